Source: an optimization exercise on an open RTL-to-GDS flow (aim: small area, a short achievable clock period and few clock cycles). Production flows keep margins and buffers that such runs may drop. Where RTL was checked, it was by simulation tests only, not by an equivalence proof against the original. Runs are listed by start time; runs that overlapped did not see each other's results, and the first one shown may already differ from the original design. Some runs may be left out. An edit can pass the tests and still lose a function that they never use. No functional check of the RTL was part of runs 20, 21, 23 to 26, 32, 34, 41, 43, 44 and 49. Power and IR drop assume default switching activity.

===== flow/run.sh =====
#!/bin/bash
# synth_recipe.tcl (not shown) runs the flow's synth.tcl, then flattens the netlist and writes it again
# the make line also repeats each setting of config.mk as NAME=value (left out here)
make -C /OpenROAD-flow-scripts/flow DESIGN_CONFIG=/design/flow/config.mk WORK_HOME=/design/flow/orfs CLKGATE_MAP_FILE= SYNTH_SCRIPT=/design/flow/synth_recipe.tcl finish

===== flow/config.mk =====
export PLATFORM = sky130hd
export DESIGN_NAME = proc
export DESIGN_NICKNAME = proc
export VERILOG_FILES = /design/flow/design.v
export SDC_FILE = /design/flow/constraint.sdc
export NUM_CORES = 4
export LEC_CHECK = 0
export CAP_MARGIN = 20
export CORE_MARGIN = 2
export CORE_UTILIZATION = 40
export PLACE_DENSITY = 0.6
export SLEW_MARGIN = 20

===== flow/constraint.sdc =====
create_clock -name core_clock -period 12.0 [get_ports {clk}]
set_input_delay 2.4000 -clock core_clock [delete_from_list [all_inputs] [get_ports {clk}]]
set_output_delay 2.4000 -clock core_clock [all_outputs]
set_load 0.01 [all_outputs]

===== flow/design.v =====
module nand2 (in1,in2,out);
    input in1,in2;
    output out;
    assign out = ~(in1 & in2);
endmodule
module nand3 (in1,in2,in3,out);
    input in1,in2,in3;
    output out;
    assign out = ~(in1 & in2 & in3);
endmodule
module nor2 (in1,in2,out);
    input in1,in2;
    output out;
    assign out = ~(in1 | in2);
endmodule
module nor3 (in1,in2,in3,out);
    input  in1,in2,in3;
    output out;
    assign out = ~(in1 | in2 | in3);
endmodule
module not1 (in1,out);
    input in1;
    output out;
    assign out = ~in1;
endmodule
module xor2 (in1,in2,out);
    input in1,in2;
    output out;
    assign out = in1 ^ in2;
endmodule
module xor3 (in1,in2,in3,out);
   input in1,in2,in3;
   output out;
   assign out = in1 ^ in2 ^ in3;
endmodule
module fullAdder_1b(A, B, C_in, p, g, S, C_out);
    input  A, B;
    input  C_in;
    output p;
    output g;
    output S;
    output C_out;
    wire g_bar, p_bar, nand2_1_out, nand2_2_out, nand2_3_out;
    nand2 nand2_0(.in1(A), .in2(B), .out(g_bar));
    not1 not1_0(.in1(g_bar), .out(g));
    nor2 nor2_0(.in1(A), .in2(B), .out(p_bar));
    not1 not1_1(.in1(p_bar), .out(p));
    nand2 nand2_1(.in1(A), .in2(B), .out(nand2_1_out));
    nand2 nand2_2(.in1(A), .in2(C_in), .out(nand2_2_out));
    nand2 nand2_3(.in1(B), .in2(C_in), .out(nand2_3_out));
    nand3 nand3_0(.in1(nand2_1_out), .in2(nand2_2_out), 
    	.in3(nand2_3_out), .out(C_out));
    xor3 xor3_0(.in1(A), .in2(B), .in3(C_in), .out(S));
endmodule
module cla_4b(A, B, C_in, P, G, S, C_out);
    parameter   N = 4;
    input [N-1: 0] A, B;
    input          C_in;
    output [N-1:0] S;
    output         P, G, C_out;
    wire c0, c1, c2;
    wire p0, g0, p1, g1, p2, g2, p3, g3;
    wire g0_bar, g1_bar, g2_bar, g3_bar;
    wire nand2_c0_0_out, nand2_c1_0_out, nand2_c2_0_out, nand2_c3_0_out;
    wire nand2_p3_p2, nand2_p1_p0;
    wire nand2_p3g2_out, nand2_p3p2g1_out, nand3_G_0_out, nand2_p1g0_out, nor2_G_0_out;
    wire G_bar;
    not1 not1_c0_0(.in1(g0), .out(g0_bar));
    nand2 nand2_c0_0(.in1(p0), .in2(C_in), .out(nand2_c0_0_out));
    nand2 nand2_c0_1(.in1(g0_bar), .in2(nand2_c0_0_out), .out(c0));
    not1 not1_c1_0(.in1(g1), .out(g1_bar));
    nand2 nand2_c1_0(.in1(p1), .in2(c0), .out(nand2_c1_0_out));
    nand2 nand2_c1_1(.in1(g1_bar), .in2(nand2_c1_0_out), .out(c1));
    not1 not1_c2_0(.in1(g2), .out(g2_bar));
    nand2 nand2_c2_0(.in1(p2), .in2(c1), .out(nand2_c2_0_out));
    nand2 nand2_c2_1(.in1(g2_bar), .in2(nand2_c2_0_out), .out(c2));
    not1 not1_c3_0(.in1(g3), .out(g3_bar));
    nand2 nand2_c3_0(.in1(p3), .in2(c2), .out(nand2_c3_0_out));
    nand2 nand2_c3_1(.in1(g3_bar), .in2(nand2_c3_0_out), .out(C_out));
    nand2 nand2_p32(.in1(p3), .in2(p2), .out(nand2_p3_p2));
    nand2 nand2_p10(.in1(p1), .in2(p0), .out(nand2_p1_p0));
    nor2 nor2_P(.in1(nand2_p3_p2), .in2(nand2_p1_p0), .out(P));
    nand2 nand2_p3g2(.in1(p3), .in2(g2), .out(nand2_p3g2_out));
    nand3 nand2_p3p2g1(.in1(p3), .in2(p2), .in3(g1), .out(nand2_p3p2g1_out));
    nand3 nand3_G_0(.in1(g3_bar), .in2(nand2_p3g2_out), .in3(nand2_p3p2g1_out), .out(nand3_G_0_out));
    nand2 nand2_p1g0(.in1(p1), .in2(g0), .out(nand2_p1g0_out));
    nor2 nor2_G_0(.in1(nand2_p3_p2), .in2(nand2_p1g0_out), .out(nor2_G_0_out));
    nor2 nor2_G(.in1(nand3_G_0_out), .in2(nor2_G_0_out), .out(G_bar));
    not1 not1_G(.in1(G_bar), .out(G)); 
    fullAdder_1b fulladder_0(.A(A[0]), .B(B[0]), .C_in(C_in), .p(p0), .g(g0),
     .S(S[0]), .C_out());
    fullAdder_1b fulladder_1(.A(A[1]), .B(B[1]), .C_in(c0), .p(p1), .g(g1),
     .S(S[1]), .C_out());
    fullAdder_1b fulladder_2(.A(A[2]), .B(B[2]), .C_in(c1), .p(p2), .g(g2),
     .S(S[2]), .C_out());
    fullAdder_1b fulladder_3(.A(A[3]), .B(B[3]), .C_in(c2), .p(p3), .g(g3),
     .S(S[3]), .C_out());
endmodule
module cla_16b(A, B, C_in, S, C_out);
    parameter   N = 16;
    input [N-1: 0] A, B;
    input          C_in;
    output [N-1:0] S;
    output         C_out;
    wire C0, C1, C2;
    wire P0, P0_bar, P1, P1_bar, P2, P2_bar, P3, P3_bar;
    wire G0, G0_bar, G1, G1_bar, G2, G2_bar, G3, G3_bar;
    wire nand2_c0_0_out, nand2_c1_0_out, nand2_c2_0_out, nand2_c3_0_out;
    cla_4b cla4_0(.A(A[3:0]), .B(B[3:0]), .C_in(C_in), 
        .S(S[3:0]), .P(P0), .G(G0), .C_out());
    cla_4b cla4_1(.A(A[7:4]), .B(B[7:4]), .C_in(C0), 
        .S(S[7:4]), .P(P1), .G(G1), .C_out());
    cla_4b cla4_2(.A(A[11:8]), .B(B[11:8]), .C_in(C1), 
        .S(S[11:8]), .P(P2), .G(G2), .C_out());
    cla_4b cla4_3(.A(A[15:12]), .B(B[15:12]), .C_in(C2), 
        .S(S[15:12]), .P(P3), .G(G3), .C_out());
    not1 not1_c0_0(.in1(G0), .out(G0_bar));
    nand2 nand2_c0_0(.in1(P0), .in2(C_in), .out(nand2_c0_0_out));
    nand2 nand2_c0_1(.in1(G0_bar), .in2(nand2_c0_0_out), .out(C0));
    not1 not1_c1_0(.in1(G1), .out(G1_bar));
    nand2 nand2_c1_0(.in1(P1), .in2(C0), .out(nand2_c1_0_out));
    nand2 nand2_c1_1(.in1(G1_bar), .in2(nand2_c1_0_out), .out(C1));
    not1 not1_c2_0(.in1(G2), .out(G2_bar));
    nand2 nand2_c2_0(.in1(P2), .in2(C1), .out(nand2_c2_0_out));
    nand2 nand2_c2_1(.in1(G2_bar), .in2(nand2_c2_0_out), .out(C2));
    not1 not1_c3_0(.in1(G3), .out(G3_bar));
    nand2 nand2_c3_0(.in1(P3), .in2(C2), .out(nand2_c3_0_out));
    nand2 nand2_c3_1(.in1(G3_bar), .in2(nand2_c3_0_out), .out(C_out));
endmodule
module dff (q, d, clk, rst);
    output         q;
    input          d;
    input          clk;
    input          rst;
    reg            state;
    assign q = state;
    always @(posedge clk) begin
      state <= rst? 1'b0 : d;
    end
endmodule
module reg16 (D, clk, rst, en, Q);	
	input	clk, rst, en;	
	input	[15:0]	D;	
	output	[15:0]	Q;	
	wire 	[15:0]	in, out;	
	assign in = (en)? D[15:0] : out[15:0];	
	assign Q = out[15:0];	
	dff dff_0(.d(in[0]), .clk(clk), .rst(rst), .q(out[0]));	
	dff dff_1(.d(in[1]), .clk(clk), .rst(rst), .q(out[1]));	
	dff dff_2(.d(in[2]), .clk(clk), .rst(rst), .q(out[2]));	
	dff dff_3(.d(in[3]), .clk(clk), .rst(rst), .q(out[3]));	
	dff dff_4(.d(in[4]), .clk(clk), .rst(rst), .q(out[4]));	
	dff dff_5(.d(in[5]), .clk(clk), .rst(rst), .q(out[5]));	
	dff dff_6(.d(in[6]), .clk(clk), .rst(rst), .q(out[6]));	
	dff dff_7(.d(in[7]), .clk(clk), .rst(rst), .q(out[7]));	
	dff dff_8(.d(in[8]), .clk(clk), .rst(rst), .q(out[8]));	
	dff dff_9(.d(in[9]), .clk(clk), .rst(rst), .q(out[9]));	
	dff dff_10(.d(in[10]), .clk(clk), .rst(rst), .q(out[10]));	
	dff dff_11(.d(in[11]), .clk(clk), .rst(rst), .q(out[11]));	
	dff dff_12(.d(in[12]), .clk(clk), .rst(rst), .q(out[12]));	
	dff dff_13(.d(in[13]), .clk(clk), .rst(rst), .q(out[13]));	
	dff dff_14(.d(in[14]), .clk(clk), .rst(rst), .q(out[14]));	
	dff dff_15(.d(in[15]), .clk(clk), .rst(rst), .q(out[15]));	
endmodule
module dec3to8 (in, out);
	input	[2:0]	in;
	output	[7:0]	out;
	assign out[0] = ~in[0]&~in[1]&~in[2];
	assign out[1] = in[0]&~in[1]&~in[2];
	assign out[2] = ~in[0]&in[1]&~in[2];
	assign out[3] = in[0]&in[1]&~in[2];
	assign out[4] = ~in[0]&~in[1]&in[2];
	assign out[5] = in[0]&~in[1]&in[2];
	assign out[6] = ~in[0]&in[1]&in[2];
	assign out[7] = in[0]&in[1]&in[2];
endmodule
module mux8_16 (sel, in0, in1, in2, in3, in4, in5, in6, in7, out);
	input	[2:0]	sel;
	input 	[15:0]	in0, in1, in2, in3, in4, in5, in6, in7;
	output	reg [15:0]	out;
	always @(*) begin 
		case (sel)
			3'b000: out <= in0;
			3'b001: out <= in1;
			3'b010: out <= in2;
			3'b011: out <= in3;
			3'b100: out <= in4;
			3'b101: out <= in5;
			3'b110: out <= in6;
			3'b111: out <= in7;
		endcase  
	end
endmodule
module regFile (
                read1Data, read2Data, err,
                clk, rst, read1RegSel, read2RegSel, writeRegSel, writeData, writeEn
                );
  input        clk, rst;
  input [2:0]  read1RegSel;
  input [2:0]  read2RegSel;
  input [2:0]  writeRegSel;
  input [15:0] writeData;
  input        writeEn;
  output [15:0] read1Data;
  output [15:0] read2Data;
  output        err;
  assign err = 1'b0;
  parameter N = 16;
  wire [7:0] writedec_out, writeRegSel_dec;
  wire [N-1:0] R0_out, R1_out, R2_out, R3_out, R4_out, R5_out, R6_out, R7_out;
  wire en0, en1, en2, en3, en4, en5, en6, en7;
  assign en0 = writeRegSel_dec[0] & writeEn;
  assign en1 = writeRegSel_dec[1] & writeEn;
  assign en2 = writeRegSel_dec[2] & writeEn;
  assign en3 = writeRegSel_dec[3] & writeEn;
  assign en4 = writeRegSel_dec[4] & writeEn;
  assign en5 = writeRegSel_dec[5] & writeEn;
  assign en6 = writeRegSel_dec[6] & writeEn;
  assign en7 = writeRegSel_dec[7] & writeEn;
  reg16 R0(.D(writeData), .clk(clk), .rst(rst), .en(en0), .Q(R0_out));
  reg16 R1(.D(writeData), .clk(clk), .rst(rst), .en(en1), .Q(R1_out));
  reg16 R2(.D(writeData), .clk(clk), .rst(rst), .en(en2), .Q(R2_out));
  reg16 R3(.D(writeData), .clk(clk), .rst(rst), .en(en3), .Q(R3_out));
  reg16 R4(.D(writeData), .clk(clk), .rst(rst), .en(en4), .Q(R4_out));
  reg16 R5(.D(writeData), .clk(clk), .rst(rst), .en(en5), .Q(R5_out));
  reg16 R6(.D(writeData), .clk(clk), .rst(rst), .en(en6), .Q(R6_out));
  reg16 R7(.D(writeData), .clk(clk), .rst(rst), .en(en7), .Q(R7_out));
  dec3to8 decoder_write(.in(writeRegSel), .out(writeRegSel_dec));
  mux8_16 read1mux(.sel(read1RegSel), .in0(R0_out), .in1(R1_out), .in2(R2_out),
    .in3(R3_out), .in4(R4_out), .in5(R5_out), .in6(R6_out), .in7(R7_out), .out(read1Data));
  mux8_16 read2mux(.sel(read2RegSel), .in0(R0_out), .in1(R1_out), .in2(R2_out),
    .in3(R3_out), .in4(R4_out), .in5(R5_out), .in6(R6_out), .in7(R7_out), .out(read2Data));
endmodule
module shifter (In, Cnt, Op, Out);
   parameter   N = 16;
   parameter   C = 4;
   parameter   O = 2;
   input [N-1:0]   In;
   input [C-1:0]   Cnt;
   input [O-1:0]   Op;
   output [N-1:0]  Out;
    wire [N-1:0] out_stage1, out_stage2, out_stage3;
    assign out_stage1 = (Cnt[0] == 1)? (Op[1] == 0)? {In[N-2:0], (Op[0] == 0)? In[N-1]:1'b0}:
                                                     {(Op[0] == 0)? In[N-1]:1'b0, In[N-1:1]}:In;
    assign out_stage2 = (Cnt[1] == 1)? (Op[1] == 0)? {out_stage1[N-3:0], (Op[0] == 0)? out_stage1[N-1:N-2]:2'b0}: 
                                                     {(Op[0] == 0)? {out_stage1[N-1], out_stage1[N-1]}:2'b00, out_stage1[N-1:2]}:out_stage1;
    assign out_stage3 = (Cnt[2] == 1)? (Op[1] == 0)? {out_stage2[N-5:0], (Op[0] == 0)? out_stage2[N-1:N-4]:4'b0}: 
                                                     {(Op[0] == 0)? {out_stage2[N-1], out_stage2[N-1], out_stage2[N-1], out_stage2[N-1]}:4'b0000, out_stage2[N-1:4]}:out_stage2;
    assign Out = (Cnt[3] == 1)? (Op[1] == 0)? {out_stage3[7:0], (Op[0] == 0)? out_stage3[N-1:N-8]:8'b0}: 
                                              {(Op[0] == 0)? {out_stage3[N-1], out_stage3[N-1], out_stage3[N-1], out_stage3[N-1],out_stage3[N-1], out_stage3[N-1], out_stage3[N-1], out_stage3[N-1]}:
                                                             8'b0, out_stage3[N-1:8]}:out_stage3;
endmodule
module shifter32 (In, Cnt, shft_left, log_right);
   parameter   N = 32;
   parameter   C = 5;
   parameter   O = 2;
   input [N-1:0]   In;
   input [C-1:0]   Cnt;
   output reg [N-1:0] shft_left, log_right;
   wire [N-1:0] rot_left;
   wire [N-1:0] int_arith_right, arith_right;
always @ (*)
 begin
   case (Cnt[C-1:0])
	   5'b00000: begin shft_left[31:0] <= In; log_right[31:0] <= In; end
	   5'b00001: begin shft_left[31:0]  <= {In[30:0], 1'b0}; log_right[31:0] <= {1'b0, In[31:1]}; end
	5'b00010: begin shft_left[31:0]  <= {In[29:0], {2{1'b0}}}; log_right[31:0] <= {{2{1'b0}}, In[31:2]}; end
	5'b00011: begin shft_left[31:0]  <= {In[28:0], {3{1'b0}}}; log_right[31:0] <= {{3{1'b0}}, In[31:3]}; end
	5'b00100: begin shft_left[31:0] <= {In[27:0], {4{1'b0}}}; log_right[31:0] <= {{4{1'b0}}, In[31:4]}; end
	5'b00101: begin shft_left[31:0] <= {In[26:0], {5{1'b0}}}; log_right[31:0] <= {{5{1'b0}}, In[31:5]}; end
	5'b00110: begin shft_left[31:0] <= {In[25:0], {6{1'b0}}}; log_right[31:0] <= {{6{1'b0}}, In[31:6]}; end
	5'b00111: begin shft_left[31:0] <= {In[24:0], {7{1'b0}}}; log_right[31:0] <= {{7{1'b0}}, In[31:7]}; end
	5'b01000: begin shft_left[31:0] <= {In[23:0], {8{1'b0}}}; log_right[31:0] <= {{8{1'b0}}, In[31:8]}; end
	5'b01001: begin shft_left[31:0] <= {In[22:0], {9{1'b0}}}; log_right[31:0] <= {{9{1'b0}}, In[31:9]}; end
	5'b01010: begin shft_left[31:0] <= {In[21:0], {10{1'b0}}}; log_right[31:0] <= {{10{1'b0}}, In[31:10]}; end
	5'b01011: begin shft_left[31:0] <= {In[20:0], {11{1'b0}}}; log_right[31:0] <= {{11{1'b0}}, In[31:11]}; end
	5'b01100: begin shft_left[31:0] <= {In[19:0], {12{1'b0}}}; log_right[31:0] <= {{12{1'b0}}, In[31:12]}; end
	5'b01101: begin shft_left[31:0] <= {In[18:0], {13{1'b0}}}; log_right[31:0] <= {{13{1'b0}}, In[31:13]}; end
	5'b01110: begin shft_left[31:0] <= {In[17:0], {14{1'b0}}}; log_right[31:0] <= {{14{1'b0}}, In[31:14]}; end
	5'b01111: begin shft_left[31:0] <= {In[16:0], {15{1'b0}}}; log_right[31:0] <= {{15{1'b0}}, In[31:15]}; end
        5'b10000: begin shft_left[31:0] <= {In[15:0], {16{1'b0}}}; log_right[31:0] <= {{16{1'b0}}, In[31:16]}; end
	default: begin shft_left[31:0] <= 4'hF; log_right[31:0] <= 4'hF; end
  endcase
end
endmodule
module alu (slbi, InA, InB, Cin, Op, invA, invB, sign, Out, Zero, Ofl, cout);
   parameter    N = 16;
   parameter    O = 3;
   input [N-1:0] InA;  
   input [N-1:0] InB;  
   input         Cin;  
   input [O-1:0] Op;   
   input         invA; 
   input         invB; 
   input         sign; 
   input	 slbi;
   output [N-1:0] Out;
   output         Ofl; 
   output         Zero; 
   output 	  cout;
  wire [15:0] rotate;
  wire [31:0] tmp, tmp2, tmp3;
  wire [N-1:0] shifter_out, ror_check;
  wire [N-1:0] AND_RESULT, OR_RESULT, XOR_RESULT, ADD_RESULT, LOGIC_RESULT, SUB_RESULT;
  wire [N-1:0] A, B;
  wire Overflow;
  assign A = (invA==1'b1)? ~InA : InA;
  assign B = (invB==1'b1)? ~InB : InB;
  shifter shift(.In(A), .Cnt(B[3:0]), .Op(Op[1:0]), .Out(shifter_out));
  cla_16b adder(.A(A), .B(B), .C_in(Cin), .S(ADD_RESULT), .C_out(Overflow));
  assign cout = Overflow;
  assign Ofl = (sign==1'b1)? (~A[15]&~B[15]&ADD_RESULT[15])|(A[15]&B[15]&~ADD_RESULT[15]):Overflow;
  cla_16b BminusA(.A(B), .B(~A), .C_in(1'b1), .S(SUB_RESULT), .C_out());
  assign AND_RESULT = A & ~B;
  assign OR_RESULT = A | B;
  assign XOR_RESULT = A ^ B;
  assign LOGIC_RESULT = slbi ? OR_RESULT:
			(Op == 3'b100)? ADD_RESULT: 
                        (Op == 3'b101)? SUB_RESULT: 
                        (Op == 3'b110)? XOR_RESULT:
                        AND_RESULT;
  assign Zero = (LOGIC_RESULT == 16'b0)?1:(shifter_out == 16'b00)?1:0;
  assign ror_check = (Op[1:0] == 2'b10) ? rotate : shifter_out;
  assign Out = (Op[2] == 1)? LOGIC_RESULT:ror_check;
  wire [4:0] leftShiftAmount;
  assign leftShiftAmount = 5'b10000;
  shifter32 left_shift(.In({{16{A[15]}}, A[15:0]}), .Cnt(leftShiftAmount), .shft_left(tmp), .log_right() );
  shifter32 right_shift(.In({tmp[31:16], A[15:0]}), .Cnt({1'b0, B[3:0]}), .shft_left(), .log_right(tmp3));
  assign rotate = tmp3[15:0];
endmodule
module control(instr, clk, rst, ldOrSt, sl, sco, seq, regWrite, aluSrc, aluCtl, memWrite, memRead, memToReg, branchCtl, jumpCtl, invA, invB, halt, noOp, immCtl, stu, slbi, immPres, lbi, btr);
   input clk, rst;
   input [15:0] instr;
   output reg regWrite, aluSrc, btr, memWrite, memRead, memToReg, branchCtl, jumpCtl, invA, invB, halt, noOp, immCtl, stu, slbi, immPres, lbi;
   output reg seq, sl, sco, ldOrSt;
   output reg [1:0] aluCtl;
always @ (*)
begin
	regWrite <= 0; aluSrc <= 0; memWrite <= 0; memRead <= 0; memToReg <= 0; branchCtl <= 0; jumpCtl <= 0;
	invA <= 0; invB <= 0; immCtl <= 0; slbi <= 0; immPres <= 0; lbi <= 0; aluCtl <= 0;
	stu <= 0;
	halt <= 0;
	noOp <= 0;
	ldOrSt <= 0;
	btr <= 0;
	sco <= 0;
	sl <= 0;
	seq <= 0;
	case (instr[15:11])
        5'b00000: begin
        	regWrite <= 0; aluSrc <= 0; memWrite <= 0; memRead <= 0; memToReg <= 0; branchCtl <= 0; jumpCtl <= 0;
            invA <= 0; invB <= 0; halt <= 1; noOp <= 0; immCtl <= 0; stu <= 0; slbi <= 0; immPres <= 0; lbi <= 0;	  
            aluCtl <= 0;
        end
        5'b00001: begin noOp <= 1; 
			regWrite <= 0; aluSrc <= 0; memWrite <= 0; memRead <= 0; memToReg <= 0; branchCtl <= 0; jumpCtl <= 0;
            invA <= 0; invB <= 0; halt <= 0; noOp <= 0; immCtl <= 0; stu <= 0; slbi <= 0; immPres <= 0; lbi <= 0;	  
            aluCtl <= 0;
		  end
		5'b01000: begin
			regWrite <= 1; aluSrc <= 1; memWrite <= 0; memRead <= 0; memToReg <= 0; branchCtl <= 0; jumpCtl <= 0;
            invA <= 0; invB <= 0; halt <= 0; noOp <= 0; immCtl <= 0; stu <= 0; slbi <= 0; immPres <= 1; lbi <= 0;	  
            aluCtl <= 0;
	  	end
		5'b01001: begin
			regWrite <= 1; aluSrc <= 1; memWrite <= 0; memRead <= 0; memToReg <= 0; branchCtl <= 0; jumpCtl <= 0;
            invA <= 0; invB <= 0; halt <= 0; noOp <= 0; immCtl <= 0; stu <= 0; slbi <= 0; immPres <= 1; lbi <= 0;
            aluCtl <= 1;
	  end
	5'b01010: begin
		  	regWrite <= 1; aluSrc <= 1; memWrite <= 0; memRead <= 0; memToReg <= 0; branchCtl <= 0; jumpCtl <= 0;
                  invA <= 0; invB <= 0; halt <= 0; noOp <= 0; immCtl <= 0; stu <= 0; slbi <= 0; immPres <= 1; lbi <= 0;
                  aluCtl <= 2;
	  end
	5'b01011: begin
		  regWrite <= 1; aluSrc <= 1; memWrite <= 0; memRead <= 0; memToReg <= 0; branchCtl <= 0; jumpCtl <= 0;
                  invA <= 0; invB <= 0; halt <= 0; noOp <= 0; immCtl <= 0; stu <= 0; slbi <= 0; immPres <= 1; lbi <= 0;
                  aluCtl <= 0;
	  end
	5'b10100: begin
		  regWrite <= 1; aluSrc <= 1; memWrite <= 0; memRead <= 0; memToReg <= 0; branchCtl <= 0; jumpCtl <= 0;
                  invA <= 0; invB <= 0; halt <= 0; noOp <= 0; immCtl <= 0; stu <= 0; slbi <= 0; immPres <= 1; lbi <= 0;
                  aluCtl <= 0;
	  end
	5'b10101: begin
		  regWrite <= 1; aluSrc <= 1; memWrite <= 0; memRead <= 0; memToReg <= 0; branchCtl <= 0; jumpCtl <= 0;
                  invA <= 0; invB <= 0; halt <= 0; noOp <= 0; immCtl <= 0; stu <= 0; slbi <= 0; immPres <= 1; lbi <= 0;
                  aluCtl <= 0;
	  end
	5'b10110: begin
		  regWrite <= 1; aluSrc <= 1; memWrite <= 0; memRead <= 0; memToReg <= 0; branchCtl <= 0; jumpCtl <= 0;
                  invA <= 0; invB <= 0; halt <= 0; noOp <= 0; immCtl <= 0; stu <= 0; slbi <= 0; immPres <= 1; lbi <= 0;
                  aluCtl <= 0;
	  end
	5'b10111: begin
		  regWrite <= 1; aluSrc <= 1; memWrite <= 0; memRead <= 0; memToReg <= 0; branchCtl <= 0; jumpCtl <= 0;
                  invA <= 0; invB <= 0; halt <= 0; noOp <= 0; immCtl <= 0; stu <= 0; slbi <= 0; immPres <= 1; lbi <= 0;
                  aluCtl <= 0;
	  end
	5'b10000: begin
		  regWrite <= 0; aluSrc <= 1; memWrite <= 1; memRead <= 0; memToReg <= 1; branchCtl <= 0; jumpCtl <= 0;
                  invA <= 0; invB <= 0; halt <= 0; noOp <= 0; immCtl <= 0; stu <= 0; slbi <= 0; immPres <= 1; lbi <= 0;
                  aluCtl <= 0; ldOrSt <= 1;
	  end
	5'b10001: begin
		  regWrite <= 1; aluSrc <= 1; memWrite <= 0; memRead <= 1; memToReg <= 1; branchCtl <= 0; jumpCtl <= 0;
                  invA <= 0; invB <= 0; halt <= 0; noOp <= 0; immCtl <= 0; stu <= 0; slbi <= 0; immPres <= 1; lbi <= 0;
                  aluCtl <= 0; ldOrSt <= 1;
	  end
	5'b10011: begin
		  regWrite <= 1; aluSrc <= 1; memWrite <= 1; memRead <= 0; memToReg <= 1; branchCtl <= 0; jumpCtl <= 0;
                  invA <= 0; invB <= 0; halt <= 0; noOp <= 0; immCtl <= 0; stu <= 1; slbi <= 0; immPres <= 1; lbi <= 0;
                  aluCtl <= 0; ldOrSt <= 1;
	  end
	5'b11001: begin 
	          regWrite <= 1; aluSrc <= 0; memWrite <= 0; memRead <= 0; memToReg <= 0; branchCtl <= 0; jumpCtl <= 0;
                  invA <= 0; invB <= 0; halt <= 0; noOp <= 0; immCtl <= 0; stu <= 0; slbi <= 0; immPres <= 0; lbi <= 0;
                  aluCtl <= 0;
		  btr <= 1;
	  end
	5'b11011: begin 
	          regWrite <= 1; aluSrc <= 0; memWrite <= 0; memRead <= 0; memToReg <= 0; branchCtl <= 0; jumpCtl <= 0;
                  invA <= 0; invB <= 0; halt <= 0; noOp <= 0; immCtl <= 0; stu <= 0; slbi <= 0; immPres <= 0; lbi <= 0;
                  aluCtl <= 0;
	  end
	5'b11010: begin
		  regWrite <= 1; aluSrc <= 0; memWrite <= 0; memRead <= 0; memToReg <= 0; branchCtl <= 0; jumpCtl <= 0;
                  invA <= 0; invB <= 0; halt <= 0; noOp <= 0; immCtl <= 0; stu <= 0; slbi <= 0; immPres <= 0; lbi <= 0;
                  aluCtl <= 0;
	  end
	5'b11100: begin 
		  regWrite <= 1; aluSrc <= 0; memWrite <= 0; memRead <= 0; memToReg <= 0; branchCtl <= 0; jumpCtl <= 0;
                  invA <= 0; invB <= 0; halt <= 0; noOp <= 0; immCtl <= 0; stu <= 0; slbi <= 0; immPres <= 0; lbi <= 0;
                  aluCtl <= 0;
		  seq <= 1;
	  end
	5'b11101: begin
		  regWrite <= 1; aluSrc <= 0; memWrite <= 0; memRead <= 0; memToReg <= 0; branchCtl <= 0; jumpCtl <= 0;
                  invA <= 0; invB <= 0; halt <= 0; noOp <= 0; immCtl <= 0; stu <= 0; slbi <= 0; immPres <= 0; lbi <= 0;
                  aluCtl <= 0;
		  sl <= 1;
	  end
	5'b11110: begin
		  regWrite <= 1; aluSrc <= 0; memWrite <= 0; memRead <= 0; memToReg <= 0; branchCtl <= 0; jumpCtl <= 0;
                  invA <= 0; invB <= 0; halt <= 0; noOp <= 0; immCtl <= 0; stu <= 0; slbi <= 0; immPres <= 0; lbi <= 0;
                  aluCtl <= 0;
		  sl <= 1;
	  end
	5'b11111: begin
		  regWrite <= 1; aluSrc <= 0; memWrite <= 0; memRead <= 0; memToReg <= 0; branchCtl <= 0; jumpCtl <= 0;
                  invA <= 0; invB <= 0; halt <= 0; noOp <= 0; immCtl <= 0; stu <= 0; slbi <= 0; immPres <= 0; lbi <= 0;
                  aluCtl <= 0;
		  sco <= 1;
	  end
	5'b01100: begin
		  regWrite <= 0; aluSrc <= 1; memWrite <= 0; memRead <= 0; memToReg <= 0; branchCtl <= 1; jumpCtl <= 0;
                  invA <= 0; invB <= 0; halt <= 0; noOp <= 0; immCtl <= 1; stu <= 0; slbi <= 0; immPres <= 0; lbi <= 0;
                  aluCtl <= 0;
	  end
	5'b01101: begin
		  regWrite <= 0; aluSrc <= 1; memWrite <= 0; memRead <= 0; memToReg <= 0; branchCtl <= 1; jumpCtl <= 0;
                  invA <= 0; invB <= 0; halt <= 0; noOp <= 0; immCtl <= 1; stu <= 0; slbi <= 0; immPres <= 0; lbi <= 0;
                  aluCtl <= 0;
	  end
	5'b01110: begin
		  regWrite <= 0; aluSrc <= 1; memWrite <= 0; memRead <= 0; memToReg <= 0; branchCtl <= 1; jumpCtl <= 0;
                  invA <= 0; invB <= 0; halt <= 0; noOp <= 0; immCtl <= 1; stu <= 0; slbi <= 0; immPres <= 0; lbi <= 0;
                  aluCtl <= 0;
	  end
	5'b01111: begin
		  regWrite <= 0; aluSrc <= 1; memWrite <= 0; memRead <= 0; memToReg <= 0; branchCtl <= 1; jumpCtl <= 0;
                  invA <= 0; invB <= 0; halt <= 0; noOp <= 0; immCtl <= 1; stu <= 0; slbi <= 0; immPres <= 0; lbi <= 0;
                  aluCtl <= 0;
	  end
	5'b11000: begin
		  regWrite <= 1; aluSrc <= 1; memWrite <= 0; memRead <= 0; memToReg <= 0; branchCtl <= 0; jumpCtl <= 0;
                  invA <= 0; invB <= 0; halt <= 0; noOp <= 0; immCtl <= 1; stu <= 0; slbi <= 0; immPres <= 1; lbi <= 1;
                  aluCtl <= 0;
	  end
	5'b10010: begin
		  regWrite <= 1; aluSrc <= 1; memWrite <= 0; memRead <= 0; memToReg <= 0; branchCtl <= 0; jumpCtl <= 0;
                  invA <= 0; invB <= 0; halt <= 0; noOp <= 0; immCtl <= 1; stu <= 0; slbi <= 1; immPres <= 1; lbi <= 0;
                  aluCtl <= 0;
	  end
	5'b00100: begin
		  regWrite <= 0; aluSrc <= 1; memWrite <= 0; memRead <= 0; memToReg <= 0; branchCtl <= 0; jumpCtl <= 1;
                  invA <= 0; invB <= 0; halt <= 0; noOp <= 0; immCtl <= 0; stu <= 0; slbi <= 0; immPres <= 0; lbi <= 0;
                  aluCtl <= 0;
	  end
	5'b00101: begin
		  regWrite <= 0; aluSrc <= 1; memWrite <= 0; memRead <= 0; memToReg <= 0; branchCtl <= 0; jumpCtl <= 1;
                  invA <= 0; invB <= 0; halt <= 0; noOp <= 0; immCtl <= 1; stu <= 0; slbi <= 0; immPres <= 0; lbi <= 0;
                  aluCtl <= 0;
	  end
	5'b00110: begin
		  regWrite <= 1; aluSrc <= 1; memWrite <= 0; memRead <= 0; memToReg <= 0; branchCtl <= 0; jumpCtl <= 1;
                  invA <= 0; invB <= 0; halt <= 0; noOp <= 0; immCtl <= 0; stu <= 0; slbi <= 0; immPres <= 0; lbi <= 0;
                  aluCtl <= 0;
	  end
	5'b00111: begin
		  regWrite <= 1; aluSrc <= 1; memWrite <= 0; memRead <= 0; memToReg <= 0; branchCtl <= 0; jumpCtl <= 1;
                  invA <= 0; invB <= 0; halt <= 0; noOp <= 0; immCtl <= 1; stu <= 0; slbi <= 0; immPres <= 0; lbi <= 0;
                  aluCtl <= 0;
	  end
	  5'b00010:begin end  
	  5'b00011: begin end  
	  default: begin end  
   endcase
end
endmodule
module fetch (imem_data, jumpCtl, pc, wr, enable, clk, rst, lbi, halt, noOp, immPres,  immCtl, readReg1, readReg2, writeReg1, immVal, branch, jump, new_pc, instr);
   input wr, enable, clk, rst, halt, noOp, immPres, immCtl, lbi, jumpCtl;
   input [15:0] pc;
   input [15:0] imem_data;
   output [2:0] readReg1, readReg2, writeReg1;
   output [15:0] immVal, branch, jump, new_pc, instr;
   wire   [15:0]  pc_inc, noOp_or_inc;
   assign instr = imem_data;
  cla_16b incPC(.A(pc), .B(16'h0002), .C_in(0), .S(pc_inc), .C_out());
  assign readReg1 = instr[10:8];
  assign readReg2 = instr[7:5];
  assign writeReg1 = jumpCtl ? 3'b111 : (immPres ? immCtl ? instr[10:8] : instr[7:5] : instr[4:2]);
  assign immVal = immCtl ? instr[7:0] : instr[4:0];
  assign noOp_or_inc = noOp ? pc : pc_inc;
  assign branch = instr[7:0];
  assign jump = instr[11] ? instr[7:0] : instr[10:0];
  assign new_pc = halt ? pc : noOp_or_inc;
endmodule
module decode (slbi, stu, aluOut, writeEn, writeData, writeRegSel, read2RegSel, read1RegSel, immCtl, immVal, rst, clk, jump, regRs, read1Data, read2Data, signedImmVal, err);
    input writeEn, jump, immCtl, clk, rst, slbi, stu;
    input [2:0] writeRegSel, read1RegSel, read2RegSel;
    input [15:0] writeData, aluOut;
    input [15:0] immVal;
    output err;
    output [15:0]  read1Data, read2Data;
    output [2:0] regRs;
    output [15:0] signedImmVal;
    wire [15:0] read1Out, read2Out;
    regFile decodeRegisters(
                .read1Data(read1Out), .read2Data(read2Out), .err(err),
                .clk(clk), .rst(rst), .read1RegSel(read1RegSel), .read2RegSel(read2RegSel), .writeRegSel(writeRegSel), .writeData(writeData), .writeEn(writeEn)
                );
    assign regRs = read1RegSel;
    assign signedImmVal = slbi ? immVal : immCtl ? { {8{immVal[7]}}, immVal[7:0]} : { {11{immVal[4]}} , immVal[4:0]};
    assign read1Data = read1Out;
    assign read2Data = read2Out;
endmodule
module execute (ldOrSt, sl, sco, seq, immPres, slbi, btr, aluSrc, regData1, regData2, immVal, immCtl, jump, branch, jumpVal, branchVal, pc, instr, invA, invB, next_pc, Out, wrData, Zero, Ofl, pc_modified);
   input sl, sco, seq, ldOrSt;
   input slbi, jump, branch, immCtl, invA, invB, aluSrc, immPres, btr;
   input [15:0] regData1, regData2, immVal, branchVal, jumpVal, instr, pc;
   wire [15:0] almost_newPc, newPc, InA, InB, immValShifted, jumpValSigned, branchValSigned, pc_or_rs, aluOut;
   wire [2:0] opCode;
   wire sign, setOutput, cout, doWeBranch;
   output [15:0] next_pc, Out, wrData;
   output Zero, Ofl, pc_modified;
   wire [15:0] InAminusInB, InAminusInBsgned, InB_positive;
   wire InAlessInB;
   cla_16b Twos_complementB(.A(~InB), .B(1), .C_in(0), .S(InB_positive), .C_out());
   cla_16b InA_minus_InB_Signed(.A(InA), .B(InB_positive), .C_in(0), .S(InAminusInBsgned), .C_out());
	cla_16b InA_minus_InB(.A(InA), .B(InB_positive), .C_in(0), .S(InAminusInB), .C_out());
   assign InAlessInB = (InA[15] == 1'b1 & InB[15] == 1'b0) ? 1'b1 : 
	   (InA[15] == 1'b0 & InB[15] == 1'b1) ? 1'b0 :
	   (InA[15] == 1'b1 & InB[15] == 1'b1) ? InAminusInBsgned[15] : InAminusInB[15];
   assign setOutput = sco ? cout : seq ? (InA == InB) : (sl & instr[11]) ? InAlessInB : (InAlessInB | (InA == InB));
   assign InA = slbi ? (regData1 << 8) : regData1;
   assign InB = aluSrc ? immVal : regData2;
   assign wrData = regData2;
   assign opCode = ldOrSt ? instr[15:13] : (immPres ? {~instr[13], instr[12:11]} : {instr[11],instr[1:0]});
   assign sign = (regData1[15] | regData2[15]);
   alu executeALU(.slbi(slbi), .InA(InA), .InB(InB), .Cin(1'b0), .Op(opCode), .invA(invA), .invB(invB), .sign(sign), .Out(aluOut), .Zero(Zero), .Ofl(Ofl), .cout(cout));  
   assign Out = (sl | seq | sco) ? setOutput : btr ? {InA[0],InA[1],InA[2],InA[3],InA[4],InA[5],InA[6],InA[7],InA[8],InA[9],InA[10],InA[11],InA[12],InA[13],InA[14],InA[15]} : aluOut;
   assign immValShifted = immVal << 1;
   assign jumpValSigned = instr[11] ? {{8{jumpVal[10]}}, jumpVal[7:0]} : {{5{jumpVal[10]}}, jumpVal[10:0]};
   assign branchValSigned = { {8{branchVal[7]}}, branchVal[7:0]};
   assign pc_or_rs = (jump & immCtl) ? regData1 : pc;
   assign almost_newPc = jump ? jumpValSigned : branch ? branchValSigned : immVal;
   cla_16b incPC(.A(almost_newPc), .B(pc_or_rs), .C_in(0), .S(newPc), .C_out());
   assign doWeBranch = (instr[12:11] == 2'b00 & branch) ? (regData1[15:0] == 0) :
	   (instr[12:11] == 2'b01 & branch) ? (regData1[15:0] != 0):
	   (instr[12:11] == 2'b10 & branch) ? (regData1[15]) :
	   (instr[12:11] == 2'b11 & branch) ? (~regData1[15]): 1'b0;
   assign next_pc = (jump | doWeBranch) ? newPc : pc;
   assign pc_modified = (jump | doWeBranch);
endmodule
module wb (currInstr, writeReg1, readReg1, stu, pc, jumpCtl, memToReg, memData, aluOut, lbi, immVal, writeData, writeRegSel);
   input memToReg, lbi, jumpCtl, stu;
   input [15:0] memData, aluOut, immVal, pc, currInstr;
   input [2:0] writeReg1, readReg1;
   output [15:0] writeData; 
   output [2:0] writeRegSel;
   wire [15:0] inter_writeData;
   assign inter_writeData = memToReg ? memData : aluOut;  
   assign writeData = jumpCtl ? pc : (lbi ? immVal : (stu ? aluOut : inter_writeData));
   assign writeRegSel = (currInstr[15:11] == 5'b10011) ? readReg1 : writeReg1;
endmodule
module proc (
   imem_addr, dmem_addr, dmem_wdata, dmem_we, halted,
   clk, rst, imem_data, dmem_rdata
   );
   input clk;
   input rst;
   input [15:0] imem_data;
   input [15:0] dmem_rdata;
   output [15:0] imem_addr;
   output [15:0] dmem_addr;
   output [15:0] dmem_wdata;
   output dmem_we;
   output halted;
   wire regWrite, btr, aluSrc, memWrite, memRead, memToReg, branchCtl, jumpCtl, invA, invB, halt, noOp, immCtl, stu, slbi, immPres, lbi;
   wire decode_err, sl, sco, seq, ldOrSt;
   wire [1:0] aluCtl;
   wire Zero, Ofl, pc_modified;
   wire [2:0] regRs, readReg1, readReg2, writeReg1, writeRegSel;
   wire [15:0] immVal;
   wire [15:0] currInstr, next_pc, signedImmVal, branch, jump, new_pc, Out, wrData;
   wire [15:0] read1Data, read2Data, writeData, memoryOut;
   wire [15:0] nextpc, pc;
   assign nextpc = rst ? 16'h0000 : next_pc;
   reg16 pcreg(.clk(clk), .rst(rst), .en(1'b1), .D(nextpc), .Q(pc));
   control ctlSignals(.instr(currInstr), .clk(clk), .rst(rst), .regWrite(regWrite), .aluSrc(aluSrc), .aluCtl(aluCtl), .memWrite(memWrite), .memRead(memRead), .memToReg(memToReg), .branchCtl(branchCtl),
	   .ldOrSt(ldOrSt), .jumpCtl(jumpCtl), .invA(invA), .invB(invB), .halt(halt), .noOp(noOp), .immCtl(immCtl), .stu(stu), .slbi(slbi), .immPres(immPres), .lbi(lbi), .btr(btr), .sl(sl), .sco(sco), .seq(seq));
   fetch fetchStage(.imem_data(imem_data), .jumpCtl(jumpCtl), .pc(pc), .wr(1'b0), .enable(1'b1), .clk(clk), .rst(rst), .lbi(lbi), .halt(halt), .noOp(noOp), .immPres(immPres), .immCtl(immCtl), .readReg1(readReg1), .readReg2(readReg2), .writeReg1(writeReg1), .immVal(immVal), .branch(branch), .jump(jump), .new_pc(new_pc), .instr(currInstr));
   decode decodeStage(.slbi(slbi), .writeEn(regWrite), .writeData(writeData), .writeRegSel(writeRegSel), .read2RegSel(readReg2), .read1RegSel(readReg1), .stu(stu), .aluOut(Out), .immCtl(immCtl), .immVal(immVal), .rst(rst), .clk(clk), .jump(jumpCtl), .regRs(regRs), .read1Data(read1Data), .read2Data(read2Data), .signedImmVal(signedImmVal), .err(decode_err));
   execute executeStage(.ldOrSt(ldOrSt), .sl(sl), .sco(sco), .seq(seq), .immPres(immPres), .btr(btr), .slbi(slbi), .aluSrc(aluSrc), .regData1(read1Data), .regData2(read2Data), .immVal(signedImmVal), .immCtl(immCtl), .jump(jumpCtl), .branch(branchCtl), .jumpVal(jump), .branchVal(branch), .pc(new_pc), .instr(currInstr), .invA(invA), .invB(invB), .next_pc(next_pc), .Out(Out), .wrData(wrData), .Zero(Zero), .Ofl(Ofl), .pc_modified(pc_modified));
   assign dmem_addr = Out;
   assign dmem_wdata = wrData;
   assign dmem_we = memWrite;
   assign memoryOut = dmem_rdata;
   wb wbStage(.currInstr(currInstr), .writeReg1(writeReg1), .readReg1(readReg1), .stu(stu), .pc(new_pc), .jumpCtl(jumpCtl), .memToReg(memToReg), .memData(memoryOut), .aluOut(Out), .lbi(lbi), .immVal(signedImmVal), .writeData(writeData), .writeRegSel(writeRegSel));
   assign imem_addr = pc;
   assign halted = halt;
endmodule  

==> results_dict.tcl, run 1 <==
set metrics [dict create \
    syn_nets 2507 \
    rrSetupSlack_ns 5.18 \
    path_clk_slew_ns 0.07 \
    ctsRootBufferMaster "clkbuf_16" \
    reg2regPathDepth 25 \
    grt_usage 0.430 \
    relSlewSlack 0.176 \
    busiest_layer "met2" \
    ys_warn_count 10 \
    die_area_sq_um 45400 \
    syn-cell-area_sq_um 17500 \
    critical_path_class "in -> out" \
    synth_most_common_cell "nand2_1" \
    worstHoldPathType "reg -> reg" \
    grt_max_degree 76 \
    die_h_microns 213 \
    min_period_over_period 0.977 \
    ys_types 113 \
    fmax_mhz 85.3 \
    final_max_slew_viol_count 0 \
    min_to "decodeStage.decodeRegisters.R3.dff_13.state" \
    drt-wirelength-per-cell_microns 33.3 \
    tightest_slew_ns 1.24 \
    synth_seq_cells 144 \
    dpl_cell_area_sq_um 18900 \
    final_nets 2517 \
    grt_pass1_wl_microns 140000 \
    ys_top_cells_by_count "230 x nand2_1, 224 x nor2_1, 144 x dfxtp_1" \
    ys_seq_area_frac 0.165 \
    crit_fanout 11 \
    reg2reg_from "decodeStage.decodeRegisters.R6.dff_0.state" \
    synth_top_area_cell "dfxtp_1" \
    ios 84 \
    endpoint_kind "output pin" \
    start_util 0.406 \
    clockBufferDepth 2 \
    ys.flop_type "dfxtp_1" \
    stdcell_area_sq_um 19500 \
    cts_tree "done" \
    syn_area_per_cell_sq_um 7.49 \
    p_per_area_nw_per_um2 118 \
    arrival_ns 9.33 \
    via_count 20500 \
    post_cts_resized 0 \
    run_status "complete, no violations" \
    met1_usage 0.538 \
    min_period_ns 11.73 \
    peakVddDrop_mv 0.116 \
    drive_above_1_share 0.119 \
    syn_inst 2332 \
    clock_sinks 144 \
    netlist_top_cells_area "dfxtp_1 16%, ha_1 7.7%, mux2i_1 5.4%" \
    reg2reg_to "decodeStage.decodeRegisters.R7.dff_10.state" \
    row_count 76 \
    setup_viol 0 \
    hold_path.startpoint "decodeStage.decodeRegisters.R3.dff_13.state" \
    overflow 0 \
    clock_latency_ns 0.45 \
    place.gp.congestion 1.06 \
    leakagePower_nw 7.40 \
    hold_depth 2 \
    finalPower_mw 2.31 \
    antenna_found_initial 3 \
    h-tree-depth 4 \
    numCtsBuffers 17 \
    grt_util_met3 0.0788 \
    drc 0 \
    tns_ns 0 \
    fp.dieW_microns 213 \
    synth_edf_count 0 \
    area_growth_pct 11.7 \
    postCtsSetupBuffers 0 \
    hold_viol_final 0 \
    dr.first_iter.drc_count 2512 \
    core_area_sq_um 43100 \
    hpwl_microns 73100 \
    rsz0062_at_grt "false" \
    fin_skew_ns 0.0121 \
    via_per_inst 6.97 \
    use_met2 0.664 \
    netlist.area_leader.share 0.165 \
    ys_async_sr_fraction 0 \
    worstSetupStartpointType "input pin" \
    drt_pass1_iterations 6 \
    grt_pass1_vias 19200 \
    postRouteAntennaNets 0 \
    port_buffers 83 \
    maxCapViolations 0 \
    wirelength_microns 97800 \
    hold_buffers 0 \
    diodes 0 \
    critPathRequiredTime_ns 9.60 \
]
==> power by group <==
part / internal (mW) / switching [mW] / leakage (nW)
registers: 0.510 / 0.0324 / 1.17
clock network: 0.359 / 0.224 / 0.310
logic: 0.379 / 0.805 / 5.92
==> cell families after synthesis <==
kind of cell             Yosys count  synth area share
AO/OA/AOI/OAI                    813             0.338
adder cells (fa/ha/maj)          144             0.117
flip-flops                       144             0.165
XOR/XNOR                          16           0.00802
multiplexers                     124            0.0810
AND/OR/NAND/NOR                  757             0.202
buffers and inverters            334            0.0888
==> worst max path at each step <==
stage	start	slack, ns	to
finish	imem_data[15]	0.27	dmem_addr[9]
global route	imem_data[15]	0.02	dmem_addr[14]
CTS	imem_data[15]	0.51	dmem_addr[14]
detailed placement	imem_data[15]	0.54	dmem_addr[9]
global placement	imem_data[15]	0.43	dmem_addr[9]
floorplan	imem_data[13]	2.16	dmem_addr[14]
==> metal layers <==
layer / part of all wire / wire length [microns] / vias to the layer above
met1: 0.38 / 37400 / 9970
met2: 0.44 / 43000 / 1402
met5: 0.00043 / 42 / -
li1: - / - / 8737
met3: 0.095 / 9310 / 382
met4: 0.083 / 8090 / 6
==> per-stage QoR <==
stage	instances	setup slack [ns]	hold WS, ns	utilization
2_1_floorplan	2332	2.16	0.446	-
3_5_place_dp	2906	0.536	0.469	0.438
5_1_grt	2939	0.0220	0.507	0.453
6_report	2939	0.273	0.479	0.453
3_3_place_gp	2905	0.433	0.462	0.438
4_1_cts	2937	0.514	0.476	0.453
==> final cells by class <==
cell class	instances	area (sq um)
multi-input combinational	1854	13100
inverter	118	445
sequential	144	2880
clock buffer	19	453
tap	585	732
clock inverter	12	181
timing repair buffer	207	1740
fill	4412	23600
==> placed cells by master (no fill, tap or decap), types with 17 or more instances in the layout <==
cell / instances
buf_4: 122
nand2b_1: 22
nand3_1: 68
clkbuf_16: 17
a22oi_1: 17
o22ai_1: 74
nor3_1: 64
fa_1: 33
mux2i_1: 94
nand4_1: 23
nand2_1: 230
o32ai_1: 24
a221oi_1: 31
a211oi_1: 87
dfxtp_1: 144
ha_1: 108
o21ai_0: 119
clkdlybuf4s50_1: 78
o211ai_1: 26
nor2b_1: 22
inv_1: 106
a31oi_1: 27
nor2_1: 223
o221ai_1: 28
a21oi_1: 140
==> critical path, stage by stage <==
cell and delay (ns):
clkdlybuf4s50_1 0.67, buf_4 0.26, nor3b_1 0.31, a22o_1 0.44, a21oi_1 0.29, mux2i_1 0.56
inv_1 0.37, ha_1 0.32, or3_1 0.34, o221a_2 0.23, o21bai_1 0.21, fa_1 0.21
inv_1 0.05, fa_1 0.43, nand2_1 0.07, o21ai_0 0.08, a21oi_1 0.21, o211ai_1 0.11
o21ai_0 0.34, o32ai_2 0.26, mux2_2 0.34, nor2_1 0.21, clkdlybuf4s50_1 0.58
Testbench counts, summed over its fixed seeds: cycles 36,021.
==> run 2: changes to the inputs <==
==> flow/design.v (replaced) <==
module proc (
   imem_addr, dmem_addr, dmem_wdata, dmem_we, halted,
   clk, rst, imem_data, dmem_rdata
   );
   input clk;
   input rst;
   input [15:0] imem_data;
   input [15:0] dmem_rdata;
   output [15:0] imem_addr;
   output [15:0] dmem_addr;
   output [15:0] dmem_wdata;
   output dmem_we;
   output halted;
   reg [15:0] ir;       
   reg        v;        
   reg [15:0] pcn;      
   reg [15:0] r0, r1, r2, r3, r4, r5, r6, r7;
   wire [4:0] op = ir[15:11];
   wire [2:0] rs = ir[10:8];
   wire [2:0] rt = ir[7:5];
   wire [2:0] rd = ir[4:2];
   wire is_halt  = (op == 5'b00000);
   wire is_jr    = (op == 5'b00101) | (op == 5'b00111);    
   wire is_jd    = (op == 5'b00100) | (op == 5'b00110);    
   wire is_link  = (op[4:1] == 4'b0011);                   
   wire is_br    = (op[4:2] == 3'b011);
   wire is_alui  = (op[4:2] == 3'b010);                    
   wire is_shi   = (op[4:2] == 3'b101);                    
   wire is_st    = (op == 5'b10000);
   wire is_ld    = (op == 5'b10001);
   wire is_slbi  = (op == 5'b10010);
   wire is_stu   = (op == 5'b10011);
   wire is_lbi   = (op == 5'b11000);
   wire is_btr   = (op == 5'b11001);
   wire is_shr   = (op == 5'b11010);
   wire is_arr   = (op == 5'b11011);
   wire is_set   = (op[4:2] == 3'b111);
   reg [15:0] a, b;
   always @(*) begin
      case (rs)
        3'd0: a = r0; 3'd1: a = r1; 3'd2: a = r2; 3'd3: a = r3;
        3'd4: a = r4; 3'd5: a = r5; 3'd6: a = r6; default: a = r7;
      endcase
      case (rt)
        3'd0: b = r0; 3'd1: b = r1; 3'd2: b = r2; 3'd3: b = r3;
        3'd4: b = r4; 3'd5: b = r5; 3'd6: b = r6; default: b = r7;
      endcase
   end
   wire [15:0] sext5 = {{11{ir[4]}}, ir[4:0]};
   wire [15:0] sext8 = {{8{ir[7]}}, ir[7:0]};
   wire [15:0] zext8 = {8'h00, ir[7:0]};
   wire use_imm5 = is_alui | is_st | is_ld | is_stu;
   wire sub = (is_alui & (op[1:0] == 2'b01)) | (is_arr & (ir[1:0] == 2'b01)) | (is_set & (op[1:0] != 2'b11));
   wire [15:0] y = use_imm5 ? sext5 : (is_jr ? zext8 : b);
   wire [15:0] x = sub ? ~a : a;
   wire [16:0] sum17 = {1'b0, x} + {1'b0, y} + {16'h0000, sub};
   wire [15:0] sum = sum17[15:0];
   wire cout = sum17[16];
   wire [15:0] lop = is_alui ? sext5 : b;
   wire lxor = is_alui ? (op[1:0] == 2'b10) : (ir[1:0] == 2'b10);
   wire [15:0] logic_r = lxor ? (a ^ lop) : (a & ~lop);
   wire eq  = (a == b);
   wire ovf = (a[15] ^ b[15]) & (sum[15] ^ b[15]);      
   wire le  = ~(sum[15] ^ ovf);                          
   reg set_r;
   always @(*) begin
      case (op[1:0])
        2'b00: set_r = eq;
        2'b01: set_r = le & ~eq;
        2'b10: set_r = le;
        default: set_r = cout;
      endcase
   end
   wire [1:0] shop = is_shi ? op[1:0] : ir[1:0];        
   wire [3:0] amt  = is_shi ? ir[3:0] : b[3:0];
   wire left = ~shop[1];
   wire [15:0] arev;
   genvar gi;
   generate for (gi = 0; gi < 16; gi = gi + 1) begin : g_rev
      assign arev[gi] = a[15 - gi];
   end endgenerate
   wire [15:0] sx = left ? arev : a;
   wire [15:0] s1 = amt[0] ? {sx[0], sx[15:1]} : sx;
   wire [15:0] s2 = amt[1] ? {s1[1:0], s1[15:2]} : s1;
   wire [15:0] s3 = amt[2] ? {s2[3:0], s2[15:4]} : s2;
   wire [15:0] s4 = amt[3] ? {s3[7:0], s3[15:8]} : s3;
   wire [15:0] mask = 16'hFFFF >> amt;
   wire [15:0] sm = shop[0] ? (s4 & mask) : s4;
   wire [15:0] smrev;
   generate for (gi = 0; gi < 16; gi = gi + 1) begin : g_rev2
      assign smrev[gi] = sm[15 - gi];
   end endgenerate
   wire [15:0] shift_r = left ? smrev : sm;
   wire sel_sum = (is_alui & ~op[1]) | is_stu | (is_arr & ~ir[1]);
   wire sel_log = (is_alui & op[1]) | (is_arr & ir[1]);
   wire sel_sh  = is_shi | is_shr;
   reg [15:0] wdata;
   always @(*) begin
      wdata = 16'h0000;
      if (sel_sum) wdata = sum;
      if (sel_log) wdata = logic_r;
      if (sel_sh)  wdata = shift_r;
      if (is_set)  wdata = {15'h0000, set_r};
      if (is_btr)  wdata = arev;
      if (is_slbi) wdata = {a[7:0], ir[7:0]};
      if (is_lbi)  wdata = sext8;
      if (is_ld)   wdata = dmem_rdata;
      if (is_link) wdata = pcn;
   end
   wire wen = v & (is_alui | is_shi | is_ld | is_slbi | is_stu | op[4:3] == 2'b11 | is_link);
   reg [2:0] wsel;
   always @(*) begin
      if (is_link) wsel = 3'd7;
      else if (is_alui | is_shi | is_ld) wsel = rt;
      else if (is_stu | is_slbi | is_lbi) wsel = rs;
      else wsel = rd;
   end
   wire [15:0] wd = rst ? 16'h0000 : wdata;
   wire [7:0] wdec = 8'b1 << wsel;
   wire [7:0] we = {8{rst}} | ({8{wen}} & wdec);
   always @(posedge clk) begin
      if (we[0]) r0 <= wd;
      if (we[1]) r1 <= wd;
      if (we[2]) r2 <= wd;
      if (we[3]) r3 <= wd;
      if (we[4]) r4 <= wd;
      if (we[5]) r5 <= wd;
      if (we[6]) r6 <= wd;
      if (we[7]) r7 <= wd;
   end
   assign dmem_addr  = sum;
   assign dmem_wdata = b;
   assign dmem_we    = v & (is_st | is_stu);
   wire [15:0] joff = is_br ? sext8 : {{5{ir[10]}}, ir[10:0]};
   wire [15:0] jtgt = pcn + joff;
   reg bcond;
   always @(*) begin
      case (op[1:0])
        2'b00: bcond = (a == 16'h0000);
        2'b01: bcond = (a != 16'h0000);
        2'b10: bcond = a[15];
        default: bcond = ~a[15];
      endcase
   end
   wire take_j  = v & (is_jd | (is_br & bcond));
   wire take_jr = v & is_jr;
   assign imem_addr = take_jr ? sum : (take_j ? jtgt : pcn);
   wire hold = v & is_halt;
   always @(posedge clk) begin
      if (rst) begin
         v   <= 1'b0;
         pcn <= 16'h0000;
      end else if (!hold) begin
         v   <= 1'b1;
         pcn <= imem_addr + 16'd2;
      end
   end
   always @(posedge clk) begin
      if (!hold) ir <= imem_data;
   end
   assign halted = hold;
endmodule
==> run 2 against run 1 <==
Net effect: die area is 25% lower; power down 3.8%; highest routed layer is now met4; global-route usage down 14 points; via count decreased by 41%; worst hold slack improved by 0.054 ns; sequential share of layout area rose by 17 points; design area is 24% lower; still clean; critical path type is now reg -> out; non-clock buffer count is 94 lower; combinational power fell by 19%; core utilization increased by 0.56 points.
==> results_dict.tcl, run 2 <==
set metrics [dict create \
    ys_top_cells_by_count "144 x edfxtp_1, 144 x nand2_1, 127 x nor2_1" \
    buffers 113 \
    tightest_slew_ns 1.21 \
    fillers 3169 \
    h-tree-depth 4 \
    postRouteAntennaNets 0 \
    nFlopsAndLatches 161 \
    rsz0062_at_grt "false" \
    hold_buffers 0 \
    die_area_sq_um 34100 \
    p_per_area_nw_per_um2 150 \
    drc 0 \
    inv_count 37 \
    peakVddDrop_mv 0.105 \
    die_h_microns 185 \
    clockBufferDepth 2 \
    ys.flop_type "edfxtp_1" \
    multi_input_area_sq_um 7860 \
    syn_nets 1481 \
    multi_input_area_share 0.529 \
    synth_top_area_cell "edfxtp_1" \
    min_to "pcn[14]" \
    clk_share 0.0383 \
    area_growth_pct 13.7 \
    final_max_slew_viol_count 0 \
    dr.first_iter.drc_count 1681 \
    layout_common_cells "144 x nand2_1, 144 x edfxtp_1, 127 x nor2_1" \
    final_util 0.459 \
    postCtsSetupBuffers 0 \
    critical_path_class "reg -> out" \
    clkbuf_count 19 \
    cts_tree "done" \
    multi_input_cells 1113 \
    fin_skew_ns 0.0141 \
    well_tap_count 442 \
    drt-wirelength-per-cell_microns 26.2 \
    seq_share 0.314 \
    wirelength_microns 49800 \
    fp.dieW_microns 185 \
    path_clk_slew_ns 0.07 \
    via_count 12000 \
    syn_inst 1398 \
    hold_depth 2 \
    start_util 0.403 \
    grt_max_degree 53 \
    hpwl_microns 36300 \
    final_nets 1526 \
    critPathRequiredTime_ns 9.60 \
    grt_pass1_vias 11500 \
    worstHoldPathType "reg -> reg" \
    reg2reg_from "ir[7]" \
    ys_warn_count 1 \
    overflow 0 \
    relSlewSlack 0.186 \
    ios 84 \
    setup_viol 0 \
    drive_above_1_share 0.103 \
    buf_share 0.0716 \
    maxCapViolations 0 \
    rrSetupSlack_ns 5.98 \
    tns_ns 0 \
    seq_area_sq_um 4660 \
    post_cts_resized 0 \
    core_area_sq_um 32400 \
    hold_viol_final 0 \
    clock_sinks 161 \
    largestClassByArea "multi-input gates" \
    netlist.area_leader.share 0.331 \
    synth_edf_count 144 \
    arrival_ns 5.90 \
    grt_usage 0.295 \
    reg2regPathDepth 19 \
    worstSetupStartpointType "register" \
    ys_types 110 \
    drt_pass1_iterations 6 \
    place.gp.congestion 0.978 \
    ys_seq_area_frac 0.357 \
    syn-cell-area_sq_um 13100 \
    netlist_top_cells_area "edfxtp_1 33%, mux2i_1 8.0%, ha_1 4.5%" \
    hold_path.startpoint "pcn[14]" \
    crit_fanout 40 \
    clock_latency_ns 0.46 \
    row_count 66 \
    min_period_over_period 0.691 \
    ys_async_sr_fraction 0 \
    port_buffers 83 \
    min_period_ns 8.30 \
    antenna_found_initial 0 \
    via_per_inst 6.34 \
    diodes 0 \
    endpoint_kind "output pin" \
    ctsRootBufferMaster "clkbuf_16" \
    leakagePower_nw 5.67 \
    run_status "complete, no violations" \
    reg2reg_to "r1[13]" \
    synth_seq_cells 161 \
    syn_area_per_cell_sq_um 9.34 \
    grt_pass1_wl_microns 73600 \
    fmax_mhz 121 \
    numCtsBuffers 17 \
]
## run 2: cell types whose count changed after synthesis, moves of 57 or more
cell      change
inv_1        -72
a211oi_1     -61
edfxtp_1    +144
o21ai_0      -57
ha_1         -61
nor2_1       -97
dfxtp_1     -127
nand2_1      -86
## run 2: how the worst max path moves through the flow
stage	slack, ns	depth (start not counted)	endpoint	from
finish	3.70	20	imem_addr[15]	ir[7]
floorplan	4.98	21	imem_addr[15]	ir[6]
CTS	3.80	17	imem_addr[15]	ir[9]
detailed placement	4.29	17	imem_addr[15]	ir[9]
global placement	4.34	19	imem_addr[14]	ir[6]
global route	3.15	19	imem_addr[14]	ir[14]
## run 2: stage by stage
stage                     std cells  instance area, sq um  total power, mW  worst slack (ns)  hold WS, ns
after floorplan                1398                 13100             1.31              4.98        0.461
after CTS                      1897                 14800             2.20              3.80        0.534
final                          1898                 14800             2.22              3.70        0.533
after global routing           1898                 14800             2.32              3.15        0.586
after global placement         1865                 14300             1.67              4.34        0.524
after detailed placement       1865                 14300             1.67              4.29        0.521
## run 2: power by group
part           internal [mW]  switching, mW  total, mW
clock                  0.305          0.227      0.532
sequential             0.685         0.0463      0.731
combinational          0.375          0.584      0.959
## run 2: critical path, cell delays in order, from the launching register on
cell	delay, ns
edfxtp_1	0.32
buf_4	0.43
nor2b_1	0.87
a221oi_1	0.18
nor2_1	0.16
o22a_1	0.25
o21ai_0	0.15
a21oi_1	0.21
ha_1	0.30
nand2_1	0.10
and3b_1	0.18
nor2b_1	0.25
nand2_1	0.09
a21o_1	0.19
a311oi_1	0.35
o21bai_1	0.12
a21oi_1	0.18
xnor2_1	0.23
nand2_1	0.09
o21ai_0	0.17
clkdlybuf4s50_1	0.61
## run 2: cell families after synthesis
family | Yosys count | share of synthesized area
compound gates | 427 | 0.234
fa+ha+maj | 50 | 0.0489
buf+inv | 124 | 0.0434
flops | 161 | 0.357
xor+xnor | 65 | 0.0436
mux | 138 | 0.112
simple gates | 433 | 0.161
## run 2: routing by layer
layer / GRT usage / routed length [microns]
met1: 0.407 / 21300
met2: 0.445 / 21400
met3: 0.0524 / 4690
met4: 0.145 / 2430
met5: 0 / 0
Testbench counts for the RTL of run 2, summed over its fixed seeds: cycles 36,069.
==> run 3: changes to the inputs <==
==> flow/design.v (replaced) <==
module proc (
   imem_addr, dmem_addr, dmem_wdata, dmem_we, halted,
   clk, rst, imem_data, dmem_rdata
   );
   input clk;
   input rst;
   input [15:0] imem_data;
   input [15:0] dmem_rdata;
   output [15:0] imem_addr;
   output [15:0] dmem_addr;
   output [15:0] dmem_wdata;
   output dmem_we;
   output halted;
   reg [15:0] ir;       
   reg [7:0]  sa, sb;   
   reg        v;        
   reg        hf;       
   reg        sub;      
   reg        use_b;    
   reg [15:0] pcn;      
   reg [15:0] r0, r1, r2, r3, r4, r5, r6, r7;
   wire [4:0] op = ir[15:11];
   wire [2:0] rs = ir[10:8];
   wire [2:0] rt = ir[7:5];
   wire [2:0] rd = ir[4:2];
   wire is_halt  = (op == 5'b00000);
   wire is_jr    = (op[4:2] == 3'b001) & op[0];            
   wire is_jd    = (op[4:2] == 3'b001) & ~op[0];           
   wire is_link  = (op[4:1] == 4'b0011);                   
   wire is_br    = (op[4:2] == 3'b011);
   wire is_alui  = (op[4:2] == 3'b010);                    
   wire is_shi   = (op[4:2] == 3'b101);                    
   wire is_st    = (op == 5'b10000);
   wire is_ld    = (op == 5'b10001);
   wire is_slbi  = (op == 5'b10010);
   wire is_stu   = (op == 5'b10011);
   wire is_lbi   = (op == 5'b11000);
   wire is_btr   = (op == 5'b11001);
   wire is_shr   = (op == 5'b11010);
   wire is_arr   = (op == 5'b11011);
   wire is_set   = (op[4:2] == 3'b111);
   wire [15:0] a = ({16{sa[0]}} & r0) | ({16{sa[1]}} & r1) | ({16{sa[2]}} & r2) | ({16{sa[3]}} & r3)
                 | ({16{sa[4]}} & r4) | ({16{sa[5]}} & r5) | ({16{sa[6]}} & r6) | ({16{sa[7]}} & r7);
   wire [15:0] b = ({16{sb[0]}} & r0) | ({16{sb[1]}} & r1) | ({16{sb[2]}} & r2) | ({16{sb[3]}} & r3)
                 | ({16{sb[4]}} & r4) | ({16{sb[5]}} & r5) | ({16{sb[6]}} & r6) | ({16{sb[7]}} & r7);
   wire [15:0] sext5 = {{11{ir[4]}}, ir[4:0]};
   wire [15:0] sext8 = {{8{ir[7]}}, ir[7:0]};
   wire [15:0] imm = (op[4:2] == 3'b001) ? {8'h00, ir[7:0]} : sext5;
   wire [15:0] y = use_b ? b : imm;
   wire [15:0] x = a ^ {16{sub}};
   wire [15:0] p = x ^ y;
   wire [15:0] g = x & y;
   wire [15:0] g0 = {g[15:1], g[0] | (p[0] & sub)};
   wire [15:0] p0 = p;
   wire [15:0] g1, p1, g2, p2, g3, p3, g4, p4;
   genvar gi;
   generate for (gi = 0; gi < 16; gi = gi + 1) begin : g_pfx
      if (gi % 2 == 1) begin : l1a
         assign g1[gi] = g0[gi] | (p0[gi] & g0[gi - 1]);
         assign p1[gi] = p0[gi] & p0[gi - 1];
      end else begin : l1b
         assign g1[gi] = g0[gi]; assign p1[gi] = p0[gi];
      end
      if (gi % 4 >= 2) begin : l2a
         assign g2[gi] = g1[gi] | (p1[gi] & g1[gi - (gi % 4) + 1]);
         assign p2[gi] = p1[gi] & p1[gi - (gi % 4) + 1];
      end else begin : l2b
         assign g2[gi] = g1[gi]; assign p2[gi] = p1[gi];
      end
      if (gi % 8 >= 4) begin : l3a
         assign g3[gi] = g2[gi] | (p2[gi] & g2[gi - (gi % 8) + 3]);
         assign p3[gi] = p2[gi] & p2[gi - (gi % 8) + 3];
      end else begin : l3b
         assign g3[gi] = g2[gi]; assign p3[gi] = p2[gi];
      end
      if (gi >= 8) begin : l4a
         assign g4[gi] = g3[gi] | (p3[gi] & g3[7]);
         assign p4[gi] = p3[gi] & p3[7];
      end else begin : l4b
         assign g4[gi] = g3[gi]; assign p4[gi] = p3[gi];
      end
   end endgenerate
   wire [15:0] carry = {g4[14:0], sub};                    
   wire [15:0] sum = p ^ carry;
   wire cout = g4[15];
   wire eq  = &p;                                          
   wire ovf = (a[15] ^ b[15]) & (sum[15] ^ b[15]);         
   wire le  = ~(sum[15] ^ ovf);                            
   reg set_r;
   always @(*) begin
      case (op[1:0])
        2'b00: set_r = eq;
        2'b01: set_r = le & ~eq;
        2'b10: set_r = le;
        default: set_r = cout;
      endcase
   end
   wire [1:0] shop = is_shi ? op[1:0] : ir[1:0];          
   wire [3:0] amt  = is_shi ? ir[3:0] : b[3:0];
   wire left = ~shop[1];
   wire [3:0] ramt = left ? (4'd0 - amt) : amt;
   wire [15:0] s1 = ramt[0] ? {a[0], a[15:1]} : a;
   wire [15:0] s2 = ramt[1] ? {s1[1:0], s1[15:2]} : s1;
   wire [15:0] s3 = ramt[2] ? {s2[3:0], s2[15:4]} : s2;
   wire [15:0] s4 = ramt[3] ? {s3[7:0], s3[15:8]} : s3;
   wire [15:0] mask_r = 16'hFFFF >> amt;
   wire [15:0] mask_l = 16'hFFFF << amt;
   wire [15:0] mask = ~shop[0] ? 16'hFFFF : (left ? mask_l : mask_r);
   wire [15:0] shift_r = s4 & mask;
   wire [15:0] arev;
   generate for (gi = 0; gi < 16; gi = gi + 1) begin : g_rev
      assign arev[gi] = a[15 - gi];
   end endgenerate
   wire lxor = is_alui ? ~op[0] : ~ir[0];
   wire [15:0] logic_r = lxor ? p : (p & a);
   wire sel_sum = (is_alui & ~op[1]) | is_stu | (is_arr & ~ir[1]);
   wire sel_log = (is_alui & op[1]) | (is_arr & ir[1]);
   wire sel_sh  = is_shi | is_shr;
   wire [15:0] wdata = ({16{sel_sum}} & sum)
                     | ({16{sel_log}} & logic_r)
                     | ({16{sel_sh}}  & shift_r)
                     | {15'h0000, is_set & set_r}
                     | ({16{is_btr}}  & arev)
                     | ({16{is_slbi}} & {a[7:0], ir[7:0]})
                     | ({16{is_lbi}}  & sext8)
                     | ({16{is_ld}}   & dmem_rdata)
                     | ({16{is_link}} & pcn);
   wire act = v & ~hf;
   wire wen = act & (is_alui | is_shi | is_ld | is_slbi | is_stu | op[4:3] == 2'b11 | is_link);
   reg [2:0] wsel;
   always @(*) begin
      if (is_link) wsel = 3'd7;
      else if (is_alui | is_shi | is_ld) wsel = rt;
      else if (is_stu | is_slbi | is_lbi) wsel = rs;
      else wsel = rd;
   end
   wire [15:0] wd = rst ? 16'h0000 : wdata;
   wire [7:0] wdec = 8'b1 << wsel;
   wire [7:0] we = {8{rst}} | ({8{wen}} & wdec);
   always @(posedge clk) begin
      if (we[0]) r0 <= wd;
      if (we[1]) r1 <= wd;
      if (we[2]) r2 <= wd;
      if (we[3]) r3 <= wd;
      if (we[4]) r4 <= wd;
      if (we[5]) r5 <= wd;
      if (we[6]) r6 <= wd;
      if (we[7]) r7 <= wd;
   end
   assign dmem_addr  = sum;
   assign dmem_wdata = b;
   assign dmem_we    = act & (is_st | is_stu);
   wire [15:0] joff = is_br ? sext8 : {{5{ir[10]}}, ir[10:0]};
   wire [15:0] jtgt = pcn + joff;
   wire az = ~|a;
   reg bcond;
   always @(*) begin
      case (op[1:0])
        2'b00: bcond = az;
        2'b01: bcond = ~az;
        2'b10: bcond = a[15];
        default: bcond = ~a[15];
      endcase
   end
   wire take_j  = v & (is_jd | (is_br & bcond));
   wire take_jr = v & is_jr;
   assign imem_addr = take_jr ? sum : (take_j ? jtgt : pcn);
   always @(posedge clk) begin
      if (rst) begin
         v   <= 1'b0;
         hf  <= 1'b0;
         pcn <= 16'h0000;
      end else begin
         v   <= 1'b1;
         hf  <= hf | (v & is_halt);
         pcn <= imem_addr + 16'd2;
      end
   end
   always @(posedge clk) begin
      ir <= imem_data;
      sa <= 8'b1 << imem_data[10:8];
      sb <= 8'b1 << imem_data[7:5];
      sub <= (imem_data[15:11] == 5'b01001) | (imem_data[15:11] == 5'b11011 && imem_data[1:0] == 2'b01)
           | (imem_data[15:13] == 3'b111 && imem_data[12:11] != 2'b11);
      use_b <= imem_data[15] & imem_data[14];
   end
   assign halted = hf | (v & is_halt);
endmodule
==> run 3 against run 2 <==
Net effect: still clean on timing, DRC and antenna; via count fell by 14%; core utilization decreased by 0.095 points; critical endpoint is now imem_addr[14]; register-to-register slack better by 0.60 ns; largest cell class unchanged; combinational power shrank about 20%; clock-buffer cell count decreased by 2; worst hold slack gained 0.097 ns; global-route usage down 3.0 points; sequential share of layout area rose by 4.7 points; synthesized area decreased by 8.4%; highest routed layer unchanged; fmax rose by 9.7%; sequential power is 11% higher; clock power increased by 9.2%.
==> results_dict.tcl, run 3 <==
set metrics [dict create \
    area_growth_pct 13.1 \
    netlist.area_leader.share 0.321 \
    grt_pass1_vias 9716 \
    hpwl_microns 30800 \
    fmax_mhz 132 \
    clockPowerShare 0.269 \
    worstHoldPathType "reg -> reg" \
    grt_pass1_wl_microns 61400 \
    grt_max_degree 33 \
    place_inst 1587 \
    setup_viol 0 \
    die_h_microns 177 \
    seq_area_sq_um 4880 \
    multi_input_area_sq_um 6500 \
    ys.flop_type "edfxtp_1" \
    synth_seq_cells 180 \
    ys_async_sr_fraction 0 \
    fin_cells 1619 \
    port_buffers 83 \
    seq_power_share 0.376 \
    clock_sinks 180 \
    drt_pass1_iterations 6 \
    finalPower_mw 2.16 \
    combPwrFrac 0.355 \
    leakagePower_nw 5.05 \
    path_cells "a22oi_1, nand4_4, xor2_1, inv_1, fa_1, nor2b_1, o21ai_0, a31oi_1, o21bai_1, a31o_2, nor2b_1, nor2_1, xnor2_1, a2bb2oi_1, clkdlybuf4s50_1" \
    overflow 0 \
    fillers 2796 \
    cpMaxStageDelayCell "dfxtp_1" \
    grt_usage 0.265 \
    tightest_slew_ns 1.09 \
    worstSetupStartpointType "register" \
    p_sw_frac 0.374 \
    post-place-ws_ns 4.97 \
    drc 0 \
    rsz0062_at_grt "false" \
    die_area_sq_um 31300 \
    ys_types 97 \
    ys_top_cells_by_count "129 x a22oi_1, 128 x edfxtp_1, 122 x nor2_1" \
    drive_above_1_share 0.106 \
    path_clk_slew_ns 0.07 \
    fin_skew_ns 0.0220 \
    ys_seq_area_frac 0.408 \
    hold_viol_final 0 \
    final_util 0.458 \
    place.gp.congestion 0.988 \
    p_per_area_nw_per_um2 160 \
    syn-cell-area_sq_um 12000 \
    layout_common_cells "129 x a22oi_1, 128 x edfxtp_1, 122 x nor2_1" \
    ios 84 \
    layout_commonest_cell "a22oi_1" \
    row_count 63 \
    synth_most_common_cell "a22oi_1" \
    wirelength_microns 41900 \
    netlist_top_cells_area "edfxtp_1 32%, dfxtp_1 8.7%, a22oi_1 8.1%" \
    crit_fanout 16 \
    post_cts_resized 0 \
    clock_latency_ns 0.46 \
    synth_edf_count 128 \
    ys_warn_count 1 \
    start_util 0.405 \
    critical_path_class "reg -> out" \
    peakVddDrop_mv 0.0976 \
    synth_top_area_cell "edfxtp_1" \
    final_nets 1290 \
    ctsRootBufferMaster "clkbuf_16" \
    run_status "complete, no violations" \
    h-tree-depth 4 \
    postCtsSetupBuffers 0 \
    arrival_ns 5.16 \
    cp_common_cell "nor2b_1" \
    max_stage_delay_ns 0.90 \
    relSlewSlack 0.270 \
    diodes 0 \
    via_count 10300 \
    final_max_slew_viol_count 0 \
    syn_inst 1174 \
    tns_ns 0 \
    worst-path-buf-inv 2 \
    dr.first_iter.drc_count 1422 \
    drt-wirelength-per-cell_microns 25.9 \
    critPathRequiredTime_ns 9.60 \
    p_sw_mw 0.809 \
    min_period_ns 7.56 \
    postRouteAntennaNets 0 \
    cp_top_family "compound AO/OA/AOI/OAI gates" \
    fp.dieW_microns 177 \
    numCtsBuffers 17 \
    setup_ws_ns 4.44 \
    min_period_over_period 0.630 \
    endpoint_kind "output pin" \
    syn_nets 1248 \
    clockBufferDepth 2 \
    internal-power_mw 1.35 \
    maxCapViolations 0 \
    syn_area_per_cell_sq_um 10.2 \
    core_area_sq_um 29600 \
    via_per_inst 6.38 \
    cts_tree "done" \
    hold_buffers 0 \
    antenna_found_initial 1 \
]
[run 3: cell types whose count changed in the layout (fill, tap and decap cells not counted), moves of 17 or more]
| cell | delta |
|---|---|
| a22oi_1 | +117 |
| nand2_1 | -66 |
| mux2i_1 | -53 |
| dfxtp_1 | +35 |
| a21oi_1 | -32 |
| o21ai_0 | -32 |
| a211oi_1 | -23 |
| o22ai_1 | -19 |
| buf_4 | -17 |
| xnor2_1 | -17 |
[run 3: path summary, 6_finish.rpt]
check | from | end | slack [ns] | cells after the start
setup / recovery | sa[0] | imem_addr[14] | 4.44 | 15
hold / removal | hf | hf | 0.63 | 2
setup reg to reg | ir[14] | r2[0] | 6.58 | 12
hold reg to reg | hf | hf | 0.63 | 2
[run 3: per-stage QoR]
step | instance area [sq um] | hold slack, ns
2_1_floorplan | 12000 | 0.617
6_report | 13500 | 0.629
3_5_place_dp | 12900 | 0.609
3_3_place_gp | 12900 | 0.618
4_1_cts | 13500 | 0.629
5_1_grt | 13500 | 0.647
[run 3: final cells by class]
class	count	area share
multi-input combinational	888	0.480
timing repair buffer	95	0.0681
sequential	180	0.361
tap	390	0.0361
clock inverter	15	0.0135
inverter	34	0.00943
clock buffer	17	0.0314
[run 3: power groups by stage]
stage          logic (mW)  registers [mW]  clock network (mW)
2_1_floorplan       0.494           0.782                   0
3_3_place_gp        0.746           0.826                   0
3_5_place_dp        0.753           0.824                   0
4_1_cts             0.756           0.811               0.589
5_1_grt             0.825           0.818               0.614
6_report            0.768           0.814               0.581
[run 3: cells by family (layout without fill, tap and decap cells)]
family                   count (synthesis)  after routing  share of synthesized area
adder cells (fa/ha/maj)                 41             41                     0.0458
multiplexers                            68             68                     0.0589
XOR/XNOR                                50             50                     0.0366
buffers and inverters                  106            161                     0.0513
AND/OR/NAND/NOR                        360            360                      0.169
AO/OA/AOI/OAI                          369            369                      0.230
flip-flops                             180            180                      0.408
[run 3: per-layer routing]
metal,track usage,up-vias,wire length [microns]
met4,0.0902,0,1400
met5,0,-,0
met1,0.352,4994,17100
li1,-,4622,-
met3,0.0520,105,3770
met2,0.431,615,19600
Testbench counts for the RTL of run 3, summed over its fixed seeds: cycles 36,069.
==> run 4: changes to the inputs <==
--- a/flow/config.mk
+++ b/flow/config.mk
@@ -10,3 +10,4 @@
 export CORE_UTILIZATION = 40
 export PLACE_DENSITY = 0.6
+export SETUP_SLACK_MARGIN = 5
 export SLEW_MARGIN = 20
==> run 4 against run 3 <==
Net effect: combinational power rose by 1%; non-clock buffer count grew 5; wire length increased by 0.17%; largest cell class unchanged; sequential cell count unchanged; sequential share of layout area about the same; synthesized area stayed put; die area unchanged; final cell count grew 0.31%; power rose by 0.46%.
==> results_dict.tcl, run 4 <==
set metrics [dict create \
    hpwl_microns 30800 \
    drive_above_1_share 0.141 \
    max_stage_delay_ns 0.52 \
    drt_pass1_iterations 8 \
    ys_top_cells_by_count "129 x a22oi_1, 128 x edfxtp_1, 122 x nor2_1" \
    ys_warn_count 1 \
    netlist_top_cells_area "edfxtp_1 32%, dfxtp_1 8.7%, a22oi_1 8.1%" \
    final_max_slew_viol_count 0 \
    syn_inst 1174 \
    area_growth_pct 14.7 \
    clock_sinks 180 \
    cts_tree "done" \
    grt_max_degree 33 \
    overflow 0 \
    tns_ns 0 \
    postRouteAntennaNets 0 \
    hold_depth 2 \
    finalPower_mw 2.17 \
    antenna_found_initial 1 \
    cp_top_family "adder cells" \
    core_area_sq_um 29600 \
    syn_area_per_cell_sq_um 10.2 \
    path_clk_slew_ns 0.08 \
    dpl_cell_area_sq_um 12900 \
    min_period_ns 6.80 \
    setup_viol 0 \
    hold-worst-slack_ns 0.614 \
    dr.first_iter.drc_count 1329 \
    leakagePower_nw 5.10 \
    ctsRootBufferMaster "clkbuf_16" \
    layout_commonest_cell "edfxtp_1" \
    arrival_ns 4.40 \
    run_status "complete, no violations" \
    place.gp.congestion 0.988 \
    worst-path-buf-inv 2 \
    grt_pass1_wl_microns 61600 \
    numCtsBuffers 17 \
    drc 0 \
    tightest_slew_ns 1.10 \
    synth_edf_count 128 \
    path_cells "a22oi_1, nand4_1, mux2i_2, inv_1, mux2i_1, fa_1, nor2b_1, o21ai_1, a31oi_2, nor2_1, fa_1, xor2_1, nor2_1, a221o_2, clkdlybuf4s50_1" \
    m1WireLength_microns 17400 \
    cpMaxStageDelayCell "fa_1" \
    wirelength_microns 42000 \
    layout_common_cells "128 x edfxtp_1, 121 x a22oi_1, 121 x nor2_1" \
    min_period_over_period 0.567 \
    netlist.area_leader.share 0.321 \
    fmax_mhz 147 \
    maxCapViolations 0 \
    clockBufferDepth 2 \
    ys_types 97 \
    syn-cell-area_sq_um 12000 \
    hold_viol_final 0 \
    place_inst 1587 \
    wl_met2_microns 19800 \
    synth_most_common_cell "a22oi_1" \
    combPwrFrac 0.358 \
    via_count 10400 \
    wl_met3_microns 3540 \
    setup_ws_ns 5.20 \
    syn_nets 1248 \
    die_h_microns 177 \
    row_count 63 \
    clock_latency_ns 0.46 \
    seq_power_share 0.374 \
    post-place-ws_ns 4.97 \
    drt-wirelength-per-cell_microns 25.8 \
    hold_path.startpoint "hf" \
    internal-power_mw 1.36 \
    p_sw_frac 0.374 \
    critPathRequiredTime_ns 9.60 \
    diodes 0 \
    fin_cells 1624 \
    h-tree-depth 4 \
    via_per_inst 6.38 \
    synth_seq_cells 180 \
    final_nets 1295 \
    crit_fanout 16 \
    p_sw_mw 0.814 \
    grt_pass1_vias 9698 \
    endpoint_kind "output pin" \
    fin_skew_ns 0.0188 \
    critical_path_class "reg -> out" \
    ys.flop_type "edfxtp_1" \
    rsz0062_at_grt "true" \
    ios 84 \
    p_per_area_nw_per_um2 158 \
    ys_seq_area_frac 0.408 \
    clockPowerShare 0.267 \
    worstHoldPathType "reg -> reg" \
    die_area_sq_um 31300 \
    synth_top_area_cell "edfxtp_1" \
    peakVddDrop_mv 0.0980 \
    highest_layer "met4" \
    min_to "hf" \
    worstSetupStartpointType "register" \
    stdcell_area_sq_um 13700 \
    rrSetupSlack_ns 6.75 \
    reg2reg_to "r2[0]" \
    final_util 0.464 \
    port_buffers 83 \
    reg2reg_from "ir[14]" \
    grt_usage 0.266 \
    ys_async_sr_fraction 0 \
    reg2regPathDepth 12 \
    fp.dieW_microns 177 \
    relSlewSlack 0.269 \
    start_util 0.405 \
]
[run 4: layout make-up]
cell class	instances	area (sq um)
fill	2778	15800
clock inverter	15	183
tap	390	488
timing repair buffer	100	958
multi-input combinational	888	6590
inverter	34	129
sequential	180	4950
clock buffer	17	425
[run 4: power groups by stage]
stage	logic (mW)	registers, mW	clock network (mW)
6_report	0.779	0.814	0.581
3_5_place_dp	0.753	0.824	0
4_1_cts	0.758	0.812	0.589
3_3_place_gp	0.746	0.826	0
5_1_grt	0.835	0.818	0.614
2_1_floorplan	0.494	0.782	0
[run 4: metal layers]
layer | vias up | GRT usage
li1 | 4632 | -
met1 | 5022 | 0.354
met2 | 607 | 0.438
met3 | 97 | 0.0485
met4 | 0 | 0.0826
met5 | - | 0
[run 4: how the worst max path moves through the flow]
| stage | from | endpoint | slack [ns] | cells after the start |
|---|---|---|---|---|
| detailed placement | sa[0] | imem_addr[14] | 4.97 | 15 |
| global route | r4[1] | imem_addr[9] | 4.93 | 14 |
| global placement | sa[0] | imem_addr[14] | 5.11 | 15 |
| floorplan | sub | imem_addr[14] | 6.09 | 13 |
| CTS | sa[4] | imem_addr[9] | 5.00 | 14 |
| finish | sb[2] | imem_addr[9] | 5.20 | 15 |
[run 4: worst reg2reg max path: stages, from the launching register on]
cell and delay [ns]:
dfxtp_2 0.53, and2b_1 0.25, nand2_1 0.37, mux2_2 0.56, inv_2 0.34, ha_1 0.25
inv_1 0.05, ha_1 0.29, a21oi_2 0.86, mux2i_1 0.35, a21oi_1 0.10, a311o_1 0.40
a31oi_1 0.61
[run 4: cells by family (layout without fill, tap and decap cells)]
kind of cell,count (synthesis),count (layout),share of synthesized area
XOR/XNOR,50,50,0.0366
buffers and inverters,106,166,0.0513
AO/OA/AOI/OAI,369,369,0.230
AND/OR/NAND/NOR,360,360,0.169
multiplexers,68,68,0.0589
flip-flops,180,180,0.408
adder cells (fa/ha/maj),41,41,0.0458
[run 4: timing repair]
item,CTS,global route
gates cloned,0,0
pin swaps,1,3
buffers inserted,0,5
hold buffers,0,0
endpoints found under the hold margin,0,0
gates resized for setup,36,22
setup endpoints to repair,12,9
==> run 5: changes to the inputs <==
==> flow/flow/run.sh (new file) <==
#!/bin/bash
set -euo pipefail
bash standard.sh SETUP_SLACK_MARGIN=8 finish > flow_make.log 2>&1
==> flow/standard.sh (new file) <==
#!/bin/bash
# synth_recipe.tcl (not shown) runs the flow's synth.tcl, then flattens the netlist and writes it again
# the make line also repeats each setting of config.mk as NAME=value (left out here)
make -C /OpenROAD-flow-scripts/flow DESIGN_CONFIG=/design/flow/config.mk WORK_HOME=/design/flow/orfs CLKGATE_MAP_FILE= SYNTH_SCRIPT=/design/flow/synth_recipe.tcl "${@:-finish}"
--- a/flow/config.mk
+++ b/flow/config.mk
@@ -10,4 +10,3 @@
 export CORE_UTILIZATION = 40
 export PLACE_DENSITY = 0.6
-export SETUP_SLACK_MARGIN = 5
 export SLEW_MARGIN = 20
removed: flow/run.sh
==> run 5 against run 4 <==
Net effect: sequential power up 0.5%; register-to-register slack better by 0.98 ns; critical path type unchanged; via count up 12%; wire length up 13%; first-iteration DRC count up 16%; die area unchanged; core utilization up 11 points; non-clock buffer count up 210; largest power group is now combinational logic; largest cell class unchanged; combinational power up 55%; still clean.
==> results_dict.tcl, run 5 <==
set metrics [dict create \
    cp_top_family "adder cells" \
    grt_usage 0.294 \
    finalPower_mw 2.59 \
    port_buffers 83 \
    drc 0 \
    cp_common_cell "fa_2" \
    hold_viol_final 0 \
    cts_tree "done" \
    ys_top_cells_by_count "129 x a22oi_1, 128 x edfxtp_1, 122 x nor2_1" \
    via_count 11600 \
    overflow 0 \
    ios 84 \
    synth_most_common_cell "a22oi_1" \
    core_area_sq_um 29600 \
    fin_skew_ns 0.0209 \
    post-place-ws_ns 5.38 \
    min_period_ns 6.05 \
    start_util 0.405 \
    diodes 0 \
    synth_seq_cells 180 \
    peakVddDrop_mv 0.113 \
    row_count 63 \
    p_per_area_nw_per_um2 154 \
    worst-path-buf-inv 2 \
    synth_edf_count 128 \
    setup_ws_ns 5.95 \
    max_stage_delay_ns 0.56 \
    fmax_mhz 165 \
    tns_ns 0 \
    synth_top_area_cell "edfxtp_1" \
    ctsRootBufferMaster "clkbuf_16" \
    dr.first_iter.drc_count 1547 \
    arrival_ns 3.65 \
    final_util 0.570 \
    clockBufferDepth 2 \
    path_cells "a22oi_2, nand4_4, xor2_2, inv_2, fa_2, nor2b_4, o21ai_4, a31oi_4, nor2_2, fa_2, nor2_1, a221o_2, buf_2" \
    die_h_microns 177 \
    worstHoldPathType "reg -> reg" \
    place.gp.congestion 0.982 \
    hold-worst-slack_ns 0.700 \
    via_per_inst 6.34 \
    syn_inst 1174 \
    drt-wirelength-per-cell_microns 25.8 \
    hold_buffers 0 \
    run_status "complete, no violations" \
    numCtsBuffers 17 \
    leakagePower_nw 6.58 \
    netlist_top_cells_area "edfxtp_1 32%, dfxtp_1 8.7%, a22oi_1 8.1%" \
    area_growth_pct 40.9 \
    relSlewSlack 0.522 \
    syn-cell-area_sq_um 12000 \
    clock_sinks 180 \
    grt_pass1_vias 11000 \
    grt_max_degree 33 \
    syn_nets 1248 \
    drive_above_1_share 0.420 \
    h-tree-depth 4 \
    netlist.area_leader.share 0.321 \
    critical_path_class "reg -> out" \
    ys_async_sr_fraction 0 \
    wirelength_microns 47200 \
    clock_latency_ns 0.45 \
    min_period_over_period 0.504 \
    ys_warn_count 1 \
    ys.flop_type "edfxtp_1" \
    path_clk_slew_ns 0.07 \
    ys_types 97 \
    setup_viol 0 \
    hpwl_microns 31200 \
    crit_fanout 3 \
    rsz0062_at_grt "true" \
    final_nets 1505 \
    layout_common_cells "161 x buf_4, 128 x edfxtp_1, 105 x nor2_1" \
    maxCapViolations 0 \
    final_max_slew_viol_count 0 \
    postRouteAntennaNets 0 \
    worstSetupStartpointType "register" \
    syn_area_per_cell_sq_um 10.2 \
    fillers 2443 \
    die_area_sq_um 31300 \
    antenna_found_initial 0 \
    grt_pass1_wl_microns 68200 \
    ys_seq_area_frac 0.408 \
    critPathRequiredTime_ns 9.60 \
    cpMaxStageDelayCell "fa_2" \
    layout_commonest_cell "buf_4" \
    endpoint_kind "output pin" \
    drt_pass1_iterations 6 \
    tightest_slew_ns 0.718 \
    fp.dieW_microns 177 \
]
run 5: changes by cell type in the layout (fill, tap and decap cells not counted), sizes merged:
cell	change
buf	+249
bufinv	-1
clkbuf	+10
clkdlybuf4s15	+1
clkdlybuf4s50	-50
clkinvlp	+2
inv	-1
run 5: worst paths after layout:
kind	endpoint	cells past startpoint	startpoint	slack (ns)
worst max-delay path	imem_addr[8]	13	r0[1]	5.95
worst min register to register	hf	2	hf	0.70
worst min-delay path	hf	2	hf	0.70
worst max register to register	pcn[15]	21	sa[0]	7.73
run 5: worst min-delay path, stage by stage (launching register included):
cell and delay (ns):
dfxtp_1 0.40, a41o_1 0.14, and2_1 0.13
run 5: cell families after synthesis:
kind of cell	Yosys count	share of synthesized area
DFF	180	0.408
buffers and inverters	106	0.0513
and+or+nand+nor	360	0.169
muxes	68	0.0589
adders and majority gates	41	0.0458
xor gates and xnor gates	50	0.0366
AOI/OAI and AO/OA	369	0.230
run 5: final cells by class:
type,count,area (sq um),share of cell area
multi-input cells,888,7790,0.462
inverters,34,145,0.00861
repair buffers,310,2860,0.170
clock buffers,17,425,0.0252
clock inverters,15,178,0.0105
flip-flops and latches,180,4970,0.295
well taps,390,488,0.0289
run 5: routing by layer:
layer	GRT usage	vias up	routed length (microns)
met5	0	-	0
met3	0.0619	169	4730
met1	0.379	5659	18100
li1	-	5057	-
met4	0.120	0	2240
met2	0.481	739	22100
run 5: what timing repair did:
item                                    4_1_cts  5_1_grt
endpoints found under the setup margin      317      203
pin swaps                                   103       74
cloned                                        0        1
setup buffers                               167       45
resized for setup                           419      149
run 5: stage by stage:
step                cells  instance area (sq um)
global placement     1589                  13100
floorplan            1174                  12200
finish               1834                  16900
global route         1834                  16900
CTS                  1788                  16000
detailed placement   1589                  13100
run 5: report_power, final:
part           switching (mW)  leakage (nW)  internal [mW]  total, mW
Clock                   0.281         0.296          0.284      0.565
Sequential             0.0757          1.77          0.742      0.818
Combinational           0.619          4.51          0.590       1.21
Total                   0.976          6.58           1.62       2.59
==> run 6: changes to the inputs <==
--- a/flow/design.v
+++ b/flow/design.v
@@ -14,4 +14,5 @@
    reg [15:0] ir;       
    reg [7:0]  sa, sb;   
+   reg        spc;      
    reg        v;        
    reg        hf;       
@@ -25,6 +26,4 @@
    wire [2:0] rd = ir[4:2];
    wire is_halt  = (op == 5'b00000);
-   wire is_jr    = (op[4:2] == 3'b001) & op[0];            
-   wire is_jd    = (op[4:2] == 3'b001) & ~op[0];           
    wire is_link  = (op[4:1] == 4'b0011);                   
    wire is_br    = (op[4:2] == 3'b011);
@@ -40,5 +39,5 @@
    wire is_arr   = (op == 5'b11011);
    wire is_set   = (op[4:2] == 3'b111);
-   wire [15:0] a = ({16{sa[0]}} & r0) | ({16{sa[1]}} & r1) | ({16{sa[2]}} & r2) | ({16{sa[3]}} & r3)
+   wire [15:0] a = ({16{spc}} & pcn) | ({16{sa[0]}} & r0) | ({16{sa[1]}} & r1) | ({16{sa[2]}} & r2) | ({16{sa[3]}} & r3)
                  | ({16{sa[4]}} & r4) | ({16{sa[5]}} & r5) | ({16{sa[6]}} & r6) | ({16{sa[7]}} & r7);
    wire [15:0] b = ({16{sb[0]}} & r0) | ({16{sb[1]}} & r1) | ({16{sb[2]}} & r2) | ({16{sb[3]}} & r3)
@@ -46,5 +45,6 @@
    wire [15:0] sext5 = {{11{ir[4]}}, ir[4:0]};
    wire [15:0] sext8 = {{8{ir[7]}}, ir[7:0]};
-   wire [15:0] imm = (op[4:2] == 3'b001) ? {8'h00, ir[7:0]} : sext5;
+   wire [15:0] imm = (op[4:2] == 3'b001) ? (op[0] ? {8'h00, ir[7:0]} : {{5{ir[10]}}, ir[10:0]})
+                   : (op[4:2] == 3'b011) ? sext8 : sext5;
    wire [15:0] y = use_b ? b : imm;
    wire [15:0] x = a ^ {16{sub}};
@@ -151,19 +151,16 @@
    assign dmem_wdata = b;
    assign dmem_we    = act & (is_st | is_stu);
-   wire [15:0] joff = is_br ? sext8 : {{5{ir[10]}}, ir[10:0]};
-   wire [15:0] jtgt = pcn + joff;
-   wire az = ~|a;
+   wire bz = ~|b;
    reg bcond;
    always @(*) begin
       case (op[1:0])
-        2'b00: bcond = az;
-        2'b01: bcond = ~az;
-        2'b10: bcond = a[15];
-        default: bcond = ~a[15];
+        2'b00: bcond = bz;
+        2'b01: bcond = ~bz;
+        2'b10: bcond = b[15];
+        default: bcond = ~b[15];
       endcase
    end
-   wire take_j  = v & (is_jd | (is_br & bcond));
-   wire take_jr = v & is_jr;
-   assign imem_addr = take_jr ? sum : (take_j ? jtgt : pcn);
+   wire take = v & ((op[4:2] == 3'b001) | (is_br & bcond));
+   assign imem_addr = take ? sum : pcn;
    always @(posedge clk) begin
       if (rst) begin
@@ -179,6 +176,7 @@
    always @(posedge clk) begin
       ir <= imem_data;
-      sa <= 8'b1 << imem_data[10:8];
-      sb <= 8'b1 << imem_data[7:5];
+      spc <= (imem_data[15:13] == 3'b011) | (imem_data[15:13] == 3'b001 && !imem_data[11]);
+      sa <= ((imem_data[15:13] == 3'b011) | (imem_data[15:13] == 3'b001 && !imem_data[11])) ? 8'h00 : 8'b1 << imem_data[10:8];
+      sb <= 8'b1 << ((imem_data[15:13] == 3'b011) ? imem_data[10:8] : imem_data[7:5]);
       sub <= (imem_data[15:11] == 5'b01001) | (imem_data[15:11] == 5'b11011 && imem_data[1:0] == 2'b01)
            | (imem_data[15:13] == 3'b111 && imem_data[12:11] != 2'b11);
==> flow/run.sh (new file) <==
#!/bin/bash
# synth_recipe.tcl (not shown) runs the flow's synth.tcl, then flattens the netlist and writes it again
# the make line also repeats each setting of config.mk as NAME=value (left out here)
make -C /OpenROAD-flow-scripts/flow DESIGN_CONFIG=/design/flow/config.mk WORK_HOME=/design/flow/orfs CLKGATE_MAP_FILE= SYNTH_SCRIPT=/design/flow/synth_recipe.tcl finish
--- a/flow/config.mk
+++ b/flow/config.mk
@@ -10,3 +10,4 @@
 export CORE_UTILIZATION = 40
 export PLACE_DENSITY = 0.6
+export SETUP_SLACK_MARGIN = 5
 export SLEW_MARGIN = 20
removed: flow/flow/run.sh
removed: flow/standard.sh
==> run 6 against run 5 <==
Net effect: still clean on timing, DRC and antenna; worst setup slack got worse by 0.81 ns; register-to-register slack got worse by 1.2 ns; first-iteration DRC count rose by 4.0%; critical path depth fell by 1; synthesized area fell by 7.6%; sequential power rose by 0.5%; die area fell by 7.4%; clock-buffer cell count did not move.
==> results_dict.tcl, run 6 <==
set metrics [dict create \
    run_status "complete, no violations" \
    highest_layer "met4" \
    path_cells "a22o_1, or4_4, mux2i_2, nor2_1, a21oi_1, fa_1, nand3b_1, a21oi_2, nor2_1, a21boi_1, mux2_2, clkdlybuf4s50_1" \
    grt_pass1_wl_microns 63500 \
    seq_power_share 0.356 \
    syn_area_per_cell_sq_um 10.1 \
    hold_buffers 0 \
    final_max_slew_viol_count 0 \
    tightest_slew_ns 1.06 \
    critical_path_class "reg -> out" \
    clock_sinks 181 \
    min_to "hf" \
    arrival_ns 4.46 \
    grt_pass1_vias 9603 \
    leakagePower_nw 4.80 \
    clockPowerShare 0.272 \
    combPwrFrac 0.371 \
    min_period_ns 6.86 \
    synth_seq_cells 181 \
    tns_ns 0 \
    setup_viol 0 \
    final_nets 1216 \
    reg2reg_to "r1[11]" \
    final_util 0.486 \
    hold_viol_final 0 \
    clock_latency_ns 0.45 \
    pg_clk_mw 0.628 \
    path_clk_slew_ns 0.08 \
    rsz0062_at_grt "false" \
    ys_types 71 \
    port_buffers 83 \
    drc 0 \
    place.gp.congestion 0.987 \
    comb-power_mw 0.855 \
    busiest_layer "met2" \
    min_period_over_period 0.572 \
    via_per_inst 6.80 \
    worstHoldPathType "reg -> reg" \
    syn-cell-area_sq_um 11100 \
    cts_tree "done" \
    ios 84 \
    overflow 0 \
    rrSetupSlack_ns 6.57 \
    synth_most_common_cell "edfxtp_1" \
    endpoint_kind "output pin" \
    drt_pass1_iterations 9 \
    layout_common_cells "128 x edfxtp_1, 90 x a22oi_1, 83 x clkdlybuf4s50_1" \
    area_growth_pct 18.8 \
    postRouteAntennaNets 0 \
    drt-wirelength-per-cell_microns 29.2 \
    wirelength_microns 44200 \
    hold_depth 2 \
    row_count 60 \
    reg2regPathDepth 12 \
    hpwl_microns 31800 \
    netlist.area_leader.share 0.348 \
    ys_warn_count 1 \
    grt_util_met3 0.0579 \
    fin_skew_ns 0.0165 \
    layout_commonest_cell "edfxtp_1" \
    h-tree-depth 4 \
    p_seq_mw 0.822 \
    dr.first_iter.drc_count 1609 \
    ys.flop_type "edfxtp_1" \
    cp_top_family "compound AO/OA/AOI/OAI gates" \
    die_h_microns 170 \
    antenna_found_initial 0 \
    p_sw_frac 0.393 \
    met1_usage 0.399 \
    cpMaxStageDelayCell "a21boi_1" \
    ys_top_cells_by_count "128 x edfxtp_1, 90 x a22oi_1, 77 x nand2_1" \
    peakVddDrop_mv 0.0959 \
    syn_nets 1150 \
    ctsRootBufferMaster "clkbuf_16" \
    netlist_top_cells_area "edfxtp_1 35%, dfxtp_1 9.6%, a22oi_1 6.1%" \
    m1WireLength_microns 17400 \
    die_area_sq_um 29000 \
    worst-path-buf-inv 1 \
    maxCapViolations 0 \
    wl_met3_microns 4780 \
    grt_max_degree 38 \
    p_sw_mw 0.906 \
    reg2reg_from "ir[14]" \
    start_util 0.409 \
    crit_fanout 5 \
    top_power_group "combinational logic" \
    hold_path.startpoint "hf" \
    synth_top_area_cell "edfxtp_1" \
    clockBufferDepth 2 \
    core_area_sq_um 27000 \
    via_count 10300 \
    critPathRequiredTime_ns 9.60 \
    max_stage_delay_ns 0.61 \
    synth_edf_count 128 \
    worstSetupStartpointType "register" \
    ys_async_sr_fraction 0 \
    wl_met2_microns 19400 \
    p_per_area_nw_per_um2 175 \
    numCtsBuffers 17 \
    ys_seq_area_frac 0.444 \
    fp.dieW_microns 170 \
    relSlewSlack 0.270 \
    fmax_mhz 146 \
    grt_usage 0.302 \
    cp_common_cell "nor2_1" \
    internal-power_mw 1.40 \
    drive_above_1_share 0.129 \
    use_met2 0.480 \
    syn_inst 1092 \
]
run 6: through the flow:
stage | power, mW | hold WS (ns) | setup WS [ns] | cells | instance area, sq um
floorplan | 1.28 | 0.511 | 5.65 | 1092 | 11100
global placement | 1.62 | 0.554 | 4.72 | 1462 | 12200
detailed placement | 1.62 | 0.564 | 4.59 | 1462 | 12200
CTS | 2.26 | 0.584 | 5.03 | 1498 | 12900
global route | 2.39 | 0.591 | 4.96 | 1512 | 13100
finish | 2.30 | 0.575 | 5.14 | 1513 | 13100
run 6: area by class of cell:
| type | instances | area [sq um] |
|---|---|---|
| clock buffers | 17 | 425 |
| flip-flops and latches | 181 | 4950 |
| well taps | 341 | 427 |
| clock inverters | 15 | 234 |
| diodes | 1 | 2.50 |
| multi-input cells | 802 | 5820 |
| fillers | 2491 | 13900 |
| repair buffers | 127 | 1170 |
| inverters | 29 | 109 |
run 6: how the worst max path moves through the flow:
stage | from | to | slack, ns | depth (start not counted)
6_report | r2[0] | imem_addr[7] | 5.14 | 12
5_1_grt | sa[1] | imem_addr[11] | 4.96 | 13
4_1_cts | sa[1] | imem_addr[8] | 5.03 | 13
3_5_place_dp | sa[0] | imem_addr[15] | 4.59 | 14
3_3_place_gp | sa[0] | imem_addr[15] | 4.72 | 14
2_1_floorplan | sa[2] | imem_addr[15] | 5.65 | 15
run 6: tightest hold or removal path: cells and delay by family, from the launching register on:
kind / cells / cell delay [ns]
simple gates: 1 / 0.11
compound gates: 1 / 0.11
flops: 1 / 0.33
run 6: timing repair:
item,in CTS,in global routing
pin swaps,2,7
hold endpoints to repair,0,0
gates resized for setup,29,20
endpoints found under the setup margin,25,23
setup buffers,4,14
run 6: cell families after synthesis:
group,Yosys count,share of synthesized area
DFF,181,0.444
xor gates and xnor gates,46,0.0378
adders and majority gates,24,0.0299
buffers and inverters,109,0.0411
AOI/OAI and AO/OA,347,0.226
muxes,93,0.0904
and+or+nand+nor,292,0.131
Testbench counts for the RTL of run 6, summed over its fixed seeds: cycles 36,069.
==> run 7: changes to the inputs <==
--- a/flow/config.mk
+++ b/flow/config.mk
@@ -12,2 +12,3 @@
 export SETUP_SLACK_MARGIN = 5
 export SLEW_MARGIN = 20
+export TNS_END_PERCENT = 0
==> run 7 against run 6 <==
Net effect: largest power group unchanged; clock power about the same; fmax is 1.3% lower; clock skew down 0.0017 ns; still clean; non-clock buffer count fell by 7; synthesized cell count did not move; core utilization down 0.28 points; worst hold slack worse by 0.0037 ns; sequential share of layout area increased by 0.14 points; critical path depth is 2 higher; design area is 0.58% lower.
==> results_dict.tcl, run 7 <==
set metrics [dict create \
    crit_fanout 16 \
    ys_async_sr_fraction 0 \
    grt_usage 0.302 \
    critPathRequiredTime_ns 9.60 \
    arrival_ns 4.55 \
    tightest_slew_ns 1.05 \
    via_count 10300 \
    drc 0 \
    final_util 0.483 \
    netlist.area_leader.share 0.348 \
    finalPower_mw 2.29 \
    hold-worst-slack_ns 0.572 \
    syn-cell-area_sq_um 11100 \
    fillers 2491 \
    fp.dieW_microns 170 \
    clock_sinks 181 \
    cts_tree "done" \
    syn_area_per_cell_sq_um 10.1 \
    row_count 60 \
    run_status "complete, no violations" \
    die_area_sq_um 29000 \
    leakagePower_nw 4.75 \
    ctsRootBufferMaster "clkbuf_16" \
    area_growth_pct 18.1 \
    ys.flop_type "edfxtp_1" \
    drt_pass1_iterations 9 \
    start_util 0.409 \
    relSlewSlack 0.279 \
    seq_area_sq_um 4940 \
    worstSetupStartpointType "register" \
    synth_seq_cells 181 \
    layout_commonest_cell "edfxtp_1" \
    hold_buffers 0 \
    peakVddDrop_mv 0.0962 \
    grt_pass1_vias 9619 \
    grt_max_degree 38 \
    core_area_sq_um 27000 \
    synth_top_area_cell "edfxtp_1" \
    syn_inst 1092 \
    numCtsBuffers 17 \
    dr.first_iter.drc_count 1537 \
    p_per_area_nw_per_um2 176 \
    clock_latency_ns 0.45 \
    hpwl_microns 31800 \
    min_period_ns 6.95 \
    fin_skew_ns 0.0148 \
    endpoint_kind "output pin" \
    ys_top_cells_by_count "128 x edfxtp_1, 90 x a22oi_1, 77 x nand2_1" \
    h-tree-depth 4 \
    via_per_inst 6.82 \
    rsz0062_at_grt "true" \
    antenna_found_initial 0 \
    tns_ns 0 \
    critical_path_class "reg -> out" \
    wirelength_microns 44200 \
    ys_seq_area_frac 0.444 \
    final_nets 1209 \
    synth_edf_count 128 \
    hold_viol_final 0 \
    ys_warn_count 1 \
    port_buffers 83 \
    overflow 0 \
    worstHoldPathType "reg -> reg" \
    min_period_over_period 0.579 \
    drt-wirelength-per-cell_microns 29.4 \
    layout_common_cells "128 x edfxtp_1, 90 x a22oi_1, 83 x clkdlybuf4s50_1" \
    die_h_microns 170 \
    path_clk_slew_ns 0.08 \
    maxCapViolations 0 \
    place.gp.congestion 0.987 \
    syn_nets 1150 \
    final_max_slew_viol_count 0 \
    multi_input_area_sq_um 5820 \
    fmax_mhz 144 \
    netlist_top_cells_area "edfxtp_1 35%, dfxtp_1 9.6%, a22oi_1 6.1%" \
    ios 84 \
    postRouteAntennaNets 0 \
    grt_pass1_wl_microns 63400 \
    clockBufferDepth 2 \
    setup_viol 0 \
    synth_most_common_cell "edfxtp_1" \
    ys_types 71 \
    drive_above_1_share 0.121 \
]
## run 7: cell counts after synthesis
No cell type changed its count.
## run 7: cell type report
class	count	share of cell area
diodes	1	0.000192
clock buffers	17	0.0326
clock inverters	15	0.0179
inverters	29	0.00833
multi-input cells	802	0.445
flip-flops and latches	181	0.378
well taps	341	0.0327
repair buffers	120	0.0849
## run 7: worst max-delay path: stages, from the launching register on
cell and delay [ns]:
dfxtp_4 0.43, a222oi_1 0.35, nand3_1 0.15, a221oi_2 0.22, buf_4 0.18, a21oi_1 0.09, fa_1 0.48, nand3b_1 0.27
a21oi_2 0.25, or2_4 0.18, inv_1 0.11, o211a_1 0.29, o311ai_4 0.36, mux2_2 0.21, clkdlybuf4s50_1 0.53
## run 7: per-stage QoR
step / area (sq um) / std cells / setup WS, ns
6_report: 13100 / 1506 / 5.05
5_1_grt: 13100 / 1505 / 4.86
4_1_cts: 12900 / 1497 / 4.86
3_5_place_dp: 12200 / 1462 / 4.59
3_3_place_gp: 12200 / 1462 / 4.72
2_1_floorplan: 11100 / 1092 / 5.65
## run 7: cells by family after synthesis
logic type,share of synthesized area
simple gates,0.131
buf+inv,0.0411
fa+ha+maj,0.0299
flops,0.444
mux,0.0904
compound gates,0.226
xor+xnor,0.0378
## run 7: repair_timing
item	in CTS	in global routing
buffers inserted	3	8
gates resized for setup	24	19
setup endpoints to repair	25	25
pin swaps	1	4
## run 7: final timing paths
check,depth (start not counted),endpoint,from,slack [ns]
setup reg to reg,12,r1[11],ir[14],6.65
setup / recovery,14,imem_addr[15],sa[3],5.05
hold reg to reg,2,hf,hf,0.57
hold / removal,2,hf,hf,0.57
## run 7: routing by layer
metal / global-route usage / routed length (microns) / vias to the layer above
met4: 0.138 / 2500 / 0
met1: 0.399 / 17600 / 4937
li1: - / - / 4423
met2: 0.478 / 19400 / 746
met3: 0.0579 / 4720 / 166
met5: 0 / 0 / -
## run 7: power by group
group / switching, mW / internal, mW
sequential: 0.0763 / 0.747
clock: 0.326 / 0.300
combinational: 0.500 / 0.346
total: 0.901 / 1.39
==> run 8: changes to the inputs <==
==> flow/flow/run.sh (new file) <==
#!/bin/bash
set -euo pipefail
bash standard.sh SETUP_SLACK_MARGIN=7 finish > flow_make.log 2>&1
==> flow/standard.sh (new file) <==
#!/bin/bash
# synth_recipe.tcl (not shown) runs the flow's synth.tcl, then flattens the netlist and writes it again
# the make line also repeats each setting of config.mk as NAME=value (left out here)
make -C /OpenROAD-flow-scripts/flow DESIGN_CONFIG=/design/flow/config.mk WORK_HOME=/design/flow/orfs CLKGATE_MAP_FILE= SYNTH_SCRIPT=/design/flow/synth_recipe.tcl "${@:-finish}"
--- a/flow/config.mk
+++ b/flow/config.mk
@@ -10,5 +10,4 @@
 export CORE_UTILIZATION = 40
 export PLACE_DENSITY = 0.6
-export SETUP_SLACK_MARGIN = 5
 export SLEW_MARGIN = 20
 export TNS_END_PERCENT = 0
removed: flow/run.sh
==> run 8 against run 7 <==
Net effect: still clean; synthesized cell count unchanged; critical endpoint is now imem_addr[9]; largest power group unchanged; worst hold slack better by 0.016 ns; clock-buffer cell count unchanged; sequential cell count stayed put; global-route usage grew 2.7 points; clock power shrank 5.0%; highest routed layer unchanged; largest cell class unchanged.
==> results_dict.tcl, run 8 <==
set metrics [dict create \
    run_status "complete, no violations" \
    peakVddDrop_mv 0.0970 \
    dr.first_iter.drc_count 1922 \
    arrival_ns 4.16 \
    ys_top_cells_by_count "128 x edfxtp_1, 90 x a22oi_1, 77 x nand2_1" \
    min_period_ns 6.56 \
    ctsRootBufferMaster "clkbuf_16" \
    cpMaxStageDelayCell "ha_1" \
    via_per_inst 6.85 \
    fin_cells 1587 \
    synth_seq_cells 181 \
    path_cells "buf_12, buf_6, buf_12, a222oi_1, nand3_1, a221oi_2, buf_4, xnor2_2, ha_1, nand4_1, a21oi_4, or2_4, inv_6, fa_2, xnor2_4, mux2_4, buf_6" \
    layout_common_cells "128 x edfxtp_1, 89 x a22oi_1, 85 x buf_4" \
    hold_viol_final 0 \
    drt-wirelength-per-cell_microns 30.5 \
    overflow 0 \
    synth_top_area_cell "edfxtp_1" \
    synth_edf_count 128 \
    grt_usage 0.329 \
    drive_above_1_share 0.227 \
    crit_fanout 6 \
    die_area_sq_um 29000 \
    ys.flop_type "edfxtp_1" \
    max_stage_delay_ns 0.38 \
    critPathRequiredTime_ns 9.60 \
    place.gp.congestion 0.974 \
    rrSetupSlack_ns 5.48 \
    worstSetupStartpointType "register" \
    area_growth_pct 28.2 \
    drc 0 \
    ys_warn_count 1 \
    p_per_area_nw_per_um2 174 \
    fmax_mhz 153 \
    setup_ws_ns 5.44 \
    fin_skew_ns 0.0143 \
    start_util 0.409 \
    tns_ns 0 \
    final_max_slew_viol_count 0 \
    syn_nets 1150 \
    worst-path-buf-inv 6 \
    netlist_top_cells_area "edfxtp_1 35%, dfxtp_1 9.6%, a22oi_1 6.1%" \
    ys_async_sr_fraction 0 \
    dpl_cell_area_sq_um 12300 \
    syn_area_per_cell_sq_um 10.1 \
    synth_most_common_cell "edfxtp_1" \
    fp.dieW_microns 170 \
    h-tree-depth 4 \
    path_clk_slew_ns 0.08 \
    ys_seq_area_frac 0.444 \
    hold_buffers 0 \
    ios 84 \
    leakagePower_nw 5.33 \
    die_h_microns 170 \
    final_nets 1290 \
    stdcell_area_sq_um 14200 \
    critical_path_class "reg -> out" \
    relSlewSlack 0.231 \
    antenna_found_initial 0 \
    port_buffers 83 \
    layout_commonest_cell "edfxtp_1" \
    min_period_over_period 0.546 \
    numCtsBuffers 17 \
    via_count 10900 \
    drt_pass1_iterations 10 \
    row_count 60 \
    grt_pass1_wl_microns 68800 \
    rsz0062_at_grt "true" \
    tightest_slew_ns 1.14 \
    hold-worst-slack_ns 0.588 \
    setup_viol 0 \
    clock_latency_ns 0.45 \
    grt_max_degree 38 \
    maxCapViolations 0 \
    final_util 0.524 \
    place_inst 1460 \
    hpwl_microns 32500 \
    grt_pass1_vias 10000 \
    core_area_sq_um 27000 \
    netlist.area_leader.share 0.348 \
    cts_tree "done" \
    wirelength_microns 48400 \
    syn_inst 1092 \
    endpoint_kind "output pin" \
    postRouteAntennaNets 0 \
    finalPower_mw 2.47 \
    ys_types 71 \
    syn-cell-area_sq_um 11100 \
    post-place-ws_ns 4.91 \
    cp_top_family "compound AO/OA/AOI/OAI gates" \
    clockBufferDepth 2 \
    worstHoldPathType "reg -> reg" \
    clock_sinks 181 \
]
-- run 8: cell counts after synthesis --
No cell type changed its count.
-- run 8: worst register-to-register path, delay by kind of cell, from the launching register on --
kind,cells,cell delay [ns]
xor+xnor,1,0.13
fa+ha+maj,1,0.26
flops,1,0.33
compound gates,5,1.30
simple gates,4,0.63
buf+inv,33,3.60
-- run 8: final cells by class --
class / count / area, sq um
fillers: 2406 / 12900
multi-input cells: 802 / 6190
flip-flops and latches: 181 / 4950
repair buffers: 201 / 1860
well taps: 341 / 427
clock buffers: 17 / 425
clock inverters: 15 / 201
inverters: 29 / 114
diodes: 1 / 2.50
-- run 8: routing by layer --
layer | GRT usage | wire length [microns] | up-vias
met4 | 0.175 | 2760 | 0
met5 | 0 | 0 | -
li1 | - | - | 4583
met3 | 0.0756 | 5270 | 174
met1 | 0.429 | 19100 | 5288
met2 | 0.508 | 21300 | 825
-- run 8: path summary, 6_finish.rpt --
kind,start,to,cells past startpoint
setup / recovery,sa[0],imem_addr[9],17
hold / removal,hf,hf,2
setup reg to reg,sa[0],r4[0],44
hold reg to reg,hf,hf,2
-- run 8: timing repair --
item	in CTS	in global routing
resized for setup	135	28
pin swaps	28	21
setup endpoints to repair	116	115
buffers inserted	85	9
-- run 8: kinds of logic after synthesis --
group	share of synthesized area
AOI/OAI and AO/OA	0.226
and+or+nand+nor	0.131
DFF	0.444
buffers and inverters	0.0411
muxes	0.0904
xor gates and xnor gates	0.0378
adders and majority gates	0.0299
-- run 8: report_power, final --
part	switching [mW]	internal [mW]
Sequential	0.0768	0.746
Clock	0.305	0.290
Combinational	0.590	0.461
==> run 9: changes to the inputs <==
==> flow/flow/run.sh (replaced) <==
#!/bin/bash
# The standard layout (standard.sh: standard synthesis, ORFS floorplan to finish)
# with two choices of cells changed:
#  - every input and output port still gets its own buffer, but a plain buf_2 instead of
#    the delay cell (clkdlybuf4s50_1) that buffer_ports picks by default;
#  - clock tree synthesis as ORFS runs it, without dummy loads.
set -euo pipefail
bash standard.sh \
  "BUFFER_PORTS_ARGS=-buffer_cell sky130_fd_sc_hd__buf_2" \
  "CTS_ARGS=-sink_clustering_enable -repair_clock_nets -dont_use_dummy_load" \
  finish > flow_make.log 2>&1
--- a/flow/config.mk
+++ b/flow/config.mk
@@ -10,4 +10,4 @@
 export CORE_UTILIZATION = 40
 export PLACE_DENSITY = 0.6
+export SETUP_SLACK_MARGIN = 5
 export SLEW_MARGIN = 20
-export TNS_END_PERCENT = 0
==> run 9 against run 8 <==
Net effect: global-route usage is 3.5 points lower; power down 17%; sequential cell count unchanged; highest routed layer is now met5; largest cell class unchanged; synthesized cell count is the same; clock power shrank 21%; sequential power about the same; synthesized area unchanged; largest power group is now sequential cells; critical path depth down 3; still clean.
==> results_dict.tcl, run 9 <==
set metrics [dict create \
    ys.flop_type "edfxtp_1" \
    fin_cells 1477 \
    fmax_mhz 144 \
    clockBufferDepth 2 \
    core_area_sq_um 27000 \
    clock_latency_ns 0.44 \
    setup_ws_ns 5.03 \
    maxCapViolations 0 \
    drive_above_1_share 0.158 \
    drt_pass1_iterations 10 \
    synth_top_family_by_area "compound AO/OA/AOI/OAI gates" \
    synth_top_area_cell "edfxtp_1" \
    synth_edf_count 128 \
    ctsRootBufferMaster "clkbuf_16" \
    cts_tree "done" \
    endpoint_kind "output pin" \
    place_inst 1458 \
    path_clk_slew_ns 0.07 \
    worstSetupStartpointType "register" \
    run_status "complete, no violations" \
    place.gp.congestion 1.05 \
    min_period_over_period 0.581 \
    diodes 0 \
    syn_nets 1150 \
    syn_area_per_cell_sq_um 10.1 \
    ys_async_sr_fraction 0 \
    layout_common_cells "128 x edfxtp_1, 90 x a22oi_1, 83 x buf_2" \
    rsz0062_at_grt "true" \
    leakagePower_nw 4.60 \
    area_growth_pct 10.6 \
    die_area_sq_um 29000 \
    postRouteAntennaNets 0 \
    worstHoldPathType "reg -> reg" \
    hpwl_microns 31000 \
    syn-cell-area_sq_um 11100 \
    start_util 0.409 \
    critPathRequiredTime_ns 9.60 \
    grt_max_degree 38 \
    tns_ns 0 \
    numCtsBuffers 17 \
    row_count 60 \
    final_nets 1196 \
    yosys.area_share.adder 0.0299 \
    drt-wirelength-per-cell_microns 28.8 \
    syn_inst 1092 \
    h-tree-depth 4 \
    layout_commonest_cell "edfxtp_1" \
    synth_seq_cells 181 \
    grt_pass1_wl_microns 61900 \
    hold_viol_final 0 \
    synth-simple-area-share 0.131 \
    critical_path_class "reg -> out" \
    fp.dieW_microns 170 \
    antenna_found_initial 1 \
    port_buffers 83 \
    final_max_slew_viol_count 0 \
    fillers 2576 \
    tightest_slew_ns 1.11 \
    fin_skew_ns 0.0277 \
    finalPower_mw 2.06 \
    min_period_ns 6.97 \
    clock_sinks 181 \
    synthMuxAreaShare 0.0904 \
    post-place-ws_ns 4.96 \
    netlist_top_cells_area "edfxtp_1 35%, dfxtp_1 9.6%, a22oi_1 6.1%" \
    via_count 10100 \
    ys_types 71 \
    overflow 0 \
    ios 84 \
    synth_most_common_cell "edfxtp_1" \
    peakVddDrop_mv 0.0866 \
    hold_buffers 0 \
    dr.first_iter.drc_count 1578 \
    arrival_ns 4.57 \
    synth_compound_area_frac 0.226 \
    p_per_area_nw_per_um2 168 \
    ys_top_cells_by_count "128 x edfxtp_1, 90 x a22oi_1, 77 x nand2_1" \
    ys_seq_area_frac 0.444 \
    grt_usage 0.293 \
    final_util 0.453 \
    relSlewSlack 0.260 \
    via_per_inst 6.84 \
    drc 0 \
    wirelength_microns 42600 \
    ys_warn_count 1 \
    crit_fanout 16 \
    netlist.area_leader.share 0.348 \
    die_h_microns 170 \
    setup_viol 0 \
    synth_xor_area_frac 0.0378 \
    grt_pass1_vias 9386 \
]
==> run 9: cell counts after synthesis <==
Identical to the previous run, type by type.
==> run 9: layout make-up <==
class	count	area, sq um	share of cell area
inverter	29	109	0.00890
sequential	181	4910	0.402
timing repair buffer	107	596	0.0487
tap	341	427	0.0349
clock buffer	17	425	0.0348
multi-input combinational	802	5760	0.471
==> run 9: worst paths after layout <==
check              from            to  slack [ns]  cells after the start
setup / recovery  sa[1]  imem_addr[9]        5.03                     14
hold / removal       hf            hf        0.56                      2
setup reg to reg  sb[2]        r4[11]        6.60                     13
hold reg to reg      hf            hf        0.56                      2
==> run 9: critical path: stages, from the launching register on <==
cell and delay, ns:
dfxtp_1 0.57, a222oi_1 0.49, nand3_1 0.11, a221oi_1 0.24, buf_4 0.22, xnor2_1 0.08, ha_1 0.45, nand4_1 0.21
a21oi_2 0.26, or2_1 0.23, inv_1 0.15, fa_1 0.52, xnor2_4 0.20, mux2_2 0.28, buf_2 0.14
==> run 9: repair_timing <==
item | CTS | global route
pin swaps | 0 | 1
endpoints found under the setup margin | 4 | 12
setup buffers | 0 | 2
gates resized for setup | 9 | 4
==> run 9: report_power, final <==
group          switching [mW]  internal [mW]  total, mW
Combinational           0.487          0.277      0.764
Clock                   0.224          0.247      0.471
Sequential             0.0743          0.748      0.822
==> run 9: stage by stage <==
stage	instance area, sq um	hold WS [ns]
floorplan	11100	0.511
global placement	11700	0.551
detailed placement	11700	0.555
CTS	12200	0.571
global route	12200	0.585
finish	12200	0.563
==> run 9: cell families after synthesis <==
family | count (synthesis)
AOI/OAI and AO/OA | 347
xor gates and xnor gates | 46
adders and majority gates | 24
muxes | 93
buffers and inverters | 109
and+or+nand+nor | 292
DFF | 181
==> run 9: metal layers <==
| metal | vias to the layer above | global-route usage | part of all wire |
|---|---|---|---|
| li1 | 4365 | - | - |
| met1 | 4851 | 0.391 | 0.40 |
| met2 | 746 | 0.454 | 0.44 |
| met3 | 136 | 0.0698 | 0.11 |
| met4 | 2 | 0.132 | 0.049 |
| met5 | - | 0 | 0.00021 |
==> run 10: changes to the inputs <==
--- a/flow/flow/run.sh
+++ b/flow/flow/run.sh
@@ -6,5 +6,5 @@
 #  - clock tree synthesis as ORFS runs it, without dummy loads.
 set -euo pipefail
-bash standard.sh \
+bash standard.sh SETUP_SLACK_MARGIN=6.5 \
   "BUFFER_PORTS_ARGS=-buffer_cell sky130_fd_sc_hd__buf_2" \
   "CTS_ARGS=-sink_clustering_enable -repair_clock_nets -dont_use_dummy_load" \
--- a/flow/config.mk
+++ b/flow/config.mk
@@ -10,4 +10,3 @@
 export CORE_UTILIZATION = 40
 export PLACE_DENSITY = 0.6
-export SETUP_SLACK_MARGIN = 5
 export SLEW_MARGIN = 20
==> run 10 against run 9 <==
Net effect: power rose by 12%; core utilization rose by 6.0 points; critical path type unchanged; highest routed layer is now met4; final cell count increased by 7.2%; clock power fell by 4.7%; fmax is 9.3% higher; wire length rose by 5.6%.
==> results_dict.tcl, run 10 <==
set metrics [dict create \
    clockBufferDepth 2 \
    path_cells "buf_8, a222oi_1, nand3_1, a221oi_4, xnor2_1, ha_1, nand4_1, a21oi_2, or2_4, inv_6, fa_2, xnor2_4, mux2_4, buf_6" \
    ios 84 \
    critical_path_class "reg -> out" \
    synth_top_area_cell "edfxtp_1" \
    via_per_inst 6.81 \
    rsz0062_at_grt "true" \
    worstSetupStartpointType "register" \
    diodes 0 \
    min_period_over_period 0.531 \
    fp.dieW_microns 170 \
    clock_sinks 181 \
    tightest_slew_ns 1.15 \
    wirelength_microns 44900 \
    syn-cell-area_sq_um 11100 \
    overflow 0 \
    stdcell_area_sq_um 13900 \
    cts_tree "done" \
    place.gp.congestion 0.950 \
    maxCapViolations 0 \
    grt_pass1_vias 10000 \
    relSlewSlack 0.226 \
    via_count 10800 \
    worst-path-buf-inv 3 \
    fin_skew_ns 0.0231 \
    critPathRequiredTime_ns 9.60 \
    ys_seq_area_frac 0.444 \
    leakagePower_nw 5.35 \
    syn_inst 1092 \
    run_status "complete, no violations" \
    drt-wirelength-per-cell_microns 28.4 \
    wl_met2_microns 18600 \
    die_h_microns 170 \
    grt_max_degree 38 \
    max_stage_delay_ns 0.43 \
    syn_area_per_cell_sq_um 10.1 \
    dr.first_iter.drc_count 1824 \
    hpwl_microns 30600 \
    grt_util_met3 0.0940 \
    ys_warn_count 1 \
    ctsRootBufferMaster "clkbuf_16" \
    arrival_ns 3.97 \
    final_max_slew_viol_count 0 \
    wl_met3_microns 6090 \
    port_buffers 83 \
    path_clk_slew_ns 0.07 \
    min_period_ns 6.37 \
    hold_buffers 0 \
    setup_viol 0 \
    syn_nets 1150 \
    synth_edf_count 128 \
    peakVddDrop_mv 0.0950 \
    drive_above_1_share 0.288 \
    fillers 2412 \
    ys_top_cells_by_count "128 x edfxtp_1, 90 x a22oi_1, 77 x nand2_1" \
    synth_most_common_cell "edfxtp_1" \
    layout_commonest_cell "edfxtp_1" \
    m1WireLength_microns 17500 \
    ys_async_sr_fraction 0 \
    tns_ns 0 \
    dpl_cell_area_sq_um 11900 \
    cpMaxStageDelayCell "a222oi_1" \
    h-tree-depth 4 \
    area_growth_pct 25.4 \
    busiest_layer "met2" \
    antenna_found_initial 0 \
    netlist_top_cells_area "edfxtp_1 35%, dfxtp_1 9.6%, a22oi_1 6.1%" \
    drt_pass1_iterations 9 \
    highest_layer "met4" \
    die_area_sq_um 29000 \
    hold_viol_final 0 \
    netlist.area_leader.share 0.348 \
    grt_usage 0.305 \
    numCtsBuffers 17 \
    grt_pass1_wl_microns 64500 \
    layout_common_cells "128 x edfxtp_1, 96 x buf_4, 89 x a22oi_1" \
    cp_top_family "compound AO/OA/AOI/OAI gates" \
    endpoint_kind "output pin" \
    final_nets 1302 \
    core_area_sq_um 27000 \
    drc 0 \
    use_met2 0.443 \
    crit_fanout 8 \
    p_per_area_nw_per_um2 166 \
    fmax_mhz 157 \
    clock_latency_ns 0.43 \
    postRouteAntennaNets 0 \
    ys.flop_type "edfxtp_1" \
    ys_types 71 \
    met1_usage 0.413 \
    synth_seq_cells 181 \
    row_count 60 \
    worstHoldPathType "reg -> reg" \
    start_util 0.409 \
]
==> run 10: cell types whose count changed in the layout (fill, tap and decap cells not counted), sizes merged <==
| cell | previous run | this run |
|---|---|---|
| or2 | 5 | 6 |
| mux2i | 66 | 67 |
| buf | 107 | 211 |
==> run 10: timing repair <==
item                                    in CTS  in global routing
hold endpoints to repair                     0                  0
gates resized for setup                    100                 65
endpoints found under the setup margin      31                 46
pin swaps                                   26                 26
setup buffers                               83                 28
cloned                                       1                  1
==> run 10: per-stage QoR <==
stage	std cells	utilization	setup slack (ns)	hold WS, ns	power (mW)
2_1_floorplan	1092	-	6.38	0.511	1.31
3_3_place_gp	1453	0.439	5.34	0.554	1.58
3_5_place_dp	1453	0.439	5.30	0.557	1.57
4_1_cts	1554	0.494	5.71	0.575	2.16
5_1_grt	1583	0.513	5.52	0.594	2.39
6_report	1583	0.513	5.63	0.573	2.31
==> run 10: final cells by class <==
cell class / instances / area [sq um] / share of cell area
Sequential cell: 181 / 4960 / 0.358
Tap cell: 341 / 427 / 0.0308
Timing Repair Buffer: 211 / 1620 / 0.117
Multi-Input combinational cell: 804 / 6320 / 0.456
Clock buffer: 17 / 425 / 0.0307
Inverter: 29 / 114 / 0.00821
==> run 10: final timing paths <==
kind | startpoint | end | slack [ns] | cells past startpoint
worst max-delay path | sa[0] | imem_addr[9] | 5.63 | 14
worst max register to register | sa[0] | r0[0] | 6.40 | 33
worst min-delay path | hf | hf | 0.57 | 2
worst min register to register | hf | hf | 0.57 | 2
==> run 10: where the power goes <==
part | switching [mW] | total (mW) | leakage [nW] | internal (mW)
combinational | 0.576 | 1.03 | 3.37 | 0.459
sequential | 0.0745 | 0.822 | 1.77 | 0.747
clock | 0.203 | 0.449 | 0.209 | 0.246
==> run 10: kinds of logic after synthesis <==
kind of cell               Yosys count  synth area share
xor gates and xnor gates            46            0.0378
and+or+nand+nor                    292             0.131
AOI/OAI and AO/OA                  347             0.226
adders and majority gates           24            0.0299
buffers and inverters              109            0.0411
muxes                               93            0.0904
DFF                                181             0.444
==> run 11: changes to the inputs <==
--- a/flow/flow/run.sh
+++ b/flow/flow/run.sh
@@ -6,5 +6,5 @@
 #  - clock tree synthesis as ORFS runs it, without dummy loads.
 set -euo pipefail
-bash standard.sh SETUP_SLACK_MARGIN=6.5 \
+bash standard.sh SETUP_SLACK_MARGIN=7.5 \
   "BUFFER_PORTS_ARGS=-buffer_cell sky130_fd_sc_hd__buf_2" \
   "CTS_ARGS=-sink_clustering_enable -repair_clock_nets -dont_use_dummy_load" \
==> run 11 against run 10 <==
Net effect: still clean on timing, DRC and antenna; sequential power hardly changed; worst setup slack better by 0.10 ns; wire length down 0.64%; sequential cell count unchanged; worst hold slack got worse by 0.0056 ns; clock-buffer cell count did not move; non-clock buffer count rose by 3; global-route usage hardly changed; register-to-register slack better by 1.1 ns; first-iteration DRC count up 8.5%.
==> results_dict.tcl, run 11 <==
set metrics [dict create \
    fmax_mhz 159 \
    cts_tree "done" \
    area_growth_pct 27.3 \
    crit_fanout 5 \
    post_cts_resized 108 \
    buf_share 0.115 \
    via_per_inst 6.78 \
    synth_seq_cells 181 \
    leakagePower_nw 5.40 \
    well_tap_count 341 \
    min_period_over_period 0.523 \
    fillers 2363 \
    syn_inst 1092 \
    stdcell_area_sq_um 14100 \
    grt_usage 0.305 \
    seq_share 0.353 \
    ys_top_cells_by_count "128 x edfxtp_1, 90 x a22oi_1, 77 x nand2_1" \
    final_nets 1305 \
    overflow 0 \
    netlist_top_cells_area "edfxtp_1 35%, dfxtp_1 9.6%, a22oi_1 6.1%" \
    multi_input_area_sq_um 6510 \
    place.gp.congestion 1.02 \
    hold_viol_final 0 \
    syn-cell-area_sq_um 11100 \
    drc 0 \
    syn_area_per_cell_sq_um 10.1 \
    buffers 214 \
    run_status "complete, no violations" \
    seq_area_sq_um 4970 \
    worstSetupStartpointType "register" \
    rsz0062_at_grt "true" \
    p_per_area_nw_per_um2 168 \
    ys.flop_type "edfxtp_1" \
    cpMaxStageDelayCell "edfxtp_1" \
    numCtsBuffers 17 \
    multi_input_area_share 0.462 \
    hpwl_microns 30400 \
    critical_path_class "reg -> out" \
    netlist.area_leader.share 0.348 \
    tightest_slew_ns 1.06 \
    arrival_ns 3.87 \
    postCtsSetupBuffers 86 \
    layout_commonest_cell "edfxtp_1" \
    fp.dieW_microns 170 \
    wirelength_microns 44700 \
    multi_input_cells 804 \
    row_count 60 \
    endpoint_kind "output pin" \
    worstHoldPathType "reg -> reg" \
    core_area_sq_um 27000 \
    dpl_cell_area_sq_um 11900 \
    hold_buffers 0 \
    start_util 0.409 \
    synth_top_area_cell "edfxtp_1" \
    clockBufferDepth 2 \
    layout_common_cells "128 x edfxtp_1, 118 x buf_4, 89 x a22oi_1" \
    max_stage_delay_ns 0.42 \
    largestClassByArea "multi-input gates" \
    path_cells "a222oi_1, nand3_2, a221oi_4, xnor2_2, inv_2, fa_2, nand3b_1, a21oi_2, or2_4, inv_6, fa_2, xnor2_4, mux2_4, buf_6" \
    ios 84 \
    synth_most_common_cell "edfxtp_1" \
    tns_ns 0 \
    antenna_found_initial 0 \
    ys_warn_count 1 \
    inv_count 29 \
    clk_share 0.0302 \
    synth_edf_count 128 \
    peakVddDrop_mv 0.0990 \
    via_count 10800 \
    final_max_slew_viol_count 0 \
    path_clk_slew_ns 0.07 \
    drt_pass1_iterations 9 \
    min_period_ns 6.27 \
    cp_common_cell "fa_2" \
    postRouteAntennaNets 0 \
    nFlopsAndLatches 181 \
    die_h_microns 170 \
    drive_above_1_share 0.317 \
    ctsRootBufferMaster "clkbuf_16" \
    clkbuf_count 17 \
    relSlewSlack 0.291 \
    grt_pass1_wl_microns 64700 \
    setup_viol 0 \
    diodes 0 \
    ys_async_sr_fraction 0 \
    clock_sinks 181 \
    port_buffers 83 \
    grt_max_degree 38 \
    clock_latency_ns 0.44 \
    grt_pass1_vias 9855 \
    h-tree-depth 4 \
    dr.first_iter.drc_count 1979 \
    maxCapViolations 0 \
    critPathRequiredTime_ns 9.60 \
    die_area_sq_um 29000 \
    drt-wirelength-per-cell_microns 28.2 \
    syn_nets 1150 \
    fin_skew_ns 0.0310 \
    ys_seq_area_frac 0.444 \
    ys_types 71 \
]
## run 11: cell types whose count changed in the layout (fill, tap and decap cells not counted), sizes merged
cell,delta
buf,+3
## run 11: through the flow
step / total power, mW / utilization / worst slack, ns / hold WS [ns] / std cells
floorplan: 1.34 / - / 6.38 / 0.511 / 1092
global placement: 1.59 / 0.442 / 5.68 / 0.556 / 1450
detailed placement: 1.59 / 0.442 / 5.61 / 0.553 / 1450
CTS: 2.23 / 0.501 / 5.76 / 0.572 / 1555
global route: 2.45 / 0.521 / 5.57 / 0.630 / 1586
finish: 2.37 / 0.521 / 5.73 / 0.568 / 1586
## run 11: final timing paths
path         startpoint  depth (start not counted)            to  slack (ns)
max               r0[1]                         14  imem_addr[9]        5.73
min                  hf                          2            hf        0.57
max reg2reg       r7[0]                         18       pcn[15]        7.49
min reg2reg          hf                          2            hf        0.57
## run 11: kinds of logic after synthesis
logic type               share of synthesized area
adder cells (fa/ha/maj)                     0.0299
multiplexers                                0.0904
flip-flops                                   0.444
AND/OR/NAND/NOR                              0.131
buffers and inverters                       0.0411
AO/OA/AOI/OAI                                0.226
XOR/XNOR                                    0.0378
## run 11: power breakdown
| group | internal (mW) | total [mW] | switching (mW) | leakage (nW) |
|---|---|---|---|---|
| registers | 0.747 | 0.822 | 0.0748 | 1.77 |
| clock network | 0.246 | 0.452 | 0.205 | 0.209 |
| logic | 0.494 | 1.09 | 0.599 | 3.42 |
| total | 1.49 | 2.37 | 0.879 | 5.40 |
## run 11: layer usage
| layer | GRT usage | routed length, microns |
|---|---|---|
| met5 | 0 | 0 |
| met4 | 0.133 | 2590 |
| met3 | 0.0770 | 5620 |
| met2 | 0.450 | 18600 |
| met1 | 0.423 | 17800 |
## run 11: critical path, delay by kind of cell, from the launching register on
| kind | cells | cell delay, ns |
|---|---|---|
| compound gates | 3 | 0.89 |
| fa+ha+maj | 2 | 0.75 |
| xor+xnor | 2 | 0.33 |
| simple gates | 3 | 0.54 |
| mux | 1 | 0.28 |
| flops | 1 | 0.42 |
| buf+inv | 3 | 0.22 |
==> run 12: changes to the inputs <==
--- a/flow/flow/run.sh
+++ b/flow/flow/run.sh
@@ -6,5 +6,5 @@
 #  - clock tree synthesis as ORFS runs it, without dummy loads.
 set -euo pipefail
-bash standard.sh SETUP_SLACK_MARGIN=7.5 \
+bash standard.sh \
   "BUFFER_PORTS_ARGS=-buffer_cell sky130_fd_sc_hd__buf_2" \
   "CTS_ARGS=-sink_clustering_enable -repair_clock_nets -dont_use_dummy_load" \
--- a/flow/config.mk
+++ b/flow/config.mk
@@ -8,5 +8,6 @@
 export CAP_MARGIN = 20
 export CORE_MARGIN = 2
-export CORE_UTILIZATION = 40
-export PLACE_DENSITY = 0.6
+export CORE_UTILIZATION = 65
+export PLACE_DENSITY = 0.75
+export SETUP_SLACK_MARGIN = 5
 export SLEW_MARGIN = 20
==> run 12 against run 11 <==
Net effect: highest routed layer unchanged; worst setup slack worse by 0.59 ns; critical path type unchanged; combinational power down 32%; non-clock buffer count down 111; worst hold slack worse by 0.011 ns; clock skew down 0.0034 ns; synthesized area unchanged; core utilization up 21 points; critical endpoint unchanged; wire length down 10%; sequential share of layout area up 5.2 points; via count down 3.2%; global-route usage up 13 points; largest power group is now sequential cells.
==> results_dict.tcl, run 12 <==
set metrics [dict create \
    synth_seq_cells 181 \
    layout_commonest_cell "edfxtp_1" \
    p_seq_mw 0.824 \
    wirelength_microns 40000 \
    ys.flop_type "edfxtp_1" \
    min_period_over_period 0.572 \
    synth_top_area_cell "edfxtp_1" \
    clock_latency_ns 0.44 \
    grt_pass1_vias 9628 \
    worstSetupStartpointType "register" \
    crit_fanout 16 \
    fin_skew_ns 0.0275 \
    clockPowerShare 0.226 \
    final_nets 1192 \
    hold-worst-slack_ns 0.556 \
    netlist_top_cells_area "edfxtp_1 35%, dfxtp_1 9.6%, a22oi_1 6.1%" \
    numCtsBuffers 17 \
    area_growth_pct 9.90 \
    path_clk_slew_ns 0.06 \
    relSlewSlack 0.225 \
    worst-path-buf-inv 3 \
    port_buffers 83 \
    start_util 0.667 \
    syn-cell-area_sq_um 11100 \
    ys_top_cells_by_count "128 x edfxtp_1, 90 x a22oi_1, 77 x nand2_1" \
    syn_area_per_cell_sq_um 10.1 \
    reg2reg_from "sb[2]" \
    cp_top_family "compound AO/OA/AOI/OAI gates" \
    ctsRootBufferMaster "clkbuf_16" \
    rrSetupSlack_ns 6.67 \
    postRouteAntennaNets 0 \
    drc 0 \
    cts_tree "done" \
    path_cells "a222oi_1, nand3_1, a221oi_1, buf_4, a21oi_1, fa_1, nand3b_1, a21oi_2, or2_1, inv_1, fa_1, xnor2_2, mux2_2, buf_2" \
    ys_types 71 \
    drt_pass1_iterations 13 \
    hpwl_microns 28000 \
    combPwrFrac 0.366 \
    min_to "hf" \
    busiest_layer "met2" \
    internal-power_mw 1.27 \
    netlist.area_leader.share 0.348 \
    hold_buffers 0 \
    post-place-ws_ns 4.95 \
    p_per_area_nw_per_um2 166 \
    hold_path.startpoint "hf" \
    max_stage_delay_ns 0.55 \
    overflow 0 \
    die_area_sq_um 18100 \
    drive_above_1_share 0.165 \
    tightest_slew_ns 1.15 \
    comb-power_mw 0.739 \
    p_sw_frac 0.373 \
    via_per_inst 7.70 \
    tns_ns 0 \
    grt_pass1_wl_microns 58400 \
    reg2regPathDepth 13 \
    setup_ws_ns 5.13 \
    grt_max_degree 38 \
    leakagePower_nw 4.61 \
    cpMaxStageDelayCell "dfxtp_1" \
    die_h_microns 134 \
    maxCapViolations 0 \
    seq_power_share 0.408 \
    cp_common_cell "fa_1" \
    syn_inst 1092 \
    min_period_ns 6.87 \
    via_count 10400 \
    stdcell_area_sq_um 12200 \
    endpoint_kind "output pin" \
    use_met2 0.659 \
    critPathRequiredTime_ns 9.60 \
    finalPower_mw 2.02 \
    peakVddDrop_mv 0.108 \
    clockBufferDepth 2 \
    dr.first_iter.drc_count 2199 \
    pg_clk_mw 0.456 \
    run_status "complete, no violations" \
    met1_usage 0.564 \
    hold_depth 2 \
    place.gp.congestion 1.06 \
    grt_usage 0.439 \
    ios 84 \
    top_power_group "sequential cells" \
    dpl_cell_area_sq_um 11500 \
    reg2reg_to "r5[11]" \
    ys_seq_area_frac 0.444 \
    synth_edf_count 128 \
    fp.dieW_microns 134 \
    synth_most_common_cell "edfxtp_1" \
    h-tree-depth 4 \
    hold_viol_final 0 \
    rsz0062_at_grt "false" \
    ys_warn_count 1 \
    clock_sinks 181 \
    ys_async_sr_fraction 0 \
    arrival_ns 4.47 \
    final_max_slew_viol_count 0 \
    antenna_found_initial 1 \
    worstHoldPathType "reg -> reg" \
    syn_nets 1150 \
    row_count 47 \
    drt-wirelength-per-cell_microns 29.6 \
    core_area_sq_um 16600 \
    setup_viol 0 \
    p_sw_mw 0.754 \
    layout_common_cells "128 x edfxtp_1, 90 x a22oi_1, 83 x buf_2" \
    grt_util_met3 0.135 \
    critical_path_class "reg -> out" \
    fmax_mhz 146 \
]
run 12: worst max-delay path by stage:
stage	cells after the start	slack, ns	endpoint	from
floorplan	15	5.65	imem_addr[15]	sa[2]
global placement	14	5.18	imem_addr[15]	sa[0]
detailed placement	14	4.95	imem_addr[15]	sa[0]
CTS	14	5.01	imem_addr[9]	sa[0]
global route	14	4.99	imem_addr[9]	sa[4]
finish	14	5.13	imem_addr[9]	sa[4]
run 12: final cells by class:
| type | count | area (sq um) |
|---|---|---|
| Multi-Input combinational cell | 802 | 5850 |
| Sequential cell | 181 | 4920 |
| Fill cell | 1217 | 4430 |
| Timing Repair Buffer | 103 | 566 |
| Clock buffer | 17 | 425 |
| Tap cell | 220 | 275 |
| Inverter | 29 | 109 |
| Antenna cell | 1 | 2.50 |
run 12: cells by family after synthesis:
| group | Yosys count | share of synthesized area |
|---|---|---|
| XOR/XNOR | 46 | 0.0378 |
| buffers and inverters | 109 | 0.0411 |
| multiplexers | 93 | 0.0904 |
| AO/OA/AOI/OAI | 347 | 0.226 |
| AND/OR/NAND/NOR | 292 | 0.131 |
| adder cells (fa/ha/maj) | 24 | 0.0299 |
| flip-flops | 181 | 0.444 |
run 12: routing by layer:
layer / wire length (microns) / vias up
met3: 5940 / 245
met1: 13800 / 4871
met5: 0 / -
met2: 17300 / 943
li1: - / 4354
met4: 2960 / 0
run 12: repair_timing:
item	in CTS	in global routing
pin swaps	0	0
endpoints found under the setup margin	11	8
buffers inserted	0	3
resized for setup	23	8
hold endpoints to repair	0	0
run 12: per-stage QoR:
| stage | util | cells |
|---|---|---|
| 3_3_place_gp | 0.696 | 1332 |
| 4_1_cts | 0.727 | 1349 |
| 5_1_grt | 0.733 | 1352 |
| 2_1_floorplan | - | 1092 |
| 3_5_place_dp | 0.696 | 1332 |
| 6_report | 0.733 | 1353 |
run 12: worst min-delay path: cells and delay by family (launching register included):
family | cells | cell delay [ns]
AO/OA/AOI/OAI | 1 | 0.10
AND/OR/NAND/NOR | 1 | 0.11
flip-flops | 1 | 0.32
==> run 13: changes to the inputs <==
--- a/flow/flow/run.sh
+++ b/flow/flow/run.sh
@@ -8,4 +8,4 @@
 bash standard.sh \
   "BUFFER_PORTS_ARGS=-buffer_cell sky130_fd_sc_hd__buf_2" \
-  "CTS_ARGS=-sink_clustering_enable -repair_clock_nets -dont_use_dummy_load" \
+  "CTS_ARGS=-sink_clustering_enable -repair_clock_nets -dont_use_dummy_load -buf_list sky130_fd_sc_hd__clkbuf_8 -sink_clustering_size 30" \
   finish > flow_make.log 2>&1
--- a/flow/config.mk
+++ b/flow/config.mk
@@ -8,6 +8,6 @@
 export CAP_MARGIN = 20
 export CORE_MARGIN = 2
-export CORE_UTILIZATION = 65
-export PLACE_DENSITY = 0.75
+export CORE_UTILIZATION = 40
+export PLACE_DENSITY = 0.6
 export SETUP_SLACK_MARGIN = 5
 export SLEW_MARGIN = 20
==> run 13 against run 12 <==
Net effect: still clean on timing, DRC and antenna; core utilization down 29 points; register-to-register slack worse by 0.09 ns; sequential share of layout area up 0.22 points; via count decreased by 2.9%; wire length grew 6.8%; global-route usage is 15 points lower; combinational power is 3.2% higher; non-clock buffer count up 5; die area increased by 60%; worst setup slack got worse by 0.074 ns; design area decreased by 0.66%; critical path depth down 1.
==> results_dict.tcl, run 13 <==
set metrics [dict create \
    post-place-ws_ns 4.96 \
    area_growth_pct 9.18 \
    syn_area_per_cell_sq_um 10.1 \
    min_period_ns 6.94 \
    final_util 0.447 \
    ios 84 \
    critical_path_class "reg -> out" \
    synth_top_area_cell "edfxtp_1" \
    clock_sinks 181 \
    numCtsBuffers 17 \
    ys_top_cells_by_count "128 x edfxtp_1, 90 x a22oi_1, 77 x nand2_1" \
    tightest_slew_ns 1.04 \
    diodes 0 \
    overflow 0 \
    cpMaxStageDelayCell "dfxtp_1" \
    fmax_mhz 144 \
    hold_path.startpoint "hf" \
    synth_edf_count 128 \
    place_inst 1458 \
    tns_ns 0 \
    dr.first_iter.drc_count 1819 \
    ctsRootBufferMaster "clkbuf_8" \
    p_per_area_nw_per_um2 159 \
    path_cells "a22oi_1, nand4_1, mux2_2, inv_1, fa_1, nand3b_1, a21oi_4, or2_1, inv_1, fa_1, xnor2_4, mux2_2, buf_2" \
    worst-path-buf-inv 3 \
    relSlewSlack 0.293 \
    setup_viol 0 \
    wirelength_microns 42800 \
    peakVddDrop_mv 0.0699 \
    layout_commonest_cell "edfxtp_1" \
    ys_types 71 \
    synth_seq_cells 181 \
    ys_async_sr_fraction 0 \
    final_max_slew_viol_count 0 \
    crit_fanout 16 \
    postRouteAntennaNets 0 \
    critPathRequiredTime_ns 9.60 \
    grt_pass1_wl_microns 61700 \
    antenna_found_initial 0 \
    run_status "complete, no violations" \
    row_count 60 \
    reg2reg_to "r4[11]" \
    core_area_sq_um 27000 \
    min_to "hf" \
    clock_latency_ns 0.50 \
    grt_max_degree 38 \
    drc 0 \
    min_period_over_period 0.578 \
    final_nets 1197 \
    arrival_ns 4.54 \
    cts_tree "done" \
    hold_depth 2 \
    start_util 0.409 \
    stdcell_area_sq_um 12100 \
    fin_skew_ns 0.0464 \
    netlist_top_cells_area "edfxtp_1 35%, dfxtp_1 9.6%, a22oi_1 6.1%" \
    dpl_cell_area_sq_um 11700 \
    port_buffers 83 \
    clockBufferDepth 2 \
    reg2reg_from "sb[3]" \
    netlist.area_leader.share 0.348 \
    endpoint_kind "output pin" \
    worstSetupStartpointType "register" \
    syn_inst 1092 \
    leakagePower_nw 4.52 \
    place.gp.congestion 1.05 \
    die_h_microns 170 \
    fp.dieW_microns 170 \
    worstHoldPathType "reg -> reg" \
    hold-worst-slack_ns 0.570 \
    path_clk_slew_ns 0.10 \
    hold_viol_final 0 \
    drt_pass1_iterations 10 \
    synth_most_common_cell "edfxtp_1" \
    syn-cell-area_sq_um 11100 \
    hpwl_microns 31000 \
    h-tree-depth 4 \
    reg2regPathDepth 13 \
    max_stage_delay_ns 0.84 \
    syn_nets 1150 \
    finalPower_mw 1.92 \
    rrSetupSlack_ns 6.58 \
    maxCapViolations 0 \
    via_per_inst 6.84 \
    setup_ws_ns 5.06 \
    drive_above_1_share 0.163 \
    grt_usage 0.293 \
    layout_common_cells "128 x edfxtp_1, 90 x a22oi_1, 83 x buf_2" \
    drt-wirelength-per-cell_microns 28.9 \
    ys.flop_type "edfxtp_1" \
    ys_seq_area_frac 0.444 \
    grt_pass1_vias 9355 \
    ys_warn_count 1 \
    die_area_sq_um 29000 \
    rsz0062_at_grt "true" \
    cp_top_family "adder cells" \
    via_count 10100 \
    fin_cells 1478 \
]
[run 13: cell counts after synthesis]
No cell type changed its count.
[run 13: timing repair]
| action | in CTS | in global routing |
|---|---|---|
| pin swaps | 0 | 0 |
| setup endpoints to repair | 4 | 10 |
| setup buffers | 0 | 3 |
| gates resized for setup | 13 | 6 |
| hold buffers | 0 | 0 |
[run 13: how the worst max path moves through the flow]
stage | slack (ns) | cells after the start | from | to
after floorplan | 5.65 | 15 | sa[2] | imem_addr[15]
after global placement | 5.11 | 15 | sa[0] | imem_addr[15]
after detailed placement | 4.96 | 15 | sa[0] | imem_addr[15]
after CTS | 5.02 | 14 | sb[2] | imem_addr[9]
after global routing | 4.91 | 14 | sb[1] | imem_addr[9]
final | 5.06 | 13 | sb[5] | imem_addr[9]
[run 13: cell type report]
| class | count | area [sq um] |
|---|---|---|
| clock buffers | 17 | 234 |
| multi-input cells | 802 | 5780 |
| inverters | 29 | 109 |
| repair buffers | 108 | 603 |
| flip-flops and latches | 181 | 4920 |
| well taps | 341 | 427 |
| fillers | 2595 | 15000 |
[run 13: tightest hold or removal path: stages, from the launching register on]
cell	delay [ns]
dfxtp_1	0.34
a31o_2	0.10
and2_1	0.11
[run 13: power breakdown]
part,switching [mW],internal (mW),leakage [nW],total [mW]
Sequential,0.0751,0.747,1.77,0.822
Combinational,0.489,0.275,2.63,0.763
Clock,0.206,0.126,0.122,0.331
[run 13: metal layers]
metal,part of all wire,GRT usage,routed length (microns)
met1,0.40,0.395,17000
met2,0.44,0.452,18600
met5,0,0,0
met4,0.048,0.130,2070
met3,0.12,0.0642,5100
[run 13: cells by family after synthesis]
family / synth area share
AO/OA/AOI/OAI: 0.226
XOR/XNOR: 0.0378
adder cells (fa/ha/maj): 0.0299
buffers and inverters: 0.0411
flip-flops: 0.444
multiplexers: 0.0904
AND/OR/NAND/NOR: 0.131
==> run 14: changes to the inputs <==
==> flow/design.v (replaced) <==
module proc (
   imem_addr, dmem_addr, dmem_wdata, dmem_we, halted,
   clk, rst, imem_data, dmem_rdata
   );
   input clk;
   input rst;
   input [15:0] imem_data;
   input [15:0] dmem_rdata;
   output [15:0] imem_addr;
   output [15:0] dmem_addr;
   output [15:0] dmem_wdata;
   output dmem_we;
   output halted;
   reg [15:0] ir;       
   reg        v;        
   reg        hf;       
   reg [15:0] pcn;      
   reg [15:0] ra;       
   reg [15:0] rb;       
   reg [15:0] rw;       
   reg        sub;      
   reg [15:0] r0, r1, r2, r3, r4, r5, r6, r7;
   wire [4:0] op = ir[15:11];
   wire [2:0] rs = ir[10:8];
   wire [2:0] rt = ir[7:5];
   wire [2:0] rd = ir[4:2];
   wire is_halt  = (op == 5'b00000);
   wire is_j     = (op[4:2] == 3'b001);                    
   wire is_link  = (op[4:1] == 4'b0011);                   
   wire is_br    = (op[4:2] == 3'b011);
   wire is_alui  = (op[4:2] == 3'b010);                    
   wire is_shi   = (op[4:2] == 3'b101);                    
   wire is_st    = (op == 5'b10000);
   wire is_ld    = (op == 5'b10001);
   wire is_slbi  = (op == 5'b10010);
   wire is_stu   = (op == 5'b10011);
   wire is_lbi   = (op == 5'b11000);
   wire is_btr   = (op == 5'b11001);
   wire is_shr   = (op == 5'b11010);
   wire is_arr   = (op == 5'b11011);
   wire is_set   = (op[4:2] == 3'b111);
   wire [16:0] s17 = {1'b0, ra} + {1'b0, rb};
   wire [15:0] sum = s17[15:0];
   wire cout = s17[16];
   wire [15:0] p = ra ^ rb;
   wire eq = &p;                                           
   wire le = (ra[15] ^ rb[15]) ? sum[15] : ra[15];         
   reg set_r;
   always @(*) begin
      case (op[1:0])
        2'b00: set_r = eq;
        2'b01: set_r = le & ~eq;
        2'b10: set_r = le;
        default: set_r = cout;
      endcase
   end
   wire [1:0] shop = is_shi ? op[1:0] : ir[1:0];          
   wire [3:0] amt  = rb[3:0];
   wire left = ~shop[1];
   wire [15:0] arev;
   genvar gi;
   generate for (gi = 0; gi < 16; gi = gi + 1) begin : g_rev
      assign arev[gi] = ra[15 - gi];
   end endgenerate
   wire [15:0] sx = left ? arev : ra;
   wire [15:0] s1 = amt[0] ? {sx[0], sx[15:1]} : sx;
   wire [15:0] s2 = amt[1] ? {s1[1:0], s1[15:2]} : s1;
   wire [15:0] s3 = amt[2] ? {s2[3:0], s2[15:4]} : s2;
   wire [15:0] s4 = amt[3] ? {s3[7:0], s3[15:8]} : s3;
   wire [15:0] mask = 16'hFFFF >> amt;
   wire [15:0] sm = shop[0] ? (s4 & mask) : s4;
   wire [15:0] smrev;
   generate for (gi = 0; gi < 16; gi = gi + 1) begin : g_rev2
      assign smrev[gi] = sm[15 - gi];
   end endgenerate
   wire [15:0] shift_r = left ? smrev : sm;
   wire lxor = is_alui ? ~op[0] : ~ir[0];
   wire [15:0] logic_r = lxor ? p : (p & ra);
   wire sel_sum = (is_alui & ~op[1]) | is_stu | (is_arr & ~ir[1]);
   wire sel_log = (is_alui & op[1]) | (is_arr & ir[1]);
   wire sel_sh  = is_shi | is_shr;
   wire [15:0] wdata = ({16{sel_sum}} & (sum ^ {16{sub}}))
                     | ({16{sel_log}} & logic_r)
                     | ({16{sel_sh}}  & shift_r)
                     | {15'h0000, is_set & set_r}
                     | ({16{is_btr}}  & arev)
                     | ({16{is_slbi}} & {ra[7:0], ir[7:0]})
                     | ({16{is_lbi}}  & {{8{ir[7]}}, ir[7:0]})
                     | ({16{is_ld}}   & dmem_rdata)
                     | ({16{is_link}} & pcn);
   wire act = v & ~hf;
   wire wen = act & (is_alui | is_shi | is_ld | is_slbi | is_stu | op[4:3] == 2'b11 | is_link);
   reg [2:0] wsel;
   always @(*) begin
      if (is_link) wsel = 3'd7;
      else if (is_alui | is_shi | is_ld) wsel = rt;
      else if (is_stu | is_slbi | is_lbi) wsel = rs;
      else wsel = rd;
   end
   wire [15:0] wd = rst ? 16'h0000 : wdata;
   wire [7:0] wdec = 8'b1 << wsel;
   wire [7:0] we = {8{rst}} | ({8{wen}} & wdec);
   always @(posedge clk) begin
      if (we[0]) r0 <= wd;
      if (we[1]) r1 <= wd;
      if (we[2]) r2 <= wd;
      if (we[3]) r3 <= wd;
      if (we[4]) r4 <= wd;
      if (we[5]) r5 <= wd;
      if (we[6]) r6 <= wd;
      if (we[7]) r7 <= wd;
   end
   assign dmem_addr  = sum;
   assign dmem_wdata = rw;
   assign dmem_we    = act & (is_st | is_stu);
   wire wz = ~|rw;
   reg bcond;
   always @(*) begin
      case (op[1:0])
        2'b00: bcond = wz;
        2'b01: bcond = ~wz;
        2'b10: bcond = rw[15];
        default: bcond = ~rw[15];
      endcase
   end
   wire take = v & (is_j | (is_br & bcond));
   assign imem_addr = take ? sum : pcn;
   wire [15:0] pcn_next = imem_addr + 16'd2;
   wire [15:0] fi = imem_data;
   wire [4:0] fop = fi[15:11];
   wire f_br  = (fop[4:2] == 3'b011);
   wire f_pc  = f_br | (fop[4:2] == 3'b001 && !fop[0]);    
   wire [2:0] fa = fi[10:8];
   wire [2:0] fb = f_br ? fi[10:8] : fi[7:5];
   wire [7:0] fa1 = 8'b1 << fa;
   wire [7:0] fb1 = 8'b1 << fb;
   wire [15:0] rda = ({16{fa1[0]}} & r0) | ({16{fa1[1]}} & r1) | ({16{fa1[2]}} & r2) | ({16{fa1[3]}} & r3)
                   | ({16{fa1[4]}} & r4) | ({16{fa1[5]}} & r5) | ({16{fa1[6]}} & r6) | ({16{fa1[7]}} & r7);
   wire [15:0] rdb = ({16{fb1[0]}} & r0) | ({16{fb1[1]}} & r1) | ({16{fb1[2]}} & r2) | ({16{fb1[3]}} & r3)
                   | ({16{fb1[4]}} & r4) | ({16{fb1[5]}} & r5) | ({16{fb1[6]}} & r6) | ({16{fb1[7]}} & r7);
   wire fwa = wen & (wsel == fa);
   wire fwb = wen & (wsel == fb);
   wire [15:0] opa = fwa ? wdata : rda;
   wire [15:0] opb = fwb ? wdata : rdb;
   wire f_sub = (fop == 5'b01001) | (fop == 5'b11011 && fi[1:0] == 2'b01)
              | (fop[4:2] == 3'b111 && fop[1:0] != 2'b11);
   reg [15:0] fimm;
   always @(*) begin
      if (fop[4:2] == 3'b001) fimm = fop[0] ? {8'h00, fi[7:0]} : {{5{fi[10]}}, fi[10:0]};
      else if (f_br) fimm = {{8{fi[7]}}, fi[7:0]};
      else fimm = {{11{fi[4]}}, fi[4:0]};
   end
   wire [15:0] fb_val = (fop[4] & fop[3]) ? opb : fimm;
   always @(posedge clk) begin
      ir  <= fi;
      ra  <= f_pc ? pcn_next : opa;
      rb  <= fb_val ^ {16{f_sub}};
      rw  <= opb;
      sub <= f_sub;
   end
   always @(posedge clk) begin
      if (rst) begin
         v   <= 1'b0;
         hf  <= 1'b0;
         pcn <= 16'h0000;
      end else begin
         v   <= 1'b1;
         hf  <= hf | (v & is_halt);
         pcn <= pcn_next;
      end
   end
   assign halted = hf | (v & is_halt);
endmodule
--- a/flow/flow/run.sh
+++ b/flow/flow/run.sh
@@ -8,4 +8,4 @@
 bash standard.sh \
   "BUFFER_PORTS_ARGS=-buffer_cell sky130_fd_sc_hd__buf_2" \
-  "CTS_ARGS=-sink_clustering_enable -repair_clock_nets -dont_use_dummy_load -buf_list sky130_fd_sc_hd__clkbuf_8 -sink_clustering_size 30" \
+  "CTS_ARGS=-sink_clustering_enable -repair_clock_nets -dont_use_dummy_load" \
   finish > flow_make.log 2>&1
--- a/flow/config.mk
+++ b/flow/config.mk
@@ -6,4 +6,5 @@
 export NUM_CORES = 4
 export LEC_CHECK = 0
+export ABC_AREA = 1
 export CAP_MARGIN = 20
 export CORE_MARGIN = 2
==> run 14 against run 13 <==
Net effect: worst hold slack worse by 0.043 ns; critical endpoint is now imem_addr[15]; still clean; combinational power up 1%; clock skew up 0.020 ns; global-route usage up 0.87 points; worst setup slack better by 0.21 ns; synthesized area up 20%; design area up 22%; die area up 20%; wire length up 22%; sequential cell count up 30; power up 22%.
==> results_dict.tcl, run 14 <==
set metrics [dict create \
    drive_above_1_share 0.113 \
    ys.flop_type "edfxtp_1" \
    worstSetupStartpointType "register" \
    fmax_mhz 149 \
    synth_xor_area_frac 0.0125 \
    fin_skew_ns 0.0666 \
    post_cts_resized 0 \
    hold_depth 2 \
    max_stage_delay_ns 0.87 \
    ios 84 \
    tns_ns 0 \
    core_area_sq_um 32600 \
    wirelength_microns 52400 \
    die_area_sq_um 34700 \
    synth_compound_area_frac 0.141 \
    cts_tree "done" \
    ys_async_sr_fraction 0 \
    maxCapViolations 0 \
    syn_inst 1749 \
    synth-simple-area-share 0.314 \
    ys_top_cells_by_count "444 x nand2_1, 269 x nand3_1, 190 x inv_1" \
    overflow 0 \
    layout_common_cells "444 x nand2_1, 269 x nand3_1, 190 x inv_1" \
    path_clk_slew_ns 0.05 \
    min_period_over_period 0.561 \
    critPathRequiredTime_ns 9.60 \
    leakagePower_nw 6.56 \
    grt_usage 0.302 \
    ctsRootBufferMaster "clkbuf_16" \
    multi_input_area_sq_um 6680 \
    synth_most_common_cell "nand2_1" \
    clock_sinks 211 \
    syn_area_per_cell_sq_um 7.59 \
    relSlewSlack 0.264 \
    hold_path.startpoint "v" \
    worstHoldPathType "reg -> reg" \
    cpMaxStageDelayCell "dfxtp_1" \
    seq_area_sq_um 5510 \
    arrival_ns 4.33 \
    via_per_inst 5.83 \
    yosys.area_share.adder 0.0326 \
    synthMuxAreaShare 0 \
    drc 0 \
    port_buffers 83 \
    cp_common_cell "nand2_1" \
    netlist.area_leader.share 0.290 \
    area_growth_pct 11.1 \
    min_period_ns 6.73 \
    postRouteAntennaNets 0 \
    place.gp.congestion 0.993 \
    grt_pass1_wl_microns 76700 \
    synth_seq_cells 211 \
    clock_latency_ns 0.55 \
    dr.first_iter.drc_count 1432 \
    grt_pass1_vias 12200 \
    fp.dieW_microns 186 \
    grt_max_degree 34 \
    numCtsBuffers 25 \
    start_util 0.407 \
    synth_top_area_cell "edfxtp_1" \
    h-tree-depth 1 \
    cp.depth 14 \
    reg2reg_from "rb[1]" \
    hpwl_microns 39800 \
    setup_viol 0 \
    finalPower_mw 2.34 \
    drt_pass1_iterations 8 \
    drt-wirelength-per-cell_microns 23.2 \
    ys_types 59 \
    syn-cell-area_sq_um 13300 \
    crit_fanout 22 \
    run_status "complete, no violations" \
    final_nets 1886 \
    row_count 66 \
    path_cells "clkinv_1, ha_1, or2_1, o21ai_1, nand2_1, nand2_1, nand2_1, nand2_1, nand2_1, nand3_1, nand2_1, o21ai_0, inv_1, buf_2" \
    die_h_microns 186 \
    hold_buffers 0 \
    rrSetupSlack_ns 7.25 \
    synth_top_family_by_area "simple AND/OR/NAND/NOR gates" \
    endpoint_kind "output pin" \
    antenna_found_initial 2 \
    rsz0062_at_grt "false" \
    ys_seq_area_frac 0.415 \
    peakVddDrop_mv 0.129 \
    via_count 13200 \
    syn_nets 1817 \
    min_to "hf" \
    cp_top_family "buffers and inverters" \
    postCtsSetupBuffers 0 \
    synth_edf_count 128 \
    worst-path-buf-inv 3 \
    clockBufferDepth 3 \
    final_max_slew_viol_count 0 \
    critical_path_class "reg -> out" \
    hold_viol_final 0 \
    ys_warn_count 1 \
    fillers 3290 \
    layout_commonest_cell "nand2_1" \
    reg2regPathDepth 14 \
    reg2reg_to "r0[7]" \
    netlist_top_cells_area "edfxtp_1 29%, nand2_1 13%, dfxtp_1 13%" \
    tightest_slew_ns 1.09 \
    p_per_area_nw_per_um2 159 \
]
[run 14: cell types whose count changed in the layout (fill, tap and decap cells not counted), sizes merged, moves of 24 or more]
cell | before | now
mux2 | 25 | 0
xnor2 | 37 | 1
mux2i | 66 | 0
o21ai | 46 | 85
nand3 | 34 | 280
nor2 | 63 | 104
a22oi | 90 | 16
nand2 | 77 | 460
dfxtp | 53 | 83
inv | 29 | 207
a222oi | 24 | 0
[run 14: final cells by class]
cell class,count,area share
sequential,211,0.373
tap,442,0.0375
inverter,217,0.0559
antenna,1,0.000170
timing repair buffer,103,0.0383
clock buffer,25,0.0424
multi-input combinational,1260,0.453
[run 14: metal layers]
layer | GRT usage | wire [microns]
met2 | 0.492 | 23400
met4 | 0.153 | 3100
met1 | 0.392 | 21600
met3 | 0.0434 | 4330
met5 | 0 | 11
[run 14: report_power, final]
group,switching [mW],internal (mW)
Sequential,0.0667,0.869
Clock,0.274,0.362
Combinational,0.546,0.228
Total,0.886,1.46
[run 14: worst max path at each step]
stage	end	slack, ns	start
2_1_floorplan	imem_addr[7]	6.86	rb[2]
3_3_place_gp	imem_addr[15]	6.01	rb[1]
3_5_place_dp	imem_addr[7]	5.90	rb[1]
4_1_cts	imem_addr[7]	5.36	rb[1]
5_1_grt	imem_addr[15]	5.01	rb[1]
6_report	imem_addr[15]	5.27	rb[1]
[run 14: through the flow]
stage / std cells / utilization / setup slack (ns) / cell area, sq um / hold slack (ns)
floorplan: 1749 / - / 6.86 / 13300 / 0.481
global placement: 2233 / 0.433 / 6.01 / 14100 / 0.507
detailed placement: 2233 / 0.433 / 5.90 / 14100 / 0.516
CTS: 2258 / 0.452 / 5.36 / 14800 / 0.525
global route: 2258 / 0.452 / 5.01 / 14800 / 0.561
finish: 2259 / 0.452 / 5.27 / 14800 / 0.527
Testbench counts for the RTL of run 14, summed over its fixed seeds: cycles 36,069.
==> run 15: changes to the inputs <==
==> flow/design.v: back to that of run 6 <==
--- a/flow/flow/run.sh
+++ b/flow/flow/run.sh
@@ -8,4 +8,4 @@
 bash standard.sh \
   "BUFFER_PORTS_ARGS=-buffer_cell sky130_fd_sc_hd__buf_2" \
-  "CTS_ARGS=-sink_clustering_enable -repair_clock_nets -dont_use_dummy_load" \
+  "CTS_ARGS=-sink_clustering_enable -repair_clock_nets -dont_use_dummy_load -buf_list sky130_fd_sc_hd__clkbuf_8 -sink_clustering_size 20" \
   finish > flow_make.log 2>&1
--- a/flow/config.mk
+++ b/flow/config.mk
@@ -6,5 +6,4 @@
 export NUM_CORES = 4
 export LEC_CHECK = 0
-export ABC_AREA = 1
 export CAP_MARGIN = 20
 export CORE_MARGIN = 2
==> run 15 against run 14 <==
Net effect: still clean; via count shrank 23%; register-to-register slack got worse by 0.67 ns; core utilization is 0.57 points lower; worst hold slack better by 0.043 ns; power is 18% lower; first-iteration DRC count is 27% higher; synthesized cell count is 38% lower; wire length shrank 18%; worst setup slack worse by 0.21 ns; critical path type unchanged.
==> results_dict.tcl, run 15 <==
set metrics [dict create \
    run_status "complete, no violations" \
    path_clk_slew_ns 0.10 \
    via_count 10100 \
    ys_warn_count 1 \
    worst-path-buf-inv 3 \
    synth_top_area_cell "edfxtp_1" \
    clock_sinks 181 \
    final_util 0.447 \
    ios 84 \
    grt_usage 0.293 \
    postRouteAntennaNets 0 \
    synth_xor_area_frac 0.0378 \
    wirelength_microns 42800 \
    ys_seq_area_frac 0.444 \
    syn_inst 1092 \
    synth_most_common_cell "edfxtp_1" \
    crit_fanout 16 \
    antenna_found_initial 0 \
    arrival_ns 4.54 \
    grt_pass1_wl_microns 61700 \
    setup_viol 0 \
    critical_path_class "reg -> out" \
    rrSetupSlack_ns 6.58 \
    finalPower_mw 1.92 \
    worstSetupStartpointType "register" \
    hold-worst-slack_ns 0.570 \
    overflow 0 \
    numCtsBuffers 17 \
    final_nets 1197 \
    port_buffers 83 \
    relSlewSlack 0.293 \
    start_util 0.409 \
    multi_input_area_sq_um 5780 \
    cts_tree "done" \
    die_area_sq_um 29000 \
    min_period_over_period 0.578 \
    grt_max_degree 38 \
    via_per_inst 6.84 \
    netlist.area_leader.share 0.348 \
    drt_pass1_iterations 10 \
    drc 0 \
    fp.dieW_microns 170 \
    ys_async_sr_fraction 0 \
    final_max_slew_viol_count 0 \
    hpwl_microns 31000 \
    fmax_mhz 144 \
    rsz0062_at_grt "true" \
    area_growth_pct 9.18 \
    endpoint_kind "output pin" \
    ys_top_cells_by_count "128 x edfxtp_1, 90 x a22oi_1, 77 x nand2_1" \
    cp_top_family "adder cells" \
    tns_ns 0 \
    synth_edf_count 128 \
    layout_common_cells "128 x edfxtp_1, 90 x a22oi_1, 83 x buf_2" \
    path_cells "a22oi_1, nand4_1, mux2_2, inv_1, fa_1, nand3b_1, a21oi_4, or2_1, inv_1, fa_1, xnor2_4, mux2_2, buf_2" \
    synth_top_family_by_area "compound AO/OA/AOI/OAI gates" \
    core_area_sq_um 27000 \
    syn-cell-area_sq_um 11100 \
    drt-wirelength-per-cell_microns 28.9 \
    ys_types 71 \
    peakVddDrop_mv 0.0699 \
    diodes 0 \
    ys.flop_type "edfxtp_1" \
    yosys.area_share.adder 0.0299 \
    drive_above_1_share 0.163 \
    die_h_microns 170 \
    synth_compound_area_frac 0.226 \
    netlist_top_cells_area "edfxtp_1 35%, dfxtp_1 9.6%, a22oi_1 6.1%" \
    cpMaxStageDelayCell "dfxtp_1" \
    hold_viol_final 0 \
    max_stage_delay_ns 0.84 \
    place.gp.congestion 1.05 \
    post-place-ws_ns 4.96 \
    synth_seq_cells 181 \
    syn_area_per_cell_sq_um 10.1 \
    seq_area_sq_um 4920 \
    synthMuxAreaShare 0.0904 \
    h-tree-depth 4 \
    worstHoldPathType "reg -> reg" \
    clockBufferDepth 2 \
    layout_commonest_cell "edfxtp_1" \
    dr.first_iter.drc_count 1819 \
    maxCapViolations 0 \
    ctsRootBufferMaster "clkbuf_8" \
    clock_latency_ns 0.50 \
    tightest_slew_ns 1.04 \
    grt_pass1_vias 9355 \
    p_per_area_nw_per_um2 159 \
    row_count 60 \
    fillers 2595 \
    critPathRequiredTime_ns 9.60 \
    setup_ws_ns 5.06 \
    fin_skew_ns 0.0464 \
    hold_buffers 0 \
    leakagePower_nw 4.52 \
    syn_nets 1150 \
    synth-simple-area-share 0.131 \
    min_period_ns 6.94 \
]
## run 15: through the flow
step           cells  cell area (sq um)
2_1_floorplan   1092              11100
4_1_cts         1475              12000
3_5_place_dp    1458              11700
6_report        1478              12100
5_1_grt         1478              12100
3_3_place_gp    1458              11700
## run 15: worst min-delay path, delay by kind of cell (launching register included)
| family | cells | cell delay [ns] |
|---|---|---|
| compound gates | 1 | 0.10 |
| simple gates | 1 | 0.11 |
| flops | 1 | 0.34 |
## run 15: area by class of cell
class	count	share of cell area
tap	341	0.0353
multi-input combinational	802	0.479
clock buffer	17	0.0194
inverter	29	0.00902
sequential	181	0.407
timing repair buffer	108	0.0500
## run 15: cell families (layout without fill, tap and decap cells)
group,count (synthesis),count (layout)
AND/OR/NAND/NOR,292,292
XOR/XNOR,46,46
buffers and inverters,109,154
AO/OA/AOI/OAI,347,347
adder cells (fa/ha/maj),24,24
multiplexers,93,93
flip-flops,181,181
## run 15: path summary, 6_finish.rpt
path	from	endpoint	cells past startpoint
min	hf	hf	2
max reg2reg	sb[3]	r4[11]	13
max	sb[5]	imem_addr[9]	13
min reg2reg	hf	hf	2
## run 15: repair_timing
action	CTS	global route
setup endpoints to repair	4	10
gates resized for setup	13	6
hold endpoints to repair	0	0
gates cloned	0	0
setup buffers	0	3
## run 15: per-layer routing
metal,GRT usage,part of all wire
met1,0.395,0.40
met2,0.452,0.44
met3,0.0642,0.12
met5,0,0
met4,0.130,0.048
## run 15: where the power goes
group / internal [mW] / leakage (nW) / switching, mW
registers: 0.747 / 1.77 / 0.0751
logic: 0.275 / 2.63 / 0.489
clock network: 0.126 / 0.122 / 0.206
Testbench counts for the RTL of run 15, summed over its fixed seeds: cycles 36,069.
==> run 16: changes to the inputs <==
--- a/flow/config.mk
+++ b/flow/config.mk
@@ -6,4 +6,5 @@
 export NUM_CORES = 4
 export LEC_CHECK = 0
+export ABC_AREA = 1
 export CAP_MARGIN = 20
 export CORE_MARGIN = 2
==> run 16 against run 15 <==
Net effect: worst setup slack better by 0.13 ns; synthesized area is 2.5% higher; clock-buffer cell count stayed put; synthesized cell count is 37% higher; wire length is 2.9% higher; still clean; non-clock buffer count is 4 lower; final cell count is 31% higher.
==> results_dict.tcl, run 16 <==
set metrics [dict create \
    run_status "complete, no violations" \
    clock_latency_ns 0.48 \
    peakVddDrop_mv 0.0755 \
    final_max_slew_viol_count 0 \
    synth_most_common_cell "nand2_1" \
    postRouteAntennaNets 0 \
    hold_path.startpoint "hf" \
    clock_sinks 181 \
    start_util 0.407 \
    syn-cell-area_sq_um 11300 \
    synth_edf_count 128 \
    final_nets 1624 \
    overflow 0 \
    hpwl_microns 34800 \
    reg2regPathDepth 18 \
    drt-wirelength-per-cell_microns 22.7 \
    diodes 0 \
    netlist_top_cells_area "edfxtp_1 34%, nand2_1 18%, dfxtp_1 9.4%" \
    critical_path_class "reg -> out" \
    final_util 0.444 \
    die_area_sq_um 29700 \
    grt_max_degree 24 \
    ys_top_cells_by_count "544 x nand2_1, 135 x inv_1, 128 x edfxtp_1" \
    endpoint_kind "output pin" \
    fp.dieW_microns 172 \
    tns_ns 0 \
    ctsRootBufferMaster "clkbuf_8" \
    synth_top_area_cell "edfxtp_1" \
    port_buffers 83 \
    ys_warn_count 1 \
    hold_buffers 0 \
    path_clk_slew_ns 0.10 \
    ys_async_sr_fraction 0 \
    row_count 61 \
    rsz0062_at_grt "true" \
    worstSetupStartpointType "register" \
    synth_seq_cells 181 \
    post-place-ws_ns 5.24 \
    layout_commonest_cell "nand2_1" \
    min_to "hf" \
    syn_nets 1557 \
    use_met2 0.447 \
    p_per_area_nw_per_um2 149 \
    core_area_sq_um 27900 \
    ys_seq_area_frac 0.433 \
    finalPower_mw 1.84 \
    ys_types 57 \
    grt_usage 0.298 \
    min_period_ns 6.81 \
    grt_pass1_vias 10100 \
    area_growth_pct 9.05 \
    netlist.area_leader.share 0.339 \
    hold-worst-slack_ns 0.493 \
    reg2reg_to "r0[7]" \
    worstHoldPathType "reg -> reg" \
    critPathRequiredTime_ns 9.60 \
    syn_inst 1499 \
    grt_util_met3 0.0682 \
    setup_ws_ns 5.19 \
    die_h_microns 172 \
    clockBufferDepth 2 \
    stdcell_area_sq_um 12400 \
    rrSetupSlack_ns 6.75 \
    layout_common_cells "544 x nand2_1, 134 x inv_1, 128 x edfxtp_1" \
    relSlewSlack 0.260 \
    antenna_found_initial 0 \
    hold_depth 2 \
    ios 84 \
    dr.first_iter.drc_count 1160 \
    numCtsBuffers 17 \
    hold_viol_final 0 \
    busiest_layer "met2" \
    syn_area_per_cell_sq_um 7.56 \
    grt_pass1_wl_microns 63400 \
    via_per_inst 5.69 \
    fillers 2851 \
    leakagePower_nw 5.44 \
    reg2reg_from "r4[0]" \
    min_period_over_period 0.568 \
    crit_fanout 16 \
    ys.flop_type "edfxtp_1" \
    place_inst 1916 \
    met1_usage 0.414 \
    fin_skew_ns 0.0447 \
    cts_tree "done" \
    fmax_mhz 147 \
    tightest_slew_ns 1.11 \
    drc 0 \
    h-tree-depth 4 \
    drive_above_1_share 0.129 \
    wirelength_microns 44000 \
    dpl_cell_area_sq_um 12000 \
    drt_pass1_iterations 7 \
    arrival_ns 4.41 \
    via_count 11100 \
    fin_cells 1942 \
    maxCapViolations 0 \
    place.gp.congestion 0.994 \
    setup_viol 0 \
]
## run 16: where the power goes
part	total (mW)	switching (mW)	internal (mW)
Sequential	0.812	0.0619	0.750
Combinational	0.711	0.502	0.209
Clock	0.321	0.196	0.126
## run 16: worst max path at each step
stage / from / endpoint / slack [ns] / depth (start not counted)
3_3_place_gp: sa[0] / imem_addr[9] / 5.43 / 17
2_1_floorplan: sa[0] / imem_addr[9] / 6.00 / 17
6_report: sa[0] / imem_addr[15] / 5.19 / 18
4_1_cts: ir[15] / imem_addr[15] / 5.05 / 18
5_1_grt: sb[6] / imem_addr[9] / 4.99 / 17
3_5_place_dp: sb[4] / imem_addr[9] / 5.24 / 17
## run 16: final cells by class
class / instances / area [sq um] / share of cell area
inverter: 143 / 537 / 0.0434
tap: 378 / 473 / 0.0383
clock buffer: 17 / 234 / 0.0189
sequential: 181 / 4930 / 0.399
multi-input combinational: 1119 / 5610 / 0.454
timing repair buffer: 104 / 577 / 0.0467
## run 16: critical path: stages (launching register included)
cell	delay (ns)
dfxtp_1	0.48
nand2_1	0.14
nand2_1	0.07
a221oi_1	0.28
nand3_1	0.11
nor2_1	0.59
xor2_1	0.21
ha_1	0.25
a21o_1	0.20
a21oi_1	0.21
o21bai_1	0.16
a21boi_0	0.25
nand2_1	0.09
nand2_1	0.08
nand2_1	0.09
xor2_2	0.19
o21ai_1	0.33
inv_1	0.09
buf_2	0.15
## run 16: routing by layer
metal / up-vias / wire length [microns]
met2: 661 / 18800
met4: 0 / 1830
met1: 5178 / 18800
met3: 107 / 4530
met5: - / 0
li1: 5104 / -
## run 16: timing repair
item                                    in CTS  in global routing
resized for setup                           10                 18
pin swaps                                    1                  4
buffers inserted                             1                  8
endpoints found under the setup margin       4                  6
## run 16: cells by family after synthesis
group                    Yosys count  synth area share
XOR/XNOR                          25            0.0200
AO/OA/AOI/OAI                    257             0.134
multiplexers                       6           0.00530
AND/OR/NAND/NOR                  807             0.300
buffers and inverters            199            0.0793
flip-flops                       181             0.433
adder cells (fa/ha/maj)           24            0.0291
==> run 17: changes to the inputs <==
==> flow/design.v: back to that of run 14 <==
--- a/flow/flow/run.sh
+++ b/flow/flow/run.sh
@@ -6,6 +6,6 @@
 #  - clock tree synthesis as ORFS runs it, without dummy loads.
 set -euo pipefail
-bash standard.sh \
+bash standard.sh SETUP_SLACK_MARGIN=7 \
   "BUFFER_PORTS_ARGS=-buffer_cell sky130_fd_sc_hd__buf_2" \
-  "CTS_ARGS=-sink_clustering_enable -repair_clock_nets -dont_use_dummy_load -buf_list sky130_fd_sc_hd__clkbuf_8 -sink_clustering_size 20" \
+  "CTS_ARGS=-sink_clustering_enable -repair_clock_nets -dont_use_dummy_load" \
   finish > flow_make.log 2>&1
--- a/flow/config.mk
+++ b/flow/config.mk
@@ -11,4 +11,3 @@
 export CORE_UTILIZATION = 40
 export PLACE_DENSITY = 0.6
-export SETUP_SLACK_MARGIN = 5
 export SLEW_MARGIN = 20
==> run 17 against run 16 <==
Net effect: critical path type unchanged; clock skew grew 0.012 ns; global-route usage grew 0.49 points; clock-buffer cell count grew 8.
==> results_dict.tcl, run 17 <==
set metrics [dict create \
    run_status "complete, no violations" \
    fmax_mhz 200 \
    grt_usage 0.303 \
    final_max_slew_viol_count 0 \
    port_buffers 83 \
    hold_depth 2 \
    wirelength_microns 53600 \
    row_count 66 \
    worstHoldPathType "reg -> reg" \
    postRouteAntennaNets 0 \
    ys_top_cells_by_count "444 x nand2_1, 269 x nand3_1, 190 x inv_1" \
    layout_commonest_cell "nand2_1" \
    netlist_top_cells_area "edfxtp_1 29%, nand2_1 13%, dfxtp_1 13%" \
    crit_fanout 4 \
    netlist.area_leader.share 0.290 \
    cp_top_family "simple AND/OR/NAND/NOR gates" \
    ys_warn_count 1 \
    peakVddDrop_mv 0.106 \
    endpoint_kind "output pin" \
    dpl_cell_area_sq_um 14100 \
    synth_top_area_cell "edfxtp_1" \
    tightest_slew_ns 1.16 \
    crit_path_start "rb[2]" \
    core_area_sq_um 32600 \
    cpMaxStageDelayCell "dfxtp_4" \
    relSlewSlack 0.229 \
    drive_above_1_share 0.196 \
    path_cells "clkinv_8, ha_4, inv_1, a21oi_2, o21ai_2, nand2_1, nand2_2, nand2_2, nand2_2, nand2_2, nand2_2, nand2_2, nand2_2, o21ai_2, inv_1, buf_6" \
    die_area_sq_um 34700 \
    reg2reg_to "r2[3]" \
    highest_layer "met4" \
    min_to "hf" \
    reg2reg_from "ir[15]" \
    area_growth_pct 18.7 \
    hold_path.startpoint "v" \
    syn_nets 1817 \
    max_stage_delay_ns 0.38 \
    syn_inst 1749 \
    dr.first_iter.drc_count 1576 \
    h-tree-depth 1 \
    critical_path_class "reg -> out" \
    ctsRootBufferMaster "clkbuf_16" \
    post-place-ws_ns 5.84 \
    numCtsBuffers 25 \
    wl_met3_microns 4580 \
    synth_most_common_cell "nand2_1" \
    ys_types 59 \
    min_period_over_period 0.417 \
    path_clk_slew_ns 0.05 \
    drt_pass1_iterations 6 \
    hold_buffers 0 \
    synth_edf_count 128 \
    wl_met2_microns 24600 \
    reg2regPathDepth 9 \
    place.gp.congestion 0.989 \
    diodes 0 \
    grt_pass1_wl_microns 77400 \
    clockBufferDepth 3 \
    die_h_microns 186 \
    syn_area_per_cell_sq_um 7.59 \
    cp_common_cell "nand2_2" \
    setup_viol 0 \
    synth_seq_cells 211 \
    setup_ws_ns 6.99 \
    ys_seq_area_frac 0.415 \
    clock_sinks 211 \
    via_per_inst 5.89 \
    rrSetupSlack_ns 7.83 \
    start_util 0.407 \
    stdcell_area_sq_um 15800 \
    grt_max_degree 34 \
    via_count 13600 \
    drt-wirelength-per-cell_microns 23.3 \
    overflow 0 \
    worst-path-buf-inv 4 \
    leakagePower_nw 6.89 \
    m1WireLength_microns 21400 \
    final_nets 1930 \
    ios 84 \
    ys.flop_type "edfxtp_1" \
    grt_pass1_vias 12400 \
    cts_tree "done" \
    clock_latency_ns 0.54 \
    maxCapViolations 0 \
    hold_viol_final 0 \
    layout_common_cells "421 x nand2_1, 265 x nand3_1, 177 x inv_1" \
    min_period_ns 5.01 \
    worstSetupStartpointType "register" \
    rsz0062_at_grt "true" \
    fp.dieW_microns 186 \
    hold-worst-slack_ns 0.524 \
    drc 0 \
    fin_skew_ns 0.0562 \
    hpwl_microns 39600 \
    p_per_area_nw_per_um2 159 \
    arrival_ns 2.61 \
    ys_async_sr_fraction 0 \
    antenna_found_initial 0 \
    syn-cell-area_sq_um 13300 \
    tns_ns 0 \
    critPathRequiredTime_ns 9.60 \
]
run 17: worst max-delay path by stage:
stage                          to  slack, ns  cells after the start
floorplan           imem_addr[15]       7.09                     15
global placement    imem_addr[15]       5.93                     14
detailed placement  imem_addr[15]       5.84                     14
CTS                 imem_addr[15]       6.88                     14
global route         imem_addr[8]       6.90                     10
finish              imem_addr[15]       6.99                     16
run 17: cells by family after synthesis:
group           count (synthesis)  synth area share
simple gates                  921             0.314
compound gates                286             0.141
buf+inv                       278            0.0854
flops                         211             0.415
fa+ha+maj                      34            0.0326
xor+xnor                       19            0.0125
run 17: through the flow:
stage / instances / total power, mW / utilization
2_1_floorplan: 1749 / 1.41 / -
5_1_grt: 2302 / 2.62 / 0.483
6_report: 2302 / 2.50 / 0.483
4_1_cts: 2277 / 2.40 / 0.467
3_3_place_gp: 2230 / 1.70 / 0.433
3_5_place_dp: 2231 / 1.70 / 0.433
run 17: cell type report:
type | count | area, sq um
fill | 3181 | 16900
multi-input combinational | 1260 | 7200
sequential | 211 | 5530
timing repair buffer | 146 | 981
inverter | 217 | 860
clock buffer | 25 | 626
tap | 442 | 553
timing repair inverter | 1 | 5.00
run 17: timing repair:
action,4_1_cts,5_1_grt
buffers inserted,18,25
gates resized for setup,83,79
pin swaps,14,31
endpoints found under the hold margin,0,0
cloned,3,0
endpoints found under the setup margin,31,21
run 17: per-layer routing:
layer | vias to the layer above | GRT usage
li1 | 6232 | -
met1 | 6367 | 0.392
met2 | 819 | 0.501
met4 | 0 | 0.152
met5 | - | 0
met3 | 151 | 0.0366
run 17: power by group:
group	switching (mW)	internal (mW)
Clock	0.268	0.362
Combinational	0.623	0.315
Sequential	0.0628	0.870
run 17: worst reg2reg max path, stage by stage (launching register included):
cell	delay [ns]
dfxtp_1	0.59
inv_1	0.15
nand3_1	0.26
nor2_1	0.08
nor3_1	0.81
inv_1	0.58
o21ai_0	0.22
a21oi_1	0.11
nor4_1	0.64
a21oi_1	0.42
Testbench counts for the RTL of run 17, summed over its fixed seeds: cycles 36,069.
==> run 18: changes to the inputs <==
==> flow/design.v: back to that of run 6 <==
--- a/flow/flow/run.sh
+++ b/flow/flow/run.sh
@@ -6,6 +6,6 @@
 #  - clock tree synthesis as ORFS runs it, without dummy loads.
 set -euo pipefail
-bash standard.sh SETUP_SLACK_MARGIN=7 \
+bash standard.sh SETUP_SLACK_MARGIN=6.5 SKIP_LAST_GASP=1 \
   "BUFFER_PORTS_ARGS=-buffer_cell sky130_fd_sc_hd__buf_2" \
-  "CTS_ARGS=-sink_clustering_enable -repair_clock_nets -dont_use_dummy_load" \
+  "CTS_ARGS=-sink_clustering_enable -repair_clock_nets -dont_use_dummy_load -buf_list sky130_fd_sc_hd__clkbuf_8 -sink_clustering_size 20" \
   finish > flow_make.log 2>&1
--- a/flow/config.mk
+++ b/flow/config.mk
@@ -6,5 +6,4 @@
 export NUM_CORES = 4
 export LEC_CHECK = 0
-export ABC_AREA = 1
 export CAP_MARGIN = 20
 export CORE_MARGIN = 2
==> run 18 against run 17 <==
Net effect: clock power is 51% lower; clock skew is 0.015 ns lower; largest power group unchanged; clock-buffer cell count fell by 8; still clean.
==> results_dict.tcl, run 18 <==
set metrics [dict create \
    rrSetupSlack_ns 6.94 \
    leakagePower_nw 5.05 \
    seq_power_share 0.386 \
    maxCapViolations 0 \
    endpoint_kind "output pin" \
    cp_top_family "compound AO/OA/AOI/OAI gates" \
    dr.first_iter.drc_count 1988 \
    highest_layer "met4" \
    row_count 60 \
    setup_viol 0 \
    arrival_ns 4.02 \
    hpwl_microns 30600 \
    endpoint "imem_addr[9]" \
    ys_types 71 \
    p_sw_frac 0.386 \
    layout_common_cells "128 x edfxtp_1, 89 x a22oi_1, 87 x buf_4" \
    met1_usage 0.405 \
    p_per_area_nw_per_um2 159 \
    diodes 0 \
    combPwrFrac 0.467 \
    grt_util_met3 0.0849 \
    wirelength_microns 44100 \
    synth_top_area_cell "edfxtp_1" \
    via_count 10600 \
    antenna_found_initial 1 \
    tightest_slew_ns 1.14 \
    worstSetupStartpointType "register" \
    max_stage_delay_ns 0.44 \
    min_period_over_period 0.535 \
    min_period_ns 6.42 \
    path_clk_slew_ns 0.10 \
    internal-power_mw 1.30 \
    wl_met2_microns 18600 \
    peakVddDrop_mv 0.0733 \
    start_util 0.409 \
    ys.flop_type "edfxtp_1" \
    cp_common_cell "fa_2" \
    syn_inst 1092 \
    drive_above_1_share 0.270 \
    cts_tree "done" \
    via_per_inst 6.81 \
    h-tree-depth 4 \
    grt_usage 0.296 \
    cp.depth 14 \
    finalPower_mw 2.12 \
    synth_most_common_cell "edfxtp_1" \
    clock_sinks 181 \
    core_area_sq_um 27000 \
    overflow 0 \
    ys_seq_area_frac 0.444 \
    worst-path-buf-inv 3 \
    seq_area_sq_um 4970 \
    place.gp.congestion 0.950 \
    path_cells "a222oi_1, nand3_2, a221oi_4, xnor2_2, inv_2, fa_2, nand3b_1, a21oi_2, or2_4, inv_6, fa_2, xnor2_4, mux2_4, buf_6" \
    die_h_microns 170 \
    fillers 2492 \
    clockPowerShare 0.146 \
    tns_ns 0 \
    ctsRootBufferMaster "clkbuf_8" \
    reg2reg_from "ir[15]" \
    crit_fanout 6 \
    synth_edf_count 128 \
    critPathRequiredTime_ns 9.60 \
    critical_path_class "reg -> out" \
    reg2regPathDepth 12 \
    run_status "complete, no violations" \
    drc 0 \
    netlist.area_leader.share 0.348 \
    die_area_sq_um 29000 \
    ys_async_sr_fraction 0 \
    worstHoldPathType "reg -> reg" \
    hold_viol_final 0 \
    use_met2 0.428 \
    syn_nets 1150 \
    synth_seq_cells 181 \
    relSlewSlack 0.230 \
    drt-wirelength-per-cell_microns 28.4 \
    cpMaxStageDelayCell "edfxtp_1" \
    hold_buffers 0 \
    grt_max_degree 38 \
    wl_met3_microns 5840 \
    fmax_mhz 156 \
    drt_pass1_iterations 12 \
    port_buffers 83 \
    layout_commonest_cell "edfxtp_1" \
    postRouteAntennaNets 0 \
    ys_warn_count 1 \
    syn_area_per_cell_sq_um 10.1 \
    clockBufferDepth 2 \
    p_sw_mw 0.819 \
    final_max_slew_viol_count 0 \
    clock_latency_ns 0.48 \
    area_growth_pct 20.3 \
    ys_top_cells_by_count "128 x edfxtp_1, 90 x a22oi_1, 77 x nand2_1" \
    fin_skew_ns 0.0414 \
    netlist_top_cells_area "edfxtp_1 35%, dfxtp_1 9.6%, a22oi_1 6.1%" \
    crit_path_start "r6[1]" \
    multi_input_area_sq_um 6310 \
    fp.dieW_microns 170 \
    ios 84 \
    syn-cell-area_sq_um 11100 \
    rsz0062_at_grt "true" \
    grt_pass1_wl_microns 62400 \
    m1WireLength_microns 17300 \
    final_nets 1269 \
    reg2reg_to "r7[11]" \
    numCtsBuffers 17 \
    grt_pass1_vias 9689 \
    busiest_layer "met2" \
]
-- run 18: what timing repair did --
item | in CTS | in global routing
buffers inserted | 32 | 45
pin swaps | 12 | 32
setup endpoints to repair | 31 | 38
gates resized for setup | 66 | 67
gates cloned | 2 | 1
-- run 18: worst min-delay path by stage --
stage,start,end,cells after the start
6_report,hf,hf,2
2_1_floorplan,pcn[11],pcn[11],1
3_3_place_gp,hf,hf,2
3_5_place_dp,hf,hf,2
4_1_cts,hf,hf,2
5_1_grt,hf,hf,2
-- run 18: through the flow --
stage	cell area, sq um	setup WS, ns	utilization	std cells	hold WS (ns)
after floorplan	11300	6.38	-	1092	0.511
after global placement	11900	5.34	0.439	1453	0.554
after detailed placement	11900	5.30	0.439	1453	0.557
after CTS	12600	5.61	0.466	1504	0.582
after global routing	13300	5.46	0.492	1550	0.602
final	13300	5.58	0.492	1550	0.582
-- run 18: power by group through the flow --
stage,sequential [mW],clock [mW],combinational [mW]
2_1_floorplan,0.785,0,0.530
3_5_place_dp,0.831,0,0.742
6_report,0.819,0.310,0.991
4_1_cts,0.817,0.316,0.809
3_3_place_gp,0.833,0,0.743
5_1_grt,0.821,0.338,1.04
-- run 18: kinds of logic after synthesis --
logic type	Yosys count	share of synthesized area
adder cells (fa/ha/maj)	24	0.0299
AO/OA/AOI/OAI	347	0.226
XOR/XNOR	46	0.0378
multiplexers	93	0.0904
AND/OR/NAND/NOR	292	0.131
flip-flops	181	0.444
buffers and inverters	109	0.0411
-- run 18: final cells by class --
class,count,share of cell area
flip-flops and latches,181,0.374
repair buffers,177,0.0930
well taps,341,0.0321
clock buffers,17,0.0176
inverters,29,0.00875
multi-input cells,805,0.475
-- run 18: worst register-to-register path, stage by stage (launching register included) --
cell	delay, ns
dfxtp_1	0.57
nand3b_1	0.62
mux2i_4	0.76
ha_1	0.31
inv_1	0.05
ha_1	0.26
nand2_1	0.06
o21ai_2	0.05
buf_4	0.32
mux4_2	0.61
nor4_1	0.21
a21oi_1	0.14
a31oi_1	0.75
Testbench counts for the RTL of run 18, summed over its fixed seeds: cycles 36,069.
==> run 19: changes to the inputs <==
==> flow/design.v (replaced) <==
module proc (
   imem_addr, dmem_addr, dmem_wdata, dmem_we, halted,
   clk, rst, imem_data, dmem_rdata
   );
   input clk;
   input rst;
   input [15:0] imem_data;
   input [15:0] dmem_rdata;
   output [15:0] imem_addr;
   output [15:0] dmem_addr;
   output [15:0] dmem_wdata;
   output dmem_we;
   output halted;
   reg [15:0] ir;       
   reg        v;        
   reg        hf;       
   reg [15:0] pcn;      
   reg [15:0] ra;       
   reg [15:0] rb;       
   reg [15:0] rw;       
   reg        sub;      
   reg [15:0] r0, r1, r2, r3, r4, r5, r6, r7;
   wire [4:0] op = ir[15:11];
   wire [2:0] rs = ir[10:8];
   wire [2:0] rt = ir[7:5];
   wire [2:0] rd = ir[4:2];
   wire is_halt  = (op == 5'b00000);
   wire is_j     = (op[4:2] == 3'b001);                    
   wire is_link  = (op[4:1] == 4'b0011);                   
   wire is_br    = (op[4:2] == 3'b011);
   wire is_alui  = (op[4:2] == 3'b010);                    
   wire is_shi   = (op[4:2] == 3'b101);                    
   wire is_st    = (op == 5'b10000);
   wire is_ld    = (op == 5'b10001);
   wire is_slbi  = (op == 5'b10010);
   wire is_stu   = (op == 5'b10011);
   wire is_lbi   = (op == 5'b11000);
   wire is_btr   = (op == 5'b11001);
   wire is_shr   = (op == 5'b11010);
   wire is_arr   = (op == 5'b11011);
   wire is_set   = (op[4:2] == 3'b111);
   wire [15:0] p = ra ^ rb;
   wire [15:0] g = ra & rb;
   wire [15:0] g1, p1, g2, p2, g3, p3, g4, p4;
   genvar gi;
   generate for (gi = 0; gi < 16; gi = gi + 1) begin : g_pfx
      if (gi % 2 == 1) begin : l1a
         assign g1[gi] = g[gi] | (p[gi] & g[gi - 1]);
         assign p1[gi] = p[gi] & p[gi - 1];
      end else begin : l1b
         assign g1[gi] = g[gi]; assign p1[gi] = p[gi];
      end
      if (gi % 4 >= 2) begin : l2a
         assign g2[gi] = g1[gi] | (p1[gi] & g1[gi - (gi % 4) + 1]);
         assign p2[gi] = p1[gi] & p1[gi - (gi % 4) + 1];
      end else begin : l2b
         assign g2[gi] = g1[gi]; assign p2[gi] = p1[gi];
      end
      if (gi % 8 >= 4) begin : l3a
         assign g3[gi] = g2[gi] | (p2[gi] & g2[gi - (gi % 8) + 3]);
         assign p3[gi] = p2[gi] & p2[gi - (gi % 8) + 3];
      end else begin : l3b
         assign g3[gi] = g2[gi]; assign p3[gi] = p2[gi];
      end
      if (gi >= 8) begin : l4a
         assign g4[gi] = g3[gi] | (p3[gi] & g3[7]);
      end else begin : l4b
         assign g4[gi] = g3[gi];
      end
   end endgenerate
   wire [15:0] sum = p ^ {g4[14:0], 1'b0};
   wire cout = g4[15];
   wire eq = &p;                                           
   wire le = (ra[15] ^ rb[15]) ? sum[15] : ra[15];         
   reg set_r;
   always @(*) begin
      case (op[1:0])
        2'b00: set_r = eq;
        2'b01: set_r = le & ~eq;
        2'b10: set_r = le;
        default: set_r = cout;
      endcase
   end
   wire [1:0] shop = is_shi ? op[1:0] : ir[1:0];          
   wire [3:0] amt  = rb[3:0];
   wire left = ~shop[1];
   wire [15:0] arev;
   generate for (gi = 0; gi < 16; gi = gi + 1) begin : g_rev
      assign arev[gi] = ra[15 - gi];
   end endgenerate
   wire [15:0] sx = left ? arev : ra;
   wire [15:0] s1 = amt[0] ? {sx[0], sx[15:1]} : sx;
   wire [15:0] s2 = amt[1] ? {s1[1:0], s1[15:2]} : s1;
   wire [15:0] s3 = amt[2] ? {s2[3:0], s2[15:4]} : s2;
   wire [15:0] s4 = amt[3] ? {s3[7:0], s3[15:8]} : s3;
   wire [15:0] mask = 16'hFFFF >> amt;
   wire [15:0] sm = shop[0] ? (s4 & mask) : s4;
   wire [15:0] smrev;
   generate for (gi = 0; gi < 16; gi = gi + 1) begin : g_rev2
      assign smrev[gi] = sm[15 - gi];
   end endgenerate
   wire [15:0] shift_r = left ? smrev : sm;
   wire lxor = is_alui ? ~op[0] : ~ir[0];
   wire [15:0] logic_r = lxor ? p : (p & ra);
   wire sel_sum = (is_alui & ~op[1]) | is_stu | (is_arr & ~ir[1]);
   wire sel_log = (is_alui & op[1]) | (is_arr & ir[1]);
   wire sel_sh  = is_shi | is_shr;
   wire [15:0] wdata = ({16{sel_sum}} & (sum ^ {16{sub}}))
                     | ({16{sel_log}} & logic_r)
                     | ({16{sel_sh}}  & shift_r)
                     | {15'h0000, is_set & set_r}
                     | ({16{is_btr}}  & arev)
                     | ({16{is_slbi}} & {ra[7:0], ir[7:0]})
                     | ({16{is_lbi}}  & {{8{ir[7]}}, ir[7:0]})
                     | ({16{is_ld}}   & dmem_rdata)
                     | ({16{is_link}} & pcn);
   wire act = v & ~hf;
   wire wen = act & (is_alui | is_shi | is_ld | is_slbi | is_stu | op[4:3] == 2'b11 | is_link);
   reg [2:0] wsel;
   always @(*) begin
      if (is_link) wsel = 3'd7;
      else if (is_alui | is_shi | is_ld) wsel = rt;
      else if (is_stu | is_slbi | is_lbi) wsel = rs;
      else wsel = rd;
   end
   wire [15:0] wd = rst ? 16'h0000 : wdata;
   wire [7:0] wdec = 8'b1 << wsel;
   wire [7:0] we = {8{rst}} | ({8{wen}} & wdec);
   always @(posedge clk) begin
      if (we[0]) r0 <= wd;
      if (we[1]) r1 <= wd;
      if (we[2]) r2 <= wd;
      if (we[3]) r3 <= wd;
      if (we[4]) r4 <= wd;
      if (we[5]) r5 <= wd;
      if (we[6]) r6 <= wd;
      if (we[7]) r7 <= wd;
   end
   assign dmem_addr  = sum;
   assign dmem_wdata = rw;
   assign dmem_we    = act & (is_st | is_stu);
   wire wz = ~|rw;
   reg bcond;
   always @(*) begin
      case (op[1:0])
        2'b00: bcond = wz;
        2'b01: bcond = ~wz;
        2'b10: bcond = rw[15];
        default: bcond = ~rw[15];
      endcase
   end
   wire take = v & (is_j | (is_br & bcond));
   assign imem_addr = take ? sum : pcn;
   wire [15:0] pcn_next = imem_addr + 16'd2;
   wire [15:0] fi = imem_data;
   wire [4:0] fop = fi[15:11];
   wire f_br  = (fop[4:2] == 3'b011);
   wire f_pc  = f_br | (fop[4:2] == 3'b001 && !fop[0]);    
   wire [2:0] fa = fi[10:8];
   wire [2:0] fb = f_br ? fi[10:8] : fi[7:5];
   wire [7:0] fa1 = 8'b1 << fa;
   wire [7:0] fb1 = 8'b1 << fb;
   wire [15:0] rda = ({16{fa1[0]}} & r0) | ({16{fa1[1]}} & r1) | ({16{fa1[2]}} & r2) | ({16{fa1[3]}} & r3)
                   | ({16{fa1[4]}} & r4) | ({16{fa1[5]}} & r5) | ({16{fa1[6]}} & r6) | ({16{fa1[7]}} & r7);
   wire [15:0] rdb = ({16{fb1[0]}} & r0) | ({16{fb1[1]}} & r1) | ({16{fb1[2]}} & r2) | ({16{fb1[3]}} & r3)
                   | ({16{fb1[4]}} & r4) | ({16{fb1[5]}} & r5) | ({16{fb1[6]}} & r6) | ({16{fb1[7]}} & r7);
   wire fwa = wen & (wsel == fa);
   wire fwb = wen & (wsel == fb);
   wire [15:0] opa = fwa ? wdata : rda;
   wire [15:0] opb = fwb ? wdata : rdb;
   wire f_sub = (fop == 5'b01001) | (fop == 5'b11011 && fi[1:0] == 2'b01)
              | (fop[4:2] == 3'b111 && fop[1:0] != 2'b11);
   reg [15:0] fimm;
   always @(*) begin
      if (fop[4:2] == 3'b001) fimm = fop[0] ? {8'h00, fi[7:0]} : {{5{fi[10]}}, fi[10:0]};
      else if (f_br) fimm = {{8{fi[7]}}, fi[7:0]};
      else fimm = {{11{fi[4]}}, fi[4:0]};
   end
   wire [15:0] fb_val = (fop[4] & fop[3]) ? opb : fimm;
   always @(posedge clk) begin
      ir  <= fi;
      ra  <= f_pc ? pcn_next : opa;
      rb  <= fb_val ^ {16{f_sub}};
      rw  <= opb;
      sub <= f_sub;
   end
   always @(posedge clk) begin
      if (rst) begin
         v   <= 1'b0;
         hf  <= 1'b0;
         pcn <= 16'h0000;
      end else begin
         v   <= 1'b1;
         hf  <= hf | (v & is_halt);
         pcn <= pcn_next;
      end
   end
   assign halted = hf | (v & is_halt);
endmodule
--- a/flow/flow/run.sh
+++ b/flow/flow/run.sh
@@ -6,5 +6,5 @@
 #  - clock tree synthesis as ORFS runs it, without dummy loads.
 set -euo pipefail
-bash standard.sh SETUP_SLACK_MARGIN=6.5 SKIP_LAST_GASP=1 \
+bash standard.sh SETUP_SLACK_MARGIN=7 SKIP_LAST_GASP=1 \
   "BUFFER_PORTS_ARGS=-buffer_cell sky130_fd_sc_hd__buf_2" \
   "CTS_ARGS=-sink_clustering_enable -repair_clock_nets -dont_use_dummy_load -buf_list sky130_fd_sc_hd__clkbuf_8 -sink_clustering_size 20" \
--- a/flow/config.mk
+++ b/flow/config.mk
@@ -6,4 +6,5 @@
 export NUM_CORES = 4
 export LEC_CHECK = 0
+export ABC_AREA = 1
 export CAP_MARGIN = 20
 export CORE_MARGIN = 2
==> run 19 against run 18 <==
Net effect: fmax up 22%; via count up 26%; core utilization decreased by 1.6 points; global-route usage rose by 0.95 points; power is 11% higher; first-iteration DRC count decreased by 15%.
==> results_dict.tcl, run 19 <==
set metrics [dict create \
    run_status "complete, no violations" \
    netlist_top_cells_area "edfxtp_1 29%, nand2_1 13%, dfxtp_1 13%" \
    numCtsBuffers 37 \
    grt_pass1_wl_microns 77000 \
    reg2reg_to "ra[14]" \
    endpoint "imem_addr[1]" \
    diodes 0 \
    synth_edf_count 128 \
    grt_usage 0.305 \
    grt_max_degree 34 \
    h-tree-depth 2 \
    maxCapViolations 0 \
    seq_area_sq_um 5530 \
    ys_top_cells_by_count "452 x nand2_1, 253 x nand3_1, 201 x inv_1" \
    arrival_ns 2.85 \
    min_period_over_period 0.437 \
    critPathRequiredTime_ns 9.60 \
    final_max_slew_viol_count 0 \
    cpMaxStageDelayCell "dfxtp_1" \
    clockBufferDepth 3 \
    final_nets 1933 \
    rsz0062_at_grt "true" \
    ys_types 66 \
    rrSetupSlack_ns 6.81 \
    start_util 0.404 \
    drt_pass1_iterations 8 \
    via_count 13300 \
    path_clk_slew_ns 0.05 \
    max_stage_delay_ns 0.35 \
    clock_latency_ns 0.56 \
    fmax_mhz 191 \
    wirelength_microns 52900 \
    dpl_cell_area_sq_um 13900 \
    worstSetupStartpointType "register" \
    die_area_sq_um 34200 \
    ys_async_sr_fraction 0 \
    die_h_microns 185 \
    dr.first_iter.drc_count 1692 \
    hold_buffers 0 \
    worstHoldPathType "reg -> reg" \
    min_period_ns 5.25 \
    antenna_found_initial 0 \
    reg2reg_from "ra[0]" \
    path_cells "nor2_2, nand4_1, nand3b_1, nand3_1, nand3_2, nand2_8, nand2_1, o21ai_1, inv_1, buf_2" \
    ys.flop_type "edfxtp_1" \
    overflow 0 \
    place.gp.congestion 0.978 \
    layout_commonest_cell "nand2_1" \
    multi_input_area_sq_um 6800 \
    area_growth_pct 17.7 \
    crit_fanout 27 \
    relSlewSlack 0.328 \
    row_count 66 \
    syn_inst 1724 \
    syn_nets 1794 \
    grt_pass1_vias 12500 \
    tns_ns 0 \
    endpoint_kind "output pin" \
    synth_top_area_cell "edfxtp_1" \
    layout_common_cells "428 x nand2_1, 244 x nand3_1, 182 x inv_1" \
    port_buffers 83 \
    drive_above_1_share 0.191 \
    drt-wirelength-per-cell_microns 23.0 \
    syn_area_per_cell_sq_um 7.59 \
    reg2regPathDepth 40 \
    peakVddDrop_mv 0.114 \
    synth_seq_cells 211 \
    cts_tree "done" \
    synth_most_common_cell "nand2_1" \
    hpwl_microns 38700 \
    ys_warn_count 1 \
    leakagePower_nw 6.82 \
    postRouteAntennaNets 0 \
    fp.dieW_microns 185 \
    p_per_area_nw_per_um2 153 \
    drc 0 \
    ios 84 \
    clock_sinks 211 \
    ctsRootBufferMaster "clkbuf_8" \
    core_area_sq_um 32400 \
    stdcell_area_sq_um 15400 \
    setup_viol 0 \
    critical_path_class "reg -> out" \
    fillers 3179 \
    syn-cell-area_sq_um 13100 \
    fin_skew_ns 0.0518 \
    via_per_inst 5.79 \
    tightest_slew_ns 0.983 \
    netlist.area_leader.share 0.294 \
    ys_seq_area_frac 0.421 \
    crit_path_start "rw[5]" \
    hold_viol_final 0 \
]
run 19: how the worst min path moves through the flow:
stage,endpoint,slack (ns),depth (start not counted),start
global route,hf,0.51,2,hf
global placement,hf,0.47,2,hf
finish,hf,0.49,2,hf
CTS,hf,0.49,2,hf
detailed placement,hf,0.48,2,hf
floorplan,hf,0.46,2,hf
run 19: area by class of cell:
type / count / share of cell area
timing repair inverter: 2 / 0.000650
inverter: 223 / 0.0569
timing repair buffer: 164 / 0.0729
multi-input combinational: 1224 / 0.442
tap: 442 / 0.0359
clock buffer: 37 / 0.0331
sequential: 211 / 0.359
run 19: cell families after synthesis:
kind of cell               after synthesis  synth area share
and+or+nand+nor                        894             0.307
buffers and inverters                  289            0.0875
AOI/OAI and AO/OA                      282             0.140
DFF                                    211             0.421
adders and majority gates               36            0.0367
xor gates and xnor gates                12           0.00803
run 19: where the power goes:
group	leakage [nW]	internal (mW)	switching, mW
sequential	2.02	0.869	0.0645
combinational	4.53	0.308	0.576
clock	0.266	0.271	0.264
total	6.82	1.45	0.904
run 19: metrics by stage:
step	cells	worst slack (ns)	hold slack, ns	total power, mW	utilization
after global routing	2303	6.68	0.514	2.47	0.476
after floorplan	1724	7.04	0.456	1.39	-
final	2303	6.75	0.489	2.35	0.476
after detailed placement	2202	5.81	0.484	1.66	0.431
after global placement	2202	5.87	0.471	1.66	0.430
after CTS	2289	6.74	0.494	2.30	0.466
run 19: routing by layer:
| metal | global-route usage | share of wire |
|---|---|---|
| met1 | 0.388 | 0.40 |
| met2 | 0.494 | 0.45 |
| met3 | 0.0442 | 0.080 |
| met4 | 0.180 | 0.064 |
| met5 | 0 | 0 |
run 19: what timing repair did:
item | CTS | global route
pin swaps | 20 | 23
endpoints found under the setup margin | 49 | 38
resized for setup | 80 | 54
setup buffers | 48 | 14
cloned | 2 | 0
run 19: critical path: cells and delay by family, from the launching register on:
family                 cells  cell delay [ns]
flip-flops                 1             0.35
buffers and inverters      2             0.42
AO/OA/AOI/OAI              1             0.18
AND/OR/NAND/NOR            7             1.33
Testbench counts for the RTL of run 19, summed over its fixed seeds: cycles 36,069.
==> run 20: changes to the inputs <==
--- a/flow/design.v
+++ b/flow/design.v
@@ -20,4 +20,5 @@
    reg [15:0] rw;       
    reg        sub;      
+   reg [3:0]  samt;     
    reg [15:0] r0, r1, r2, r3, r4, r5, r6, r7;
    wire [4:0] op = ir[15:11];
@@ -83,22 +84,23 @@
    end
    wire [1:0] shop = is_shi ? op[1:0] : ir[1:0];          
-   wire [3:0] amt  = rb[3:0];
-   wire left = ~shop[1];
+   wire [15:0] s1 = samt[0] ? {ra[0], ra[15:1]} : ra;
+   wire [15:0] s2 = samt[1] ? {s1[1:0], s1[15:2]} : s1;
+   wire [15:0] s3 = samt[2] ? {s2[3:0], s2[15:4]} : s2;
+   wire [15:0] s4 = samt[3] ? {s3[7:0], s3[15:8]} : s3;
+   wire [15:0] mask_r = 16'hFFFF >> samt;                  
+   reg [15:0] mask;
+   always @(*) begin
+      case (shop)
+        2'b01: mask = (samt == 4'd0) ? 16'hFFFF : ~mask_r;   
+        2'b11: mask = mask_r;                                
+        default: mask = 16'hFFFF;                            
+      endcase
+   end
+   wire [15:0] shift_r = s4 & mask;
    wire [15:0] arev;
-   generate for (gi = 0; gi < 16; gi = gi + 1) begin : g_rev
-      assign arev[gi] = ra[15 - gi];
+   genvar gr;
+   generate for (gr = 0; gr < 16; gr = gr + 1) begin : g_rev
+      assign arev[gr] = ra[15 - gr];
    end endgenerate
-   wire [15:0] sx = left ? arev : ra;
-   wire [15:0] s1 = amt[0] ? {sx[0], sx[15:1]} : sx;
-   wire [15:0] s2 = amt[1] ? {s1[1:0], s1[15:2]} : s1;
-   wire [15:0] s3 = amt[2] ? {s2[3:0], s2[15:4]} : s2;
-   wire [15:0] s4 = amt[3] ? {s3[7:0], s3[15:8]} : s3;
-   wire [15:0] mask = 16'hFFFF >> amt;
-   wire [15:0] sm = shop[0] ? (s4 & mask) : s4;
-   wire [15:0] smrev;
-   generate for (gi = 0; gi < 16; gi = gi + 1) begin : g_rev2
-      assign smrev[gi] = sm[15 - gi];
-   end endgenerate
-   wire [15:0] shift_r = left ? smrev : sm;
    wire lxor = is_alui ? ~op[0] : ~ir[0];
    wire [15:0] logic_r = lxor ? p : (p & ra);
@@ -178,4 +180,7 @@
    end
    wire [15:0] fb_val = (fop[4] & fop[3]) ? opb : fimm;
+   wire f_shi = (fop[4:2] == 3'b101);
+   wire [3:0] f_amt = f_shi ? fi[3:0] : opb[3:0];
+   wire f_left = f_shi ? ~fop[1] : ~fi[1];
    always @(posedge clk) begin
       ir  <= fi;
@@ -184,4 +189,5 @@
       rw  <= opb;
       sub <= f_sub;
+      samt <= f_left ? 4'd0 - f_amt : f_amt;
    end
    always @(posedge clk) begin
==> run 20 against run 19 <==
Net effect: worst hold slack improved by 0.0040 ns; clock power increased by 7.3%; combinational power increased by 13%; wire length increased by 3.5%; critical path type unchanged.
==> results_dict.tcl, run 20 <==
set metrics [dict create \
    diodes 0 \
    syn_nets 1879 \
    via_count 13700 \
    clock_sinks 215 \
    drive_above_1_share 0.187 \
    hold-worst-slack_ns 0.493 \
    ys_async_sr_fraction 0 \
    row_count 67 \
    cp_top_family "adder cells" \
    antenna_found_initial 1 \
    maxCapViolations 0 \
    netlist.area_leader.share 0.285 \
    grt_max_degree 33 \
    worstHoldPathType "reg -> reg" \
    ctsRootBufferMaster "clkbuf_8" \
    port_buffers 83 \
    met1_usage 0.382 \
    postRouteAntennaNets 0 \
    dpl_cell_area_sq_um 14400 \
    syn_inst 1809 \
    h-tree-depth 2 \
    ys_warn_count 1 \
    p_per_area_nw_per_um2 163 \
    grt_util_met3 0.0687 \
    seq_area_sq_um 5610 \
    arrival_ns 2.82 \
    drt-wirelength-per-cell_microns 23.0 \
    tns_ns 0 \
    worst-path-buf-inv 5 \
    core_area_sq_um 33400 \
    die_area_sq_um 35200 \
    netlist_top_cells_area "edfxtp_1 29%, nand2_1 15%, dfxtp_1 13%" \
    drt_pass1_iterations 6 \
    fin_cells 2381 \
    cpMaxStageDelayCell "fa_2" \
    tightest_slew_ns 0.999 \
    grt_usage 0.301 \
    overflow 0 \
    ys.flop_type "edfxtp_1" \
    ios 84 \
    busiest_layer "met2" \
    place_inst 2304 \
    wirelength_microns 54700 \
    hold_buffers 0 \
    drc 0 \
    clock_latency_ns 0.55 \
    worstSetupStartpointType "register" \
    fp.dieW_microns 188 \
    min_period_ns 5.22 \
    area_growth_pct 16.3 \
    ys_top_cells_by_count "526 x nand2_1, 207 x inv_1, 156 x nand3_1" \
    place.gp.congestion 0.977 \
    synth_seq_cells 215 \
    dr.first_iter.drc_count 1839 \
    endpoint_kind "output pin" \
    final_util 0.470 \
    finalPower_mw 2.55 \
    syn_area_per_cell_sq_um 7.45 \
    ys_seq_area_frac 0.414 \
    use_met2 0.481 \
    synth_edf_count 128 \
    numCtsBuffers 40 \
    setup_viol 0 \
    peakVddDrop_mv 0.0929 \
    critical_path_class "reg -> out" \
    layout_common_cells "506 x nand2_1, 193 x inv_1, 151 x nand3_1" \
    critPathRequiredTime_ns 9.60 \
    fmax_mhz 192 \
    synth_top_area_cell "edfxtp_1" \
    grt_pass1_wl_microns 79200 \
    run_status "complete, no violations" \
    cts_tree "done" \
    leakagePower_nw 7.02 \
    setup_ws_ns 6.78 \
    crit_fanout 4 \
    hold_viol_final 0 \
    stdcell_area_sq_um 15700 \
    multi_input_area_sq_um 7150 \
    fin_skew_ns 0.0606 \
    synth_most_common_cell "nand2_1" \
    layout_commonest_cell "nand2_1" \
    hpwl_microns 39900 \
    min_period_over_period 0.435 \
    rsz0062_at_grt "true" \
    final_nets 2005 \
    path_cells "ha_2, inv_2, fa_2, inv_2, nand2_2, nand2_4, nand2_4, nand2_4, inv_2, fa_2, xnor2_2, nand3_1, nand2_2, inv_2, buf_6" \
    start_util 0.404 \
    max_stage_delay_ns 0.35 \
    via_per_inst 5.76 \
    path_clk_slew_ns 0.05 \
    post-place-ws_ns 6.46 \
    fillers 3333 \
    relSlewSlack 0.332 \
    ys_types 54 \
    cp_common_cell "inv_2" \
    die_h_microns 188 \
    grt_pass1_vias 12700 \
    final_max_slew_viol_count 0 \
    syn-cell-area_sq_um 13500 \
    clockBufferDepth 3 \
]
[run 20: worst paths after layout]
kind / startpoint / to / slack [ns] / cells after the start
worst min register to register: hf / hf / 0.49 / 2
worst max-delay path: rb[0] / imem_addr[9] / 6.78 / 15
worst max register to register: ir[14] / rb[3] / 8.21 / 14
worst min-delay path: hf / hf / 0.49 / 2
[run 20: logic make-up after synthesis]
kind of cell | share of synthesized area
AND/OR/NAND/NOR | 0.299
XOR/XNOR | 0.0110
AO/OA/AOI/OAI | 0.151
flip-flops | 0.414
adder cells (fa/ha/maj) | 0.0356
buffers and inverters | 0.0868
multiplexers | 0.00149
[run 20: routing by layer]
metal | vias up | wire length (microns)
li1 | 6328 | -
met3 | 166 | 5710
met2 | 785 | 24800
met5 | - | 13
met1 | 6438 | 21400
met4 | 2 | 2860
[run 20: worst register-to-register path: stages, from the launching register on]
cell and delay, ns:
dfxtp_1 0.55, inv_2 0.21, nand4_1 0.63, and3_1 0.40, nand2_1 0.05, nand2_1 0.14
inv_1 0.13, nand2_1 0.08, nor2_2 0.12, nand2_2 0.31, o21ai_1 0.38, nand2_1 0.16
nand2_1 0.08, o21ai_1 0.09, xor2_1 0.32
[run 20: timing repair]
action,CTS,global route
setup buffers,18,18
cloned,1,0
gates resized for setup,61,61
endpoints found under the setup margin,27,27
pin swaps,13,24
[run 20: cell type report]
| cell class | count | area share |
|---|---|---|
| multi-input cells | 1307 | 0.456 |
| flip-flops and latches | 215 | 0.358 |
| well taps | 448 | 0.0358 |
| repair buffers | 142 | 0.0589 |
| inverters | 229 | 0.0559 |
| clock buffers | 40 | 0.0351 |
[run 20: power breakdown]
part	leakage (nW)	internal (mW)	switching [mW]
Combinational	4.69	0.328	0.666
Clock	0.288	0.293	0.281
Sequential	2.05	0.896	0.0877
==> run 21: changes to the inputs <==
--- a/flow/design.v
+++ b/flow/design.v
@@ -12,5 +12,8 @@
    output dmem_we;
    output halted;
-   reg [15:0] ir;       
+   reg [4:0]  op;       
+   reg [1:0]  fn;       
+   reg [2:0]  wsel;     
+   reg        wr;       
    reg        v;        
    reg        hf;       
@@ -22,8 +25,4 @@
    reg [3:0]  samt;     
    reg [15:0] r0, r1, r2, r3, r4, r5, r6, r7;
-   wire [4:0] op = ir[15:11];
-   wire [2:0] rs = ir[10:8];
-   wire [2:0] rt = ir[7:5];
-   wire [2:0] rd = ir[4:2];
    wire is_halt  = (op == 5'b00000);
    wire is_j     = (op[4:2] == 3'b001);                    
@@ -36,6 +35,5 @@
    wire is_slbi  = (op == 5'b10010);
    wire is_stu   = (op == 5'b10011);
-   wire is_lbi   = (op == 5'b11000);
-   wire is_btr   = (op == 5'b11001);
+   wire is_lbi_btr = (op[4:1] == 4'b1100);                 
    wire is_shr   = (op == 5'b11010);
    wire is_arr   = (op == 5'b11011);
@@ -43,5 +41,5 @@
    wire [15:0] p = ra ^ rb;
    wire [15:0] g = ra & rb;
-   wire [15:0] g1, p1, g2, p2, g3, p3, g4, p4;
+   wire [15:0] g1, p1, g2, p2, g3, p3, g4;
    genvar gi;
    generate for (gi = 0; gi < 16; gi = gi + 1) begin : g_pfx
@@ -83,5 +81,5 @@
       endcase
    end
-   wire [1:0] shop = is_shi ? op[1:0] : ir[1:0];          
+   wire [1:0] shop = is_shi ? op[1:0] : fn;                
    wire [15:0] s1 = samt[0] ? {ra[0], ra[15:1]} : ra;
    wire [15:0] s2 = samt[1] ? {s1[1:0], s1[15:2]} : s1;
@@ -98,13 +96,8 @@
    end
    wire [15:0] shift_r = s4 & mask;
-   wire [15:0] arev;
-   genvar gr;
-   generate for (gr = 0; gr < 16; gr = gr + 1) begin : g_rev
-      assign arev[gr] = ra[15 - gr];
-   end endgenerate
-   wire lxor = is_alui ? ~op[0] : ~ir[0];
+   wire lxor = is_alui ? ~op[0] : ~fn[0];
    wire [15:0] logic_r = lxor ? p : (p & ra);
-   wire sel_sum = (is_alui & ~op[1]) | is_stu | (is_arr & ~ir[1]);
-   wire sel_log = (is_alui & op[1]) | (is_arr & ir[1]);
+   wire sel_sum = (is_alui & ~op[1]) | is_stu | (is_arr & ~fn[1]) | is_slbi | is_lbi_btr;
+   wire sel_log = (is_alui & op[1]) | (is_arr & fn[1]);
    wire sel_sh  = is_shi | is_shr;
    wire [15:0] wdata = ({16{sel_sum}} & (sum ^ {16{sub}}))
@@ -112,18 +105,8 @@
                      | ({16{sel_sh}}  & shift_r)
                      | {15'h0000, is_set & set_r}
-                     | ({16{is_btr}}  & arev)
-                     | ({16{is_slbi}} & {ra[7:0], ir[7:0]})
-                     | ({16{is_lbi}}  & {{8{ir[7]}}, ir[7:0]})
                      | ({16{is_ld}}   & dmem_rdata)
                      | ({16{is_link}} & pcn);
    wire act = v & ~hf;
-   wire wen = act & (is_alui | is_shi | is_ld | is_slbi | is_stu | op[4:3] == 2'b11 | is_link);
-   reg [2:0] wsel;
-   always @(*) begin
-      if (is_link) wsel = 3'd7;
-      else if (is_alui | is_shi | is_ld) wsel = rt;
-      else if (is_stu | is_slbi | is_lbi) wsel = rs;
-      else wsel = rd;
-   end
+   wire wen = act & wr;
    wire [15:0] wd = rst ? 16'h0000 : wdata;
    wire [7:0] wdec = 8'b1 << wsel;
@@ -157,6 +140,23 @@
    wire [15:0] fi = imem_data;
    wire [4:0] fop = fi[15:11];
-   wire f_br  = (fop[4:2] == 3'b011);
-   wire f_pc  = f_br | (fop[4:2] == 3'b001 && !fop[0]);    
+   wire f_br   = (fop[4:2] == 3'b011);
+   wire f_j    = (fop[4:2] == 3'b001);
+   wire f_pc   = f_br | (f_j & ~fop[0]);                   
+   wire f_lbi  = (fop == 5'b11000);
+   wire f_btr  = (fop == 5'b11001);
+   wire f_slbi = (fop == 5'b10010);
+   wire f_shi  = (fop[4:2] == 3'b101);
+   wire f_sub  = (fop == 5'b01001) | (fop == 5'b11011 && fi[1:0] == 2'b01)
+               | (fop[4:2] == 3'b111 && fop[1:0] != 2'b11);
+   wire f_rt   = fop[4] & fop[3] & (fop[2] | fop[1]);
+   wire f_wr   = (fop[4:2] == 3'b010) | f_shi | (fop[4:2] == 3'b100 && fop[1:0] != 2'b00)
+               | (fop[4:3] == 2'b11) | (fop[4:1] == 4'b0011);
+   reg [2:0] f_wsel;
+   always @(*) begin
+      if (fop[4:1] == 4'b0011) f_wsel = 3'd7;                                    
+      else if ((fop[4:2] == 3'b010) | f_shi | (fop == 5'b10001)) f_wsel = fi[7:5];  
+      else if (f_slbi | (fop == 5'b10011) | f_lbi) f_wsel = fi[10:8];              
+      else f_wsel = fi[4:2];
+   end
    wire [2:0] fa = fi[10:8];
    wire [2:0] fb = f_br ? fi[10:8] : fi[7:5];
@@ -171,22 +171,36 @@
    wire [15:0] opa = fwa ? wdata : rda;
    wire [15:0] opb = fwb ? wdata : rdb;
-   wire f_sub = (fop == 5'b01001) | (fop == 5'b11011 && fi[1:0] == 2'b01)
-              | (fop[4:2] == 3'b111 && fop[1:0] != 2'b11);
+   wire [15:0] opa_rev;
+   generate for (gi = 0; gi < 16; gi = gi + 1) begin : g_rev
+      assign opa_rev[gi] = opa[15 - gi];
+   end endgenerate
+   reg [15:0] fa_val;
+   always @(*) begin
+      if (f_pc) fa_val = pcn_next;
+      else if (f_lbi) fa_val = 16'h0000;
+      else if (f_slbi) fa_val = {opa[7:0], 8'h00};
+      else if (f_btr) fa_val = opa_rev;
+      else fa_val = opa;
+   end
    reg [15:0] fimm;
    always @(*) begin
-      if (fop[4:2] == 3'b001) fimm = fop[0] ? {8'h00, fi[7:0]} : {{5{fi[10]}}, fi[10:0]};
-      else if (f_br) fimm = {{8{fi[7]}}, fi[7:0]};
+      if (f_j) fimm = fop[0] ? {8'h00, fi[7:0]} : {{5{fi[10]}}, fi[10:0]};
+      else if (f_br | f_lbi) fimm = {{8{fi[7]}}, fi[7:0]};
+      else if (f_slbi) fimm = {8'h00, fi[7:0]};
+      else if (f_btr) fimm = 16'h0000;
       else fimm = {{11{fi[4]}}, fi[4:0]};
    end
-   wire [15:0] fb_val = (fop[4] & fop[3]) ? opb : fimm;
-   wire f_shi = (fop[4:2] == 3'b101);
+   wire [15:0] fb_val = f_rt ? opb : fimm;
    wire [3:0] f_amt = f_shi ? fi[3:0] : opb[3:0];
    wire f_left = f_shi ? ~fop[1] : ~fi[1];
    always @(posedge clk) begin
-      ir  <= fi;
-      ra  <= f_pc ? pcn_next : opa;
-      rb  <= fb_val ^ {16{f_sub}};
-      rw  <= opb;
-      sub <= f_sub;
+      op   <= fop;
+      fn   <= fi[1:0];
+      wsel <= f_wsel;
+      wr   <= f_wr;
+      ra   <= fa_val;
+      rb   <= fb_val ^ {16{f_sub}};
+      rw   <= opb;
+      sub  <= f_sub;
       samt <= f_left ? 4'd0 - f_amt : f_amt;
    end
--- a/flow/flow/run.sh
+++ b/flow/flow/run.sh
@@ -6,5 +6,5 @@
 #  - clock tree synthesis as ORFS runs it, without dummy loads.
 set -euo pipefail
-bash standard.sh SETUP_SLACK_MARGIN=7 SKIP_LAST_GASP=1 \
+bash standard.sh SETUP_SLACK_MARGIN=7 \
   "BUFFER_PORTS_ARGS=-buffer_cell sky130_fd_sc_hd__buf_2" \
   "CTS_ARGS=-sink_clustering_enable -repair_clock_nets -dont_use_dummy_load -buf_list sky130_fd_sc_hd__clkbuf_8 -sink_clustering_size 20" \
==> run 21 against run 20 <==
Net effect: synthesized area down 0.58%; wire length down 7.8%; clock power down 9.4%; critical path depth unchanged; synthesized cell count up 2.3%; core utilization up 0.68 points; non-clock buffer count up 9; highest routed layer is now met4.
==> results_dict.tcl, run 21 <==
set metrics [dict create \
    run_status "complete, no violations" \
    synth_top_area_cell "edfxtp_1" \
    fin_skew_ns 0.0475 \
    synth_top_family_by_area "simple AND/OR/NAND/NOR gates" \
    synth_compound_area_frac 0.161 \
    synthMuxAreaShare 0 \
    dr.first_iter.drc_count 1411 \
    worstSetupStartpointType "register" \
    endpoint_kind "output pin" \
    finalPower_mw 2.64 \
    arrival_ns 2.76 \
    ys_types 48 \
    port_buffers 83 \
    die_h_microns 187 \
    cts_tree "done" \
    peakVddDrop_mv 0.0712 \
    via_per_inst 5.56 \
    path_clk_slew_ns 0.05 \
    final_util 0.476 \
    fillers 3364 \
    yosys.area_share.adder 0.0359 \
    clock_latency_ns 0.54 \
    critPathRequiredTime_ns 9.60 \
    ys_seq_area_frac 0.409 \
    setup_ws_ns 6.84 \
    overflow 0 \
    place_inst 2336 \
    ys.flop_type "edfxtp_1" \
    ys_warn_count 1 \
    synth-simple-area-share 0.270 \
    h-tree-depth 2 \
    min_period_over_period 0.430 \
    worstHoldPathType "reg -> reg" \
    syn_inst 1850 \
    fp.dieW_microns 187 \
    rsz0062_at_grt "true" \
    fmax_mhz 194 \
    hpwl_microns 36300 \
    min_period_ns 5.16 \
    drive_above_1_share 0.180 \
    syn_nets 1920 \
    netlist.area_leader.share 0.287 \
    drt-wirelength-per-cell_microns 20.8 \
    p_per_area_nw_per_um2 166 \
    ys_async_sr_fraction 0 \
    grt_max_degree 33 \
    layout_commonest_cell "nand2_1" \
    critical_path_class "reg -> out" \
    syn-cell-area_sq_um 13400 \
    final_max_slew_viol_count 0 \
    die_area_sq_um 35000 \
    grt_pass1_vias 12300 \
    synth_most_common_cell "nand2_1" \
    syn_area_per_cell_sq_um 7.24 \
    maxCapViolations 0 \
    row_count 67 \
    core_area_sq_um 33300 \
    postRouteAntennaNets 0 \
    final_nets 2048 \
    clockBufferDepth 3 \
    netlist_top_cells_area "edfxtp_1 29%, nand2_1 12%, dfxtp_1 12%" \
    grt_usage 0.273 \
    stdcell_area_sq_um 15900 \
    ctsRootBufferMaster "clkbuf_8" \
    tns_ns 0 \
    synth_seq_cells 210 \
    diodes 0 \
    ios 84 \
    antenna_found_initial 1 \
    start_util 0.403 \
    layout_common_cells "404 x nand2_1, 282 x inv_1, 165 x nor2_1" \
    synth_edf_count 128 \
    numCtsBuffers 36 \
    hold_buffers 0 \
    dpl_cell_area_sq_um 14300 \
    setup_viol 0 \
    place.gp.congestion 0.960 \
    tightest_slew_ns 1.12 \
    crit_fanout 3 \
    grt_pass1_wl_microns 72600 \
    area_growth_pct 18.3 \
    relSlewSlack 0.253 \
    post-place-ws_ns 6.52 \
    leakagePower_nw 7.17 \
    via_count 13500 \
    drt_pass1_iterations 6 \
    wirelength_microns 50500 \
    ys_top_cells_by_count "443 x nand2_1, 304 x inv_1, 175 x nand3_1" \
    synth_xor_area_frac 0.0124 \
    hold-worst-slack_ns 0.508 \
    clock_sinks 210 \
    hold_viol_final 0 \
    drc 0 \
    fin_cells 2424 \
]
## run 21: cell types whose count changed after synthesis, moves of 9 or more
cell | previous run | this run
nor2_1 | 121 | 168
a221oi_1 | 21 | 12
nand4_1 | 37 | 13
nand2_1 | 526 | 443
nand2_2 | 18 | 6
nand3_1 | 156 | 175
a22oi_1 | 23 | 0
o21ai_0 | 100 | 85
inv_1 | 207 | 304
a21oi_1 | 76 | 65
inv_2 | 18 | 5
o22ai_1 | 28 | 103
## run 21: worst paths after layout
| check | startpoint | endpoint | slack, ns | cells after the start |
|---|---|---|---|---|
| worst max-delay path | ra[0] | imem_addr[5] | 6.84 | 15 |
| worst min-delay path | hf | hf | 0.51 | 2 |
| worst max register to register | samt[2] | r3[11] | 8.09 | 8 |
| worst min register to register | hf | hf | 0.51 | 2 |
## run 21: what timing repair did
action | in CTS | in global routing
setup buffers | 20 | 30
pin swaps | 18 | 34
gates cloned | 1 | 1
setup endpoints to repair | 27 | 34
resized for setup | 69 | 110
## run 21: power by group
group          total, mW  internal (mW)  switching [mW]  leakage (nW)
registers          0.970          0.889          0.0811          2.01
clock network      0.520          0.264           0.256         0.259
logic               1.15          0.413           0.736          4.91
total               2.64           1.57            1.07          7.17
## run 21: routing by layer
layer / GRT usage / up-vias / part of all wire
li1: - / 6406 / -
met1: 0.333 / 6262 / 0.39
met2: 0.467 / 634 / 0.47
met3: 0.0495 / 187 / 0.082
met4: 0.132 / 0 / 0.058
met5: 0 / - / 0
## run 21: worst max-delay path, cell delays in order, from the launching register on
cell and delay, ns:
dfxtp_4 0.36, ha_4 0.12, inv_2 0.03, fa_2 0.36
inv_2 0.06, nand2_2 0.06, nand2_4 0.09, buf_4 0.11
inv_1 0.05, fa_2 0.36, xor2_2 0.20, inv_2 0.07
nand3_2 0.08, nand2_2 0.11, inv_2 0.06, buf_2 0.13
## run 21: cell type report
cell class              instances  area [sq um]  area share
well taps                     448           561      0.0354
flip-flops and latches        210          5510       0.347
multi-input cells            1264          7030       0.443
repair buffers                151          1060      0.0669
inverters                     315          1200      0.0758
clock buffers                  36           495      0.0312
==> run 22: changes to the inputs <==
==> flow/design.v: back to that of run 19 <==
==> run 22 against run 21 <==
Net effect: clock skew increased by 0.0043 ns; non-clock buffer count rose by 13; sequential cell count rose by 1; final cell count down 5.0%; sequential share of layout area grew 1.1 points; synthesized cell count decreased by 6.8%; fmax shrank 1.5%; worst hold slack worse by 0.019 ns; largest cell class unchanged.
==> results_dict.tcl, run 22 <==
set metrics [dict create \
    run_status "complete, no violations" \
    clock_sinks 211 \
    clock_latency_ns 0.56 \
    cpMaxStageDelayCell "dfxtp_1" \
    drt_pass1_iterations 8 \
    hold_viol_final 0 \
    path_clk_slew_ns 0.05 \
    die_h_microns 185 \
    hold_depth 2 \
    stdcell_area_sq_um 15400 \
    netlist.area_leader.share 0.294 \
    die_area_sq_um 34200 \
    via_count 13300 \
    min_period_ns 5.25 \
    area_growth_pct 17.7 \
    ctsRootBufferMaster "clkbuf_8" \
    syn_inst 1724 \
    synth_seq_cells 211 \
    fmax_mhz 191 \
    ys_seq_area_frac 0.421 \
    critical_path_class "reg -> out" \
    dpl_cell_area_sq_um 13900 \
    synth_most_common_cell "nand2_1" \
    start_util 0.404 \
    relSlewSlack 0.328 \
    ys_types 66 \
    place.gp.congestion 0.978 \
    cts_tree "done" \
    critPathRequiredTime_ns 9.60 \
    grt_pass1_vias 12500 \
    p_per_area_nw_per_um2 153 \
    synth_edf_count 128 \
    via_per_inst 5.79 \
    ys_warn_count 1 \
    min_period_over_period 0.437 \
    use_met2 0.494 \
    grt_max_degree 34 \
    busiest_layer "met2" \
    drc 0 \
    diodes 0 \
    worst-path-buf-inv 2 \
    clockBufferDepth 3 \
    rsz0062_at_grt "true" \
    fp.dieW_microns 185 \
    syn_nets 1794 \
    grt_pass1_wl_microns 77000 \
    drive_above_1_share 0.191 \
    dr.first_iter.drc_count 1692 \
    row_count 66 \
    leakagePower_nw 6.82 \
    antenna_found_initial 0 \
    grt_util_met3 0.0442 \
    reg2regPathDepth 40 \
    worstSetupStartpointType "register" \
    endpoint_kind "output pin" \
    fin_skew_ns 0.0518 \
    syn_area_per_cell_sq_um 7.59 \
    postRouteAntennaNets 0 \
    h-tree-depth 2 \
    ios 84 \
    syn-cell-area_sq_um 13100 \
    setup_viol 0 \
    layout_common_cells "428 x nand2_1, 244 x nand3_1, 182 x inv_1" \
    cp_top_family "simple AND/OR/NAND/NOR gates" \
    port_buffers 83 \
    arrival_ns 2.85 \
    tns_ns 0 \
    tightest_slew_ns 0.983 \
    met1_usage 0.388 \
    drt-wirelength-per-cell_microns 23.0 \
    numCtsBuffers 37 \
    overflow 0 \
    final_max_slew_viol_count 0 \
    netlist_top_cells_area "edfxtp_1 29%, nand2_1 13%, dfxtp_1 13%" \
    cp.depth 10 \
    wirelength_microns 52900 \
    layout_commonest_cell "nand2_1" \
    crit_fanout 27 \
    peakVddDrop_mv 0.114 \
    ys_async_sr_fraction 0 \
    maxCapViolations 0 \
    final_nets 1933 \
    ys_top_cells_by_count "452 x nand2_1, 253 x nand3_1, 201 x inv_1" \
    worstHoldPathType "reg -> reg" \
    hold_buffers 0 \
    core_area_sq_um 32400 \
    path_cells "nor2_2, nand4_1, nand3b_1, nand3_1, nand3_2, nand2_8, nand2_1, o21ai_1, inv_1, buf_2" \
    ys.flop_type "edfxtp_1" \
    synth_top_area_cell "edfxtp_1" \
    grt_usage 0.305 \
    max_stage_delay_ns 0.35 \
    hpwl_microns 38700 \
]
run 22: cell families after synthesis:
logic type,Yosys count,share of synthesized area
AND/OR/NAND/NOR,894,0.307
buffers and inverters,289,0.0875
AO/OA/AOI/OAI,282,0.140
flip-flops,211,0.421
adder cells (fa/ha/maj),36,0.0367
XOR/XNOR,12,0.00803
run 22: report_power, final:
group          total [mW]  switching, mW  internal, mW
logic               0.884          0.576         0.308
clock network       0.535          0.264         0.271
registers           0.934         0.0645         0.869
run 22: what timing repair did:
item                       CTS  global route
pin swaps                   20            23
gates cloned                 2             0
buffers inserted            48            14
setup endpoints to repair   49            38
gates resized for setup     80            54
run 22: worst reg2reg max path, delay by kind of cell, from the launching register on:
kind	cells	cell delay, ns
AOI/OAI and AO/OA	1	0.19
buffers and inverters	22	2.57
DFF	1	0.38
and+or+nand+nor	15	1.43
adders and majority gates	2	0.47
run 22: worst paths after layout:
kind / slack, ns / start / to
hold / removal: 0.49 / hf / hf
hold reg to reg: 0.49 / hf / hf
setup / recovery: 6.75 / rw[5] / imem_addr[1]
setup reg to reg: 6.81 / ra[0] / ra[14]
run 22: through the flow:
step | hold slack, ns | setup WS [ns] | power [mW] | utilization | std cells
6_report | 0.489 | 6.75 | 2.35 | 0.476 | 2303
5_1_grt | 0.514 | 6.68 | 2.47 | 0.476 | 2303
4_1_cts | 0.494 | 6.74 | 2.30 | 0.466 | 2289
3_5_place_dp | 0.484 | 5.81 | 1.66 | 0.431 | 2202
3_3_place_gp | 0.471 | 5.87 | 1.66 | 0.430 | 2202
2_1_floorplan | 0.456 | 7.04 | 1.39 | - | 1724
run 22: final cells by class:
type | instances | area (sq um)
multi-input combinational | 1224 | 6800
fill | 3179 | 17000
clock buffer | 37 | 509
timing repair buffer | 164 | 1120
timing repair inverter | 2 | 10.0
inverter | 223 | 877
sequential | 211 | 5530
tap | 442 | 553
run 22: layer usage:
layer  share of wire  vias up
met1            0.40     6219
met4           0.064        0
met5               0        -
met2            0.45      760
li1                -     6173
met3           0.080      171
Testbench counts for the RTL of run 22, summed over its fixed seeds: cycles 36,069.
==> run 23: changes to the inputs <==
--- a/flow/design.v
+++ b/flow/design.v
@@ -20,4 +20,5 @@
    reg [15:0] rw;       
    reg        sub;      
+   reg [3:0]  samt;     
    reg [15:0] r0, r1, r2, r3, r4, r5, r6, r7;
    wire [4:0] op = ir[15:11];
@@ -83,22 +84,23 @@
    end
    wire [1:0] shop = is_shi ? op[1:0] : ir[1:0];          
-   wire [3:0] amt  = rb[3:0];
-   wire left = ~shop[1];
+   wire [15:0] s1 = samt[0] ? {ra[0], ra[15:1]} : ra;
+   wire [15:0] s2 = samt[1] ? {s1[1:0], s1[15:2]} : s1;
+   wire [15:0] s3 = samt[2] ? {s2[3:0], s2[15:4]} : s2;
+   wire [15:0] s4 = samt[3] ? {s3[7:0], s3[15:8]} : s3;
+   wire [15:0] mask_r = 16'hFFFF >> samt;                  
+   reg [15:0] mask;
+   always @(*) begin
+      case (shop)
+        2'b01: mask = (samt == 4'd0) ? 16'hFFFF : ~mask_r;   
+        2'b11: mask = mask_r;                                
+        default: mask = 16'hFFFF;                            
+      endcase
+   end
+   wire [15:0] shift_r = s4 & mask;
    wire [15:0] arev;
-   generate for (gi = 0; gi < 16; gi = gi + 1) begin : g_rev
-      assign arev[gi] = ra[15 - gi];
+   genvar gr;
+   generate for (gr = 0; gr < 16; gr = gr + 1) begin : g_rev
+      assign arev[gr] = ra[15 - gr];
    end endgenerate
-   wire [15:0] sx = left ? arev : ra;
-   wire [15:0] s1 = amt[0] ? {sx[0], sx[15:1]} : sx;
-   wire [15:0] s2 = amt[1] ? {s1[1:0], s1[15:2]} : s1;
-   wire [15:0] s3 = amt[2] ? {s2[3:0], s2[15:4]} : s2;
-   wire [15:0] s4 = amt[3] ? {s3[7:0], s3[15:8]} : s3;
-   wire [15:0] mask = 16'hFFFF >> amt;
-   wire [15:0] sm = shop[0] ? (s4 & mask) : s4;
-   wire [15:0] smrev;
-   generate for (gi = 0; gi < 16; gi = gi + 1) begin : g_rev2
-      assign smrev[gi] = sm[15 - gi];
-   end endgenerate
-   wire [15:0] shift_r = left ? smrev : sm;
    wire lxor = is_alui ? ~op[0] : ~ir[0];
    wire [15:0] logic_r = lxor ? p : (p & ra);
@@ -159,14 +161,12 @@
    wire [2:0] fa = fi[10:8];
    wire [2:0] fb = f_br ? fi[10:8] : fi[7:5];
-   wire [7:0] fa1 = 8'b1 << fa;
-   wire [7:0] fb1 = 8'b1 << fb;
-   wire [15:0] rda = ({16{fa1[0]}} & r0) | ({16{fa1[1]}} & r1) | ({16{fa1[2]}} & r2) | ({16{fa1[3]}} & r3)
-                   | ({16{fa1[4]}} & r4) | ({16{fa1[5]}} & r5) | ({16{fa1[6]}} & r6) | ({16{fa1[7]}} & r7);
-   wire [15:0] rdb = ({16{fb1[0]}} & r0) | ({16{fb1[1]}} & r1) | ({16{fb1[2]}} & r2) | ({16{fb1[3]}} & r3)
-                   | ({16{fb1[4]}} & r4) | ({16{fb1[5]}} & r5) | ({16{fb1[6]}} & r6) | ({16{fb1[7]}} & r7);
    wire fwa = wen & (wsel == fa);
    wire fwb = wen & (wsel == fb);
-   wire [15:0] opa = fwa ? wdata : rda;
-   wire [15:0] opb = fwb ? wdata : rdb;
+   wire [7:0] fa1 = (8'b1 << fa) & {8{~fwa}};
+   wire [7:0] fb1 = (8'b1 << fb) & {8{~fwb}};
+   wire [15:0] opa = ({16{fwa}} & wdata) | ({16{fa1[0]}} & r0) | ({16{fa1[1]}} & r1) | ({16{fa1[2]}} & r2) | ({16{fa1[3]}} & r3)
+                   | ({16{fa1[4]}} & r4) | ({16{fa1[5]}} & r5) | ({16{fa1[6]}} & r6) | ({16{fa1[7]}} & r7);
+   wire [15:0] opb = ({16{fwb}} & wdata) | ({16{fb1[0]}} & r0) | ({16{fb1[1]}} & r1) | ({16{fb1[2]}} & r2) | ({16{fb1[3]}} & r3)
+                   | ({16{fb1[4]}} & r4) | ({16{fb1[5]}} & r5) | ({16{fb1[6]}} & r6) | ({16{fb1[7]}} & r7);
    wire f_sub = (fop == 5'b01001) | (fop == 5'b11011 && fi[1:0] == 2'b01)
               | (fop[4:2] == 3'b111 && fop[1:0] != 2'b11);
@@ -178,4 +178,7 @@
    end
    wire [15:0] fb_val = (fop[4] & fop[3]) ? opb : fimm;
+   wire f_shi = (fop[4:2] == 3'b101);
+   wire [3:0] f_amt = f_shi ? fi[3:0] : opb[3:0];
+   wire f_left = f_shi ? ~fop[1] : ~fi[1];
    always @(posedge clk) begin
       ir  <= fi;
@@ -184,4 +187,5 @@
       rw  <= opb;
       sub <= f_sub;
+      samt <= f_left ? 4'd0 - f_amt : f_amt;
    end
    always @(posedge clk) begin
--- a/flow/flow/run.sh
+++ b/flow/flow/run.sh
@@ -8,4 +8,4 @@
 bash standard.sh SETUP_SLACK_MARGIN=7 \
   "BUFFER_PORTS_ARGS=-buffer_cell sky130_fd_sc_hd__buf_2" \
-  "CTS_ARGS=-sink_clustering_enable -repair_clock_nets -dont_use_dummy_load -buf_list sky130_fd_sc_hd__clkbuf_8 -sink_clustering_size 20" \
+  "CTS_ARGS=-sink_clustering_enable -repair_clock_nets -dont_use_dummy_load" \
   finish > flow_make.log 2>&1
==> run 23 against run 22 <==
Net effect: still clean on timing, DRC and antenna; combinational power up 14%; via count increased by 0.14%; sequential power grew 6.2%; worst setup slack improved by 0.066 ns; core utilization is 0.36 points higher; worst hold slack better by 0.0064 ns; critical endpoint is now imem_addr[9]; largest power group is now combinational logic.
==> results_dict.tcl, run 23 <==
set metrics [dict create \
    run_status "complete, no violations" \
    grt_usage 0.309 \
    cp.depth 13 \
    path_cells "ha_4, inv_2, fa_2, inv_1, nand2_1, nand2_2, nand2_2, nand2_4, inv_2, fa_2, xnor2_4, o21ai_2, buf_2" \
    crit_fanout 5 \
    hpwl_microns 41000 \
    p_sw_mw 1.03 \
    clock_sinks 215 \
    hold-worst-slack_ns 0.495 \
    numCtsBuffers 23 \
    synth_compound_area_frac 0.133 \
    path_clk_slew_ns 0.06 \
    drt_pass1_iterations 6 \
    fillers 3255 \
    dr.first_iter.drc_count 1619 \
    synth_seq_cells 215 \
    syn_nets 1895 \
    overflow 0 \
    via_per_inst 5.61 \
    reg2regPathDepth 14 \
    grt_util_met3 0.0596 \
    hold_depth 2 \
    min_period_over_period 0.432 \
    stdcell_area_sq_um 15600 \
    netlist.area_leader.share 0.290 \
    layout_common_cells "478 x nand2_1, 222 x inv_1, 162 x nor2_1" \
    seq_area_sq_um 5620 \
    tightest_slew_ns 0.953 \
    port_buffers 83 \
    synth_edf_count 128 \
    fin_skew_ns 0.0205 \
    min_period_ns 5.18 \
    worstHoldPathType "reg -> reg" \
    fmax_mhz 193 \
    netlist_top_cells_area "edfxtp_1 29%, nand2_1 14%, dfxtp_1 13%" \
    fp.dieW_microns 186 \
    post-place-ws_ns 6.56 \
    postRouteAntennaNets 0 \
    drc 0 \
    syn_area_per_cell_sq_um 7.27 \
    ys.flop_type "edfxtp_1" \
    synth_top_area_cell "edfxtp_1" \
    area_growth_pct 17.8 \
    grt_pass1_vias 12300 \
    clock_latency_ns 0.52 \
    synth_top_family_by_area "simple AND/OR/NAND/NOR gates" \
    worstSetupStartpointType "register" \
    clockBufferDepth 3 \
    ys_top_cells_by_count "500 x nand2_1, 243 x inv_1, 168 x nor2_1" \
    critical_path_class "reg -> out" \
    setup_viol 0 \
    ctsRootBufferMaster "clkbuf_16" \
    peakVddDrop_mv 0.0898 \
    relSlewSlack 0.364 \
    core_area_sq_um 32600 \
    max_stage_delay_ns 0.38 \
    use_met2 0.492 \
    multi_input_area_sq_um 6920 \
    maxCapViolations 0 \
    antenna_found_initial 2 \
    h-tree-depth 1 \
    combPwrFrac 0.388 \
    leakagePower_nw 7.11 \
    start_util 0.407 \
    drive_above_1_share 0.175 \
    ys_types 52 \
    synth_xor_area_frac 0.0125 \
    layout_commonest_cell "nand2_1" \
    synthMuxAreaShare 0.000754 \
    p_sw_frac 0.396 \
    internal-power_mw 1.58 \
    synth_most_common_cell "nand2_1" \
    clockPowerShare 0.232 \
    ys_async_sr_fraction 0 \
    cp_top_family "adder cells" \
    final_max_slew_viol_count 0 \
    syn_inst 1825 \
    synth-simple-area-share 0.302 \
    ys_seq_area_frac 0.421 \
    worst-path-buf-inv 4 \
    ys_warn_count 1 \
    grt_pass1_wl_microns 78300 \
    p_per_area_nw_per_um2 167 \
    ios 84 \
    dpl_cell_area_sq_um 14100 \
    wirelength_microns 53800 \
    seq_power_share 0.380 \
    via_count 13300 \
    die_area_sq_um 34700 \
    met1_usage 0.405 \
    die_h_microns 186 \
    syn-cell-area_sq_um 13300 \
    arrival_ns 2.78 \
    hold_viol_final 0 \
    place.gp.congestion 1.01 \
    yosys.area_share.adder 0.0362 \
    endpoint_kind "output pin" \
    cpMaxStageDelayCell "dfxtp_4" \
    setup_ws_ns 6.82 \
    cts_tree "done" \
    grt_max_degree 41 \
    row_count 66 \
    rsz0062_at_grt "true" \
    busiest_layer "met2" \
    final_nets 2008 \
    hold_buffers 0 \
    tns_ns 0 \
    critPathRequiredTime_ns 9.60 \
    drt-wirelength-per-cell_microns 22.6 \
]
==> run 23: changes by cell type after synthesis, sizes merged, moves of 9 or more <==
| cell | change |
|---|---|
| a21oi | +24 |
| a22oi | -27 |
| a221oi | -15 |
| o22ai | +17 |
| o21ai | +32 |
| nand2 | +61 |
| o211ai | +14 |
| inv | +45 |
| nand3 | -97 |
| xor2 | +9 |
| nor2 | +78 |
==> run 23: repair_timing <==
item                       in CTS  in global routing
setup buffers                  24                 16
resized for setup             107                 69
setup endpoints to repair      28                 42
pin swaps                      23                 30
cloned                          1                  0
==> run 23: through the flow <==
stage          power, mW  std cells  utilization
3_5_place_dp        1.81       2314        0.433
2_1_floorplan       1.49       1825            -
3_3_place_gp        1.82       2313        0.433
4_1_cts             2.50       2362        0.467
6_report            2.61       2379        0.479
5_1_grt             2.74       2378        0.479
==> run 23: logic make-up after synthesis <==
logic type,Yosys count
multiplexers,1
adder cells (fa/ha/maj),36
flip-flops,215
XOR/XNOR,19
buffers and inverters,317
AO/OA/AOI/OAI,307
AND/OR/NAND/NOR,930
==> run 23: final timing paths <==
check,startpoint,to,slack [ns]
max,rb[0],imem_addr[9],6.82
min,hf,hf,0.50
max reg2reg,ir[14],ra[3],7.36
min reg2reg,hf,hf,0.50
==> run 23: cell type report <==
class,instances,share of cell area
sequential,215,0.359
clock buffer,23,0.0368
antenna,1,0.000160
multi-input combinational,1293,0.443
timing repair buffer,142,0.0620
inverter,263,0.0637
tap,442,0.0354
==> run 23: routing by layer <==
metal,up-vias,part of all wire
met5,-,0.00017
met4,2,0.055
met3,153,0.090
met2,705,0.45
met1,6229,0.41
li1,6253,-
==> run 23: power groups by stage <==
stage / registers, mW / logic (mW) / clock network [mW]
final: 0.992 / 1.01 / 0.607
after global routing: 0.999 / 1.10 / 0.642
after CTS: 0.985 / 0.906 / 0.612
after detailed placement: 0.996 / 0.818 / 0
after global placement: 0.997 / 0.820 / 0
after floorplan: 0.955 / 0.533 / 0
==> run 24: changes to the inputs <==
--- a/flow/flow/run.sh
+++ b/flow/flow/run.sh
@@ -8,4 +8,4 @@
 bash standard.sh SETUP_SLACK_MARGIN=7 \
   "BUFFER_PORTS_ARGS=-buffer_cell sky130_fd_sc_hd__buf_2" \
-  "CTS_ARGS=-sink_clustering_enable -repair_clock_nets -dont_use_dummy_load" \
+  "CTS_ARGS=-sink_clustering_enable -repair_clock_nets -dont_use_dummy_load -buf_list sky130_fd_sc_hd__clkbuf_8 -sink_clustering_size 20" \
   finish > flow_make.log 2>&1
==> run 24 against run 23 <==
Net effect: still clean on timing, DRC and antenna; critical endpoint unchanged; design area increased by 0.34%; first-iteration DRC count increased by 0.25%; synthesized cell count unchanged; via count increased by 0.85%; global-route usage increased by 0.28 points; fmax increased by 0.85%; wire length increased by 0.53%; combinational power about the same; worst setup slack improved by 0.043 ns; sequential share of layout area decreased by 0.075 points; final cell count increased by 0.84%.
==> results_dict.tcl, run 24 <==
set metrics [dict create \
    run_status "complete, no violations" \
    syn_area_per_cell_sq_um 7.27 \
    ys.flop_type "edfxtp_1" \
    core_area_sq_um 32600 \
    start_util 0.407 \
    ys_async_sr_fraction 0 \
    worstSetupStartpointType "register" \
    place.gp.congestion 1.01 \
    rsz0062_at_grt "true" \
    synth-simple-area-share 0.302 \
    p_per_area_nw_per_um2 165 \
    drive_above_1_share 0.190 \
    synth_seq_cells 215 \
    ys_types 52 \
    peakVddDrop_mv 0.0880 \
    grt_usage 0.312 \
    seq_area_sq_um 5620 \
    crit_path_start "rb[0]" \
    area_growth_pct 18.2 \
    ys_top_cells_by_count "500 x nand2_1, 243 x inv_1, 168 x nor2_1" \
    via_per_inst 5.61 \
    fmax_mhz 195 \
    leakagePower_nw 7.16 \
    grt_pass1_vias 12500 \
    fin_skew_ns 0.0671 \
    ys_warn_count 1 \
    wirelength_microns 54100 \
    dr.first_iter.drc_count 1623 \
    min_period_ns 5.14 \
    fp.dieW_microns 186 \
    ys_seq_area_frac 0.421 \
    drt-wirelength-per-cell_microns 22.5 \
    netlist_top_cells_area "edfxtp_1 29%, nand2_1 14%, dfxtp_1 13%" \
    synth_xor_area_frac 0.0125 \
    arrival_ns 2.74 \
    hold_path.startpoint "hf" \
    critPathRequiredTime_ns 9.60 \
    dpl_cell_area_sq_um 14100 \
    final_nets 2029 \
    hold_viol_final 0 \
    numCtsBuffers 38 \
    grt_pass1_wl_microns 78700 \
    tightest_slew_ns 0.923 \
    syn_inst 1825 \
    postRouteAntennaNets 0 \
    die_h_microns 186 \
    overflow 0 \
    drc 0 \
    synth_top_area_cell "edfxtp_1" \
    clock_latency_ns 0.56 \
    endpoint_kind "output pin" \
    tns_ns 0 \
    syn-cell-area_sq_um 13300 \
    min_period_over_period 0.428 \
    h-tree-depth 2 \
    cts_tree "done" \
    synth_compound_area_frac 0.133 \
    critical_path_class "reg -> out" \
    drt_pass1_iterations 8 \
    layout_commonest_cell "nand2_1" \
    hold_buffers 0 \
    finalPower_mw 2.59 \
    hpwl_microns 41000 \
    maxCapViolations 0 \
    die_area_sq_um 34700 \
    clockBufferDepth 3 \
    diodes 0 \
    ios 84 \
    syn_nets 1895 \
    worstHoldPathType "reg -> reg" \
    ctsRootBufferMaster "clkbuf_8" \
    path_clk_slew_ns 0.06 \
    synthMuxAreaShare 0.000754 \
    port_buffers 83 \
    grt_max_degree 41 \
    crit_fanout 3 \
    multi_input_area_sq_um 6940 \
    final_max_slew_viol_count 0 \
    clock_sinks 215 \
    stdcell_area_sq_um 15700 \
    reg2reg_from "ir[14]" \
    antenna_found_initial 4 \
    synth_edf_count 128 \
    yosys.area_share.adder 0.0362 \
    relSlewSlack 0.384 \
    via_count 13500 \
    fillers 3246 \
    synth_top_family_by_area "simple AND/OR/NAND/NOR gates" \
    netlist.area_leader.share 0.290 \
    setup_viol 0 \
    synth_most_common_cell "nand2_1" \
    row_count 66 \
    layout_common_cells "475 x nand2_1, 220 x inv_1, 162 x nor2_1" \
]
==> run 24: per-stage QoR <==
stage / setup WS (ns) / hold slack [ns] / instances / util
5_1_grt: 6.76 / 0.523 / 2399 / 0.481
4_1_cts: 6.86 / 0.494 / 2382 / 0.467
6_report: 6.86 / 0.492 / 2399 / 0.481
3_3_place_gp: 6.53 / 0.476 / 2313 / 0.433
3_5_place_dp: 6.56 / 0.486 / 2314 / 0.433
2_1_floorplan: 7.22 / 0.456 / 1825 / -
==> run 24: layout make-up <==
type / instances / area share
clock buffer: 38 / 0.0333
inverter: 263 / 0.0635
multi-input combinational: 1293 / 0.442
sequential: 215 / 0.358
tap: 442 / 0.0352
timing repair buffer: 148 / 0.0675
==> run 24: what timing repair did <==
item | in CTS | in global routing
resized for setup | 116 | 74
cloned | 1 | 0
setup buffers | 29 | 17
pin swaps | 28 | 25
setup endpoints to repair | 28 | 41
==> run 24: logic make-up after synthesis <==
kind of cell,after synthesis
AOI/OAI and AO/OA,307
xor gates and xnor gates,19
adders and majority gates,36
buffers and inverters,317
DFF,215
muxes,1
and+or+nand+nor,930
==> run 24: final timing paths <==
kind,to,cells past startpoint,slack [ns]
setup / recovery,imem_addr[9],13,6.86
hold / removal,hf,2,0.49
hold reg to reg,hf,2,0.49
setup reg to reg,ra[3],14,7.26
==> run 24: where the power goes <==
part | leakage, nW | total, mW | internal (mW) | switching (mW)
registers | 2.05 | 0.994 | 0.900 | 0.0936
clock network | 0.273 | 0.555 | 0.279 | 0.276
logic | 4.83 | 1.04 | 0.367 | 0.676
total | 7.16 | 2.59 | 1.55 | 1.05
==> run 24: layer usage <==
metal,vias to the layer above,GRT usage,share of wire
li1,6295,-,-
met1,6271,0.404,0.41
met2,711,0.487,0.44
met3,170,0.0670,0.092
met4,8,0.172,0.060
met5,-,0,0.0011
==> run 24: critical path, stage by stage, from the launching register on <==
cell and delay (ns):
dfxtp_4 0.37, ha_4 0.13, inv_2 0.03, fa_2 0.34, inv_2 0.06, nand2_2 0.05, nand2_2 0.07, nand2_2 0.07
nand2_4 0.09, inv_2 0.04, fa_2 0.38, xnor2_4 0.17, o21ai_2 0.23, buf_2 0.17
==> run 25: changes to the inputs <==
==> flow/flow/run.sh (replaced) <==
#!/bin/bash
# The standard layout (standard.sh: standard synthesis, ORFS floorplan to finish)
# with these changes:
#  - ABC maps the logic with flow/abc_area.script (ABC_AREA is 1) instead of ORFS's
#    abc_area.script; ORFS's scripts are copied into the work folder for that, nothing
#    else in them changes, and the registers are those of the standard synthesis;
#  - repair_timing aims at a larger setup slack (SETUP_SLACK_MARGIN) at the design's
#    unchanged clock period;
#  - every input and output port still gets its own buffer, a plain buf_2 instead of
#    the delay cell (clkdlybuf4s50_1) that buffer_ports picks by default;
#  - clock tree synthesis with clkbuf_8 and without dummy loads.
set -euo pipefail
rm -rf orfs_scripts
cp -r "$FLOW_HOME/scripts" orfs_scripts
cp flow/abc_area.script orfs_scripts/abc_area.script
bash standard.sh SCRIPTS_DIR="$PWD/orfs_scripts" SETUP_SLACK_MARGIN=7 \
  "BUFFER_PORTS_ARGS=-buffer_cell sky130_fd_sc_hd__buf_2" \
  "CTS_ARGS=-sink_clustering_enable -repair_clock_nets -dont_use_dummy_load -buf_list sky130_fd_sc_hd__clkbuf_8 -sink_clustering_size 20" \
  finish > flow_make.log 2>&1
==> flow/flow/abc_area.script (new file) <==
strash
dch
map -a
topo
stime -c
buffer -c
upsize -c
dnsize -c
==> run 25 against run 24 <==
Net effect: sequential power is essentially flat; via count is 12% lower; worst hold slack gained 0.0031 ns; critical path depth is 3 higher; power rose by 0.81%; clock power fell by 6.8%; fmax is 6.0% lower; combinational power grew 6%; sequential share of layout area is 1.6 points higher; first-iteration DRC count down 4.9%; die area shrank 8.5%; critical endpoint is now imem_addr[15]; largest power group unchanged; highest routed layer is now met4.
==> results_dict.tcl, run 25 <==
set metrics [dict create \
    rsz0062_at_grt "true" \
    p_sw_mw 1.01 \
    synth_top_family_by_area "compound AO/OA/AOI/OAI gates" \
    via_per_inst 5.99 \
    ios 84 \
    cpMaxStageDelayCell "dfxtp_4" \
    max_stage_delay_ns 0.37 \
    drt_pass1_iterations 6 \
    grt_pass1_wl_microns 71600 \
    row_count 63 \
    netlist_top_cells_area "edfxtp_1 32%, dfxtp_1 14%, inv_1 6.2%" \
    top_power_group "combinational logic" \
    port_buffers 83 \
    pg_clk_mw 0.517 \
    drive_above_1_share 0.245 \
    syn_nets 1467 \
    rrSetupSlack_ns 7.42 \
    dpl_cell_area_sq_um 13100 \
    netlist.area_leader.share 0.317 \
    h-tree-depth 2 \
    peakVddDrop_mv 0.0976 \
    syn-cell-area_sq_um 12100 \
    finalPower_mw 2.61 \
    final_max_slew_viol_count 0 \
    wirelength_microns 49700 \
    area_growth_pct 23.3 \
    via_count 11800 \
    setup_viol 0 \
    numCtsBuffers 35 \
    drc 0 \
    core_area_sq_um 29700 \
    reg2regPathDepth 21 \
    combPwrFrac 0.421 \
    run_status "complete, no violations" \
    p_sw_frac 0.388 \
    endpoint_kind "output pin" \
    antenna_found_initial 0 \
    fmax_mhz 183 \
    seq_power_share 0.382 \
    min_period_over_period 0.455 \
    synth-simple-area-share 0.149 \
    yosys.area_share.adder 0.0396 \
    syn_area_per_cell_sq_um 8.68 \
    setup_ws_ns 6.54 \
    hold-worst-slack_ns 0.495 \
    worstSetupStartpointType "register" \
    ys_warn_count 1 \
    clockPowerShare 0.198 \
    final_nets 1657 \
    min_period_ns 5.46 \
    p_seq_mw 0.997 \
    synth_edf_count 128 \
    ys_async_sr_fraction 0 \
    ys_seq_area_frac 0.461 \
    synth_compound_area_frac 0.215 \
    synth_xor_area_frac 0.0295 \
    comb-power_mw 1.10 \
    overflow 0 \
    drt-wirelength-per-cell_microns 25.2 \
    grt_pass1_vias 11300 \
    cts_tree "done" \
    maxCapViolations 0 \
    cp.depth 16 \
    grt_max_degree 38 \
    synthMuxAreaShare 0.0215 \
    ys_types 58 \
    clockBufferDepth 3 \
    syn_inst 1397 \
    die_h_microns 178 \
    tightest_slew_ns 1.18 \
    place.gp.congestion 0.974 \
    diodes 0 \
    clock_sinks 215 \
    leakagePower_nw 6.23 \
    fin_skew_ns 0.0331 \
    fin_cells 1975 \
    path_clk_slew_ns 0.06 \
    reg2reg_from "ir[11]" \
    crit_path_start "rb[0]" \
    worstHoldPathType "reg -> reg" \
    place_inst 1853 \
    fp.dieW_microns 178 \
    stdcell_area_sq_um 14900 \
    start_util 0.408 \
    synth_top_area_cell "edfxtp_1" \
    synth_most_common_cell "inv_1" \
    ys.flop_type "edfxtp_1" \
    ctsRootBufferMaster "clkbuf_8" \
    path_cells "ha_4, inv_2, fa_2, nor2_1, nor2_1, nor2_1, nor2_2, nor2_2, nor2_4, buf_4, buf_6, o221ai_4, xor2_2, nand2_1, nand2_2, buf_6" \
    dr.first_iter.drc_count 1543 \
    grt_usage 0.308 \
    post-place-ws_ns 5.91 \
    critPathRequiredTime_ns 9.60 \
    final_util 0.503 \
    endpoint "imem_addr[15]" \
    hpwl_microns 35600 \
    clock_latency_ns 0.52 \
    layout_commonest_cell "inv_1" \
    arrival_ns 3.06 \
    hold_viol_final 0 \
    ys_top_cells_by_count "201 x inv_1, 177 x nand2_1, 146 x nor2_1" \
    synth_seq_cells 215 \
    die_area_sq_um 31700 \
    postRouteAntennaNets 0 \
    crit_fanout 4 \
    worst-path-buf-inv 4 \
    cp_common_cell "nor2_1" \
    relSlewSlack 0.192 \
    layout_common_cells "177 x inv_1, 169 x nand2_1, 136 x nor2_1" \
    critical_path_class "reg -> out" \
    reg2reg_to "ra[15]" \
    cp_top_family "simple AND/OR/NAND/NOR gates" \
    tns_ns 0 \
    internal-power_mw 1.60 \
    p_per_area_nw_per_um2 175 \
]
run 25: cell types whose count changed after synthesis, moves of 10 or more:
| cell | before | now |
|---|---|---|
| a221oi_1 | 6 | 52 |
| a22oi_1 | 0 | 43 |
| inv_1 | 243 | 201 |
| mux2i_1 | 1 | 26 |
| nand2_1 | 500 | 177 |
| nand2_2 | 15 | 5 |
| nand3_1 | 159 | 26 |
| nand4_1 | 27 | 16 |
| nor2_1 | 168 | 146 |
| o211ai_1 | 28 | 5 |
| o22ai_1 | 46 | 17 |
| xor2_1 | 16 | 34 |
run 25: area by class of cell:
| class | count | area, sq um |
|---|---|---|
| repair buffers | 203 | 1520 |
| multi-input cells | 916 | 6020 |
| inverters | 215 | 832 |
| flip-flops and latches | 215 | 5600 |
| well taps | 390 | 488 |
| clock buffers | 35 | 482 |
| fillers | 2735 | 14800 |
| repair inverters | 1 | 7.51 |
run 25: logic make-up (layout without fill, tap and decap cells):
group / after synthesis / after routing
simple gates: 419 / 419
buf+inv: 266 / 454
mux: 26 / 26
compound gates: 395 / 395
flops: 215 / 215
fa+ha+maj: 36 / 36
xor+xnor: 40 / 40
run 25: worst min-delay path: stages, from the launching register on:
cell	delay [ns]
dfxtp_1	0.32
inv_1	0.07
a21oi_1	0.06
run 25: worst min-delay path by stage:
stage / depth (start not counted) / slack [ns] / end / from
3_3_place_gp: 2 / 0.48 / hf / hf
4_1_cts: 2 / 0.49 / hf / hf
5_1_grt: 2 / 0.55 / rw[14] / r7[14]
6_report: 2 / 0.50 / hf / hf
3_5_place_dp: 2 / 0.48 / hf / hf
2_1_floorplan: 2 / 0.46 / hf / hf
run 25: what timing repair did:
action | CTS | global route
cloned | 1 | 0
hold buffers | 0 | 0
pin swaps | 41 | 37
gates resized for setup | 105 | 78
buffers inserted | 59 | 27
setup endpoints to repair | 56 | 49
run 25: per-layer routing:
metal | global-route usage | part of all wire
met2 | 0.491 | 0.45
met3 | 0.0465 | 0.094
met1 | 0.399 | 0.39
met4 | 0.179 | 0.065
met5 | 0 | 0
==> run 26: changes to the inputs <==
==> flow/flow/abc_area.script (replaced) <==
&get -n
&st
&dch
&nf -R 1000
&put
topo
stime -c
buffer -c
upsize -c
dnsize -c
==> run 26 against run 25 <==
Net effect: first-iteration DRC count rose by 27%; clock-buffer cell count did not move; highest routed layer unchanged; clock skew rose by 0.0088 ns; register-to-register slack got worse by 0.29 ns; worst setup slack got worse by 0.094 ns; critical path depth did not move; critical endpoint is now imem_addr[14]; power rose by 2.2%; synthesized area fell by 3.3%; largest power group unchanged.
==> results_dict.tcl, run 26 <==
set metrics [dict create \
    post-place-ws_ns 5.77 \
    die_area_sq_um 30700 \
    drt_pass1_iterations 9 \
    netlist.area_leader.share 0.328 \
    wirelength_microns 43300 \
    setup_ws_ns 6.44 \
    hold_path.startpoint "r4[8]" \
    grt_max_degree 44 \
    die_h_microns 175 \
    start_util 0.407 \
    endpoint_kind "output pin" \
    fillers 2536 \
    drive_above_1_share 0.290 \
    reg2regPathDepth 23 \
    drc 0 \
    ios 84 \
    stdcell_area_sq_um 14800 \
    rsz0062_at_grt "true" \
    tns_ns 0 \
    p_seq_mw 1.00 \
    clock_latency_ns 0.52 \
    clock_sinks 215 \
    via_per_inst 6.24 \
    top_power_group "combinational logic" \
    overflow 0 \
    cts_tree "done" \
    hold_viol_final 0 \
    final_nets 1439 \
    dr.first_iter.drc_count 1959 \
    synth_seq_cells 215 \
    ys_seq_area_frac 0.476 \
    rrSetupSlack_ns 7.13 \
    synth_edf_count 128 \
    seq_power_share 0.374 \
    p_sw_mw 0.989 \
    ys_warn_count 1 \
    via_count 10900 \
    grt_pass1_wl_microns 62000 \
    final_max_slew_viol_count 0 \
    place.gp.congestion 0.954 \
    relSlewSlack 0.301 \
    hold_buffers 0 \
    endpoint "imem_addr[14]" \
    grt_pass1_vias 10300 \
    worstHoldPathType "reg -> reg" \
    clockBufferDepth 3 \
    max_stage_delay_ns 0.33 \
    finalPower_mw 2.67 \
    ys_async_sr_fraction 0 \
    peakVddDrop_mv 0.0592 \
    hold-worst-slack_ns 0.546 \
    core_area_sq_um 28800 \
    ys_types 74 \
    tightest_slew_ns 1.05 \
    clockPowerShare 0.189 \
    syn_area_per_cell_sq_um 9.88 \
    critical_path_class "reg -> out" \
    hpwl_microns 29000 \
    synth_most_common_cell "nand2_1" \
    internal-power_mw 1.68 \
    ctsRootBufferMaster "clkbuf_8" \
    cpMaxStageDelayCell "dfxtp_1" \
    syn-cell-area_sq_um 11700 \
    setup_viol 0 \
    syn_inst 1187 \
    min_period_ns 5.56 \
    row_count 62 \
    antenna_found_initial 0 \
    grt_usage 0.267 \
    ys.flop_type "edfxtp_1" \
    cp_common_cell "nor2_1" \
    fp.dieW_microns 175 \
    crit_fanout 4 \
    diodes 0 \
    p_sw_frac 0.370 \
    area_growth_pct 26.3 \
    reg2reg_to "ra[9]" \
    crit_path_start "rb[5]" \
    fmax_mhz 180 \
    syn_nets 1257 \
    arrival_ns 3.16 \
    path_clk_slew_ns 0.05 \
    comb-power_mw 1.17 \
    layout_commonest_cell "edfxtp_1" \
    min_period_over_period 0.463 \
    reg2reg_from "ra[1]" \
    pg_clk_mw 0.505 \
    combPwrFrac 0.437 \
    leakagePower_nw 5.84 \
    drt-wirelength-per-cell_microns 24.7 \
    port_buffers 83 \
    p_per_area_nw_per_um2 180 \
    layout_common_cells "128 x edfxtp_1, 127 x nand2_1, 109 x nor2_1" \
    postRouteAntennaNets 0 \
    netlist_top_cells_area "edfxtp_1 33%, dfxtp_1 15%, a222oi_1 6.0%" \
    seq_area_sq_um 5620 \
    fin_skew_ns 0.0419 \
    h-tree-depth 2 \
    maxCapViolations 0 \
    synth_top_area_cell "edfxtp_1" \
    dpl_cell_area_sq_um 12700 \
    run_status "complete, no violations" \
    worstSetupStartpointType "register" \
    critPathRequiredTime_ns 9.60 \
    ys_top_cells_by_count "132 x nand2_1, 128 x edfxtp_1, 117 x nor2_1" \
    numCtsBuffers 35 \
    path_cells "inv_1, ha_4, inv_1, a21oi_2, nor2_1, nor2_1, nor2_1, nor3_4, o21a_1, nor2_1, nor2_1, nor2_1, nor2_2, xor2_2, mux2_4, buf_6" \
    multi_input_area_sq_um 6450 \
]
[run 26: cell types whose count changed after synthesis, moves of 30 or more]
| cell | before | now |
|---|---|---|
| inv_1 | 201 | 47 |
| a222oi_1 | 0 | 70 |
| nand2_1 | 177 | 132 |
| o21ai_0 | 105 | 60 |
| a221oi_1 | 52 | 21 |
| xnor2_1 | 5 | 35 |
[run 26: kinds of logic after synthesis]
logic type | count (synthesis) | share of synthesized area
AO/OA/AOI/OAI | 318 | 0.195
XOR/XNOR | 64 | 0.0485
adder cells (fa/ha/maj) | 36 | 0.0410
buffers and inverters | 115 | 0.0384
flip-flops | 215 | 0.476
multiplexers | 49 | 0.0435
AND/OR/NAND/NOR | 390 | 0.157
[run 26: worst min path at each step]
stage / to / slack (ns) / depth (start not counted)
CTS: rw[8] / 0.55 / 2
detailed placement: rw[8] / 0.54 / 2
floorplan: rw[13] / 0.47 / 2
global route: rw[12] / 0.59 / 2
global placement: rw[8] / 0.53 / 2
finish: rw[8] / 0.55 / 2
[run 26: final cells by class]
class / instances / share of cell area
flip-flops and latches: 215 / 0.380
inverters: 48 / 0.0122
clock buffers: 35 / 0.0325
multi-input cells: 859 / 0.435
well taps: 384 / 0.0325
repair buffers: 210 / 0.108
[run 26: stage by stage]
stage	utilization	cells
after global routing	0.514	1751
after floorplan	-	1187
after global placement	0.441	1619
final	0.514	1751
after detailed placement	0.441	1619
after CTS	0.490	1709
[run 26: routing by layer]
metal | global-route usage | routed length [microns]
met1 | 0.331 | 16200
met3 | 0.0416 | 4070
met4 | 0.137 | 2310
met2 | 0.449 | 20700
met5 | 0 | 0
[run 26: worst max-delay path: cells and delay by family (launching register included)]
kind	cells	cell delay, ns
xor+xnor	1	0.10
mux	1	0.30
compound gates	2	0.38
fa+ha+maj	1	0.28
flops	1	0.33
simple gates	8	1.03
buf+inv	3	0.24
[run 26: what timing repair did]
item / CTS / global route
cloned: 3 / 0
setup endpoints to repair: 68 / 49
pin swaps: 36 / 34
resized for setup: 105 / 80
setup buffers: 52 / 42
==> run 27: changes to the inputs <==
==> flow/design.v: back to that of run 6 <==
--- a/flow/flow/run.sh
+++ b/flow/flow/run.sh
@@ -14,5 +14,5 @@
 cp -r "$FLOW_HOME/scripts" orfs_scripts
 cp flow/abc_area.script orfs_scripts/abc_area.script
-bash standard.sh SCRIPTS_DIR="$PWD/orfs_scripts" SETUP_SLACK_MARGIN=7 \
+bash standard.sh SCRIPTS_DIR="$PWD/orfs_scripts" SETUP_SLACK_MARGIN=5 \
   "BUFFER_PORTS_ARGS=-buffer_cell sky130_fd_sc_hd__buf_2" \
   "CTS_ARGS=-sink_clustering_enable -repair_clock_nets -dont_use_dummy_load -buf_list sky130_fd_sc_hd__clkbuf_8 -sink_clustering_size 20" \
==> flow/flow/abc_area.script (replaced) <==
strash
dch
map -a
topo
stime -c
buffer -c
upsize -c
dnsize -c
==> run 27 against run 26 <==
Net effect: still clean on timing, DRC and antenna; worst setup slack lost 1.3 ns; sequential power shrank 19%; sequential cell count shrank 34; global-route usage grew 2.7 points; die area shrank 9.0%; clock skew shrank 0.0079 ns; final cell count shrank 5.7%; critical path depth grew 2; core utilization shrank 6.0 points; first-iteration DRC count shrank 30%; power shrank 34%; non-clock buffer count shrank 105; largest cell class unchanged.
==> results_dict.tcl, run 27 <==
set metrics [dict create \
    diodes 0 \
    place.gp.congestion 1.02 \
    clockBufferDepth 2 \
    ys_top_cells_by_count "213 x nand2_1, 153 x inv_1, 128 x edfxtp_1" \
    hold_viol_final 0 \
    finalPower_mw 1.77 \
    syn_inst 1250 \
    final_max_slew_viol_count 0 \
    grt_pass1_vias 9492 \
    worstHoldPathType "reg -> reg" \
    tns_ns 0 \
    core_area_sq_um 26100 \
    postRouteAntennaNets 0 \
    leakagePower_nw 4.91 \
    place_inst 1629 \
    layout_commonest_cell "nand2_1" \
    endpoint_kind "output pin" \
    grt_usage 0.293 \
    rsz0062_at_grt "false" \
    syn_area_per_cell_sq_um 8.51 \
    p_per_area_nw_per_um2 150 \
    fmax_mhz 147 \
    endpoint "imem_addr[15]" \
    final_util 0.455 \
    max_stage_delay_ns 0.47 \
    synth_most_common_cell "nand2_1" \
    netlist_top_cells_area "edfxtp_1 36%, dfxtp_1 10%, a22oi_1 8.0%" \
    critical_path_class "reg -> out" \
    syn-cell-area_sq_um 10600 \
    fillers 2532 \
    antenna_found_initial 0 \
    drt-wirelength-per-cell_microns 24.9 \
    port_buffers 83 \
    ys_types 59 \
    hold_depth 2 \
    path_clk_slew_ns 0.11 \
    synth_edf_count 128 \
    die_area_sq_um 27900 \
    netlist.area_leader.share 0.361 \
    reg2reg_to "r1[6]" \
    min_to "hf" \
    worstSetupStartpointType "register" \
    die_h_microns 167 \
    setup_viol 0 \
    crit_path_start "r7[3]" \
    fin_skew_ns 0.0339 \
    clock_sinks 181 \
    rrSetupSlack_ns 7.00 \
    crit_fanout 4 \
    overflow 0 \
    grt_max_degree 29 \
    ys_seq_area_frac 0.461 \
    grt_pass1_wl_microns 61000 \
    numCtsBuffers 17 \
    postCtsSetupBuffers 0 \
    row_count 59 \
    seq_area_sq_um 4950 \
    tightest_slew_ns 1.06 \
    ios 84 \
    reg2reg_from "ir[13]" \
    hpwl_microns 30500 \
    via_per_inst 6.13 \
    syn_nets 1308 \
    hold_buffers 0 \
    post_cts_resized 32 \
    hold_path.startpoint "hf" \
    cts_tree "done" \
    path_cells "a22oi_1, nand2_1, nor2_1, o21ai_0, ha_1, a21oi_1, a21boi_1, o21ai_1, inv_1, o21ai_4, a21o_1, a21o_1, a21oi_1, xor2_2, or2_2, o21ai_0, inv_1, buf_2" \
    dr.first_iter.drc_count 1372 \
    ys_async_sr_fraction 0 \
    via_count 10100 \
    cpMaxStageDelayCell "edfxtp_1" \
    start_util 0.408 \
    drt_pass1_iterations 6 \
    min_period_over_period 0.568 \
    ys.flop_type "edfxtp_1" \
    final_nets 1377 \
    min_period_ns 6.82 \
    area_growth_pct 11.4 \
    arrival_ns 4.42 \
    peakVddDrop_mv 0.0768 \
    ys_warn_count 1 \
    drc 0 \
    ctsRootBufferMaster "clkbuf_8" \
    reg2regPathDepth 19 \
    run_status "complete, no violations" \
    relSlewSlack 0.295 \
    maxCapViolations 0 \
    synth_top_area_cell "edfxtp_1" \
    fp.dieW_microns 167 \
    wirelength_microns 41200 \
    critPathRequiredTime_ns 9.60 \
    fin_cells 1652 \
    clock_latency_ns 0.47 \
    drive_above_1_share 0.156 \
    synth_seq_cells 181 \
    h-tree-depth 4 \
    layout_common_cells "213 x nand2_1, 153 x inv_1, 128 x edfxtp_1" \
    multi_input_area_sq_um 5040 \
]
==> run 27: cell count changes after synthesis, moves of 16 or more <==
cell / before / now
a222oi_1: 70 / 0
nor2_1: 117 / 94
o21ai_0: 60 / 99
inv_1: 47 / 153
nand2_1: 132 / 213
mux2_2: 16 / 0
mux2i_1: 33 / 1
a22oi_1: 14 / 114
xnor2_1: 35 / 4
dfxtp_1: 87 / 53
==> run 27: cell type report <==
cell class | instances | area share
inverter | 167 | 0.0529
multi-input combinational | 847 | 0.425
sequential | 181 | 0.418
clock buffer | 17 | 0.0197
tap | 335 | 0.0354
timing repair buffer | 105 | 0.0490
==> run 27: kinds of logic after synthesis <==
group                      count (synthesis)  share of synthesized area
AOI/OAI and AO/OA                        390                      0.237
muxes                                      1                   0.000941
DFF                                      181                      0.461
buffers and inverters                    222                     0.0811
and+or+nand+nor                          404                      0.166
adders and majority gates                 24                     0.0310
xor gates and xnor gates                  28                     0.0231
==> run 27: critical path: cells and delay by family, from the launching register on <==
kind / cells / cell delay (ns)
XOR/XNOR: 1 / 0.14
buffers and inverters: 3 / 0.39
adder cells (fa/ha/maj): 1 / 0.38
AO/OA/AOI/OAI: 10 / 1.81
flip-flops: 1 / 0.47
AND/OR/NAND/NOR: 3 / 0.75
==> run 27: power by group <==
part / leakage, nW / internal, mW / total (mW) / switching [mW]
Combinational: 3.02 / 0.198 / 0.638 / 0.440
Clock: 0.122 / 0.126 / 0.324 / 0.198
Sequential: 1.77 / 0.746 / 0.812 / 0.0661
Total: 4.91 / 1.07 / 1.77 / 0.705
==> run 27: per-layer routing <==
metal | up-vias | track usage | wire length, microns
li1 | 4561 | - | -
met5 | - | 0 | 0
met4 | 0 | 0.133 | 2200
met2 | 681 | 0.425 | 17200
met1 | 4770 | 0.415 | 17100
met3 | 120 | 0.0706 | 4720
==> run 27: per-stage QoR <==
step	setup WS, ns	area (sq um)	hold slack [ns]
CTS	5.00	11700	0.496
floorplan	5.89	10600	0.456
finish	5.18	11800	0.489
detailed placement	4.80	11400	0.484
global placement	4.97	11400	0.472
global route	4.98	11800	0.523
Testbench counts for the RTL of run 27, summed over its fixed seeds: cycles 36,069.
==> run 28: changes to the inputs <==
==> flow/design.v: back to that of run 14 <==
==> flow/flow/run.sh (replaced) <==
#!/bin/bash
# The standard layout (standard.sh: standard synthesis, ORFS floorplan to finish)
# with these changes:
#  - repair_timing aims at a larger setup slack (SETUP_SLACK_MARGIN) at the design's
#    unchanged clock period;
#  - every input and output port still gets its own buffer, a plain buf_2 instead of
#    the delay cell (clkdlybuf4s50_1) that buffer_ports picks by default;
#  - clock tree synthesis as ORFS runs it, without dummy loads.
set -euo pipefail
bash standard.sh SETUP_SLACK_MARGIN=7 \
  "BUFFER_PORTS_ARGS=-buffer_cell sky130_fd_sc_hd__buf_2" \
  "CTS_ARGS=-sink_clustering_enable -repair_clock_nets -dont_use_dummy_load" \
  finish > flow_make.log 2>&1
removed: flow/flow/abc_area.script
==> run 28 against run 27 <==
Net effect: still clean; worst hold slack better by 0.034 ns; worst setup slack better by 1.8 ns; combinational power up 47%; final cell count up 39%; register-to-register slack better by 0.83 ns; synthesized area up 25%; global-route usage up 0.93 points; wire length up 30%; sequential share of layout area down 6.7 points; power up 41%; largest power group is now combinational logic; fmax up 36%; non-clock buffer count up 41.
==> results_dict.tcl, run 28 <==
set metrics [dict create \
    ys_async_sr_fraction 0 \
    netlist_top_cells_area "edfxtp_1 29%, nand2_1 13%, dfxtp_1 13%" \
    fmax_mhz 200 \
    dpl_cell_area_sq_um 14100 \
    h-tree-depth 1 \
    antenna_found_initial 0 \
    hold_buffers 0 \
    ys_warn_count 1 \
    max_stage_delay_ns 0.38 \
    die_area_sq_um 34700 \
    grt_max_degree 34 \
    layout_commonest_cell "nand2_1" \
    numCtsBuffers 25 \
    row_count 66 \
    ys_seq_area_frac 0.415 \
    setup_viol 0 \
    ys_types 59 \
    die_h_microns 186 \
    final_max_slew_viol_count 0 \
    syn_inst 1749 \
    multi_input_area_sq_um 7200 \
    hpwl_microns 39600 \
    min_period_ns 5.01 \
    ios 84 \
    start_util 0.407 \
    final_nets 1930 \
    seq_area_sq_um 5530 \
    area_growth_pct 18.7 \
    fillers 3181 \
    leakagePower_nw 6.89 \
    postRouteAntennaNets 0 \
    min_period_over_period 0.417 \
    place.gp.congestion 0.989 \
    tightest_slew_ns 1.16 \
    worstHoldPathType "reg -> reg" \
    grt_usage 0.303 \
    stdcell_area_sq_um 15800 \
    drt-wirelength-per-cell_microns 23.3 \
    cp_top_family "simple AND/OR/NAND/NOR gates" \
    cp_common_cell "nand2_2" \
    clock_sinks 211 \
    clockBufferDepth 3 \
    crit_fanout 4 \
    setup_ws_ns 6.99 \
    endpoint_kind "output pin" \
    fin_skew_ns 0.0562 \
    drt_pass1_iterations 6 \
    wirelength_microns 53600 \
    maxCapViolations 0 \
    fp.dieW_microns 186 \
    via_count 13600 \
    layout_common_cells "421 x nand2_1, 265 x nand3_1, 177 x inv_1" \
    ys_top_cells_by_count "444 x nand2_1, 269 x nand3_1, 190 x inv_1" \
    post-place-ws_ns 5.84 \
    path_clk_slew_ns 0.05 \
    syn_nets 1817 \
    grt_pass1_wl_microns 77400 \
    cpMaxStageDelayCell "dfxtp_4" \
    drc 0 \
    peakVddDrop_mv 0.106 \
    tns_ns 0 \
    via_per_inst 5.89 \
    cts_tree "done" \
    port_buffers 83 \
    finalPower_mw 2.50 \
    critical_path_class "reg -> out" \
    final_util 0.483 \
    synth_most_common_cell "nand2_1" \
    netlist.area_leader.share 0.290 \
    arrival_ns 2.61 \
    clock_latency_ns 0.54 \
    worst-path-buf-inv 4 \
    run_status "complete, no violations" \
    core_area_sq_um 32600 \
    syn_area_per_cell_sq_um 7.59 \
    syn-cell-area_sq_um 13300 \
    p_per_area_nw_per_um2 159 \
    drive_above_1_share 0.196 \
    overflow 0 \
    relSlewSlack 0.229 \
    grt_pass1_vias 12400 \
    ctsRootBufferMaster "clkbuf_16" \
    path_cells "clkinv_8, ha_4, inv_1, a21oi_2, o21ai_2, nand2_1, nand2_2, nand2_2, nand2_2, nand2_2, nand2_2, nand2_2, nand2_2, o21ai_2, inv_1, buf_6" \
    synth_edf_count 128 \
    synth_top_area_cell "edfxtp_1" \
    dr.first_iter.drc_count 1576 \
    rsz0062_at_grt "true" \
    diodes 0 \
    critPathRequiredTime_ns 9.60 \
    synth_seq_cells 211 \
    worstSetupStartpointType "register" \
    ys.flop_type "edfxtp_1" \
    hold_viol_final 0 \
]
run 28: power breakdown:
part / internal (mW) / total, mW / switching [mW]
registers: 0.870 / 0.933 / 0.0628
clock network: 0.362 / 0.630 / 0.268
logic: 0.315 / 0.937 / 0.623
total: 1.55 / 2.50 / 0.953
run 28: per-stage QoR:
step	hold WS [ns]	cells
after global routing	0.578	2302
final	0.524	2302
after floorplan	0.481	1749
after detailed placement	0.515	2231
after global placement	0.508	2230
after CTS	0.524	2277
run 28: area by class of cell:
cell class	instances	share of cell area
clock buffer	25	0.0397
inverter	217	0.0545
multi-input combinational	1260	0.457
sequential	211	0.351
tap	442	0.0351
timing repair buffer	146	0.0623
timing repair inverter	1	0.000318
run 28: routing by layer:
layer | vias up | GRT usage | part of all wire
li1 | 6232 | - | -
met1 | 6367 | 0.392 | 0.40
met2 | 819 | 0.501 | 0.46
met3 | 151 | 0.0366 | 0.085
met4 | 0 | 0.152 | 0.056
met5 | - | 0 | 0
run 28: timing repair:
action / CTS / global route
gates cloned: 3 / 0
resized for setup: 83 / 79
endpoints found under the setup margin: 31 / 21
pin swaps: 14 / 31
buffers inserted: 18 / 25
run 28: final timing paths:
path,start,slack [ns],endpoint,cells after the start
hold / removal,v,0.52,hf,2
setup reg to reg,ir[15],7.83,r2[3],9
hold reg to reg,v,0.52,hf,2
setup / recovery,rb[2],6.99,imem_addr[15],16
run 28: worst reg2reg max path, stage by stage (launching register included):
cell and delay [ns]:
dfxtp_1 0.59, inv_1 0.15, nand3_1 0.26, nor2_1 0.08, nor3_1 0.81, inv_1 0.58
o21ai_0 0.22, a21oi_1 0.11, nor4_1 0.64, a21oi_1 0.42
run 28: kinds of logic (layout without fill, tap and decap cells):
logic type | after synthesis | in the layout | share of synthesized area
AO/OA/AOI/OAI | 286 | 286 | 0.141
XOR/XNOR | 19 | 19 | 0.0125
adder cells (fa/ha/maj) | 34 | 34 | 0.0326
buffers and inverters | 278 | 389 | 0.0854
flip-flops | 211 | 211 | 0.415
AND/OR/NAND/NOR | 921 | 921 | 0.314
Testbench counts for the RTL of run 28, summed over its fixed seeds: cycles 36,069.
==> run 29: changes to the inputs <==
--- a/flow/flow/run.sh
+++ b/flow/flow/run.sh
@@ -8,5 +8,5 @@
 #  - clock tree synthesis as ORFS runs it, without dummy loads.
 set -euo pipefail
-bash standard.sh SETUP_SLACK_MARGIN=7 \
+bash standard.sh SETUP_SLACK_MARGIN=7 MATCH_CELL_FOOTPRINT=0 \
   "BUFFER_PORTS_ARGS=-buffer_cell sky130_fd_sc_hd__buf_2" \
   "CTS_ARGS=-sink_clustering_enable -repair_clock_nets -dont_use_dummy_load" \
==> run 29 against run 28 <==
Net effect: core utilization shrank 0.18 points; clock skew shrank 0.020 ns; sequential share of layout area grew 0.19 points; global-route usage grew 0.22 points; worst hold slack gained 0.0049 ns; clock-buffer cell count shrank 1; wire length grew 0.45%; highest routed layer unchanged; critical path depth shrank 1; largest cell class unchanged.
==> results_dict.tcl, run 29 <==
set metrics [dict create \
    run_status "complete, no violations" \
    drt-wirelength-per-cell_microns 23.4 \
    synth_xor_area_frac 0.0125 \
    via_per_inst 5.88 \
    m1WireLength_microns 22100 \
    peakVddDrop_mv 0.162 \
    fin_skew_ns 0.0358 \
    synth-simple-area-share 0.314 \
    cp_top_family "simple AND/OR/NAND/NOR gates" \
    ys_seq_area_frac 0.415 \
    start_util 0.407 \
    p_per_area_nw_per_um2 158 \
    rrSetupSlack_ns 7.95 \
    tightest_slew_ns 1.16 \
    area_growth_pct 18.2 \
    path_cells "buf_12, ha_4, fa_2, nand3_2, nand2_4, nand3_2, nand3_4, nand2_1, nand2_1, nand2_1, nand2_4, nand2_1, nand2_2, inv_1, buf_2" \
    setup_viol 0 \
    worstSetupStartpointType "register" \
    tns_ns 0 \
    reg2reg_to "r1[3]" \
    worst-path-buf-inv 3 \
    reg2reg_from "ir[15]" \
    leakagePower_nw 6.85 \
    hpwl_microns 39700 \
    final_max_slew_viol_count 0 \
    grt_pass1_wl_microns 77700 \
    synth_top_family_by_area "simple AND/OR/NAND/NOR gates" \
    path_clk_slew_ns 0.07 \
    cpMaxStageDelayCell "fa_2" \
    cp_common_cell "nand2_1" \
    wirelength_microns 53800 \
    max_stage_delay_ns 0.36 \
    netlist.area_leader.share 0.290 \
    crit_fanout 4 \
    hold-worst-slack_ns 0.529 \
    rsz0062_at_grt "true" \
    min_to "hf" \
    clock_sinks 211 \
    drive_above_1_share 0.195 \
    via_count 13500 \
    row_count 66 \
    syn_area_per_cell_sq_um 7.59 \
    syn_inst 1749 \
    ios 84 \
    wl_met3_microns 4430 \
    layout_commonest_cell "nand2_1" \
    fmax_mhz 199 \
    diodes 0 \
    min_period_ns 5.03 \
    place.gp.congestion 0.983 \
    port_buffers 83 \
    reg2regPathDepth 9 \
    yosys.area_share.adder 0.0326 \
    postRouteAntennaNets 0 \
    critical_path_class "reg -> out" \
    ys_async_sr_fraction 0 \
    ys_types 59 \
    fillers 3237 \
    numCtsBuffers 24 \
    ys_warn_count 1 \
    synth_compound_area_frac 0.141 \
    cts_tree "done" \
    die_area_sq_um 34700 \
    final_nets 1927 \
    grt_max_degree 34 \
    core_area_sq_um 32600 \
    h-tree-depth 1 \
    synth_seq_cells 211 \
    drc 0 \
    layout_common_cells "423 x nand2_1, 263 x nand3_1, 177 x inv_1" \
    grt_usage 0.305 \
    synth_top_area_cell "edfxtp_1" \
    worstHoldPathType "reg -> reg" \
    netlist_top_cells_area "edfxtp_1 29%, nand2_1 13%, dfxtp_1 13%" \
    clock_latency_ns 0.53 \
    critPathRequiredTime_ns 9.60 \
    grt_pass1_vias 12200 \
    antenna_found_initial 0 \
    min_period_over_period 0.419 \
    die_h_microns 186 \
    arrival_ns 2.63 \
    clockBufferDepth 3 \
    drt_pass1_iterations 6 \
    relSlewSlack 0.227 \
    synthMuxAreaShare 0 \
    synth_most_common_cell "nand2_1" \
    fp.dieW_microns 186 \
    ys.flop_type "edfxtp_1" \
    hold_path.startpoint "v" \
    synth_edf_count 128 \
    ys_top_cells_by_count "444 x nand2_1, 269 x nand3_1, 190 x inv_1" \
    syn_nets 1817 \
    wl_met2_microns 24400 \
    ctsRootBufferMaster "clkbuf_16" \
    hold_depth 2 \
    dr.first_iter.drc_count 1626 \
    overflow 0 \
    hold_viol_final 0 \
    syn-cell-area_sq_um 13300 \
    endpoint_kind "output pin" \
    hold_buffers 0 \
    maxCapViolations 0 \
    highest_layer "met4" \
]
-- run 29: cell counts after synthesis --
Identical to the previous run, type by type.
-- run 29: power by group --
| group | internal (mW) | switching (mW) | total [mW] |
|---|---|---|---|
| combinational | 0.309 | 0.617 | 0.926 |
| clock | 0.349 | 0.275 | 0.624 |
| sequential | 0.871 | 0.0640 | 0.935 |
-- run 29: tightest hold or removal path: cells and delay by family (launching register included) --
| family | cells | cell delay [ns] |
|---|---|---|
| simple gates | 1 | 0.11 |
| compound gates | 1 | 0.06 |
| flops | 1 | 0.31 |
-- run 29: final cells by class --
class                   count  area [sq um]  area share
multi-input cells        1260          7190       0.458
flip-flops and latches    211          5540       0.353
repair buffers            144           952      0.0607
inverters                 217           858      0.0547
clock buffers              24           601      0.0383
well taps                 442           553      0.0352
repair inverters            1          5.00    0.000319
-- run 29: how the worst max path moves through the flow --
stage | start | end | slack (ns) | cells after the start
finish | rb[0] | imem_addr[14] | 6.97 | 15
global placement | rb[1] | imem_addr[15] | 5.99 | 14
CTS | rb[1] | imem_addr[15] | 6.94 | 14
global route | rb[2] | imem_addr[15] | 6.87 | 16
floorplan | rb[2] | imem_addr[7] | 7.02 | 13
detailed placement | rb[1] | imem_addr[7] | 5.89 | 12
-- run 29: what timing repair did --
item	CTS	global route
gates resized for setup	90	82
setup buffers	19	19
endpoints found under the setup margin	29	22
gates cloned	3	0
pin swaps	6	28
-- run 29: per-layer routing --
layer  vias to the layer above  global-route usage
met5                         -                   0
li1                       6224                   -
met3                       137              0.0370
met2                       781               0.496
met1                      6365               0.406
met4                         0               0.143
-- run 29: stage by stage --
step           total power [mW]  instance area [sq um]  utilization  instances  setup WS [ns]
6_report                   2.49                  15700        0.481       2299           6.97
3_5_place_dp               1.70                  14100        0.433       2234           5.89
4_1_cts                    2.39                  15200        0.466       2280           6.94
3_3_place_gp               1.70                  14100        0.433       2233           5.99
5_1_grt                    2.60                  15700        0.481       2299           6.87
2_1_floorplan              1.41                  13300            -       1749           7.02
==> run 30: changes to the inputs <==
--- a/flow/flow/run.sh
+++ b/flow/flow/run.sh
@@ -8,5 +8,5 @@
 #  - clock tree synthesis as ORFS runs it, without dummy loads.
 set -euo pipefail
-bash standard.sh SETUP_SLACK_MARGIN=7 MATCH_CELL_FOOTPRINT=0 \
+bash standard.sh SETUP_SLACK_MARGIN=7.5 \
   "BUFFER_PORTS_ARGS=-buffer_cell sky130_fd_sc_hd__buf_2" \
   "CTS_ARGS=-sink_clustering_enable -repair_clock_nets -dont_use_dummy_load" \
--- a/flow/config.mk
+++ b/flow/config.mk
@@ -6,5 +6,4 @@
 export NUM_CORES = 4
 export LEC_CHECK = 0
-export ABC_AREA = 1
 export CAP_MARGIN = 20
 export CORE_MARGIN = 2
==> run 30 against run 29 <==
Net effect: still clean on timing, DRC and antenna; worst hold slack gained 0.039 ns; wire length grew 10%; register-to-register slack lost 0.31 ns; clock skew shrank 0.014 ns; via count grew 3.7%; synthesized cell count shrank 15%; highest routed layer unchanged.
==> results_dict.tcl, run 30 <==
set metrics [dict create \
    internal-power_mw 1.80 \
    worstSetupStartpointType "register" \
    port_buffers 83 \
    synth_edf_count 128 \
    die_area_sq_um 37100 \
    synth_top_area_cell "edfxtp_1" \
    numCtsBuffers 21 \
    min_period_ns 5.31 \
    ys_async_sr_fraction 0 \
    critical_path_class "reg -> out" \
    cp_top_family "simple AND/OR/NAND/NOR gates" \
    rsz0062_at_grt "true" \
    ios 84 \
    wirelength_microns 59200 \
    maxCapViolations 0 \
    drc 0 \
    tns_ns 0 \
    dpl_cell_area_sq_um 15300 \
    reg2reg_to "r1[12]" \
    ys_warn_count 1 \
    final_max_slew_viol_count 0 \
    ys_top_cells_by_count "147 x nand2_1, 128 x edfxtp_1, 100 x nor2_1" \
    clockBufferDepth 3 \
    place_inst 1947 \
    worst-path-buf-inv 3 \
    grt_max_degree 58 \
    row_count 69 \
    syn_nets 1548 \
    combPwrFrac 0.469 \
    via_count 14000 \
    p_sw_mw 1.14 \
    final_util 0.514 \
    setup_ws_ns 6.69 \
    endpoint "imem_addr[13]" \
    tightest_slew_ns 1.12 \
    syn_area_per_cell_sq_um 9.61 \
    netlist.area_leader.share 0.270 \
    run_status "complete, no violations" \
    cpMaxStageDelayCell "or4_1" \
    max_stage_delay_ns 0.52 \
    seq_power_share 0.341 \
    layout_common_cells "140 x nand2_1, 139 x buf_4, 128 x edfxtp_1" \
    setup_viol 0 \
    reg2regPathDepth 9 \
    ys_seq_area_frac 0.387 \
    grt_usage 0.305 \
    diodes 0 \
    h-tree-depth 1 \
    p_sw_frac 0.387 \
    fillers 3138 \
    syn-cell-area_sq_um 14200 \
    clock_sinks 211 \
    hpwl_microns 39800 \
    layout_commonest_cell "nand2_1" \
    top_power_group "combinational logic" \
    fin_skew_ns 0.0218 \
    critPathRequiredTime_ns 9.60 \
    arrival_ns 2.91 \
    clockPowerShare 0.190 \
    endpoint_kind "output pin" \
    drt-wirelength-per-cell_microns 28.0 \
    hold_viol_final 0 \
    p_per_area_nw_per_um2 162 \
    dr.first_iter.drc_count 1741 \
    core_area_sq_um 35300 \
    path_clk_slew_ns 0.06 \
    fmax_mhz 188 \
    stdcell_area_sq_um 18100 \
    post-place-ws_ns 6.25 \
    crit_path_start "rb[2]" \
    p_seq_mw 1.00 \
    grt_pass1_wl_microns 84000 \
    drt_pass1_iterations 6 \
    finalPower_mw 2.93 \
    min_period_over_period 0.443 \
    ctsRootBufferMaster "clkbuf_16" \
    comb-power_mw 1.38 \
    postRouteAntennaNets 0 \
    syn_inst 1480 \
    netlist_top_cells_area "edfxtp_1 27%, dfxtp_1 12%, mux2i_1 5.1%" \
    area_growth_pct 27.6 \
    hold-worst-slack_ns 0.567 \
    clock_latency_ns 0.50 \
    cts_tree "done" \
    synth_seq_cells 211 \
    drive_above_1_share 0.326 \
    pg_clk_mw 0.557 \
    hold_depth 2 \
    grt_pass1_vias 12900 \
    die_h_microns 193 \
    worstHoldPathType "reg -> reg" \
    ys.flop_type "edfxtp_1" \
    start_util 0.403 \
    synth_most_common_cell "nand2_1" \
    fp.dieW_microns 193 \
    fin_cells 2116 \
    cp.depth 9 \
    final_nets 1725 \
    reg2reg_from "ir[1]" \
    antenna_found_initial 0 \
    crit_fanout 10 \
    relSlewSlack 0.251 \
    peakVddDrop_mv 0.123 \
    path_cells "buf_4, ha_2, inv_2, a31o_4, nand3_4, or4_1, nand4_1, o21a_1, buf_2" \
    overflow 0 \
    leakagePower_nw 6.97 \
    ys_types 88 \
    rrSetupSlack_ns 7.64 \
    via_per_inst 6.62 \
    place.gp.congestion 0.971 \
]
[run 30: cell count changes after synthesis, moves of 17 or more]
cell / delta
nand2b_1: +17
and2_1: +21
xnor2_1: +35
o21ai_0: -17
clkbuf_1: +43
nand2_1: -297
a22oi_1: +35
mux4_2: +31
mux2_2: +33
inv_1: -132
nand3_1: -223
o211ai_1: +28
nor2b_1: +17
mux2i_1: +72
[run 30: metal layers]
layer,global-route usage,up-vias,part of all wire
met1,0.400,6830,0.39
met5,0,-,0
met4,0.171,0,0.075
met3,0.0446,236,0.093
met2,0.484,926,0.45
li1,-,6013,-
[run 30: what timing repair did]
action                                  in CTS  in global routing
hold buffers                                 0                  0
pin swaps                                   45                 40
gates cloned                                 6                  4
hold endpoints to repair                     0                  0
buffers inserted                            84                 54
gates resized for setup                    176                 79
endpoints found under the setup margin      69                 88
[run 30: worst register-to-register path, cell delays in order (launching register included)]
cell and delay, ns:
dfxtp_1 0.83, inv_1 0.35, o21ai_4 0.40, a21boi_0 0.27, mux4_2 0.58, mux2i_1 0.44
mux2i_1 0.15, o2111ai_1 0.37, nor3_1 0.17, nor2_1 0.51
[run 30: cell families (layout without fill, tap and decap cells)]
family | after synthesis | after routing | share of synthesized area
DFF | 211 | 211 | 0.387
muxes | 137 | 139 | 0.127
and+or+nand+nor | 451 | 451 | 0.154
adders and majority gates | 34 | 34 | 0.0304
xor gates and xnor gates | 46 | 46 | 0.0304
AOI/OAI and AO/OA | 439 | 440 | 0.224
buffers and inverters | 162 | 334 | 0.0465
[run 30: worst min-delay path by stage]
stage	startpoint	endpoint	slack [ns]
4_1_cts	hf	hf	0.57
5_1_grt	hf	hf	0.60
6_report	hf	hf	0.57
3_5_place_dp	hf	hf	0.56
3_3_place_gp	hf	hf	0.54
2_1_floorplan	pcn[0]	pcn[0]	0.48
[run 30: cell type report]
cell class	instances	area, sq um	share of cell area
Multi-Input combinational cell	1110	9120	0.503
Inverter	59	248	0.0137
Sequential cell	211	5590	0.308
Tap cell	461	577	0.0318
Clock buffer	21	526	0.0290
Timing Repair Buffer	254	2080	0.115
==> run 31: changes to the inputs <==
==> flow/flow/run.sh (replaced) <==
#!/bin/bash
# The standard layout (standard.sh: standard synthesis, ORFS floorplan to finish)
# with these changes:
#  - ABC maps the logic with flow/abc_area.script (ABC_AREA is 1) instead of ORFS's
#    abc_area.script; ORFS's scripts are copied into the work folder for that, nothing
#    else in them changes, and the registers are those of the standard synthesis;
#  - repair_timing aims at a larger setup slack (SETUP_SLACK_MARGIN) at the design's
#    unchanged clock period;
#  - every input and output port still gets its own buffer, a plain buf_2 instead of
#    the delay cell (clkdlybuf4s50_1) that buffer_ports picks by default;
#  - clock tree synthesis without dummy loads.
set -euo pipefail
rm -rf orfs_scripts
cp -r "$FLOW_HOME/scripts" orfs_scripts
cp flow/abc_area.script orfs_scripts/abc_area.script
bash standard.sh SCRIPTS_DIR="$PWD/orfs_scripts" SETUP_SLACK_MARGIN=7 \
  "BUFFER_PORTS_ARGS=-buffer_cell sky130_fd_sc_hd__buf_2" \
  "CTS_ARGS=-sink_clustering_enable -repair_clock_nets -dont_use_dummy_load " \
  finish > flow_make.log 2>&1
==> flow/flow/abc_area.script (new file) <==
strash
dch
map -D 1800
topo
stime -c
buffer -c
upsize -c
dnsize -c
--- a/flow/config.mk
+++ b/flow/config.mk
@@ -6,4 +6,5 @@
 export NUM_CORES = 4
 export LEC_CHECK = 0
+export ABC_AREA = 1
 export CAP_MARGIN = 20
 export CORE_MARGIN = 2
==> run 31 against run 30 <==
Net effect: still clean; non-clock buffer count decreased by 74; sequential cell count unchanged; clock-buffer cell count grew 2; wire length decreased by 13%; core utilization is 2.2 points lower; first-iteration DRC count decreased by 14%; combinational power down 25%; design area fell by 15%; sequential power shrank 4%; clock power is 6.8% higher.
==> results_dict.tcl, run 31 <==
set metrics [dict create \
    ys_seq_area_frac 0.432 \
    setup_viol 0 \
    clockBufferDepth 3 \
    drt_pass1_iterations 7 \
    netlist_top_cells_area "edfxtp_1 30%, dfxtp_1 13%, nand2_1 8.6%" \
    critPathRequiredTime_ns 9.60 \
    grt_usage 0.302 \
    synth_seq_cells 211 \
    drive_above_1_share 0.232 \
    syn_area_per_cell_sq_um 8.25 \
    final_max_slew_viol_count 0 \
    synth_edf_count 128 \
    worstSetupStartpointType "register" \
    endpoint_kind "output pin" \
    ys_top_cells_by_count "293 x nand2_1, 172 x inv_1, 128 x edfxtp_1" \
    area_growth_pct 21.6 \
    min_period_over_period 0.440 \
    postRouteAntennaNets 0 \
    clock_latency_ns 0.53 \
    drt-wirelength-per-cell_microns 24.8 \
    netlist.area_leader.share 0.302 \
    die_h_microns 182 \
    layout_commonest_cell "nand2_1" \
    hold_buffers 0 \
    tightest_slew_ns 0.875 \
    rsz0062_at_grt "true" \
    stdcell_area_sq_um 15500 \
    relSlewSlack 0.414 \
    path_clk_slew_ns 0.06 \
    syn-cell-area_sq_um 12700 \
    ys_types 72 \
    hold_path.startpoint "hf" \
    ys_warn_count 1 \
    via_per_inst 6.04 \
    dr.first_iter.drc_count 1502 \
    synth_top_area_cell "edfxtp_1" \
    setup_ws_ns 6.72 \
    cpMaxStageDelayCell "dfxtp_4" \
    hold_viol_final 0 \
    place_inst 1986 \
    synth_most_common_cell "nand2_1" \
    arrival_ns 2.88 \
    grt_pass1_wl_microns 74900 \
    rrSetupSlack_ns 7.30 \
    layout_common_cells "283 x nand2_1, 154 x inv_1, 128 x edfxtp_1" \
    fin_skew_ns 0.0443 \
    cts_tree "done" \
    worstHoldPathType "reg -> reg" \
    place.gp.congestion 0.988 \
    final_nets 1754 \
    crit_path_start "rb[2]" \
    diodes 0 \
    clock_sinks 211 \
    ys.flop_type "edfxtp_1" \
    grt_pass1_vias 11700 \
    cp_common_cell "o21ai_2" \
    h-tree-depth 1 \
    worst-path-buf-inv 4 \
    max_stage_delay_ns 0.36 \
    ios 84 \
    start_util 0.405 \
    hpwl_microns 37100 \
    antenna_found_initial 0 \
    via_count 12600 \
    tns_ns 0 \
    reg2reg_from "rb[0]" \
    cp_top_family "compound AO/OA/AOI/OAI gates" \
    syn_inst 1543 \
    post-place-ws_ns 6.12 \
    syn_nets 1611 \
    final_util 0.492 \
    path_cells "clkinvlp_4, ha_4, inv_2, a221oi_4, o21ai_2, a21oi_2, o21ai_2, buf_6, a21oi_4, xor2_1, nand2_1, o21a_1, buf_2" \
    fp.dieW_microns 182 \
    drc 0 \
    ctsRootBufferMaster "clkbuf_16" \
    critical_path_class "reg -> out" \
    port_buffers 83 \
    die_area_sq_um 33300 \
    overflow 0 \
    fmax_mhz 189 \
    dpl_cell_area_sq_um 13600 \
    core_area_sq_um 31500 \
    ys_async_sr_fraction 0 \
    run_status "complete, no violations" \
    p_per_area_nw_per_um2 167 \
    fin_cells 2086 \
    maxCapViolations 0 \
    grt_max_degree 66 \
    leakagePower_nw 6.23 \
    min_period_ns 5.28 \
    numCtsBuffers 23 \
    wirelength_microns 51700 \
    peakVddDrop_mv 0.126 \
    crit_fanout 4 \
    row_count 65 \
]
[run 31: cell types whose count changed after synthesis, sizes merged, moves of 19 or more]
cell / before / now
xor2: 8 / 28
mux2: 34 / 0
nand2: 147 / 296
clkbuf: 73 / 40
a211oi: 24 / 5
a21oi: 68 / 88
xnor2: 36 / 2
inv: 59 / 182
mux2i: 72 / 6
o21ai: 57 / 164
and2: 29 / 3
mux4: 31 / 0
[run 31: logic make-up after synthesis]
family,Yosys count,share of synthesized area
and+or+nand+nor,517,0.173
AOI/OAI and AO/OA,490,0.252
buffers and inverters,255,0.0825
DFF,211,0.432
adders and majority gates,34,0.0340
xor gates and xnor gates,30,0.0212
muxes,6,0.00472
[run 31: path summary, 6_finish.rpt]
path,end,cells after the start
min reg2reg,hf,2
max reg2reg,rb[0],15
max,imem_addr[13],13
min,hf,2
[run 31: per-layer routing]
layer	vias to the layer above	track usage	part of all wire	wire, microns
li1	5732	-	-	-
met2	705	0.507	0.47	24400
met1	5991	0.375	0.39	19900
met4	0	0.160	0.061	3160
met3	167	0.0489	0.083	4310
met5	-	0	0	0
[run 31: layout make-up]
cell class / count / area (sq um)
Fill cell: 2985 / 16000
Multi-Input combinational cell: 1078 / 6850
Sequential cell: 211 / 5550
Timing Repair Buffer: 180 / 1240
Inverter: 189 / 748
Clock buffer: 23 / 576
Tap cell: 402 / 503
Timing Repair inverter: 3 / 16.3
[run 31: repair_timing]
action	4_1_cts	5_1_grt
resized for setup	113	66
pin swaps	29	21
endpoints found under the setup margin	41	44
gates cloned	4	0
buffers inserted	51	22
[run 31: stage by stage]
stage	hold slack, ns	power, mW
CTS	0.480	2.48
finish	0.486	2.58
global placement	0.464	1.72
detailed placement	0.471	1.72
floorplan	0.451	1.42
global route	0.522	2.69
[run 31: worst min-delay path, stage by stage, from the launching register on]
cell,delay (ns)
dfxtp_1,0.31
inv_1,0.06
a21oi_1,0.06
[run 31: power breakdown]
part / internal (mW) / switching [mW] / leakage (nW)
registers: 0.873 / 0.0831 / 2.02
logic: 0.397 / 0.635 / 3.92
clock network: 0.335 / 0.261 / 0.283
total: 1.60 / 0.978 / 6.23
==> run 32: changes to the inputs <==
--- a/flow/design.v
+++ b/flow/design.v
@@ -133,14 +133,12 @@
    wire [2:0] fa = fi[10:8];
    wire [2:0] fb = f_br ? fi[10:8] : fi[7:5];
-   wire [7:0] fa1 = 8'b1 << fa;
-   wire [7:0] fb1 = 8'b1 << fb;
-   wire [15:0] rda = ({16{fa1[0]}} & r0) | ({16{fa1[1]}} & r1) | ({16{fa1[2]}} & r2) | ({16{fa1[3]}} & r3)
-                   | ({16{fa1[4]}} & r4) | ({16{fa1[5]}} & r5) | ({16{fa1[6]}} & r6) | ({16{fa1[7]}} & r7);
-   wire [15:0] rdb = ({16{fb1[0]}} & r0) | ({16{fb1[1]}} & r1) | ({16{fb1[2]}} & r2) | ({16{fb1[3]}} & r3)
-                   | ({16{fb1[4]}} & r4) | ({16{fb1[5]}} & r5) | ({16{fb1[6]}} & r6) | ({16{fb1[7]}} & r7);
    wire fwa = wen & (wsel == fa);
    wire fwb = wen & (wsel == fb);
-   wire [15:0] opa = fwa ? wdata : rda;
-   wire [15:0] opb = fwb ? wdata : rdb;
+   wire [7:0] fa1 = (8'b1 << fa) & {8{~fwa}};
+   wire [7:0] fb1 = (8'b1 << fb) & {8{~fwb}};
+   wire [15:0] opa = ({16{fwa}} & wdata) | ({16{fa1[0]}} & r0) | ({16{fa1[1]}} & r1) | ({16{fa1[2]}} & r2) | ({16{fa1[3]}} & r3)
+                   | ({16{fa1[4]}} & r4) | ({16{fa1[5]}} & r5) | ({16{fa1[6]}} & r6) | ({16{fa1[7]}} & r7);
+   wire [15:0] opb = ({16{fwb}} & wdata) | ({16{fb1[0]}} & r0) | ({16{fb1[1]}} & r1) | ({16{fb1[2]}} & r2) | ({16{fb1[3]}} & r3)
+                   | ({16{fb1[4]}} & r4) | ({16{fb1[5]}} & r5) | ({16{fb1[6]}} & r6) | ({16{fb1[7]}} & r7);
    wire f_sub = (fop == 5'b01001) | (fop == 5'b11011 && fi[1:0] == 2'b01)
               | (fop[4:2] == 3'b111 && fop[1:0] != 2'b11);
==> flow/flow/run.sh (replaced) <==
#!/bin/bash
# The standard layout (standard.sh: standard synthesis, ORFS floorplan to finish)
# with these changes:
#  - repair_timing aims at a larger setup slack (SETUP_SLACK_MARGIN) at the design's
#    unchanged clock period;
#  - every input and output port still gets its own buffer, a plain buf_2 instead of
#    the delay cell (clkdlybuf4s50_1) that buffer_ports picks by default;
#  - clock tree synthesis as ORFS runs it, without dummy loads.
set -euo pipefail
bash standard.sh SETUP_SLACK_MARGIN=7 \
  "BUFFER_PORTS_ARGS=-buffer_cell sky130_fd_sc_hd__buf_2" \
  "CTS_ARGS=-sink_clustering_enable -repair_clock_nets -dont_use_dummy_load" \
  finish > flow_make.log 2>&1
removed: flow/flow/abc_area.script
==> run 32 against run 31 <==
Net effect: worst setup slack improved by 0.30 ns; non-clock buffer count down 29; first-iteration DRC count increased by 21%; synthesized area rose by 10%; via count rose by 16%; worst hold slack got worse by 0.0070 ns; critical endpoint is now dmem_addr[10]; highest routed layer unchanged.
==> results_dict.tcl, run 32 <==
set metrics [dict create \
    final_util 0.480 \
    fmax_mhz 201 \
    cts_tree "done" \
    crit_fanout 4 \
    grt_pass1_wl_microns 82200 \
    drt_pass1_iterations 8 \
    cpMaxStageDelayCell "dfxtp_4" \
    finalPower_mw 2.63 \
    area_growth_pct 18.2 \
    cp_top_family "simple AND/OR/NAND/NOR gates" \
    wirelength_microns 56600 \
    hold_viol_final 0 \
    syn_nets 2054 \
    fin_cells 2533 \
    min_period_ns 4.98 \
    numCtsBuffers 26 \
    start_util 0.406 \
    netlist_top_cells_area "edfxtp_1 27%, nand3_1 17%, nand2_1 14%" \
    max_stage_delay_ns 0.38 \
    synth_most_common_cell "nand2_1" \
    run_status "complete, no violations" \
    fin_skew_ns 0.0816 \
    synth_seq_cells 211 \
    relSlewSlack 0.259 \
    drive_above_1_share 0.184 \
    maxCapViolations 0 \
    die_area_sq_um 36700 \
    ios 84 \
    row_count 68 \
    post_cts_resized 101 \
    endpoint_kind "output pin" \
    drc 0 \
    cp_common_cell "nand2_4" \
    clock_sinks 211 \
    overflow 0 \
    setup_viol 0 \
    worstHoldPathType "reg -> reg" \
    core_area_sq_um 34600 \
    hold_buffers 0 \
    fillers 3438 \
    leakagePower_nw 7.50 \
    synth_top_area_cell "edfxtp_1" \
    ys_async_sr_fraction 0 \
    grt_max_degree 84 \
    drt-wirelength-per-cell_microns 22.4 \
    place.gp.congestion 0.972 \
    layout_commonest_cell "nand2_1" \
    syn_area_per_cell_sq_um 7.08 \
    clockBufferDepth 3 \
    dr.first_iter.drc_count 1824 \
    ys_types 56 \
    worstSetupStartpointType "register" \
    netlist.area_leader.share 0.273 \
    synth_edf_count 128 \
    layout_common_cells "478 x nand2_1, 473 x nand3_1, 165 x inv_1" \
    ctsRootBufferMaster "clkbuf_16" \
    critical_path_class "reg -> out" \
    hpwl_microns 40300 \
    final_max_slew_viol_count 0 \
    place_inst 2450 \
    port_buffers 83 \
    h-tree-depth 1 \
    diodes 0 \
    ys_top_cells_by_count "507 x nand2_1, 482 x nand3_1, 186 x inv_1" \
    antenna_found_initial 0 \
    postCtsSetupBuffers 30 \
    worst-path-buf-inv 3 \
    syn-cell-area_sq_um 14100 \
    fp.dieW_microns 192 \
    postRouteAntennaNets 0 \
    path_clk_slew_ns 0.06 \
    ys_warn_count 1 \
    via_per_inst 5.78 \
    tightest_slew_ns 1.11 \
    ys.flop_type "edfxtp_1" \
    arrival_ns 2.58 \
    min_period_over_period 0.415 \
    grt_usage 0.301 \
    syn_inst 1986 \
    tns_ns 0 \
    die_h_microns 192 \
    clock_latency_ns 0.57 \
    peakVddDrop_mv 0.114 \
    path_cells "clkinvlp_4, ha_4, inv_6, nand3_2, nand2_4, nand3_2, nand2_4, nand2_2, nand2_4, xor2_1, buf_2" \
    final_nets 2148 \
    critPathRequiredTime_ns 9.60 \
    hold-worst-slack_ns 0.479 \
    via_count 14600 \
    grt_pass1_vias 13400 \
    ys_seq_area_frac 0.391 \
    rsz0062_at_grt "true" \
    p_per_area_nw_per_um2 158 \
]
run 32: cell types whose count changed after synthesis, sizes merged, moves of 28 or more:
| cell | previous run | this run |
|---|---|---|
| a21oi | 88 | 60 |
| a22oi | 67 | 0 |
| buf | 26 | 54 |
| nand2 | 296 | 519 |
| nand3 | 45 | 490 |
| nor2 | 114 | 176 |
| o21ai | 164 | 59 |
run 32: final cells by class:
type	instances	area [sq um]	share of cell area
multi-input cells	1485	8090	0.487
flip-flops and latches	211	5530	0.332
repair buffers	151	971	0.0584
inverters	203	805	0.0484
clock buffers	26	651	0.0391
well taps	455	569	0.0342
repair inverters	2	10.0	0.000602
run 32: through the flow:
stage	area, sq um	worst slack [ns]
after global routing	16600	6.95
after detailed placement	14800	5.82
after CTS	16000	6.94
final	16600	7.02
after global placement	14700	5.92
after floorplan	14100	7.09
run 32: kinds of logic after synthesis:
kind of cell / synth area share
flip-flops: 0.391
XOR/XNOR: 0.0136
AND/OR/NAND/NOR: 0.402
buffers and inverters: 0.0911
adder cells (fa/ha/maj): 0.0308
AO/OA/AOI/OAI: 0.0711
run 32: metal layers:
| layer | wire length (microns) | GRT usage | share of wire | vias to the layer above |
|---|---|---|---|---|
| met3 | 4760 | 0.0387 | 0.084 | 160 |
| met4 | 3290 | 0.152 | 0.058 | 0 |
| met1 | 22500 | 0.384 | 0.40 | 6820 |
| met2 | 26100 | 0.500 | 0.46 | 796 |
| li1 | - | - | - | 6868 |
| met5 | 0 | 0 | 0 | - |
run 32: power breakdown:
part           total, mW  leakage (nW)  internal [mW]  switching, mW
Combinational       1.02          5.16          0.340          0.682
Sequential         0.946          2.02          0.873         0.0735
Clock              0.659         0.320          0.376          0.284
run 32: worst min-delay path, stage by stage, from the launching register on:
cell,delay (ns)
dfxtp_1,0.31
inv_1,0.06
a21oi_1,0.06
run 32: path summary, 6_finish.rpt:
| path | startpoint | end | slack [ns] | depth (start not counted) |
|---|---|---|---|---|
| setup reg to reg | ir[14] | ra[14] | 7.27 | 17 |
| setup / recovery | rb[3] | dmem_addr[10] | 7.02 | 11 |
| hold reg to reg | hf | hf | 0.48 | 2 |
| hold / removal | hf | hf | 0.48 | 2 |
==> run 33: changes to the inputs <==
--- a/flow/design.v
+++ b/flow/design.v
@@ -133,12 +133,14 @@
    wire [2:0] fa = fi[10:8];
    wire [2:0] fb = f_br ? fi[10:8] : fi[7:5];
+   wire [7:0] fa1 = 8'b1 << fa;
+   wire [7:0] fb1 = 8'b1 << fb;
+   wire [15:0] rda = ({16{fa1[0]}} & r0) | ({16{fa1[1]}} & r1) | ({16{fa1[2]}} & r2) | ({16{fa1[3]}} & r3)
+                   | ({16{fa1[4]}} & r4) | ({16{fa1[5]}} & r5) | ({16{fa1[6]}} & r6) | ({16{fa1[7]}} & r7);
+   wire [15:0] rdb = ({16{fb1[0]}} & r0) | ({16{fb1[1]}} & r1) | ({16{fb1[2]}} & r2) | ({16{fb1[3]}} & r3)
+                   | ({16{fb1[4]}} & r4) | ({16{fb1[5]}} & r5) | ({16{fb1[6]}} & r6) | ({16{fb1[7]}} & r7);
    wire fwa = wen & (wsel == fa);
    wire fwb = wen & (wsel == fb);
-   wire [7:0] fa1 = (8'b1 << fa) & {8{~fwa}};
-   wire [7:0] fb1 = (8'b1 << fb) & {8{~fwb}};
-   wire [15:0] opa = ({16{fwa}} & wdata) | ({16{fa1[0]}} & r0) | ({16{fa1[1]}} & r1) | ({16{fa1[2]}} & r2) | ({16{fa1[3]}} & r3)
-                   | ({16{fa1[4]}} & r4) | ({16{fa1[5]}} & r5) | ({16{fa1[6]}} & r6) | ({16{fa1[7]}} & r7);
-   wire [15:0] opb = ({16{fwb}} & wdata) | ({16{fb1[0]}} & r0) | ({16{fb1[1]}} & r1) | ({16{fb1[2]}} & r2) | ({16{fb1[3]}} & r3)
-                   | ({16{fb1[4]}} & r4) | ({16{fb1[5]}} & r5) | ({16{fb1[6]}} & r6) | ({16{fb1[7]}} & r7);
+   wire [15:0] opa = fwa ? wdata : rda;
+   wire [15:0] opb = fwb ? wdata : rdb;
    wire f_sub = (fop == 5'b01001) | (fop == 5'b11011 && fi[1:0] == 2'b01)
               | (fop[4:2] == 3'b111 && fop[1:0] != 2'b11);
--- a/flow/config.mk
+++ b/flow/config.mk
@@ -9,5 +9,5 @@
 export CAP_MARGIN = 20
 export CORE_MARGIN = 2
-export CORE_UTILIZATION = 40
-export PLACE_DENSITY = 0.6
+export CORE_UTILIZATION = 50
+export PLACE_DENSITY = 0.7
 export SLEW_MARGIN = 20
==> run 33 against run 32 <==
Net effect: still clean on timing, DRC and antenna; sequential cell count unchanged; wire length decreased by 7.5%; global-route usage increased by 6.2 points; worst setup slack got worse by 0.036 ns; worst hold slack improved by 0.036 ns; register-to-register slack improved by 0.83 ns; via count decreased by 6.4%; clock skew decreased by 0.061 ns; largest cell class unchanged.
==> results_dict.tcl, run 33 <==
set metrics [dict create \
    run_status "complete, no violations" \
    antenna_found_initial 0 \
    peakVddDrop_mv 0.132 \
    grt_usage 0.363 \
    grt_pass1_vias 12800 \
    leakagePower_nw 7.00 \
    dr.first_iter.drc_count 1957 \
    cp_common_cell "nand2_4" \
    overflow 0 \
    fmax_mhz 199 \
    worstSetupStartpointType "register" \
    final_max_slew_viol_count 0 \
    ys_async_sr_fraction 0 \
    synth_most_common_cell "nand2_1" \
    relSlewSlack 0.296 \
    row_count 59 \
    drt-wirelength-per-cell_microns 23.6 \
    ys_warn_count 1 \
    ys_seq_area_frac 0.415 \
    arrival_ns 2.61 \
    critical_path_class "reg -> out" \
    h-tree-depth 1 \
    drt_pass1_iterations 8 \
    setup_ws_ns 6.99 \
    p_per_area_nw_per_um2 159 \
    hold_buffers 0 \
    clock_sinks 211 \
    drc 0 \
    postRouteAntennaNets 0 \
    synth_edf_count 128 \
    via_per_inst 6.19 \
    grt_pass1_wl_microns 77000 \
    worst-path-buf-inv 3 \
    ys_top_cells_by_count "444 x nand2_1, 269 x nand3_1, 190 x inv_1" \
    layout_common_cells "417 x nand2_1, 264 x nand3_1, 172 x inv_1" \
    worstHoldPathType "reg -> reg" \
    syn_nets 1817 \
    syn-cell-area_sq_um 13300 \
    min_period_ns 5.01 \
    rsz0062_at_grt "true" \
    min_period_over_period 0.418 \
    clockBufferDepth 3 \
    cpMaxStageDelayCell "dfxtp_4" \
    rrSetupSlack_ns 8.10 \
    ios 84 \
    tightest_slew_ns 1.05 \
    endpoint_kind "output pin" \
    grt_max_degree 34 \
    ctsRootBufferMaster "clkbuf_16" \
    start_util 0.509 \
    via_count 13700 \
    numCtsBuffers 24 \
    setup_viol 0 \
    netlist.area_leader.share 0.290 \
    die_area_sq_um 27900 \
    port_buffers 83 \
    maxCapViolations 0 \
    wirelength_microns 52400 \
    path_clk_slew_ns 0.06 \
    synth_seq_cells 211 \
    core_area_sq_um 26100 \
    tns_ns 0 \
    place.gp.congestion 1.01 \
    final_util 0.609 \
    clock_latency_ns 0.53 \
    max_stage_delay_ns 0.40 \
    fin_skew_ns 0.0205 \
    area_growth_pct 19.5 \
    cts_tree "done" \
    final_nets 1950 \
    diodes 0 \
    critPathRequiredTime_ns 9.60 \
    path_cells "clkinv_8, ha_4, or2_4, o21ai_4, nand2_2, nand2_4, nand2_2, nand2_4, nand2_4, nand3_4, nand2_4, o21ai_4, inv_1, buf_2" \
    syn_inst 1749 \
    synth_top_area_cell "edfxtp_1" \
    cp_top_family "simple AND/OR/NAND/NOR gates" \
    finalPower_mw 2.52 \
    ys.flop_type "edfxtp_1" \
    layout_commonest_cell "nand2_1" \
    fp.dieW_microns 167 \
    crit_fanout 6 \
    hold_viol_final 0 \
    hpwl_microns 38700 \
    post-place-ws_ns 5.89 \
    drive_above_1_share 0.208 \
    die_h_microns 167 \
    netlist_top_cells_area "edfxtp_1 29%, nand2_1 13%, dfxtp_1 13%" \
    syn_area_per_cell_sq_um 7.59 \
    ys_types 59 \
]
run 33: cell count changes after synthesis, sizes merged, moves of 16 or more:
cell / previous run / this run
a221oi: 3 / 29
a22oi: 0 / 16
buf: 54 / 31
nand2: 519 / 460
nand3: 490 / 280
nand4: 42 / 22
nor2: 176 / 104
o21ai: 59 / 85
run 33: routing by layer:
layer / track usage / up-vias / wire (microns)
met2: 0.580 / 885 / 23600
met4: 0.202 / 0 / 3390
met1: 0.471 / 6359 / 20200
li1: - / 6271 / -
met5: 0 / - / 0
met3: 0.0585 / 185 / 5210
run 33: final timing paths:
check | endpoint | cells after the start | from
setup / recovery | imem_addr[15] | 14 | rb[1]
hold reg to reg | hf | 2 | v
setup reg to reg | r6[3] | 9 | ir[15]
hold / removal | hf | 2 | v
run 33: kinds of logic after synthesis:
group                      count (synthesis)  share of synthesized area
buffers and inverters                    278                     0.0854
xor gates and xnor gates                  19                     0.0125
and+or+nand+nor                          921                      0.314
adders and majority gates                 34                     0.0326
DFF                                      211                      0.415
AOI/OAI and AO/OA                        286                      0.141
run 33: layout make-up:
| class | count | area [sq um] |
|---|---|---|
| repair buffers | 167 | 1150 |
| multi-input cells | 1260 | 7290 |
| inverters | 217 | 867 |
| fillers | 2379 | 10200 |
| flip-flops and latches | 211 | 5530 |
| well taps | 335 | 419 |
| clock buffers | 24 | 601 |
| repair inverters | 1 | 5.00 |
run 33: power breakdown:
| part | internal [mW] | switching, mW | leakage, nW |
|---|---|---|---|
| combinational | 0.338 | 0.636 | 4.69 |
| sequential | 0.870 | 0.0635 | 2.02 |
| clock | 0.349 | 0.268 | 0.296 |
| total | 1.56 | 0.968 | 7.00 |
run 33: per-stage QoR:
stage,instance area (sq um),cells,hold WS (ns)
3_5_place_dp,14000,2129,0.507
4_1_cts,15200,2176,0.510
6_report,15900,2215,0.514
3_3_place_gp,14000,2129,0.496
5_1_grt,15900,2215,0.601
2_1_floorplan,13300,1749,0.481
run 33: repair_timing:
action                                  in CTS  in global routing
endpoints found under the setup margin      30                 19
buffers inserted                            20                 39
resized for setup                          103                 91
cloned                                       3                  0
pin swaps                                   12                 39
Testbench counts for the RTL of run 33, summed over its fixed seeds: cycles 36,069.
==> run 34: changes to the inputs <==
--- a/flow/design.v
+++ b/flow/design.v
@@ -17,7 +17,8 @@
    reg [15:0] pcn;      
    reg [15:0] ra;       
-   reg [15:0] rb;       
+   reg [15:0] p, g;
    reg [15:0] rw;       
    reg        sub;      
+   reg [3:0]  samt;     
    reg [15:0] r0, r1, r2, r3, r4, r5, r6, r7;
    wire [4:0] op = ir[15:11];
@@ -40,10 +41,35 @@
    wire is_arr   = (op == 5'b11011);
    wire is_set   = (op[4:2] == 3'b111);
-   wire [16:0] s17 = {1'b0, ra} + {1'b0, rb};
-   wire [15:0] sum = s17[15:0];
-   wire cout = s17[16];
-   wire [15:0] p = ra ^ rb;
+   wire [15:0] g1, p1, g2, p2, g3, p3, g4, p4;
+   genvar gi;
+   generate for (gi = 0; gi < 16; gi = gi + 1) begin : g_pfx
+      if (gi % 2 == 1) begin : l1a
+         assign g1[gi] = g[gi] | (p[gi] & g[gi - 1]);
+         assign p1[gi] = p[gi] & p[gi - 1];
+      end else begin : l1b
+         assign g1[gi] = g[gi]; assign p1[gi] = p[gi];
+      end
+      if (gi % 4 >= 2) begin : l2a
+         assign g2[gi] = g1[gi] | (p1[gi] & g1[gi - (gi % 4) + 1]);
+         assign p2[gi] = p1[gi] & p1[gi - (gi % 4) + 1];
+      end else begin : l2b
+         assign g2[gi] = g1[gi]; assign p2[gi] = p1[gi];
+      end
+      if (gi % 8 >= 4) begin : l3a
+         assign g3[gi] = g2[gi] | (p2[gi] & g2[gi - (gi % 8) + 3]);
+         assign p3[gi] = p2[gi] & p2[gi - (gi % 8) + 3];
+      end else begin : l3b
+         assign g3[gi] = g2[gi]; assign p3[gi] = p2[gi];
+      end
+      if (gi >= 8) begin : l4a
+         assign g4[gi] = g3[gi] | (p3[gi] & g3[7]);
+      end else begin : l4b
+         assign g4[gi] = g3[gi];
+      end
+   end endgenerate
+   wire [15:0] sum = p ^ {g4[14:0], 1'b0};
+   wire cout = g4[15];
    wire eq = &p;                                           
-   wire le = (ra[15] ^ rb[15]) ? sum[15] : ra[15];         
+   wire le = p[15] ? sum[15] : ra[15];                     
    reg set_r;
    always @(*) begin
@@ -56,23 +82,23 @@
    end
    wire [1:0] shop = is_shi ? op[1:0] : ir[1:0];          
-   wire [3:0] amt  = rb[3:0];
-   wire left = ~shop[1];
+   wire [15:0] s1 = samt[0] ? {ra[0], ra[15:1]} : ra;
+   wire [15:0] s2 = samt[1] ? {s1[1:0], s1[15:2]} : s1;
+   wire [15:0] s3 = samt[2] ? {s2[3:0], s2[15:4]} : s2;
+   wire [15:0] s4 = samt[3] ? {s3[7:0], s3[15:8]} : s3;
+   wire [15:0] mask_r = 16'hFFFF >> samt;                  
+   reg [15:0] mask;
+   always @(*) begin
+      case (shop)
+        2'b01: mask = (samt == 4'd0) ? 16'hFFFF : ~mask_r;   
+        2'b11: mask = mask_r;                                
+        default: mask = 16'hFFFF;                            
+      endcase
+   end
+   wire [15:0] shift_r = s4 & mask;
    wire [15:0] arev;
-   genvar gi;
-   generate for (gi = 0; gi < 16; gi = gi + 1) begin : g_rev
-      assign arev[gi] = ra[15 - gi];
+   genvar gr;
+   generate for (gr = 0; gr < 16; gr = gr + 1) begin : g_rev
+      assign arev[gr] = ra[15 - gr];
    end endgenerate
-   wire [15:0] sx = left ? arev : ra;
-   wire [15:0] s1 = amt[0] ? {sx[0], sx[15:1]} : sx;
-   wire [15:0] s2 = amt[1] ? {s1[1:0], s1[15:2]} : s1;
-   wire [15:0] s3 = amt[2] ? {s2[3:0], s2[15:4]} : s2;
-   wire [15:0] s4 = amt[3] ? {s3[7:0], s3[15:8]} : s3;
-   wire [15:0] mask = 16'hFFFF >> amt;
-   wire [15:0] sm = shop[0] ? (s4 & mask) : s4;
-   wire [15:0] smrev;
-   generate for (gi = 0; gi < 16; gi = gi + 1) begin : g_rev2
-      assign smrev[gi] = sm[15 - gi];
-   end endgenerate
-   wire [15:0] shift_r = left ? smrev : sm;
    wire lxor = is_alui ? ~op[0] : ~ir[0];
    wire [15:0] logic_r = lxor ? p : (p & ra);
@@ -133,14 +159,12 @@
    wire [2:0] fa = fi[10:8];
    wire [2:0] fb = f_br ? fi[10:8] : fi[7:5];
-   wire [7:0] fa1 = 8'b1 << fa;
-   wire [7:0] fb1 = 8'b1 << fb;
-   wire [15:0] rda = ({16{fa1[0]}} & r0) | ({16{fa1[1]}} & r1) | ({16{fa1[2]}} & r2) | ({16{fa1[3]}} & r3)
-                   | ({16{fa1[4]}} & r4) | ({16{fa1[5]}} & r5) | ({16{fa1[6]}} & r6) | ({16{fa1[7]}} & r7);
-   wire [15:0] rdb = ({16{fb1[0]}} & r0) | ({16{fb1[1]}} & r1) | ({16{fb1[2]}} & r2) | ({16{fb1[3]}} & r3)
-                   | ({16{fb1[4]}} & r4) | ({16{fb1[5]}} & r5) | ({16{fb1[6]}} & r6) | ({16{fb1[7]}} & r7);
    wire fwa = wen & (wsel == fa);
    wire fwb = wen & (wsel == fb);
-   wire [15:0] opa = fwa ? wdata : rda;
-   wire [15:0] opb = fwb ? wdata : rdb;
+   wire [7:0] fa1 = (8'b1 << fa) & {8{~fwa}};
+   wire [7:0] fb1 = (8'b1 << fb) & {8{~fwb}};
+   wire [15:0] opa = ({16{fwa}} & wdata) | ({16{fa1[0]}} & r0) | ({16{fa1[1]}} & r1) | ({16{fa1[2]}} & r2) | ({16{fa1[3]}} & r3)
+                   | ({16{fa1[4]}} & r4) | ({16{fa1[5]}} & r5) | ({16{fa1[6]}} & r6) | ({16{fa1[7]}} & r7);
+   wire [15:0] opb = ({16{fwb}} & wdata) | ({16{fb1[0]}} & r0) | ({16{fb1[1]}} & r1) | ({16{fb1[2]}} & r2) | ({16{fb1[3]}} & r3)
+                   | ({16{fb1[4]}} & r4) | ({16{fb1[5]}} & r5) | ({16{fb1[6]}} & r6) | ({16{fb1[7]}} & r7);
    wire f_sub = (fop == 5'b01001) | (fop == 5'b11011 && fi[1:0] == 2'b01)
               | (fop[4:2] == 3'b111 && fop[1:0] != 2'b11);
@@ -151,11 +175,17 @@
       else fimm = {{11{fi[4]}}, fi[4:0]};
    end
+   wire [15:0] fa_val = f_pc ? pcn_next : opa;
    wire [15:0] fb_val = (fop[4] & fop[3]) ? opb : fimm;
+   wire f_shi = (fop[4:2] == 3'b101);
+   wire [3:0] f_amt = f_shi ? fi[3:0] : opb[3:0];
+   wire f_left = f_shi ? ~fop[1] : ~fi[1];
    always @(posedge clk) begin
       ir  <= fi;
-      ra  <= f_pc ? pcn_next : opa;
-      rb  <= fb_val ^ {16{f_sub}};
+      ra  <= fa_val;
+      p   <= fa_val ^ fb_val ^ {16{f_sub}};
+      g   <= fa_val & (fb_val ^ {16{f_sub}});
       rw  <= opb;
       sub <= f_sub;
+      samt <= f_left ? 4'd0 - f_amt : f_amt;
    end
    always @(posedge clk) begin
--- a/flow/flow/run.sh
+++ b/flow/flow/run.sh
@@ -8,5 +8,5 @@
 #  - clock tree synthesis as ORFS runs it, without dummy loads.
 set -euo pipefail
-bash standard.sh SETUP_SLACK_MARGIN=7 \
+bash standard.sh SETUP_SLACK_MARGIN=7.5 \
   "BUFFER_PORTS_ARGS=-buffer_cell sky130_fd_sc_hd__buf_2" \
   "CTS_ARGS=-sink_clustering_enable -repair_clock_nets -dont_use_dummy_load" \
--- a/flow/config.mk
+++ b/flow/config.mk
@@ -9,5 +9,5 @@
 export CAP_MARGIN = 20
 export CORE_MARGIN = 2
-export CORE_UTILIZATION = 50
-export PLACE_DENSITY = 0.7
+export CORE_UTILIZATION = 40
+export PLACE_DENSITY = 0.6
 export SLEW_MARGIN = 20
==> run 34 against run 33 <==
Net effect: sequential cell count rose by 20; synthesized cell count rose by 19%; worst setup slack improved by 0.26 ns; first-iteration DRC count rose by 4.5%; highest routed layer is now met5; fmax rose by 5.5%; combinational power rose by 9%; die area rose by 33%.
==> results_dict.tcl, run 34 <==
set metrics [dict create \
    fin_skew_ns 0.0252 \
    ys_top_cells_by_count "590 x nand2_1, 444 x nand3_1, 205 x nor2_1" \
    grt_usage 0.316 \
    synth_top_area_cell "edfxtp_1" \
    setup_viol 0 \
    cts_tree "done" \
    rrSetupSlack_ns 7.33 \
    reg2regPathDepth 39 \
    maxCapViolations 0 \
    dpl_cell_area_sq_um 15000 \
    relSlewSlack 0.279 \
    reg2reg_from "p[1]" \
    multi_input_area_sq_um 8310 \
    row_count 69 \
    grt_pass1_vias 14100 \
    fmax_mhz 210 \
    syn_inst 2076 \
    worstSetupStartpointType "register" \
    final_util 0.511 \
    endpoint_kind "output pin" \
    met1_usage 0.405 \
    post-place-ws_ns 6.06 \
    internal-power_mw 1.71 \
    layout_common_cells "522 x nand2_1, 418 x nand3_1, 173 x inv_1" \
    drt-wirelength-per-cell_microns 23.1 \
    rsz0062_at_grt "true" \
    postRouteAntennaNets 0 \
    drt_pass1_iterations 8 \
    clock_latency_ns 0.55 \
    arrival_ns 2.35 \
    synth_edf_count 128 \
    ys_async_sr_fraction 0 \
    leakagePower_nw 8.16 \
    dr.first_iter.drc_count 2046 \
    hold_path.startpoint "hf" \
    hold-worst-slack_ns 0.483 \
    synth_most_common_cell "nand2_1" \
    combPwrFrac 0.377 \
    netlist.area_leader.share 0.270 \
    setup_ws_ns 7.25 \
    tightest_slew_ns 1.08 \
    seq_power_share 0.380 \
    min_period_ns 4.75 \
    overflow 0 \
    highest_layer "met5" \
    syn_area_per_cell_sq_um 6.86 \
    busiest_layer "met2" \
    ys_seq_area_frac 0.414 \
    die_h_microns 193 \
    syn_nets 2115 \
    grt_pass1_wl_microns 86500 \
    diodes 0 \
    antenna_found_initial 1 \
    wirelength_microns 62500 \
    crit_fanout 8 \
    via_per_inst 5.91 \
    ctsRootBufferMaster "clkbuf_16" \
    tns_ns 0 \
    numCtsBuffers 26 \
    hold_depth 2 \
    synth_seq_cells 231 \
    critical_path_class "reg -> out" \
    finalPower_mw 2.80 \
    p_per_area_nw_per_um2 156 \
    run_status "complete, no violations" \
    die_area_sq_um 37200 \
    hold_viol_final 0 \
    start_util 0.404 \
    ys_warn_count 1 \
    clockBufferDepth 3 \
    syn-cell-area_sq_um 14300 \
    grt_util_met3 0.0464 \
    wl_met2_microns 28000 \
    p_sw_frac 0.392 \
    clock_sinks 231 \
    via_count 16000 \
    final_max_slew_viol_count 0 \
    reg2reg_to "p[15]" \
    worstHoldPathType "reg -> reg" \
    drc 0 \
    min_to "hf" \
    path_clk_slew_ns 0.06 \
    ys_types 42 \
    netlist_top_cells_area "edfxtp_1 27%, nand3_1 16%, nand2_1 16%" \
    min_period_over_period 0.396 \
    fin_cells 2703 \
    fp.dieW_microns 193 \
    final_nets 2283 \
    stdcell_area_sq_um 18000 \
    ys.flop_type "edfxtp_1" \
    place_inst 2556 \
    layout_commonest_cell "nand2_1" \
    place.gp.congestion 0.995 \
    seq_area_sq_um 5930 \
    h-tree-depth 1 \
    m1WireLength_microns 23700 \
    drive_above_1_share 0.231 \
    ios 84 \
    wl_met3_microns 6460 \
    critPathRequiredTime_ns 9.60 \
    p_sw_mw 1.10 \
    area_growth_pct 26.5 \
    fillers 3422 \
    hpwl_microns 42300 \
    port_buffers 83 \
    core_area_sq_um 35300 \
    use_met2 0.504 \
    grt_max_degree 76 \
    clockPowerShare 0.243 \
    peakVddDrop_mv 0.0775 \
]
-- run 34: changes by cell type after synthesis, sizes merged, moves of 16 or more --
cell / before / now
dfxtp: 83 / 103
a221oi: 29 / 0
nand2: 460 / 601
ha: 33 / 5
nand3: 280 / 449
o21ai: 85 / 103
a22oi: 16 / 0
nor2: 104 / 219
clkbuf: 30 / 46
-- run 34: power groups by stage --
stage	sequential, mW	clock (mW)	combinational (mW)
2_1_floorplan	1.03	0	0.533
3_3_place_gp	1.07	0	0.798
3_5_place_dp	1.07	0	0.802
4_1_cts	1.05	0.682	0.897
5_1_grt	1.07	0.708	1.14
6_report	1.07	0.681	1.06
-- run 34: how the worst max path moves through the flow --
| stage | startpoint | to | slack, ns | cells past startpoint |
|---|---|---|---|---|
| after floorplan | imem_data[13] | p[5] | 7.55 | 21 |
| after global placement | imem_data[13] | p[15] | 6.15 | 20 |
| after detailed placement | imem_data[13] | p[15] | 6.06 | 20 |
| after CTS | ir[12] | imem_addr[15] | 7.28 | 10 |
| after global routing | ir[12] | imem_addr[10] | 7.18 | 12 |
| final | ir[12] | imem_addr[10] | 7.25 | 12 |
-- run 34: worst max-delay path: stages, from the launching register on --
cell and delay [ns]:
dfxtp_4 0.34, or2_1 0.23, nor2_2 0.16, nand3_2 0.13, nand2_2 0.09, nand2_2 0.06, nand3_4 0.07, buf_12 0.17
buf_12 0.13, nand3_1 0.09, nand2_2 0.13, inv_1 0.07, buf_2 0.14
-- run 34: cell families (layout without fill, tap and decap cells) --
group           Yosys count  after routing  synth area share
simple gates           1322           1339             0.405
buf+inv                 298            447            0.0876
flops                   231            231             0.414
compound gates          210            210            0.0827
xor+xnor                 10             10           0.00615
fa+ha+maj                 5              5           0.00439
-- run 34: cell type report --
cell class                 count  area share
sequential                   231       0.329
timing repair inverter         1    0.000278
tap                          461      0.0320
clock buffer                  26      0.0361
multi-input combinational   1564       0.461
inverter                     213      0.0458
timing repair buffer         207      0.0960
-- run 34: timing repair --
action,4_1_cts,5_1_grt
cloned,5,15
pin swaps,29,95
hold buffers,0,0
endpoints found under the setup margin,83,71
resized for setup,113,204
buffers inserted,49,52
==> run 35: changes to the inputs <==
==> flow/design.v: back to that of run 14 <==
--- a/flow/flow/run.sh
+++ b/flow/flow/run.sh
@@ -8,5 +8,5 @@
 #  - clock tree synthesis as ORFS runs it, without dummy loads.
 set -euo pipefail
-bash standard.sh SETUP_SLACK_MARGIN=7.5 \
+bash standard.sh SETUP_SLACK_MARGIN=7 \
   "BUFFER_PORTS_ARGS=-buffer_cell sky130_fd_sc_hd__buf_2" \
   "CTS_ARGS=-sink_clustering_enable -repair_clock_nets -dont_use_dummy_load" \
--- a/flow/config.mk
+++ b/flow/config.mk
@@ -12,2 +12,3 @@
 export PLACE_DENSITY = 0.6
 export SLEW_MARGIN = 20
+export TNS_END_PERCENT = 0
==> run 35 against run 34 <==
Net effect: via count down 16%; wire length down 14%; sequential cell count down 20; sequential share of layout area up 2.7 points; clock skew up 0.048 ns; clock-buffer cell count down 2; final cell count down 15%; fmax down 5.5%; global-route usage down 1.5 points; critical endpoint is now imem_addr[7]; non-clock buffer count down 66; still clean; design area down 14%; clock power down 8.2%.
==> results_dict.tcl, run 35 <==
set metrics [dict create \
    run_status "complete, no violations" \
    place.gp.congestion 0.984 \
    syn-cell-area_sq_um 13300 \
    endpoint_kind "output pin" \
    final_max_slew_viol_count 0 \
    endpoint "imem_addr[7]" \
    final_util 0.477 \
    row_count 66 \
    reg2reg_from "ir[15]" \
    synth_top_area_cell "edfxtp_1" \
    drive_above_1_share 0.184 \
    final_nets 1924 \
    fp.dieW_microns 186 \
    hpwl_microns 39700 \
    cp.depth 12 \
    ys_seq_area_frac 0.415 \
    rrSetupSlack_ns 8.24 \
    ys_types 59 \
    critPathRequiredTime_ns 9.60 \
    ys_top_cells_by_count "444 x nand2_1, 269 x nand3_1, 190 x inv_1" \
    stdcell_area_sq_um 15600 \
    grt_pass1_wl_microns 76700 \
    overflow 0 \
    path_clk_slew_ns 0.06 \
    fmax_mhz 199 \
    grt_pass1_vias 12300 \
    ys_async_sr_fraction 0 \
    place_inst 2232 \
    postRouteAntennaNets 0 \
    drc 0 \
    hold-worst-slack_ns 0.517 \
    drt-wirelength-per-cell_microns 23.3 \
    core_area_sq_um 32600 \
    die_h_microns 186 \
    tightest_slew_ns 1.09 \
    min_period_ns 5.03 \
    ctsRootBufferMaster "clkbuf_16" \
    wirelength_microns 53500 \
    area_growth_pct 17.2 \
    syn_area_per_cell_sq_um 7.59 \
    fin_skew_ns 0.0735 \
    reg2regPathDepth 9 \
    cpMaxStageDelayCell "dfxtp_4" \
    ios 84 \
    via_per_inst 5.87 \
    syn_inst 1749 \
    finalPower_mw 2.47 \
    synth_edf_count 128 \
    ys_warn_count 1 \
    port_buffers 83 \
    critical_path_class "reg -> out" \
    setup_viol 0 \
    netlist.area_leader.share 0.290 \
    start_util 0.407 \
    crit_path_start "rb[2]" \
    die_area_sq_um 34700 \
    cp_top_family "simple AND/OR/NAND/NOR gates" \
    numCtsBuffers 24 \
    max_stage_delay_ns 0.38 \
    clockBufferDepth 3 \
    p_per_area_nw_per_um2 159 \
    diodes 0 \
    clock_sinks 211 \
    rsz0062_at_grt "true" \
    synth_seq_cells 211 \
    cts_tree "done" \
    via_count 13500 \
    path_cells "clkinv_8, ha_4, or2_4, o21ai_2, nand2_1, nand2_2, nand2_1, nand2_2, xor2_2, o21ai_1, inv_1, buf_2" \
    maxCapViolations 0 \
    worstHoldPathType "reg -> reg" \
    dpl_cell_area_sq_um 14100 \
    post-place-ws_ns 5.91 \
    netlist_top_cells_area "edfxtp_1 29%, nand2_1 13%, dfxtp_1 13%" \
    relSlewSlack 0.267 \
    worstSetupStartpointType "register" \
    fin_cells 2296 \
    crit_fanout 4 \
    layout_commonest_cell "nand2_1" \
    syn_nets 1817 \
    dr.first_iter.drc_count 1500 \
    min_period_over_period 0.419 \
    clock_latency_ns 0.55 \
    worst-path-buf-inv 3 \
    synth_most_common_cell "nand2_1" \
    antenna_found_initial 1 \
    grt_usage 0.301 \
    h-tree-depth 1 \
    tns_ns 0 \
    hold_buffers 0 \
    grt_max_degree 34 \
    drt_pass1_iterations 5 \
    layout_common_cells "428 x nand2_1, 264 x nand3_1, 178 x inv_1" \
    ys.flop_type "edfxtp_1" \
    peakVddDrop_mv 0.125 \
    leakagePower_nw 6.84 \
    arrival_ns 2.63 \
    hold_viol_final 0 \
    reg2reg_to "r0[5]" \
    setup_ws_ns 6.97 \
]
==> run 35: cell types whose count changed after synthesis, moves of 14 or more <==
cell,previous run,this run
ha_1,5,33
a221oi_1,0,29
dfxtp_1,103,83
o2111ai_1,1,15
o21ai_0,91,72
a22oi_1,0,16
nand3_1,444,269
clkbuf_1,46,30
o22ai_1,9,23
nor2_1,205,97
nand2_1,590,444
==> run 35: final cells by class <==
class,count,area [sq um]
Fill cell,3257,17100
Multi-Input combinational cell,1260,7110
Sequential cell,211,5530
Timing Repair Buffer,141,902
Inverter,217,855
Clock buffer,24,601
Tap cell,442,553
Timing Repair inverter,1,5.00
==> run 35: power breakdown <==
| group | switching (mW) | leakage, nW | total (mW) | internal [mW] |
|---|---|---|---|---|
| Clock | 0.276 | 0.296 | 0.625 | 0.349 |
| Sequential | 0.0621 | 2.02 | 0.932 | 0.870 |
| Combinational | 0.611 | 4.53 | 0.913 | 0.302 |
==> run 35: how the worst min path moves through the flow <==
stage	startpoint	end	slack [ns]	depth (start not counted)
after floorplan	v	hf	0.48	2
after global placement	v	hf	0.51	2
after detailed placement	v	hf	0.51	2
after CTS	v	hf	0.52	2
after global routing	v	hf	0.54	2
final	v	hf	0.52	2
==> run 35: cells by family (layout without fill, tap and decap cells) <==
kind of cell,count (synthesis),after routing,synth area share
simple gates,921,921,0.314
buf+inv,278,383,0.0854
flops,211,211,0.415
xor+xnor,19,19,0.0125
compound gates,286,286,0.141
fa+ha+maj,34,34,0.0326
==> run 35: repair_timing <==
action / CTS / global route
gates resized for setup: 52 / 86
endpoints found under the hold margin: 0 / 0
cloned: 1 / 2
buffers inserted: 9 / 28
pin swaps: 0 / 24
setup endpoints to repair: 31 / 23
==> run 35: layer usage <==
layer | up-vias | part of all wire | global-route usage
met3 | 165 | 0.077 | 0.0341
met2 | 734 | 0.45 | 0.496
met5 | - | 0.00017 | 0
met1 | 6364 | 0.41 | 0.392
li1 | 6204 | - | -
met4 | 2 | 0.059 | 0.155
==> run 35: worst min-delay path, cell delays in order (launching register included) <==
cell and delay, ns:
dfxtp_1 0.31, nand3_1 0.10, a21oi_1 0.06
Testbench counts for the RTL of run 35, summed over its fixed seeds: cycles 36,069.
==> run 36: changes to the inputs <==
--- a/flow/design.v
+++ b/flow/design.v
@@ -40,8 +40,35 @@
    wire is_arr   = (op == 5'b11011);
    wire is_set   = (op[4:2] == 3'b111);
-   wire [16:0] s17 = {1'b0, ra} + {1'b0, rb};
-   wire [15:0] sum = s17[15:0];
-   wire cout = s17[16];
    wire [15:0] p = ra ^ rb;
+   wire [15:0] g = ra & rb;
+   wire [15:0] g1, p1, g2, p2, g3, p3, g4, p4;
+   genvar gi;
+   generate for (gi = 0; gi < 16; gi = gi + 1) begin : g_pfx
+      if (gi % 2 == 1) begin : l1a
+         assign g1[gi] = g[gi] | (p[gi] & g[gi - 1]);
+         assign p1[gi] = p[gi] & p[gi - 1];
+      end else begin : l1b
+         assign g1[gi] = g[gi]; assign p1[gi] = p[gi];
+      end
+      if (gi % 4 >= 2) begin : l2a
+         assign g2[gi] = g1[gi] | (p1[gi] & g1[gi - (gi % 4) + 1]);
+         assign p2[gi] = p1[gi] & p1[gi - (gi % 4) + 1];
+      end else begin : l2b
+         assign g2[gi] = g1[gi]; assign p2[gi] = p1[gi];
+      end
+      if (gi % 8 >= 4) begin : l3a
+         assign g3[gi] = g2[gi] | (p2[gi] & g2[gi - (gi % 8) + 3]);
+         assign p3[gi] = p2[gi] & p2[gi - (gi % 8) + 3];
+      end else begin : l3b
+         assign g3[gi] = g2[gi]; assign p3[gi] = p2[gi];
+      end
+      if (gi >= 8) begin : l4a
+         assign g4[gi] = g3[gi] | (p3[gi] & g3[7]);
+      end else begin : l4b
+         assign g4[gi] = g3[gi];
+      end
+   end endgenerate
+   wire [15:0] sum = p ^ {g4[14:0], 1'b0};
+   wire cout = g4[15];
    wire eq = &p;                                           
    wire le = (ra[15] ^ rb[15]) ? sum[15] : ra[15];         
@@ -59,5 +86,4 @@
    wire left = ~shop[1];
    wire [15:0] arev;
-   genvar gi;
    generate for (gi = 0; gi < 16; gi = gi + 1) begin : g_rev
       assign arev[gi] = ra[15 - gi];
==> flow/flow/run.sh (replaced) <==
#!/bin/bash
# The standard layout (standard.sh: standard synthesis, ORFS floorplan to finish)
# with these changes:
#  - ABC maps the logic with flow/abc_area.script (ABC_AREA is 1) instead of ORFS's
#    abc_area.script; ORFS's scripts are copied into the work folder for that, nothing
#    else in them changes, and the registers are those of the standard synthesis;
#  - repair_timing aims at a larger setup slack (SETUP_SLACK_MARGIN) at the design's
#    unchanged clock period;
#  - every input and output port still gets its own buffer, a plain buf_2 instead of
#    the delay cell (clkdlybuf4s50_1) that buffer_ports picks by default;
#  - clock tree synthesis without dummy loads.
set -euo pipefail
rm -rf orfs_scripts
cp -r "$FLOW_HOME/scripts" orfs_scripts
cp flow/abc_area.script orfs_scripts/abc_area.script
bash standard.sh SCRIPTS_DIR="$PWD/orfs_scripts" SETUP_SLACK_MARGIN=7 \
  "BUFFER_PORTS_ARGS=-buffer_cell sky130_fd_sc_hd__buf_2" \
  "CTS_ARGS=-sink_clustering_enable -repair_clock_nets -dont_use_dummy_load " \
  finish > flow_make.log 2>&1
==> flow/flow/abc_area.script (new file) <==
strash
dc2
balance
dch
map -B 0.9
topo
stime -c
buffer -c
upsize -c
dnsize -c
==> run 36 against run 35 <==
Net effect: still clean on timing, DRC and antenna; clock-buffer cell count is the same; critical path depth grew 1; clock skew shrank 0.015 ns; first-iteration DRC count shrank 2.5%; clock power shrank 1%; global-route usage shrank 1.2 points; largest cell class unchanged; largest power group unchanged.
==> results_dict.tcl, run 36 <==
set metrics [dict create \
    run_status "complete, no violations" \
    setup_ws_ns 6.58 \
    wl_met2_microns 22300 \
    cts_tree "done" \
    ys_async_sr_fraction 0 \
    internal-power_mw 1.47 \
    drt_pass1_iterations 6 \
    leakagePower_nw 6.28 \
    clock_sinks 211 \
    ios 84 \
    m1WireLength_microns 20600 \
    fmax_mhz 185 \
    via_count 12400 \
    use_met2 0.475 \
    highest_layer "met4" \
    min_period_over_period 0.451 \
    arrival_ns 3.02 \
    grt_util_met3 0.0391 \
    hpwl_microns 36300 \
    worstSetupStartpointType "register" \
    dr.first_iter.drc_count 1463 \
    crit_fanout 5 \
    overflow 0 \
    endpoint_kind "output pin" \
    final_max_slew_viol_count 0 \
    seq_power_share 0.400 \
    syn_area_per_cell_sq_um 7.88 \
    via_per_inst 5.85 \
    p_per_area_nw_per_um2 160 \
    antenna_found_initial 0 \
    core_area_sq_um 31500 \
    grt_max_degree 50 \
    grt_usage 0.289 \
    met1_usage 0.388 \
    maxCapViolations 0 \
    synth_seq_cells 211 \
    critical_path_class "reg -> out" \
    p_sw_mw 0.866 \
    row_count 65 \
    rsz0062_at_grt "true" \
    hold-worst-slack_ns 0.483 \
    final_nets 1782 \
    busiest_layer "met2" \
    start_util 0.406 \
    layout_common_cells "377 x nand2_1, 197 x inv_1, 148 x nand3_1" \
    fin_skew_ns 0.0585 \
    die_area_sq_um 33400 \
    syn_nets 1690 \
    p_sw_frac 0.370 \
    grt_pass1_vias 11500 \
    clock_latency_ns 0.54 \
    place.gp.congestion 0.984 \
    worstHoldPathType "reg -> reg" \
    critPathRequiredTime_ns 9.60 \
    tightest_slew_ns 1.11 \
    ys_types 60 \
    setup_viol 0 \
    final_util 0.465 \
    wl_met3_microns 4010 \
    ys_seq_area_frac 0.431 \
    peakVddDrop_mv 0.119 \
    hold_buffers 0 \
    die_h_microns 183 \
    ctsRootBufferMaster "clkbuf_16" \
    fp.dieW_microns 183 \
    path_clk_slew_ns 0.06 \
    post-place-ws_ns 5.79 \
    synth_most_common_cell "nand2_1" \
    grt_pass1_wl_microns 72200 \
    min_period_ns 5.42 \
    numCtsBuffers 24 \
    drc 0 \
    wirelength_microns 49000 \
    ys_warn_count 1 \
    ys.flop_type "edfxtp_1" \
    port_buffers 83 \
    synth_edf_count 128 \
    diodes 0 \
    syn-cell-area_sq_um 12800 \
    ys_top_cells_by_count "381 x nand2_1, 201 x inv_1, 150 x nand3_1" \
    clockPowerShare 0.264 \
    combPwrFrac 0.336 \
    synth_top_area_cell "edfxtp_1" \
    drt-wirelength-per-cell_microns 23.2 \
    clockBufferDepth 3 \
    netlist_top_cells_area "edfxtp_1 30%, dfxtp_1 13%, nand2_1 11%" \
    postRouteAntennaNets 0 \
    layout_commonest_cell "nand2_1" \
    relSlewSlack 0.259 \
    drive_above_1_share 0.152 \
    h-tree-depth 1 \
    tns_ns 0 \
    netlist.area_leader.share 0.301 \
    area_growth_pct 14.6 \
    fillers 3099 \
    syn_inst 1620 \
    hold_viol_final 0 \
]
run 36: final timing paths:
| check | from | end | slack (ns) | depth (start not counted) |
|---|---|---|---|---|
| max | rb[5] | imem_addr[9] | 6.58 | 13 |
| min | hf | hf | 0.48 | 2 |
| max reg2reg | rb[5] | r2[9] | 8.09 | 15 |
| min reg2reg | hf | hf | 0.48 | 2 |
run 36: repair_timing:
item | CTS | global route
resized for setup | 46 | 8
setup buffers | 17 | 2
cloned | 2 | 0
hold endpoints to repair | 0 | 0
setup endpoints to repair | 39 | 44
pin swaps | 9 | 3
run 36: power by group through the flow:
| stage | Clock [mW] | Sequential, mW | Combinational (mW) |
|---|---|---|---|
| global route | 0.653 | 0.943 | 0.856 |
| global placement | 0 | 0.951 | 0.703 |
| detailed placement | 0 | 0.952 | 0.706 |
| CTS | 0.626 | 0.934 | 0.756 |
| floorplan | 0 | 0.925 | 0.465 |
| finish | 0.617 | 0.936 | 0.785 |
run 36: cell type report:
class                      instances  area, sq um  area share
timing repair inverter             1         5.00    0.000342
tap                              402          503      0.0344
multi-input combinational       1121         6340       0.434
sequential                       211         5520       0.378
inverter                         229          880      0.0601
clock buffer                      24          601      0.0411
timing repair buffer             124          773      0.0529
run 36: critical path, cell delays in order, from the launching register on:
cell and delay [ns]:
dfxtp_1 0.34, inv_1 0.08, ha_4 0.31, inv_1 0.06, nand2_1 0.05, nand2_1 0.10, a22oi_2 0.17, nand3b_1 0.20
buf_4 0.19, fa_2 0.37, xnor2_4 0.18, inv_2 0.07, o21ai_4 0.19, buf_2 0.16
run 36: cells by family after synthesis:
family | after synthesis | share of synthesized area
flops | 211 | 0.431
simple gates | 704 | 0.243
compound gates | 359 | 0.182
fa+ha+maj | 36 | 0.0376
xor+xnor | 22 | 0.0151
buf+inv | 288 | 0.0904
run 36: per-stage QoR:
step	power, mW	area [sq um]	instances
2_1_floorplan	1.39	12800	1620
3_3_place_gp	1.65	13600	2067
3_5_place_dp	1.66	13600	2067
4_1_cts	2.32	14600	2110
5_1_grt	2.45	14600	2112
6_report	2.34	14600	2112
Testbench counts for the RTL of run 36, summed over its fixed seeds: cycles 36,069.
==> run 37: changes to the inputs <==
--- a/flow/design.v
+++ b/flow/design.v
@@ -40,35 +40,8 @@
    wire is_arr   = (op == 5'b11011);
    wire is_set   = (op[4:2] == 3'b111);
+   wire [16:0] s17 = {1'b0, ra} + {1'b0, rb};
+   wire [15:0] sum = s17[15:0];
+   wire cout = s17[16];
    wire [15:0] p = ra ^ rb;
-   wire [15:0] g = ra & rb;
-   wire [15:0] g1, p1, g2, p2, g3, p3, g4, p4;
-   genvar gi;
-   generate for (gi = 0; gi < 16; gi = gi + 1) begin : g_pfx
-      if (gi % 2 == 1) begin : l1a
-         assign g1[gi] = g[gi] | (p[gi] & g[gi - 1]);
-         assign p1[gi] = p[gi] & p[gi - 1];
-      end else begin : l1b
-         assign g1[gi] = g[gi]; assign p1[gi] = p[gi];
-      end
-      if (gi % 4 >= 2) begin : l2a
-         assign g2[gi] = g1[gi] | (p1[gi] & g1[gi - (gi % 4) + 1]);
-         assign p2[gi] = p1[gi] & p1[gi - (gi % 4) + 1];
-      end else begin : l2b
-         assign g2[gi] = g1[gi]; assign p2[gi] = p1[gi];
-      end
-      if (gi % 8 >= 4) begin : l3a
-         assign g3[gi] = g2[gi] | (p2[gi] & g2[gi - (gi % 8) + 3]);
-         assign p3[gi] = p2[gi] & p2[gi - (gi % 8) + 3];
-      end else begin : l3b
-         assign g3[gi] = g2[gi]; assign p3[gi] = p2[gi];
-      end
-      if (gi >= 8) begin : l4a
-         assign g4[gi] = g3[gi] | (p3[gi] & g3[7]);
-      end else begin : l4b
-         assign g4[gi] = g3[gi];
-      end
-   end endgenerate
-   wire [15:0] sum = p ^ {g4[14:0], 1'b0};
-   wire cout = g4[15];
    wire eq = &p;                                           
    wire le = (ra[15] ^ rb[15]) ? sum[15] : ra[15];         
@@ -86,4 +59,5 @@
    wire left = ~shop[1];
    wire [15:0] arev;
+   genvar gi;
    generate for (gi = 0; gi < 16; gi = gi + 1) begin : g_rev
       assign arev[gi] = ra[15 - gi];
==> run 37 against run 36 <==
Net effect: non-clock buffer count shrank 5; largest power group unchanged; worst setup slack worse by 0.50 ns; via count down 4.3%; worst hold slack improved by 0.011 ns; largest cell class unchanged; sequential power increased by 2%; critical endpoint is now imem_addr[15]; critical path type unchanged; clock-buffer cell count is 1 lower; critical path depth up 22; synthesized cell count shrank 6.3%; highest routed layer is now met5; still clean; clock power is 3.4% lower.
==> results_dict.tcl, run 37 <==
set metrics [dict create \
    grt_pass1_vias 11300 \
    netlist_top_cells_area "edfxtp_1 31%, dfxtp_1 13%, nand2_1 9.5%" \
    worstSetupStartpointType "register" \
    synth_compound_area_frac 0.219 \
    hpwl_microns 35300 \
    synth_edf_count 128 \
    worstHoldPathType "reg -> reg" \
    drc 0 \
    synth_seq_cells 211 \
    cp_common_cell "nand2_2" \
    synth_most_common_cell "nand2_1" \
    setup_ws_ns 6.08 \
    row_count 64 \
    relSlewSlack 0.332 \
    drive_above_1_share 0.150 \
    ios 84 \
    max_stage_delay_ns 0.36 \
    critPathRequiredTime_ns 9.60 \
    arrival_ns 3.52 \
    peakVddDrop_mv 0.129 \
    ctsRootBufferMaster "clkbuf_16" \
    rrSetupSlack_ns 7.13 \
    dr.first_iter.drc_count 1346 \
    grt_pass1_wl_microns 70000 \
    hold_buffers 0 \
    fin_skew_ns 0.0378 \
    drt_pass1_iterations 6 \
    netlist.area_leader.share 0.309 \
    ys_types 61 \
    syn_inst 1518 \
    p_per_area_nw_per_um2 165 \
    reg2regPathDepth 13 \
    multi_input_area_sq_um 5970 \
    numCtsBuffers 23 \
    crit_path_start "rb[1]" \
    overflow 0 \
    port_buffers 83 \
    seq_area_sq_um 5520 \
    via_count 11800 \
    synthMuxAreaShare 0.00564 \
    wirelength_microns 47200 \
    layout_commonest_cell "nand2_1" \
    critical_path_class "reg -> out" \
    endpoint "imem_addr[15]" \
    diodes 0 \
    endpoint_kind "output pin" \
    h-tree-depth 1 \
    run_status "complete, no violations" \
    maxCapViolations 0 \
    finalPower_mw 2.33 \
    leakagePower_nw 5.96 \
    clock_latency_ns 0.52 \
    synth_top_family_by_area "compound AO/OA/AOI/OAI gates" \
    reg2reg_from "ir[11]" \
    clock_sinks 211 \
    syn_area_per_cell_sq_um 8.18 \
    synth-simple-area-share 0.181 \
    place.gp.congestion 1.02 \
    path_clk_slew_ns 0.06 \
    min_period_ns 5.92 \
    crit_fanout 3 \
    rsz0062_at_grt "true" \
    layout_common_cells "299 x nand2_1, 204 x inv_1, 128 x edfxtp_1" \
    ys.flop_type "edfxtp_1" \
    synth_xor_area_frac 0.0261 \
    yosys.area_share.adder 0.0349 \
    core_area_sq_um 30600 \
    setup_viol 0 \
    syn_nets 1586 \
    via_per_inst 5.92 \
    clockBufferDepth 3 \
    min_period_over_period 0.493 \
    grt_max_degree 48 \
    reg2reg_to "rb[1]" \
    area_growth_pct 13.6 \
    final_nets 1672 \
    tns_ns 0 \
    cts_tree "done" \
    postRouteAntennaNets 0 \
    tightest_slew_ns 0.999 \
    post-place-ws_ns 6.08 \
    antenna_found_initial 1 \
    fillers 3053 \
    grt_usage 0.283 \
    start_util 0.406 \
    hold_viol_final 0 \
    cpMaxStageDelayCell "dfxtp_4" \
    ys_seq_area_frac 0.443 \
    syn-cell-area_sq_um 12400 \
    fp.dieW_microns 180 \
    die_area_sq_um 32500 \
    drt-wirelength-per-cell_microns 23.6 \
    ys_top_cells_by_count "315 x nand2_1, 206 x inv_1, 128 x edfxtp_1" \
    synth_top_area_cell "edfxtp_1" \
    ys_async_sr_fraction 0 \
    final_max_slew_viol_count 0 \
    die_h_microns 180 \
    fmax_mhz 169 \
    hold_depth 2 \
    ys_warn_count 1 \
]
-- run 37: changes by cell type after synthesis, moves of 8 or more --
| cell | delta |
|---|---|
| nand3_1 | -104 |
| nand2_1 | -66 |
| o21ai_0 | +39 |
| xor2_1 | +16 |
| a221oi_1 | +11 |
| o22ai_1 | -8 |
-- run 37: worst min-delay path by stage --
stage,start,endpoint,slack (ns)
finish,hf,hf,0.49
global placement,hf,hf,0.47
floorplan,hf,hf,0.46
CTS,hf,hf,0.50
detailed placement,hf,hf,0.48
global route,hf,hf,0.53
-- run 37: power breakdown --
part	switching (mW)	internal [mW]	total (mW)	leakage (nW)
Clock	0.261	0.335	0.596	0.283
Combinational	0.530	0.244	0.774	3.66
Sequential	0.0806	0.875	0.955	2.01
-- run 37: layer usage --
metal  part of all wire  global-route usage
met1               0.39               0.359
met2               0.46               0.472
met3              0.095              0.0467
met4              0.048               0.134
met5            0.00025                   0
-- run 37: repair_timing --
item / CTS / global route
setup endpoints to repair: 42 / 55
pin swaps: 2 / 20
gates resized for setup: 14 / 18
endpoints found under the hold margin: 0 / 0
cloned: 0 / 0
buffers inserted: 6 / 4
-- run 37: cell type report --
class / count / share of cell area
multi-input cells: 1023 / 0.423
repair buffers: 119 / 0.0490
flip-flops and latches: 211 / 0.391
inverters: 226 / 0.0612
clock buffers: 23 / 0.0408
well taps: 396 / 0.0351
-- run 37: stage by stage --
stage | utilization | hold WS [ns] | area (sq um) | std cells
4_1_cts | 0.459 | 0.495 | 14000 | 1994
5_1_grt | 0.461 | 0.527 | 14100 | 1998
2_1_floorplan | - | 0.456 | 12500 | 1518
3_5_place_dp | 0.437 | 0.485 | 13400 | 1965
6_report | 0.461 | 0.494 | 14100 | 1998
3_3_place_gp | 0.437 | 0.474 | 13400 | 1965
-- run 37: worst max-delay path: cells and delay by family, from the launching register on --
family | cells | cell delay (ns)
simple gates | 30 | 1.94
fa+ha+maj | 1 | 0.28
flops | 1 | 0.36
buf+inv | 3 | 0.28
compound gates | 1 | 0.16
Testbench counts for the RTL of run 37, summed over its fixed seeds: cycles 36,069.
==> run 38: changes to the inputs <==
==> flow/flow/run.sh (replaced) <==
#!/bin/bash
# The standard layout (standard.sh: standard synthesis, ORFS floorplan to finish)
# with these changes:
#  - repair_timing aims at a larger setup slack (SETUP_SLACK_MARGIN) at the design's
#    unchanged clock period;
#  - every input and output port still gets its own buffer, a plain buf_2 instead of
#    the delay cell (clkdlybuf4s50_1) that buffer_ports picks by default;
#  - clock tree synthesis as ORFS runs it, without dummy loads.
set -euo pipefail
bash standard.sh SETUP_SLACK_MARGIN=7.5 ADDER_MAP_FILE= \
  "BUFFER_PORTS_ARGS=-buffer_cell sky130_fd_sc_hd__buf_2" \
  "CTS_ARGS=-sink_clustering_enable -repair_clock_nets -dont_use_dummy_load" \
  finish > flow_make.log 2>&1
removed: flow/flow/abc_area.script
==> run 38 against run 37 <==
Net effect: die area increased by 5.5%; fmax rose by 19%; register-to-register slack better by 1.0 ns; power rose by 0.22%; critical path type unchanged; critical endpoint is now imem_addr[9]; highest routed layer is now met4; clock skew down 0.014 ns; largest cell class unchanged; largest power group unchanged; first-iteration DRC count grew 40%.
==> results_dict.tcl, run 38 <==
set metrics [dict create \
    hold_buffers 0 \
    netlist_top_cells_area "edfxtp_1 29%, nand2_1 16%, dfxtp_1 13%" \
    layout_commonest_cell "nand2_1" \
    drt-wirelength-per-cell_microns 22.7 \
    grt_usage 0.305 \
    grt_pass1_wl_microns 77400 \
    final_nets 1917 \
    synth_edf_count 128 \
    grt_max_degree 36 \
    rsz0062_at_grt "true" \
    ys.flop_type "edfxtp_1" \
    m1WireLength_microns 21200 \
    ys_top_cells_by_count "545 x nand2_1, 258 x nand3_1, 184 x inv_1" \
    maxCapViolations 0 \
    ios 84 \
    synth_seq_cells 211 \
    syn_inst 1798 \
    relSlewSlack 0.209 \
    cts_tree "done" \
    antenna_found_initial 0 \
    use_met2 0.500 \
    port_buffers 83 \
    synth_most_common_cell "nand2_1" \
    run_status "complete, no violations" \
    seq_power_share 0.402 \
    h-tree-depth 1 \
    fmax_mhz 201 \
    die_area_sq_um 34200 \
    die_h_microns 185 \
    peakVddDrop_mv 0.118 \
    drt_pass1_iterations 7 \
    place.gp.congestion 1.04 \
    clock_sinks 211 \
    netlist.area_leader.share 0.293 \
    tns_ns 0 \
    path_clk_slew_ns 0.07 \
    via_per_inst 5.84 \
    combPwrFrac 0.332 \
    tightest_slew_ns 1.17 \
    leakagePower_nw 6.65 \
    row_count 66 \
    overflow 0 \
    min_period_ns 4.98 \
    postRouteAntennaNets 0 \
    layout_common_cells "530 x nand2_1, 258 x nand3_1, 179 x inv_1" \
    syn_nets 1832 \
    ctsRootBufferMaster "clkbuf_16" \
    internal-power_mw 1.45 \
    arrival_ns 2.58 \
    endpoint_kind "output pin" \
    finalPower_mw 2.33 \
    hpwl_microns 39500 \
    highest_layer "met4" \
    worstSetupStartpointType "register" \
    wl_met3_microns 4810 \
    wl_met2_microns 24000 \
    place_inst 2278 \
    clock_latency_ns 0.53 \
    met1_usage 0.396 \
    ys_async_sr_fraction 0 \
    critPathRequiredTime_ns 9.60 \
    fin_cells 2323 \
    drive_above_1_share 0.158 \
    fin_skew_ns 0.0234 \
    ys_warn_count 1 \
    synth_top_area_cell "edfxtp_1" \
    area_growth_pct 15.0 \
    grt_pass1_vias 12500 \
    hold_viol_final 0 \
    critical_path_class "reg -> out" \
    via_count 13600 \
    fp.dieW_microns 185 \
    start_util 0.405 \
    clockBufferDepth 3 \
    min_period_over_period 0.415 \
    p_sw_frac 0.378 \
    p_per_area_nw_per_um2 155 \
    clockPowerShare 0.266 \
    diodes 0 \
    grt_util_met3 0.0423 \
    syn_area_per_cell_sq_um 7.29 \
    crit_fanout 8 \
    syn-cell-area_sq_um 13100 \
    wirelength_microns 52800 \
    ys_seq_area_frac 0.420 \
    busiest_layer "met2" \
    core_area_sq_um 32400 \
    p_sw_mw 0.880 \
    ys_types 62 \
    worstHoldPathType "reg -> reg" \
    numCtsBuffers 24 \
    drc 0 \
    final_max_slew_viol_count 0 \
    setup_viol 0 \
    dr.first_iter.drc_count 1891 \
]
[run 38: worst max-delay path, stage by stage, from the launching register on]
cell and delay [ns]:
dfxtp_1 0.32, nor2_1 0.08, nand4_1 0.29, nand3b_1 0.32, a21o_1 0.25, nand2_4 0.23, nand2_8 0.16, o21a_4 0.27
buf_6 0.13
[run 38: per-stage QoR]
stage	util	cell area, sq um	hold slack, ns	worst slack [ns]
after global placement	0.431	14000	0.486	6.94
after global routing	0.466	15100	0.569	6.92
after floorplan	-	13100	0.451	7.83
after CTS	0.464	15000	0.495	7.11
final	0.466	15100	0.501	7.02
after detailed placement	0.432	14000	0.484	6.85
[run 38: logic make-up (layout without fill, tap and decap cells)]
group                  Yosys count  after routing  synth area share
XOR/XNOR                        14             14            0.0111
AO/OA/AOI/OAI                  282            282             0.140
flip-flops                     211            211             0.420
AND/OR/NAND/NOR               1013           1016             0.343
buffers and inverters          278            358            0.0858
[run 38: final timing paths]
kind | start | end | slack, ns | cells after the start
setup / recovery | rw[5] | imem_addr[9] | 7.02 | 8
hold / removal | hf | hf | 0.50 | 2
setup reg to reg | ir[15] | r4[1] | 8.17 | 10
hold reg to reg | hf | hf | 0.50 | 2
[run 38: repair_timing]
item | in CTS | in global routing
gates resized for setup | 76 | 14
pin swaps | 16 | 9
setup buffers | 14 | 3
setup endpoints to repair | 29 | 49
gates cloned | 4 | 0
[run 38: cell type report]
| class | count | area, sq um |
|---|---|---|
| sequential | 211 | 5540 |
| multi-input combinational | 1312 | 6810 |
| clock buffer | 24 | 601 |
| fill | 3309 | 17300 |
| inverter | 210 | 791 |
| tap | 442 | 553 |
| timing repair buffer | 124 | 786 |
[run 38: power by group through the flow]
stage | Clock (mW) | Combinational [mW] | Sequential [mW]
3_3_place_gp | 0 | 0.701 | 0.945
3_5_place_dp | 0 | 0.704 | 0.945
2_1_floorplan | 0 | 0.466 | 0.920
6_report | 0.621 | 0.774 | 0.936
5_1_grt | 0.657 | 0.836 | 0.941
4_1_cts | 0.629 | 0.750 | 0.932
==> run 39: changes to the inputs <==
--- a/flow/design.v
+++ b/flow/design.v
@@ -40,8 +40,35 @@
    wire is_arr   = (op == 5'b11011);
    wire is_set   = (op[4:2] == 3'b111);
-   wire [16:0] s17 = {1'b0, ra} + {1'b0, rb};
-   wire [15:0] sum = s17[15:0];
-   wire cout = s17[16];
    wire [15:0] p = ra ^ rb;
+   wire [15:0] g = ra & rb;
+   wire [15:0] g1, p1, g2, p2, g3, p3, g4, p4;
+   genvar gi;
+   generate for (gi = 0; gi < 16; gi = gi + 1) begin : g_pfx
+      if (gi % 2 == 1) begin : l1a
+         assign g1[gi] = g[gi] | (p[gi] & g[gi - 1]);
+         assign p1[gi] = p[gi] & p[gi - 1];
+      end else begin : l1b
+         assign g1[gi] = g[gi]; assign p1[gi] = p[gi];
+      end
+      if (gi % 4 >= 2) begin : l2a
+         assign g2[gi] = g1[gi] | (p1[gi] & g1[gi - (gi % 4) + 1]);
+         assign p2[gi] = p1[gi] & p1[gi - (gi % 4) + 1];
+      end else begin : l2b
+         assign g2[gi] = g1[gi]; assign p2[gi] = p1[gi];
+      end
+      if (gi % 8 >= 4) begin : l3a
+         assign g3[gi] = g2[gi] | (p2[gi] & g2[gi - (gi % 8) + 3]);
+         assign p3[gi] = p2[gi] & p2[gi - (gi % 8) + 3];
+      end else begin : l3b
+         assign g3[gi] = g2[gi]; assign p3[gi] = p2[gi];
+      end
+      if (gi >= 8) begin : l4a
+         assign g4[gi] = g3[gi] | (p3[gi] & g3[7]);
+      end else begin : l4b
+         assign g4[gi] = g3[gi];
+      end
+   end endgenerate
+   wire [15:0] sum = p ^ {g4[14:0], 1'b0};
+   wire cout = g4[15];
    wire eq = &p;                                           
    wire le = (ra[15] ^ rb[15]) ? sum[15] : ra[15];         
@@ -59,5 +86,4 @@
    wire left = ~shop[1];
    wire [15:0] arev;
-   genvar gi;
    generate for (gi = 0; gi < 16; gi = gi + 1) begin : g_rev
       assign arev[gi] = ra[15 - gi];
==> run 39 against run 38 <==
Net effect: synthesized cell count shrank 2.6%; critical path type unchanged; first-iteration DRC count down 15%; core utilization rose by 1.0 points; clock skew increased by 0.020 ns; fmax up 4.7%.
==> results_dict.tcl, run 39 <==
set metrics [dict create \
    dr.first_iter.drc_count 1607 \
    hold_buffers 0 \
    via_count 13300 \
    seq_area_sq_um 5560 \
    final_nets 1891 \
    overflow 0 \
    multi_input_area_share 0.447 \
    inv_count 222 \
    cpMaxStageDelayCell "dfxtp_4" \
    fin_skew_ns 0.0434 \
    ys_seq_area_frac 0.421 \
    via_per_inst 5.81 \
    antenna_found_initial 0 \
    finalPower_mw 2.40 \
    numCtsBuffers 25 \
    wirelength_microns 53500 \
    rsz0062_at_grt "true" \
    arrival_ns 2.36 \
    hold_viol_final 0 \
    p_per_area_nw_per_um2 156 \
    critical_path_class "reg -> out" \
    diodes 0 \
    relSlewSlack 0.219 \
    ios 84 \
    largestClassByArea "multi-input gates" \
    endpoint_kind "output pin" \
    grt_pass1_wl_microns 78600 \
    worstSetupStartpointType "register" \
    syn_area_per_cell_sq_um 7.46 \
    clockBufferDepth 3 \
    ys_async_sr_fraction 0 \
    drc 0 \
    path_cells "xor2_2, nand2_2, inv_1, a21oi_4, nand2_8, nand2_4, nand2_1, nand2_2, nand2_4, buf_4, inv_1, buf_2" \
    well_tap_count 442 \
    clockPowerShare 0.266 \
    syn_inst 1752 \
    layout_common_cells "467 x nand2_1, 250 x nand3_1, 182 x inv_1" \
    min_period_over_period 0.397 \
    min_period_ns 4.76 \
    ctsRootBufferMaster "clkbuf_16" \
    final_max_slew_viol_count 0 \
    combPwrFrac 0.340 \
    buf_share 0.0594 \
    path_clk_slew_ns 0.06 \
    hpwl_microns 39600 \
    drt-wirelength-per-cell_microns 23.3 \
    leakagePower_nw 6.81 \
    multi_input_area_sq_um 6890 \
    grt_pass1_vias 12400 \
    internal-power_mw 1.49 \
    start_util 0.404 \
    h-tree-depth 1 \
    ys.flop_type "edfxtp_1" \
    clock_sinks 211 \
    fillers 3290 \
    layout_commonest_cell "nand2_1" \
    critPathRequiredTime_ns 9.60 \
    syn_nets 1786 \
    grt_usage 0.311 \
    place.gp.congestion 0.974 \
    tightest_slew_ns 1.16 \
    synth_seq_cells 211 \
    row_count 66 \
    crit_fanout 7 \
    clkbuf_count 25 \
    postRouteAntennaNets 0 \
    core_area_sq_um 32400 \
    ys_types 63 \
    peakVddDrop_mv 0.118 \
    nFlopsAndLatches 211 \
    fp.dieW_microns 185 \
    syn-cell-area_sq_um 13100 \
    multi_input_cells 1259 \
    drive_above_1_share 0.199 \
    die_area_sq_um 34100 \
    max_stage_delay_ns 0.39 \
    setup_viol 0 \
    netlist_top_cells_area "edfxtp_1 29%, nand2_1 14%, dfxtp_1 13%" \
    seq_share 0.361 \
    synth_top_area_cell "edfxtp_1" \
    synth_most_common_cell "nand2_1" \
    run_status "complete, no violations" \
    port_buffers 83 \
    tns_ns 0 \
    maxCapViolations 0 \
    cts_tree "done" \
    fmax_mhz 210 \
    grt_max_degree 36 \
    buffers 138 \
    p_sw_mw 0.913 \
    p_sw_frac 0.380 \
    worst-path-buf-inv 4 \
    die_h_microns 185 \
    synth_edf_count 128 \
    clock_latency_ns 0.54 \
    ys_top_cells_by_count "498 x nand2_1, 257 x nand3_1, 191 x inv_1" \
    seq_power_share 0.394 \
    clk_share 0.0406 \
    drt_pass1_iterations 6 \
    area_growth_pct 17.9 \
    ys_warn_count 1 \
    netlist.area_leader.share 0.294 \
    worstHoldPathType "reg -> reg" \
    cp_top_family "simple AND/OR/NAND/NOR gates" \
    final_util 0.476 \
]
-- run 39: cell count changes after synthesis, moves of 7 or more --
cell       delta
inv_1         +7
a21oi_1      -16
o2111ai_1    -10
nand2_1      -47
a22oi_1      +19
nor3_1       -12
-- run 39: power by group through the flow --
stage / clock (mW) / combinational (mW) / sequential [mW]
3_3_place_gp: 0 / 0.691 / 0.955
5_1_grt: 0.672 / 0.884 / 0.954
6_report: 0.640 / 0.816 / 0.948
3_5_place_dp: 0 / 0.694 / 0.955
4_1_cts: 0.649 / 0.773 / 0.942
2_1_floorplan: 0 / 0.462 / 0.923
-- run 39: metal layers --
| metal | GRT usage | wire, microns | share of wire |
|---|---|---|---|
| met5 | 0 | 0 | 0 |
| met1 | 0.395 | 21500 | 0.40 |
| met4 | 0.172 | 3350 | 0.063 |
| met3 | 0.0342 | 3930 | 0.074 |
| met2 | 0.517 | 24700 | 0.46 |
-- run 39: what timing repair did --
item,CTS,global route
setup endpoints to repair,48,48
gates cloned,4,0
pin swaps,30,21
gates resized for setup,121,45
setup buffers,31,3
-- run 39: cell families (layout without fill, tap and decap cells) --
family	after synthesis	after routing	share of synthesized area
flip-flops	211	211	0.421
buffers and inverters	283	385	0.0885
XOR/XNOR	15	15	0.0106
AND/OR/NAND/NOR	966	967	0.334
AO/OA/AOI/OAI	277	277	0.146
-- run 39: per-stage QoR --
stage / instances / setup WS (ns) / hold WS [ns] / area (sq um)
finish: 2297 / 7.24 / 0.480 / 15400
global route: 2297 / 7.17 / 0.511 / 15400
CTS: 2293 / 7.23 / 0.482 / 15200
detailed placement: 2233 / 6.63 / 0.473 / 13900
global placement: 2233 / 6.70 / 0.465 / 13900
floorplan: 1752 / 7.83 / 0.451 / 13100
-- run 39: final timing paths --
check | startpoint | endpoint | slack (ns) | cells after the start
worst max register to register | ir[14] | ra[10] | 7.94 | 11
worst max-delay path | ra[7] | dmem_addr[10] | 7.24 | 12
worst min-delay path | hf | hf | 0.48 | 2
worst min register to register | hf | hf | 0.48 | 2
-- run 39: tightest hold or removal path, stage by stage (launching register included) --
cell and delay, ns:
dfxtp_1 0.31, inv_1 0.06, a21oi_1 0.06
Testbench counts for the RTL of run 39, summed over its fixed seeds: cycles 36,069.
==> run 40: changes to the inputs <==
==> flow/design.v: back to that of run 6 <==
--- a/flow/flow/run.sh
+++ b/flow/flow/run.sh
@@ -8,5 +8,5 @@
 #  - clock tree synthesis as ORFS runs it, without dummy loads.
 set -euo pipefail
-bash standard.sh SETUP_SLACK_MARGIN=7.5 ADDER_MAP_FILE= \
+bash standard.sh SETUP_SLACK_MARGIN=7 ADDER_MAP_FILE= \
   "BUFFER_PORTS_ARGS=-buffer_cell sky130_fd_sc_hd__buf_2" \
   "CTS_ARGS=-sink_clustering_enable -repair_clock_nets -dont_use_dummy_load" \
==> run 40 against run 39 <==
Net effect: synthesized area down 7.9%; fmax down 12%; critical endpoint is now imem_addr[15]; sequential power down 16%; core utilization up 1.8 points; critical path type unchanged.
==> results_dict.tcl, run 40 <==
set metrics [dict create \
    grt_pass1_vias 11500 \
    grt_pass1_wl_microns 69300 \
    drive_above_1_share 0.276 \
    ys_warn_count 1 \
    relSlewSlack 0.261 \
    clock_latency_ns 0.44 \
    path_clk_slew_ns 0.06 \
    maxCapViolations 0 \
    start_util 0.406 \
    core_area_sq_um 29600 \
    area_growth_pct 21.6 \
    diodes 0 \
    clockBufferDepth 2 \
    max_stage_delay_ns 0.40 \
    fmax_mhz 186 \
    ios 84 \
    leakagePower_nw 6.82 \
    layout_commonest_cell "nand2_1" \
    worstSetupStartpointType "register" \
    syn-cell-area_sq_um 12000 \
    netlist_top_cells_area "edfxtp_1 32%, nand2_1 21%, dfxtp_1 8.8%" \
    p_per_area_nw_per_um2 145 \
    synth_edf_count 128 \
    cp_common_cell "nand2_2" \
    via_count 12600 \
    highest_layer "met4" \
    ys_types 62 \
    hpwl_microns 35300 \
    min_period_over_period 0.448 \
    p_sw_frac 0.398 \
    antenna_found_initial 0 \
    hold_viol_final 0 \
    via_per_inst 5.70 \
    drc 0 \
    endpoint_kind "output pin" \
    combPwrFrac 0.404 \
    postRouteAntennaNets 0 \
    ys_top_cells_by_count "662 x nand2_1, 145 x nand3_1, 136 x inv_1" \
    syn_nets 1694 \
    hold_depth 2 \
    finalPower_mw 2.12 \
    drt_pass1_iterations 8 \
    ys_async_sr_fraction 0 \
    fillers 2968 \
    m1WireLength_microns 20000 \
    min_to "hf" \
    ys_seq_area_frac 0.407 \
    rrSetupSlack_ns 6.62 \
    dr.first_iter.drc_count 1456 \
    seq_power_share 0.377 \
    fp.dieW_microns 178 \
    hold_path.startpoint "hf" \
    die_area_sq_um 31500 \
    port_buffers 83 \
    wirelength_microns 49300 \
    ctsRootBufferMaster "clkbuf_16" \
    layout_common_cells "601 x nand2_1, 133 x nand3_1, 128 x edfxtp_1" \
    synth_top_area_cell "edfxtp_1" \
    critical_path_class "reg -> out" \
    synth_seq_cells 181 \
    cpMaxStageDelayCell "dfxtp_4" \
    tightest_slew_ns 1.09 \
    path_cells "buf_6, nand2_2, nand3_2, nor2_4, nand2_4, nand2_2, nand2_2, nand2_2, inv_2, nor2_4, nand2_4, nor2_4, nand2_2, nand2_4, nand2_4, nand2_4, nand2_4, nand2_2, nand2_2, and2_4, o21ai_4, inv_1, buf_2" \
    grt_max_degree 25 \
    die_h_microns 178 \
    row_count 63 \
    netlist.area_leader.share 0.319 \
    final_max_slew_viol_count 0 \
    ys.flop_type "edfxtp_1" \
    arrival_ns 2.98 \
    peakVddDrop_mv 0.0790 \
    setup_viol 0 \
    wl_met2_microns 22200 \
    critPathRequiredTime_ns 9.60 \
    syn_area_per_cell_sq_um 7.26 \
    reg2reg_from "sa[1]" \
    grt_usage 0.303 \
    place_inst 2086 \
    syn_inst 1660 \
    reg2regPathDepth 33 \
    fin_cells 2218 \
    min_period_ns 5.38 \
    synth_most_common_cell "nand2_1" \
    worstHoldPathType "reg -> reg" \
    worst-path-buf-inv 4 \
    p_sw_mw 0.843 \
    h-tree-depth 4 \
    cts_tree "done" \
    tns_ns 0 \
    crit_fanout 6 \
    clock_sinks 181 \
    drt-wirelength-per-cell_microns 22.2 \
    clockPowerShare 0.219 \
    cp_top_family "simple AND/OR/NAND/NOR gates" \
    run_status "complete, no violations" \
    cp.depth 23 \
    place.gp.congestion 1.05 \
    overflow 0 \
    numCtsBuffers 17 \
    wl_met3_microns 4440 \
    fin_skew_ns 0.0201 \
    final_nets 1864 \
    reg2reg_to "r6[12]" \
    rsz0062_at_grt "true" \
    internal-power_mw 1.28 \
    hold_buffers 0 \
]
## run 40: how the worst max path moves through the flow
stage / start / to / slack [ns]
after global routing: sa[4] / imem_addr[15] / 6.48
after detailed placement: sub / imem_addr[15] / 6.12
after floorplan: sb[4] / imem_addr[15] / 7.37
after global placement: sub / imem_addr[15] / 6.17
after CTS: sa[1] / imem_addr[15] / 6.58
final: sa[0] / imem_addr[15] / 6.62
## run 40: what timing repair did
item	in CTS	in global routing
gates resized for setup	92	143
setup endpoints to repair	31	108
pin swaps	14	60
buffers inserted	42	72
cloned	0	1
## run 40: worst reg2reg max path, delay by kind of cell, from the launching register on
kind	cells	cell delay [ns]
DFF	1	0.35
and+or+nand+nor	7	0.74
AOI/OAI and AO/OA	4	1.20
buffers and inverters	22	2.71
## run 40: stage by stage
stage / worst slack [ns] / instance area (sq um) / util / hold slack [ns]
after CTS: 6.58 / 13600 / 0.459 / 0.492
after floorplan: 7.37 / 12000 / - / 0.456
final: 6.62 / 14600 / 0.494 / 0.486
after detailed placement: 6.12 / 12600 / 0.425 / 0.483
after global routing: 6.48 / 14600 / 0.494 / 0.517
after global placement: 6.17 / 12600 / 0.425 / 0.476
## run 40: layout make-up
cell class	count	area [sq um]	share of cell area
multi-input cells	1259	6600	0.451
flip-flops and latches	181	4970	0.339
repair buffers	213	1540	0.105
inverters	158	617	0.0421
well taps	390	488	0.0333
clock buffers	17	425	0.0291
## run 40: kinds of logic after synthesis
logic type | after synthesis | share of synthesized area
simple gates | 1039 | 0.375
buf+inv | 221 | 0.0926
compound gates | 210 | 0.116
flops | 181 | 0.407
xor+xnor | 9 | 0.00873
## run 40: routing by layer
layer / track usage / up-vias
met2: 0.482 / 715
met4: 0.143 / 0
met1: 0.398 / 5988
met5: 0 / -
met3: 0.0540 / 144
li1: - / 5785
## run 40: power by group through the flow
stage | clock [mW] | sequential (mW) | combinational, mW
floorplan | 0 | 0.782 | 0.481
global placement | 0 | 0.812 | 0.699
detailed placement | 0 | 0.811 | 0.694
CTS | 0.468 | 0.799 | 0.736
global route | 0.489 | 0.804 | 0.916
finish | 0.463 | 0.799 | 0.856
Testbench counts for the RTL of run 40, summed over its fixed seeds: cycles 36,069.
==> run 41: changes to the inputs <==
==> flow/design.v: back to that of run 23 <==
--- a/flow/flow/run.sh
+++ b/flow/flow/run.sh
@@ -8,5 +8,5 @@
 #  - clock tree synthesis as ORFS runs it, without dummy loads.
 set -euo pipefail
-bash standard.sh SETUP_SLACK_MARGIN=7 ADDER_MAP_FILE= \
+bash standard.sh SETUP_SLACK_MARGIN=7.5 ADDER_MAP_FILE= \
   "BUFFER_PORTS_ARGS=-buffer_cell sky130_fd_sc_hd__buf_2" \
   "CTS_ARGS=-sink_clustering_enable -repair_clock_nets -dont_use_dummy_load" \
==> run 41 against run 40 <==
Net effect: still clean on timing, DRC and antenna; synthesized cell count grew 8.9%; die area grew 7.8%; first-iteration DRC count up 13%; via count up 3.4%; critical path depth fell by 10; fmax is 8.6% higher; sequential cell count increased by 34; critical path type unchanged; critical endpoint unchanged; largest power group is now sequential cells; highest routed layer is now met5.
==> results_dict.tcl, run 41 <==
set metrics [dict create \
    fillers 3285 \
    worstHoldPathType "reg -> reg" \
    start_util 0.403 \
    worst-path-buf-inv 4 \
    syn_inst 1808 \
    synth_edf_count 128 \
    fin_cells 2353 \
    maxCapViolations 0 \
    leakagePower_nw 6.80 \
    ys_seq_area_frac 0.430 \
    drt-wirelength-per-cell_microns 22.6 \
    overflow 0 \
    ys_async_sr_fraction 0 \
    path_clk_slew_ns 0.06 \
    setup_viol 0 \
    max_stage_delay_ns 0.39 \
    via_per_inst 5.55 \
    crit_fanout 7 \
    core_area_sq_um 32300 \
    critical_path_class "reg -> out" \
    hold-worst-slack_ns 0.482 \
    rsz0062_at_grt "true" \
    p_per_area_nw_per_um2 164 \
    tns_ns 0 \
    h-tree-depth 1 \
    layout_common_cells "532 x nand2_1, 201 x inv_1, 164 x nor2_1" \
    hold_buffers 0 \
    finalPower_mw 2.47 \
    cts_tree "done" \
    syn_nets 1842 \
    fmax_mhz 202 \
    final_util 0.466 \
    worstSetupStartpointType "register" \
    relSlewSlack 0.373 \
    layout_commonest_cell "nand2_1" \
    syn_area_per_cell_sq_um 7.19 \
    antenna_found_initial 1 \
    die_area_sq_um 34000 \
    grt_usage 0.310 \
    post-place-ws_ns 6.77 \
    drive_above_1_share 0.171 \
    wirelength_microns 53200 \
    clock_latency_ns 0.53 \
    ys.flop_type "edfxtp_1" \
    cpMaxStageDelayCell "dfxtp_2" \
    grt_pass1_wl_microns 77600 \
    cp_common_cell "nand2_1" \
    cp_top_family "simple AND/OR/NAND/NOR gates" \
    clock_sinks 215 \
    final_max_slew_viol_count 0 \
    die_h_microns 184 \
    endpoint_kind "output pin" \
    ios 84 \
    area_growth_pct 15.8 \
    netlist_top_cells_area "edfxtp_1 30%, nand2_1 16%, dfxtp_1 13%" \
    place_inst 2302 \
    postRouteAntennaNets 0 \
    setup_ws_ns 7.05 \
    ys_top_cells_by_count "546 x nand2_1, 207 x inv_1, 174 x nor2_1" \
    run_status "complete, no violations" \
    tightest_slew_ns 0.941 \
    row_count 66 \
    synth_seq_cells 215 \
    diodes 0 \
    place.gp.congestion 1.03 \
    stdcell_area_sq_um 15100 \
    dpl_cell_area_sq_um 13800 \
    ys_types 59 \
    fp.dieW_microns 184 \
    path_cells "inv_1, nand2_1, nand2_1, inv_2, nor2_1, a21oi_2, nand2_4, nand2_1, nand2_2, xor2_4, o21ai_4, inv_2, buf_2" \
    numCtsBuffers 24 \
    critPathRequiredTime_ns 9.60 \
    ys_warn_count 1 \
    ctsRootBufferMaster "clkbuf_16" \
    port_buffers 83 \
    dr.first_iter.drc_count 1640 \
    drc 0 \
    drt_pass1_iterations 6 \
    netlist.area_leader.share 0.296 \
    arrival_ns 2.55 \
    syn-cell-area_sq_um 13000 \
    clockBufferDepth 3 \
    min_period_over_period 0.413 \
    hold_viol_final 0 \
    synth_most_common_cell "nand2_1" \
    synth_top_area_cell "edfxtp_1" \
    min_period_ns 4.95 \
    final_nets 1947 \
    grt_pass1_vias 11900 \
    via_count 13100 \
    peakVddDrop_mv 0.127 \
    grt_max_degree 36 \
    hpwl_microns 41300 \
    fin_skew_ns 0.0369 \
]
[run 41: cell types whose count changed after synthesis, moves of 18 or more]
cell and change:
dfxtp_1 +34, nand2_1 -116, nor2_1 +58, buf_6 -26, inv_1 +71, o21ai_1 +18, o22ai_1 +44, o21ai_0 +46
[run 41: tightest hold or removal path, cell delays in order (launching register included)]
cell     delay, ns
dfxtp_1       0.31
inv_1         0.07
a21oi_1       0.06
[run 41: area by class of cell]
cell class | instances | area [sq um] | area share
Inverter | 238 | 897 | 0.0596
Timing Repair Buffer | 124 | 752 | 0.0500
Clock buffer | 24 | 601 | 0.0399
Sequential cell | 215 | 5620 | 0.373
Multi-Input combinational cell | 1310 | 6630 | 0.441
Tap cell | 442 | 553 | 0.0367
[run 41: logic make-up after synthesis]
kind of cell	after synthesis	synth area share
DFF	215	0.430
and+or+nand+nor	974	0.326
buffers and inverters	285	0.0878
AOI/OAI and AO/OA	313	0.142
muxes	1	0.000770
xor gates and xnor gates	20	0.0146
[run 41: report_power, final]
group / leakage [nW] / switching (mW) / internal (mW)
combinational: 4.45 / 0.602 / 0.261
clock: 0.296 / 0.268 / 0.349
sequential: 2.05 / 0.0927 / 0.896
[run 41: routing by layer]
layer / vias up / GRT usage / wire length, microns
met1: 6081 / 0.425 / 22500
met3: 129 / 0.0336 / 4050
met4: 2 / 0.146 / 2900
li1: 6184 / - / -
met5: - / 0 / 13
met2: 669 / 0.491 / 23700
[run 41: repair_timing]
action | 4_1_cts | 5_1_grt
resized for setup | 69 | 41
pin swaps | 16 | 14
gates cloned | 1 | 1
buffers inserted | 17 | 8
endpoints found under the setup margin | 49 | 69
[run 41: path summary, 6_finish.rpt]
path	start	endpoint	slack [ns]	cells past startpoint
worst min-delay path	hf	hf	0.48	2
worst max-delay path	ra[7]	imem_addr[15]	7.05	13
worst max register to register	ir[15]	ra[1]	7.79	14
worst min register to register	hf	hf	0.48	2
==> run 42: changes to the inputs <==
==> flow/design.v: back to that of run 19 <==
--- a/flow/flow/run.sh
+++ b/flow/flow/run.sh
@@ -8,5 +8,5 @@
 #  - clock tree synthesis as ORFS runs it, without dummy loads.
 set -euo pipefail
-bash standard.sh SETUP_SLACK_MARGIN=7.5 ADDER_MAP_FILE= \
+bash standard.sh SETUP_SLACK_MARGIN=8 ADDER_MAP_FILE= \
   "BUFFER_PORTS_ARGS=-buffer_cell sky130_fd_sc_hd__buf_2" \
   "CTS_ARGS=-sink_clustering_enable -repair_clock_nets -dont_use_dummy_load" \
==> run 42 against run 41 <==
Net effect: still clean on timing, DRC and antenna; core utilization grew 0.98 points; via count is 2.1% higher; fmax grew 3.3%; combinational power is 7.9% lower; synthesized cell count fell by 3.1%; worst setup slack improved by 0.16 ns; design area is 2.4% higher; sequential share of layout area shrank 1.3 points; worst hold slack better by 0.0019 ns; largest power group unchanged; highest routed layer is now met4.
==> results_dict.tcl, run 42 <==
set metrics [dict create \
    arrival_ns 2.39 \
    clock_sinks 211 \
    cts_tree "done" \
    seq_area_sq_um 5550 \
    drt-wirelength-per-cell_microns 22.8 \
    grt_max_degree 36 \
    maxCapViolations 0 \
    postRouteAntennaNets 0 \
    run_status "complete, no violations" \
    grt_pass1_vias 12600 \
    path_clk_slew_ns 0.06 \
    place.gp.congestion 0.972 \
    post-place-ws_ns 6.72 \
    core_area_sq_um 32400 \
    tns_ns 0 \
    dpl_cell_area_sq_um 14000 \
    internal-power_mw 1.49 \
    seq_power_share 0.393 \
    peakVddDrop_mv 0.117 \
    tightest_slew_ns 0.923 \
    ys_types 63 \
    synth_top_area_cell "edfxtp_1" \
    ys_async_sr_fraction 0 \
    h-tree-depth 1 \
    min_period_over_period 0.400 \
    critical_path_class "reg -> out" \
    fillers 3282 \
    final_max_slew_viol_count 0 \
    finalPower_mw 2.40 \
    diodes 0 \
    hold_viol_final 0 \
    drive_above_1_share 0.202 \
    reg2regPathDepth 12 \
    worstSetupStartpointType "register" \
    row_count 66 \
    p_per_area_nw_per_um2 156 \
    p_sw_frac 0.378 \
    leakagePower_nw 6.81 \
    ys_warn_count 1 \
    antenna_found_initial 0 \
    numCtsBuffers 26 \
    min_period_ns 4.79 \
    met1_usage 0.391 \
    hold-worst-slack_ns 0.484 \
    critPathRequiredTime_ns 9.60 \
    layout_common_cells "466 x nand2_1, 244 x nand3_1, 180 x inv_1" \
    overflow 0 \
    ys.flop_type "edfxtp_1" \
    worstHoldPathType "reg -> reg" \
    drt_pass1_iterations 5 \
    busiest_layer "met2" \
    endpoint_kind "output pin" \
    netlist_top_cells_area "edfxtp_1 29%, nand2_1 14%, dfxtp_1 13%" \
    synth_most_common_cell "nand2_1" \
    drc 0 \
    grt_pass1_wl_microns 77500 \
    place_inst 2235 \
    combPwrFrac 0.331 \
    setup_ws_ns 7.21 \
    clock_latency_ns 0.55 \
    dr.first_iter.drc_count 1489 \
    die_h_microns 185 \
    hold_buffers 0 \
    stdcell_area_sq_um 15400 \
    crit_fanout 5 \
    start_util 0.404 \
    via_count 13300 \
    multi_input_area_sq_um 6890 \
    setup_viol 0 \
    final_nets 1892 \
    layout_commonest_cell "nand2_1" \
    area_growth_pct 17.9 \
    grt_usage 0.305 \
    relSlewSlack 0.384 \
    syn_inst 1752 \
    fp.dieW_microns 185 \
    syn_area_per_cell_sq_um 7.46 \
    wirelength_microns 52300 \
    die_area_sq_um 34100 \
    port_buffers 83 \
    fin_cells 2298 \
    grt_util_met3 0.0407 \
    use_met2 0.501 \
    clockBufferDepth 3 \
    netlist.area_leader.share 0.294 \
    synth_edf_count 128 \
    ys_top_cells_by_count "498 x nand2_1, 257 x nand3_1, 191 x inv_1" \
    ios 84 \
    syn_nets 1786 \
    hold_depth 2 \
    syn-cell-area_sq_um 13100 \
    p_sw_mw 0.907 \
    clockPowerShare 0.276 \
    ys_seq_area_frac 0.421 \
    rsz0062_at_grt "true" \
    final_util 0.476 \
    hpwl_microns 38700 \
    via_per_inst 5.81 \
    fmax_mhz 209 \
    synth_seq_cells 211 \
    ctsRootBufferMaster "clkbuf_16" \
    fin_skew_ns 0.0538 \
]
[run 42: changes by cell type in the layout (fill, tap and decap cells not counted), moves of 16 or more]
cell and delta:
o21ai_0 -35, a21oi_1 -21, o22ai_1 -30, a22oi_1 +33
nor2_1 -76, a221oi_1 +19, nand2_1 -66, nand3_1 +105
nand2_2 +16, inv_1 -21
[run 42: cell type report]
class | count | area share
inverters | 220 | 0.0560
repair buffers | 139 | 0.0579
multi-input cells | 1259 | 0.447
well taps | 442 | 0.0359
clock buffers | 26 | 0.0422
repair inverters | 1 | 0.000325
flip-flops and latches | 211 | 0.360
[run 42: path summary, 6_finish.rpt]
kind                             start             to  slack (ns)
worst max-delay path             rw[1]  imem_addr[12]        7.21
worst min register to register      hf             hf        0.48
worst max register to register  ir[15]          r4[6]        8.31
worst min-delay path                hf             hf        0.48
[run 42: what timing repair did]
action                     in CTS  in global routing
buffers inserted               25                  7
cloned                          3                  0
pin swaps                      18                 19
gates resized for setup        79                 63
setup endpoints to repair      73                 80
[run 42: worst max-delay path, cell delays in order, from the launching register on]
cell and delay (ns):
dfxtp_2 0.34, nor2_2 0.08, nand2_1 0.07, nor3_2 0.14
nand3_2 0.17, nand3_2 0.13, nand3_4 0.09, nand2_4 0.10
clkinvlp_4 0.14, buf_8 0.17, buf_12 0.13, a21boi_4 0.13
buf_2 0.15
[run 42: kinds of logic (layout without fill, tap and decap cells)]
| kind of cell | count (synthesis) | count (layout) | synth area share |
|---|---|---|---|
| xor+xnor | 15 | 15 | 0.0106 |
| flops | 211 | 211 | 0.421 |
| buf+inv | 283 | 386 | 0.0885 |
| simple gates | 966 | 967 | 0.334 |
| compound gates | 277 | 277 | 0.146 |
[run 42: power by group through the flow]
stage | Sequential [mW] | Clock, mW | Combinational [mW]
after floorplan | 0.923 | 0 | 0.466
after global placement | 0.953 | 0 | 0.686
after detailed placement | 0.954 | 0 | 0.688
after CTS | 0.938 | 0.668 | 0.742
after global routing | 0.949 | 0.693 | 0.863
final | 0.941 | 0.662 | 0.795
[run 42: layer usage]
metal	routed length, microns	vias up
met5	0	-
met4	3070	0
met3	4260	158
met2	24000	722
met1	21000	6271
li1	-	6189
Testbench counts for the RTL of run 42, summed over its fixed seeds: cycles 36,069.
==> run 43: changes to the inputs <==
--- a/flow/design.v
+++ b/flow/design.v
@@ -158,5 +158,5 @@
    wire f_pc  = f_br | (fop[4:2] == 3'b001 && !fop[0]);    
    wire [2:0] fa = fi[10:8];
-   wire [2:0] fb = f_br ? fi[10:8] : fi[7:5];
+   wire [2:0] fb = fi[7:5];
    wire [7:0] fa1 = 8'b1 << fa;
    wire [7:0] fb1 = 8'b1 << fb;
@@ -182,5 +182,5 @@
       ra  <= f_pc ? pcn_next : opa;
       rb  <= fb_val ^ {16{f_sub}};
-      rw  <= opb;
+      rw  <= f_br ? opa : opb;
       sub <= f_sub;
    end
--- a/flow/flow/run.sh
+++ b/flow/flow/run.sh
@@ -8,5 +8,5 @@
 #  - clock tree synthesis as ORFS runs it, without dummy loads.
 set -euo pipefail
-bash standard.sh SETUP_SLACK_MARGIN=8 ADDER_MAP_FILE= \
+bash standard.sh SETUP_SLACK_MARGIN=7.5 ADDER_MAP_FILE= \
   "BUFFER_PORTS_ARGS=-buffer_cell sky130_fd_sc_hd__buf_2" \
   "CTS_ARGS=-sink_clustering_enable -repair_clock_nets -dont_use_dummy_load" \
==> run 43 against run 42 <==
Net effect: design area increased by 4.6%; still clean on timing, DRC and antenna; die area decreased by 1.6%; combinational power rose by 18%; register-to-register slack got worse by 1.0 ns; power rose by 5.0%; synthesized cell count rose by 2.0%; final cell count rose by 3.1%; clock power decreased by 3.6%; synthesized area is 1.6% lower.
==> results_dict.tcl, run 43 <==
set metrics [dict create \
    setup_ws_ns 7.23 \
    synth_most_common_cell "nand2_1" \
    relSlewSlack 0.267 \
    fmax_mhz 209 \
    drt-wirelength-per-cell_microns 23.4 \
    hold-worst-slack_ns 0.499 \
    tns_ns 0 \
    cpMaxStageDelayCell "dfxtp_4" \
    die_area_sq_um 33600 \
    die_h_microns 183 \
    final_max_slew_viol_count 0 \
    finalPower_mw 2.52 \
    hold_viol_final 0 \
    worstSetupStartpointType "register" \
    drc 0 \
    clock_sinks 211 \
    ios 84 \
    rsz0062_at_grt "true" \
    drive_above_1_share 0.233 \
    via_per_inst 5.98 \
    fillers 3046 \
    ys.flop_type "edfxtp_1" \
    via_count 14200 \
    leakagePower_nw 7.24 \
    setup_viol 0 \
    synth_seq_cells 211 \
    ys_top_cells_by_count "590 x nand2_1, 307 x nand3_1, 165 x inv_1" \
    min_period_over_period 0.398 \
    stdcell_area_sq_um 16100 \
    synth_edf_count 128 \
    internal-power_mw 1.58 \
    ys_seq_area_frac 0.428 \
    netlist.area_leader.share 0.299 \
    crit_fanout 4 \
    cts_tree "done" \
    row_count 65 \
    numCtsBuffers 25 \
    fin_skew_ns 0.0436 \
    syn-cell-area_sq_um 12900 \
    grt_max_degree 34 \
    reg2regPathDepth 38 \
    endpoint_kind "output pin" \
    arrival_ns 2.37 \
    synth_top_area_cell "edfxtp_1" \
    fin_cells 2369 \
    tightest_slew_ns 1.09 \
    drt_pass1_iterations 7 \
    p_sw_frac 0.374 \
    antenna_found_initial 2 \
    p_sw_mw 0.940 \
    seq_area_sq_um 5560 \
    syn_inst 1787 \
    syn_area_per_cell_sq_um 7.20 \
    area_growth_pct 25.3 \
    p_per_area_nw_per_um2 156 \
    path_cells "inv_2, nand2_1, nand2_2, inv_1, nor2_4, nand2_4, inv_2, nand3_4, nand3b_1, buf_4, nand2_2, buf_6" \
    critPathRequiredTime_ns 9.60 \
    maxCapViolations 0 \
    grt_pass1_wl_microns 81600 \
    port_buffers 83 \
    grt_usage 0.322 \
    layout_common_cells "537 x nand2_1, 293 x nand3_1, 147 x inv_1" \
    worstHoldPathType "reg -> reg" \
    syn_nets 1821 \
    max_stage_delay_ns 0.37 \
    ys_warn_count 1 \
    min_period_ns 4.77 \
    netlist_top_cells_area "edfxtp_1 30%, nand2_1 17%, dfxtp_1 13%" \
    dpl_cell_area_sq_um 13800 \
    ys_types 52 \
    fp.dieW_microns 183 \
    wirelength_microns 55300 \
    start_util 0.407 \
    seq_power_share 0.372 \
    combPwrFrac 0.374 \
    clock_latency_ns 0.54 \
    grt_pass1_vias 13400 \
    multi_input_area_sq_um 7130 \
    diodes 0 \
    dr.first_iter.drc_count 1774 \
    place_inst 2234 \
    hpwl_microns 38300 \
    critical_path_class "reg -> out" \
    layout_commonest_cell "nand2_1" \
    run_status "complete, no violations" \
    overflow 0 \
    path_clk_slew_ns 0.05 \
    peakVddDrop_mv 0.114 \
    postRouteAntennaNets 0 \
    ys_async_sr_fraction 0 \
    final_util 0.509 \
    clockBufferDepth 3 \
    core_area_sq_um 31600 \
    h-tree-depth 1 \
    final_nets 2003 \
    post-place-ws_ns 6.69 \
    ctsRootBufferMaster "clkbuf_16" \
    clockPowerShare 0.253 \
    place.gp.congestion 1.03 \
    hold_depth 2 \
]
-- run 43: cell count changes after synthesis, sizes merged, moves of 7 or more --
cell / delta
nand2: +73
nor2: -10
or2: +7
a211oi: -7
nand3: +44
a221oi: +22
a22oi: -24
buf: -15
o211ai: -7
clkbuf: +21
o22ai: -16
o21ai: +7
inv: -40
-- run 43: logic make-up (layout without fill, tap and decap cells) --
| kind of cell | after synthesis | count (layout) | synth area share |
|---|---|---|---|
| simple gates | 1067 | 1068 | 0.359 |
| compound gates | 248 | 248 | 0.128 |
| buf+inv | 246 | 425 | 0.0749 |
| flops | 211 | 211 | 0.428 |
| xor+xnor | 14 | 14 | 0.00953 |
| fa+ha+maj | 1 | 1 | 0.000778 |
-- run 43: cell type report --
type | count | area share
Tap cell | 402 | 0.0312
Timing Repair Buffer | 221 | 0.0993
Timing Repair inverter | 2 | 0.000621
Clock buffer | 25 | 0.0388
Sequential cell | 211 | 0.345
Inverter | 177 | 0.0429
Multi-Input combinational cell | 1331 | 0.442
-- run 43: timing repair --
| action | CTS | global route |
|---|---|---|
| hold buffers | 0 | 0 |
| setup buffers | 96 | 9 |
| pin swaps | 25 | 43 |
| setup endpoints to repair | 40 | 77 |
| cloned | 5 | 0 |
| gates resized for setup | 126 | 113 |
-- run 43: worst paths after layout --
path,start,end,slack [ns]
setup / recovery,ra[9],dmem_addr[15],7.23
hold reg to reg,hf,hf,0.50
hold / removal,hf,hf,0.50
setup reg to reg,ra[9],ra[0],7.30
-- run 43: power groups by stage --
stage | clock network, mW | registers, mW | logic [mW]
floorplan | 0 | 0.919 | 0.433
global placement | 0 | 0.942 | 0.661
detailed placement | 0 | 0.943 | 0.663
CTS | 0.648 | 0.930 | 0.831
global route | 0.674 | 0.943 | 1.01
finish | 0.638 | 0.937 | 0.942
-- run 43: layer usage --
layer	share of wire	up-vias	global-route usage
met5	0	-	0
met4	0.056	0	0.138
met3	0.093	203	0.0512
met2	0.46	835	0.551
met1	0.39	6667	0.405
li1	-	6467	-
-- run 43: critical path, delay by kind of cell (launching register included) --
family        cells  cell delay [ns]
simple gates      7             0.87
flops             1             0.37
buf+inv           5             0.62
==> run 44: changes to the inputs <==
--- a/flow/flow/run.sh
+++ b/flow/flow/run.sh
@@ -8,5 +8,5 @@
 #  - clock tree synthesis as ORFS runs it, without dummy loads.
 set -euo pipefail
-bash standard.sh SETUP_SLACK_MARGIN=7.5 ADDER_MAP_FILE= \
+bash standard.sh SETUP_SLACK_MARGIN=7 ADDER_MAP_FILE= \
   "BUFFER_PORTS_ARGS=-buffer_cell sky130_fd_sc_hd__buf_2" \
   "CTS_ARGS=-sink_clustering_enable -repair_clock_nets -dont_use_dummy_load" \
==> run 44 against run 43 <==
Net effect: critical path depth is 1 higher; still clean on timing, DRC and antenna; sequential power hardly changed; non-clock buffer count is 80 lower; first-iteration DRC count fell by 6.1%; synthesized area unchanged; combinational power decreased by about 20%; fmax shrank 3.3%; clock-buffer cell count unchanged; wire length down 4.7%; worst hold slack better by 0.0011 ns.
==> results_dict.tcl, run 44 <==
set metrics [dict create \
    run_status "complete, no violations" \
    critPathRequiredTime_ns 9.60 \
    start_util 0.407 \
    path_cells "inv_1, nand2_1, nand2_1, a21boi_2, nor2_2, nor2_4, nand2_8, nand2_4, nand2_1, nand2_1, nand2_2, o21ai_4, buf_6" \
    worst-path-buf-inv 2 \
    grt_usage 0.304 \
    grt_pass1_vias 12500 \
    fmax_mhz 203 \
    hold_depth 2 \
    cts_tree "done" \
    wirelength_microns 52700 \
    ys.flop_type "edfxtp_1" \
    synth_most_common_cell "nand2_1" \
    place.gp.congestion 1.03 \
    area_growth_pct 17.0 \
    place_inst 2234 \
    critical_path_class "reg -> out" \
    via_count 13700 \
    reg2reg_to "r4[12]" \
    syn-cell-area_sq_um 12900 \
    wl_met3_microns 4300 \
    ys_warn_count 1 \
    cp_top_family "simple AND/OR/NAND/NOR gates" \
    fillers 3155 \
    worstSetupStartpointType "register" \
    ys_seq_area_frac 0.428 \
    dr.first_iter.drc_count 1666 \
    tns_ns 0 \
    die_h_microns 183 \
    antenna_found_initial 0 \
    multi_input_area_sq_um 6790 \
    setup_viol 0 \
    die_area_sq_um 33600 \
    path_clk_slew_ns 0.06 \
    fin_skew_ns 0.0521 \
    reg2regPathDepth 12 \
    ctsRootBufferMaster "clkbuf_16" \
    layout_commonest_cell "nand2_1" \
    hold_viol_final 0 \
    post-place-ws_ns 6.69 \
    peakVddDrop_mv 0.114 \
    synth_seq_cells 211 \
    leakagePower_nw 6.72 \
    clock_sinks 211 \
    grt_max_degree 34 \
    m1WireLength_microns 21200 \
    maxCapViolations 0 \
    core_area_sq_um 31600 \
    use_met2 0.522 \
    drive_above_1_share 0.157 \
    hold_path.startpoint "hf" \
    hpwl_microns 38300 \
    numCtsBuffers 25 \
    endpoint_kind "output pin" \
    arrival_ns 2.54 \
    syn_area_per_cell_sq_um 7.20 \
    layout_common_cells "571 x nand2_1, 300 x nand3_1, 157 x inv_1" \
    clockBufferDepth 3 \
    syn_inst 1787 \
    row_count 65 \
    syn_nets 1821 \
    final_nets 1923 \
    finalPower_mw 2.32 \
    final_util 0.475 \
    synth_edf_count 128 \
    synth_top_area_cell "edfxtp_1" \
    rrSetupSlack_ns 8.16 \
    setup_ws_ns 7.06 \
    ios 84 \
    max_stage_delay_ns 0.40 \
    worstHoldPathType "reg -> reg" \
    wl_met2_microns 24900 \
    postRouteAntennaNets 0 \
    tightest_slew_ns 1.06 \
    netlist_top_cells_area "edfxtp_1 30%, nand2_1 17%, dfxtp_1 13%" \
    min_to "hf" \
    port_buffers 83 \
    clock_latency_ns 0.54 \
    netlist.area_leader.share 0.299 \
    overflow 0 \
    crit_fanout 7 \
    relSlewSlack 0.293 \
    fin_cells 2289 \
    fp.dieW_microns 183 \
    reg2reg_from "ir[12]" \
    min_period_over_period 0.411 \
    ys_async_sr_fraction 0 \
    met1_usage 0.393 \
    via_per_inst 5.97 \
    rsz0062_at_grt "true" \
    ys_types 52 \
    busiest_layer "met2" \
    p_per_area_nw_per_um2 154 \
    cpMaxStageDelayCell "dfxtp_4" \
    ys_top_cells_by_count "590 x nand2_1, 307 x nand3_1, 165 x inv_1" \
    hold_buffers 0 \
    highest_layer "met4" \
    cp_common_cell "nand2_1" \
    drt-wirelength-per-cell_microns 23.0 \
    grt_util_met3 0.0373 \
    diodes 0 \
    final_max_slew_viol_count 0 \
    grt_pass1_wl_microns 76900 \
    drc 0 \
    seq_area_sq_um 5520 \
    min_period_ns 4.94 \
    drt_pass1_iterations 6 \
    h-tree-depth 1 \
]
run 44: cell counts after synthesis:
No cell type changed its count.
run 44: worst register-to-register path: stages, from the launching register on:
cell,delay (ns)
dfxtp_1,0.55
nand4_1,0.54
nand2_2,0.70
nand2_1,0.14
nand2_1,0.10
nand2_1,0.08
nand3_1,0.12
nand3_1,0.11
nand3_1,0.11
nand3_1,0.14
nand2_1,0.09
nand3_1,0.28
a21oi_1,0.62
run 44: area by class of cell:
type	count	share of cell area
repair inverters	2	0.000665
repair buffers	141	0.0600
clock buffers	25	0.0416
flip-flops and latches	211	0.367
multi-input cells	1331	0.451
well taps	402	0.0334
inverters	177	0.0460
run 44: what timing repair did:
item | 4_1_cts | 5_1_grt
gates resized for setup | 34 | 78
cloned | 2 | 2
buffers inserted | 4 | 22
setup endpoints to repair | 29 | 20
pin swaps | 1 | 18
run 44: where the power goes:
group | internal (mW) | total [mW] | switching (mW)
Sequential | 0.865 | 0.934 | 0.0692
Combinational | 0.231 | 0.751 | 0.520
Clock | 0.362 | 0.639 | 0.276
Total | 1.46 | 2.32 | 0.865
run 44: kinds of logic after synthesis:
logic type,after synthesis,share of synthesized area
xor+xnor,14,0.00953
fa+ha+maj,1,0.000778
flops,211,0.428
simple gates,1067,0.359
compound gates,248,0.128
buf+inv,246,0.0749
run 44: worst max-delay path by stage:
stage          cells past startpoint            end   start  slack, ns
2_1_floorplan                     12   imem_addr[0]  ir[12]       7.78
3_3_place_gp                      11   imem_addr[6]   rb[3]       6.76
3_5_place_dp                      14   imem_addr[6]   rb[2]       6.69
4_1_cts                           10   imem_addr[1]   rw[7]       6.93
5_1_grt                           14  imem_addr[14]   ra[9]       6.96
6_report                          13  imem_addr[10]   ra[5]       7.06
run 44: stage by stage:
| step | instance area (sq um) | hold WS, ns |
|---|---|---|
| floorplan | 12900 | 0.455 |
| global placement | 13800 | 0.489 |
| detailed placement | 13800 | 0.495 |
| CTS | 14600 | 0.503 |
| global route | 15000 | 0.525 |
| finish | 15000 | 0.500 |
==> run 45: changes to the inputs <==
--- a/flow/design.v
+++ b/flow/design.v
@@ -158,5 +158,5 @@
    wire f_pc  = f_br | (fop[4:2] == 3'b001 && !fop[0]);    
    wire [2:0] fa = fi[10:8];
-   wire [2:0] fb = fi[7:5];
+   wire [2:0] fb = f_br ? fi[10:8] : fi[7:5];
    wire [7:0] fa1 = 8'b1 << fa;
    wire [7:0] fb1 = 8'b1 << fb;
@@ -182,5 +182,5 @@
       ra  <= f_pc ? pcn_next : opa;
       rb  <= fb_val ^ {16{f_sub}};
-      rw  <= f_br ? opa : opb;
+      rw  <= opb;
       sub <= f_sub;
    end
--- a/flow/flow/run.sh
+++ b/flow/flow/run.sh
@@ -8,6 +8,6 @@
 #  - clock tree synthesis as ORFS runs it, without dummy loads.
 set -euo pipefail
-bash standard.sh SETUP_SLACK_MARGIN=7 ADDER_MAP_FILE= \
+bash standard.sh SETUP_SLACK_MARGIN=7.5 ADDER_MAP_FILE= \
   "BUFFER_PORTS_ARGS=-buffer_cell sky130_fd_sc_hd__buf_2" \
-  "CTS_ARGS=-sink_clustering_enable -repair_clock_nets -dont_use_dummy_load" \
+  "CTS_ARGS=-sink_clustering_enable -repair_clock_nets -dont_use_dummy_load -buf_list sky130_fd_sc_hd__clkbuf_8" \
   finish > flow_make.log 2>&1
==> run 45 against run 44 <==
Net effect: still clean on timing, DRC and antenna; first-iteration DRC count is 7.5% lower; via count is 2.0% lower; worst setup slack better by 0.19 ns; sequential share of layout area is 0.45 points lower; synthesized area is 1.6% higher; non-clock buffer count is 1 higher; combinational power is 8.8% higher; core utilization is 0.19 points lower; synthesized cell count is 2.0% lower; critical endpoint is now imem_addr[14].
==> results_dict.tcl, run 45 <==
set metrics [dict create \
    drc 0 \
    setup_viol 0 \
    cp_common_cell "nand2_1" \
    drive_above_1_share 0.212 \
    drt-wirelength-per-cell_microns 23.1 \
    setup_ws_ns 7.26 \
    p_seq_mw 0.948 \
    seq_power_share 0.409 \
    tns_ns 0 \
    hold_path.startpoint "hf" \
    grt_pass1_vias 12500 \
    leakagePower_nw 6.79 \
    netlist.area_leader.share 0.294 \
    ys_seq_area_frac 0.421 \
    top_power_group "sequential cells" \
    fin_skew_ns 0.0714 \
    via_count 13400 \
    max_stage_delay_ns 0.40 \
    netlist_top_cells_area "edfxtp_1 29%, nand2_1 14%, dfxtp_1 13%" \
    cts_tree "done" \
    clock_sinks 211 \
    start_util 0.404 \
    drt_pass1_iterations 6 \
    wirelength_microns 53500 \
    synth_top_area_cell "edfxtp_1" \
    relSlewSlack 0.267 \
    stdcell_area_sq_um 15300 \
    path_cells "xor2_2, nand2_2, inv_2, a21oi_4, nand2_8, nand2_1, nand2_1, nand2_1, nand2_2, a21boi_2, buf_2" \
    ctsRootBufferMaster "clkbuf_8" \
    reg2reg_from "ir[13]" \
    ys.flop_type "edfxtp_1" \
    hold_viol_final 0 \
    rrSetupSlack_ns 7.98 \
    clock_latency_ns 0.55 \
    min_period_ns 4.74 \
    hold_buffers 0 \
    clockPowerShare 0.238 \
    worstSetupStartpointType "register" \
    p_sw_frac 0.391 \
    fp.dieW_microns 185 \
    place_inst 2233 \
    grt_max_degree 36 \
    ios 84 \
    syn-cell-area_sq_um 13100 \
    synth_most_common_cell "nand2_1" \
    p_sw_mw 0.906 \
    p_per_area_nw_per_um2 151 \
    synth_seq_cells 211 \
    dpl_cell_area_sq_um 13900 \
    peakVddDrop_mv 0.0918 \
    antenna_found_initial 0 \
    combPwrFrac 0.353 \
    fin_cells 2314 \
    critPathRequiredTime_ns 9.60 \
    syn_area_per_cell_sq_um 7.46 \
    port_buffers 83 \
    syn_inst 1752 \
    comb-power_mw 0.817 \
    path_clk_slew_ns 0.06 \
    layout_common_cells "464 x nand2_1, 249 x nand3_1, 180 x inv_1" \
    crit_fanout 7 \
    ys_async_sr_fraction 0 \
    ys_top_cells_by_count "498 x nand2_1, 257 x nand3_1, 191 x inv_1" \
    cpMaxStageDelayCell "dfxtp_4" \
    clockBufferDepth 3 \
    place.gp.congestion 0.974 \
    synth_edf_count 128 \
    die_area_sq_um 34100 \
    ys_warn_count 1 \
    hold-worst-slack_ns 0.479 \
    layout_commonest_cell "nand2_1" \
    tightest_slew_ns 1.09 \
    final_util 0.474 \
    hpwl_microns 39600 \
    run_status "complete, no violations" \
    die_h_microns 185 \
    min_period_over_period 0.395 \
    maxCapViolations 0 \
    grt_pass1_wl_microns 78600 \
    core_area_sq_um 32400 \
    via_per_inst 5.79 \
    worst-path-buf-inv 2 \
    finalPower_mw 2.32 \
    row_count 66 \
    min_to "hf" \
    area_growth_pct 17.3 \
    grt_usage 0.312 \
    endpoint_kind "output pin" \
    dr.first_iter.drc_count 1541 \
    internal-power_mw 1.41 \
    final_max_slew_viol_count 0 \
    h-tree-depth 2 \
    overflow 0 \
    worstHoldPathType "reg -> reg" \
    hold_depth 2 \
    ys_types 63 \
    post-place-ws_ns 6.63 \
    cp_top_family "simple AND/OR/NAND/NOR gates" \
    critical_path_class "reg -> out" \
    postRouteAntennaNets 0 \
    fmax_mhz 211 \
    numCtsBuffers 38 \
    rsz0062_at_grt "true" \
    reg2regPathDepth 10 \
    arrival_ns 2.34 \
    final_nets 1908 \
    diodes 0 \
    pg_clk_mw 0.551 \
    reg2reg_to "ra[10]" \
    syn_nets 1786 \
]
## run 45: changes by cell type after synthesis, sizes merged, moves of 10 or more
| cell | delta |
|---|---|
| nor2 | +10 |
| inv | +40 |
| clkbuf | -21 |
| o22ai | +16 |
| buf | +15 |
| nand2 | -73 |
| a22oi | +24 |
| a221oi | -22 |
| nand3 | -44 |
## run 45: cell type report
class	instances	area [sq um]
clock buffers	38	523
flip-flops and latches	211	5560
repair inverters	2	11.3
well taps	442	553
fillers	3311	17000
repair buffers	142	942
multi-input cells	1259	6880
inverters	220	861
## run 45: worst max-delay path by stage
stage	from	endpoint	slack, ns	cells past startpoint
6_report	ra[7]	imem_addr[14]	7.26	11
5_1_grt	rw[9]	imem_addr[10]	7.17	12
4_1_cts	rb[1]	imem_addr[10]	7.23	15
2_1_floorplan	imem_data[13]	rb[9]	7.83	16
3_3_place_gp	rb[3]	imem_addr[15]	6.70	16
3_5_place_dp	rb[3]	imem_addr[15]	6.63	16
## run 45: layer usage
| metal | part of all wire | GRT usage | vias up |
|---|---|---|---|
| met3 | 0.069 | 0.0372 | 146 |
| met4 | 0.057 | 0.159 | 0 |
| met1 | 0.41 | 0.394 | 6308 |
| met2 | 0.47 | 0.525 | 717 |
| met5 | 0 | 0 | - |
| li1 | - | - | 6218 |
## run 45: cells by family (layout without fill, tap and decap cells)
| logic type | Yosys count | in the layout | synth area share |
|---|---|---|---|
| and+or+nand+nor | 966 | 967 | 0.334 |
| buffers and inverters | 283 | 402 | 0.0885 |
| AOI/OAI and AO/OA | 277 | 277 | 0.146 |
| DFF | 211 | 211 | 0.421 |
| xor gates and xnor gates | 15 | 15 | 0.0106 |
## run 45: timing repair
item,4_1_cts,5_1_grt
pin swaps,30,22
setup endpoints to repair,48,48
cloned,4,0
buffers inserted,34,4
gates resized for setup,126,45
## run 45: worst reg2reg max path, delay by kind of cell (launching register included)
kind,cells,cell delay [ns]
buffers and inverters,2,0.45
AOI/OAI and AO/OA,2,0.89
and+or+nand+nor,6,1.96
DFF,1,0.55
Testbench counts for the RTL of run 45, summed over its fixed seeds: cycles 36,069.
==> run 46: changes to the inputs <==
--- a/flow/flow/run.sh
+++ b/flow/flow/run.sh
@@ -8,6 +8,6 @@
 #  - clock tree synthesis as ORFS runs it, without dummy loads.
 set -euo pipefail
-bash standard.sh SETUP_SLACK_MARGIN=7.5 ADDER_MAP_FILE= \
+bash standard.sh SETUP_SLACK_MARGIN=7 ADDER_MAP_FILE= \
   "BUFFER_PORTS_ARGS=-buffer_cell sky130_fd_sc_hd__buf_2" \
-  "CTS_ARGS=-sink_clustering_enable -repair_clock_nets -dont_use_dummy_load -buf_list sky130_fd_sc_hd__clkbuf_8" \
+  "CTS_ARGS=-sink_clustering_enable -repair_clock_nets -dont_use_dummy_load" \
   finish > flow_make.log 2>&1
==> run 46 against run 45 <==
Net effect: first-iteration DRC count increased by 3.2%; worst setup slack got worse by 0.19 ns; die area unchanged; via count down 1.0%; sequential share of layout area is 0.78 points higher; critical path type unchanged; highest routed layer unchanged.
==> results_dict.tcl, run 46 <==
set metrics [dict create \
    hold_viol_final 0 \
    netlist.area_leader.share 0.294 \
    overflow 0 \
    cp_top_family "simple AND/OR/NAND/NOR gates" \
    syn_area_per_cell_sq_um 7.46 \
    grt_pass1_wl_microns 77100 \
    rsz0062_at_grt "true" \
    cts_tree "done" \
    synth_seq_cells 211 \
    die_h_microns 185 \
    worst-path-buf-inv 1 \
    antenna_found_initial 0 \
    dpl_cell_area_sq_um 13900 \
    ys_top_cells_by_count "498 x nand2_1, 257 x nand3_1, 191 x inv_1" \
    setup_viol 0 \
    min_period_ns 4.93 \
    h-tree-depth 1 \
    fin_skew_ns 0.0450 \
    ys_async_sr_fraction 0 \
    arrival_ns 2.53 \
    endpoint_kind "output pin" \
    worstSetupStartpointType "register" \
    fp.dieW_microns 185 \
    netlist_top_cells_area "edfxtp_1 29%, nand2_1 14%, dfxtp_1 13%" \
    layout_commonest_cell "nand2_1" \
    syn_inst 1752 \
    synth_top_area_cell "edfxtp_1" \
    grt_max_degree 36 \
    hpwl_microns 39600 \
    drt_pass1_iterations 6 \
    ys_warn_count 1 \
    via_per_inst 5.81 \
    row_count 66 \
    port_buffers 83 \
    path_cells "nor2_1, nand2_2, nor2_1, nand3_1, nand2_1, nand2_1, nand3_4, nand2_4, o21ai_2, buf_2" \
    wirelength_microns 52900 \
    final_max_slew_viol_count 0 \
    drive_above_1_share 0.161 \
    place.gp.congestion 0.974 \
    tns_ns 0 \
    cpMaxStageDelayCell "o21ai_2" \
    numCtsBuffers 25 \
    leakagePower_nw 6.63 \
    stdcell_area_sq_um 14900 \
    diodes 0 \
    via_count 13200 \
    final_nets 1875 \
    ctsRootBufferMaster "clkbuf_16" \
    clock_sinks 211 \
    max_stage_delay_ns 0.44 \
    clock_latency_ns 0.54 \
    ys.flop_type "edfxtp_1" \
    grt_pass1_vias 12100 \
    ys_types 63 \
    run_status "complete, no violations" \
    die_area_sq_um 34100 \
    area_growth_pct 14.3 \
    ios 84 \
    drt-wirelength-per-cell_microns 23.2 \
    critical_path_class "reg -> out" \
    path_clk_slew_ns 0.06 \
    layout_common_cells "491 x nand2_1, 254 x nand3_1, 188 x inv_1" \
    relSlewSlack 0.262 \
    core_area_sq_um 32400 \
    tightest_slew_ns 1.10 \
    critPathRequiredTime_ns 9.60 \
    min_period_over_period 0.411 \
    dr.first_iter.drc_count 1590 \
    synth_edf_count 128 \
    drc 0 \
    synth_most_common_cell "nand2_1" \
    peakVddDrop_mv 0.116 \
    p_per_area_nw_per_um2 156 \
    rrSetupSlack_ns 7.87 \
    ys_seq_area_frac 0.421 \
    grt_usage 0.305 \
    maxCapViolations 0 \
    worstHoldPathType "reg -> reg" \
    syn-cell-area_sq_um 13100 \
    clockBufferDepth 3 \
    hold_buffers 0 \
    start_util 0.404 \
    syn_nets 1786 \
    fmax_mhz 203 \
    postRouteAntennaNets 0 \
    crit_fanout 11 \
]
## run 46: cells by family (layout without fill, tap and decap cells)
group / count (synthesis) / count (layout) / share of synthesized area
xor+xnor: 15 / 15 / 0.0106
simple gates: 966 / 967 / 0.334
flops: 211 / 211 / 0.421
compound gates: 277 / 277 / 0.146
buf+inv: 283 / 369 / 0.0885
## run 46: per-stage QoR
step	hold WS, ns	power [mW]	util	instances	setup WS (ns)
CTS	0.482	2.30	0.455	2270	6.95
finish	0.481	2.33	0.461	2281	7.07
detailed placement	0.473	1.65	0.429	2233	6.63
global route	0.511	2.44	0.461	2281	6.96
global placement	0.465	1.65	0.429	2233	6.70
floorplan	0.451	1.39	-	1752	7.83
## run 46: path summary, 6_finish.rpt
kind                             start            to  cells after the start
worst min register to register      hf            hf                      2
worst min-delay path                hf            hf                      2
worst max-delay path             rw[8]  imem_addr[1]                     10
worst max register to register  ir[12]        ra[10]                     10
## run 46: layer usage
metal	wire length, microns	part of all wire	vias to the layer above	GRT usage
met5	0	0	-	0
met4	2580	0.049	0	0.129
met3	3810	0.072	133	0.0354
met2	25100	0.47	679	0.520
met1	21500	0.41	6284	0.392
li1	-	-	6153	-
## run 46: repair_timing
item,CTS,global route
endpoints found under the setup margin,30,14
cloned,2,1
buffers inserted,10,9
pin swaps,2,4
resized for setup,35,35
## run 46: worst register-to-register path: stages, from the launching register on
cell,delay (ns)
dfxtp_1,0.57
inv_1,0.17
nor3_2,0.85
inv_2,0.31
nand3_1,0.15
o21a_1,0.32
inv_1,0.14
nor3_1,0.22
nand4_1,0.56
o21ai_0,0.57
nand2_1,0.13
## run 46: cell type report
class                           count  area, sq um
Fill cell                        3338        17400
Multi-Input combinational cell   1259         6620
Sequential cell                   211         5540
Inverter                          220          851
Timing Repair Buffer              123          749
Clock buffer                       25          626
Tap cell                          442          553
Timing Repair inverter              1         5.00
## run 46: report_power, final
group | switching, mW | internal, mW | total [mW] | leakage (nW)
clock network | 0.276 | 0.362 | 0.639 | 0.308
logic | 0.527 | 0.225 | 0.752 | 4.30
registers | 0.0753 | 0.868 | 0.944 | 2.02
==> run 47: changes to the inputs <==
==> flow/flow/run.sh (replaced) <==
#!/bin/bash
# The standard layout (standard.sh: standard synthesis, ORFS floorplan to finish)
# with these changes, all passed to ORFS as make variables:
#  - ADDER_MAP_FILE is empty, so synthesis skips ORFS's adder step (extract_fa and the
#    mapping of adders to the ha/fa cells) and ABC maps the adders as plain logic;
#    the registers are those of the standard synthesis;
#  - repair_timing aims at a larger setup slack (SETUP_SLACK_MARGIN) at the design's
#    unchanged clock period;
#  - every input and output port still gets its own buffer, a plain buf_2 instead of
#    the delay cell (clkdlybuf4s50_1) that buffer_ports picks by default;
#  - clock tree synthesis as ORFS runs it, with clkbuf_8 and without dummy loads.
# make's output goes to flow_make.log; each ORFS step writes its own log under orfs/logs.
set -euo pipefail
bash standard.sh SETUP_SLACK_MARGIN=7.5 ADDER_MAP_FILE= \
  "BUFFER_PORTS_ARGS=-buffer_cell sky130_fd_sc_hd__buf_2" \
  "CTS_ARGS=-sink_clustering_enable -repair_clock_nets -dont_use_dummy_load -buf_list sky130_fd_sc_hd__clkbuf_8" \
  finish > flow_make.log 2>&1
==> run 47 against run 46 <==
Net effect: critical path depth rose by 1; sequential cell count stayed put; design area grew 2.6%; die area unchanged; global-route usage up 0.65 points; core utilization is 1.2 points higher; clock-buffer cell count rose by 13; critical path type unchanged.
==> results_dict.tcl, run 47 <==
set metrics [dict create \
    run_status "complete, no violations" \
    relSlewSlack 0.267 \
    tns_ns 0 \
    syn-cell-area_sq_um 13100 \
    drive_above_1_share 0.212 \
    synth_edf_count 128 \
    via_count 13400 \
    crit_fanout 7 \
    min_period_ns 4.74 \
    rsz0062_at_grt "true" \
    reg2reg_from "ir[13]" \
    ys_top_cells_by_count "498 x nand2_1, 257 x nand3_1, 191 x inv_1" \
    endpoint_kind "output pin" \
    wirelength_microns 53500 \
    fp.dieW_microns 185 \
    h-tree-depth 2 \
    reg2reg_to "ra[10]" \
    overflow 0 \
    diodes 0 \
    netlist_top_cells_area "edfxtp_1 29%, nand2_1 14%, dfxtp_1 13%" \
    maxCapViolations 0 \
    clockBufferDepth 3 \
    critPathRequiredTime_ns 9.60 \
    start_util 0.404 \
    path_clk_slew_ns 0.06 \
    via_per_inst 5.79 \
    row_count 66 \
    endpoint "imem_addr[14]" \
    ys_async_sr_fraction 0 \
    syn_nets 1786 \
    crit_path_start "ra[7]" \
    numCtsBuffers 38 \
    fin_skew_ns 0.0714 \
    final_max_slew_viol_count 0 \
    grt_pass1_vias 12500 \
    fillers 3311 \
    ctsRootBufferMaster "clkbuf_8" \
    final_util 0.474 \
    synth_top_area_cell "edfxtp_1" \
    peakVddDrop_mv 0.0918 \
    cts_tree "done" \
    leakagePower_nw 6.79 \
    ys_warn_count 1 \
    rrSetupSlack_ns 7.98 \
    die_h_microns 185 \
    grt_usage 0.312 \
    postRouteAntennaNets 0 \
    ys_seq_area_frac 0.421 \
    antenna_found_initial 0 \
    port_buffers 83 \
    tightest_slew_ns 1.09 \
    drt-wirelength-per-cell_microns 23.1 \
    reg2regPathDepth 10 \
    setup_viol 0 \
    hpwl_microns 39600 \
    min_period_over_period 0.395 \
    hold_viol_final 0 \
    drc 0 \
    place.gp.congestion 0.974 \
    multi_input_area_sq_um 6880 \
    p_per_area_nw_per_um2 151 \
    layout_commonest_cell "nand2_1" \
    area_growth_pct 17.3 \
    synth_seq_cells 211 \
    clock_sinks 211 \
    hold_buffers 0 \
    grt_max_degree 36 \
    seq_area_sq_um 5560 \
    layout_common_cells "464 x nand2_1, 249 x nand3_1, 180 x inv_1" \
    syn_area_per_cell_sq_um 7.46 \
    netlist.area_leader.share 0.294 \
    ios 84 \
    ys_types 63 \
    arrival_ns 2.34 \
    drt_pass1_iterations 6 \
    dr.first_iter.drc_count 1541 \
    fmax_mhz 211 \
    worstSetupStartpointType "register" \
    clock_latency_ns 0.55 \
    worstHoldPathType "reg -> reg" \
    final_nets 1908 \
    core_area_sq_um 32400 \
    synth_most_common_cell "nand2_1" \
    die_area_sq_um 34100 \
    ys.flop_type "edfxtp_1" \
    grt_pass1_wl_microns 78600 \
    syn_inst 1752 \
    critical_path_class "reg -> out" \
]
-- run 47: cell counts after synthesis --
Identical to the previous run, type by type.
-- run 47: how the worst min path moves through the flow --
stage,startpoint,to,slack (ns),cells past startpoint
after floorplan,hf,hf,0.45,2
after detailed placement,hf,hf,0.47,2
after global placement,hf,hf,0.46,2
final,hf,hf,0.48,2
after CTS,hf,hf,0.48,2
after global routing,hf,hf,0.51,2
-- run 47: cell type report --
cell class | instances | area share
repair inverters | 2 | 0.000735
clock buffers | 38 | 0.0341
repair buffers | 142 | 0.0615
inverters | 220 | 0.0562
multi-input cells | 1259 | 0.449
flip-flops and latches | 211 | 0.363
well taps | 442 | 0.0361
-- run 47: repair_timing --
action                                  CTS  global route
pin swaps                                30            22
buffers inserted                         34             4
gates cloned                              4             0
resized for setup                       126            45
endpoints found under the setup margin   48            48
-- run 47: critical path: stages (launching register included) --
cell and delay, ns:
dfxtp_4 0.40, xor2_2 0.19, nand2_2 0.14, inv_2 0.06, a21oi_4 0.27, nand2_8 0.13
nand2_1 0.10, nand2_1 0.05, nand2_1 0.08, nand2_2 0.08, a21boi_2 0.17, buf_2 0.15
-- run 47: power breakdown --
part / internal [mW] / switching, mW
sequential: 0.871 / 0.0771
combinational: 0.260 / 0.557
clock: 0.279 / 0.272
total: 1.41 / 0.906
-- run 47: cells by family after synthesis --
group	count (synthesis)	synth area share
AO/OA/AOI/OAI	277	0.146
AND/OR/NAND/NOR	966	0.334
XOR/XNOR	15	0.0106
flip-flops	211	0.421
buffers and inverters	283	0.0885
-- run 47: through the flow --
stage	power [mW]	worst slack, ns	hold WS [ns]	cell area (sq um)	cells
6_report	2.32	7.26	0.479	15300	2314
3_3_place_gp	1.65	6.70	0.465	13900	2233
3_5_place_dp	1.65	6.63	0.473	13900	2233
5_1_grt	2.42	7.17	0.510	15300	2314
4_1_cts	2.28	7.23	0.480	15100	2309
2_1_floorplan	1.39	7.83	0.451	13100	1752
-- run 47: per-layer routing --
layer	share of wire	track usage	vias to the layer above
li1	-	-	6218
met1	0.41	0.394	6308
met2	0.47	0.525	717
met3	0.069	0.0372	146
met4	0.057	0.159	0
met5	0	0	-
==> run 48: changes to the inputs <==
--- a/flow/flow/run.sh
+++ b/flow/flow/run.sh
@@ -14,4 +14,4 @@
 bash standard.sh SETUP_SLACK_MARGIN=7.5 ADDER_MAP_FILE= \
   "BUFFER_PORTS_ARGS=-buffer_cell sky130_fd_sc_hd__buf_2" \
-  "CTS_ARGS=-sink_clustering_enable -repair_clock_nets -dont_use_dummy_load -buf_list sky130_fd_sc_hd__clkbuf_8" \
+  "CTS_ARGS=-sink_clustering_enable -repair_clock_nets -dont_use_dummy_load -buf_list {sky130_fd_sc_hd__clkbuf_4 sky130_fd_sc_hd__clkbuf_8}" \
   finish > flow_make.log 2>&1
==> run 48 against run 47 <==
Net effect: still clean; clock-buffer cell count unchanged; core utilization is the same; clock skew did not move; sequential power about the same; worst setup slack is the same; critical path type unchanged; critical endpoint unchanged; largest power group unchanged.
==> results_dict.tcl, run 48 <==
set metrics [dict create \
    synth_seq_cells 211 \
    hold_viol_final 0 \
    syn-cell-area_sq_um 13100 \
    overflow 0 \
    drive_above_1_share 0.212 \
    synth_edf_count 128 \
    fillers 3311 \
    reg2regPathDepth 10 \
    ios 84 \
    synth_top_family_by_area "simple AND/OR/NAND/NOR gates" \
    clock_sinks 211 \
    cpMaxStageDelayCell "dfxtp_4" \
    relSlewSlack 0.267 \
    syn_inst 1752 \
    max_stage_delay_ns 0.40 \
    via_count 13400 \
    netlist_top_cells_area "edfxtp_1 29%, nand2_1 14%, dfxtp_1 13%" \
    ctsRootBufferMaster "clkbuf_8" \
    area_growth_pct 17.3 \
    maxCapViolations 0 \
    reg2reg_to "ra[10]" \
    worst-path-buf-inv 2 \
    grt_pass1_wl_microns 78600 \
    rrSetupSlack_ns 7.98 \
    synth_xor_area_frac 0.0106 \
    ys_async_sr_fraction 0 \
    hold_buffers 0 \
    h-tree-depth 2 \
    finalPower_mw 2.32 \
    antenna_found_initial 0 \
    critical_path_class "reg -> out" \
    fmax_mhz 211 \
    min_period_over_period 0.395 \
    dpl_cell_area_sq_um 13900 \
    netlist.area_leader.share 0.294 \
    clockBufferDepth 3 \
    worstSetupStartpointType "register" \
    final_max_slew_viol_count 0 \
    min_to "hf" \
    clock_latency_ns 0.55 \
    reg2reg_from "ir[13]" \
    tns_ns 0 \
    synth_compound_area_frac 0.146 \
    start_util 0.404 \
    run_status "complete, no violations" \
    arrival_ns 2.34 \
    fin_skew_ns 0.0714 \
    cp_top_family "simple AND/OR/NAND/NOR gates" \
    cts_tree "done" \
    endpoint_kind "output pin" \
    layout_commonest_cell "nand2_1" \
    path_cells "xor2_2, nand2_2, inv_2, a21oi_4, nand2_8, nand2_1, nand2_1, nand2_1, nand2_2, a21boi_2, buf_2" \
    hpwl_microns 39600 \
    rsz0062_at_grt "true" \
    hold_path.startpoint "hf" \
    ys_top_cells_by_count "498 x nand2_1, 257 x nand3_1, 191 x inv_1" \
    ys.flop_type "edfxtp_1" \
    stdcell_area_sq_um 15300 \
    crit_path_start "ra[7]" \
    numCtsBuffers 38 \
    crit_fanout 7 \
    place.gp.congestion 0.974 \
    hold_depth 2 \
    yosys.area_share.adder 0 \
    ys_warn_count 1 \
    row_count 66 \
    worstHoldPathType "reg -> reg" \
    final_nets 1908 \
    cp_common_cell "nand2_1" \
    via_per_inst 5.79 \
    ys_seq_area_frac 0.421 \
    synth-simple-area-share 0.334 \
    synthMuxAreaShare 0 \
    wirelength_microns 53500 \
    grt_max_degree 36 \
    drt_pass1_iterations 6 \
    syn_nets 1786 \
    path_clk_slew_ns 0.06 \
    postRouteAntennaNets 0 \
    drc 0 \
    port_buffers 83 \
    fp.dieW_microns 185 \
    setup_viol 0 \
    p_per_area_nw_per_um2 151 \
    ys_types 63 \
    die_h_microns 185 \
    die_area_sq_um 34100 \
    synth_top_area_cell "edfxtp_1" \
    grt_usage 0.312 \
    tightest_slew_ns 1.09 \
    critPathRequiredTime_ns 9.60 \
    dr.first_iter.drc_count 1541 \
    synth_most_common_cell "nand2_1" \
    min_period_ns 4.74 \
    syn_area_per_cell_sq_um 7.46 \
    drt-wirelength-per-cell_microns 23.1 \
    leakagePower_nw 6.79 \
    peakVddDrop_mv 0.0918 \
    core_area_sq_um 32400 \
    layout_common_cells "464 x nand2_1, 249 x nand3_1, 180 x inv_1" \
    grt_pass1_vias 12500 \
    diodes 0 \
]
## run 48: cell counts after synthesis
No cell type changed its count.
## run 48: cells by family (layout without fill, tap and decap cells)
group                  count (synthesis)  in the layout
AO/OA/AOI/OAI                        277            277
XOR/XNOR                              15             15
buffers and inverters                283            402
flip-flops                           211            211
AND/OR/NAND/NOR                      966            967
## run 48: final cells by class
cell class | instances | area, sq um | area share
Clock buffer | 38 | 523 | 0.0341
Inverter | 220 | 861 | 0.0562
Multi-Input combinational cell | 1259 | 6880 | 0.449
Sequential cell | 211 | 5560 | 0.363
Tap cell | 442 | 553 | 0.0361
Timing Repair Buffer | 142 | 942 | 0.0615
Timing Repair inverter | 2 | 11.3 | 0.000735
## run 48: power breakdown
part           switching, mW  leakage (nW)  internal, mW
clock                  0.272         0.273         0.279
combinational          0.557          4.50         0.260
sequential            0.0771          2.02         0.871
total                  0.906          6.79          1.41
## run 48: how the worst max path moves through the flow
stage | endpoint | slack (ns) | cells past startpoint
2_1_floorplan | rb[9] | 7.83 | 16
3_3_place_gp | imem_addr[15] | 6.70 | 16
3_5_place_dp | imem_addr[15] | 6.63 | 16
4_1_cts | imem_addr[10] | 7.23 | 15
5_1_grt | imem_addr[10] | 7.17 | 12
6_report | imem_addr[14] | 7.26 | 11
## run 48: through the flow
step,hold WS [ns],util,setup WS [ns],instances
floorplan,0.451,-,7.83,1752
detailed placement,0.473,0.429,6.63,2233
global placement,0.465,0.429,6.70,2233
CTS,0.480,0.467,7.23,2309
finish,0.479,0.474,7.26,2314
global route,0.510,0.474,7.17,2314
## run 48: what timing repair did
action / CTS / global route
buffers inserted: 34 / 4
gates cloned: 4 / 0
setup endpoints to repair: 48 / 48
gates resized for setup: 126 / 45
pin swaps: 30 / 22
## run 48: per-layer routing
metal,global-route usage,vias to the layer above,routed length [microns]
met4,0.159,0,3040
met3,0.0372,146,3700
met5,0,-,0
met1,0.394,6308,21800
met2,0.525,717,25000
li1,-,6218,-
==> run 49: changes to the inputs <==
--- a/flow/design.v
+++ b/flow/design.v
@@ -158,5 +158,5 @@
    wire f_pc  = f_br | (fop[4:2] == 3'b001 && !fop[0]);    
    wire [2:0] fa = fi[10:8];
-   wire [2:0] fb = f_br ? fi[10:8] : fi[7:5];
+   wire [2:0] fb = fi[7:5];
    wire [7:0] fa1 = 8'b1 << fa;
    wire [7:0] fb1 = 8'b1 << fb;
@@ -182,5 +182,5 @@
       ra  <= f_pc ? pcn_next : opa;
       rb  <= fb_val ^ {16{f_sub}};
-      rw  <= opb;
+      rw  <= f_br ? opa : opb;
       sub <= f_sub;
    end
--- a/flow/flow/run.sh
+++ b/flow/flow/run.sh
@@ -14,4 +14,4 @@
 bash standard.sh SETUP_SLACK_MARGIN=7.5 ADDER_MAP_FILE= \
   "BUFFER_PORTS_ARGS=-buffer_cell sky130_fd_sc_hd__buf_2" \
-  "CTS_ARGS=-sink_clustering_enable -repair_clock_nets -dont_use_dummy_load -buf_list {sky130_fd_sc_hd__clkbuf_4 sky130_fd_sc_hd__clkbuf_8}" \
+  "CTS_ARGS=-sink_clustering_enable -repair_clock_nets -dont_use_dummy_load -buf_list sky130_fd_sc_hd__clkbuf_8" \
   finish > flow_make.log 2>&1
==> run 49 against run 48 <==
Net effect: register-to-register slack worse by 0.74 ns; critical path depth up 2; global-route usage up 0.66 points; wire length up 1.2%; clock skew down 0.019 ns; critical path type unchanged; largest cell class unchanged; largest power group unchanged.
==> results_dict.tcl, run 49 <==
set metrics [dict create \
    netlist.area_leader.share 0.299 \
    min_period_over_period 0.403 \
    clock_latency_ns 0.55 \
    antenna_found_initial 1 \
    place.gp.congestion 1.03 \
    numCtsBuffers 39 \
    area_growth_pct 20.9 \
    layout_common_cells "545 x nand2_1, 293 x nand3_1, 150 x inv_1" \
    setup_viol 0 \
    dpl_cell_area_sq_um 13800 \
    ys_warn_count 1 \
    multi_input_area_sq_um 7020 \
    rsz0062_at_grt "true" \
    reg2reg_from "ra[5]" \
    tightest_slew_ns 1.04 \
    row_count 65 \
    synth_seq_cells 211 \
    hold_viol_final 0 \
    drt-wirelength-per-cell_microns 23.1 \
    p_per_area_nw_per_um2 151 \
    hold_path.startpoint "hf" \
    netlist_top_cells_area "edfxtp_1 30%, nand2_1 17%, dfxtp_1 13%" \
    synth_top_area_cell "edfxtp_1" \
    dr.first_iter.drc_count 1636 \
    relSlewSlack 0.305 \
    worstSetupStartpointType "register" \
    via_per_inst 5.98 \
    wirelength_microns 54100 \
    path_cells "clkinvlp_4, nand2_2, nand2_4, inv_4, nor2_4, nand2_2, nand2_4, nand2_1, nand2_1, nand2_1, nand2_1, o21ai_1, buf_2" \
    start_util 0.407 \
    leakagePower_nw 7.01 \
    grt_pass1_wl_microns 80100 \
    ios 84 \
    cts_tree "done" \
    p_seq_mw 0.937 \
    top_power_group "sequential cells" \
    cpMaxStageDelayCell "o21ai_1" \
    syn_nets 1821 \
    syn-cell-area_sq_um 12900 \
    fin_skew_ns 0.0519 \
    hold_buffers 0 \
    ys.flop_type "edfxtp_1" \
    tns_ns 0 \
    ys_seq_area_frac 0.428 \
    stdcell_area_sq_um 15500 \
    run_status "complete, no violations" \
    path_clk_slew_ns 0.05 \
    drc 0 \
    p_sw_frac 0.385 \
    arrival_ns 2.44 \
    seq_power_share 0.399 \
    syn_area_per_cell_sq_um 7.20 \
    critical_path_class "reg -> out" \
    hpwl_microns 38300 \
    synth_most_common_cell "nand2_1" \
    peakVddDrop_mv 0.119 \
    p_sw_mw 0.903 \
    clockPowerShare 0.238 \
    fillers 3148 \
    min_period_ns 4.84 \
    worstHoldPathType "reg -> reg" \
    max_stage_delay_ns 0.42 \
    cp_common_cell "nand2_1" \
    clock_sinks 211 \
    final_util 0.491 \
    clockBufferDepth 3 \
    postRouteAntennaNets 0 \
    die_area_sq_um 33600 \
    core_area_sq_um 31600 \
    diodes 0 \
    ctsRootBufferMaster "clkbuf_8" \
    syn_inst 1787 \
    grt_max_degree 34 \
    h-tree-depth 2 \
    ys_top_cells_by_count "590 x nand2_1, 307 x nand3_1, 165 x inv_1" \
    ys_types 52 \
    pg_clk_mw 0.559 \
    layout_commonest_cell "nand2_1" \
    die_h_microns 183 \
    port_buffers 83 \
    combPwrFrac 0.363 \
    drt_pass1_iterations 6 \
    crit_fanout 4 \
    maxCapViolations 0 \
    comb-power_mw 0.851 \
    seq_area_sq_um 5550 \
    grt_usage 0.318 \
    grt_pass1_vias 13200 \
    drive_above_1_share 0.210 \
    internal-power_mw 1.44 \
    via_count 14000 \
    final_max_slew_viol_count 0 \
    final_nets 1976 \
    critPathRequiredTime_ns 9.60 \
    synth_edf_count 128 \
    fp.dieW_microns 183 \
    endpoint_kind "output pin" \
    overflow 0 \
    ys_async_sr_fraction 0 \
    fmax_mhz 207 \
    crit_path_start "rb[3]" \
]
-- run 49: cell count changes in the layout (fill, tap and decap cells not counted), moves of 22 or more --
cell / delta
a221oi_1: +22
a22oi_1: -24
buf_4: +35
inv_1: -30
nand2_1: +81
nand3_1: +44
-- run 49: layout make-up --
cell class / count / share of cell area
Clock buffer: 39 / 0.0345
Inverter: 177 / 0.0446
Multi-Input combinational cell: 1331 / 0.451
Sequential cell: 211 / 0.357
Tap cell: 402 / 0.0324
Timing Repair Buffer: 180 / 0.0796
Timing Repair inverter: 2 / 0.000644
-- run 49: through the flow --
stage          power, mW  cells  setup slack (ns)  hold WS [ns]
2_1_floorplan       1.35   1787              7.78         0.455
3_3_place_gp        1.60   2234              6.76         0.489
3_5_place_dp        1.61   2234              6.69         0.495
4_1_cts             2.28   2338              7.15         0.504
5_1_grt             2.46   2342              7.10         0.526
6_report            2.35   2342              7.16         0.495
-- run 49: cells by family after synthesis --
logic type,Yosys count,share of synthesized area
and+or+nand+nor,1067,0.359
adders and majority gates,1,0.000778
AOI/OAI and AO/OA,248,0.128
DFF,211,0.428
xor gates and xnor gates,14,0.00953
buffers and inverters,246,0.0749
-- run 49: worst max-delay path, delay by kind of cell, from the launching register on --
family	cells	cell delay, ns
AO/OA/AOI/OAI	1	0.42
buffers and inverters	3	0.46
flip-flops	1	0.37
AND/OR/NAND/NOR	9	0.68
-- run 49: worst paths after layout --
kind,slack [ns],to,cells after the start
worst max-delay path,7.16,imem_addr[5],13
worst min-delay path,0.50,hf,2
worst max register to register,7.24,r0[0],38
worst min register to register,0.50,hf,2
-- run 49: per-layer routing --
metal,vias up,wire (microns),track usage
met5,-,0,0
met4,0,2610,0.148
met3,154,4990,0.0548
met2,804,25400,0.533
met1,6646,21100,0.401
li1,6409,-,-
-- run 49: timing repair --
item                                    CTS  global route
endpoints found under the setup margin   35            57
pin swaps                                21            29
cloned                                    5             0
resized for setup                       123            73
setup buffers                            60             4
==> run 50: changes to the inputs <==
--- a/flow/design.v
+++ b/flow/design.v
@@ -158,5 +158,5 @@
    wire f_pc  = f_br | (fop[4:2] == 3'b001 && !fop[0]);    
    wire [2:0] fa = fi[10:8];
-   wire [2:0] fb = fi[7:5];
+   wire [2:0] fb = f_br ? fi[10:8] : fi[7:5];
    wire [7:0] fa1 = 8'b1 << fa;
    wire [7:0] fb1 = 8'b1 << fb;
@@ -182,5 +182,5 @@
       ra  <= f_pc ? pcn_next : opa;
       rb  <= fb_val ^ {16{f_sub}};
-      rw  <= f_br ? opa : opb;
+      rw  <= opb;
       sub <= f_sub;
    end
--- a/flow/config.mk
+++ b/flow/config.mk
@@ -9,6 +9,6 @@
 export CAP_MARGIN = 20
 export CORE_MARGIN = 2
-export CORE_UTILIZATION = 40
-export PLACE_DENSITY = 0.6
+export CORE_UTILIZATION = 45
+export PLACE_DENSITY = 0.65
 export SLEW_MARGIN = 20
 export TNS_END_PERCENT = 0
==> run 50 against run 49 <==
Net effect: wire length down 2.4%; clock skew up 0.028 ns; critical path type unchanged; largest power group unchanged; combinational power down 9.5%; design area down 3.9%; sequential cell count unchanged; synthesized area up 1.6%; die area down 9.4%; global-route usage up 2.5 points; worst setup slack worse by 0.048 ns; sequential share of layout area up 1.5 points; synthesized cell count down 2.0%; clock power down 3%.
==> results_dict.tcl, run 50 <==
set metrics [dict create \
    p_seq_mw 0.946 \
    critical_path_class "reg -> out" \
    relSlewSlack 0.329 \
    endpoint_kind "output pin" \
    comb-power_mw 0.770 \
    wirelength_microns 52800 \
    die_area_sq_um 30400 \
    dr.first_iter.drc_count 1551 \
    rsz0062_at_grt "true" \
    p_per_area_nw_per_um2 151 \
    syn_area_per_cell_sq_um 7.46 \
    die_h_microns 174 \
    endpoint "imem_addr[12]" \
    run_status "complete, no violations" \
    ys_async_sr_fraction 0 \
    reg2regPathDepth 10 \
    diodes 0 \
    crit_path_start "ra[7]" \
    ys.flop_type "edfxtp_1" \
    fp.dieW_microns 174 \
    clock_sinks 211 \
    fin_skew_ns 0.0803 \
    netlist_top_cells_area "edfxtp_1 29%, nand2_1 14%, dfxtp_1 13%" \
    ctsRootBufferMaster "clkbuf_8" \
    hold-worst-slack_ns 0.504 \
    hold_buffers 0 \
    ios 84 \
    crit_fanout 7 \
    h-tree-depth 2 \
    cts_tree "done" \
    internal-power_mw 1.38 \
    drive_above_1_share 0.183 \
    hold_depth 2 \
    maxCapViolations 0 \
    arrival_ns 2.49 \
    p_sw_frac 0.391 \
    grt_max_degree 36 \
    area_growth_pct 14.2 \
    syn-cell-area_sq_um 13100 \
    ys_seq_area_frac 0.421 \
    reg2reg_to "r5[6]" \
    cp_top_family "compound AO/OA/AOI/OAI gates" \
    grt_pass1_vias 12800 \
    synth_seq_cells 211 \
    ys_warn_count 1 \
    start_util 0.457 \
    worst-path-buf-inv 1 \
    drt-wirelength-per-cell_microns 23.5 \
    netlist.area_leader.share 0.294 \
    drc 0 \
    layout_common_cells "485 x nand2_1, 252 x nand3_1, 185 x inv_1" \
    rrSetupSlack_ns 8.36 \
    combPwrFrac 0.341 \
    synth_top_area_cell "edfxtp_1" \
    peakVddDrop_mv 0.122 \
    place.gp.congestion 1.00 \
    via_count 13500 \
    ys_types 63 \
    layout_commonest_cell "nand2_1" \
    path_cells "xnor2_1, o21ai_0, a21oi_4, nand2_4, nand2_1, nand2_1, nand2_1, nand2_1, a21boi_4, buf_2" \
    seq_power_share 0.419 \
    max_stage_delay_ns 0.40 \
    grt_usage 0.343 \
    grt_pass1_wl_microns 78800 \
    synth_edf_count 128 \
    clock_latency_ns 0.56 \
    final_max_slew_viol_count 0 \
    synth_most_common_cell "nand2_1" \
    clockPowerShare 0.240 \
    hold_viol_final 0 \
    core_area_sq_um 28600 \
    port_buffers 83 \
    ys_top_cells_by_count "498 x nand2_1, 257 x nand3_1, 191 x inv_1" \
    worstHoldPathType "reg -> reg" \
    cp.depth 10 \
    clockBufferDepth 3 \
    worstSetupStartpointType "register" \
    drt_pass1_iterations 7 \
    top_power_group "sequential cells" \
    leakagePower_nw 6.64 \
    tightest_slew_ns 0.996 \
    postRouteAntennaNets 0 \
    cp_common_cell "nand2_1" \
    p_sw_mw 0.883 \
    row_count 62 \
    final_nets 1898 \
    min_period_ns 4.89 \
    fmax_mhz 205 \
    cpMaxStageDelayCell "dfxtp_4" \
    overflow 0 \
    syn_nets 1786 \
    antenna_found_initial 1 \
    setup_viol 0 \
    path_clk_slew_ns 0.05 \
    final_util 0.522 \
    hpwl_microns 38900 \
    numCtsBuffers 37 \
    reg2reg_from "ir[15]" \
    pg_clk_mw 0.542 \
    tns_ns 0 \
    min_period_over_period 0.407 \
    critPathRequiredTime_ns 9.60 \
    syn_inst 1752 \
    via_per_inst 6.02 \
]
[run 50: cell types whose count changed after synthesis, sizes merged, moves of 10 or more]
cell    delta
a221oi    -22
buf       +15
o22ai     +16
nor2      +10
inv       +40
nand3     -44
clkbuf    -21
nand2     -73
a22oi     +24
[run 50: final cells by class]
cell class | count | area (sq um)
flip-flops and latches | 211 | 5550
fillers | 2802 | 13700
well taps | 384 | 480
repair buffers | 134 | 825
clock buffers | 37 | 509
repair inverters | 1 | 5.00
multi-input cells | 1259 | 6720
inverters | 220 | 848
[run 50: repair_timing]
action                     CTS  global route
setup buffers               19             9
resized for setup           68            39
setup endpoints to repair   32            48
pin swaps                    6            13
cloned                       2             0
hold endpoints to repair     0             0
[run 50: worst min-delay path, cell delays in order, from the launching register on]
cell     delay, ns
dfxtp_1       0.32
inv_1         0.07
a21oi_1       0.06
[run 50: kinds of logic (layout without fill, tap and decap cells)]
logic type / Yosys count / count (layout) / synth area share
buffers and inverters: 283 / 392 / 0.0885
AND/OR/NAND/NOR: 966 / 967 / 0.334
flip-flops: 211 / 211 / 0.421
XOR/XNOR: 15 / 15 / 0.0106
AO/OA/AOI/OAI: 277 / 277 / 0.146
[run 50: how the worst min path moves through the flow]
stage,slack (ns),endpoint,start
after floorplan,0.45,hf,hf
after global placement,0.47,hf,hf
after detailed placement,0.49,hf,hf
after CTS,0.50,hf,hf
after global routing,0.54,hf,hf
final,0.50,hf,hf
[run 50: stage by stage]
step,instances,power (mW),setup WS [ns],area (sq um)
floorplan,1752,1.39,7.83,13100
global placement,2178,1.64,6.80,13800
detailed placement,2178,1.64,6.70,13800
CTS,2236,2.22,7.11,14700
global route,2246,2.37,7.06,14900
finish,2246,2.26,7.11,14900
[run 50: metal layers]
layer,routed length (microns),part of all wire,track usage,vias up
met5,0,0,0,-
met3,4370,0.083,0.0483,179
met1,21100,0.40,0.439,6329
met4,2890,0.055,0.169,0
met2,24500,0.46,0.569,812
li1,-,-,-,6205
Testbench counts for the RTL of run 50, summed over its fixed seeds: cycles 36,069.
==> run 51: changes to the inputs <==
--- a/flow/flow/run.sh
+++ b/flow/flow/run.sh
@@ -12,5 +12,5 @@
 # make's output goes to flow_make.log; each ORFS step writes its own log under orfs/logs.
 set -euo pipefail
-bash standard.sh SETUP_SLACK_MARGIN=7.5 ADDER_MAP_FILE= \
+bash standard.sh SETUP_SLACK_MARGIN=7.3 ADDER_MAP_FILE= \
   "BUFFER_PORTS_ARGS=-buffer_cell sky130_fd_sc_hd__buf_2" \
   "CTS_ARGS=-sink_clustering_enable -repair_clock_nets -dont_use_dummy_load -buf_list sky130_fd_sc_hd__clkbuf_8" \
--- a/flow/config.mk
+++ b/flow/config.mk
@@ -9,6 +9,6 @@
 export CAP_MARGIN = 20
 export CORE_MARGIN = 2
-export CORE_UTILIZATION = 45
-export PLACE_DENSITY = 0.65
+export CORE_UTILIZATION = 40
+export PLACE_DENSITY = 0.6
 export SLEW_MARGIN = 20
 export TNS_END_PERCENT = 0
==> run 51 against run 50 <==
Net effect: register-to-register slack worse by 0.38 ns; wire length rose by 1.2%; non-clock buffer count is 8 higher; largest cell class unchanged; largest power group unchanged.
==> results_dict.tcl, run 51 <==
set metrics [dict create \
    post-place-ws_ns 6.63 \
    ys_types 63 \
    fmax_mhz 211 \
    drc 0 \
    ctsRootBufferMaster "clkbuf_8" \
    netlist.area_leader.share 0.294 \
    critical_path_class "reg -> out" \
    clockBufferDepth 3 \
    row_count 66 \
    wirelength_microns 53500 \
    drive_above_1_share 0.212 \
    hold-worst-slack_ns 0.479 \
    synth_most_common_cell "nand2_1" \
    fp.dieW_microns 185 \
    area_growth_pct 17.3 \
    core_area_sq_um 32400 \
    syn_inst 1752 \
    use_met2 0.525 \
    ys.flop_type "edfxtp_1" \
    worstHoldPathType "reg -> reg" \
    tightest_slew_ns 1.09 \
    setup_ws_ns 7.26 \
    layout_commonest_cell "nand2_1" \
    die_h_microns 185 \
    postRouteAntennaNets 0 \
    antenna_found_initial 0 \
    cp_common_cell "nand2_1" \
    fin_cells 2314 \
    min_period_over_period 0.395 \
    place.gp.congestion 0.974 \
    final_nets 1908 \
    leakagePower_nw 6.79 \
    final_max_slew_viol_count 0 \
    place_inst 2233 \
    ios 84 \
    overflow 0 \
    drt-wirelength-per-cell_microns 23.1 \
    critPathRequiredTime_ns 9.60 \
    hold_buffers 0 \
    numCtsBuffers 38 \
    grt_pass1_wl_microns 78600 \
    hold_viol_final 0 \
    relSlewSlack 0.267 \
    clock_sinks 211 \
    dr.first_iter.drc_count 1541 \
    ys_seq_area_frac 0.421 \
    grt_pass1_vias 12500 \
    fillers 3311 \
    tns_ns 0 \
    synth_top_area_cell "edfxtp_1" \
    clock_latency_ns 0.55 \
    min_period_ns 4.74 \
    ys_warn_count 1 \
    busiest_layer "met2" \
    path_clk_slew_ns 0.06 \
    netlist_top_cells_area "edfxtp_1 29%, nand2_1 14%, dfxtp_1 13%" \
    crit_fanout 7 \
    syn_area_per_cell_sq_um 7.46 \
    p_per_area_nw_per_um2 151 \
    cts_tree "done" \
    port_buffers 83 \
    arrival_ns 2.34 \
    met1_usage 0.394 \
    die_area_sq_um 34100 \
    synth_edf_count 128 \
    syn-cell-area_sq_um 13100 \
    h-tree-depth 2 \
    path_cells "xor2_2, nand2_2, inv_2, a21oi_4, nand2_8, nand2_1, nand2_1, nand2_1, nand2_2, a21boi_2, buf_2" \
    run_status "complete, no violations" \
    setup_viol 0 \
    diodes 0 \
    ys_async_sr_fraction 0 \
    synth_seq_cells 211 \
    grt_usage 0.312 \
    worstSetupStartpointType "register" \
    syn_nets 1786 \
    grt_max_degree 36 \
    cpMaxStageDelayCell "dfxtp_4" \
    hpwl_microns 39600 \
    drt_pass1_iterations 6 \
    peakVddDrop_mv 0.0918 \
    start_util 0.404 \
    grt_util_met3 0.0372 \
    max_stage_delay_ns 0.40 \
    via_per_inst 5.79 \
    via_count 13400 \
    layout_common_cells "464 x nand2_1, 249 x nand3_1, 180 x inv_1" \
    maxCapViolations 0 \
    finalPower_mw 2.32 \
    rsz0062_at_grt "true" \
    endpoint_kind "output pin" \
    fin_skew_ns 0.0714 \
    ys_top_cells_by_count "498 x nand2_1, 257 x nand3_1, 191 x inv_1" \
]
run 51: cell counts after synthesis:
Identical to the previous run, type by type.
run 51: worst max-delay path, delay by kind of cell (launching register included):
kind,cells,cell delay (ns)
buf+inv,2,0.21
compound gates,2,0.44
simple gates,6,0.58
xor+xnor,1,0.19
flops,1,0.40
run 51: timing repair:
action | in CTS | in global routing
setup endpoints to repair | 31 | 42
cloned | 4 | 0
gates resized for setup | 126 | 45
buffers inserted | 34 | 4
pin swaps | 30 | 22
run 51: per-layer routing:
| metal | up-vias | routed length (microns) |
|---|---|---|
| met5 | - | 0 |
| met4 | 0 | 3040 |
| met1 | 6308 | 21800 |
| li1 | 6218 | - |
| met3 | 146 | 3700 |
| met2 | 717 | 25000 |
run 51: final timing paths:
| kind | start | endpoint | slack [ns] | cells past startpoint |
|---|---|---|---|---|
| worst max-delay path | ra[7] | imem_addr[14] | 7.26 | 11 |
| worst min register to register | hf | hf | 0.48 | 2 |
| worst max register to register | ir[13] | ra[10] | 7.98 | 10 |
| worst min-delay path | hf | hf | 0.48 | 2 |
run 51: cell families (layout without fill, tap and decap cells):
logic type	count (synthesis)	after routing	share of synthesized area
flops	211	211	0.421
compound gates	277	277	0.146
xor+xnor	15	15	0.0106
simple gates	966	967	0.334
buf+inv	283	402	0.0885
run 51: layout make-up:
class	count	area [sq um]	area share
timing repair inverter	2	11.3	0.000735
timing repair buffer	142	942	0.0615
sequential	211	5560	0.363
clock buffer	38	523	0.0341
inverter	220	861	0.0562
multi-input combinational	1259	6880	0.449
tap	442	553	0.0361
run 51: power breakdown:
group | leakage (nW) | internal, mW | switching, mW | total [mW]
clock network | 0.273 | 0.279 | 0.272 | 0.551
logic | 4.50 | 0.260 | 0.557 | 0.817
registers | 2.02 | 0.871 | 0.0771 | 0.948
total | 6.79 | 1.41 | 0.906 | 2.32
run 51: per-stage QoR:
stage	area, sq um	util
finish	15300	0.474
global route	15300	0.474
CTS	15100	0.467
detailed placement	13900	0.429
global placement	13900	0.429
floorplan	13100	-
==> run 52: changes to the inputs <==
--- a/flow/flow/run.sh
+++ b/flow/flow/run.sh
@@ -12,5 +12,8 @@
 # make's output goes to flow_make.log; each ORFS step writes its own log under orfs/logs.
 set -euo pipefail
-bash standard.sh SETUP_SLACK_MARGIN=7.3 ADDER_MAP_FILE= \
+rm -rf orfs_scripts
+cp -r "$FLOW_HOME/scripts" orfs_scripts
+cp flow/abc_area.script orfs_scripts/abc_area.script
+bash standard.sh SCRIPTS_DIR="$PWD/orfs_scripts" SETUP_SLACK_MARGIN=7.5 ADDER_MAP_FILE= \
   "BUFFER_PORTS_ARGS=-buffer_cell sky130_fd_sc_hd__buf_2" \
   "CTS_ARGS=-sink_clustering_enable -repair_clock_nets -dont_use_dummy_load -buf_list sky130_fd_sc_hd__clkbuf_8" \
==> flow/flow/abc_area.script (new file) <==
strash
balance
rewrite
refactor
balance
rewrite
rewrite -z
balance
refactor -z
rewrite -z
balance
dch
map -a
topo
stime -c
buffer -c
upsize -c
dnsize -c
==> run 52 against run 51 <==
Net effect: synthesized cell count fell by 19%; fmax is 12% lower; power decreased by 2.9%; critical path depth is the same; critical path type unchanged; clock power is 3% lower; wire length decreased by 9.7%; sequential power grew 0.9%; worst hold slack improved by 0.019 ns; sequential cell count stayed put.
==> results_dict.tcl, run 52 <==
set metrics [dict create \
    drive_above_1_share 0.169 \
    overflow 0 \
    via_per_inst 6.00 \
    antenna_found_initial 0 \
    min_period_ns 5.38 \
    numCtsBuffers 38 \
    final_nets 1559 \
    critPathRequiredTime_ns 9.60 \
    worst-path-buf-inv 3 \
    die_h_microns 176 \
    hold-worst-slack_ns 0.499 \
    setup_viol 0 \
    ios 84 \
    netlist_top_cells_area "edfxtp_1 33%, dfxtp_1 14%, nand2_1 7.7%" \
    place_inst 1853 \
    ys.flop_type "edfxtp_1" \
    maxCapViolations 0 \
    endpoint_kind "output pin" \
    drt-wirelength-per-cell_microns 25.3 \
    ys_async_sr_fraction 0 \
    reg2reg_from "ir[12]" \
    path_cells "nor4_4, nand2_1, o21ai_1, o311ai_1, and3_1, o21ai_4, buf_4, inv_6, nand2_1, nand2_2, buf_2" \
    peakVddDrop_mv 0.0834 \
    hpwl_microns 35500 \
    p_sw_frac 0.383 \
    combPwrFrac 0.338 \
    rsz0062_at_grt "true" \
    p_per_area_nw_per_um2 167 \
    syn_inst 1411 \
    hold_buffers 0 \
    p_sw_mw 0.862 \
    h-tree-depth 2 \
    max_stage_delay_ns 0.38 \
    stdcell_area_sq_um 13500 \
    cp_top_family "simple AND/OR/NAND/NOR gates" \
    worstSetupStartpointType "register" \
    port_buffers 83 \
    reg2reg_to "ra[0]" \
    min_to "hf" \
    grt_usage 0.309 \
    ctsRootBufferMaster "clkbuf_8" \
    synth_top_family_by_area "compound AO/OA/AOI/OAI gates" \
    die_area_sq_um 30800 \
    start_util 0.408 \
    hold_depth 2 \
    clockPowerShare 0.237 \
    row_count 62 \
    run_status "complete, no violations" \
    grt_pass1_wl_microns 70300 \
    final_max_slew_viol_count 0 \
    ys_types 61 \
    synth_edf_count 128 \
    fin_skew_ns 0.0591 \
    critical_path_class "reg -> out" \
    clock_sinks 211 \
    crit_fanout 17 \
    arrival_ns 2.98 \
    cpMaxStageDelayCell "nor4_4" \
    dr.first_iter.drc_count 1197 \
    path_clk_slew_ns 0.06 \
    netlist.area_leader.share 0.327 \
    area_growth_pct 14.5 \
    diodes 0 \
    seq_power_share 0.425 \
    fmax_mhz 186 \
    clock_latency_ns 0.53 \
    worstHoldPathType "reg -> reg" \
    reg2regPathDepth 18 \
    syn_area_per_cell_sq_um 8.34 \
    crit_path_start "rw[10]" \
    grt_pass1_vias 10800 \
    yosys.area_share.adder 0 \
    layout_commonest_cell "nand2_1" \
    rrSetupSlack_ns 7.40 \
    finalPower_mw 2.25 \
    fin_cells 1907 \
    ys_seq_area_frac 0.468 \
    comb-power_mw 0.759 \
    hold_viol_final 0 \
    internal-power_mw 1.39 \
    synth_most_common_cell "nand2_1" \
    ys_top_cells_by_count "242 x nand2_1, 158 x inv_1, 156 x nor2_1" \
    dpl_cell_area_sq_um 12700 \
    ys_warn_count 1 \
    cp_common_cell "nand2_1" \
    tns_ns 0 \
    grt_max_degree 50 \
    leakagePower_nw 5.43 \
    syn_nets 1445 \
    synth_top_area_cell "edfxtp_1" \
    layout_common_cells "242 x nand2_1, 154 x inv_1, 151 x nor2_1" \
    syn-cell-area_sq_um 11800 \
    p_seq_mw 0.957 \
    synth_seq_cells 211 \
    via_count 11400 \
    synth_xor_area_frac 0.0289 \
    hold_path.startpoint "hf" \
    min_period_over_period 0.448 \
    top_power_group "sequential cells" \
    synth_compound_area_frac 0.248 \
    drt_pass1_iterations 8 \
    pg_clk_mw 0.533 \
    fp.dieW_microns 176 \
    clockBufferDepth 3 \
    place.gp.congestion 0.997 \
    drc 0 \
    relSlewSlack 0.267 \
    synth-simple-area-share 0.171 \
    core_area_sq_um 28900 \
    cts_tree "done" \
    wirelength_microns 48300 \
    tightest_slew_ns 1.10 \
    synthMuxAreaShare 0.00595 \
    postRouteAntennaNets 0 \
]
run 52: cell types whose count changed after synthesis, sizes merged, moves of 12 or more:
cell,delta
nand2,-278
nand3,-237
o21ai,+65
nor2,+54
inv,-41
a31oi,+31
a221oi,+24
a22oi,+19
nand4,-18
buf,-15
xor2,+12
run 52: kinds of logic (layout without fill, tap and decap cells):
logic type,count (synthesis),in the layout
buffers and inverters,233,345
AO/OA/AOI/OAI,437,437
multiplexers,7,7
AND/OR/NAND/NOR,485,485
XOR/XNOR,38,38
flip-flops,211,211
run 52: what timing repair did:
action	4_1_cts	5_1_grt
buffers inserted	13	2
setup endpoints to repair	67	73
cloned	1	0
resized for setup	29	8
pin swaps	6	3
run 52: stage by stage:
step / setup WS [ns] / utilization
finish: 6.62 / 0.467
global route: 6.47 / 0.467
CTS: 6.58 / 0.465
detailed placement: 6.18 / 0.441
global placement: 6.23 / 0.440
floorplan: 7.39 / -
run 52: routing by layer:
layer,GRT usage,vias to the layer above,wire length [microns]
li1,-,5254,-
met1,0.382,5375,18700
met2,0.515,663,22800
met3,0.0565,148,3960
met4,0.160,0,2750
met5,0,-,0
run 52: how the worst max path moves through the flow:
stage          cells after the start       endpoint  slack (ns)
2_1_floorplan                     15         rb[14]        7.39
3_5_place_dp                      16  imem_addr[13]        6.18
4_1_cts                           19  imem_addr[15]        6.58
6_report                          11   imem_addr[1]        6.62
3_3_place_gp                      16  imem_addr[13]        6.23
5_1_grt                           19  imem_addr[15]        6.47
run 52: worst reg2reg max path: cells and delay by family (launching register included):
family	cells	cell delay [ns]
AOI/OAI and AO/OA	4	1.43
buffers and inverters	6	1.33
and+or+nand+nor	8	1.26
DFF	1	0.44
run 52: final cells by class:
| type | instances | area (sq um) |
|---|---|---|
| Sequential cell | 211 | 5520 |
| Multi-Input combinational cell | 967 | 5490 |
| Timing Repair Buffer | 129 | 768 |
| Timing Repair inverter | 1 | 5.00 |
| Clock buffer | 38 | 523 |
| Fill cell | 2906 | 15400 |
| Inverter | 177 | 688 |
| Tap cell | 384 | 480 |
==> run 53: changes to the inputs <==
==> flow/flow/abc_area.script (replaced) <==
strash
dch
map -a
topo
stime -c
buffer -c
upsize -c
dnsize -c
==> run 53 against run 52 <==
Net effect: critical endpoint is now imem_addr[7]; fmax is 0.95% higher; die area is 1.0% higher; synthesized cell count is 3.7% higher; still clean; first-iteration DRC count is 25% higher.
==> results_dict.tcl, run 53 <==
set metrics [dict create \
    synth_edf_count 128 \
    crit_path_start "rb[3]" \
    min_to "hf" \
    fmax_mhz 188 \
    ys_types 62 \
    ys.flop_type "edfxtp_1" \
    fp.dieW_microns 176 \
    place.gp.congestion 0.997 \
    worstHoldPathType "reg -> reg" \
    area_growth_pct 19.2 \
    synth_most_common_cell "nand2_1" \
    drt_pass1_iterations 6 \
    postRouteAntennaNets 0 \
    die_area_sq_um 31100 \
    netlist_top_cells_area "edfxtp_1 32%, dfxtp_1 14%, nand2_1 9.0%" \
    min_period_ns 5.33 \
    reg2regPathDepth 18 \
    layout_commonest_cell "nand2_1" \
    rsz0062_at_grt "true" \
    hold-worst-slack_ns 0.527 \
    syn-cell-area_sq_um 11900 \
    ys_top_cells_by_count "285 x nand2_1, 176 x nor2_1, 157 x inv_1" \
    dr.first_iter.drc_count 1493 \
    syn_nets 1497 \
    hold_depth 2 \
    overflow 0 \
    clockBufferDepth 3 \
    core_area_sq_um 29500 \
    cpMaxStageDelayCell "dfxtp_4" \
    ys_async_sr_fraction 0 \
    leakagePower_nw 5.81 \
    hold_buffers 0 \
    cts_tree "done" \
    p_per_area_nw_per_um2 162 \
    grt_max_degree 50 \
    synth_seq_cells 211 \
    peakVddDrop_mv 0.0850 \
    syn_area_per_cell_sq_um 8.13 \
    drt-wirelength-per-cell_microns 23.8 \
    maxCapViolations 0 \
    start_util 0.403 \
    arrival_ns 2.93 \
    path_cells "buf_12, inv_8, nor2_2, nor2_2, nor2_2, a21oi_1, nand2_2, nand2_1, nand2_1, nand2_1, inv_2, a21oi_4, nor2_1, nor2_2, xnor2_2, nand2_1, o21ai_4, inv_1, buf_2" \
    fin_skew_ns 0.0577 \
    relSlewSlack 0.232 \
    wirelength_microns 47300 \
    hold_path.startpoint "hf" \
    h-tree-depth 2 \
    endpoint_kind "output pin" \
    hpwl_microns 34300 \
    antenna_found_initial 0 \
    tns_ns 0 \
    grt_pass1_vias 11000 \
    die_h_microns 176 \
    ys_warn_count 1 \
    reg2reg_from "ir[13]" \
    worstSetupStartpointType "register" \
    clock_sinks 211 \
    finalPower_mw 2.29 \
    setup_viol 0 \
    tightest_slew_ns 1.15 \
    synth_top_area_cell "edfxtp_1" \
    syn_inst 1463 \
    hold_viol_final 0 \
    min_period_over_period 0.444 \
    port_buffers 83 \
    ios 84 \
    critPathRequiredTime_ns 9.60 \
    ys_seq_area_frac 0.463 \
    endpoint "imem_addr[7]" \
    via_per_inst 5.98 \
    final_max_slew_viol_count 0 \
    grt_pass1_wl_microns 68700 \
    path_clk_slew_ns 0.05 \
    run_status "complete, no violations" \
    drc 0 \
    drive_above_1_share 0.211 \
    crit_fanout 18 \
    critical_path_class "reg -> out" \
    numCtsBuffers 37 \
    layout_common_cells "281 x nand2_1, 157 x nor2_1, 142 x inv_1" \
    netlist.area_leader.share 0.323 \
    row_count 63 \
    rrSetupSlack_ns 7.63 \
    via_count 11900 \
    grt_usage 0.298 \
    final_nets 1634 \
    reg2reg_to "rb[1]" \
    max_stage_delay_ns 0.36 \
    ctsRootBufferMaster "clkbuf_8" \
    clock_latency_ns 0.55 \
]
-- run 53: changes by cell type after synthesis, moves of 9 or more --
cell and delta:
nor3_1 +9, xnor2_1 -13, a41oi_1 -9, nor2_1 +20, nand2_1 +43, nand3_1 +10
-- run 53: power breakdown --
part / internal [mW] / switching (mW) / total [mW]
registers: 0.874 / 0.0820 / 0.956
logic: 0.261 / 0.532 / 0.793
clock network: 0.272 / 0.269 / 0.541
total: 1.41 / 0.883 / 2.29
-- run 53: area by class of cell --
type	instances	area, sq um
Fill cell	2873	15300
Multi-Input combinational cell	1012	5840
Sequential cell	211	5540
Timing Repair Buffer	154	1050
Inverter	184	746
Clock buffer	37	509
Tap cell	390	488
Antenna cell	1	2.50
-- run 53: cell families (layout without fill, tap and decap cells) --
kind of cell              count (synthesis)  after routing  synth area share
AOI/OAI and AO/OA                       406            406             0.227
DFF                                     211            211             0.463
and+or+nand+nor                         567            567             0.202
buffers and inverters                   240            375            0.0782
xor gates and xnor gates                 30             30            0.0227
muxes                                     9              9           0.00758
other                                     0              1                 0
-- run 53: critical path: cells and delay by family, from the launching register on --
family	cells	cell delay (ns)
and+or+nand+nor	10	0.94
buffers and inverters	5	0.55
AOI/OAI and AO/OA	3	0.41
DFF	1	0.36
xor gates and xnor gates	1	0.15
-- run 53: repair_timing --
action / in CTS / in global routing
gates cloned: 1 / 2
pin swaps: 9 / 17
buffers inserted: 15 / 24
gates resized for setup: 51 / 47
endpoints found under the setup margin: 62 / 83
-- run 53: per-stage QoR --
stage	area (sq um)	util	instances	worst slack (ns)
finish	14200	0.481	1989	6.67
global route	14200	0.481	1988	6.48
CTS	13800	0.469	1961	6.60
detailed placement	13000	0.441	1908	6.26
global placement	13000	0.440	1908	6.31
floorplan	12000	-	1463	7.41
-- run 53: per-layer routing --
layer  up-vias  share of wire  global-route usage  wire length, microns
met3       169          0.098              0.0497                  4640
met4         0          0.053               0.143                  2490
met2       783           0.46               0.480                 21600
li1       5429              -                   -                     -
met1      5518           0.39               0.390                 18600
met5         -              0                   0                     0
==> run 54: changes to the inputs <==
--- a/flow/flow/run.sh
+++ b/flow/flow/run.sh
@@ -12,9 +12,6 @@
 # make's output goes to flow_make.log; each ORFS step writes its own log under orfs/logs.
 set -euo pipefail
-rm -rf orfs_scripts
-cp -r "$FLOW_HOME/scripts" orfs_scripts
-cp flow/abc_area.script orfs_scripts/abc_area.script
-bash standard.sh SCRIPTS_DIR="$PWD/orfs_scripts" SETUP_SLACK_MARGIN=7.5 ADDER_MAP_FILE= \
+bash standard.sh SETUP_SLACK_MARGIN=7.5 ADDER_MAP_FILE= \
   "BUFFER_PORTS_ARGS=-buffer_cell sky130_fd_sc_hd__buf_2" \
-  "CTS_ARGS=-sink_clustering_enable -repair_clock_nets -dont_use_dummy_load -buf_list sky130_fd_sc_hd__clkbuf_8" \
+  "CTS_ARGS=-sink_clustering_enable -repair_clock_nets -dont_use_dummy_load -buf_list sky130_fd_sc_hd__clkbuf_4" \
   finish > flow_make.log 2>&1
removed: flow/flow/abc_area.script
==> run 54 against run 53 <==
Net effect: final cell count grew 17%; synthesized cell count grew 20%; via count grew 14%; sequential power shrank 1%; combinational power grew 2%; global-route usage grew 1.4 points; critical path type unchanged; critical endpoint is now imem_addr[10]; largest power group unchanged; highest routed layer unchanged.
==> results_dict.tcl, run 54 <==
set metrics [dict create \
    run_status "complete, no violations" \
    dr.first_iter.drc_count 1543 \
    relSlewSlack 0.266 \
    numCtsBuffers 57 \
    netlist.area_leader.share 0.294 \
    ys_async_sr_fraction 0 \
    worstHoldPathType "reg -> reg" \
    dpl_cell_area_sq_um 13900 \
    final_max_slew_viol_count 0 \
    min_period_over_period 0.409 \
    fin_skew_ns 0.116 \
    cts_tree "done" \
    fmax_mhz 204 \
    stdcell_area_sq_um 15200 \
    layout_common_cells "465 x nand2_1, 250 x nand3_1, 181 x inv_1" \
    port_buffers 83 \
    layout_commonest_cell "nand2_1" \
    core_area_sq_um 32400 \
    h-tree-depth 2 \
    ys_top_cells_by_count "498 x nand2_1, 257 x nand3_1, 191 x inv_1" \
    ys_seq_area_frac 0.421 \
    hold_viol_final 0 \
    peakVddDrop_mv 0.0915 \
    drt_pass1_iterations 6 \
    worstSetupStartpointType "register" \
    rsz0062_at_grt "true" \
    clock_latency_ns 0.70 \
    synth_most_common_cell "nand2_1" \
    maxCapViolations 0 \
    hold_buffers 0 \
    drc 0 \
    fillers 3360 \
    met1_usage 0.393 \
    synth_edf_count 128 \
    min_period_ns 4.91 \
    p_per_area_nw_per_um2 147 \
    synth_top_area_cell "edfxtp_1" \
    syn_nets 1786 \
    endpoint_kind "output pin" \
    area_growth_pct 16.3 \
    via_per_inst 5.79 \
    reg2reg_from "ir[13]" \
    setup_viol 0 \
    ctsRootBufferMaster "clkbuf_4" \
    grt_pass1_vias 12600 \
    antenna_found_initial 1 \
    ys.flop_type "edfxtp_1" \
    multi_input_area_sq_um 6860 \
    arrival_ns 2.51 \
    grt_util_met3 0.0403 \
    path_cells "nor2_1, nand2_2, nor2_4, nand3_2, nand3_2, nand3_4, nand2_8, clkinvlp_4, buf_8, buf_6, a21boi_4, buf_6" \
    grt_max_degree 36 \
    grt_pass1_wl_microns 78600 \
    crit_fanout 7 \
    die_h_microns 185 \
    via_count 13500 \
    final_nets 1926 \
    syn_inst 1752 \
    hold_path.startpoint "hf" \
    die_area_sq_um 34100 \
    critPathRequiredTime_ns 9.60 \
    critical_path_class "reg -> out" \
    seq_area_sq_um 5560 \
    max_stage_delay_ns 0.30 \
    use_met2 0.518 \
    clock_sinks 211 \
    tns_ns 0 \
    drt-wirelength-per-cell_microns 22.9 \
    wirelength_microns 53500 \
    hpwl_microns 39600 \
    ys_warn_count 1 \
    fp.dieW_microns 185 \
    leakagePower_nw 6.77 \
    tightest_slew_ns 1.09 \
    synth_seq_cells 211 \
    row_count 66 \
    ios 84 \
    drive_above_1_share 0.214 \
    postRouteAntennaNets 0 \
    syn-cell-area_sq_um 13100 \
    crit_path_start "rw[11]" \
    grt_usage 0.312 \
    netlist_top_cells_area "edfxtp_1 29%, nand2_1 14%, dfxtp_1 13%" \
    syn_area_per_cell_sq_um 7.46 \
    cp_top_family "simple AND/OR/NAND/NOR gates" \
    path_clk_slew_ns 0.06 \
    overflow 0 \
    cpMaxStageDelayCell "dfxtp_1" \
    clockBufferDepth 3 \
    start_util 0.404 \
    ys_types 63 \
    place.gp.congestion 0.974 \
    worst-path-buf-inv 4 \
    busiest_layer "met2" \
]
-- run 54: logic make-up after synthesis --
family / after synthesis / synth area share
buffers and inverters: 283 / 0.0885
flip-flops: 211 / 0.421
AND/OR/NAND/NOR: 966 / 0.334
AO/OA/AOI/OAI: 277 / 0.146
XOR/XNOR: 15 / 0.0106
-- run 54: worst paths after layout --
path | slack, ns | endpoint | cells past startpoint
max | 7.09 | imem_addr[10] | 12
min | 0.48 | hf | 2
max reg2reg | 7.87 | ra[10] | 10
min reg2reg | 0.48 | hf | 2
-- run 54: final cells by class --
cell class                 count  share of cell area
inverter                     220              0.0560
timing repair inverter         2            0.000741
timing repair buffer         141              0.0617
multi-input combinational   1259               0.451
antenna                        1            0.000165
sequential                   211               0.366
clock buffer                  57              0.0282
tap                          442              0.0364
-- run 54: routing by layer --
metal	wire length, microns	vias to the layer above
met5	0	-
met4	2930	0
met3	3760	143
met2	25100	718
met1	21700	6372
li1	-	6286
-- run 54: timing repair --
action,CTS,global route
gates resized for setup,112,45
pin swaps,28,17
endpoints found under the setup margin,32,47
gates cloned,4,0
buffers inserted,30,7
-- run 54: stage by stage --
stage               worst slack, ns  hold WS (ns)   util  power [mW]  std cells
floorplan                      7.83         0.451      -        1.39       1752
global placement               6.70         0.465  0.429        1.65       2233
detailed placement             6.63         0.473  0.429        1.65       2233
CTS                            7.03         0.482  0.462        2.20       2324
global route                   6.99         0.512  0.470        2.35       2333
finish                         7.09         0.480  0.470        2.24       2333
-- run 54: where the power goes --
group,total [mW],switching [mW],internal (mW)
logic,0.812,0.556,0.256
registers,0.945,0.0757,0.870
clock network,0.479,0.266,0.213
total,2.24,0.898,1.34
-- run 54: tightest hold or removal path, cell delays in order, from the launching register on --
cell	delay, ns
dfxtp_1	0.31
inv_1	0.06
a21oi_1	0.06
==> run 55: changes to the inputs <==
--- a/flow/flow/run.sh
+++ b/flow/flow/run.sh
@@ -14,4 +14,4 @@
 bash standard.sh SETUP_SLACK_MARGIN=7.5 ADDER_MAP_FILE= \
   "BUFFER_PORTS_ARGS=-buffer_cell sky130_fd_sc_hd__buf_2" \
-  "CTS_ARGS=-sink_clustering_enable -repair_clock_nets -dont_use_dummy_load -buf_list sky130_fd_sc_hd__clkbuf_4" \
+  "CTS_ARGS=-sink_clustering_enable -repair_clock_nets -dont_use_dummy_load -buf_list sky130_fd_sc_hd__clkbuf_8" \
   finish > flow_make.log 2>&1
--- a/flow/config.mk
+++ b/flow/config.mk
@@ -10,5 +10,5 @@
 export CORE_MARGIN = 2
 export CORE_UTILIZATION = 40
-export PLACE_DENSITY = 0.6
+export PLACE_DENSITY = 0.5
 export SLEW_MARGIN = 20
 export TNS_END_PERCENT = 0
==> run 55 against run 54 <==
Net effect: clock power grew about 20%; final cell count grew 2.9%; worst setup slack gained 0.054 ns; synthesized cell count is the same; global-route usage grew 3.4 points; synthesized area is the same; still clean on timing, DRC and antenna; sequential power grew 0.5%; largest power group unchanged; power grew 8.7%; sequential cell count is the same; non-clock buffer count grew 86; via count grew 3.4%.
==> results_dict.tcl, run 55 <==
set metrics [dict create \
    layout_commonest_cell "nand2_1" \
    postRouteAntennaNets 0 \
    via_count 14000 \
    worst-path-buf-inv 6 \
    ys_top_cells_by_count "498 x nand2_1, 257 x nand3_1, 191 x inv_1" \
    hold_buffers 0 \
    netlist_top_cells_area "edfxtp_1 29%, nand2_1 14%, dfxtp_1 13%" \
    cp_common_cell "nand2_2" \
    netlist.area_leader.share 0.294 \
    diodes 0 \
    final_nets 1994 \
    ys_warn_count 1 \
    synth_top_area_cell "edfxtp_1" \
    crit_path_start "ra[5]" \
    cp_top_family "buffers and inverters" \
    syn_inst 1752 \
    post-place-ws_ns 6.58 \
    crit_fanout 5 \
    critPathRequiredTime_ns 9.60 \
    min_period_over_period 0.404 \
    grt_usage 0.346 \
    drive_above_1_share 0.255 \
    tns_ns 0 \
    clock_sinks 211 \
    port_buffers 83 \
    reg2reg_from "ra[5]" \
    die_area_sq_um 34100 \
    syn_area_per_cell_sq_um 7.46 \
    clockBufferDepth 3 \
    min_period_ns 4.85 \
    overflow 0 \
    leakagePower_nw 7.24 \
    fp.dieW_microns 185 \
    via_per_inst 5.83 \
    max_stage_delay_ns 0.36 \
    syn-cell-area_sq_um 13100 \
    dpl_cell_area_sq_um 14000 \
    stdcell_area_sq_um 16100 \
    cts_tree "done" \
    antenna_found_initial 0 \
    cpMaxStageDelayCell "dfxtp_4" \
    drc 0 \
    arrival_ns 2.45 \
    h-tree-depth 2 \
    final_max_slew_viol_count 0 \
    row_count 66 \
    core_area_sq_um 32400 \
    ios 84 \
    drt_pass1_iterations 6 \
    ys_seq_area_frac 0.421 \
    worstHoldPathType "reg -> reg" \
    hold_path.startpoint "hf" \
    tightest_slew_ns 1.08 \
    wirelength_microns 59400 \
    ys.flop_type "edfxtp_1" \
    path_clk_slew_ns 0.06 \
    synth_most_common_cell "nand2_1" \
    drt-wirelength-per-cell_microns 24.7 \
    ctsRootBufferMaster "clkbuf_8" \
    path_cells "inv_4, nand2_2, nand2_2, inv_2, o21ai_4, a21oi_4, nand2_4, buf_6, nand2_2, nand2_2, inv_1, o21ai_2, inv_2, buf_2" \
    layout_common_cells "450 x nand2_1, 246 x nand3_1, 179 x inv_1" \
    grt_max_degree 36 \
    hpwl_microns 41800 \
    fmax_mhz 206 \
    synth_seq_cells 211 \
    p_per_area_nw_per_um2 151 \
    critical_path_class "reg -> out" \
    numCtsBuffers 40 \
    worstSetupStartpointType "register" \
    dr.first_iter.drc_count 1566 \
    peakVddDrop_mv 0.107 \
    relSlewSlack 0.279 \
    synth_edf_count 128 \
    endpoint_kind "output pin" \
    hold-worst-slack_ns 0.495 \
    fin_skew_ns 0.0441 \
    grt_pass1_wl_microns 85400 \
    die_h_microns 185 \
    syn_nets 1786 \
    hold_viol_final 0 \
    rsz0062_at_grt "true" \
    ys_types 63 \
    area_growth_pct 23.2 \
    place.gp.congestion 0.955 \
    start_util 0.404 \
    maxCapViolations 0 \
    run_status "complete, no violations" \
    clock_latency_ns 0.54 \
    grt_pass1_vias 13100 \
    setup_viol 0 \
    ys_async_sr_fraction 0 \
    setup_ws_ns 7.15 \
]
-- run 55: cell count changes in the layout (fill, tap and decap cells not counted), moves of 7 or more --
| cell | delta |
|---|---|
| buf_4 | +78 |
| clkbuf_4 | -57 |
| clkbuf_8 | +39 |
| nand2_1 | -15 |
| nand2_2 | +14 |
| buf_6 | +7 |
-- run 55: where the power goes --
part           switching (mW)  internal [mW]
registers              0.0789          0.871
logic                   0.594          0.315
clock network           0.280          0.293
-- run 55: cells by family (layout without fill, tap and decap cells) --
kind of cell | count (synthesis) | after routing | share of synthesized area
xor gates and xnor gates | 15 | 15 | 0.0106
and+or+nand+nor | 966 | 967 | 0.334
buffers and inverters | 283 | 488 | 0.0885
DFF | 211 | 211 | 0.421
AOI/OAI and AO/OA | 277 | 277 | 0.146
-- run 55: timing repair --
item,CTS,global route
pin swaps,33,29
resized for setup,133,64
cloned,3,0
endpoints found under the setup margin,49,75
buffers inserted,105,14
-- run 55: final cells by class --
class                   count  area, sq um
well taps                 442          553
repair inverters            1         5.00
flip-flops and latches    211         5570
repair buffers            227         1620
inverters                 220          857
multi-input cells        1259         6950
clock buffers              40          551
fillers                  3248        16300
-- run 55: final timing paths --
kind	endpoint	slack, ns	cells past startpoint
setup reg to reg	ra[14]	7.20	40
setup / recovery	imem_addr[8]	7.15	14
hold reg to reg	hf	0.50	2
hold / removal	hf	0.50	2
-- run 55: metal layers --
| layer | vias to the layer above | part of all wire | GRT usage |
|---|---|---|---|
| met5 | - | 0 | 0 |
| met2 | 761 | 0.47 | 0.576 |
| li1 | 6391 | - | - |
| met1 | 6635 | 0.39 | 0.427 |
| met4 | 0 | 0.058 | 0.188 |
| met3 | 197 | 0.079 | 0.0584 |
-- run 55: worst min-delay path: stages (launching register included) --
cell and delay, ns:
dfxtp_1 0.31, inv_1 0.07, a21oi_1 0.06
-- run 55: metrics by stage --
stage / util / power (mW) / std cells
final: 0.498 / 2.43 / 2400
after detailed placement: 0.431 / 1.66 / 2238
after CTS: 0.488 / 2.38 / 2386
after global placement: 0.430 / 1.66 / 2236
after floorplan: - / 1.39 / 1752
after global routing: 0.498 / 2.54 / 2400

## static timing again, ports no longer ideal
The results above use ideal ports. As a check the final layouts listed here were re-extracted and re-timed, cells and wires unchanged.
Step 1 (the two cells are an assumption about what drives the block):
set clk [get_ports {clk}]
set_driving_cell -lib_cell sky130_fd_sc_hd__clkbuf_16 $clk
set_driving_cell -lib_cell sky130_fd_sc_hd__buf_2 [delete_from_list [all_inputs] $clk]
Step 2, shift: input delay + t, output delay - t, t = (earliest + latest rising clock arrival at the registers) / 2. This alone moves slack from input paths to output paths.
Slacks: ideal / step 1 / step 2; pairs: ideal / step 1.
run	shift t [ns]	slack for setup (ns)	hold WS [ns]	worst slew at a driven data input, ns
run 1	0.493	0.273 / 0.160 / 0.160	0.479 / 0.479 / 0.479	0.11
run 2	0.502	3.704 / 3.651 / 4.153	0.533 / 0.533 / 0.533	0.04
run 3	0.499	4.439 / 4.390 / 4.889	0.629 / 0.629 / 0.629	0.05
run 4	0.495	5.199 / 5.151 / 5.646	0.614 / 0.614 / 0.614	0.05
run 5	0.494	5.951 / 5.899 / 6.394	0.700 / 0.700 / 0.700	0.05
run 6	0.494	5.138 / 5.087 / 5.582	0.575 / 0.575 / 0.575	0.05
run 7	0.494	5.050 / 5.001 / 5.495	0.572 / 0.572 / 0.572	0.05
run 8	0.490	5.443 / 5.395 / 5.484	0.588 / 0.588 / 0.588	0.04
run 9	0.477	5.033 / 4.986 / 5.463	0.563 / 0.563 / 0.563	0.04
run 10	0.470	5.627 / 5.579 / 6.048	0.573 / 0.573 / 0.573	0.04
run 11	0.471	5.729 / 5.681 / 6.151	0.568 / 0.568 / 0.568	0.04
run 12	0.476	5.134 / 5.085 / 5.561	0.556 / 0.556 / 0.556	0.04
run 13	0.520	5.060 / 5.017 / 5.536	0.570 / 0.570 / 0.570	0.04
run 14	0.567	5.269 / 5.217 / 5.783	0.527 / 0.527 / 0.527	0.08
run 15	0.520	5.060 / 5.017 / 5.536	0.570 / 0.570 / 0.570	0.04
run 16	0.494	5.188 / 5.150 / 5.644	0.493 / 0.493 / 0.493	0.04
run 17	0.564	6.992 / 6.943 / 6.720	0.524 / 0.524 / 0.524	0.04
run 18	0.502	5.583 / 5.536 / 6.038	0.582 / 0.582 / 0.582	0.04
run 19	0.579	6.754 / 6.708 / 6.569	0.489 / 0.489 / 0.489	0.06
run 20	0.568	6.785 / 6.739 / 6.838	0.493 / 0.493 / 0.493	0.04
run 21	0.568	6.835 / 6.786 / 6.578	0.508 / 0.508 / 0.508	0.04
run 22	0.579	6.754 / 6.708 / 6.569	0.489 / 0.489 / 0.489	0.06
run 23	0.563	6.821 / 6.771 / 6.747	0.495 / 0.495 / 0.495	0.04
run 24	0.572	6.864 / 6.813 / 6.697	0.492 / 0.492 / 0.492	0.04
run 25	0.544	6.536 / 6.495 / 6.538	0.495 / 0.495 / 0.495	0.04
run 26	0.542	6.442 / 6.395 / 6.322	0.546 / 0.546 / 0.546	0.06
run 27	0.503	5.179 / 5.133 / 5.636	0.489 / 0.489 / 0.489	0.04
run 28	0.564	6.992 / 6.943 / 6.720	0.524 / 0.524 / 0.524	0.04
run 29	0.562	6.968 / 6.916 / 6.689	0.529 / 0.529 / 0.529	0.05
run 30	0.541	6.687 / 6.637 / 7.031	0.567 / 0.567 / 0.567	0.07
run 31	0.551	6.721 / 6.674 / 6.615	0.486 / 0.486 / 0.486	0.04
run 32	0.577	7.022 / 6.971 / 6.648	0.479 / 0.479 / 0.479	0.03
run 33	0.564	6.986 / 6.939 / 6.827	0.514 / 0.514 / 0.514	0.05
run 34	0.583	7.247 / 7.197 / 6.931	0.483 / 0.483 / 0.483	0.05
run 35	0.566	6.970 / 6.920 / 6.753	0.517 / 0.517 / 0.517	0.05
run 36	0.558	6.583 / 6.537 / 6.352	0.483 / 0.483 / 0.483	0.04
run 37	0.551	6.083 / 6.031 / 5.941	0.494 / 0.494 / 0.494	0.03
run 38	0.565	7.018 / 6.968 / 6.865	0.501 / 0.501 / 0.501	0.05
run 39	0.570	7.240 / 7.189 / 6.772	0.480 / 0.480 / 0.480	0.05
run 40	0.479	6.619 / 6.568 / 6.621	0.486 / 0.486 / 0.486	0.04
run 41	0.565	7.047 / 6.996 / 6.768	0.482 / 0.482 / 0.482	0.04
run 42	0.578	7.206 / 7.156 / 6.988	0.484 / 0.484 / 0.484	0.04
run 43	0.565	7.226 / 7.176 / 7.006	0.499 / 0.499 / 0.499	0.04
run 44	0.563	7.065 / 7.015 / 6.876	0.500 / 0.500 / 0.500	0.04
run 45	0.559	7.258 / 7.213 / 6.832	0.479 / 0.479 / 0.479	0.05
run 46	0.567	7.067 / 7.016 / 6.744	0.481 / 0.481 / 0.481	0.06
run 47	0.559	7.258 / 7.213 / 6.832	0.479 / 0.479 / 0.479	0.05
run 48	0.559	7.258 / 7.213 / 6.832	0.479 / 0.479 / 0.479	0.05
run 49	0.571	7.161 / 7.113 / 6.835	0.495 / 0.495 / 0.495	0.04
run 50	0.569	7.113 / 7.068 / 6.922	0.504 / 0.504 / 0.504	0.04
run 51	0.559	7.258 / 7.213 / 6.832	0.479 / 0.479 / 0.479	0.05
run 52	0.544	6.622 / 6.577 / 6.295	0.499 / 0.499 / 0.499	0.04
run 53	0.563	6.673 / 6.627 / 6.268	0.527 / 0.527 / 0.527	0.03
run 54	0.694	7.094 / 7.047 / 6.736	0.480 / 0.480 / 0.480	0.06
run 55	0.571	7.148 / 7.099 / 6.777	0.495 / 0.495 / 0.495	0.05
After both steps every run listed still meets setup and hold. For run 39, which loses most, drivers alone change the setup slack by -0.051 ns; drivers and shift together by -0.468 ns.
